Context: an optimization exercise on an open-source flow, tuned for small area and few clock cycles. The choices shown serve that exercise and are no tape-out recipe.
Where RTL was checked, it was by simulation tests only, not by an equivalence proof against the original.
The runs stand in the order in which they began. Some may have run side by side, so a run need not build on the results above it, and the first need not be the original design.
Not every run is shown, and edits may drop behaviour that the tests do not exercise.
No functional check of the RTL was part of run 1.
Power and IR drop assume default switching activity.

File: flow/run.sh
#!/bin/bash
# synth_recipe.tcl (not shown) runs the flow's synth.tcl, then flattens the netlist and writes it again
# the make line also repeats each setting of config.mk as NAME=value (left out here)
make -C /OpenROAD-flow-scripts/flow DESIGN_CONFIG=/design/flow/config.mk WORK_HOME=/design/flow/orfs CLKGATE_MAP_FILE= SYNTH_SCRIPT=/design/flow/synth_recipe.tcl finish
File: flow/config.mk
export PLATFORM = sky130hd
export DESIGN_NAME = ao68000
export DESIGN_NICKNAME = ao68000
export VERILOG_FILES = /design/flow/design.v
export SDC_FILE = /design/flow/constraint.sdc
export NUM_CORES = 4
export LEC_CHECK = 0
export CAP_MARGIN = 20
export CORE_MARGIN = 2
export CORE_UTILIZATION = 40
export SLEW_MARGIN = 20
export SYNTH_MEMORY_MAX_BITS = 65536
File: flow/constraint.sdc
create_clock -name core_clock -period 12.0 [get_ports {CLK_I}]
set_input_delay 2.4000 -clock core_clock [delete_from_list [all_inputs] [get_ports {CLK_I}]]
set_output_delay 2.4000 -clock core_clock [all_outputs]
set_load 0.01 [all_outputs]
File: flow/design.v
module ao68000 (
    input           CLK_I,               
    input           reset_n,             
    output          CYC_O,               
    output  [31:2]  ADR_O,               
    output  [31:0]  DAT_O,               
    input   [31:0]  DAT_I,               
    output  [3:0]   SEL_O,               
    output          STB_O,               
    output          WE_O,                
    input           ACK_I,               
    input           ERR_I,               
    input           RTY_I,               
    output          SGL_O,               
    output          BLK_O,               
    output          RMW_O,               
    output [2:0]    CTI_O,               
    output [1:0]    BTE_O,               
    output [2:0]    fc_o,                
    input [2:0]     ipl_i,               
    output          reset_o,             
    output          blocked_o            
);
wire [15:0] sr;
wire [2:0]  size;
wire [31:0] address;
wire        address_type;
wire        read_modify_write_flag;
wire [31:0] data_read;
wire [31:0] data_write;
wire [31:0] pc;
wire        prefetch_ir_valid;
wire [79:0] prefetch_ir;
wire        do_reset;
wire        do_read;
wire        do_write;
wire        do_interrupt;
wire        do_blocked;
wire        jmp_address_trap;
wire        jmp_bus_trap;
wire        finished;
wire [7:0]  interrupt_trap;
wire [2:0]  interrupt_mask;
wire        rw_state;
wire [2:0]  fc_state;
wire [7:0]  decoder_trap;
wire [31:0] usp;
wire [31:0] Dn_output;
wire [31:0] An_output;
wire [31:0] result;
wire [3:0]  An_address;
wire [31:0] An_input;
wire [2:0]  Dn_address;
wire [15:0] ir;
wire [8:0]  decoder_micropc;
wire        alu_signal;
wire        alu_mult_div_ready;
wire [8:0]  load_ea;
wire [8:0]  perform_ea_read;
wire [8:0]  perform_ea_write;
wire [8:0]  save_ea;
wire        trace_flag;
wire        group_0_flag;
wire        stop_flag;
wire [8:0]  micro_pc;
wire [31:0] operand1;
wire [31:0] operand2;
wire [4:0]  movem_loop;
wire [15:0] movem_reg;
wire        condition;
wire [87:0] micro_data;
wire [31:0] fault_address_state;
wire [1:0]  pc_change;
wire        prefetch_ir_valid_32;
wire [3:0]  ea_type;
wire [2:0]  ea_mod;
wire [2:0]  ea_reg;
wire [17:0] decoder_alu;
wire [17:0] decoder_alu_reg;
bus_control bus_control_m(
    .CLK_I                  (CLK_I),
    .reset_n                (reset_n),
    .CYC_O                  (CYC_O),
    .ADR_O                  (ADR_O),
    .DAT_O                  (DAT_O),
    .DAT_I                  (DAT_I),
    .SEL_O                  (SEL_O),
    .STB_O                  (STB_O),
    .WE_O                   (WE_O),
    .ACK_I                  (ACK_I),
    .ERR_I                  (ERR_I),
    .RTY_I                  (RTY_I),
    .SGL_O                  (SGL_O),
    .BLK_O                  (BLK_O),
    .RMW_O                  (RMW_O),
    .CTI_O                  (CTI_O),
    .BTE_O                  (BTE_O),
    .fc_o                   (fc_o),
    .ipl_i                  (ipl_i),
    .reset_o                (reset_o),
    .blocked_o              (blocked_o),
    .supervisor_i           (sr[13]),
    .ipm_i                  (sr[10:8]),
    .size_i                 (size),
    .address_i              (address),
    .address_type_i         (address_type),
    .read_modify_write_i    (read_modify_write_flag),
    .data_write_i           (data_write),
    .data_read_o            (data_read),
    .pc_i                   (pc),
    .pc_change_i            (pc_change),
    .prefetch_ir_o          (prefetch_ir),
    .prefetch_ir_valid_32_o (prefetch_ir_valid_32),
    .prefetch_ir_valid_o    (prefetch_ir_valid),
    .prefetch_ir_valid_80_o (),
    .do_reset_i             (do_reset),
    .do_blocked_i           (do_blocked),
    .do_read_i              (do_read),
    .do_write_i             (do_write),
    .do_interrupt_i         (do_interrupt),
    .jmp_address_trap_o     (jmp_address_trap),
    .jmp_bus_trap_o         (jmp_bus_trap),
    .finished_o             (finished),
    .interrupt_trap_o       (interrupt_trap),
    .interrupt_mask_o       (interrupt_mask),
    .rw_state_o             (rw_state),
    .fc_state_o             (fc_state),
    .fault_address_state_o  (fault_address_state)
);
registers registers_m(
    .clock                          (CLK_I),
    .reset_n                        (reset_n),
    .data_read                      (data_read),
    .prefetch_ir                    (prefetch_ir),
    .prefetch_ir_valid              (prefetch_ir_valid),
    .result                         (result),
    .sr                             (sr),
    .rw_state                       (rw_state),
    .fc_state                       (fc_state),
    .fault_address_state            (fault_address_state),
    .interrupt_trap                 (interrupt_trap),
    .interrupt_mask                 (interrupt_mask),
    .decoder_trap                   (decoder_trap),
    .usp                            (usp),
    .Dn_output                      (Dn_output),
    .An_output                      (An_output),
    .pc_change                      (pc_change),
    .ea_reg                         (ea_reg),
    .ea_reg_control                 (micro_data[2:0]),
    .ea_mod                         (ea_mod),
    .ea_mod_control                 (micro_data[6:3]),
    .ea_type                        (ea_type),
    .ea_type_control                (micro_data[10:7]),
    .operand1                       (operand1),
    .operand1_control               (micro_data[14:11]),
    .operand2                       (operand2),
    .operand2_control               (micro_data[17:15]),
    .address                        (address),
    .address_type                   (address_type),
    .address_control                (micro_data[21:18]),
    .size                           (size),
    .size_control                   (micro_data[25:22]),
    .movem_modreg                   (),
    .movem_modreg_control           (micro_data[28:26]),
    .movem_loop                     (movem_loop),
    .movem_loop_control             (micro_data[30:29]),
    .movem_reg                      (movem_reg),
    .movem_reg_control              (micro_data[32:31]),
    .ir                             (ir),
    .ir_control                     (micro_data[34:33]),
    .pc                             (pc),
    .pc_control                     (micro_data[37:35]),
    .trap                           (),
    .trap_control                   (micro_data[41:38]),
    .offset                         (),
    .offset_control                 (micro_data[43:42]),
    .index                          (),
    .index_control                  (micro_data[45:44]),
    .stop_flag                      (stop_flag),
    .stop_flag_control              (micro_data[47:46]),
    .trace_flag                     (trace_flag),
    .trace_flag_control             (micro_data[49:48]),
    .group_0_flag                   (group_0_flag),
    .group_0_flag_control           (micro_data[51:50]),
    .instruction_flag               (),
    .instruction_flag_control       (micro_data[53:52]),
    .read_modify_write_flag         (read_modify_write_flag),
    .read_modify_write_flag_control (micro_data[55:54]),
    .do_reset_flag                  (do_reset),
    .do_reset_flag_control          (micro_data[57:56]),
    .do_interrupt_flag              (do_interrupt),
    .do_interrupt_flag_control      (micro_data[59:58]),
    .do_read_flag                   (do_read),
    .do_read_flag_control           (micro_data[61:60]),
    .do_write_flag                  (do_write),
    .do_write_flag_control          (micro_data[63:62]),
    .do_blocked_flag                (do_blocked),
    .do_blocked_flag_control        (micro_data[65:64]),
    .data_write                     (data_write),
    .data_write_control             (micro_data[67:66]),
    .An_address                     (An_address),
    .An_address_control             (micro_data[69:68]),
    .An_input                       (An_input),
    .An_input_control               (micro_data[72:71]),
    .Dn_address                     (Dn_address),
    .Dn_address_control             (micro_data[73:73]),
    .decoder_alu                    (decoder_alu),
    .decoder_alu_reg                (decoder_alu_reg)
);
memory_registers memory_registers_m(
    .clock              (CLK_I),
    .reset_n            (reset_n),
    .An_address         (An_address),
    .An_input           (An_input),
    .An_write_enable    (micro_data[70:70]),
    .An_output          (An_output),
    .usp                (usp),
    .Dn_address         (Dn_address),
    .Dn_input           (result),
    .Dn_write_enable    (micro_data[74:74]),
    .Dn_size            (size),
    .Dn_output          (Dn_output),
    .micro_pc           (micro_pc),
    .micro_data         (micro_data)
);
decoder decoder_m(
    .clock              (CLK_I),
    .reset_n            (reset_n),
    .supervisor         (sr[13]),
    .ir                 (prefetch_ir[79:64]),
    .decoder_trap       (decoder_trap),
    .decoder_micropc    (decoder_micropc),
    .decoder_alu        (decoder_alu),
    .load_ea            (load_ea),
    .perform_ea_read    (perform_ea_read),
    .perform_ea_write   (perform_ea_write),
    .save_ea            (save_ea),
    .ea_type            (ea_type),
    .ea_mod             (ea_mod),
    .ea_reg             (ea_reg)
);
condition condition_m(
    .cond               (ir[11:8]),
    .ccr                (sr[7:0]),
    .condition          (condition)
);
alu alu_m(
    .clock              (CLK_I),
    .reset_n            (reset_n),
    .address            (address),
    .ir                 (ir),
    .size               (size),
    .operand1           (operand1),
    .operand2           (operand2),
    .interrupt_mask     (interrupt_mask),
    .alu_control        (micro_data[79:75]),
    .sr                 (sr),
    .result             (result),
    .alu_signal         (alu_signal),
    .alu_mult_div_ready (alu_mult_div_ready),
    .decoder_alu_reg    (decoder_alu_reg)
);
microcode_branch microcode_branch_m(
    .clock                  (CLK_I),
    .reset_n                (reset_n),
    .movem_loop             (movem_loop),
    .movem_reg              (movem_reg),
    .operand2               (operand2),
    .alu_signal             (alu_signal),
    .alu_mult_div_ready     (alu_mult_div_ready),
    .condition              (condition),
    .result                 (result),
    .overflow               (sr[1]),
    .stop_flag              (stop_flag),
    .ir                     (ir),
    .decoder_trap           (decoder_trap),
    .trace_flag             (trace_flag),
    .group_0_flag           (group_0_flag),
    .interrupt_mask         (interrupt_mask),
    .load_ea                (load_ea),
    .perform_ea_read        (perform_ea_read),
    .perform_ea_write       (perform_ea_write),
    .save_ea                (save_ea),
    .decoder_micropc        (decoder_micropc),
    .prefetch_ir_valid_32   (prefetch_ir_valid_32),
    .prefetch_ir_valid      (prefetch_ir_valid),
    .jmp_address_trap       (jmp_address_trap),
    .jmp_bus_trap           (jmp_bus_trap),
    .finished               (finished),
    .branch_control         (micro_data[83:80]),
    .branch_offset          (micro_data[87:84]),
    .micro_pc               (micro_pc)
);
endmodule
module bus_control(
    input CLK_I,
    input reset_n,
    output reg CYC_O,
    output reg [31:2] ADR_O,
    output reg [31:0] DAT_O,
    input [31:0] DAT_I,
    output reg [3:0] SEL_O,
    output reg STB_O,
    output reg WE_O,
    input ACK_I,
    input ERR_I,
    input RTY_I,
    output reg SGL_O,
    output reg BLK_O,
    output reg RMW_O,
    output reg [2:0] CTI_O,
    output [1:0] BTE_O,
    output reg [2:0] fc_o,
    input [2:0] ipl_i,
    output reg reset_o,
    output reg blocked_o,
    input supervisor_i,
    input [2:0] ipm_i,
    input [2:0] size_i,
    input [31:0] address_i,
    input address_type_i,
    input read_modify_write_i,
    input [31:0] data_write_i,
    output reg [31:0] data_read_o,
    input [31:0] pc_i,
    input [1:0] pc_change_i,
    output reg [79:0] prefetch_ir_o,
    output reg prefetch_ir_valid_32_o,
    output reg prefetch_ir_valid_o,
    output reg prefetch_ir_valid_80_o,
    input do_reset_i,
    input do_blocked_i,
    input do_read_i,
    input do_write_i,
    input do_interrupt_i,
    output reg jmp_address_trap_o,
    output reg jmp_bus_trap_o,
    output reg finished_o,
    output reg [7:0] interrupt_trap_o,
    output reg [2:0] interrupt_mask_o,
    output reg rw_state_o,
    output reg [2:0] fc_state_o,
    output reg [31:0] fault_address_state_o
);
assign BTE_O = 2'b00;
wire [31:0] pc_i_plus_6;
assign pc_i_plus_6 = pc_i + 32'd6;
wire [31:0] pc_i_plus_4;
assign pc_i_plus_4 = pc_i + 32'd4;
wire [31:0] address_i_plus_4;
assign address_i_plus_4 = address_i + 32'd4;
reg [1:0] saved_pc_change;
parameter [4:0]
    S_INIT      = 5'd0,
    S_RESET     = 5'd1,
    S_BLOCKED   = 5'd2,
    S_INT_1     = 5'd3,
    S_READ_1    = 5'd4,
    S_READ_2    = 5'd5,
    S_READ_3    = 5'd6,
    S_WAIT      = 5'd7,
    S_WRITE_1   = 5'd8,
    S_WRITE_2   = 5'd9,
    S_WRITE_3   = 5'd10,
    S_PC_0      = 5'd11,
    S_PC_1      = 5'd12,
    S_PC_2      = 5'd13,
    S_PC_3      = 5'd14,
    S_PC_4      = 5'd15,
    S_PC_5      = 5'd16,
    S_PC_6      = 5'd17;
parameter [2:0]
    FC_USER_DATA            = 3'd1,
    FC_USER_PROGRAM         = 3'd2,
    FC_SUPERVISOR_DATA      = 3'd5,         
    FC_SUPERVISOR_PROGRAM   = 3'd6,         
    FC_CPU_SPACE            = 3'd7;         
parameter [2:0]
    CTI_CLASSIC_CYCLE       = 3'd0,
    CTI_CONST_CYCLE         = 3'd1,
    CTI_INCR_CYCLE          = 3'd2,
    CTI_END_OF_BURST        = 3'd7;
parameter [7:0]
    VECTOR_BUS_TRAP         = 8'd2,
    VECTOR_ADDRESS_TRAP     = 8'd3;
reg [4:0] current_state;
reg [7:0] reset_counter;
reg [2:0] last_interrupt_mask;
always @(posedge CLK_I or negedge reset_n) begin
    if(reset_n == 1'b0) begin
        interrupt_mask_o <= 3'b000;
        last_interrupt_mask <= 3'b000;
    end
    else if(ipl_i > ipm_i && do_interrupt_i == 1'b0) begin
        interrupt_mask_o <= ipl_i;
        last_interrupt_mask <= interrupt_mask_o;
    end
    else if(do_interrupt_i == 1'b1) begin
        interrupt_mask_o <= last_interrupt_mask;
    end
    else begin
        interrupt_mask_o <= 3'b000;
        last_interrupt_mask <= 3'b000;
    end
end
always @(posedge CLK_I or negedge reset_n) begin
    if(reset_n == 1'b0) begin
        current_state <= S_INIT;
        interrupt_trap_o <= 8'd0;
        prefetch_ir_valid_o <= 1'b0;
        prefetch_ir_valid_32_o <= 1'b0;
        prefetch_ir_valid_80_o <= 1'b0;
        jmp_address_trap_o <= 1'b0;
        jmp_bus_trap_o <= 1'b0;
        CYC_O <= 1'b0;
        ADR_O <= 30'd0;
        DAT_O <= 32'd0;
        SEL_O <= 4'b0;
        STB_O <= 1'b0;
        WE_O <= 1'b0;
        SGL_O <= 1'b0;
        BLK_O <= 1'b0;
        RMW_O <= 1'b0;
        CTI_O <= 3'd0;
        fc_o <= 3'd0;
        reset_o <= 1'b0;
        blocked_o <= 1'b0;
        data_read_o <= 32'd0;
        finished_o <= 1'b0;
        rw_state_o <= 1'b0;
        fc_state_o <= 3'd0;
        fault_address_state_o <= 32'd0;
        saved_pc_change <= 2'b0;
        reset_counter <= 8'd0;
    end
    else begin
        case(current_state)
            S_INIT: begin
                finished_o <= 1'b0;
                jmp_address_trap_o <= 1'b0;
                jmp_bus_trap_o <= 1'b0;
                reset_o <= 1'b0;
                blocked_o <= 1'b0;
                if(do_blocked_i == 1'b1) begin
                    blocked_o <= 1'b1;
                    current_state <= S_BLOCKED;
                end
                else if(do_reset_i == 1'b1) begin
                    reset_o <= 1'b1;
                    reset_counter <= 8'd124;
                    current_state <= S_RESET;
                end
                else if(do_read_i == 1'b1) begin
                    WE_O <= 1'b0;
                    if(supervisor_i == 1'b1)    fc_o <= (address_type_i == 1'b0) ? FC_SUPERVISOR_DATA : FC_SUPERVISOR_PROGRAM;
                    else                        fc_o <= (address_type_i == 1'b0) ? FC_USER_DATA : FC_USER_PROGRAM;
                    if(address_i[0] == 1'b1 && (size_i[0] == 1'b0)) begin  
                        fault_address_state_o <= address_i;
                        rw_state_o <= 1'b1;
                        fc_state_o <= (supervisor_i == 1'b1) ?  ((address_type_i == 1'b0) ? FC_SUPERVISOR_DATA : FC_SUPERVISOR_PROGRAM) :
                                                                ((address_type_i == 1'b0) ? FC_USER_DATA : FC_USER_PROGRAM);
                        interrupt_trap_o <= VECTOR_ADDRESS_TRAP;
                        jmp_address_trap_o <= 1'b1;
                        current_state <= S_WAIT;
                    end
                    else begin
                        CYC_O <= 1'b1;
                        ADR_O <= address_i[31:2];
                        SEL_O <=    (size_i[0] == 1'b1 && address_i[1:0] == 2'b00)? 4'b1000 :
                                    (size_i[0] == 1'b1 && address_i[1:0] == 2'b01)? 4'b0100 :
                                    (size_i[0] == 1'b1 && address_i[1:0] == 2'b10)? 4'b0010 :
                                    (size_i[0] == 1'b1 && address_i[1:0] == 2'b11)? 4'b0001 :
                                    (size_i[1] == 1'b1 && address_i[1] == 2'b0)?    4'b1100 :
                                    (size_i[0] == 1'b0 && address_i[1] == 2'b1)?    4'b0011 :
                                                                                    4'b1111;
                        STB_O <= 1'b1;
                        if(read_modify_write_i == 1'b1) begin
                            SGL_O <= 1'b0;
                            BLK_O <= 1'b0;
                            RMW_O <= 1'b1;
                            CTI_O <= CTI_END_OF_BURST;
                        end
                        else if(address_i[1:0] == 2'b10 && size_i[2] == 1'b1) begin
                            SGL_O <= 1'b0;
                            BLK_O <= 1'b1;
                            RMW_O <= 1'b0;
                            CTI_O <= CTI_INCR_CYCLE;
                        end
                        else begin
                            SGL_O <= 1'b1;
                            BLK_O <= 1'b0;
                            RMW_O <= 1'b0;
                            CTI_O <= CTI_END_OF_BURST;
                        end
                        current_state <= S_READ_1;
                    end
                end
                else if(do_write_i == 1'b1) begin
                    WE_O <= 1'b1;
                    if(supervisor_i == 1'b1)    fc_o <= FC_SUPERVISOR_DATA;
                    else                        fc_o <= FC_USER_DATA;
                    if(address_i[0] == 1'b1 && size_i[0] == 1'b0) begin  
                        fault_address_state_o <= address_i;
                        rw_state_o <= 1'b0;
                        fc_state_o <= (supervisor_i == 1'b1) ? FC_SUPERVISOR_DATA : FC_USER_DATA;
                        interrupt_trap_o <= VECTOR_ADDRESS_TRAP;
                        jmp_address_trap_o <= 1'b1;
                        current_state <= S_WAIT;
                    end
                    else begin
                        CYC_O <= 1'b1;
                        ADR_O <= address_i[31:2];
                        STB_O <= 1'b1;
                        if(address_i[1:0] == 2'b10 && size_i[2] == 1'b1) begin
                            DAT_O <= { 16'b0, data_write_i[31:16] };
                            SEL_O <= 4'b0011;
                        end
                        else if(address_i[1:0] == 2'b00 && size_i[2] == 1'b1) begin
                            DAT_O <= data_write_i[31:0];
                            SEL_O <= 4'b1111;
                        end
                        else if(address_i[1:0] == 2'b10 && size_i[1] == 1'b1) begin
                            DAT_O <= { 16'b0, data_write_i[15:0] };
                            SEL_O <= 4'b0011;
                        end
                        else if(address_i[1:0] == 2'b00 && size_i[1] == 1'b1) begin
                            DAT_O <= { data_write_i[15:0], 16'b0 };
                            SEL_O <= 4'b1100;
                        end
                        else if(address_i[1:0] == 2'b11 && size_i[0] == 1'b1) begin
                            DAT_O <= { 24'b0, data_write_i[7:0] };
                            SEL_O <= 4'b0001;
                        end
                        else if(address_i[1:0] == 2'b10 && size_i[0] == 1'b1) begin
                            DAT_O <= { 16'b0, data_write_i[7:0], 8'b0 };
                            SEL_O <= 4'b0010;
                        end
                        else if(address_i[1:0] == 2'b01 && size_i[0] == 1'b1) begin
                            DAT_O <= { 8'b0, data_write_i[7:0], 16'b0 };
                            SEL_O <= 4'b0100;
                        end
                        else if(address_i[1:0] == 2'b00 && size_i[0] == 1'b1) begin
                            DAT_O <= { data_write_i[7:0], 24'b0 };
                            SEL_O <= 4'b1000;
                        end
                        if(read_modify_write_i == 1'b1) begin
                            SGL_O <= 1'b0;
                            BLK_O <= 1'b0;
                            RMW_O <= 1'b1;
                            CTI_O <= CTI_END_OF_BURST;
                        end
                        else if(address_i[1:0] == 2'b10 && size_i[2] == 1'b1) begin
                            SGL_O <= 1'b0;
                            BLK_O <= 1'b1;
                            RMW_O <= 1'b0;
                            CTI_O <= CTI_INCR_CYCLE;
                        end
                        else begin
                            SGL_O <= 1'b1;
                            BLK_O <= 1'b0;
                            RMW_O <= 1'b0;
                            CTI_O <= CTI_END_OF_BURST;
                        end
                        current_state <= S_WRITE_1;
                    end
                end
                else if(prefetch_ir_valid_o == 1'b0 || pc_change_i != 2'b00) begin
                    if(prefetch_ir_valid_o == 1'b0 || pc_change_i == 2'b10 || pc_change_i == 2'b11) begin
                        prefetch_ir_valid_32_o <= 1'b0;
                        prefetch_ir_valid_o <= 1'b0;
                        prefetch_ir_valid_80_o <= 1'b0;
                        current_state <= S_PC_0;
                    end
                    else if(prefetch_ir_valid_80_o == 1'b0 && pc_change_i == 2'b01) begin
                        prefetch_ir_valid_32_o <= 1'b1;
                        prefetch_ir_valid_o <= 1'b0;
                        prefetch_ir_valid_80_o <= 1'b0;
                        prefetch_ir_o <= { prefetch_ir_o[63:0], 16'b0 };
                        current_state <= S_PC_0;
                    end
                    else begin
                        prefetch_ir_valid_32_o <= 1'b1;
                        prefetch_ir_valid_o <= 1'b1;
                        prefetch_ir_valid_80_o <= 1'b0;
                        prefetch_ir_o <= { prefetch_ir_o[63:0], 16'b0 };
                    end
                end
                else if(do_interrupt_i == 1'b1) begin
                    CYC_O <= 1'b1;
                    ADR_O <= { 27'b111_1111_1111_1111_1111_1111_1111, last_interrupt_mask };
                    SEL_O <= 4'b1111;
                    STB_O <= 1'b1;
                    WE_O <= 1'b0;
                    SGL_O <= 1'b1;
                    BLK_O <= 1'b0;
                    RMW_O <= 1'b0;
                    CTI_O <= CTI_END_OF_BURST;
                    fc_o <= FC_CPU_SPACE;
                    current_state <= S_INT_1;
                end
            end
            S_RESET: begin
                reset_counter <= reset_counter - 8'd1;
                if(reset_counter == 8'd0) begin
                    finished_o <= 1'b1;
                    current_state <= S_WAIT;
                end
            end
            S_BLOCKED: begin
            end
            S_INT_1: begin
                if(ACK_I == 1'b1) begin
                    CYC_O <= 1'b0;
                    STB_O <= 1'b0;
                    interrupt_trap_o <= DAT_I[7:0];
                    finished_o <= 1'b1;
                    current_state <= S_WAIT;
                end
                else if(RTY_I == 1'b1) begin
                    CYC_O <= 1'b0;
                    STB_O <= 1'b0;
                    interrupt_trap_o <= 8'd24 + { 5'b0, interrupt_mask_o };
                    finished_o <= 1'b1;
                    current_state <= S_WAIT;
                end
                else if(ERR_I == 1'b1) begin
                    CYC_O <= 1'b0;
                    STB_O <= 1'b0;
                    interrupt_trap_o <= 8'd24;  
                    finished_o <= 1'b1;
                    current_state <= S_WAIT;
                end
            end
            S_PC_0: begin
                WE_O <= 1'b0;
                if(supervisor_i == 1'b1)    fc_o <= FC_SUPERVISOR_PROGRAM;
                else                        fc_o <= FC_USER_PROGRAM;
                if(pc_i[0] == 1'b1) begin
                    prefetch_ir_valid_32_o <= 1'b1;
                    prefetch_ir_valid_o <= 1'b1;
                    prefetch_ir_valid_80_o <= 1'b1;
                    fault_address_state_o <= pc_i;
                    rw_state_o <= 1'b1;
                    fc_state_o <= (supervisor_i == 1'b1) ? FC_SUPERVISOR_PROGRAM : FC_USER_PROGRAM;
                    interrupt_trap_o <= VECTOR_ADDRESS_TRAP;
                    jmp_address_trap_o <= 1'b1;
                    current_state <= S_WAIT;
                end
                else begin
                    CYC_O <= 1'b1;
                    if(prefetch_ir_valid_32_o == 1'b0)                      ADR_O <= pc_i[31:2];
                    else                                                    ADR_O <= pc_i_plus_6[31:2];
                    SEL_O <= (prefetch_ir_valid_32_o == 1'b0 && pc_i[1:0] == 2'b10)?    4'b0011 :
                                                                                        4'b1111;
                    STB_O <= 1'b1;
                    if(prefetch_ir_valid_32_o == 1'b0) begin
                        SGL_O <= 1'b0;
                        BLK_O <= 1'b1;
                        RMW_O <= 1'b0;
                        CTI_O <= CTI_INCR_CYCLE;
                    end
                    else begin
                        SGL_O <= 1'b1;
                        BLK_O <= 1'b0;
                        RMW_O <= 1'b0;
                        CTI_O <= CTI_END_OF_BURST;
                    end
                    saved_pc_change <= pc_change_i;
                    prefetch_ir_valid_32_o <= 1'b0;
                    current_state <= S_PC_1;
                end
            end
            S_PC_1: begin
                if(pc_change_i != 2'b00) saved_pc_change <= pc_change_i;
                if(ACK_I == 1'b1) begin
                    if(CTI_O == CTI_INCR_CYCLE) begin
                        ADR_O <= pc_i_plus_4[31:2];
                        SEL_O <= 4'b1111;
                        if(pc_i[1:0] == 2'b10) begin
                            SGL_O <= 1'b0;
                            BLK_O <= 1'b1;
                            RMW_O <= 1'b0;
                            CTI_O <= CTI_INCR_CYCLE;
                        end
                        else begin
                            SGL_O <= 1'b0;
                            BLK_O <= 1'b1;
                            RMW_O <= 1'b0;
                            CTI_O <= CTI_END_OF_BURST;
                        end
                        if(pc_i[1:0] == 2'b10)      prefetch_ir_o <= { DAT_I[15:0], 64'b0 };
                        else                        prefetch_ir_o <= { DAT_I[31:0], 48'b0 };
                        current_state <= S_PC_3;
                    end
                    else begin
                        CYC_O <= 1'b0;
                        STB_O <= 1'b0;
                        if(saved_pc_change == 2'b10 || saved_pc_change == 2'b11 || pc_change_i == 2'b10 || pc_change_i == 2'b11) begin
                            prefetch_ir_valid_32_o <= 1'b0;
                            prefetch_ir_valid_o <= 1'b0;
                            prefetch_ir_valid_80_o <= 1'b0;
                            current_state <= S_PC_0;
                        end
                        else if(saved_pc_change == 2'b01 || pc_change_i == 2'b01) begin
                            prefetch_ir_valid_32_o <= 1'b1;
                            prefetch_ir_valid_o <= 1'b1;
                            prefetch_ir_valid_80_o <= 1'b0;
                            prefetch_ir_o <= { prefetch_ir_o[63:32], DAT_I[31:0], 16'b0 };
                            current_state <= S_INIT;
                        end
                        else begin
                            prefetch_ir_valid_32_o <= 1'b1;
                            prefetch_ir_valid_o <= 1'b1;
                            prefetch_ir_valid_80_o <= 1'b1;
                            prefetch_ir_o <= { prefetch_ir_o[79:32], DAT_I[31:0] };
                            current_state <= S_INIT;
                        end
                    end
                end
                else if(RTY_I == 1'b1) begin
                    CYC_O <= 1'b0;
                    STB_O <= 1'b0;
                    current_state <= S_PC_2;
                end
                else if(ERR_I == 1'b1) begin
                    CYC_O <= 1'b0;
                    STB_O <= 1'b0;
                    fault_address_state_o <= { ADR_O, 2'b00 };
                    rw_state_o <= ~WE_O;
                    fc_state_o <= fc_o;
                    interrupt_trap_o <= VECTOR_BUS_TRAP;
                    jmp_bus_trap_o <= 1'b1;
                    current_state <= S_WAIT;
                end
            end
            S_PC_2: begin
                CYC_O <= 1'b1;
                STB_O <= 1'b1;
                current_state <= S_PC_1;
            end
            S_PC_3: begin
                if(ACK_I == 1'b1) begin
                    if(pc_i[1:0] == 2'b10) begin
                        ADR_O <= pc_i_plus_6[31:2];
                        SEL_O <= 4'b1111;
                        SGL_O <= 1'b0;
                        BLK_O <= 1'b1;
                        RMW_O <= 1'b0;
                        CTI_O <= CTI_END_OF_BURST;
                        prefetch_ir_o <= { prefetch_ir_o[79:64], DAT_I[31:0], 32'b0 };
                        current_state <= S_PC_5;
                    end
                    else begin
                        CYC_O <= 1'b0;
                        STB_O <= 1'b0;
                        prefetch_ir_o <= { prefetch_ir_o[79:48], DAT_I[31:0], 16'b0 };
                        prefetch_ir_valid_32_o <= 1'b1;
                        prefetch_ir_valid_o <= 1'b1;
                        prefetch_ir_valid_80_o <= 1'b0;
                        current_state <= S_INIT;
                    end
                end
                else if(RTY_I == 1'b1) begin
                    CYC_O <= 1'b0;
                    STB_O <= 1'b0;
                    current_state <= S_PC_4;
                end
                else if(ERR_I == 1'b1) begin
                    CYC_O <= 1'b0;
                    STB_O <= 1'b0;
                    fault_address_state_o <= { ADR_O, 2'b00 };
                    rw_state_o <= ~WE_O;
                    fc_state_o <= fc_o;
                    interrupt_trap_o <= VECTOR_BUS_TRAP;
                    jmp_bus_trap_o <= 1'b1;
                    current_state <= S_WAIT;
                end
            end
            S_PC_4: begin
                CYC_O <= 1'b1;
                STB_O <= 1'b1;
                current_state <= S_PC_3;
            end
            S_PC_5: begin
                if(ACK_I == 1'b1) begin
                    CYC_O <= 1'b0;
                    STB_O <= 1'b0;
                    prefetch_ir_o <= { prefetch_ir_o[79:32], DAT_I[31:0] };
                    prefetch_ir_valid_32_o <= 1'b1;
                    prefetch_ir_valid_o <= 1'b1;
                    prefetch_ir_valid_80_o <= 1'b1;
                    current_state <= S_INIT;
                end
                else if(RTY_I == 1'b1) begin
                    CYC_O <= 1'b0;
                    STB_O <= 1'b0;
                    current_state <= S_PC_6;
                end
                else if(ERR_I == 1'b1) begin
                    CYC_O <= 1'b0;
                    STB_O <= 1'b0;
                    fault_address_state_o <= { ADR_O, 2'b00 };
                    rw_state_o <= ~WE_O;
                    fc_state_o <= fc_o;
                    interrupt_trap_o <= VECTOR_BUS_TRAP;
                    jmp_bus_trap_o <= 1'b1;
                    current_state <= S_WAIT;
                end
            end
            S_PC_6: begin
                CYC_O <= 1'b1;
                STB_O <= 1'b1;
                current_state <= S_PC_5;
            end
            S_READ_1: begin
                if(ACK_I == 1'b1) begin
                    if(address_i[1:0] == 2'b10 && size_i[2] == 1'b1) begin
                        ADR_O <= address_i_plus_4[31:2];
                        SEL_O <= 4'b1100;
                        CTI_O <= CTI_END_OF_BURST;
                        data_read_o <= { DAT_I[15:0], 16'b0 };
                        current_state <= S_READ_2;
                    end
                    else begin
                        if(read_modify_write_i == 1'b1) begin
                            CYC_O <= 1'b1;
                            STB_O <= 1'b0;
                        end
                        else begin
                            CYC_O <= 1'b0;
                            STB_O <= 1'b0;
                        end
                        if(address_i[1:0] == 2'b00 && size_i[2] == 1'b1)             data_read_o <= DAT_I[31:0];
                        else if(address_i[1:0] == 2'b10 && size_i[1] == 1'b1)        data_read_o <= { {16{DAT_I[15]}}, DAT_I[15:0] };
                        else if(address_i[1:0] == 2'b00 && size_i[1] == 1'b1)        data_read_o <= { {16{DAT_I[31]}}, DAT_I[31:16] };
                        else if(address_i[1:0] == 2'b11 && size_i[0] == 1'b1)        data_read_o <= { {24{DAT_I[7]}}, DAT_I[7:0] };
                        else if(address_i[1:0] == 2'b10 && size_i[0] == 1'b1)        data_read_o <= { {24{DAT_I[15]}}, DAT_I[15:8] };
                        else if(address_i[1:0] == 2'b01 && size_i[0] == 1'b1)        data_read_o <= { {24{DAT_I[23]}}, DAT_I[23:16] };
                        else if(address_i[1:0] == 2'b00 && size_i[0] == 1'b1)        data_read_o <= { {24{DAT_I[31]}}, DAT_I[31:24] };
                        finished_o <= 1'b1;
                        current_state <= S_WAIT;
                    end
                end
                else if(RTY_I == 1'b1) begin
                    CYC_O <= 1'b0;
                    STB_O <= 1'b0;
                    current_state <= S_INIT;
                end
                else if(ERR_I == 1'b1) begin
                    CYC_O <= 1'b0;
                    STB_O <= 1'b0;
                    fault_address_state_o <= { ADR_O, 2'b00 };
                    rw_state_o <= ~WE_O;
                    fc_state_o <= fc_o;
                    interrupt_trap_o <= VECTOR_BUS_TRAP;
                    jmp_bus_trap_o <= 1'b1;
                    current_state <= S_WAIT;
                end
            end
            S_READ_2: begin
                if(ACK_I == 1'b1) begin
                    CYC_O <= 1'b0;
                    STB_O <= 1'b0;
                    data_read_o <= { data_read_o[31:16], DAT_I[31:16] };
                    finished_o <= 1'b1;
                    current_state <= S_WAIT;
                end
                else if(RTY_I == 1'b1) begin
                    CYC_O <= 1'b0;
                    STB_O <= 1'b0;
                    current_state <= S_READ_3;
                end
                else if(ERR_I == 1'b1) begin
                    CYC_O <= 1'b0;
                    STB_O <= 1'b0;
                    fault_address_state_o <= { ADR_O, 2'b00 };
                    rw_state_o <= ~WE_O;
                    fc_state_o <= fc_o;
                    interrupt_trap_o <= VECTOR_BUS_TRAP;
                    jmp_bus_trap_o <= 1'b1;
                    current_state <= S_WAIT;
                end
            end
            S_READ_3: begin
                CYC_O <= 1'b1;
                STB_O <= 1'b1;
                current_state <= S_READ_2;
            end
            S_WAIT: begin
                jmp_address_trap_o <= 1'b0;
                jmp_bus_trap_o <= 1'b0;
                if(do_read_i == 1'b0 && do_write_i == 1'b0 && do_interrupt_i == 1'b0 && do_reset_i == 1'b0) begin
                    finished_o <= 1'b0;
                    current_state <= S_INIT;
                end
            end
            S_WRITE_1: begin
                if(ACK_I == 1'b1) begin
                    if(address_i[1:0] == 2'b10 && size_i[2] == 1'b1) begin
                        ADR_O <= address_i_plus_4[31:2];
                        DAT_O <= { data_write_i[15:0], 16'b0 };
                        SEL_O <= 4'b1100;
                        CTI_O <= CTI_END_OF_BURST;
                        current_state <= S_WRITE_2;
                    end
                    else begin
                        CYC_O <= 1'b0;
                        STB_O <= 1'b0;
                        finished_o <= 1'b1;
                        current_state <= S_WAIT;
                    end
                end
                else if(RTY_I == 1'b1) begin
                    CYC_O <= 1'b0;
                    STB_O <= 1'b0;
                    current_state <= S_INIT;
                end
                else if(ERR_I == 1'b1) begin
                    CYC_O <= 1'b0;
                    STB_O <= 1'b0;
                    fault_address_state_o <= { ADR_O, 2'b00 };
                    rw_state_o <= ~WE_O;
                    fc_state_o <= fc_o;
                    interrupt_trap_o <= VECTOR_BUS_TRAP;
                    jmp_bus_trap_o <= 1'b1;
                    current_state <= S_WAIT;
                end
            end
            S_WRITE_2: begin
                if(ACK_I == 1'b1) begin
                    CYC_O <= 1'b0;
                    STB_O <= 1'b0;
                    finished_o <= 1'b1;
                    current_state <= S_WAIT;
                end
                else if(RTY_I == 1'b1) begin
                    CYC_O <= 1'b0;
                    STB_O <= 1'b0;
                    current_state <= S_WRITE_3;
                end
                else if(ERR_I == 1'b1) begin
                    CYC_O <= 1'b0;
                    STB_O <= 1'b0;
                    fault_address_state_o <= { ADR_O, 2'b00 };
                    rw_state_o <= ~WE_O;
                    fc_state_o <= fc_o;
                    interrupt_trap_o <= VECTOR_BUS_TRAP;
                    jmp_bus_trap_o <= 1'b1;
                    current_state <= S_WAIT;
                end
            end
            S_WRITE_3: begin
                CYC_O <= 1'b1;
                STB_O <= 1'b1;
                current_state <= S_WRITE_2;
            end
        endcase
    end
end
endmodule
module registers(
    input clock,
    input reset_n,
    input [31:0] data_read,
    input [79:0] prefetch_ir,
    input prefetch_ir_valid,
    input [31:0] result,
    input [15:0] sr,
    input rw_state,
    input [2:0] fc_state,
    input [31:0] fault_address_state,
    input [7:0] interrupt_trap,
    input [2:0] interrupt_mask,
    input [7:0] decoder_trap,
    input [31:0] usp,
    input [31:0] Dn_output,
    input [31:0] An_output,
    output [1:0] pc_change,
    output reg [2:0] ea_reg,
    input [2:0] ea_reg_control,
    output reg [2:0] ea_mod,
    input [3:0] ea_mod_control,
    output reg [3:0] ea_type,
    input [3:0] ea_type_control,
    output reg [31:0] operand1,
    input [3:0] operand1_control,
    output reg [31:0] operand2,
    input [2:0] operand2_control,
    output reg [31:0] address,
    output reg address_type,
    input [3:0] address_control,
    output reg [2:0] size,
    input [3:0] size_control,
    output reg [5:0] movem_modreg,
    input [2:0] movem_modreg_control,
    output reg [4:0] movem_loop,
    input [1:0] movem_loop_control,
    output reg [15:0] movem_reg,
    input [1:0] movem_reg_control,
    output reg [15:0] ir,
    input [1:0] ir_control,
    output reg [31:0] pc,
    input [2:0] pc_control,
    output reg [7:0] trap,
    input [3:0] trap_control,
    output reg [31:0] offset,
    input [1:0] offset_control,
    output reg [31:0] index,
    input [1:0] index_control,
    output reg stop_flag,
    input [1:0] stop_flag_control,
    output reg trace_flag,
    input [1:0] trace_flag_control,
    output reg group_0_flag,
    input [1:0] group_0_flag_control,
    output reg instruction_flag,
    input [1:0] instruction_flag_control,
    output reg read_modify_write_flag,
    input [1:0] read_modify_write_flag_control,
    output reg do_reset_flag,
    input [1:0] do_reset_flag_control,
    output reg do_interrupt_flag,
    input [1:0] do_interrupt_flag_control,
    output reg do_read_flag,
    input [1:0] do_read_flag_control,
    output reg do_write_flag,
    input [1:0] do_write_flag_control,
    output reg do_blocked_flag,
    input [1:0] do_blocked_flag_control,
    output reg [31:0] data_write,
    input [1:0] data_write_control,
    output [3:0] An_address,
    input [1:0] An_address_control,
    output [31:0] An_input,
    input [1:0] An_input_control,
    output [2:0] Dn_address,
    input Dn_address_control,
    input [17:0] decoder_alu,
    output reg [17:0] decoder_alu_reg
);
reg [31:0] pc_valid;
always @(posedge clock or negedge reset_n) begin
    if(reset_n == 1'b0) begin
        pc <= 32'd0;
        pc_valid <= 32'd0;
    end
    else begin
        if(pc_control == 3'd1)                       pc = result;
        else if(pc_control == 3'd2)                    pc = pc + 32'd2;
        else if(pc_control == 3'd3)                    pc = pc + 32'd4;
        else if(pc_control == 3'd4)                 pc = (size[2] == 1'b0) ? pc + 32'd2 : pc + 32'd4;
        else if(pc_control == 3'd5)             pc = prefetch_ir[47:16];
        else if(pc_control == 3'd6 && prefetch_ir_valid == 1'b1 && decoder_trap == 8'd0 && stop_flag == 1'b0)
                                                                pc = pc + 32'd2;
        if(pc[0] == 1'b0)  pc_valid <= pc;
    end
end
assign pc_change =
    (    pc_control == 3'd1 || pc_control == 3'd5
    ) ? 2'b11 :
    (    pc_control == 3'd3 || (pc_control == 3'd4 && size[2] == 1'b1)
    ) ? 2'b10 :
    (    pc_control == 3'd2 || (pc_control == 3'd4 && size[2] == 1'b0) ||
        (pc_control == 3'd6 && prefetch_ir_valid == 1'b1 && decoder_trap == 8'd0 && stop_flag == 1'b0)
    ) ? 2'b01 :
    2'b00;
always @(posedge clock or negedge reset_n) begin
    if(reset_n == 1'b0) begin
        size <= 2'b00;
    end
    else if(size_control != 4'd0) begin
        size[0] <= (size_control == 4'd1)
                | ((size_control == 4'd7) && (ir[7:6] == 2'b00))
                | ((size_control == 4'd8) && (ir[13:12] == 2'b01))
                | ((size_control == 4'd10) && (ir[5:3] != 3'b000));
        size[1] <= (size_control == 4'd2)
                | ((size_control == 4'd4) && (ir[7:6] == 2'b00))
                | ((size_control == 4'd5) && (ir[7:6] == 2'b10))
                | ((size_control == 4'd6) && (ir[6] == 1'b0))
                | ((size_control == 4'd7) && (ir[7:6] == 2'b01))
                | ((size_control == 4'd8) && (ir[13:12] == 2'b11))
                | ((size_control == 4'd9) && (ir[8] == 1'b0));
        size[2] <= (size_control == 4'd3)
                | ((size_control == 4'd4) && (ir[7:6] != 2'b00))
                | ((size_control == 4'd5) && (ir[7:6] != 2'b10))
                | ((size_control == 4'd6) && (ir[6] == 1'b1))
                | ((size_control == 4'd7) && (ir[7] == 1'b1))
                | ((size_control == 4'd8) && (ir[12] == 1'b0))
                | ((size_control == 4'd9) && (ir[8] == 1'b1))
                | ((size_control == 4'd10) && (ir[5:3] == 3'b000));
    end
end
always @(posedge clock or negedge reset_n) begin
    if(reset_n == 1'b0)                                         ea_reg <= 3'b000;
    else if(ea_reg_control == 3'd1)                   ea_reg <= ir[2:0];
    else if(ea_reg_control == 3'd2)                  ea_reg <= ir[11:9];
    else if(ea_reg_control == 3'd3)            ea_reg <= movem_modreg[2:0];
    else if(ea_reg_control == 3'd4)                    ea_reg <= 3'b111;
    else if(ea_reg_control == 3'd5)                    ea_reg <= 3'b100;
end
always @(posedge clock or negedge reset_n) begin
    if(reset_n == 1'b0)                                         ea_mod <= 3'b000;
    else if(ea_mod_control == 4'd1)                   ea_mod <= ir[5:3];
    else if(ea_mod_control == 4'd2)            ea_mod <= movem_modreg[5:3];
    else if(ea_mod_control == 4'd3)                   ea_mod <= ir[8:6];
    else if(ea_mod_control == 4'd4)                   ea_mod <= 3'b100;
    else if(ea_mod_control == 4'd5)                    ea_mod <= 3'b111;
    else if(ea_mod_control == 4'd6)                ea_mod <= (ir[3] == 1'b0) ?   3'b000 :   3'b100;
    else if(ea_mod_control == 4'd7)                ea_mod <= (ir[7:3] == 5'b01000 || ir[7:3] == 5'b10001) ?   3'b000 :   3'b001;
    else if(ea_mod_control == 4'd8)                  ea_mod <= 3'b011;
    else if(ea_mod_control == 4'd9)                       ea_mod <= 3'b001;
    else if(ea_mod_control == 4'd10)                       ea_mod <= 3'b000;
    else if(ea_mod_control == 4'd11)           ea_mod <= 3'b101;
end
always @(posedge clock or negedge reset_n) begin
    if(reset_n == 1'b0)                                         ea_type <= 4'd0;
    else if(ea_type_control == 4'd1)                    ea_type <= 4'd1;
    else if(ea_type_control == 4'd2)        ea_type <= 4'd2;
    else if(ea_type_control == 4'd3)    ea_type <= 4'd3;
    else if(ea_type_control == 4'd4)                ea_type <= 4'd4;
    else if(ea_type_control == 4'd5)              ea_type <= 4'd5;
    else if(ea_type_control == 4'd6)                  ea_type <= 4'd6;
    else if(ea_type_control == 4'd7)            ea_type <= 4'd7;
    else if(ea_type_control == 4'd8)                   ea_type <= 4'd8;
end
always @(posedge clock or negedge reset_n) begin
    if(reset_n == 1'b0)                                         operand1 <= 32'hFFFFFFFF;
    else if(operand1_control == 4'd1)                  operand1 <= operand2;
    else if(operand1_control == 4'd2)              operand1 <= address;
    else if(operand1_control == 4'd3)                 operand1 <=
                                                                    (size[0] == 1'b1) ? { {24{data_read[7]}}, data_read[7:0] } :
                                                                    (size[1] == 1'b1) ? { {16{data_read[15]}}, data_read[15:0] } :
                                                                    data_read[31:0];
    else if(operand1_control == 4'd4)            operand1 <=
                                                                    (size[0] == 1'b1) ? { {24{prefetch_ir[71]}}, prefetch_ir[71:64] } :
                                                                    (size[1] == 1'b1) ? { {16{prefetch_ir[79]}}, prefetch_ir[79:64] } :
                                                                    prefetch_ir[79:48];
    else if(operand1_control == 4'd5)               operand1 <= result;
    else if(operand1_control == 4'd6)                     operand1 <= { {24{ir[7]}}, ir[7:0] };
    else if(operand1_control == 4'd7)                   operand1 <= pc_valid;
    else if(operand1_control == 4'd8)                operand1 <= 32'b0;
    else if(operand1_control == 4'd9)                 operand1 <= 32'hFFFFFFFF;
    else if(operand1_control == 4'd10)                   operand1 <= { 16'b0, sr[15], 1'b0, sr[13], 2'b0, sr[10:8], 3'b0, sr[4:0] };
    else if(operand1_control == 4'd11)                  operand1 <= usp;
    else if(operand1_control == 4'd12)                   operand1 <= 
                                                                    (size[1] == 1'b1) ? { {16{An_output[15]}}, An_output[15:0] } :
                                                                    An_output[31:0];
    else if(operand1_control == 4'd13)                   operand1 <=
                                                                    (size[0] == 1'b1) ? { {24{Dn_output[7]}}, Dn_output[7:0] } :
                                                                    (size[1] == 1'b1) ? { {16{Dn_output[15]}}, Dn_output[15:0] } :
                                                                    Dn_output[31:0];
    else if(operand1_control == 4'd14)                   operand1 <= { 16'b0, ir[15:0] };
    else if(operand1_control == 4'd15)        operand1 <= fault_address_state;
end
always @(posedge clock or negedge reset_n) begin
    if(reset_n == 1'b0)                                         operand2 <= 32'hFFFFFFFF;
    else if(operand2_control == 3'd1)                  operand2 <= operand1;
    else if(operand2_control == 3'd2)                    operand2 <= 32'd1;
    else if(operand2_control == 3'd3)                operand2 <=
                                                                    (ir[5] == 1'b0) ? ( (ir[11:9] == 3'b000) ? 32'b1000 : { 29'b0, ir[11:9] } ) :
                                                                    { 26'b0, operand2[5:0] };
    else if(operand2_control == 3'd4)                 operand2 <= (ir[11:9] == 3'b000) ? 32'b1000 : { 29'b0, ir[11:9] };
    else if(operand2_control == 3'd5)               operand2 <= (ir[7:0] == 8'b0) ? operand2[31:0] : { {24{ir[7]}}, ir[7:0] };
    else if(operand2_control == 3'd6)     operand2 <= { 16'b0, 11'b0, rw_state, instruction_flag, fc_state};
    else if(operand2_control == 3'd7)                 operand2 <= operand2 - 32'b1;
end
always @(posedge clock or negedge reset_n) begin
    if(reset_n == 1'b0)                                         address <= 32'b0;
    else if(address_control == 4'd1)           address <= ((size[0]) && ea_reg == 3'b111) ? address + 32'd2 : address + {29'd0,size};
    else if(address_control == 4'd2)           address <= ((size[0]) && ea_reg == 3'b111) ? address - 32'd2 : address - {29'd0,size};
    else if(address_control == 4'd3)              address <= address + 32'd2;
    else if(address_control == 4'd4)         address <= An_output;
    else if(address_control == 4'd5) address <= address + index + offset;
    else if(address_control == 4'd6)            address <= { {16{prefetch_ir[79]}}, prefetch_ir[79:64] };
    else if(address_control == 4'd7)            address <= prefetch_ir[79:48];
    else if(address_control == 4'd8)   address <= pc_valid + index + offset;
    else if(address_control == 4'd9)              address <= {22'b0, trap[7:0], 2'b0};
end
always @(posedge clock or negedge reset_n) begin
    if(reset_n == 1'b0)                                         address_type <= 1'b0;
    else if(address_control == 4'd8)   address_type <= 1'b1;
    else if(address_control != 4'd0)                   address_type <= 1'b0;
end
always @(posedge clock or negedge reset_n) begin
    if(reset_n == 1'b0)                                         movem_modreg <= 6'b0;
    else if(movem_modreg_control == 3'd1)       movem_modreg <= 6'b0;
    else if(movem_modreg_control == 3'd2)movem_modreg <= 6'b001111;
    else if(movem_modreg_control == 3'd3)    movem_modreg <= movem_modreg + 6'd1;
    else if(movem_modreg_control == 3'd4)    movem_modreg <= movem_modreg - 6'd1;
end
always @(posedge clock or negedge reset_n) begin
    if(reset_n == 1'b0)                                         movem_loop <= 5'b0;
    else if(movem_loop_control == 2'd1)           movem_loop <= 5'b0;
    else if(movem_loop_control == 2'd2)        movem_loop <= movem_loop + 5'd1;
end
always @(posedge clock or negedge reset_n) begin
    if(reset_n == 1'b0)                                         movem_reg <= 16'b0;
    else if(movem_reg_control == 2'd1)           movem_reg <= operand1[15:0];
    else if(movem_reg_control == 2'd2)        movem_reg <= { 1'b0, movem_reg[15:1] };
end
always @(posedge clock or negedge reset_n) begin
    if(reset_n == 1'b0)                                         ir <= 16'b0;
    else if(ir_control == 2'd1 && prefetch_ir_valid == 1'b1 && stop_flag == 1'b0)
                                                                ir <= prefetch_ir[79:64];
end
always @(posedge clock or negedge reset_n) begin
    if(reset_n == 1'b0)                                         decoder_alu_reg <= 18'b0;
    else if(ir_control == 2'd1 && prefetch_ir_valid == 1'b1 && stop_flag == 1'b0)
                                                                decoder_alu_reg <= decoder_alu;
end
always @(posedge clock or negedge reset_n) begin
    if(reset_n == 1'b0)                                         trap <= 8'd0;
    else if(trap_control == 4'd1)                trap <= 8'd4;
    else if(trap_control == 4'd2)                  trap <= 8'd5;
    else if(trap_control == 4'd3)                          trap <= 8'd6;
    else if(trap_control == 4'd4)                        trap <= 8'd7;
    else if(trap_control == 4'd5)                trap <= 8'd8;
    else if(trap_control == 4'd6)                        trap <= 8'd9;
    else if(trap_control == 4'd7)                         trap <= { 4'b0010, ir[3:0] };
    else if(trap_control == 4'd8)                 trap <= decoder_trap;
    else if(trap_control == 4'd9)               trap <= interrupt_trap;
end
always @(posedge clock or negedge reset_n) begin
    if(reset_n == 1'b0)                                         offset <= 32'd0;
    else if(offset_control == 2'd1)                    offset <= { {24{prefetch_ir[71]}}, prefetch_ir[71:64] };
    else if(offset_control == 2'd2)                   offset <= { {16{prefetch_ir[79]}}, prefetch_ir[79:64] };
end
always @(posedge clock or negedge reset_n) begin
    if(reset_n == 1'b0)                                         index <= 32'd0;
    else if(index_control == 2'd1)                          index <= 32'd0;
    else if(index_control == 2'd2)              index <=
                                                                    (prefetch_ir[79] == 1'b0) ?
                                                                    (     (prefetch_ir[75] == 1'b0)  ?
                                                                            { {16{Dn_output[15]}}, Dn_output[15:0] } : Dn_output[31:0]
                                                                    ) :
                                                                    (     (prefetch_ir[75] == 1'b0) ?
                                                                            { {16{An_output[15]}}, An_output[15:0] } : An_output[31:0]
                                                                    );
end
always @(posedge clock or negedge reset_n) begin
    if(reset_n == 1'b0)                                         stop_flag <= 1'b0;
    else if(stop_flag_control == 2'd1)                stop_flag <= 1'b1;
    else if(stop_flag_control == 2'd2)              stop_flag <= 1'b0;
end
always @(posedge clock or negedge reset_n) begin
    if(reset_n == 1'b0)                                         trace_flag <= 1'b0;
    else if(trace_flag_control == 2'd1 && prefetch_ir_valid == 1'b1 && decoder_trap == 8'd0 && stop_flag == 1'b0)
                                                                trace_flag <= sr[15];
end
always @(posedge clock or negedge reset_n) begin
    if(reset_n == 1'b0)                                         group_0_flag <= 1'b0;
    else if(group_0_flag_control == 2'd1)          group_0_flag <= 1'b1;
    else if(group_0_flag_control == 2'd2 && prefetch_ir_valid == 1'b1 && stop_flag == 1'b0)
                                                                group_0_flag <= 1'b0;
end
always @(posedge clock or negedge reset_n) begin
    if(reset_n == 1'b0)                                         instruction_flag <= 1'b0;
    else if(instruction_flag_control == 2'd1)  instruction_flag <= 1'b1;
    else if(instruction_flag_control == 2'd2 && prefetch_ir_valid == 1'b1 && decoder_trap == 8'd0 && stop_flag == 1'b0)
                                                                instruction_flag <= 1'b0;
end
always @(posedge clock or negedge reset_n) begin
    if(reset_n == 1'b0)                                                         read_modify_write_flag <= 1'b0;
    else if(read_modify_write_flag_control == 2'd1)      read_modify_write_flag <= 1'b1;
    else if(read_modify_write_flag_control == 2'd2)    read_modify_write_flag <= 1'b0;
end
always @(posedge clock or negedge reset_n) begin
    if(reset_n == 1'b0)                                         do_reset_flag <= 1'b0;
    else if(do_reset_flag_control == 2'd1)        do_reset_flag <= 1'b1;
    else if(do_reset_flag_control == 2'd2)      do_reset_flag <= 1'b0;
end
always @(posedge clock or negedge reset_n) begin
    if(reset_n == 1'b0)                                                         do_interrupt_flag <= 1'b0;
    else if(do_interrupt_flag_control == 2'd1)      do_interrupt_flag <= (interrupt_mask != 3'b000) ? 1'b1 : 1'b0;
    else if(do_interrupt_flag_control == 2'd2)              do_interrupt_flag <= 1'b0;
end
always @(posedge clock or negedge reset_n) begin
    if(reset_n == 1'b0)                                         do_read_flag <= 1'b0;
    else if(do_read_flag_control == 2'd1)          do_read_flag <= 1'b1;
    else if(do_read_flag_control == 2'd2)        do_read_flag <= 1'b0;
end
always @(posedge clock or negedge reset_n) begin
    if(reset_n == 1'b0)                                         do_write_flag <= 1'b0;
    else if(do_write_flag_control == 2'd1)        do_write_flag <= 1'b1;
    else if(do_write_flag_control == 2'd2)      do_write_flag <= 1'b0;
end
always @(posedge clock or negedge reset_n) begin
    if(reset_n == 1'b0)                                         do_blocked_flag <= 1'b0;
    else if(do_blocked_flag_control == 2'd1)    do_blocked_flag <= 1'b1;
end
always @(posedge clock or negedge reset_n) begin
    if(reset_n == 1'b0)                                         data_write <= 32'd0;
    else if(data_write_control == 2'd1)      data_write <= result;
end
assign An_address =
    (An_address_control == 2'd1) ? { sr[13], prefetch_ir[78:76] } :
    (An_address_control == 2'd2) ?           4'b0111 :
    (An_address_control == 2'd3) ?           4'b1111 :
    { sr[13], ea_reg };
assign An_input =
    (An_input_control == 2'd1) ?      address :
    (An_input_control == 2'd2) ?  prefetch_ir[79:48] :
    result;
assign Dn_address = (Dn_address_control == 1'd1) ? prefetch_ir[78:76] : ea_reg;
endmodule
module memory_registers(
    input clock,
    input reset_n,
    input [3:0] An_address,
    input [31:0] An_input,
    input An_write_enable,
    output [31:0] An_output,
    output reg [31:0] usp,
    input [2:0] Dn_address,
    input [31:0] Dn_input,
    input Dn_write_enable,
    input [2:0] Dn_size,
    output [31:0] Dn_output,
    input [8:0] micro_pc,
    output [87:0] micro_data
);
wire An_ram_write_enable    = (An_address == 4'b0111) ? 1'b0 : An_write_enable;
wire [31:0] An_ram_output;
assign An_output            = (An_address == 4'b0111) ? usp : An_ram_output;
wire [3:0] dn_byteena       = (Dn_size[0] == 1'b1) ? 4'b0001 :
                              (Dn_size[1] == 1'b1) ? 4'b0011 :
                              (Dn_size[2] == 1'b1) ? 4'b1111 :
                              4'b0000;
always @(posedge clock or negedge reset_n) begin
    if(reset_n == 1'b0)                                 usp <= 32'd0;
    else if(An_address == 4'b0111 && An_write_enable)   usp <= An_input;
end
reg [31:0] an_mem [0:7];
reg [2:0]  an_addr_q;
always @(posedge clock) begin
    if(An_ram_write_enable) an_mem[An_address[2:0]] <= An_input;
    an_addr_q <= An_address[2:0];
end
assign An_ram_output = an_mem[an_addr_q];
reg [31:0] dn_mem [0:7];
reg [2:0]  dn_addr_q;
always @(posedge clock) begin
    if(Dn_write_enable && dn_byteena[0]) dn_mem[Dn_address][7:0]   <= Dn_input[7:0];
    if(Dn_write_enable && dn_byteena[1]) dn_mem[Dn_address][15:8]  <= Dn_input[15:8];
    if(Dn_write_enable && dn_byteena[2]) dn_mem[Dn_address][23:16] <= Dn_input[23:16];
    if(Dn_write_enable && dn_byteena[3]) dn_mem[Dn_address][31:24] <= Dn_input[31:24];
    dn_addr_q <= Dn_address;
end
assign Dn_output = dn_mem[dn_addr_q];
reg [87:0] micro_rom_q;
always @(posedge clock) begin
    case(micro_pc)
        9'd0: micro_rom_q <= 88'h0000000004000000000000;
        9'd1: micro_rom_q <= 88'h7f00000000000000000000;
        9'd2: micro_rom_q <= 88'h9f01700000002800000000;
        9'd3: micro_rom_q <= 88'h2e0000a890024000030000;
        9'd4: micro_rom_q <= 88'h6f00010000000000000000;
        9'd5: micro_rom_q <= 88'h0000000004000000000000;
        9'd6: micro_rom_q <= 88'h0000000000000000003800;
        9'd7: micro_rom_q <= 88'h00d8000000000000005000;
        9'd8: micro_rom_q <= 88'h0010000000000000000000;
        9'd9: micro_rom_q <= 88'h0000000000000000c000a4;
        9'd10: micro_rom_q <= 88'h1f00000000000000000000;
        9'd11: micro_rom_q <= 88'h3f00000000000000000000;
        9'd12: micro_rom_q <= 88'h4fd8000000000000007000;
        9'd13: micro_rom_q <= 88'h00000000000000008000a4;
        9'd14: micro_rom_q <= 88'h1f00000000000000000000;
        9'd15: micro_rom_q <= 88'h3f00000000000000000000;
        9'd16: micro_rom_q <= 88'h4fd8000000000000007800;
        9'd17: micro_rom_q <= 88'h1f00000000000000000000;
        9'd18: micro_rom_q <= 88'h3f00000000000000000000;
        9'd19: micro_rom_q <= 88'h4fd8000000000000000800;
        9'd20: micro_rom_q <= 88'h0000000000000000c000a4;
        9'd21: micro_rom_q <= 88'h1f00000000000000000000;
        9'd22: micro_rom_q <= 88'h3f00000000000000000000;
        9'd23: micro_rom_q <= 88'h4fd8000000000000000000;
        9'd24: micro_rom_q <= 88'h00000000000000008000a4;
        9'd25: micro_rom_q <= 88'h1f00000000000000000000;
        9'd26: micro_rom_q <= 88'h3f00000000000000000000;
        9'd27: micro_rom_q <= 88'h4f00000000000000000000;
        9'd28: micro_rom_q <= 88'h0000000000000000e400a4;
        9'd29: micro_rom_q <= 88'h2f00000000000000000000;
        9'd30: micro_rom_q <= 88'h00d8000000000000000000;
        9'd31: micro_rom_q <= 88'h7f00000000000000000000;
        9'd32: micro_rom_q <= 88'h0000000000000800000000;
        9'd33: micro_rom_q <= 88'h0000000000000000000800;
        9'd34: micro_rom_q <= 88'h9f00000000000000000000;
        9'd35: micro_rom_q <= 88'h0000000000000000003800;
        9'd36: micro_rom_q <= 88'h00d8000000000000005000;
        9'd37: micro_rom_q <= 88'h0010000000000000000000;
        9'd38: micro_rom_q <= 88'h0000000000000000c000a4;
        9'd39: micro_rom_q <= 88'h1f00000000000000000000;
        9'd40: micro_rom_q <= 88'h3f00000000000000000000;
        9'd41: micro_rom_q <= 88'h4fd8000000000000000000;
        9'd42: micro_rom_q <= 88'h00000000000000008000a4;
        9'd43: micro_rom_q <= 88'h1f00000000000000000000;
        9'd44: micro_rom_q <= 88'h3f00000000000000000000;
        9'd45: micro_rom_q <= 88'h4f00000000000000000000;
        9'd46: micro_rom_q <= 88'h0000000000000000e400a4;
        9'd47: micro_rom_q <= 88'h2f00000000000000000000;
        9'd48: micro_rom_q <= 88'h00d8000000000000000000;
        9'd49: micro_rom_q <= 88'h7f00000000000000000000;
        9'd50: micro_rom_q <= 88'h0000000000000800000000;
        9'd51: micro_rom_q <= 88'h0000000000000000000800;
        9'd52: micro_rom_q <= 88'h5f00000000000000000000;
        9'd53: micro_rom_q <= 88'h3b000000a9003200000000;
        9'd54: micro_rom_q <= 88'hbf00000010020000000000;
        9'd55: micro_rom_q <= 88'h9f00000000000000000000;
        9'd56: micro_rom_q <= 88'h2d00000010000000000000;
        9'd57: micro_rom_q <= 88'hbf00000000818000000000;
        9'd58: micro_rom_q <= 88'hdf00000400000000000000;
        9'd59: micro_rom_q <= 88'h6f08000000000000000000;
        9'd60: micro_rom_q <= 88'hbf00000800824000000000;
        9'd61: micro_rom_q <= 88'h9f00000000000000000000;
        9'd62: micro_rom_q <= 88'h5f00000000000000100000;
        9'd63: micro_rom_q <= 88'h0000000000000000100000;
        9'd64: micro_rom_q <= 88'h5f00000000000000080000;
        9'd65: micro_rom_q <= 88'h7f00000000000000000000;
        9'd66: micro_rom_q <= 88'h0000000000181000100000;
        9'd67: micro_rom_q <= 88'h5f00000000000000140000;
        9'd68: micro_rom_q <= 88'h7f00000000000000100000;
        9'd69: micro_rom_q <= 88'h0002100000040000000000;
        9'd70: micro_rom_q <= 88'h0000100000201000000000;
        9'd71: micro_rom_q <= 88'h5f00000000000000140000;
        9'd72: micro_rom_q <= 88'h7f00000000000000000000;
        9'd73: micro_rom_q <= 88'h5f00000000001000180000;
        9'd74: micro_rom_q <= 88'h7f00000000000000000000;
        9'd75: micro_rom_q <= 88'h5f000000000018001c0000;
        9'd76: micro_rom_q <= 88'h7f00000000000000000000;
        9'd77: micro_rom_q <= 88'h0000000000180000000000;
        9'd78: micro_rom_q <= 88'h5f00000000001000200000;
        9'd79: micro_rom_q <= 88'h7f00000000000000000000;
        9'd80: micro_rom_q <= 88'h0002100000040000000000;
        9'd81: micro_rom_q <= 88'h0000100000200000000000;
        9'd82: micro_rom_q <= 88'h5f00000000001000200000;
        9'd83: micro_rom_q <= 88'hbf00000000004000000000;
        9'd84: micro_rom_q <= 88'h9f00000000000000000000;
        9'd85: micro_rom_q <= 88'h5f00000000000000006800;
        9'd86: micro_rom_q <= 88'h5f00000000000000006000;
        9'd87: micro_rom_q <= 88'h7f00000000000000000000;
        9'd88: micro_rom_q <= 88'h5f00000000002000002000;
        9'd89: micro_rom_q <= 88'h6f00001000000000000000;
        9'd90: micro_rom_q <= 88'h5f00002000000000001800;
        9'd91: micro_rom_q <= 88'h5f04000000000000000000;
        9'd92: micro_rom_q <= 88'h5f00400000000000000000;
        9'd93: micro_rom_q <= 88'h6f00044000000000000000;
        9'd94: micro_rom_q <= 88'h5f00008000000000000000;
        9'd95: micro_rom_q <= 88'h0000000000000000040000;
        9'd96: micro_rom_q <= 88'h5f00c00000000000000000;
        9'd97: micro_rom_q <= 88'h5f00c00000000000000000;
        9'd98: micro_rom_q <= 88'h00000000000000004000d9;
        9'd99: micro_rom_q <= 88'hef00000000000000000000;
        9'd100: micro_rom_q <= 88'h2f180000000000000c0000;
        9'd101: micro_rom_q <= 88'h2f200000000000000c0000;
        9'd102: micro_rom_q <= 88'h2f280000000000000c0000;
        9'd103: micro_rom_q <= 88'h00300000000000010000d2;
        9'd104: micro_rom_q <= 88'h3f00000000000000000000;
        9'd105: micro_rom_q <= 88'h5f00000000000000000000;
        9'd106: micro_rom_q <= 88'h00000000000000014000d2;
        9'd107: micro_rom_q <= 88'h2f00000000000000000000;
        9'd108: micro_rom_q <= 88'h00000000000000004000d9;
        9'd109: micro_rom_q <= 88'h1f00000000000000000000;
        9'd110: micro_rom_q <= 88'h3f38000000000000000000;
        9'd111: micro_rom_q <= 88'h3f400000000000000c0000;
        9'd112: micro_rom_q <= 88'h3a00000000000000000000;
        9'd113: micro_rom_q <= 88'h3f480000000000000c0000;
        9'd114: micro_rom_q <= 88'h3f500000000000000c0000;
        9'd115: micro_rom_q <= 88'h5f00000000000000000000;
        9'd116: micro_rom_q <= 88'h8f000000000000008000ad;
        9'd117: micro_rom_q <= 88'h0000000000002000002000;
        9'd118: micro_rom_q <= 88'h00000000000000a5800109;
        9'd119: micro_rom_q <= 88'h1f00000000000000000000;
        9'd120: micro_rom_q <= 88'haf00000000000000000000;
        9'd121: micro_rom_q <= 88'h7100000000000000000000;
        9'd122: micro_rom_q <= 88'h5200000000000000000000;
        9'd123: micro_rom_q <= 88'h0000000000000001800109;
        9'd124: micro_rom_q <= 88'h2f00000000000000000000;
        9'd125: micro_rom_q <= 88'h0058000000000000c40313;
        9'd126: micro_rom_q <= 88'h3f00000000000000000000;
        9'd127: micro_rom_q <= 88'h5f0000000000014c000000;
        9'd128: micro_rom_q <= 88'hcf00000000000001800109;
        9'd129: micro_rom_q <= 88'h4f00000000000000080000;
        9'd130: micro_rom_q <= 88'h5f00000000000000000000;
        9'd131: micro_rom_q <= 88'h8f000000000000008000ad;
        9'd132: micro_rom_q <= 88'h0000000000002000002000;
        9'd133: micro_rom_q <= 88'h00000000000000a9800189;
        9'd134: micro_rom_q <= 88'h1f00000000000000000000;
        9'd135: micro_rom_q <= 88'haf00000000000000000000;
        9'd136: micro_rom_q <= 88'h8100000000000000000000;
        9'd137: micro_rom_q <= 88'h6200000000000000000000;
        9'd138: micro_rom_q <= 88'h0000000000000001800313;
        9'd139: micro_rom_q <= 88'h2f00000000000000000000;
        9'd140: micro_rom_q <= 88'h0058000000000001800189;
        9'd141: micro_rom_q <= 88'h3f00000000000000000000;
        9'd142: micro_rom_q <= 88'h0000000000000000080000;
        9'd143: micro_rom_q <= 88'h5f00000000000150000000;
        9'd144: micro_rom_q <= 88'hcf00000000000000040000;
        9'd145: micro_rom_q <= 88'h4f00000000000000000000;
        9'd146: micro_rom_q <= 88'h5f00000000000000000000;
        9'd147: micro_rom_q <= 88'h8f000000000000008000ad;
        9'd148: micro_rom_q <= 88'h0000000000002000002000;
        9'd149: micro_rom_q <= 88'h00000000000000a5800189;
        9'd150: micro_rom_q <= 88'h1f00000000000000000000;
        9'd151: micro_rom_q <= 88'haf00000000000000000000;
        9'd152: micro_rom_q <= 88'h8100000000000000000000;
        9'd153: micro_rom_q <= 88'h6200000000000000000000;
        9'd154: micro_rom_q <= 88'h0000000000000001800313;
        9'd155: micro_rom_q <= 88'h2f00000000000000000000;
        9'd156: micro_rom_q <= 88'h0058000000000001800189;
        9'd157: micro_rom_q <= 88'h3f00000000000000000000;
        9'd158: micro_rom_q <= 88'h0000000000000000040000;
        9'd159: micro_rom_q <= 88'h5f0000000000014c000000;
        9'd160: micro_rom_q <= 88'hcf00000000000000000000;
        9'd161: micro_rom_q <= 88'h5f00000000000000000000;
        9'd162: micro_rom_q <= 88'h0000000000000000c00209;
        9'd163: micro_rom_q <= 88'h1f00000000000000000000;
        9'd164: micro_rom_q <= 88'h0000000000000000001000;
        9'd165: micro_rom_q <= 88'h00d8000000000000c000ca;
        9'd166: micro_rom_q <= 88'h3f00000000000000000000;
        9'd167: micro_rom_q <= 88'h5f00000000000000000000;
        9'd168: micro_rom_q <= 88'h0000000000000000c00209;
        9'd169: micro_rom_q <= 88'h1f00000000000000000000;
        9'd170: micro_rom_q <= 88'h0000000000000000001000;
        9'd171: micro_rom_q <= 88'h00d8000000000000c000a4;
        9'd172: micro_rom_q <= 88'h1f00000000000000000000;
        9'd173: micro_rom_q <= 88'hff00000000000000000000;
        9'd174: micro_rom_q <= 88'h8f00000000000001c000ad;
        9'd175: micro_rom_q <= 88'h0000000000002001c02289;
        9'd176: micro_rom_q <= 88'hef00000000000000008000;
        9'd177: micro_rom_q <= 88'hff60000000000000000000;
        9'd178: micro_rom_q <= 88'h8f00000000000001c000ad;
        9'd179: micro_rom_q <= 88'h0000000000002000002000;
        9'd180: micro_rom_q <= 88'h000000000000000000d000;
        9'd181: micro_rom_q <= 88'h0060000000000000000000;
        9'd182: micro_rom_q <= 88'h0000000000000000002800;
        9'd183: micro_rom_q <= 88'h5fd0000000000000000000;
        9'd184: micro_rom_q <= 88'h8f00000000000001c000ad;
        9'd185: micro_rom_q <= 88'h0000000000002001c02289;
        9'd186: micro_rom_q <= 88'hef00000000000000008000;
        9'd187: micro_rom_q <= 88'h4f60000000000000000000;
        9'd188: micro_rom_q <= 88'h5f00000000000000000000;
        9'd189: micro_rom_q <= 88'h0000000000000001c000b1;
        9'd190: micro_rom_q <= 88'h1f00000000000000000000;
        9'd191: micro_rom_q <= 88'h2f00000000000000000000;
        9'd192: micro_rom_q <= 88'h4f00000000000000000000;
        9'd193: micro_rom_q <= 88'h0000000000000001c080b2;
        9'd194: micro_rom_q <= 88'h1f00000000000000000000;
        9'd195: micro_rom_q <= 88'h2f00000000000000000000;
        9'd196: micro_rom_q <= 88'h0068000000000000000000;
        9'd197: micro_rom_q <= 88'hff70000000000000000000;
        9'd198: micro_rom_q <= 88'h0000000000000000c00309;
        9'd199: micro_rom_q <= 88'h2f00000000000000000000;
        9'd200: micro_rom_q <= 88'h00d8000000000000c000ba;
        9'd201: micro_rom_q <= 88'h2f00000000000000000000;
        9'd202: micro_rom_q <= 88'h3f00000000000000000000;
        9'd203: micro_rom_q <= 88'h00d8000000000000c00309;
        9'd204: micro_rom_q <= 88'h3f00000000000000000000;
        9'd205: micro_rom_q <= 88'h5f00000000000000000000;
        9'd206: micro_rom_q <= 88'h0000000000000001c000c1;
        9'd207: micro_rom_q <= 88'hef00000000000000000000;
        9'd208: micro_rom_q <= 88'h4f00000000000000000000;
        9'd209: micro_rom_q <= 88'h0000000000000001c080c2;
        9'd210: micro_rom_q <= 88'hef00000000000000000000;
        9'd211: micro_rom_q <= 88'h4f60000000000000000000;
        9'd212: micro_rom_q <= 88'h5f00000000000000000000;
        9'd213: micro_rom_q <= 88'h0000000000000001c000d2;
        9'd214: micro_rom_q <= 88'h2f00000000000000000000;
        9'd215: micro_rom_q <= 88'h0000000000000001c080d1;
        9'd216: micro_rom_q <= 88'h2f00000000000000000000;
        9'd217: micro_rom_q <= 88'h0000000000000000018000;
        9'd218: micro_rom_q <= 88'h0078000000000000000000;
        9'd219: micro_rom_q <= 88'haf00000000000000000000;
        9'd220: micro_rom_q <= 88'h3300000000000000000000;
        9'd221: micro_rom_q <= 88'h0080000000000000000000;
        9'd222: micro_rom_q <= 88'h5f0000000000000003a800;
        9'd223: micro_rom_q <= 88'hcf00000000000000000000;
        9'd224: micro_rom_q <= 88'h3f00000000000000000000;
        9'd225: micro_rom_q <= 88'h5f00000000000000000000;
        9'd226: micro_rom_q <= 88'h0000000000000000800389;
        9'd227: micro_rom_q <= 88'hef00000000000000000000;
        9'd228: micro_rom_q <= 88'h0000000000000000010000;
        9'd229: micro_rom_q <= 88'h0078000000000000000000;
        9'd230: micro_rom_q <= 88'h0080000000000000000000;
        9'd231: micro_rom_q <= 88'hff00000000000000000000;
        9'd232: micro_rom_q <= 88'h0000000000000002000089;
        9'd233: micro_rom_q <= 88'hef00000000000000000000;
        9'd234: micro_rom_q <= 88'h4f00000000000000000000;
        9'd235: micro_rom_q <= 88'h00d800000000000200029a;
        9'd236: micro_rom_q <= 88'h1f00000000000000000000;
        9'd237: micro_rom_q <= 88'h3f00000000000000000000;
        9'd238: micro_rom_q <= 88'h4f00000000000000000000;
        9'd239: micro_rom_q <= 88'h5f88000000000000000000;
        9'd240: micro_rom_q <= 88'h0000000000000002000089;
        9'd241: micro_rom_q <= 88'hef00000000000000000000;
        9'd242: micro_rom_q <= 88'h4f00000000000000000000;
        9'd243: micro_rom_q <= 88'h00580000000000020000ca;
        9'd244: micro_rom_q <= 88'h3f00000000000000000000;
        9'd245: micro_rom_q <= 88'h5f00000000000000000000;
        9'd246: micro_rom_q <= 88'h0000000000000001c000d2;
        9'd247: micro_rom_q <= 88'h2f00000000000000000000;
        9'd248: micro_rom_q <= 88'h0000000000000001c08289;
        9'd249: micro_rom_q <= 88'hef00000000000000000000;
        9'd250: micro_rom_q <= 88'hff60000000000000000000;
        9'd251: micro_rom_q <= 88'h0000000000000001c000d2;
        9'd252: micro_rom_q <= 88'h2f00000000000000000000;
        9'd253: micro_rom_q <= 88'h0000000000000001c08389;
        9'd254: micro_rom_q <= 88'hef00000000000000000000;
        9'd255: micro_rom_q <= 88'hff60000000000000000000;
        9'd256: micro_rom_q <= 88'h0000000000000001c00089;
        9'd257: micro_rom_q <= 88'hef00000000000000000000;
        9'd258: micro_rom_q <= 88'h4f00000000000000000000;
        9'd259: micro_rom_q <= 88'h0000000000000001c080d2;
        9'd260: micro_rom_q <= 88'h2f00000000000000000000;
        9'd261: micro_rom_q <= 88'h3f60000000000000000000;
        9'd262: micro_rom_q <= 88'h5f00000000000000000000;
        9'd263: micro_rom_q <= 88'h0000000000000001c00089;
        9'd264: micro_rom_q <= 88'hef00000000000000000000;
        9'd265: micro_rom_q <= 88'h4f00000000000000000000;
        9'd266: micro_rom_q <= 88'h0000000000000001c080d2;
        9'd267: micro_rom_q <= 88'h2f00000000000000000000;
        9'd268: micro_rom_q <= 88'h5f60000000000000000000;
        9'd269: micro_rom_q <= 88'h0000000000000002400089;
        9'd270: micro_rom_q <= 88'hef00000000000000000000;
        9'd271: micro_rom_q <= 88'h4f00000000000000000000;
        9'd272: micro_rom_q <= 88'h0000000000000000c080ca;
        9'd273: micro_rom_q <= 88'h2f00000000000000000000;
        9'd274: micro_rom_q <= 88'h3f90000000000000000000;
        9'd275: micro_rom_q <= 88'h5f00000000000000000000;
        9'd276: micro_rom_q <= 88'h0000000000000002400089;
        9'd277: micro_rom_q <= 88'hef00000000000000000000;
        9'd278: micro_rom_q <= 88'h4f00000000000000000000;
        9'd279: micro_rom_q <= 88'h0000000000000000c080ca;
        9'd280: micro_rom_q <= 88'h2f00000000000000000000;
        9'd281: micro_rom_q <= 88'h5f90000000000000000000;
        9'd282: micro_rom_q <= 88'h0000000000000000800409;
        9'd283: micro_rom_q <= 88'hef00000000000000000000;
        9'd284: micro_rom_q <= 88'h4f00000000000000000000;
        9'd285: micro_rom_q <= 88'h00000000000000008080d2;
        9'd286: micro_rom_q <= 88'h2f00000000000000000000;
        9'd287: micro_rom_q <= 88'h0098000000000000000000;
        9'd288: micro_rom_q <= 88'h2400000000000000000000;
        9'd289: micro_rom_q <= 88'hbf0000000000c000000000;
        9'd290: micro_rom_q <= 88'h5f00000000000000000000;
        9'd291: micro_rom_q <= 88'h0000000000000000800409;
        9'd292: micro_rom_q <= 88'hef00000000000000000000;
        9'd293: micro_rom_q <= 88'h4f00000000000000000000;
        9'd294: micro_rom_q <= 88'h0000000000000000c080d2;
        9'd295: micro_rom_q <= 88'h2f00000000000000000000;
        9'd296: micro_rom_q <= 88'h00a0000000000000000000;
        9'd297: micro_rom_q <= 88'h3400000000000000000000;
        9'd298: micro_rom_q <= 88'hbf00000000008000000000;
        9'd299: micro_rom_q <= 88'h5f00000000000000000000;
        9'd300: micro_rom_q <= 88'haf00000000000000000000;
        9'd301: micro_rom_q <= 88'h2500000000000000000000;
        9'd302: micro_rom_q <= 88'h5f00000000000000000000;
        9'd303: micro_rom_q <= 88'hcfa0000000000000000000;
        9'd304: micro_rom_q <= 88'h2400000000000000000000;
        9'd305: micro_rom_q <= 88'h5f00000000000000000000;
        9'd306: micro_rom_q <= 88'h3f00000000000000000000;
        9'd307: micro_rom_q <= 88'h5f00000000000000000000;
        9'd308: micro_rom_q <= 88'h0000000000000000c030d2;
        9'd309: micro_rom_q <= 88'h3f88000000000000000000;
        9'd310: micro_rom_q <= 88'h5f00000000000000000000;
        9'd311: micro_rom_q <= 88'h8f000000000000004000ad;
        9'd312: micro_rom_q <= 88'h0000000000002000002000;
        9'd313: micro_rom_q <= 88'h0000000000000002808289;
        9'd314: micro_rom_q <= 88'hef00000000000000000000;
        9'd315: micro_rom_q <= 88'hffa8000000000000000000;
        9'd316: micro_rom_q <= 88'h8f000000000000004000ad;
        9'd317: micro_rom_q <= 88'h0000000000002000002000;
        9'd318: micro_rom_q <= 88'h0000000000000002808409;
        9'd319: micro_rom_q <= 88'hef00000000000000000000;
        9'd320: micro_rom_q <= 88'h4f00000000000000000000;
        9'd321: micro_rom_q <= 88'h5fa8000000000000000000;
        9'd322: micro_rom_q <= 88'h00000000000000028000d2;
        9'd323: micro_rom_q <= 88'h2f00000000000000000000;
        9'd324: micro_rom_q <= 88'h0000000000000002808289;
        9'd325: micro_rom_q <= 88'hef00000000000000000000;
        9'd326: micro_rom_q <= 88'hffa8000000000000000000;
        9'd327: micro_rom_q <= 88'h00000000000000028000d2;
        9'd328: micro_rom_q <= 88'h2f00000000000000000000;
        9'd329: micro_rom_q <= 88'h0000000000000002808409;
        9'd330: micro_rom_q <= 88'hef00000000000000000000;
        9'd331: micro_rom_q <= 88'h4f00000000000000000000;
        9'd332: micro_rom_q <= 88'h5fa8000000000000000000;
        9'd333: micro_rom_q <= 88'h0000000040000000400289;
        9'd334: micro_rom_q <= 88'hef00000000000000000000;
        9'd335: micro_rom_q <= 88'h3fb0000000000000000000;
        9'd336: micro_rom_q <= 88'h4f00000000000000000000;
        9'd337: micro_rom_q <= 88'h5f00000080000000000000;
        9'd338: micro_rom_q <= 88'h0000000000000001c00289;
        9'd339: micro_rom_q <= 88'hef00000000000000000000;
        9'd340: micro_rom_q <= 88'hffb8000000000000000000;
        9'd341: micro_rom_q <= 88'h00000000000000018000d1;
        9'd342: micro_rom_q <= 88'h2f00000000000000000000;
        9'd343: micro_rom_q <= 88'h3fb8000000000000000000;
        9'd344: micro_rom_q <= 88'h5f00000000000000000000;
        9'd345: micro_rom_q <= 88'h0000000000000001c00289;
        9'd346: micro_rom_q <= 88'hef00000000000000000000;
        9'd347: micro_rom_q <= 88'h4f00000000000000000000;
        9'd348: micro_rom_q <= 88'h5f88000000000000000000;
        9'd349: micro_rom_q <= 88'h0000000000000001c20289;
        9'd350: micro_rom_q <= 88'hef00000000000000000000;
        9'd351: micro_rom_q <= 88'hff60000000000000000000;
        9'd352: micro_rom_q <= 88'h0000000000000000c200c9;
        9'd353: micro_rom_q <= 88'h2f00000000000000000000;
        9'd354: micro_rom_q <= 88'h3f90000000000000000000;
        9'd355: micro_rom_q <= 88'h5f00000000000000000000;
        9'd356: micro_rom_q <= 88'h2600000000000000000000;
        9'd357: micro_rom_q <= 88'h0000000000000000004800;
        9'd358: micro_rom_q <= 88'h2700000000000000000000;
        9'd359: micro_rom_q <= 88'h0000000000000000004000;
        9'd360: micro_rom_q <= 88'h00d8000000000000400289;
        9'd361: micro_rom_q <= 88'h1f00000000000000000000;
        9'd362: micro_rom_q <= 88'hff00000000000000000000;
        9'd363: micro_rom_q <= 88'h0000000000000000003800;
        9'd364: micro_rom_q <= 88'h3cd8000000000000000000;
        9'd365: micro_rom_q <= 88'h8f000000000000008000ad;
        9'd366: micro_rom_q <= 88'h0000000000002000002000;
        9'd367: micro_rom_q <= 88'h7600000000000000000000;
        9'd368: micro_rom_q <= 88'h0000000000000000008000;
        9'd369: micro_rom_q <= 88'h000000000000000002a800;
        9'd370: micro_rom_q <= 88'h00c0000000000000000000;
        9'd371: micro_rom_q <= 88'h7f00000000000000000000;
        9'd372: micro_rom_q <= 88'h0000000000000800000000;
        9'd373: micro_rom_q <= 88'h00d8000000000000000000;
        9'd374: micro_rom_q <= 88'h5f00000000000000000000;
        9'd375: micro_rom_q <= 88'hd700000000000000000000;
        9'd376: micro_rom_q <= 88'h00000000000000008100d1;
        9'd377: micro_rom_q <= 88'h2f00000000000000000000;
        9'd378: micro_rom_q <= 88'h00c8000000000000000000;
        9'd379: micro_rom_q <= 88'h3f00000000000000000000;
        9'd380: micro_rom_q <= 88'h8f000000000000008038ad;
        9'd381: micro_rom_q <= 88'h7800000000000000000000;
        9'd382: micro_rom_q <= 88'h00d8000000000000002000;
        9'd383: micro_rom_q <= 88'h000000000000000000a800;
        9'd384: micro_rom_q <= 88'h7fc0000000000000000000;
        9'd385: micro_rom_q <= 88'h0000000000000800000000;
        9'd386: micro_rom_q <= 88'h00d8000000000000000000;
        9'd387: micro_rom_q <= 88'h5f00000000000000000000;
        9'd388: micro_rom_q <= 88'h5f00000000001000000000;
        9'd389: micro_rom_q <= 88'h0000000000000000805289;
        9'd390: micro_rom_q <= 88'h1fd8000000000000000000;
        9'd391: micro_rom_q <= 88'hff00000000000000000000;
        9'd392: micro_rom_q <= 88'h0000000000000000800409;
        9'd393: micro_rom_q <= 88'hef00000000000000000000;
        9'd394: micro_rom_q <= 88'h4f00000000000000000000;
        9'd395: micro_rom_q <= 88'h5fd0000000000000000000;
        9'd396: micro_rom_q <= 88'h0000000000000000c000c9;
        9'd397: micro_rom_q <= 88'h2f00000000000000000000;
        9'd398: micro_rom_q <= 88'h00d8000000000000000000;
        9'd399: micro_rom_q <= 88'h0000600000000000000000;
        9'd400: micro_rom_q <= 88'h5f00000000000000000000;
        9'd401: micro_rom_q <= 88'h0000000000000000c058c9;
        9'd402: micro_rom_q <= 88'h3fd8000000000000000000;
        9'd403: micro_rom_q <= 88'h5f00000000000000000000;
        9'd404: micro_rom_q <= 88'h0000000000000000c000c9;
        9'd405: micro_rom_q <= 88'h2f00000000000000000000;
        9'd406: micro_rom_q <= 88'h00e0000000000000c000a4;
        9'd407: micro_rom_q <= 88'h1f00000000000000000000;
        9'd408: micro_rom_q <= 88'h3f00000000000000000000;
        9'd409: micro_rom_q <= 88'h4f00000000000000000000;
        9'd410: micro_rom_q <= 88'h0000000000000000c000cc;
        9'd411: micro_rom_q <= 88'h2f00000000000000000000;
        9'd412: micro_rom_q <= 88'h00d8000000000000c000c9;
        9'd413: micro_rom_q <= 88'h3f00000000000000000000;
        9'd414: micro_rom_q <= 88'h8f000000000000008000ad;
        9'd415: micro_rom_q <= 88'h0000000000002000002000;
        9'd416: micro_rom_q <= 88'h0000000000000000c080cc;
        9'd417: micro_rom_q <= 88'h2f00000000000000000000;
        9'd418: micro_rom_q <= 88'h3fc0000000000000000000;
        9'd419: micro_rom_q <= 88'h5f00000000000000000000;
        9'd420: micro_rom_q <= 88'h0000000000000000c000c9;
        9'd421: micro_rom_q <= 88'h2f00000000000000000000;
        9'd422: micro_rom_q <= 88'h00d8000000000000c000cc;
        9'd423: micro_rom_q <= 88'h3f00000000000000000000;
        9'd424: micro_rom_q <= 88'h0000000000000000c000c4;
        9'd425: micro_rom_q <= 88'h1f00000000000000000000;
        9'd426: micro_rom_q <= 88'h2f00000000000000000000;
        9'd427: micro_rom_q <= 88'h4f00000000000000000000;
        9'd428: micro_rom_q <= 88'h00d8000000000000c000c9;
        9'd429: micro_rom_q <= 88'h3f00000000000000000000;
        9'd430: micro_rom_q <= 88'h5f00000000000000000000;
        9'd431: micro_rom_q <= 88'h0000000000000000003800;
        9'd432: micro_rom_q <= 88'h3cd8000000000000000000;
        9'd433: micro_rom_q <= 88'h8f000000000000008000ad;
        9'd434: micro_rom_q <= 88'h0000000000002000002000;
        9'd435: micro_rom_q <= 88'h0000000000000000008000;
        9'd436: micro_rom_q <= 88'h000000000000000002a800;
        9'd437: micro_rom_q <= 88'h00c0000000000000000000;
        9'd438: micro_rom_q <= 88'h7f00000000000000000000;
        9'd439: micro_rom_q <= 88'h0000000000000800003800;
        9'd440: micro_rom_q <= 88'h0000000000000000c000a4;
        9'd441: micro_rom_q <= 88'h1fd8000000000000000000;
        9'd442: micro_rom_q <= 88'hff00000000000000000000;
        9'd443: micro_rom_q <= 88'h0000000000000000c00209;
        9'd444: micro_rom_q <= 88'h1f00000000000000000000;
        9'd445: micro_rom_q <= 88'h0000000000000000001000;
        9'd446: micro_rom_q <= 88'h00d8000000000000000000;
        9'd447: micro_rom_q <= 88'h7f00000000000000000000;
        9'd448: micro_rom_q <= 88'h0000000000000800000000;
        9'd449: micro_rom_q <= 88'h00d8000000000000000000;
        9'd450: micro_rom_q <= 88'h5f00000000000000000000;
        9'd451: micro_rom_q <= 88'h0000000000000000c00209;
        9'd452: micro_rom_q <= 88'h1f00000000000000000000;
        9'd453: micro_rom_q <= 88'h0000000000000000001000;
        9'd454: micro_rom_q <= 88'h00d8000000000000000000;
        9'd455: micro_rom_q <= 88'h7f00000000000000000000;
        9'd456: micro_rom_q <= 88'h0000000000000800003800;
        9'd457: micro_rom_q <= 88'h0000000000000000c000a4;
        9'd458: micro_rom_q <= 88'h1fd8000000000000000000;
        9'd459: micro_rom_q <= 88'hff00000000000000000000;
        9'd460: micro_rom_q <= 88'h00000000000000008000c4;
        9'd461: micro_rom_q <= 88'hef00000000000000000000;
        9'd462: micro_rom_q <= 88'h4f00000000000000000000;
        9'd463: micro_rom_q <= 88'h00d8000000000000c000c4;
        9'd464: micro_rom_q <= 88'hef00000000000000000000;
        9'd465: micro_rom_q <= 88'h4f00000000000000000000;
        9'd466: micro_rom_q <= 88'h00d8000000000000002800;
        9'd467: micro_rom_q <= 88'h00d0000000000000000000;
        9'd468: micro_rom_q <= 88'h7f00000000000000000000;
        9'd469: micro_rom_q <= 88'h0000000000000800000000;
        9'd470: micro_rom_q <= 88'h00d8000000000000000000;
        9'd471: micro_rom_q <= 88'h5f00000000000000000000;
        9'd472: micro_rom_q <= 88'h0000000000000000c000c4;
        9'd473: micro_rom_q <= 88'hef00000000000000000000;
        9'd474: micro_rom_q <= 88'h4f00000000000000000000;
        9'd475: micro_rom_q <= 88'h00d8000000000000000000;
        9'd476: micro_rom_q <= 88'h7f00000000000000000000;
        9'd477: micro_rom_q <= 88'h0000000000000800000000;
        9'd478: micro_rom_q <= 88'h00d8000000000000000000;
        9'd479: micro_rom_q <= 88'h5f00000000000000000000;
        9'd480: micro_rom_q <= 88'h5f00000000000000000000;
        9'd481: micro_rom_q <= 88'hbf0000000001c000000000;
        9'd482: micro_rom_q <= 88'h5f00000000000000000000;
        9'd483: micro_rom_q <= 88'h2900000000000000000000;
        9'd484: micro_rom_q <= 88'hbf00000000010000000000;
        9'd485: micro_rom_q <= 88'h5f00000000000000000000;
        9'd486: micro_rom_q <= 88'h0000000100000000000000;
        9'd487: micro_rom_q <= 88'h6f00000000000000000000;
        9'd488: micro_rom_q <= 88'h5f00000200000000000000;
        9'd489: micro_rom_q <= 88'h8f000000000000008000ad;
        9'd490: micro_rom_q <= 88'h0000000000002000002000;
        9'd491: micro_rom_q <= 88'h5fd0000000400000000000;
        default: micro_rom_q <= 88'h0;
    endcase
end
assign micro_data = micro_rom_q;
endmodule
module decoder(
    input           clock,
    input           reset_n,
    input           supervisor,
    input [15:0]    ir,
    output [7:0]    decoder_trap,
    output [8:0]    decoder_micropc,
    output [17:0]   decoder_alu,
    output [8:0]    save_ea,
    output [8:0]    perform_ea_write,
    output [8:0]    perform_ea_read,
    output [8:0]    load_ea,
    input [3:0]     ea_type,
    input [2:0]     ea_mod,
    input [2:0]     ea_reg
);
parameter [7:0]
    NO_TRAP                             = 8'd0,
    ILLEGAL_INSTRUCTION_TRAP            = 8'd4,
    PRIVILEGE_VIOLATION_TRAP            = 8'd8,
    ILLEGAL_1010_INSTRUCTION_TRAP       = 8'd10,
    ILLEGAL_1111_INSTRUCTION_TRAP       = 8'd11;
parameter [8:0]
    UNUSED_MICROPC                      = 9'd0;
assign { decoder_trap, decoder_micropc } =
    (reset_n == 1'b0) ? { NO_TRAP, UNUSED_MICROPC } :
    ( ( ir[15:0] == 16'b0000_0010_01_111_100 ||
          ir[15:0] == 16'b0000_1010_01_111_100 ||
          ir[15:0] == 16'b0000_0000_01_111_100 ||
          ir[15:0] == 16'b0100_1110_0111_0000 ||
          ir[15:0] == 16'b0100_1110_0111_0010 ||
          ir[15:0] == 16'b0100_1110_0111_0011 ||
         (ir[15:6] == 10'b0100_0110_11 && ir[5:3] != 3'b001 && ir[5:0] != 6'b111_101 && ir[5:0] != 6'b111_110 && ir[5:0] != 6'b111_111) ||
          ir[15:3] == 13'b0100_1110_0110_0 ||
          ir[15:3] == 13'b0100_1110_0110_1 ) && supervisor == 1'b0 ) ? { PRIVILEGE_VIOLATION_TRAP, UNUSED_MICROPC } :
    ( ir[15:0] == 16'b0100_1010_11_111100 ) ? { ILLEGAL_INSTRUCTION_TRAP, UNUSED_MICROPC } :
    ( ir[15:12] == 4'b1010 ) ? { ILLEGAL_1010_INSTRUCTION_TRAP, UNUSED_MICROPC } :
    ( ir[15:12] == 4'b1111 ) ? { ILLEGAL_1111_INSTRUCTION_TRAP, UNUSED_MICROPC } :
    ( ir[15:12] == 4'b0000 && ir[11:9] != 3'b100 && ir[11:9] != 3'b110 && ir[11:9] != 3'b111 && ir[8] == 1'b0 &&
        (ir[7:6] == 2'b00 || ir[7:6] == 2'b01 || ir[7:6] == 2'b10) && ir[5:3] != 3'b001 &&
        (ir[5:3] != 3'b111 || (ir[5:0] == 6'b111_000 || ir[5:0] == 6'b111_001)) &&
        ir[15:0] != 16'b0000_000_0_00_111100 && ir[15:0] != 16'b0000_000_0_01_111100 &&
        ir[15:0] != 16'b0000_001_0_00_111100 && ir[15:0] != 16'b0000_001_0_01_111100 &&
        ir[15:0] != 16'b0000_101_0_00_111100 && ir[15:0] != 16'b0000_101_0_01_111100 ) ? { NO_TRAP, 9'd174 } :
    ( ir[15:0] == 16'b0000_000_0_00_111100 || ir[15:0] == 16'b0000_000_0_01_111100 ||
        ir[15:0] == 16'b0000_001_0_00_111100 || ir[15:0] == 16'b0000_001_0_01_111100 ||
        ir[15:0] == 16'b0000_101_0_00_111100 || ir[15:0] == 16'b0000_101_0_01_111100 ) ?
        { NO_TRAP, 9'd178 } :
    ( ir[15:12] == 4'b0000 && ir[8:6] == 3'b100 && ir[5:3] != 3'b001 &&
        (ir[5:3] != 3'b111 ||
            (ir[5:0] == 6'b111_000 || ir[5:0] == 6'b111_001 || ir[5:0] == 6'b111_010 || ir[5:0] == 6'b111_011 || ir[5:0] == 6'b111_100))
    ) ? { NO_TRAP, 9'd327 } :
    ( ir[15:12] == 4'b0000 && ir[8] == 1'b1 && ir[5:3] == 3'b001 && ( ir[7:6] == 2'b00 || ir[7:6] == 2'b01 ) ) ?
        { NO_TRAP, 9'd98 } :
    ( ir[15:12] == 4'b0000 && ir[8] == 1'b1 && ir[5:3] == 3'b001 && ( ir[7:6] == 2'b10 || ir[7:6] == 2'b11 ) ) ?
        { NO_TRAP, 9'd106 } :
    ( ir[15:12] == 4'b0000 && ir[8] == 1'b1 && ir[5:3] != 3'b001 && ir[8:6] != 3'b100 &&
        (ir[5:3] != 3'b111 || (ir[5:0] == 6'b111_000 || ir[5:0] == 6'b111_001))
    ) ?  { NO_TRAP, 9'd322 } :
    ( ir[15:12] == 4'b0000 && ir[11:8] == 4'b1000 && ir[7:6] == 2'b00 && ir[5:3] != 3'b001 &&
        (ir[5:3] != 3'b111 ||
            (ir[5:0] == 6'b111_000 || ir[5:0] == 6'b111_001 || ir[5:0] == 6'b111_010 || ir[5:0] == 6'b111_011))
    ) ? { NO_TRAP, 9'd316 } :
    ( ir[15:12] == 4'b0000 && ir[11:8] == 4'b1000 && ir[7:6] != 2'b00 && ir[5:3] != 3'b001 &&
        (ir[5:3] != 3'b111 || (ir[5:0] == 6'b111_000 || ir[5:0] == 6'b111_001))
    ) ? { NO_TRAP, 9'd311 } :
    ( ir[15:12] == 4'b0000 && ir[8] == 1'b0 && ir[11:9] == 3'b110 && ir[7:6] != 2'b11 && ir[5:3] != 3'b001 &&
        (ir[5:3] != 3'b111 || (ir[5:0] == 6'b111_000 || ir[5:0] == 6'b111_001))
    ) ? { NO_TRAP, 9'd184 } :
    ( ir[15:14] == 2'b00 && ir[13:12] != 2'b00 && ir[8:6] != 3'b001 &&
        (ir[8:6] != 3'b111 || (ir[11:6] == 6'b000_111 || ir[11:6] == 6'b001_111)) &&
        (ir[13:12] != 2'b01 || ir[5:3] != 3'b001) &&
        (ir[5:3] != 3'b111 ||
            (ir[5:0] == 6'b111_000 || ir[5:0] == 6'b111_001 || ir[5:0] == 6'b111_010 || ir[5:0] == 6'b111_011 || ir[5:0] == 6'b111_100))
    ) ? { NO_TRAP, 9'd232 } :
    ( ir[15:14] == 2'b00 && (ir[13:12] == 2'b11 || ir[13:12] == 2'b10) && ir[8:6] == 3'b001 &&
        (ir[5:3] != 3'b111 ||
            (ir[5:0] == 6'b111_000 || ir[5:0] == 6'b111_001 || ir[5:0] == 6'b111_010 || ir[5:0] == 6'b111_011 || ir[5:0] == 6'b111_100))
    ) ? { NO_TRAP, 9'd240 } :
    (    ir[15:12] == 4'b0100 && ir[5:3] != 3'b001 && (ir[5:3] != 3'b111 || ir[5:0] == 6'b111_000 || ir[5:0] == 6'b111_001) &&
            (    (ir[11:8] == 4'b0000 && ir[7:6] != 2'b11) || (ir[11:8] == 4'b0010 && ir[7:6] != 2'b11) || 
                (ir[11:8] == 4'b0100 && ir[7:6] != 2'b11) || (ir[11:8] == 4'b0110 && ir[7:6] != 2'b11) ||
                (ir[11:6] == 6'b1000_00)
            )
    ) ? { NO_TRAP, 9'd338 } :
    ( ir[15:6] == 10'b0100_0000_11 && ir[5:3] != 3'b001 && (ir[5:3] != 3'b111 || ir[5:0] == 6'b111_000 || ir[5:0] == 6'b111_001)
    ) ? { NO_TRAP, 9'd389 } :
    ( ir[15:12] == 4'b0100 && ir[8:6] == 3'b110 && ir[5:3] != 3'b001 &&
        (ir[5:3] != 3'b111 ||
            (ir[5:0] == 6'b111_000 || ir[5:0] == 6'b111_001 || ir[5:0] == 6'b111_010 || ir[5:0] == 6'b111_011 || ir[5:0] == 6'b111_100))
    ) ? { NO_TRAP, 9'd282 } :
    ( ir[15:12] == 4'b0100 && ir[8:6] == 3'b111  && (ir[5:3] == 3'b010 || ir[5:3] == 3'b101 || ir[5:3] == 3'b110 || ir[5:3] == 3'b111) &&
        (ir[5:3] != 3'b111 ||
            (ir[5:0] == 6'b111_000 || ir[5:0] == 6'b111_001 || ir[5:0] == 6'b111_010 || ir[5:0] == 6'b111_011))
    ) ? { NO_TRAP, 9'd162 } :
    ( (ir[15:6] == 10'b0100_0100_11 || ir[15:6] == 10'b0100_0110_11) && ir[5:3] != 3'b001 &&
        (ir[5:3] != 3'b111 ||
            (ir[5:0] == 6'b111_000 || ir[5:0] == 6'b111_001 || ir[5:0] == 6'b111_010 || ir[5:0] == 6'b111_011 || ir[5:0] == 6'b111_100))
    ) ? { NO_TRAP, 9'd392 } :
    ( ir[15:12] == 4'b0100 && (ir[11:3] == 9'b1000_01_000 || (ir[11:7] == 5'b1000_1 && ir[5:3] == 3'b000) ) ) ? { NO_TRAP, 9'd341 } :
    ( ir[15:6] == 10'b0100_1000_01 && ir[5:3] != 3'b000 && (ir[5:3] == 3'b010 || ir[5:3] == 3'b101 || ir[5:3] == 3'b110 || ir[5:3] == 3'b111) &&
        (ir[5:3] != 3'b111 ||
            (ir[5:0] == 6'b111_000 || ir[5:0] == 6'b111_001 || ir[5:0] == 6'b111_010 || ir[5:0] == 6'b111_011))
    ) ? { NO_TRAP, 9'd168 } :
    ( ir[15:7] == 9'b0100_1000_1 && ir[5:3] == 3'b100 ) ? { NO_TRAP, 9'd131 } :
    ( ir[15:7] == 9'b0100_1000_1 && (ir[5:3] == 3'b010 || ir[5:3] == 3'b101 || ir[5:3] == 3'b110 || ir[5:3] == 3'b111) &&
        (ir[5:3] != 3'b111 || ir[5:0] == 6'b111_000 || ir[5:0] == 6'b111_001)
    ) ? { NO_TRAP, 9'd147 } :
    ( ir[15:8] == 8'b0100_1010 && ir[7:6] != 2'b11 && ir[5:3] != 3'b001 &&
        (ir[5:3] != 3'b111 || (ir[5:0] == 6'b111_000 || ir[5:0] == 6'b111_001))
    ) ? { NO_TRAP, 9'd345 } :
    ( ir[15:6] == 10'b0100_1010_11 && ir[5:3] != 3'b001 &&
        (ir[5:3] != 3'b111 || (ir[5:0] == 6'b111_000 || ir[5:0] == 6'b111_001))
    ) ? { NO_TRAP, 9'd333 } :
    ( ir[15:7] == 9'b0100_1100_1 && (ir[5:3] == 3'b010 || ir[5:3] == 3'b011 || ir[5:3] == 3'b101 || ir[5:3] == 3'b110 || ir[5:3] == 3'b111) &&
        (ir[5:3] != 3'b111 ||
            (ir[5:0] == 6'b111_000 || ir[5:0] == 6'b111_001 || ir[5:0] == 6'b111_010 || ir[5:0] == 6'b111_011))
    ) ? { NO_TRAP, 9'd116 } :
    ( ir[15:4] == 12'b0100_1110_0100 ) ? { NO_TRAP, 9'd481 } :
    ( ir[15:3] == 13'b0100_1110_0101_0 ) ? { NO_TRAP, 9'd404 } :
    ( ir[15:3] == 13'b0100_1110_0101_1 ) ? { NO_TRAP, 9'd420 } :
    ( ir[15:3] == 13'b0100_1110_0110_0 ) ? { NO_TRAP, 9'd396 } :
    ( ir[15:3] == 13'b0100_1110_0110_1 ) ? { NO_TRAP, 9'd401 } :
    ( ir[15:0] == 16'b0100_1110_0111_0000 ) ? { NO_TRAP, 9'd486 } :
    ( ir[15:0] == 16'b0100_1110_0111_0001 ) ? { NO_TRAP, 9'd480 } :
    ( ir[15:0] == 16'b0100_1110_0111_0010 ) ? { NO_TRAP, 9'd489 } :
    ( ir[15:0] == 16'b0100_1110_0111_0011 || ir[15:0] == 16'b0100_1110_0111_0111 ) ? { NO_TRAP, 9'd460 } :
    ( ir[15:0] == 16'b0100_1110_0111_0101 ) ? { NO_TRAP, 9'd472 } :
    ( ir[15:0] == 16'b0100_1110_0111_0110 ) ? { NO_TRAP, 9'd483 } :
    ( ir[15:6] == 10'b0100_1110_10 && (ir[5:3] == 3'b010 || ir[5:3] == 3'b101 || ir[5:3] == 3'b110 || ir[5:3] == 3'b111) &&
        (ir[5:3] != 3'b111 ||
            (ir[5:0] == 6'b111_000 || ir[5:0] == 6'b111_001 || ir[5:0] == 6'b111_010 || ir[5:0] == 6'b111_011))
    ) ? { NO_TRAP, 9'd451 } :
    ( ir[15:6] == 10'b0100_1110_11 && (ir[5:3] == 3'b010 || ir[5:3] == 3'b101 || ir[5:3] == 3'b110 || ir[5:3] == 3'b111) &&
        (ir[5:3] != 3'b111 ||
            (ir[5:0] == 6'b111_000 || ir[5:0] == 6'b111_001 || ir[5:0] == 6'b111_010 || ir[5:0] == 6'b111_011))
    ) ? { NO_TRAP, 9'd443 } :
    ( ir[15:12] == 4'b0101 && ir[7:6] != 2'b11 && ir[5:3] != 3'b001 &&
        (ir[5:3] != 3'b111 || (ir[5:0] == 6'b111_000 || ir[5:0] == 6'b111_001))
    ) ? { NO_TRAP, 9'd349 } :
    ( ir[15:12] == 4'b0101 && ir[7:6] != 2'b11 && ir[7:6] != 2'b00 && ir[5:3] == 3'b001 ) ? { NO_TRAP, 9'd352 } :
    ( ir[15:12] == 4'b0101 && ir[7:6] == 2'b11 && ir[5:3] != 3'b001 &&
        (ir[5:3] != 3'b111 || (ir[5:0] == 6'b111_000 || ir[5:0] == 6'b111_001))
    ) ? { NO_TRAP, 9'd356 } :
    ( ir[15:12] == 4'b0101 && ir[7:6] == 2'b11 && ir[5:3] == 3'b001 ) ? { NO_TRAP, 9'd375 } :
    ( ir[15:12] == 4'b0110 && ir[11:8] == 4'b0001 ) ? { NO_TRAP, 9'd431 } :
    ( ir[15:12] == 4'b0110 && ir[11:8] != 4'b0001 ) ? { NO_TRAP, 9'd363 } :
    ( ir[15:12] == 4'b0111 && ir[8] == 1'b0 ) ? { NO_TRAP, 9'd308 } :
    ( (ir[15:12] == 4'b1011) && (ir[8:6] == 3'b000 || ir[8:6] == 3'b001 || ir[8:6] == 3'b010) &&
        (ir[8:6] != 3'b000 || ir[5:3] != 3'b001) &&
        (ir[5:3] != 3'b111 ||
            (ir[5:0] == 6'b111_000 || ir[5:0] == 6'b111_001 || ir[5:0] == 6'b111_010 || ir[5:0] == 6'b111_011 || ir[5:0] == 6'b111_100))
    ) ? { NO_TRAP, 9'd263 } :
    ( (ir[15:12] == 4'b1011) && (ir[8:6] == 3'b011 || ir[8:6] == 3'b111) &&
        (ir[5:3] != 3'b111 ||
            (ir[5:0] == 6'b111_000 || ir[5:0] == 6'b111_001 || ir[5:0] == 6'b111_010 || ir[5:0] == 6'b111_011 || ir[5:0] == 6'b111_100))
    ) ? { NO_TRAP, 9'd276 } :
    ( ir[15:12] == 4'b1011 && (ir[8:6] == 3'b100 || ir[8:6] == 3'b101 || ir[8:6] == 3'b110) && ir[5:3] == 3'b001) ? { NO_TRAP, 9'd206 } :
    ( ir[15:12] == 4'b1011 && (ir[8:6] == 3'b100 || ir[8:6] == 3'b101 || ir[8:6] == 3'b110) && ir[5:3] != 3'b001 &&
        (ir[5:3] != 3'b111 || (ir[5:0] == 6'b111_000 || ir[5:0] == 6'b111_001))
    ) ? { NO_TRAP, 9'd246 } :
    (     (ir[15:12] == 4'b1101 || ir[15:12] == 4'b1001 || ir[15:12] == 4'b1100 || ir[15:12] == 4'b1000) &&
        (ir[8:4] == 5'b10001 || ir[8:4] == 5'b10010 || ir[8:4] == 5'b10011 ||
         ir[8:4] == 5'b10101 || ir[8:4] == 5'b10110 || ir[8:4] == 5'b10111 ||
         ir[8:4] == 5'b11001 || ir[8:4] == 5'b11010 || ir[8:4] == 5'b11011) &&
        (ir[5:3] != 3'b111 || (ir[5:0] == 6'b111_000 || ir[5:0] == 6'b111_001))
    ) ? { NO_TRAP, 9'd251 } :
    (     (ir[15:12] == 4'b1101 || ir[15:12] == 4'b1001 || ir[15:12] == 4'b1100 || ir[15:12] == 4'b1000) &&
        (ir[8:6] == 3'b000 || ir[8:6] == 3'b001 || ir[8:6] == 3'b010) &&
        (ir[12] != 1'b1 || ir[8:6] != 3'b000 || ir[5:3] != 3'b001) && (ir[12] == 1'b1 || ir[5:3] != 3'b001) &&
        (ir[5:3] != 3'b111 ||
            (ir[5:0] == 6'b111_000 || ir[5:0] == 6'b111_001 || ir[5:0] == 6'b111_010 || ir[5:0] == 6'b111_011 || ir[5:0] == 6'b111_100))
    ) ? { NO_TRAP, 9'd256 } :
    ( (ir[15:12] == 4'b1101 || ir[15:12] == 4'b1001) && (ir[8:6] == 3'b011 || ir[8:6] == 3'b111) &&
        (ir[5:3] != 3'b111 ||
            (ir[5:0] == 6'b111_000 || ir[5:0] == 6'b111_001 || ir[5:0] == 6'b111_010 || ir[5:0] == 6'b111_011 || ir[5:0] == 6'b111_100))
    ) ? { NO_TRAP, 9'd269 } :
    (     ((ir[15:12] == 4'b1100 || ir[15:12] == 4'b1000) && ir[8:4] == 5'b10000) ||
        ((ir[15:12] == 4'b1101 || ir[15:12] == 4'b1001) && (ir[8:4] == 5'b10000 || ir[8:4] == 5'b10100 || ir[8:4] == 5'b11000) ) ) ?
        { NO_TRAP, 9'd189 } :
    ( ir[15:12] == 4'b1100 && (ir[8:3] == 6'b101000 || ir[8:3] == 6'b101001 || ir[8:3] == 6'b110001) ) ? { NO_TRAP, 9'd198 } :
    ( (ir[15:12] == 4'b1100 || ir[15:12] == 4'b1000) && ir[7:6] == 2'b11 && ir[5:3] != 3'b001 &&
        (ir[5:3] != 3'b111 ||
            (ir[5:0] == 6'b111_000 || ir[5:0] == 6'b111_001 || ir[5:0] == 6'b111_010 || ir[5:0] == 6'b111_011 || ir[5:0] == 6'b111_100))
    ) ? { NO_TRAP, 9'd291 } :
    ( ir[15:12] == 4'b1110 && ir[11] == 1'b0 && ir[7:6] == 2'b11 && ir[5:3] != 3'b000 && ir[5:3] != 3'b001 &&
        (ir[5:3] != 3'b111 || (ir[5:0] == 6'b111_000 || ir[5:0] == 6'b111_001))
    ) ?  { NO_TRAP, 9'd226 } :
    ( ir[15:12] == 4'b1110 && (ir[7:6] == 2'b00 || ir[7:6] == 2'b01 || ir[7:6] == 2'b10) ) ?
        { NO_TRAP, 9'd213 } :
    { ILLEGAL_INSTRUCTION_TRAP, UNUSED_MICROPC }
;
assign load_ea =
    (
        (ea_type == 4'd1 && (ea_mod == 3'b000 || ea_mod == 3'b001 || (ea_mod == 3'b111 && ea_reg == 3'b100))) ||
        (ea_type == 4'd5 && ea_mod == 3'b000) ||
        (ea_type == 4'd6 && (ea_mod == 3'b000 || ea_mod == 3'b001)) ||
        (ea_type == 4'd8 && (ea_mod == 3'b000 || (ea_mod == 3'b111 && ea_reg == 3'b100)))
    ) ? 9'd0  
    :
    (ea_mod == 3'b010 && (
        ea_type == 4'd1 || ea_type == 4'd2 || ea_type == 4'd3 ||
        ea_type == 4'd4 || ea_type == 4'd5 || ea_type == 4'd7 ||
        ea_type == 4'd8
    )) ? 9'd62  
    :
    (ea_mod == 3'b011 && (
        ea_type == 4'd1 || ea_type == 4'd2 || ea_type == 4'd7 ||
        ea_type == 4'd5 || ea_type == 4'd8
    )) ? 9'd62  
    :
    (ea_mod == 3'b100 && (
        ea_type == 4'd1 || ea_type == 4'd3 || ea_type == 4'd5 ||
        ea_type == 4'd7 ||    ea_type == 4'd8
    )) ? 9'd63  
    :
    (ea_mod == 3'b101 && (
        ea_type == 4'd1 || ea_type == 4'd2 || ea_type == 4'd3 ||
        ea_type == 4'd4 ||    ea_type == 4'd5 || ea_type == 4'd7 || ea_type == 4'd8
    )) ? 9'd65  
    :
    (ea_mod == 3'b110 && (
        ea_type == 4'd1 || ea_type == 4'd2 || ea_type == 4'd3 ||
        ea_type == 4'd4 || ea_type == 4'd5 || ea_type == 4'd7 || ea_type == 4'd8
    )) ? 9'd68  
    :
    (ea_mod == 3'b111 && ea_reg == 3'b000 && (
        ea_type == 4'd1 || ea_type == 4'd2 || ea_type == 4'd3 ||
        ea_type == 4'd4 ||    ea_type == 4'd5 || ea_type == 4'd7 || ea_type == 4'd8
    )) ? 9'd72  
    :
    (ea_mod == 3'b111 && ea_reg == 3'b001 && (
        ea_type == 4'd1 || ea_type == 4'd2 || ea_type == 4'd3 ||
        ea_type == 4'd4 || ea_type == 4'd5 || ea_type == 4'd7 || ea_type == 4'd8
    )) ? 9'd74  
    :
    (ea_mod == 3'b111 && ea_reg == 3'b010 && (
        ea_type == 4'd1 || ea_type == 4'd2 || ea_type == 4'd4 || ea_type == 4'd8
    )) ? 9'd76  
    :
    (ea_mod == 3'b111 && ea_reg == 3'b011 && (
        ea_type == 4'd1 || ea_type == 4'd2 || ea_type == 4'd4 || ea_type == 4'd8
    )) ? 9'd79  
    :
    9'd83  
;
assign perform_ea_read =
    ( ea_mod == 3'b000 && (ea_type == 4'd1 || ea_type == 4'd5 || ea_type == 4'd6 ||
      ea_type == 4'd8) ) ?
        9'd85 :
    ( ea_mod == 3'b001 && (ea_type == 4'd1 || ea_type == 4'd6) ) ? 9'd86 :
    ( ea_mod == 3'b111 && ea_reg == 3'b100 && (ea_type == 4'd1 || ea_type == 4'd8) ) ?
        9'd87 :
    9'd89
;
assign perform_ea_write =
    ( ea_mod == 3'b000 && (ea_type == 4'd1 || ea_type == 4'd5 || ea_type == 4'd6 ||
      ea_type == 4'd8) ) ?
        9'd91 :
    ( ea_mod == 3'b001 && (ea_type == 4'd1 || ea_type == 4'd6) ) ? 9'd92 :
    9'd93
;
assign save_ea =
    (ea_mod == 3'b011 && (
        ea_type == 4'd1 || ea_type == 4'd2 || ea_type == 4'd7 ||
        ea_type == 4'd5 || ea_type == 4'd8
    )) ? 9'd95  
    :
    (ea_mod == 3'b100 && (
        ea_type == 4'd1 || ea_type == 4'd3 || ea_type == 4'd5 ||
        ea_type == 4'd7 || ea_type == 4'd8
    )) ? 9'd97  
    :
    9'd0  
;
assign decoder_alu[0]  = ((ir[15:12] == 4'b0000 && ir[11:9] == 3'b000)  
                       || (ir[15:12] == 4'b1000));
assign decoder_alu[1]  = ((ir[15:12] == 4'b0000 && ir[11:9] == 3'b001)  
                       || (ir[15:12] == 4'b1100));
assign decoder_alu[2]  = ((ir[15:12] == 4'b0000 && ir[11:9] == 3'b101)  
                       || (ir[15:12] == 4'b1011 && (ir[8:7] == 2'b10 || ir[8:6] == 3'b110) && ir[5:3] != 3'b001));
assign decoder_alu[3]  = ((ir[15:12] == 4'b0000 && ir[11:9] == 3'b011)  
                       || (ir[15:12] == 4'b1101)
                       || (ir[15:12] == 4'b0101 && ir[8] == 1'b0));
assign decoder_alu[4]  = ((ir[15:12] == 4'b0000 && ir[11:9] == 3'b010)  
                       || (ir[15:12] == 4'b1001)
                       || (ir[15:12] == 4'b0101 && ir[8] == 1'b1));
assign decoder_alu[5]  = ((ir[15:12] == 4'b0000 && ir[11:9] == 3'b110)  
                       || (ir[15:12] == 4'b1011 && (ir[8:7] == 2'b10 || ir[8:6] == 3'b110) && ir[5:3] == 3'b001)
                       || (ir[15:12] == 4'b1011 && (ir[8:7] == 2'b00 || ir[8:6] == 3'b010)));
assign decoder_alu[6]  = ((ir[15:12] == 4'b1101)                        
                       || (ir[15:12] == 4'b0101 && ir[8] == 1'b0));
assign decoder_alu[7]  = ((ir[15:12] == 4'b1001)                        
                       || (ir[15:12] == 4'b1011)
                       || (ir[15:12] == 4'b0101 && ir[8] == 1'b1));
assign decoder_alu[8]  = (((ir[7:6] == 2'b11 && ir[10:9] == 2'b00)      
                       ||  (ir[7:6] != 2'b11 && ir[4:3] == 2'b00)) && ir[8] == 1'b1);
assign decoder_alu[9]  = (((ir[7:6] == 2'b11 && ir[10:9] == 2'b01)      
                       ||  (ir[7:6] != 2'b11 && ir[4:3] == 2'b01)) && ir[8] == 1'b1);
assign decoder_alu[10] = (((ir[7:6] == 2'b11 && ir[10:9] == 2'b11)      
                       ||  (ir[7:6] != 2'b11 && ir[4:3] == 2'b11)) && ir[8] == 1'b1);
assign decoder_alu[11] = (((ir[7:6] == 2'b11 && ir[10:9] == 2'b10)      
                       ||  (ir[7:6] != 2'b11 && ir[4:3] == 2'b10)) && ir[8] == 1'b1);
assign decoder_alu[12] = (((ir[7:6] == 2'b11 && ir[10:9] == 2'b00)      
                       ||  (ir[7:6] != 2'b11 && ir[4:3] == 2'b00)) && ir[8] == 1'b0);
assign decoder_alu[13] = (((ir[7:6] == 2'b11 && ir[10:9] == 2'b01)      
                       ||  (ir[7:6] != 2'b11 && ir[4:3] == 2'b01)) && ir[8] == 1'b0);
assign decoder_alu[14] = (((ir[7:6] == 2'b11 && ir[10:9] == 2'b11)      
                       ||  (ir[7:6] != 2'b11 && ir[4:3] == 2'b11)) && ir[8] == 1'b0);
assign decoder_alu[15] = (((ir[7:6] == 2'b11 && ir[10:9] == 2'b10)      
                       ||  (ir[7:6] != 2'b11 && ir[4:3] == 2'b10)) && ir[8] == 1'b0);
assign decoder_alu[16] = ((ir[15:8] == 8'b0100_0110)                    
                       || (ir[15:0] == 16'b0100_1110_0111_0011)
                       || (ir[15:0] == 16'b0100_1110_0111_0010)
                       || (ir[15:0] == 16'b0000_000_0_01_111100)
                       || (ir[15:0] == 16'b0000_001_0_01_111100)
                       || (ir[15:0] == 16'b0000_101_0_01_111100));
assign decoder_alu[17] = ((ir[15:8] == 8'b0100_0100)                    
                       || (ir[15:0] == 16'b0100_1110_0111_0111)
                       || (ir[15:0] == 16'b0000_000_0_00_111100)
                       || (ir[15:0] == 16'b0000_001_0_00_111100)
                       || (ir[15:0] == 16'b0000_101_0_00_111100));
endmodule
module condition(
    input [3:0] cond,
    input [7:0] ccr,
    output condition
);
wire C,V,Z,N;
assign C = ccr[0];
assign V = ccr[1];
assign Z = ccr[2];
assign N = ccr[3];
assign condition =  (cond == 4'b0000) ? 1'b1 :                               
                    (cond == 4'b0001) ? 1'b0 :                               
                    (cond == 4'b0010) ? ~C & ~Z    :                         
                    (cond == 4'b0011) ? C | Z :                              
                    (cond == 4'b0100) ? ~C :                                 
                    (cond == 4'b0101) ? C :                                  
                    (cond == 4'b0110) ? ~Z :                                 
                    (cond == 4'b0111) ? Z :                                  
                    (cond == 4'b1000) ? ~V :                                 
                    (cond == 4'b1001) ? V :                                  
                    (cond == 4'b1010) ? ~N :                                 
                    (cond == 4'b1011) ? N :                                  
                    (cond == 4'b1100) ? (N & V) | (~N & ~V) :                
                    (cond == 4'b1101) ? (N & ~V) | (~N & V)    :             
                    (cond == 4'b1110) ? (N & V & ~Z) | (~N & ~V & ~Z) :      
                    (cond == 4'b1111) ? (Z) | (N & ~V) | (~N & V) :          
                    1'b0;
endmodule
module alu(
    input clock,
    input reset_n,
    input [31:0] address,
    input [15:0] ir,
    input [2:0] size,
    input [31:0] operand1,
    input [31:0] operand2,
    input [2:0] interrupt_mask,
    input [4:0] alu_control,
    output reg [15:0] sr,
    output reg [31:0] result,
    output reg alu_signal,
    output alu_mult_div_ready,
    input [17:0] decoder_alu_reg
);
wire        mult_div_sign = ir[8];
reg  [4:0]  div_count;
reg [16:0]  quotient;
reg [31:0]  dividend, divider;
wire [32:0] div_diff = (dividend - divider);
wire        div_overflow =
    (quotient[16] == 1'b1 ||
        (mult_div_sign == 1'b1 && (
            ((operand1[31] ^ operand2[15]) == 1'b0 && quotient[15] == 1'b1) ||
            ((operand1[31] ^ operand2[15]) == 1'b1 && quotient[15:0] > 16'd32768) )));
wire [15:0] div_quotient = 
    (((operand1[31] ^ operand2[15]) & mult_div_sign) == 1'b0)? quotient[15:0] :
    -quotient[15:0];
wire [15:0] div_remainder =
    ((operand1[31] & mult_div_sign) == 1'b0)? dividend[15:0] :
    -dividend[15:0];
always @(posedge clock or negedge reset_n) begin
    if(reset_n == 1'b0) begin
        div_count <= 5'd0;
    end
    else if(alu_control == 5'd20 && ir[15:12] == 4'b1000 && div_count == 5'd0 && operand2[15:0] != 16'd0) begin
        div_count   <= 5'd18;
        quotient    <= 17'd0;
        if ((!mult_div_sign) || (!operand1[31]))    dividend <= operand1;
        else                                        dividend <= -operand1;
        if ((!mult_div_sign) || (!operand2[15]))    divider <= {operand2[15:0],16'd0};
        else                                        divider <= {-operand2[15:0],16'd0};
    end
    else if(div_count > 5'd1) begin
        if (!div_diff[32]) begin
          dividend <= div_diff[31:0];
          quotient <= {quotient[15:0], 1'b1};
        end
        else begin
          quotient <= {quotient[15:0], 1'b0};
        end
        divider <= {1'b0, divider[31:1]};
        div_count <= div_count - 5'd1;
    end
    else if(alu_control == 5'd20 && ir[15:12] == 4'b1000 && div_count == 5'd1) begin
        div_count <= div_count - 5'd1;
    end
end
wire [33:0] mult_result;
reg signed [33:0] mult_result_q;
always @(posedge clock)
    mult_result_q <= $signed({operand1[15] & mult_div_sign, operand1[15:0]}) * $signed({operand2[15] & mult_div_sign, operand2[15:0]});
assign mult_result = mult_result_q;
assign alu_mult_div_ready = (div_count == 5'd1 || div_count == 5'd0);
reg [2:0] interrupt_mask_copy;
reg was_interrupt;
wire lbit = (((size[0] == 1'b1) ? operand1[7] :           (size[1] == 1'b1) ? operand1[15] :            operand1[31]) & decoder_alu_reg[10]) | (sr[4] & decoder_alu_reg[11]);
wire rbit = (((size[0] == 1'b1) ? operand1[7] :           (size[1] == 1'b1) ? operand1[15] :            operand1[31]) & decoder_alu_reg[12]) | (operand1[0] & decoder_alu_reg[14]) | (sr[4] & decoder_alu_reg[15]);
always @(posedge clock or negedge reset_n) begin
    if(reset_n == 1'b0) begin
        sr                  <= { 1'b0, 1'b0, 1'b1, 2'b0, 3'b111, 8'b0 };
        result              <= 32'd0;
        alu_signal          <= 1'b0;
        interrupt_mask_copy <= 3'b0;
        was_interrupt       <= 1'b0;
    end
    else begin
        case(alu_control)
            5'd1: begin
                interrupt_mask_copy <= interrupt_mask[2:0];
                was_interrupt <= 1'b1;
            end
            5'd2: begin
                if(was_interrupt == 1'b1) begin
                    sr <= { 1'b0, sr[14], 1'b1, sr[12:11], interrupt_mask_copy[2:0], sr[7:0] };
                end
                else begin
                    sr <= { 1'b0, sr[14], 1'b1, sr[12:0] };
                end
                was_interrupt <= 1'b0;
            end
            5'd3: begin
                if(ir[6] == 1'b1)   result[31:24] <= operand1[7:0];
                else                result[15:8] <= operand1[7:0];
            end
            5'd4: begin
                if(ir[6] == 1'b1)   result[23:16] <= operand1[7:0];
                else                result[7:0] <= operand1[7:0];
            end
            5'd5: begin
                if(ir[6] == 1'b1)   result[15:8] <= operand1[7:0];
            end
            5'd6: begin
                if(ir[6] == 1'b1)   result[7:0] <= operand1[7:0];
            end
            5'd7: begin
                if(ir[6] == 1'b1)   result[7:0] <= operand1[31:24];
                else                result[7:0] <= operand1[15:8];
            end
            5'd8: begin
                if(ir[6] == 1'b1)   result[7:0] <= operand1[23:16];
                else                result[7:0] <= operand1[7:0];
            end
            5'd9: begin
                result[7:0] <= operand1[15:8];
            end
            5'd10: begin
                result[7:0] <= operand1[7:0];
            end
            5'd11: begin
                if(size[1] == 1'b1) begin
                    result <= { {16{operand1[15]}}, operand1[15:0] };
                end
                else begin
                    result <= operand1;
                end
            end
            5'd12: begin
                if(decoder_alu_reg[0])                              result[31:0] = operand1[31:0] | operand2[31:0];
                else if(decoder_alu_reg[1])                         result[31:0] = operand1[31:0] & operand2[31:0];
                else if(decoder_alu_reg[2])                         result[31:0] = operand1[31:0] ^ operand2[31:0];
                else if(decoder_alu_reg[3])                         result[31:0] = operand1[31:0] + operand2[31:0];
                else if(decoder_alu_reg[4] | decoder_alu_reg[5])    result[31:0] = operand1[31:0] - operand2[31:0];
                sr[2] <= ((size[0] == 1'b1) ? (result[7:0] == 8'b0) : (size[1] == 1'b1) ? (result[15:0] == 16'b0) : (result[31:0] == 32'b0));
                sr[3] <= ((size[0] == 1'b1) ? result[7] :             (size[1] == 1'b1) ? result[15] :              result[31]);
                if(decoder_alu_reg[5]) begin
                    sr[0] <= (((size[0] == 1'b1) ? operand2[7] :           (size[1] == 1'b1) ? operand2[15] :            operand2[31]) & ~((size[0] == 1'b1) ? operand1[7] :           (size[1] == 1'b1) ? operand1[15] :            operand1[31])) | (((size[0] == 1'b1) ? result[7] :             (size[1] == 1'b1) ? result[15] :              result[31]) & ~((size[0] == 1'b1) ? operand1[7] :           (size[1] == 1'b1) ? operand1[15] :            operand1[31])) | (((size[0] == 1'b1) ? operand2[7] :           (size[1] == 1'b1) ? operand2[15] :            operand2[31]) & ((size[0] == 1'b1) ? result[7] :             (size[1] == 1'b1) ? result[15] :              result[31]));
                    sr[1] <= (~((size[0] == 1'b1) ? operand2[7] :           (size[1] == 1'b1) ? operand2[15] :            operand2[31]) & ((size[0] == 1'b1) ? operand1[7] :           (size[1] == 1'b1) ? operand1[15] :            operand1[31]) & ~((size[0] == 1'b1) ? result[7] :             (size[1] == 1'b1) ? result[15] :              result[31])) | (((size[0] == 1'b1) ? operand2[7] :           (size[1] == 1'b1) ? operand2[15] :            operand2[31]) & ~((size[0] == 1'b1) ? operand1[7] :           (size[1] == 1'b1) ? operand1[15] :            operand1[31]) & ((size[0] == 1'b1) ? result[7] :             (size[1] == 1'b1) ? result[15] :              result[31]));
                end
                else if(decoder_alu_reg[3]) begin
                    sr[0] <= (((size[0] == 1'b1) ? operand2[7] :           (size[1] == 1'b1) ? operand2[15] :            operand2[31]) & ((size[0] == 1'b1) ? operand1[7] :           (size[1] == 1'b1) ? operand1[15] :            operand1[31])) | (~((size[0] == 1'b1) ? result[7] :             (size[1] == 1'b1) ? result[15] :              result[31]) & ((size[0] == 1'b1) ? operand1[7] :           (size[1] == 1'b1) ? operand1[15] :            operand1[31])) | (((size[0] == 1'b1) ? operand2[7] :           (size[1] == 1'b1) ? operand2[15] :            operand2[31]) & ~((size[0] == 1'b1) ? result[7] :             (size[1] == 1'b1) ? result[15] :              result[31]));
                    sr[4] <= (((size[0] == 1'b1) ? operand2[7] :           (size[1] == 1'b1) ? operand2[15] :            operand2[31]) & ((size[0] == 1'b1) ? operand1[7] :           (size[1] == 1'b1) ? operand1[15] :            operand1[31])) | (~((size[0] == 1'b1) ? result[7] :             (size[1] == 1'b1) ? result[15] :              result[31]) & ((size[0] == 1'b1) ? operand1[7] :           (size[1] == 1'b1) ? operand1[15] :            operand1[31])) | (((size[0] == 1'b1) ? operand2[7] :           (size[1] == 1'b1) ? operand2[15] :            operand2[31]) & ~((size[0] == 1'b1) ? result[7] :             (size[1] == 1'b1) ? result[15] :              result[31]));  
                    sr[1] <= (((size[0] == 1'b1) ? operand2[7] :           (size[1] == 1'b1) ? operand2[15] :            operand2[31]) & ((size[0] == 1'b1) ? operand1[7] :           (size[1] == 1'b1) ? operand1[15] :            operand1[31]) & ~((size[0] == 1'b1) ? result[7] :             (size[1] == 1'b1) ? result[15] :              result[31])) | (~((size[0] == 1'b1) ? operand2[7] :           (size[1] == 1'b1) ? operand2[15] :            operand2[31]) & ~((size[0] == 1'b1) ? operand1[7] :           (size[1] == 1'b1) ? operand1[15] :            operand1[31]) & ((size[0] == 1'b1) ? result[7] :             (size[1] == 1'b1) ? result[15] :              result[31]));
                end
                else if(decoder_alu_reg[4]) begin
                    sr[0] <= (((size[0] == 1'b1) ? operand2[7] :           (size[1] == 1'b1) ? operand2[15] :            operand2[31]) & ~((size[0] == 1'b1) ? operand1[7] :           (size[1] == 1'b1) ? operand1[15] :            operand1[31])) | (((size[0] == 1'b1) ? result[7] :             (size[1] == 1'b1) ? result[15] :              result[31]) & ~((size[0] == 1'b1) ? operand1[7] :           (size[1] == 1'b1) ? operand1[15] :            operand1[31])) | (((size[0] == 1'b1) ? operand2[7] :           (size[1] == 1'b1) ? operand2[15] :            operand2[31]) & ((size[0] == 1'b1) ? result[7] :             (size[1] == 1'b1) ? result[15] :              result[31]));
                    sr[4] <= (((size[0] == 1'b1) ? operand2[7] :           (size[1] == 1'b1) ? operand2[15] :            operand2[31]) & ~((size[0] == 1'b1) ? operand1[7] :           (size[1] == 1'b1) ? operand1[15] :            operand1[31])) | (((size[0] == 1'b1) ? result[7] :             (size[1] == 1'b1) ? result[15] :              result[31]) & ~((size[0] == 1'b1) ? operand1[7] :           (size[1] == 1'b1) ? operand1[15] :            operand1[31])) | (((size[0] == 1'b1) ? operand2[7] :           (size[1] == 1'b1) ? operand2[15] :            operand2[31]) & ((size[0] == 1'b1) ? result[7] :             (size[1] == 1'b1) ? result[15] :              result[31]));  
                    sr[1] <= (~((size[0] == 1'b1) ? operand2[7] :           (size[1] == 1'b1) ? operand2[15] :            operand2[31]) & ((size[0] == 1'b1) ? operand1[7] :           (size[1] == 1'b1) ? operand1[15] :            operand1[31]) & ~((size[0] == 1'b1) ? result[7] :             (size[1] == 1'b1) ? result[15] :              result[31])) | (((size[0] == 1'b1) ? operand2[7] :           (size[1] == 1'b1) ? operand2[15] :            operand2[31]) & ~((size[0] == 1'b1) ? operand1[7] :           (size[1] == 1'b1) ? operand1[15] :            operand1[31]) & ((size[0] == 1'b1) ? result[7] :             (size[1] == 1'b1) ? result[15] :              result[31]));
                end
                else begin
                    sr[0] <= 1'b0;
                    sr[1] <= 1'b0;
                end
            end
            5'd13: begin
                if( ir[14:12] == 3'b100) begin
                    result[13:8] = {1'b0, operand1[3:0]} + {1'b0, operand2[3:0]} + {4'b0, sr[4]};
                    result[19:14] = {1'b0, operand1[7:4]} + {1'b0, operand2[7:4]};
                    result[31:23] = operand1[7:0] + operand2[7:0] + {7'b0, sr[4]};
                    result[13:8] = (result[13:8] > 6'd9) ? (result[13:8] + 6'd6) : result[13:8];
                end
                else if( ir[14:12] == 3'b000 ) begin
                    result[13:8] = 6'd32 + {2'b0, operand1[3:0]} - {2'b0, operand2[3:0]} - {5'b0, sr[4]};
                    result[19:14] = 6'd32 + {2'b0, operand1[7:4]} - {2'b0, operand2[7:4]};
                    result[31:23] = operand1[7:0] - operand2[7:0] - {7'b0, sr[4]};
                    result[13:8] = (result[13:8] < 6'd32) ? (result[13:8] - 6'd6) : result[13:8];
                end
            end
            5'd14: begin
                if( ir[14:12] == 3'b100) begin
                    result[19:14] = (result[13:8] > 6'h1F) ? (result[19:14] + 6'd2) :
                                    (result[13:8] > 6'h0F) ? (result[19:14] + 6'd1) :
                                    result[19:14];
                    result[19:14] = (result[19:14] > 6'd9) ? (result[19:14] + 6'd6) : result[19:14];
                    result[7:4] = result[17:14];
                    result[3:0] = result[11:8];
                    sr[0] <= (result[19:14] > 6'd9) ? 1'b1 : 1'b0;
                    sr[4] <= (result[19:14] > 6'd9) ? 1'b1 : 1'b0;
                    sr[1] <= (result[30] == 1'b0 && result[7] == 1'b1) ? 1'b1 : 1'b0;
                end
                else if( ir[14:12] == 3'b000 ) begin
                    result[19:14] = (result[13:8] < 6'd16) ? (result[19:14] - 6'd2) :
                                    (result[13:8] < 6'd32) ? (result[19:14] - 6'd1) :
                                    result[19:14];
                    result[19:14] = (result[19:14] < 6'd32 && result[31] == 1'b1) ? (result[19:14] - 6'd6) : result[19:14];
                    result[7:4] = result[17:14];
                    result[3:0] = result[11:8];
                    sr[0] <= (result[19:14] < 6'd32) ? 1'b1 : 1'b0;
                    sr[4] <= (result[19:14] < 6'd32) ? 1'b1 : 1'b0;
                    sr[1] <= (result[30] == 1'b1 && result[7] == 1'b0) ? 1'b1 : 1'b0;
                end
                else if( ir[14:12] == 3'b101 ) begin
                    result[31:0] = operand1[31:0] + operand2[31:0] + sr[4];
                    sr[0] <= (((size[0] == 1'b1) ? operand2[7] :           (size[1] == 1'b1) ? operand2[15] :            operand2[31]) & ((size[0] == 1'b1) ? operand1[7] :           (size[1] == 1'b1) ? operand1[15] :            operand1[31])) | (~((size[0] == 1'b1) ? result[7] :             (size[1] == 1'b1) ? result[15] :              result[31]) & ((size[0] == 1'b1) ? operand1[7] :           (size[1] == 1'b1) ? operand1[15] :            operand1[31])) | (((size[0] == 1'b1) ? operand2[7] :           (size[1] == 1'b1) ? operand2[15] :            operand2[31]) & ~((size[0] == 1'b1) ? result[7] :             (size[1] == 1'b1) ? result[15] :              result[31]));
                    sr[4] <= (((size[0] == 1'b1) ? operand2[7] :           (size[1] == 1'b1) ? operand2[15] :            operand2[31]) & ((size[0] == 1'b1) ? operand1[7] :           (size[1] == 1'b1) ? operand1[15] :            operand1[31])) | (~((size[0] == 1'b1) ? result[7] :             (size[1] == 1'b1) ? result[15] :              result[31]) & ((size[0] == 1'b1) ? operand1[7] :           (size[1] == 1'b1) ? operand1[15] :            operand1[31])) | (((size[0] == 1'b1) ? operand2[7] :           (size[1] == 1'b1) ? operand2[15] :            operand2[31]) & ~((size[0] == 1'b1) ? result[7] :             (size[1] == 1'b1) ? result[15] :              result[31]));  
                    sr[1] <= (((size[0] == 1'b1) ? operand2[7] :           (size[1] == 1'b1) ? operand2[15] :            operand2[31]) & ((size[0] == 1'b1) ? operand1[7] :           (size[1] == 1'b1) ? operand1[15] :            operand1[31]) & ~((size[0] == 1'b1) ? result[7] :             (size[1] == 1'b1) ? result[15] :              result[31])) | (~((size[0] == 1'b1) ? operand2[7] :           (size[1] == 1'b1) ? operand2[15] :            operand2[31]) & ~((size[0] == 1'b1) ? operand1[7] :           (size[1] == 1'b1) ? operand1[15] :            operand1[31]) & ((size[0] == 1'b1) ? result[7] :             (size[1] == 1'b1) ? result[15] :              result[31]));
                end
                else if( ir[14:12] == 3'b001 ) begin
                    result[31:0] = operand1[31:0] - operand2[31:0] - sr[4];
                    sr[0] <= (((size[0] == 1'b1) ? operand2[7] :           (size[1] == 1'b1) ? operand2[15] :            operand2[31]) & ~((size[0] == 1'b1) ? operand1[7] :           (size[1] == 1'b1) ? operand1[15] :            operand1[31])) | (((size[0] == 1'b1) ? result[7] :             (size[1] == 1'b1) ? result[15] :              result[31]) & ~((size[0] == 1'b1) ? operand1[7] :           (size[1] == 1'b1) ? operand1[15] :            operand1[31])) | (((size[0] == 1'b1) ? operand2[7] :           (size[1] == 1'b1) ? operand2[15] :            operand2[31]) & ((size[0] == 1'b1) ? result[7] :             (size[1] == 1'b1) ? result[15] :              result[31]));
                    sr[4] <= (((size[0] == 1'b1) ? operand2[7] :           (size[1] == 1'b1) ? operand2[15] :            operand2[31]) & ~((size[0] == 1'b1) ? operand1[7] :           (size[1] == 1'b1) ? operand1[15] :            operand1[31])) | (((size[0] == 1'b1) ? result[7] :             (size[1] == 1'b1) ? result[15] :              result[31]) & ~((size[0] == 1'b1) ? operand1[7] :           (size[1] == 1'b1) ? operand1[15] :            operand1[31])) | (((size[0] == 1'b1) ? operand2[7] :           (size[1] == 1'b1) ? operand2[15] :            operand2[31]) & ((size[0] == 1'b1) ? result[7] :             (size[1] == 1'b1) ? result[15] :              result[31]));  
                    sr[1] <= (~((size[0] == 1'b1) ? operand2[7] :           (size[1] == 1'b1) ? operand2[15] :            operand2[31]) & ((size[0] == 1'b1) ? operand1[7] :           (size[1] == 1'b1) ? operand1[15] :            operand1[31]) & ~((size[0] == 1'b1) ? result[7] :             (size[1] == 1'b1) ? result[15] :              result[31])) | (((size[0] == 1'b1) ? operand2[7] :           (size[1] == 1'b1) ? operand2[15] :            operand2[31]) & ~((size[0] == 1'b1) ? operand1[7] :           (size[1] == 1'b1) ? operand1[15] :            operand1[31]) & ((size[0] == 1'b1) ? result[7] :             (size[1] == 1'b1) ? result[15] :              result[31]));
                end
                sr[2] <= sr[2] & ((size[0] == 1'b1) ? (result[7:0] == 8'b0) : (size[1] == 1'b1) ? (result[15:0] == 16'b0) : (result[31:0] == 32'b0));
                sr[3] <= ((size[0] == 1'b1) ? result[7] :             (size[1] == 1'b1) ? result[15] :              result[31]);
            end
            5'd15: begin
                result[31:0] = operand1[31:0];
                sr[1] <= 1'b0;
                if(decoder_alu_reg[11] | decoder_alu_reg[15]) begin
                    sr[0] <= sr[4];
                end
                else begin
                    sr[0] <= 1'b0;
                end
                sr[3] <= ((size[0] == 1'b1) ? result[7] :             (size[1] == 1'b1) ? result[15] :              result[31]);
                sr[2] <= ((size[0] == 1'b1) ? (result[7:0] == 8'b0) : (size[1] == 1'b1) ? (result[15:0] == 16'b0) : (result[31:0] == 32'b0));
            end
            5'd16: begin
                if (decoder_alu_reg[8] | decoder_alu_reg[9] | decoder_alu_reg[10] | decoder_alu_reg[11]) begin
                    result[31:0] = {operand1[30:0], lbit};
                    sr[0] <= ((size[0] == 1'b1) ? operand1[7] :           (size[1] == 1'b1) ? operand1[15] :            operand1[31]);  
                    if (decoder_alu_reg[8])
                        sr[1] <= (sr[1] == 1'b0)? (((size[0] == 1'b1) ? result[7] :             (size[1] == 1'b1) ? result[15] :              result[31]) != ((size[0] == 1'b1) ? operand1[7] :           (size[1] == 1'b1) ? operand1[15] :            operand1[31])) : 1'b1;  
                    else
                        sr[1] <= 1'b0;  
                    if (!decoder_alu_reg[10]) sr[4] <= ((size[0] == 1'b1) ? operand1[7] :           (size[1] == 1'b1) ? operand1[15] :            operand1[31]);  
                end
                else begin
                    result[6:0]   = operand1[7:1];
                    result[7]     = (size[0]) ? rbit : operand1[8];
                    result[14:8]  = operand1[15:9];
                    result[15]    = (size[1]) ? rbit : operand1[16];
                    result[30:16] = operand1[31:17];
                    result[31]    = rbit;
                    sr[0] <= operand1[0];  
                    sr[1] <= 1'b0;         
                    if (!decoder_alu_reg[14]) sr[4] <= operand1[0];  
                end
                sr[3] <= ((size[0] == 1'b1) ? result[7] :             (size[1] == 1'b1) ? result[15] :              result[31]);
                sr[2] <= ((size[0] == 1'b1) ? (result[7:0] == 8'b0) : (size[1] == 1'b1) ? (result[15:0] == 16'b0) : (result[31:0] == 32'b0));
            end
            5'd17: begin
                result = operand1;
                sr[0] <= 1'b0;
                sr[1] <= 1'b0;
                sr[3] <= ((size[0] == 1'b1) ? result[7] :             (size[1] == 1'b1) ? result[15] :              result[31]);
                sr[2] <= ((size[0] == 1'b1) ? (result[7:0] == 8'b0) : (size[1] == 1'b1) ? (result[15:0] == 16'b0) : (result[31:0] == 32'b0));
            end
            5'd18: begin
                if(decoder_alu_reg[6])  result[31:0] = operand1[31:0] + operand2[31:0];
                else                    result[31:0] = operand1[31:0] - operand2[31:0];
                if( ir[15:12] == 4'b1011 ) begin
                    sr[2] <= ((size[0] == 1'b1) ? (result[7:0] == 8'b0) : (size[1] == 1'b1) ? (result[15:0] == 16'b0) : (result[31:0] == 32'b0));
                    sr[3] <= ((size[0] == 1'b1) ? result[7] :             (size[1] == 1'b1) ? result[15] :              result[31]);
                    sr[0] <= (((size[0] == 1'b1) ? operand2[7] :           (size[1] == 1'b1) ? operand2[15] :            operand2[31]) & ~((size[0] == 1'b1) ? operand1[7] :           (size[1] == 1'b1) ? operand1[15] :            operand1[31])) | (((size[0] == 1'b1) ? result[7] :             (size[1] == 1'b1) ? result[15] :              result[31]) & ~((size[0] == 1'b1) ? operand1[7] :           (size[1] == 1'b1) ? operand1[15] :            operand1[31])) | (((size[0] == 1'b1) ? operand2[7] :           (size[1] == 1'b1) ? operand2[15] :            operand2[31]) & ((size[0] == 1'b1) ? result[7] :             (size[1] == 1'b1) ? result[15] :              result[31]));
                    sr[1] <= (~((size[0] == 1'b1) ? operand2[7] :           (size[1] == 1'b1) ? operand2[15] :            operand2[31]) & ((size[0] == 1'b1) ? operand1[7] :           (size[1] == 1'b1) ? operand1[15] :            operand1[31]) & ~((size[0] == 1'b1) ? result[7] :             (size[1] == 1'b1) ? result[15] :              result[31])) | (((size[0] == 1'b1) ? operand2[7] :           (size[1] == 1'b1) ? operand2[15] :            operand2[31]) & ~((size[0] == 1'b1) ? operand1[7] :           (size[1] == 1'b1) ? operand1[15] :            operand1[31]) & ((size[0] == 1'b1) ? result[7] :             (size[1] == 1'b1) ? result[15] :              result[31]));
                end
            end
            5'd19: begin
                result[15:0] = operand1[15:0] - operand2[15:0];
                if( operand1[15:0] != operand2[15:0] && ((~((size[0] == 1'b1) ? operand1[7] :           (size[1] == 1'b1) ? operand1[15] :            operand1[31]) & ((size[0] == 1'b1) ? operand2[7] :           (size[1] == 1'b1) ? operand2[15] :            operand2[31])) | (~((size[0] == 1'b1) ? operand1[7] :           (size[1] == 1'b1) ? operand1[15] :            operand1[31]) & ~((size[0] == 1'b1) ? operand2[7] :           (size[1] == 1'b1) ? operand2[15] :            operand2[31]) & ~((size[0] == 1'b1) ? result[7] :             (size[1] == 1'b1) ? result[15] :              result[31])) | (((size[0] == 1'b1) ? operand1[7] :           (size[1] == 1'b1) ? operand1[15] :            operand1[31]) & ((size[0] == 1'b1) ? operand2[7] :           (size[1] == 1'b1) ? operand2[15] :            operand2[31]) & ~((size[0] == 1'b1) ? result[7] :             (size[1] == 1'b1) ? result[15] :              result[31]))) == 1'b1 ) begin
                    sr[3] <= 1'b0;
                    alu_signal <= 1'b1;
                end
                else if( operand1[15] == 1'b1 ) begin
                    sr[3] <= 1'b1;
                    alu_signal <= 1'b1;
                end
                else begin
                    alu_signal <= 1'b0;
                end
            end
            5'd20: begin
                if(ir[15:12] == 4'b1000 && operand2[15:0] == 16'b0) begin
                    sr[0] <= 1'b0;
                    sr[1] <= 1'b0;
                    sr[2] <= 1'b0;
                    sr[3] <= 1'b0;
                    alu_signal <= 1'b1;
                end
                else if(ir[15:12] == 4'b1000 && div_count == 5'd0) begin
                    alu_signal <= 1'b0;
                end
                else if(ir[15:12] == 4'b1000 && div_overflow == 1'b1) begin
                    sr[0] <= 1'b0;
                    sr[1] <= 1'b1;
                    sr[2] <= 1'b0;
                    sr[3] <= 1'b1;
                    alu_signal <= 1'b1;
                end
                else if( ir[15:12] == 4'b1000 ) begin
                    result[31:0] <= {div_remainder, div_quotient};
                    sr[0] <= 1'b0;
                    sr[1] <= 1'b0;
                    sr[2] <= (div_quotient == 16'b0);
                    sr[3] <= (div_quotient[15] == 1'b1);
                    alu_signal <= 1'b0;
                end
                else if( ir[15:12] == 4'b1100 ) begin
                    result[31:0] <= mult_result[31:0];
                    sr[0] <= 1'b0;
                    sr[1] <= 1'b0;
                    sr[2] <= (mult_result[31:0] == 32'b0);
                    sr[3] <= (mult_result[31] == 1'b1);
                    alu_signal <= 1'b0;
                end
            end
            5'd21: begin  
                if( ir[5:3] != 3'b000 ) begin
                    sr[2] <= ~(operand1[ {2'b0, operand2[2:0]} ]);
                    result = operand1;
                    result[ {2'b0, operand2[2:0]} ] = (ir[7:6] == 2'b01) ? ~(operand1[ {2'b0, operand2[2:0]} ]) : (ir[7:6] == 2'b10) ? 1'b0 : 1'b1;
                end
                else if( ir[5:3] == 3'b000 ) begin
                    sr[2] <= ~(operand1[ operand2[4:0] ]);
                    result = operand1;
                    result[ operand2[4:0] ] = (ir[7:6] == 2'b01) ? ~(operand1[ operand2[4:0] ]) : (ir[7:6] == 2'b10) ? 1'b0 : 1'b1;
                end
            end
            5'd22: begin
                result[7:0] <= { 1'b1, operand1[6:0] };
                sr[0] <= 1'b0;
                sr[1] <= 1'b0;
                sr[3] <= (operand1[7] == 1'b1);
                sr[2] <= (operand1[7:0] == 8'b0);
            end
            5'd23: begin
                if ((ir[11:8] == 4'b0000) || (ir[11:8] == 4'b0010) || (ir[11:8] == 4'b0100) || (ir[11:8] == 4'b0110))
                    result = 32'b0 - (operand1[31:0] & {32{ir[10] | ~ir[9]}}) - ((sr[4] & ~ir[10] & ~ir[9]) | (ir[10] & ir[9]));
                else if( ir[11:6] == 6'b1000_00 ) begin
                    result[3:0] = 5'd25 - operand1[3:0];
                    result[7:4] = (operand1[3:0] > 4'd9) ? (5'd24 - operand1[7:4]) : (5'd25 - operand1[7:4]);
                    if(sr[4] == 1'b0 && result[3:0] == 4'd9 && result[7:4] == 4'd9) begin
                        result[3:0] = 4'd0;
                        result[7:4] = 4'd0;
                    end
                    else if(sr[4] == 1'b0 && (result[3:0] == 4'd9 || result[3:0] == 4'd15)) begin
                        result[3:0] = 4'd0;
                        result[7:4] = result[7:4] + 4'd1;
                    end
                    else if(sr[4] == 1'b0) begin
                        result[3:0] = result[3:0] + 4'd1;
                    end
                    sr[2] <= sr[2] & ((size[0] == 1'b1) ? (result[7:0] == 8'b0) : (size[1] == 1'b1) ? (result[15:0] == 16'b0) : (result[31:0] == 32'b0));
                    sr[0] <= (operand1[7:0] == 8'd0 && sr[4] == 1'b0) ? 1'b0 : 1'b1;
                    sr[4] <= (operand1[7:0] == 8'd0 && sr[4] == 1'b0) ? 1'b0 : 1'b1;  
                end
                else if( ir[11:6] == 6'b1000_01 ) result = { operand1[15:0], operand1[31:16] };
                else if( ir[11:6] == 6'b1000_10 ) result = { result[31:16], {8{operand1[7]}}, operand1[7:0] };
                else if( ir[11:6] == 6'b1000_11 ) result = { {16{operand1[15]}}, operand1[15:0] };
                sr[3] <= ((size[0] == 1'b1) ? result[7] :             (size[1] == 1'b1) ? result[15] :              result[31]);
                if( ir[11:8] == 4'b0010 || ir[11:8] == 4'b0110 || ir[11:6] == 6'b1000_01 || ir[11:7] == 5'b1000_1 ) begin
                    sr[0] <= 1'b0;
                    sr[1] <= 1'b0;
                    sr[2] <= ((size[0] == 1'b1) ? (result[7:0] == 8'b0) : (size[1] == 1'b1) ? (result[15:0] == 16'b0) : (result[31:0] == 32'b0));
                end
                else if( ir[11:8] == 4'b0000 ) begin
                    sr[0] <= ((size[0] == 1'b1) ? operand1[7] :           (size[1] == 1'b1) ? operand1[15] :            operand1[31]) | ((size[0] == 1'b1) ? result[7] :             (size[1] == 1'b1) ? result[15] :              result[31]);
                    sr[4] <= ((size[0] == 1'b1) ? operand1[7] :           (size[1] == 1'b1) ? operand1[15] :            operand1[31]) | ((size[0] == 1'b1) ? result[7] :             (size[1] == 1'b1) ? result[15] :              result[31]);
                    sr[1] <= ((size[0] == 1'b1) ? operand1[7] :           (size[1] == 1'b1) ? operand1[15] :            operand1[31]) & ((size[0] == 1'b1) ? result[7] :             (size[1] == 1'b1) ? result[15] :              result[31]);
                    sr[2] <= sr[2] & ((size[0] == 1'b1) ? (result[7:0] == 8'b0) : (size[1] == 1'b1) ? (result[15:0] == 16'b0) : (result[31:0] == 32'b0));
                end
                else if( ir[11:8] == 4'b0100 ) begin
                    sr[0] <= ((size[0] == 1'b1) ? operand1[7] :           (size[1] == 1'b1) ? operand1[15] :            operand1[31]) | ((size[0] == 1'b1) ? result[7] :             (size[1] == 1'b1) ? result[15] :              result[31]);
                    sr[4] <= ((size[0] == 1'b1) ? operand1[7] :           (size[1] == 1'b1) ? operand1[15] :            operand1[31]) | ((size[0] == 1'b1) ? result[7] :             (size[1] == 1'b1) ? result[15] :              result[31]);
                    sr[1] <= ((size[0] == 1'b1) ? operand1[7] :           (size[1] == 1'b1) ? operand1[15] :            operand1[31]) & ((size[0] == 1'b1) ? result[7] :             (size[1] == 1'b1) ? result[15] :              result[31]);
                    sr[2] <= ((size[0] == 1'b1) ? (result[7:0] == 8'b0) : (size[1] == 1'b1) ? (result[15:0] == 16'b0) : (result[31:0] == 32'b0));
                end
            end
            5'd24: begin
                result <= operand1[31:0] + operand2[31:0];
            end
            5'd25: begin
                result <= operand1[31:0] - operand2[31:0];
            end
            5'd26: begin
                if(decoder_alu_reg[16]) sr <= { operand1[15], 1'b0, operand1[13], 2'b0, operand1[10:8], 3'b0, operand1[4:0] };
                else                    sr <= { sr[15:8], 3'b0, operand1[4:0] };
            end
            5'd27: begin
                result <= operand1;
            end
            5'd28: begin
                if(ir[3:0] == 3'b111) begin
                    result <= operand1 - 32'd4;
                end
                else begin
                    result <= operand1;
                end
            end
        endcase
    end
end
endmodule
module microcode_branch(
    input clock,
    input reset_n,
    input [4:0]     movem_loop,
    input [15:0]    movem_reg,
    input [31:0]    operand2,
    input           alu_signal,
    input           alu_mult_div_ready,
    input           condition,
    input [31:0]    result,
    input           overflow,
    input           stop_flag,
    input [15:0]    ir,
    input [7:0]     decoder_trap,
    input           trace_flag,
    input           group_0_flag,
    input [2:0]     interrupt_mask,
    input [8:0]     load_ea,
    input [8:0]     perform_ea_read,
    input [8:0]     perform_ea_write,
    input [8:0]     save_ea,
    input [8:0]     decoder_micropc,
    input           prefetch_ir_valid_32,
    input           prefetch_ir_valid,
    input           jmp_address_trap,
    input           jmp_bus_trap,
    input           finished,
    input [3:0]     branch_control,
    input [3:0]     branch_offset,
    output [8:0]    micro_pc
);
reg [8:0] micro_pc_0;
reg [8:0] micro_pc_1;
reg [8:0] micro_pc_2;
reg [8:0] micro_pc_3;
assign micro_pc =
    (reset_n == 1'b0) ? 9'd0 :
    (jmp_address_trap == 1'b1 || jmp_bus_trap == 1'b1) ? 9'd3 :
    (   (branch_control == 4'd1               && movem_loop == 5'b10000) ||
        (branch_control == 4'd2                && movem_reg[0] == 0) ||
        (branch_control == 4'd3                 && operand2[5:0] == 6'b0) ||
        (branch_control == 4'd4               && alu_signal == 1'b0) ||
        (branch_control == 4'd5       && alu_mult_div_ready == 1'b1) ||
        (branch_control == 4'd6              && condition == 1'b0) ||
        (branch_control == 4'd7              && condition == 1'b1) ||
        (branch_control == 4'd8                   && result[15:0] == 16'hFFFF) ||
        (branch_control == 4'd9                        && overflow == 1'b0) ||
        (branch_control == 4'd10                 && ir[6] == 1'b0) ||
        (branch_control == 4'd11 && stop_flag == 1'b1) ||
        (branch_control == 4'd12                       && ir[7:0] != 8'b0) ||
        (branch_control == 4'd13 && trace_flag == 1'b0 && interrupt_mask != 3'b000) ||
        (branch_control == 4'd14             && group_0_flag == 1'b0)
    ) ? micro_pc_0 + { 5'd0, branch_offset } :
    (branch_control == 4'd11 && prefetch_ir_valid == 1'b1 && decoder_trap == 8'd0) ?         decoder_micropc :
    (branch_control == 4'd13 && trace_flag == 1'b0 && interrupt_mask == 3'b000) ?            9'd53 :
    (branch_control == 4'd15 && branch_offset == 4'd9) ?                            9'd53 :
    (branch_control == 4'd15 && branch_offset == 4'd1 && load_ea != 9'd0) ?              load_ea :
    (branch_control == 4'd15 && branch_offset == 4'd2) ?                         perform_ea_read :
    (branch_control == 4'd15 && branch_offset == 4'd3) ?                        perform_ea_write :
    (branch_control == 4'd15 && branch_offset == 4'd4 && save_ea != 9'd0) ?              save_ea :
    (branch_control == 4'd15 && branch_offset == 4'd14 && load_ea != 9'd0) ?                 load_ea :
    (branch_control == 4'd15 && branch_offset == 4'd14 && load_ea == 9'd0) ?                 perform_ea_read :
    (branch_control == 4'd15 && branch_offset == 4'd15) ?                                   perform_ea_write :
    (branch_control == 4'd15 && branch_offset == 4'd11) ?                                    9'd35 :
    (branch_control == 4'd15 && branch_offset == 4'd5) ?                                       micro_pc_1 :
    (branch_control == 4'd15 && branch_offset == 4'd13 && interrupt_mask == 3'b000) ?   9'd53 :
    (    (branch_control == 4'd15 && branch_offset == 4'd6 && finished == 1'b0) ||
        (branch_control == 4'd15 && branch_offset == 4'd7 && prefetch_ir_valid == 1'b0) ||
        (branch_control == 4'd15 && branch_offset == 4'd8 && prefetch_ir_valid_32 == 1'b0) ||
        (branch_control == 4'd11 && prefetch_ir_valid == 1'b0)
    ) ? micro_pc_0 :
    micro_pc_0 + 9'd1
;
always @(posedge clock or negedge reset_n) begin
    if(reset_n == 1'b0) micro_pc_0 <= 9'd0;
    else                micro_pc_0 <= micro_pc;
end
always @(posedge clock or negedge reset_n) begin
    if(reset_n == 1'b0) begin
        micro_pc_1 <= 9'd0;
        micro_pc_2 <= 9'd0;
        micro_pc_3 <= 9'd0;
    end
    else if(branch_control == 4'd11 && prefetch_ir_valid == 1'b1 && decoder_trap == 8'd0)
    begin
        micro_pc_1 <= micro_pc_0 + { 5'd0, branch_offset };
        micro_pc_2 <= micro_pc_1;
        micro_pc_3 <= micro_pc_2;
    end
    else if(branch_control == 4'd15) begin
        if(branch_offset == 4'd14 && load_ea != 9'd0) begin
            micro_pc_1 <= perform_ea_read;
            micro_pc_2 <= micro_pc_0 + 9'd1;
            micro_pc_3 <= micro_pc_1;
        end
        else if(branch_offset == 4'd14 && load_ea == 9'd0) begin
            micro_pc_1 <= micro_pc_0 + 9'd1;
            micro_pc_2 <= micro_pc_1;
            micro_pc_3 <= micro_pc_2;
        end
        else if(branch_offset == 4'd15 && save_ea != 9'd0) begin
            micro_pc_1 <= save_ea;
            micro_pc_2 <= micro_pc_1;
            micro_pc_3 <= micro_pc_2;
        end
        else if((branch_offset == 4'd1 && load_ea != 9'd0) ||
                (branch_offset == 4'd2) ||
                (branch_offset == 4'd3) ||
                (branch_offset == 4'd4 && save_ea != 9'd0) ||
                (branch_offset == 4'd11) )
        begin
            micro_pc_1 <= micro_pc_0 + 9'd1;
            micro_pc_2 <= micro_pc_1;
            micro_pc_3 <= micro_pc_2;
        end
        else if(branch_offset == 4'd5) begin
            micro_pc_1 <= micro_pc_2;
            micro_pc_2 <= micro_pc_3;
            micro_pc_3 <= 9'd0;
        end
        else if(branch_offset == 4'd10) begin
            micro_pc_1 <= micro_pc_0;
            micro_pc_2 <= micro_pc_1;
            micro_pc_3 <= micro_pc_2;
        end
        else if(branch_offset == 4'd12) begin
            micro_pc_1 <= micro_pc_2;
            micro_pc_2 <= micro_pc_3;
            micro_pc_3 <= 9'd0;
        end
    end
end
endmodule
==> metrics.csv, run 1 <==
metric,value,unit
synth_area_per_cell,8.36,µm²
synth_edf_count,673,
finalHoldViolations,0,
antenna_left,0,
avgViaCountPerCell,6.99,
synth-main-ff-cell,edfxtp_1,
post-cts-setup-buffers,0,
cts.sinks,1419,
crit_type,reg2reg,
die_h,554,µm
synth_top_area_share,16.7,%
cts_made_buffers,173,
grt_pass1_wl,988000,µm
antenna_found_initial,81,
min_period_over_period,74.7,%
fill_cells,30300,
core,302000,µm²
area_delta_synth_final,10.7,%
layout-drive-gt1-share,10.4,%
gp_congestion,1.10,
cp-end-kind,flop,
route.detailed.drc,0,
crit_fanout,23,
h-tree-depth,4,
rsz0062_at_grt,no,
pin_count,122,
initial_core_util,40.1,%
drv_cap,0,
grt_max_degree,124,
dieWidth,554,µm
drt-initial-drc-count,21500,
finClkSkew,0.0696,ns
async_flop_share,44.5,%
worstSetupStartpointType,flop,
track_usage,45.5,%
synth.area.top_cells,"edfxtp_1, dfrtp_1, fa_1, nand2_1, a21oi_1",
slew_viol_final,0,
synth_cells,14500,
period_needed,8.96,ns
clkLatencyLatePin,0.94,ns
slew_headroom,10.8,%
dp_hpwl,535000,µm
gr-total-overflow,0,
synth_area,121000,µm²
min_path_type,reg2reg,
vias,129000,
drt_pass1_iterations,12,
yosysTopAreaCell,edfxtp_1,
numPortBuffers,119,
synth-seq-area-share,31.7,%
synth_cell_types,124,
setup_viol,0,
wire_per_inst,39.2,µm
grt_pass1_vias,119000,
required,12.82,ns
die-area,307000,µm²
worst_slew_pin_slew,1.32,ns
final.setup.tns,0,ns
clock.fmax,0.112,GHz
wirelength,723000,µm
path_clk_slew,0.07,ns
clockBufferDepth,4,
cts_tree,built,
outcome,finished clean,
ys_ff_latch,1419,
cts-root-buf,clkbuf_16,
hold_buffers,0,
num_rows,202,
arrival,9.78,ns
fin_nets,15100,
post_cts_resized,0,
yosys_warnings,5,
final cells by class:
cell class                      count  area (µm²)  share of cell area, %
Antenna cell                       57         143                  0.106
Timing Repair Buffer              723        5790                   4.32
Clock inverter                     97        1090                  0.815
Multi-Input combinational cell  11300       76400                   57.0
Tap cell                         3978        4980                   3.71
Inverter                          691        2600                   1.94
Sequential cell                  1419       38400                   28.6
Clock buffer                      223        4670                   3.48
worst max-delay path, cell delays in order, from the launching register on:
cell       delay, ns
dfstp_2         0.90
clkinv_1        0.97
ha_1            0.56
nor3b_1         0.19
and4_1          0.28
o22ai_1         0.22
o311ai_0        0.15
a2111o_1        0.49
nor2_1          0.35
o21ai_0         0.15
a31o_2          0.43
inv_1           0.30
ha_1            0.20
buf_4           0.33
clkinv_1        0.15
a2111oi_1       0.94
nand2_1         0.67
nand2_1         0.51
nor2_1          0.07
a311oi_1        0.46
a2111oi_0       0.15
a311o_1         0.36
nand2_1         0.06
per-layer routing:
metal	global-route usage [%]	vias up	part of all wire, %
met2	64.5	10100	41
met1	57.9	63200	37
met4	33.7	54	9.2
met3	14.4	2768	13
met5	0	-	0.057
li1	-	52900	-
final timing paths:
path	slack, ns	depth (start not counted)	to	from
max in group asynchronous	7.57	4	alu_m.result[26]	reset_n
min in group asynchronous	1.40	1	microcode_branch_m.micro_pc_2[6]	reset_n
max	3.04	22	memory_registers_m.micro_rom_q[6]	registers_m.operand2[1]
min	0.42	1	registers_m.do_blocked_flag	memory_registers_m.micro_rom_q[64]
min reg2reg	0.42	1	registers_m.do_blocked_flag	memory_registers_m.micro_rom_q[64]
max reg2reg	3.04	22	memory_registers_m.micro_rom_q[6]	registers_m.operand2[1]
logic make-up after synthesis:
family	Yosys count	share of synthesized area, %
compound gates	4596	24.5
xor+xnor	533	3.87
fa+ha+maj	779	10.3
buf+inv	1814	5.72
flops	1419	31.7
mux	490	5.63
other cells	1	0.00309
simple gates	4870	18.3
synth_stat cells (all sizes together), types with 138 or more instances:
cell,number
o21ai,1168
a31oi,246
nor3,327
a211oi,237
o211ai,193
buf,215
xor2,143
nor2,1506
ha,413
clkbuf,907
a221oi,146
a21oi,1176
fa,359
dfrtp,564
o22ai,153
mux4,138
nand3,392
inv,661
edfxtp,673
mux2,152
xnor2,389
mux2i,200
a22oi,147
nand2,1626
metrics by stage:
step                      hold WS (ns)  instance area (µm²)  std cells  setup WS [ns]  utilization (%)
after floorplan                  0.395               121000      14500           4.34                -
after global placement           0.416               128000      18100           3.18             42.4
after detailed placement         0.411               128000      18100           3.10             42.4
after CTS                        0.425               134000      18400           3.29             44.3
after global routing             0.430               134000      18400           2.70             44.3
final                            0.423               134000      18500           3.04             44.4
placed cells by master, fill, tap and decap left out, types with 133 or more instances in the layout:
| master | count |
|---|---|
| a211oi_1 | 234 |
| a21oi_1 | 1168 |
| a221oi_1 | 146 |
| a22oi_1 | 145 |
| a31oi_1 | 243 |
| buf_4 | 597 |
| clkbuf_16 | 173 |
| dfrtp_1 | 555 |
| edfxtp_1 | 673 |
| fa_1 | 359 |
| ha_1 | 411 |
| inv_1 | 654 |
| mux2_2 | 151 |
| mux2i_1 | 199 |
| mux4_2 | 138 |
| nand2_1 | 1615 |
| nand3_1 | 389 |
| nand4_1 | 133 |
| nor2_1 | 1465 |
| nor3_1 | 307 |
| o211ai_1 | 192 |
| o21ai_0 | 1145 |
| o22ai_1 | 152 |
| xnor2_1 | 388 |
| xor2_1 | 142 |
Power of run 1 is not shown: the default activity estimate is doubtful for this run.
--- run 2: outline of the changes from run 1 ---
flow/design.v: 2729 -> 2890 lines; modules unchanged: 2
  ao68000: edited, 294 -> 318 lines
  bus_control: edited, 666 -> 772 lines, shown in part
  registers: edited, 345 -> 356 lines
  memory_registers: edited, 544 -> 541 lines, not shown
  alu: edited, 396 -> 400 lines
  microcode_branch: edited, 133 -> 152 lines
==> module ao68000, changes in run 2 <==
@@ -70,3 +70,15 @@
 wire        condition;
-wire [87:0] micro_data;
+wire [91:0] micro_data;
+wire        movem_skip_hold = micro_data[90] & movem_reg[0];
+wire        fin_now;
+wire [31:0] data_read_next;
+wire        skip56;
+wire [1:0]  rd_ctl = micro_data[61:60];
+wire [1:0]  wr_ctl = micro_data[63:62];
+wire        bus_done = finished | fin_now;
+wire        fast_rd = micro_data[88] & bus_done & (rd_ctl == 2'd1);
+wire        fast_wr = micro_data[88] & bus_done & (wr_ctl == 2'd1);
+wire        req_read  = ((rd_ctl == 2'd1)  | (do_read  & (rd_ctl != 2'd2)))  & ~fast_rd;
+wire        req_write = ((wr_ctl == 2'd1) | (do_write & (wr_ctl != 2'd2))) & ~fast_wr;
+wire [31:0] data_write_next = (micro_data[67:66] == 2'd1) ? result : data_write;
 wire [31:0] fault_address_state;
@@ -107,3 +119,3 @@
     .read_modify_write_i    (read_modify_write_flag),
-    .data_write_i           (data_write),
+    .data_write_i           (data_write_next),
     .data_read_o            (data_read),
@@ -117,4 +129,4 @@
     .do_blocked_i           (do_blocked),
-    .do_read_i              (do_read),
-    .do_write_i             (do_write),
+    .do_read_i              (req_read),
+    .do_write_i             (req_write),
     .do_interrupt_i         (do_interrupt),
@@ -123,2 +135,4 @@
     .finished_o             (finished),
+    .fin_now_o              (fin_now),
+    .data_read_next_o       (data_read_next),
     .interrupt_trap_o       (interrupt_trap),
@@ -163,7 +177,7 @@
     .movem_modreg                   (),
-    .movem_modreg_control           (micro_data[28:26]),
+    .movem_modreg_control           (movem_skip_hold ? 3'd0 : micro_data[28:26]),
     .movem_loop                     (movem_loop),
-    .movem_loop_control             (micro_data[30:29]),
+    .movem_loop_control             (movem_skip_hold ? 2'd0 : micro_data[30:29]),
     .movem_reg                      (movem_reg),
-    .movem_reg_control              (micro_data[32:31]),
+    .movem_reg_control              (movem_skip_hold ? 2'd0 : micro_data[32:31]),
     .ir                             (ir),
@@ -207,2 +221,6 @@
     .decoder_alu                    (decoder_alu),
+    .fast_rd                        (fast_rd),
+    .fast_wr                        (fast_wr),
+    .data_read_now                  (fin_now ? data_read_next : data_read),
+    .skip56                         (skip56),
     .decoder_alu_reg                (decoder_alu_reg)
@@ -288,3 +306,9 @@
     .jmp_bus_trap           (jmp_bus_trap),
-    .finished               (finished),
+    .finished               (bus_done),
+    .fast_ret               (micro_data[88] & bus_done),
+    .loop_stay              (micro_data[89]),
+    .skip_zero              (micro_data[90]),
+    .loop_back              (micro_data[91]),
+    .skip56                 (skip56),
+    .bus_wait               (finished),
     .branch_control         (micro_data[83:80]),
==> module bus_control, changes in run 2, first 54 of 718 lines <==
@@ -3,9 +3,9 @@
     input reset_n,
-    output reg CYC_O,
-    output reg [31:2] ADR_O,
-    output reg [31:0] DAT_O,
+    output CYC_O,
+    output [31:2] ADR_O,
+    output [31:0] DAT_O,
     input [31:0] DAT_I,
-    output reg [3:0] SEL_O,
-    output reg STB_O,
-    output reg WE_O,
+    output [3:0] SEL_O,
+    output STB_O,
+    output WE_O,
     input ACK_I,
@@ -13,8 +13,8 @@
     input RTY_I,
-    output reg SGL_O,
-    output reg BLK_O,
-    output reg RMW_O,
-    output reg [2:0] CTI_O,
+    output SGL_O,
+    output BLK_O,
+    output RMW_O,
+    output [2:0] CTI_O,
     output [1:0] BTE_O,
-    output reg [2:0] fc_o,
+    output [2:0] fc_o,
     input [2:0] ipl_i,
@@ -44,2 +44,4 @@
     output reg finished_o,
+    output fin_now_o,
+    output [31:0] data_read_next_o,
     output reg [7:0] interrupt_trap_o,
@@ -91,4 +93,112 @@
     VECTOR_ADDRESS_TRAP     = 8'd3;
+reg CYC_q, STB_q, WE_q, SGL_q, BLK_q, RMW_q;
+reg [31:2] ADR_q;
+reg [31:0] DAT_q;
+reg [3:0] SEL_q;
+reg [2:0] CTI_q, fc_q;
 reg [4:0] current_state;
 reg [7:0] reset_counter;
+wire bus_split = (address_i[1:0] == 2'b10 && size_i[2] == 1'b1);
+wire [31:0] rd_extract =
+    (address_i[1:0] == 2'b00 && size_i[2] == 1'b1) ? DAT_I[31:0] :
+    (address_i[1:0] == 2'b10 && size_i[1] == 1'b1) ? { {16{DAT_I[15]}}, DAT_I[15:0] } :
+    (address_i[1:0] == 2'b00 && size_i[1] == 1'b1) ? { {16{DAT_I[31]}}, DAT_I[31:16] } :
+    (address_i[1:0] == 2'b11 && size_i[0] == 1'b1) ? { {24{DAT_I[7]}}, DAT_I[7:0] } :
+    (address_i[1:0] == 2'b10 && size_i[0] == 1'b1) ? { {24{DAT_I[15]}}, DAT_I[15:8] } :
+    (address_i[1:0] == 2'b01 && size_i[0] == 1'b1) ? { {24{DAT_I[23]}}, DAT_I[23:16] } :
+    (address_i[1:0] == 2'b00 && size_i[0] == 1'b1) ? { {24{DAT_I[31]}}, DAT_I[31:24] } :
+    data_read_o;
==> module registers, changes in run 2 <==
@@ -78,3 +78,7 @@
     input [17:0] decoder_alu,
-    output reg [17:0] decoder_alu_reg
+    output reg [17:0] decoder_alu_reg,
+    input fast_rd,
+    input fast_wr,
+    input [31:0] data_read_now,
+    input skip56
 );
@@ -167,2 +171,6 @@
     if(reset_n == 1'b0)                                         operand1 <= 32'hFFFFFFFF;
+    else if(fast_rd)                                            operand1 <=
+                                                                    (size[0] == 1'b1) ? { {24{data_read_now[7]}}, data_read_now[7:0] } :
+                                                                    (size[1] == 1'b1) ? { {16{data_read_now[15]}}, data_read_now[15:0] } :
+                                                                    data_read_now[31:0];
     else if(operand1_control == 4'd1)                  operand1 <= operand2;
@@ -297,2 +305,3 @@
     if(reset_n == 1'b0)                                         instruction_flag <= 1'b0;
+    else if(skip56)                                             instruction_flag <= 1'b1;
     else if(instruction_flag_control == 2'd1)  instruction_flag <= 1'b1;
@@ -318,2 +327,3 @@
     if(reset_n == 1'b0)                                         do_read_flag <= 1'b0;
+    else if(fast_rd)                                            do_read_flag <= 1'b0;
     else if(do_read_flag_control == 2'd1)          do_read_flag <= 1'b1;
@@ -323,2 +333,3 @@
     if(reset_n == 1'b0)                                         do_write_flag <= 1'b0;
+    else if(fast_wr)                                            do_write_flag <= 1'b0;
     else if(do_write_flag_control == 2'd1)        do_write_flag <= 1'b1;
==> module alu, changes in run 2 <==
@@ -67,4 +67,4 @@
 reg was_interrupt;
-wire lbit = (((size[0] == 1'b1) ? operand1[7] :           (size[1] == 1'b1) ? operand1[15] :            operand1[31]) & decoder_alu_reg[10]) | (sr[4] & decoder_alu_reg[11]);
-wire rbit = (((size[0] == 1'b1) ? operand1[7] :           (size[1] == 1'b1) ? operand1[15] :            operand1[31]) & decoder_alu_reg[12]) | (operand1[0] & decoder_alu_reg[14]) | (sr[4] & decoder_alu_reg[15]);
+reg [31:0] result_sh;
+reg Dsh, lbit, rbit;
 always @(posedge clock or negedge reset_n) begin
@@ -220,21 +220,25 @@
             5'd16: begin
+                result_sh = result;
+                Dsh  = (size[0] == 1'b1) ? result_sh[7] : (size[1] == 1'b1) ? result_sh[15] : result_sh[31];
+                lbit = (Dsh & decoder_alu_reg[10]) | (sr[4] & decoder_alu_reg[11]);
+                rbit = (Dsh & decoder_alu_reg[12]) | (result_sh[0] & decoder_alu_reg[14]) | (sr[4] & decoder_alu_reg[15]);
                 if (decoder_alu_reg[8] | decoder_alu_reg[9] | decoder_alu_reg[10] | decoder_alu_reg[11]) begin
-                    result[31:0] = {operand1[30:0], lbit};
-                    sr[0] <= ((size[0] == 1'b1) ? operand1[7] :           (size[1] == 1'b1) ? operand1[15] :            operand1[31]);  
+                    result[31:0] = {result_sh[30:0], lbit};
+                    sr[0] <= Dsh;  
                     if (decoder_alu_reg[8])
-                        sr[1] <= (sr[1] == 1'b0)? (((size[0] == 1'b1) ? result[7] :             (size[1] == 1'b1) ? result[15] :              result[31]) != ((size[0] == 1'b1) ? operand1[7] :           (size[1] == 1'b1) ? operand1[15] :            operand1[31])) : 1'b1;  
+                        sr[1] <= (sr[1] == 1'b0)? (((size[0] == 1'b1) ? result[7] :             (size[1] == 1'b1) ? result[15] :              result[31]) != Dsh) : 1'b1;  
                     else
                         sr[1] <= 1'b0;  
-                    if (!decoder_alu_reg[10]) sr[4] <= ((size[0] == 1'b1) ? operand1[7] :           (size[1] == 1'b1) ? operand1[15] :            operand1[31]);  
+                    if (!decoder_alu_reg[10]) sr[4] <= Dsh;  
                 end
                 else begin
-                    result[6:0]   = operand1[7:1];
-                    result[7]     = (size[0]) ? rbit : operand1[8];
-                    result[14:8]  = operand1[15:9];
-                    result[15]    = (size[1]) ? rbit : operand1[16];
-                    result[30:16] = operand1[31:17];
+                    result[6:0]   = result_sh[7:1];
+                    result[7]     = (size[0]) ? rbit : result_sh[8];
+                    result[14:8]  = result_sh[15:9];
+                    result[15]    = (size[1]) ? rbit : result_sh[16];
+                    result[30:16] = result_sh[31:17];
                     result[31]    = rbit;
-                    sr[0] <= operand1[0];  
+                    sr[0] <= result_sh[0];  
                     sr[1] <= 1'b0;         
-                    if (!decoder_alu_reg[14]) sr[4] <= operand1[0];  
+                    if (!decoder_alu_reg[14]) sr[4] <= result_sh[0];  
                 end
==> module microcode_branch, changes in run 2 <==
@@ -29,3 +29,9 @@
     input [3:0]     branch_offset,
-    output [8:0]    micro_pc
+    output [8:0]    micro_pc,
+    input           fast_ret,
+    input           loop_stay,
+    input           skip_zero,
+    input           loop_back,
+    output          skip56,
+    input           bus_wait
 );
@@ -35,2 +41,6 @@
 reg [8:0] micro_pc_3;
+wire do_return = fast_ret || (branch_control == 4'd15 && branch_offset == 4'd5);
+assign skip56 = do_return && micro_pc_1 == 9'd56 && trace_flag == 1'b0 && interrupt_mask == 3'b000 && !bus_wait &&
+                !(jmp_address_trap == 1'b1 || jmp_bus_trap == 1'b1);
+wire [8:0] return_pc = skip56 ? 9'd53 : micro_pc_1;
 assign micro_pc =
@@ -38,3 +48,7 @@
     (jmp_address_trap == 1'b1 || jmp_bus_trap == 1'b1) ? 9'd3 :
-    (   (branch_control == 4'd1               && movem_loop == 5'b10000) ||
+    (fast_ret) ? return_pc :
+    (loop_stay && operand2[5:0] != 6'd1) ? micro_pc_0 :
+    (skip_zero && movem_reg[0] == 1'b0) ? micro_pc_0 :
+    (loop_back) ? micro_pc_1 + 9'd1 :
+    (   (branch_control == 4'd1               && movem_reg == 16'd0) ||
         (branch_control == 4'd2                && movem_reg[0] == 0) ||
@@ -64,3 +78,3 @@
     (branch_control == 4'd15 && branch_offset == 4'd11) ?                                    9'd35 :
-    (branch_control == 4'd15 && branch_offset == 4'd5) ?                                       micro_pc_1 :
+    (branch_control == 4'd15 && branch_offset == 4'd5) ?                                       return_pc :
     (branch_control == 4'd15 && branch_offset == 4'd13 && interrupt_mask == 3'b000) ?   9'd53 :
@@ -81,2 +95,7 @@
         micro_pc_2 <= 9'd0;
+        micro_pc_3 <= 9'd0;
+    end
+    else if(fast_ret) begin
+        micro_pc_1 <= micro_pc_2;
+        micro_pc_2 <= micro_pc_3;
         micro_pc_3 <= 9'd0;
==> run 2 against run 1 <==
Effect of this change:
- critical endpoint is now SEL_O[2]
- critical path depth down 10
- still clean on timing, DRC and antenna
- design area grew 3.5%
- global-route usage increased by 4.2 points
- highest routed layer unchanged
- cell count up 5.5%
- die area increased by 3.2%
- wire length up 12%
- maximum frequency down 8.2%
- non-clock buffer count up 91
- count of clock-buffer cells in the layout up 3
==> metrics.csv, run 2 <==
metric,value,unit,change
slew_viol_final,0,,unchanged
synth_cell_types,126,,was 124
required,9.60,ns,was 12.82 ns
cts-root-buf,clkbuf_16,,unchanged
synth_area,125000,µm²,was 121000 µm²
grt_pass1_vias,127000,,was 119k
clkLatencyLatePin,0.97,ns,was 0.94 ns
hold_buffers,0,,unchanged
slew_headroom,9.85,%,was 10.8%
grt_max_degree,83,,was 124
grt_pass1_wl,1090000,µm,was 988000 µm
synth_top_area_share,16.2,%,was 16.7%
wirelength,813000,µm,was 723000 µm
arrival,7.36,ns,was 9.78 ns
wl_met3,117000,µm,was 92500 µm
synth_top_family_by_area,compound AO/OA/AOI/OAI gates,,unchanged
synth_adder_area_share,9.96,%,was 10.3%
worstSetupStartpointType,input port,,was flop
dieWidth,563,µm,was 554 µm
outcome,finished clean,,unchanged
drt-initial-drc-count,25500,,was 21.5k
holdPathEnd,registers_m.group_0_flag,,was registers_m.do_blocked_flag
drt_pass1_iterations,15,,was 12
synth.most_common_cell,nand2_1,,unchanged
cp-end-kind,output pin,,was flop
crit_type,in2out,,was reg2reg
dp_hpwl,603000,µm,was 535000 µm
antenna_found_initial,124,,was 81
cpMostUsedCell,buf_4,,was nand2_1
die-area,317000,µm²,was 307000 µm²
synth-seq-area-share,30.7,%,was 31.7%
rsz0062_at_grt,no,,unchanged
numPortBuffers,119,,unchanged
clock.fmax,0.102,GHz,was 0.112 GHz
gp_congestion,1.14,,was 1.10
synth-simple-area-share,18.7,%,was 18.3%
post_cts_resized,0,,unchanged
final.setup.tns,0,ns,unchanged
wire_per_inst,41.8,µm,was 39.2 µm
fin_nets,15900,,was 15.1k
critPathSlowestCell,o21ai_0,,was clkinv_1
setup_viol,0,,unchanged
synth.area.top_cells,"edfxtp_1, dfrtp_1, nand2_1, fa_1, o21ai_0",,"was edfxtp_1, dfrtp_1, fa_1, nand2_1, a21oi_1"
core,311000,µm²,was 302000 µm²
path_clk_slew,0.06,ns,was 0.07 ns
area_delta_synth_final,11.0,%,was 10.7%
vias,139000,,was 129k
yosys_warnings,5,,unchanged
cts_made_buffers,179,,was 173
gr-total-overflow,0,,unchanged
synth-xor-area-share,4.03,%,was 3.87%
cts_tree,built,,unchanged
h-tree-depth,4,,unchanged
num_rows,205,,was 202
min_path_type,reg2reg,,unchanged
yosysTopAreaCell,edfxtp_1,,unchanged
cp_cell_sequence,buf_2 -> nor3b_1 -> and3_1 -> buf_4 -> o21ai_2 -> a22oi_1 -> nand2_1 -> nor2_2 -> buf_4 -> a221oi_1 -> o21ai_0 -> clkdlybuf4s50_1,,was clkinv_1 -> ha_1 -> nor3b_1 -> and4_1 -> o22ai_1 -> o311ai_0 -> a2111o_1 -> nor2_1 -> o21ai_0 -> a31o_2 -> inv_1 -> ha_1 -> buf_4 -> clkinv_1 -> a2111oi_1 -> nand2_1 -> nand2_1 -> nor2_1 -> a311oi_1 -> a2111oi_0 -> a311o_1 -> nand2_1
initial_core_util,40.2,%,was 40.1%
synth.area.mux_share,5.61,%,was 5.63%
worst_slew_pin_slew,1.35,ns,was 1.32 ns
period_needed,9.76,ns,was 8.96 ns
crit_fanout,34,,was 23
final_common_cell,nand2_1,,unchanged
finClkSkew,0.0961,ns,was 0.0696 ns
synth_area_per_cell,8.16,µm²,was 8.36 µm²
async_flop_share,44.2,%,was 44.5%
final_cell_mix,"nand2_1, nor2_1, o21ai_0",,"was nand2_1, nor2_1, a21oi_1"
die_h,563,µm,was 554 µm
wl_met2,318000,µm,was 294000 µm
r2r_start,alu_m.sr[1],,was registers_m.operand2[1]
min_period_over_period,81.4,%,was 74.7%
cpPeakStageDelay,0.97,ns,about the same
ys_ff_latch,1418,,was 1419
finalHoldViolations,0,,unchanged
worstReg2RegEnd,memory_registers_m.micro_rom_q[0],,was memory_registers_m.micro_rom_q[6]
routed.top_layer,met5,,unchanged
pin_count,122,,unchanged
post-cts-setup-buffers,0,,unchanged
met1_length,290000,µm,was 270000 µm
rr_worst_depth,22,,unchanged
route.detailed.drc,0,,unchanged
holdPathStages,2,,was 1
hold_start,memory_registers_m.micro_rom_q[50],,was memory_registers_m.micro_rom_q[64]
layout-drive-gt1-share,10.6,%,was 10.4%
netlist_top_cells_count,"nand2_1, nor2_1, o21ai_0, a21oi_1, clkbuf_1",,"was nand2_1, nor2_1, a21oi_1, o21ai_0, clkbuf_1"
cts.sinks,1418,,was 1419
clockBufferDepth,4,,unchanged
synth_cells,15300,,was 14.5k
synth_edf_count,673,,unchanged
avgViaCountPerCell,7.16,,was 6.99
drv_cap,0,,unchanged
track_usage,49.7,%,was 45.5%
antenna_left,0,,unchanged
regToRegSetupSlack,2.98,ns,was 3.04 ns
synth_compound_area_share,25.0,%,was 24.5%
synth-main-ff-cell,edfxtp_1,,unchanged
[run 2: cell types whose count changed in the layout (fill, tap and decap cells not counted), moves of 37 or more]
cell	delta
o22ai_1	+62
nand2_1	+299
a21oi_1	+77
a22o_1	+46
xor2_1	+49
o21ai_0	+141
buf_4	+94
diode_2	+48
inv_1	+37
[run 2: stage by stage]
stage / setup WS (ns) / util, % / hold WS, ns / instance area [µm²] / instances
floorplan: 3.72 / - / 0.395 / 125000 / 15300
global placement: 2.47 / 42.5 / 0.453 / 132000 / 19000
detailed placement: 2.53 / 42.5 / 0.454 / 132000 / 19000
CTS: 2.49 / 44.5 / 0.463 / 138000 / 19400
global route: 2.30 / 44.5 / 0.511 / 139000 / 19400
finish: 2.24 / 44.6 / 0.459 / 139000 / 19500
[run 2: worst max-delay path by stage]
| stage | startpoint | end | slack [ns] | cells after the start |
|---|---|---|---|---|
| 2_1_floorplan | registers_m.operand2[0] | alu_m.dividend[0] | 3.72 | 14 |
| 3_3_place_gp | ACK_I | SEL_O[3] | 2.47 | 12 |
| 3_5_place_dp | ACK_I | SEL_O[2] | 2.53 | 12 |
| 4_1_cts | ACK_I | SEL_O[2] | 2.49 | 12 |
| 5_1_grt | ACK_I | SEL_O[2] | 2.30 | 12 |
| 6_report | ACK_I | SEL_O[2] | 2.24 | 12 |
[run 2: worst max-delay path: cells and delay by family]
kind | cells | cell delay [ns]
buffers and inverters | 4 | 1.57
AO/OA/AOI/OAI | 4 | 1.97
AND/OR/NAND/NOR | 4 | 1.41
[run 2: cell type report]
| type | count | area (µm²) |
|---|---|---|
| Tap cell | 4140 | 5180 |
| Antenna cell | 105 | 263 |
| Multi-Input combinational cell | 11900 | 79800 |
| Fill cell | 31300 | 173000 |
| Sequential cell | 1418 | 38400 |
| Timing Repair Buffer | 814 | 6450 |
| Inverter | 727 | 2740 |
| Clock inverter | 106 | 1190 |
| Clock buffer | 226 | 4840 |
[run 2: per-layer routing]
metal	track usage (%)	vias up
li1	-	55600
met3	21.1	3813
met4	43.1	68
met5	1.60	-
met1	59.6	67700
met2	67.6	12200
[run 2: logic make-up (layout without fill, tap and decap cells)]
logic type | after synthesis | count (layout)
fa+ha+maj | 781 | 781
flops | 1418 | 1418
buf+inv | 1961 | 1873
mux | 513 | 513
xor+xnor | 575 | 575
simple gates | 5191 | 5191
compound gates | 4882 | 4882
other cells | 1 | 107
Testbench counts for the RTL of run 2, summed over its fixed seeds: cycles 128,247.
Power of run 2 is not shown: the default activity estimate is doubtful for this run.
==> run 3, diff against run 2 <==
--- a/flow/design.v
+++ b/flow/design.v
@@ -70,3 +70,4 @@
 wire        condition;
-wire [91:0] micro_data;
+wire [93:0] micro_data;
+wire        inl_rd_dn, inl_rd_an, inl_ld, inl_wr_dn, inl_wr_an;
 wire        movem_skip_hold = micro_data[90] & movem_reg[0];
@@ -75,2 +76,4 @@
 wire        skip56;
+wire        fuse53;
+wire        bus_idle;
 wire [1:0]  rd_ctl = micro_data[61:60];
@@ -85,2 +88,3 @@
 wire [1:0]  pc_change;
+wire [31:0] pc_next;
 wire        prefetch_ir_valid_32;
@@ -123,2 +127,4 @@
     .pc_change_i            (pc_change),
+    .pc_next_i              (pc_next),
+    .bus_idle_o             (bus_idle),
     .prefetch_ir_o          (prefetch_ir),
@@ -161,2 +167,3 @@
     .pc_change                      (pc_change),
+    .pc_next                        (pc_next),
     .ea_reg                         (ea_reg),
@@ -168,3 +175,3 @@
     .operand1                       (operand1),
-    .operand1_control               (micro_data[14:11]),
+    .operand1_control               (inl_rd_dn ? 4'd13 : inl_rd_an ? 4'd12 : micro_data[14:11]),
     .operand2                       (operand2),
@@ -173,3 +180,3 @@
     .address_type                   (address_type),
-    .address_control                (micro_data[21:18]),
+    .address_control                (inl_ld ? 4'd4 : micro_data[21:18]),
     .size                           (size),
@@ -183,5 +190,5 @@
     .ir                             (ir),
-    .ir_control                     (micro_data[34:33]),
+    .ir_control                     (fuse53 ? 2'd1 : micro_data[34:33]),
     .pc                             (pc),
-    .pc_control                     (micro_data[37:35]),
+    .pc_control                     (fuse53 ? 3'd6 : micro_data[37:35]),
     .trap                           (),
@@ -195,9 +202,9 @@
     .trace_flag                     (trace_flag),
-    .trace_flag_control             (micro_data[49:48]),
+    .trace_flag_control             (fuse53 ? 2'd1 : micro_data[49:48]),
     .group_0_flag                   (group_0_flag),
-    .group_0_flag_control           (micro_data[51:50]),
+    .group_0_flag_control           (fuse53 ? 2'd2 : micro_data[51:50]),
     .instruction_flag               (),
-    .instruction_flag_control       (micro_data[53:52]),
+    .instruction_flag_control       (fuse53 ? 2'd2 : micro_data[53:52]),
     .read_modify_write_flag         (read_modify_write_flag),
-    .read_modify_write_flag_control (micro_data[55:54]),
+    .read_modify_write_flag_control (fuse53 ? 2'd2 : micro_data[55:54]),
     .do_reset_flag                  (do_reset),
@@ -223,4 +230,4 @@
     .fast_wr                        (fast_wr),
-    .data_read_now                  (fin_now ? data_read_next : data_read),
-    .skip56                         (skip56),
+    .data_read_now                  (data_read_next),
+    .skip56                         (skip56 & ~fuse53),
     .decoder_alu_reg                (decoder_alu_reg)
@@ -232,3 +239,3 @@
     .An_input           (An_input),
-    .An_write_enable    (micro_data[70:70]),
+    .An_write_enable    (micro_data[70:70] | inl_wr_an),
     .An_output          (An_output),
@@ -237,3 +244,3 @@
     .Dn_input           (result),
-    .Dn_write_enable    (micro_data[74:74]),
+    .Dn_write_enable    (micro_data[74:74] | inl_wr_dn),
     .Dn_size            (size),
@@ -278,3 +285,4 @@
     .alu_mult_div_ready (alu_mult_div_ready),
-    .decoder_alu_reg    (decoder_alu_reg)
+    .decoder_alu_reg    (decoder_alu_reg),
+    .mult_start         (micro_data[93])
 );
@@ -311,3 +319,21 @@
     .loop_back              (micro_data[91]),
+    .wait_ready             (micro_data[92]),
+    .ea_idle                (micro_data[2:0] == 3'd0 && micro_data[6:3] == 4'd0 && micro_data[10:7] == 4'd0),
+    .plain_word             (micro_data[79:75] == 5'd0 && micro_data[69:68] == 2'd0 && micro_data[72:71] == 2'd0 &&
+                             micro_data[73:73] == 1'd0 && micro_data[21:18] == 4'd0 && micro_data[14:11] == 4'd0),
+    .inl_rd_dn              (inl_rd_dn),
+    .inl_rd_an              (inl_rd_an),
+    .inl_ld                 (inl_ld),
+    .inl_wr_dn              (inl_wr_dn),
+    .inl_wr_an              (inl_wr_an),
     .skip56                 (skip56),
+    .fuse53                 (fuse53),
+    .bus_idle               (bus_idle),
+    .fuse_ok_word           (micro_data[37:35] == 3'd0 && micro_data[34:33] == 2'd0 && micro_data[49:48] == 2'd0 &&
+                             micro_data[51:50] == 2'd0 && micro_data[53:52] == 2'd0 &&
+                             micro_data[55:54] == 2'd0 && micro_data[47:46] == 2'd0 &&
+                             micro_data[61:60] != 2'd1 && micro_data[63:62] != 2'd1 &&
+                             micro_data[59:58] != 2'd1 && micro_data[57:56] != 2'd1 &&
+                             micro_data[79:75] != 5'd1 && micro_data[79:75] != 5'd2 &&
+                             micro_data[79:75] != 5'd26),
     .bus_wait               (finished),
@@ -350,2 +376,4 @@
     input [1:0] pc_change_i,
+    input [31:0] pc_next_i,
+    output bus_idle_o,
     output reg [79:0] prefetch_ir_o,
@@ -371,8 +399,2 @@
 assign BTE_O = 2'b00;
-wire [31:0] pc_i_plus_6;
-assign pc_i_plus_6 = pc_i + 32'd6;
-wire [31:0] pc_i_plus_4;
-assign pc_i_plus_4 = pc_i + 32'd4;
-wire [31:0] address_i_plus_4;
-assign address_i_plus_4 = address_i + 32'd4;
 reg [1:0] saved_pc_change;
@@ -413,3 +435,2 @@
 reg [31:2] ADR_q;
-reg [31:0] DAT_q;
 reg [3:0] SEL_q;
@@ -436,3 +457,27 @@
 wire start_pc = (current_state == S_PC_0) && (pc_i[0] == 1'b0);
-wire start_any = reset_n & (start_rd | start_wr | start_pc);
+wire pf_need  = (prefetch_ir_valid_o == 1'b0 || pc_change_i != 2'b00);
+wire pf_full  = (prefetch_ir_valid_o == 1'b0 || pc_change_i == 2'b10 || pc_change_i == 2'b11);
+wire pf_half  = !pf_full && prefetch_ir_valid_80_o == 1'b0 && pc_change_i == 2'b01;
+wire start_pf = (current_state == S_INIT) && !do_blocked_i && !do_reset_i && !do_read_i && !do_write_i &&
+                pf_need && (pf_full || pf_half) && (pc_next_i[0] == 1'b0);
+wire        inc_use6 = (current_state == S_INIT || current_state == S_PC_0 || current_state == S_PC_3);
+wire [31:0] inc_base = (current_state == S_INIT) ? pc_next_i :
+                       (current_state == S_READ_1 || current_state == S_WRITE_1) ? address_i : pc_i;
+wire [31:2] inc_sum  = inc_base[31:2] + { 28'd0, inc_use6 & inc_base[1], ~(inc_use6 & inc_base[1]) };
+wire [31:0] pc_next_plus_6   = { inc_sum, 2'b00 };
+wire [31:0] pc_i_plus_6      = { inc_sum, 2'b00 };
+wire [31:0] pc_i_plus_4      = { inc_sum, 2'b00 };
+wire [31:0] address_i_plus_4 = { inc_sum, 2'b00 };
+wire start_any = reset_n & (start_rd | start_wr | start_pc | start_pf);
+assign bus_idle_o = (current_state == S_INIT);
+wire [31:0] DAT_w =
+    (current_state == S_WRITE_2 || current_state == S_WRITE_3) ? { data_write_i[15:0], 16'b0 } :
+    (address_i[1:0] == 2'b10 && size_i[2] == 1'b1) ?  { 16'b0, data_write_i[31:16] } :
+    (address_i[1:0] == 2'b00 && size_i[2] == 1'b1) ?  data_write_i[31:0] :
+    (address_i[1:0] == 2'b10 && size_i[1] == 1'b1) ?  { 16'b0, data_write_i[15:0] } :
+    (address_i[1:0] == 2'b00 && size_i[1] == 1'b1) ?  { data_write_i[15:0], 16'b0 } :
+    (address_i[1:0] == 2'b11 && size_i[0] == 1'b1) ?  { 24'b0, data_write_i[7:0] } :
+    (address_i[1:0] == 2'b10 && size_i[0] == 1'b1) ?  { 16'b0, data_write_i[7:0], 8'b0 } :
+    (address_i[1:0] == 2'b01 && size_i[0] == 1'b1) ?  { 8'b0, data_write_i[7:0], 16'b0 } :
+                                                      { data_write_i[7:0], 24'b0 };
 reg [31:2] c_ADR;
@@ -443,3 +488,3 @@
 always @(*) begin
-    c_ADR = ADR_q; c_DAT = DAT_q; c_SEL = SEL_q; c_WE = WE_q;
+    c_ADR = ADR_q; c_DAT = DAT_w; c_SEL = SEL_q; c_WE = WE_q;
     c_SGL = SGL_q; c_BLK = BLK_q; c_RMW = RMW_q; c_CTI = CTI_q; c_fc = fc_q;
@@ -473,24 +518,36 @@
         if(address_i[1:0] == 2'b10 && size_i[2] == 1'b1) begin
-            c_DAT = { 16'b0, data_write_i[31:16] }; c_SEL = 4'b0011;
+            c_SEL = 4'b0011;
         end
         else if(address_i[1:0] == 2'b00 && size_i[2] == 1'b1) begin
-            c_DAT = data_write_i[31:0]; c_SEL = 4'b1111;
+            c_SEL = 4'b1111;
         end
         else if(address_i[1:0] == 2'b10 && size_i[1] == 1'b1) begin
-            c_DAT = { 16'b0, data_write_i[15:0] }; c_SEL = 4'b0011;
+            c_SEL = 4'b0011;
         end
         else if(address_i[1:0] == 2'b00 && size_i[1] == 1'b1) begin
-            c_DAT = { data_write_i[15:0], 16'b0 }; c_SEL = 4'b1100;
+            c_SEL = 4'b1100;
         end
         else if(address_i[1:0] == 2'b11 && size_i[0] == 1'b1) begin
-            c_DAT = { 24'b0, data_write_i[7:0] }; c_SEL = 4'b0001;
+            c_SEL = 4'b0001;
         end
         else if(address_i[1:0] == 2'b10 && size_i[0] == 1'b1) begin
-            c_DAT = { 16'b0, data_write_i[7:0], 8'b0 }; c_SEL = 4'b0010;
+            c_SEL = 4'b0010;
         end
         else if(address_i[1:0] == 2'b01 && size_i[0] == 1'b1) begin
-            c_DAT = { 8'b0, data_write_i[7:0], 16'b0 }; c_SEL = 4'b0100;
+            c_SEL = 4'b0100;
         end
         else if(address_i[1:0] == 2'b00 && size_i[0] == 1'b1) begin
-            c_DAT = { data_write_i[7:0], 24'b0 }; c_SEL = 4'b1000;
+            c_SEL = 4'b1000;
+        end
+    end
+    if(reset_n && start_pf) begin
+        c_WE = 1'b0;
+        c_fc = (supervisor_i == 1'b1) ? FC_SUPERVISOR_PROGRAM : FC_USER_PROGRAM;
+        c_ADR = pf_full ? pc_next_i[31:2] : pc_next_plus_6[31:2];
+        c_SEL = (pf_full && pc_next_i[1:0] == 2'b10) ? 4'b0011 : 4'b1111;
+        if(pf_full) begin
+            c_SGL = 1'b0; c_BLK = 1'b1; c_RMW = 1'b0; c_CTI = CTI_INCR_CYCLE;
+        end
+        else begin
+            c_SGL = 1'b1; c_BLK = 1'b0; c_RMW = 1'b0; c_CTI = CTI_END_OF_BURST;
         end
@@ -550,3 +607,2 @@
         ADR_q <= 30'd0;
-        DAT_q <= 32'd0;
         SEL_q <= 4'b0;
@@ -648,3 +704,2 @@
                         if(address_i[1:0] == 2'b10 && size_i[2] == 1'b1) begin
-                            DAT_q <= { 16'b0, data_write_i[31:16] };
                             SEL_q <= 4'b0011;
@@ -652,3 +707,2 @@
                         else if(address_i[1:0] == 2'b00 && size_i[2] == 1'b1) begin
-                            DAT_q <= data_write_i[31:0];
                             SEL_q <= 4'b1111;
@@ -656,3 +710,2 @@
                         else if(address_i[1:0] == 2'b10 && size_i[1] == 1'b1) begin
-                            DAT_q <= { 16'b0, data_write_i[15:0] };
                             SEL_q <= 4'b0011;
@@ -660,3 +713,2 @@
                         else if(address_i[1:0] == 2'b00 && size_i[1] == 1'b1) begin
-                            DAT_q <= { data_write_i[15:0], 16'b0 };
                             SEL_q <= 4'b1100;
@@ -664,3 +716,2 @@
                         else if(address_i[1:0] == 2'b11 && size_i[0] == 1'b1) begin
-                            DAT_q <= { 24'b0, data_write_i[7:0] };
                             SEL_q <= 4'b0001;
@@ -668,3 +719,2 @@
                         else if(address_i[1:0] == 2'b10 && size_i[0] == 1'b1) begin
-                            DAT_q <= { 16'b0, data_write_i[7:0], 8'b0 };
                             SEL_q <= 4'b0010;
@@ -672,3 +722,2 @@
                         else if(address_i[1:0] == 2'b01 && size_i[0] == 1'b1) begin
-                            DAT_q <= { 8'b0, data_write_i[7:0], 16'b0 };
                             SEL_q <= 4'b0100;
@@ -676,3 +725,2 @@
                         else if(address_i[1:0] == 2'b00 && size_i[0] == 1'b1) begin
-                            DAT_q <= { data_write_i[7:0], 24'b0 };
                             SEL_q <= 4'b1000;
@@ -705,6 +753,19 @@
                         prefetch_ir_valid_80_o <= 1'b0;
-                        current_state <= S_PC_0;
+                        if(pc_next_i[0] == 1'b0) begin
+                            CYC_q <= 1'b1;
+                            STB_q <= 1'b1;
+                            WE_q <= 1'b0;
+                            fc_q <= (supervisor_i == 1'b1) ? FC_SUPERVISOR_PROGRAM : FC_USER_PROGRAM;
+                            ADR_q <= pc_next_i[31:2];
+                            SEL_q <= (pc_next_i[1:0] == 2'b10) ? 4'b0011 : 4'b1111;
+                            SGL_q <= 1'b0;
+                            BLK_q <= 1'b1;
+                            RMW_q <= 1'b0;
+                            CTI_q <= CTI_INCR_CYCLE;
+                            saved_pc_change <= 2'b00;
+                            current_state <= S_PC_1;
+                        end
+                        else current_state <= S_PC_0;
                     end
                     else if(prefetch_ir_valid_80_o == 1'b0 && pc_change_i == 2'b01) begin
-                        prefetch_ir_valid_32_o <= 1'b1;
                         prefetch_ir_valid_o <= 1'b0;
@@ -712,3 +773,21 @@
                         prefetch_ir_o <= { prefetch_ir_o[63:0], 16'b0 };
-                        current_state <= S_PC_0;
+                        if(pc_next_i[0] == 1'b0) begin
+                            prefetch_ir_valid_32_o <= 1'b0;
+                            CYC_q <= 1'b1;
+                            STB_q <= 1'b1;
+                            WE_q <= 1'b0;
+                            fc_q <= (supervisor_i == 1'b1) ? FC_SUPERVISOR_PROGRAM : FC_USER_PROGRAM;
+                            ADR_q <= pc_next_plus_6[31:2];
+                            SEL_q <= 4'b1111;
+                            SGL_q <= 1'b1;
+                            BLK_q <= 1'b0;
+                            RMW_q <= 1'b0;
+                            CTI_q <= CTI_END_OF_BURST;
+                            saved_pc_change <= 2'b00;
+                            current_state <= S_PC_1;
+                        end
+                        else begin
+                            prefetch_ir_valid_32_o <= 1'b1;
+                            current_state <= S_PC_0;
+                        end
                     end
@@ -1032,3 +1111,2 @@
                         ADR_q <= address_i_plus_4[31:2];
-                        DAT_q <= { data_write_i[15:0], 16'b0 };
                         SEL_q <= 4'b1100;
@@ -1108,2 +1186,3 @@
     output [1:0] pc_change,
+    output [31:0] pc_next,
     output reg [2:0] ea_reg,
@@ -1137,3 +1216,3 @@
     input [1:0] offset_control,
-    output reg [31:0] index,
+    output [31:0] index,
     input [1:0] index_control,
@@ -1175,2 +1254,34 @@
 reg [31:0] pc_valid;
+wire pc_inc4 = (pc_control == 3'd3) || (pc_control == 3'd4 && size[2] == 1'b1);
+wire [31:0] pc_plus = pc + (pc_inc4 ? 32'd4 : 32'd2);
+assign pc_next =
+    (pc_control == 3'd1) ?                               result :
+    (pc_control == 3'd2 || pc_control == 3'd3 || pc_control == 3'd4) ? pc_plus :
+    (pc_control == 3'd5) ?                          prefetch_ir[47:16] :
+    (pc_control == 3'd6 && prefetch_ir_valid == 1'b1 && decoder_trap == 8'd0 && stop_flag == 1'b0) ? pc_plus :
+                                                                    pc;
+wire [31:0] index_value =
+    (prefetch_ir[79] == 1'b0) ?
+    (     (prefetch_ir[75] == 1'b0)  ?
+            { {16{Dn_output[15]}}, Dn_output[15:0] } : Dn_output[31:0]
+    ) :
+    (     (prefetch_ir[75] == 1'b0) ?
+            { {16{An_output[15]}}, An_output[15:0] } : An_output[31:0]
+    );
+wire index_load = (index_control == 2'd2);
+wire [31:0] size_step = ((size[0]) && ea_reg == 3'b111) ? 32'd2 : {29'd0,size};
+wire [31:0] imm16 = { {16{prefetch_ir[79]}}, prefetch_ir[79:64] };
+wire [31:0] addr_a =
+    index_load ?                                                offset :
+    (address_control == 4'd8 || address_control == 4'd12) ? pc_valid :
+    (address_control == 4'd10 || address_control == 4'd11) ? An_output :
+                                                                address;
+wire [31:0] addr_b =
+    index_load ?                                                index_value :
+    (address_control == 4'd1) ?                size_step :
+    (address_control == 4'd2 || address_control == 4'd10) ? -size_step :
+    (address_control == 4'd3) ?                   32'd2 :
+    (address_control == 4'd11 || address_control == 4'd12) ? imm16 :
+                                                                offset;
+wire [31:0] addr_sum = addr_a + addr_b;
 always @(posedge clock or negedge reset_n) begin
@@ -1181,10 +1292,4 @@
     else begin
-        if(pc_control == 3'd1)                       pc = result;
-        else if(pc_control == 3'd2)                    pc = pc + 32'd2;
-        else if(pc_control == 3'd3)                    pc = pc + 32'd4;
-        else if(pc_control == 3'd4)                 pc = (size[2] == 1'b0) ? pc + 32'd2 : pc + 32'd4;
-        else if(pc_control == 3'd5)             pc = prefetch_ir[47:16];
-        else if(pc_control == 3'd6 && prefetch_ir_valid == 1'b1 && decoder_trap == 8'd0 && stop_flag == 1'b0)
-                                                                pc = pc + 32'd2;
-        if(pc[0] == 1'b0)  pc_valid <= pc;
+        pc <= pc_next;
+        if(pc_next[0] == 1'b0)  pc_valid <= pc_next;
     end
@@ -1268,5 +1373,5 @@
     else if(operand1_control == 4'd3)                 operand1 <=
-                                                                    (size[0] == 1'b1) ? { {24{data_read[7]}}, data_read[7:0] } :
-                                                                    (size[1] == 1'b1) ? { {16{data_read[15]}}, data_read[15:0] } :
-                                                                    data_read[31:0];
+                                                                    (size[0] == 1'b1) ? { {24{data_read_now[7]}}, data_read_now[7:0] } :
+                                                                    (size[1] == 1'b1) ? { {16{data_read_now[15]}}, data_read_now[15:0] } :
+                                                                    data_read_now[31:0];
     else if(operand1_control == 4'd4)            operand1 <=
@@ -1306,10 +1411,13 @@
     if(reset_n == 1'b0)                                         address <= 32'b0;
-    else if(address_control == 4'd1)           address <= ((size[0]) && ea_reg == 3'b111) ? address + 32'd2 : address + {29'd0,size};
-    else if(address_control == 4'd2)           address <= ((size[0]) && ea_reg == 3'b111) ? address - 32'd2 : address - {29'd0,size};
-    else if(address_control == 4'd3)              address <= address + 32'd2;
+    else if(address_control == 4'd1)           address <= addr_sum;
+    else if(address_control == 4'd2)           address <= addr_sum;
+    else if(address_control == 4'd3)              address <= addr_sum;
     else if(address_control == 4'd4)         address <= An_output;
-    else if(address_control == 4'd5) address <= address + index + offset;
+    else if(address_control == 4'd5) address <= addr_sum;
     else if(address_control == 4'd6)            address <= { {16{prefetch_ir[79]}}, prefetch_ir[79:64] };
     else if(address_control == 4'd7)            address <= prefetch_ir[79:48];
-    else if(address_control == 4'd8)   address <= pc_valid + index + offset;
+    else if(address_control == 4'd8)   address <= addr_sum;
+    else if(address_control == 4'd10)          address <= addr_sum;
+    else if(address_control == 4'd11)          address <= addr_sum;
+    else if(address_control == 4'd12)          address <= addr_sum;
     else if(address_control == 4'd9)              address <= {22'b0, trap[7:0], 2'b0};
@@ -1319,2 +1427,3 @@
     else if(address_control == 4'd8)   address_type <= 1'b1;
+    else if(address_control == 4'd12)          address_type <= 1'b1;
     else if(address_control != 4'd0)                   address_type <= 1'b0;
@@ -1364,15 +1473,5 @@
     else if(offset_control == 2'd2)                   offset <= { {16{prefetch_ir[79]}}, prefetch_ir[79:64] };
+    else if(index_load)                                         offset <= addr_sum;
 end
-always @(posedge clock or negedge reset_n) begin
-    if(reset_n == 1'b0)                                         index <= 32'd0;
-    else if(index_control == 2'd1)                          index <= 32'd0;
-    else if(index_control == 2'd2)              index <=
-                                                                    (prefetch_ir[79] == 1'b0) ?
-                                                                    (     (prefetch_ir[75] == 1'b0)  ?
-                                                                            { {16{Dn_output[15]}}, Dn_output[15:0] } : Dn_output[31:0]
-                                                                    ) :
-                                                                    (     (prefetch_ir[75] == 1'b0) ?
-                                                                            { {16{An_output[15]}}, An_output[15:0] } : An_output[31:0]
-                                                                    );
-end
+assign index = 32'd0;
 always @(posedge clock or negedge reset_n) begin
@@ -1441,2 +1540,3 @@
 assign An_input =
+    (An_input_control == 2'd3) ? addr_sum :
     (An_input_control == 2'd1) ?      address :
@@ -1460,3 +1560,3 @@
     input [8:0] micro_pc,
-    output [91:0] micro_data
+    output [93:0] micro_data
 );
@@ -1474,10 +1574,7 @@
 reg [31:0] an_mem [0:7];
-reg [2:0]  an_addr_q;
 always @(posedge clock) begin
     if(An_ram_write_enable) an_mem[An_address[2:0]] <= An_input;
-    an_addr_q <= An_address[2:0];
 end
-assign An_ram_output = an_mem[an_addr_q];
+assign An_ram_output = an_mem[An_address[2:0]];
 reg [31:0] dn_mem [0:7];
-reg [2:0]  dn_addr_q;
 always @(posedge clock) begin
@@ -1487,497 +1584,481 @@
     if(Dn_write_enable && dn_byteena[3]) dn_mem[Dn_address][31:24] <= Dn_input[31:24];
-    dn_addr_q <= Dn_address;
 end
-assign Dn_output = dn_mem[dn_addr_q];
-reg [91:0] micro_rom_q;
+assign Dn_output = dn_mem[Dn_address];
+reg [93:0] micro_rom_q;
 always @(posedge clock) begin
     case(micro_pc)
-        9'd0: micro_rom_q <= 92'h00000000004000000000000;
-        9'd1: micro_rom_q <= 92'h07f00000000000000000000;
-        9'd2: micro_rom_q <= 92'h09f01700000002800000000;
-        9'd3: micro_rom_q <= 92'h02e0000a890024000030000;
-        9'd4: micro_rom_q <= 92'h06f00010000000000000000;
-        9'd5: micro_rom_q <= 92'h00000000004000000000000;
-        9'd6: micro_rom_q <= 92'h00000000000000000003800;
-        9'd7: micro_rom_q <= 92'h000d8000000000000005000;
-        9'd8: micro_rom_q <= 92'h00010000000000000000000;
-        9'd9: micro_rom_q <= 92'h00000000000000000c000a4;
-        9'd10: micro_rom_q <= 92'h01f00000000000000000000;
-        9'd11: micro_rom_q <= 92'h03f00000000000000000000;
-        9'd12: micro_rom_q <= 92'h04fd8000000000000007000;
-        9'd13: micro_rom_q <= 92'h000000000000000008000a4;
-        9'd14: micro_rom_q <= 92'h01f00000000000000000000;
-        9'd15: micro_rom_q <= 92'h03f00000000000000000000;
-        9'd16: micro_rom_q <= 92'h04fd8000000000000007800;
-        9'd17: micro_rom_q <= 92'h01f00000000000000000000;
-        9'd18: micro_rom_q <= 92'h03f00000000000000000000;
-        9'd19: micro_rom_q <= 92'h04fd8000000000000000800;
-        9'd20: micro_rom_q <= 92'h00000000000000000c000a4;
-        9'd21: micro_rom_q <= 92'h01f00000000000000000000;
-        9'd22: micro_rom_q <= 92'h03f00000000000000000000;
-        9'd23: micro_rom_q <= 92'h04fd8000000000000000000;
-        9'd24: micro_rom_q <= 92'h000000000000000008000a4;
-        9'd25: micro_rom_q <= 92'h01f00000000000000000000;
-        9'd26: micro_rom_q <= 92'h03f00000000000000000000;
-        9'd27: micro_rom_q <= 92'h04f00000000000000000000;
-        9'd28: micro_rom_q <= 92'h00000000000000000e400a4;
-        9'd29: micro_rom_q <= 92'h02f00000000000000000000;
-        9'd30: micro_rom_q <= 92'h000d8000000000000000000;
-        9'd31: micro_rom_q <= 92'h07f00000000000000000000;
-        9'd32: micro_rom_q <= 92'h00000000000000800000000;
-        9'd33: micro_rom_q <= 92'h00000000000000000000800;
-        9'd34: micro_rom_q <= 92'h09f00000000000000000000;
-        9'd35: micro_rom_q <= 92'h00000000000000000003800;
-        9'd36: micro_rom_q <= 92'h000d8000000000000005000;
-        9'd37: micro_rom_q <= 92'h00010000000000000000000;
-        9'd38: micro_rom_q <= 92'h00000000000000000c000a4;
-        9'd39: micro_rom_q <= 92'h01f00000000000000000000;
-        9'd40: micro_rom_q <= 92'h03f00000000000000000000;
-        9'd41: micro_rom_q <= 92'h04fd8000000000000000000;
-        9'd42: micro_rom_q <= 92'h000000000000000008000a4;
-        9'd43: micro_rom_q <= 92'h01f00000000000000000000;
-        9'd44: micro_rom_q <= 92'h03f00000000000000000000;
-        9'd45: micro_rom_q <= 92'h04f00000000000000000000;
-        9'd46: micro_rom_q <= 92'h00000000000000000e400a4;
-        9'd47: micro_rom_q <= 92'h02f00000000000000000000;
-        9'd48: micro_rom_q <= 92'h000d8000000000000000000;
-        9'd49: micro_rom_q <= 92'h07f00000000000000000000;
-        9'd50: micro_rom_q <= 92'h00000000000000800000000;
-        9'd51: micro_rom_q <= 92'h00000000000000000000800;
-        9'd52: micro_rom_q <= 92'h05f00000000000000000000;
-        9'd53: micro_rom_q <= 92'h03b000000a9003200000000;
-        9'd54: micro_rom_q <= 92'h0bf00000010020000000000;
-        9'd55: micro_rom_q <= 92'h09f00000000000000000000;
-        9'd56: micro_rom_q <= 92'h02d00000010000000000000;
-        9'd57: micro_rom_q <= 92'h0bf00000000818000000000;
-        9'd58: micro_rom_q <= 92'h0df00000400000000000000;
-        9'd59: micro_rom_q <= 92'h06f08000000000000000000;
-        9'd60: micro_rom_q <= 92'h0bf00000800824000000000;
-        9'd61: micro_rom_q <= 92'h09f00000000000000000000;
-        9'd62: micro_rom_q <= 92'h05f00000000000000100000;
-        9'd63: micro_rom_q <= 92'h00000000000000000100000;
-        9'd64: micro_rom_q <= 92'h05f00000000000000080000;
-        9'd65: micro_rom_q <= 92'h07f00000000000000000000;
-        9'd66: micro_rom_q <= 92'h00000000000181000100000;
-        9'd67: micro_rom_q <= 92'h05f00000000000000140000;
-        9'd68: micro_rom_q <= 92'h07f00000000000000100000;
-        9'd69: micro_rom_q <= 92'h00002100000040000000000;
-        9'd70: micro_rom_q <= 92'h00000100000201000000000;
-        9'd71: micro_rom_q <= 92'h05f00000000000000140000;
-        9'd72: micro_rom_q <= 92'h07f00000000000000000000;
-        9'd73: micro_rom_q <= 92'h05f00000000001000180000;
-        9'd74: micro_rom_q <= 92'h07f00000000000000000000;
-        9'd75: micro_rom_q <= 92'h05f000000000018001c0000;
-        9'd76: micro_rom_q <= 92'h07f00000000000000000000;
-        9'd77: micro_rom_q <= 92'h00000000000180000000000;
-        9'd78: micro_rom_q <= 92'h05f00000000001000200000;
-        9'd79: micro_rom_q <= 92'h07f00000000000000000000;
-        9'd80: micro_rom_q <= 92'h00002100000040000000000;
-        9'd81: micro_rom_q <= 92'h00000100000200000000000;
-        9'd82: micro_rom_q <= 92'h05f00000000001000200000;
-        9'd83: micro_rom_q <= 92'h0bf00000000004000000000;
-        9'd84: micro_rom_q <= 92'h09f00000000000000000000;
-        9'd85: micro_rom_q <= 92'h05f00000000000000006800;
-        9'd86: micro_rom_q <= 92'h05f00000000000000006000;
-        9'd87: micro_rom_q <= 92'h07f00000000000000000000;
-        9'd88: micro_rom_q <= 92'h05f00000000002000002000;
-        9'd89: micro_rom_q <= 92'h16f00001000000000000000;
-        9'd90: micro_rom_q <= 92'h05f00002000000000001800;
-        9'd91: micro_rom_q <= 92'h05f04000000000000000000;
-        9'd92: micro_rom_q <= 92'h05f00400000000000000000;
-        9'd93: micro_rom_q <= 92'h16f00044000000000000000;
-        9'd94: micro_rom_q <= 92'h05f00008000000000000000;
-        9'd95: micro_rom_q <= 92'h00000000000000000040000;
-        9'd96: micro_rom_q <= 92'h05f00c00000000000000000;
-        9'd97: micro_rom_q <= 92'h05f00c00000000000000000;
-        9'd98: micro_rom_q <= 92'h000000000000000004000d9;
-        9'd99: micro_rom_q <= 92'h0ef00000000000000000000;
-        9'd100: micro_rom_q <= 92'h02f180000000000000c0000;
-        9'd101: micro_rom_q <= 92'h02f200000000000000c0000;
-        9'd102: micro_rom_q <= 92'h02f280000000000000c0000;
-        9'd103: micro_rom_q <= 92'h000300000000000010000d2;
-        9'd104: micro_rom_q <= 92'h03f00000000000000000000;
-        9'd105: micro_rom_q <= 92'h05f00000000000000000000;
-        9'd106: micro_rom_q <= 92'h000000000000000014000d2;
-        9'd107: micro_rom_q <= 92'h02f00000000000000000000;
-        9'd108: micro_rom_q <= 92'h000000000000000004000d9;
-        9'd109: micro_rom_q <= 92'h01f00000000000000000000;
-        9'd110: micro_rom_q <= 92'h03f38000000000000000000;
-        9'd111: micro_rom_q <= 92'h03f400000000000000c0000;
-        9'd112: micro_rom_q <= 92'h03a00000000000000000000;
-        9'd113: micro_rom_q <= 92'h03f480000000000000c0000;
-        9'd114: micro_rom_q <= 92'h03f500000000000000c0000;
-        9'd115: micro_rom_q <= 92'h05f00000000000000000000;
-        9'd116: micro_rom_q <= 92'h08f000000000000008000ad;
-        9'd117: micro_rom_q <= 92'h00000000000002000002000;
-        9'd118: micro_rom_q <= 92'h000000000000000a5800109;
-        9'd119: micro_rom_q <= 92'h01f00000000000000000000;
-        9'd120: micro_rom_q <= 92'h0af00000000000000000000;
-        9'd121: micro_rom_q <= 92'h07100000000000000000000;
-        9'd122: micro_rom_q <= 92'h4520000000000014c000000;
-        9'd123: micro_rom_q <= 92'h00000000000000001800109;
-        9'd124: micro_rom_q <= 92'h02f00000000000000000000;
-        9'd125: micro_rom_q <= 92'h00058000000000000c40313;
-        9'd126: micro_rom_q <= 92'h03f00000000000000000000;
-        9'd127: micro_rom_q <= 92'h8000000000000014c000000;
-        9'd128: micro_rom_q <= 92'h0cf00000000000001800109;
-        9'd129: micro_rom_q <= 92'h04f00000000000000080000;
-        9'd130: micro_rom_q <= 92'h05f00000000000000000000;
-        9'd131: micro_rom_q <= 92'h08f000000000000008000ad;
-        9'd132: micro_rom_q <= 92'h00000000000002000002000;
-        9'd133: micro_rom_q <= 92'h000000000000000a9800189;
-        9'd134: micro_rom_q <= 92'h01f00000000000000000000;
-        9'd135: micro_rom_q <= 92'h0af00000000000000000000;
-        9'd136: micro_rom_q <= 92'h08100000000000000000000;
-        9'd137: micro_rom_q <= 92'h46200000000000150000000;
-        9'd138: micro_rom_q <= 92'h00000000000000001800313;
-        9'd139: micro_rom_q <= 92'h02f00000000000000000000;
-        9'd140: micro_rom_q <= 92'h00058000000000001800189;
-        9'd141: micro_rom_q <= 92'h03f00000000000000000000;
-        9'd142: micro_rom_q <= 92'h00000000000000000080000;
-        9'd143: micro_rom_q <= 92'h80000000000000150000000;
-        9'd144: micro_rom_q <= 92'h0cf00000000000000040000;
-        9'd145: micro_rom_q <= 92'h04f00000000000000000000;
-        9'd146: micro_rom_q <= 92'h05f00000000000000000000;
-        9'd147: micro_rom_q <= 92'h08f000000000000008000ad;
-        9'd148: micro_rom_q <= 92'h00000000000002000002000;
-        9'd149: micro_rom_q <= 92'h000000000000000a5800189;
-        9'd150: micro_rom_q <= 92'h01f00000000000000000000;
-        9'd151: micro_rom_q <= 92'h0af00000000000000000000;
-        9'd152: micro_rom_q <= 92'h08100000000000000000000;
-        9'd153: micro_rom_q <= 92'h4620000000000014c000000;
-        9'd154: micro_rom_q <= 92'h00000000000000001800313;
-        9'd155: micro_rom_q <= 92'h02f00000000000000000000;
-        9'd156: micro_rom_q <= 92'h00058000000000001800189;
-        9'd157: micro_rom_q <= 92'h03f00000000000000000000;
-        9'd158: micro_rom_q <= 92'h00000000000000000040000;
-        9'd159: micro_rom_q <= 92'h8000000000000014c000000;
-        9'd160: micro_rom_q <= 92'h0cf00000000000000000000;
-        9'd161: micro_rom_q <= 92'h05f00000000000000000000;
-        9'd162: micro_rom_q <= 92'h00000000000000000c00209;
-        9'd163: micro_rom_q <= 92'h01f00000000000000000000;
-        9'd164: micro_rom_q <= 92'h00000000000000000001000;
-        9'd165: micro_rom_q <= 92'h000d8000000000000c000ca;
-        9'd166: micro_rom_q <= 92'h03f00000000000000000000;
-        9'd167: micro_rom_q <= 92'h05f00000000000000000000;
-        9'd168: micro_rom_q <= 92'h00000000000000000c00209;
-        9'd169: micro_rom_q <= 92'h01f00000000000000000000;
-        9'd170: micro_rom_q <= 92'h00000000000000000001000;
-        9'd171: micro_rom_q <= 92'h000d8000000000000c000a4;
-        9'd172: micro_rom_q <= 92'h01f00000000000000000000;
-        9'd173: micro_rom_q <= 92'h0ff00000000000000000000;
-        9'd174: micro_rom_q <= 92'h08f00000000000001c000ad;
-        9'd175: micro_rom_q <= 92'h00000000000002001c02289;
-        9'd176: micro_rom_q <= 92'h0ef00000000000000008000;
-        9'd177: micro_rom_q <= 92'h0ff60000000000000000000;
-        9'd178: micro_rom_q <= 92'h08f00000000000001c000ad;
-        9'd179: micro_rom_q <= 92'h00000000000002000002000;
-        9'd180: micro_rom_q <= 92'h0000000000000000000d000;
-        9'd181: micro_rom_q <= 92'h00060000000000000000000;
-        9'd182: micro_rom_q <= 92'h00000000000000000002800;
-        9'd183: micro_rom_q <= 92'h05fd0000000000000000000;
-        9'd184: micro_rom_q <= 92'h08f00000000000001c000ad;
-        9'd185: micro_rom_q <= 92'h00000000000002001c02289;
-        9'd186: micro_rom_q <= 92'h0ef00000000000000008000;
-        9'd187: micro_rom_q <= 92'h04f60000000000000000000;
-        9'd188: micro_rom_q <= 92'h05f00000000000000000000;
-        9'd189: micro_rom_q <= 92'h00000000000000001c000b1;
-        9'd190: micro_rom_q <= 92'h01f00000000000000000000;
-        9'd191: micro_rom_q <= 92'h02f00000000000000000000;
-        9'd192: micro_rom_q <= 92'h04f00000000000000000000;
-        9'd193: micro_rom_q <= 92'h00000000000000001c080b2;
-        9'd194: micro_rom_q <= 92'h01f00000000000000000000;
-        9'd195: micro_rom_q <= 92'h02f00000000000000000000;
-        9'd196: micro_rom_q <= 92'h00068000000000000000000;
-        9'd197: micro_rom_q <= 92'h0ff70000000000000000000;
-        9'd198: micro_rom_q <= 92'h00000000000000000c00309;
-        9'd199: micro_rom_q <= 92'h02f00000000000000000000;
-        9'd200: micro_rom_q <= 92'h000d8000000000000c000ba;
-        9'd201: micro_rom_q <= 92'h02f00000000000000000000;
-        9'd202: micro_rom_q <= 92'h03f00000000000000000000;
-        9'd203: micro_rom_q <= 92'h000d8000000000000c00309;
-        9'd204: micro_rom_q <= 92'h03f00000000000000000000;
-        9'd205: micro_rom_q <= 92'h05f00000000000000000000;
-        9'd206: micro_rom_q <= 92'h00000000000000001c000c1;
-        9'd207: micro_rom_q <= 92'h0ef00000000000000000000;
-        9'd208: micro_rom_q <= 92'h04f00000000000000000000;
-        9'd209: micro_rom_q <= 92'h00000000000000001c080c2;
-        9'd210: micro_rom_q <= 92'h0ef00000000000000000000;
-        9'd211: micro_rom_q <= 92'h04f60000000000000000000;
-        9'd212: micro_rom_q <= 92'h05f00000000000000000000;
-        9'd213: micro_rom_q <= 92'h00000000000000001c000d2;
-        9'd214: micro_rom_q <= 92'h02f00000000000000000000;
-        9'd215: micro_rom_q <= 92'h00000000000000001c080d1;
-        9'd216: micro_rom_q <= 92'h02f00000000000000000000;
-        9'd217: micro_rom_q <= 92'h00000000000000000018000;
-        9'd218: micro_rom_q <= 92'h00078000000000000000000;
-        9'd219: micro_rom_q <= 92'h02300000000000000000000;
-        9'd220: micro_rom_q <= 92'h20080000000000000038000;
-        9'd221: micro_rom_q <= 92'h03f00000000000000002800;
-        9'd222: micro_rom_q <= 92'h05f00000000000000000000;
-        9'd226: micro_rom_q <= 92'h00000000000000000800389;
-        9'd227: micro_rom_q <= 92'h0ef00000000000000000000;
-        9'd228: micro_rom_q <= 92'h00000000000000000010000;
-        9'd229: micro_rom_q <= 92'h00078000000000000000000;
-        9'd230: micro_rom_q <= 92'h00080000000000000000000;
-        9'd231: micro_rom_q <= 92'h0ff00000000000000000000;
-        9'd232: micro_rom_q <= 92'h00000000000000002000089;
-        9'd233: micro_rom_q <= 92'h0ef00000000000000000000;
-        9'd234: micro_rom_q <= 92'h04f00000000000000000000;
-        9'd235: micro_rom_q <= 92'h000d800000000000200029a;
-        9'd236: micro_rom_q <= 92'h01f00000000000000000000;
-        9'd237: micro_rom_q <= 92'h03f00000000000000000000;
-        9'd238: micro_rom_q <= 92'h04f00000000000000000000;
-        9'd239: micro_rom_q <= 92'h05f88000000000000000000;
-        9'd240: micro_rom_q <= 92'h00000000000000002000089;
-        9'd241: micro_rom_q <= 92'h0ef00000000000000000000;
-        9'd242: micro_rom_q <= 92'h04f00000000000000000000;
-        9'd243: micro_rom_q <= 92'h000580000000000020000ca;
-        9'd244: micro_rom_q <= 92'h03f00000000000000000000;
-        9'd245: micro_rom_q <= 92'h05f00000000000000000000;
-        9'd246: micro_rom_q <= 92'h00000000000000001c000d2;
-        9'd247: micro_rom_q <= 92'h02f00000000000000000000;
-        9'd248: micro_rom_q <= 92'h00000000000000001c08289;
-        9'd249: micro_rom_q <= 92'h0ef00000000000000000000;
-        9'd250: micro_rom_q <= 92'h0ff60000000000000000000;
-        9'd251: micro_rom_q <= 92'h00000000000000001c000d2;
-        9'd252: micro_rom_q <= 92'h02f00000000000000000000;
-        9'd253: micro_rom_q <= 92'h00000000000000001c08389;
-        9'd254: micro_rom_q <= 92'h0ef00000000000000000000;
-        9'd255: micro_rom_q <= 92'h0ff60000000000000000000;
-        9'd256: micro_rom_q <= 92'h00000000000000001c00089;
-        9'd257: micro_rom_q <= 92'h0ef00000000000000000000;
-        9'd258: micro_rom_q <= 92'h04f00000000000000000000;
-        9'd259: micro_rom_q <= 92'h00000000000000001c080d2;
-        9'd260: micro_rom_q <= 92'h02f00000000000000000000;
-        9'd261: micro_rom_q <= 92'h03f60000000000000000000;
-        9'd262: micro_rom_q <= 92'h05f00000000000000000000;
-        9'd263: micro_rom_q <= 92'h00000000000000001c00089;
-        9'd264: micro_rom_q <= 92'h0ef00000000000000000000;
-        9'd265: micro_rom_q <= 92'h04f00000000000000000000;
-        9'd266: micro_rom_q <= 92'h00000000000000001c080d2;
-        9'd267: micro_rom_q <= 92'h02f00000000000000000000;
-        9'd268: micro_rom_q <= 92'h05f60000000000000000000;
-        9'd269: micro_rom_q <= 92'h00000000000000002400089;
-        9'd270: micro_rom_q <= 92'h0ef00000000000000000000;
-        9'd271: micro_rom_q <= 92'h04f00000000000000000000;
-        9'd272: micro_rom_q <= 92'h00000000000000000c080ca;
-        9'd273: micro_rom_q <= 92'h02f00000000000000000000;
-        9'd274: micro_rom_q <= 92'h03f90000000000000000000;
-        9'd275: micro_rom_q <= 92'h05f00000000000000000000;
-        9'd276: micro_rom_q <= 92'h00000000000000002400089;
-        9'd277: micro_rom_q <= 92'h0ef00000000000000000000;
-        9'd278: micro_rom_q <= 92'h04f00000000000000000000;
-        9'd279: micro_rom_q <= 92'h00000000000000000c080ca;
-        9'd280: micro_rom_q <= 92'h02f00000000000000000000;
-        9'd281: micro_rom_q <= 92'h05f90000000000000000000;
-        9'd282: micro_rom_q <= 92'h00000000000000000800409;
-        9'd283: micro_rom_q <= 92'h0ef00000000000000000000;
-        9'd284: micro_rom_q <= 92'h04f00000000000000000000;
-        9'd285: micro_rom_q <= 92'h000000000000000008080d2;
-        9'd286: micro_rom_q <= 92'h02f00000000000000000000;
-        9'd287: micro_rom_q <= 92'h00098000000000000000000;
-        9'd288: micro_rom_q <= 92'h02400000000000000000000;
-        9'd289: micro_rom_q <= 92'h0bf0000000000c000000000;
-        9'd290: micro_rom_q <= 92'h05f00000000000000000000;
-        9'd291: micro_rom_q <= 92'h00000000000000000800409;
-        9'd292: micro_rom_q <= 92'h0ef00000000000000000000;
-        9'd293: micro_rom_q <= 92'h04f00000000000000000000;
-        9'd294: micro_rom_q <= 92'h00000000000000000c080d2;
-        9'd295: micro_rom_q <= 92'h02f00000000000000000000;
-        9'd296: micro_rom_q <= 92'h000a0000000000000000000;
-        9'd297: micro_rom_q <= 92'h03400000000000000000000;
-        9'd298: micro_rom_q <= 92'h0bf00000000008000000000;
-        9'd299: micro_rom_q <= 92'h05f00000000000000000000;
-        9'd300: micro_rom_q <= 92'h0af00000000000000000000;
-        9'd301: micro_rom_q <= 92'h02500000000000000000000;
-        9'd302: micro_rom_q <= 92'h05f00000000000000000000;
-        9'd303: micro_rom_q <= 92'h0cfa0000000000000000000;
-        9'd304: micro_rom_q <= 92'h02400000000000000000000;
-        9'd305: micro_rom_q <= 92'h05f00000000000000000000;
-        9'd306: micro_rom_q <= 92'h03f00000000000000000000;
-        9'd307: micro_rom_q <= 92'h05f00000000000000000000;
-        9'd308: micro_rom_q <= 92'h00000000000000000c030d2;
-        9'd309: micro_rom_q <= 92'h03f88000000000000000000;
-        9'd310: micro_rom_q <= 92'h05f00000000000000000000;
-        9'd311: micro_rom_q <= 92'h08f000000000000004000ad;
-        9'd312: micro_rom_q <= 92'h00000000000002000002000;
-        9'd313: micro_rom_q <= 92'h00000000000000002808289;
-        9'd314: micro_rom_q <= 92'h0ef00000000000000000000;
-        9'd315: micro_rom_q <= 92'h0ffa8000000000000000000;
-        9'd316: micro_rom_q <= 92'h08f000000000000004000ad;
-        9'd317: micro_rom_q <= 92'h00000000000002000002000;
-        9'd318: micro_rom_q <= 92'h00000000000000002808409;
-        9'd319: micro_rom_q <= 92'h0ef00000000000000000000;
-        9'd320: micro_rom_q <= 92'h04f00000000000000000000;
-        9'd321: micro_rom_q <= 92'h05fa8000000000000000000;
-        9'd322: micro_rom_q <= 92'h000000000000000028000d2;
-        9'd323: micro_rom_q <= 92'h02f00000000000000000000;
-        9'd324: micro_rom_q <= 92'h00000000000000002808289;
-        9'd325: micro_rom_q <= 92'h0ef00000000000000000000;
-        9'd326: micro_rom_q <= 92'h0ffa8000000000000000000;
-        9'd327: micro_rom_q <= 92'h000000000000000028000d2;
-        9'd328: micro_rom_q <= 92'h02f00000000000000000000;
-        9'd329: micro_rom_q <= 92'h00000000000000002808409;
-        9'd330: micro_rom_q <= 92'h0ef00000000000000000000;
-        9'd331: micro_rom_q <= 92'h04f00000000000000000000;
-        9'd332: micro_rom_q <= 92'h05fa8000000000000000000;
-        9'd333: micro_rom_q <= 92'h00000000040000000400289;
-        9'd334: micro_rom_q <= 92'h0ef00000000000000000000;
-        9'd335: micro_rom_q <= 92'h03fb0000000000000000000;
-        9'd336: micro_rom_q <= 92'h04f00000000000000000000;
-        9'd337: micro_rom_q <= 92'h05f00000080000000000000;
-        9'd338: micro_rom_q <= 92'h00000000000000001c00289;
-        9'd339: micro_rom_q <= 92'h0ef00000000000000000000;
-        9'd340: micro_rom_q <= 92'h0ffb8000000000000000000;
-        9'd341: micro_rom_q <= 92'h000000000000000018000d1;
-        9'd342: micro_rom_q <= 92'h02f00000000000000000000;
-        9'd343: micro_rom_q <= 92'h03fb8000000000000000000;
-        9'd344: micro_rom_q <= 92'h05f00000000000000000000;
-        9'd345: micro_rom_q <= 92'h00000000000000001c00289;
-        9'd346: micro_rom_q <= 92'h0ef00000000000000000000;
-        9'd347: micro_rom_q <= 92'h04f00000000000000000000;
-        9'd348: micro_rom_q <= 92'h05f88000000000000000000;
-        9'd349: micro_rom_q <= 92'h00000000000000001c20289;
-        9'd350: micro_rom_q <= 92'h0ef00000000000000000000;
-        9'd351: micro_rom_q <= 92'h0ff60000000000000000000;
-        9'd352: micro_rom_q <= 92'h00000000000000000c200c9;
-        9'd353: micro_rom_q <= 92'h02f00000000000000000000;
-        9'd354: micro_rom_q <= 92'h03f90000000000000000000;
-        9'd355: micro_rom_q <= 92'h05f00000000000000000000;
-        9'd356: micro_rom_q <= 92'h02600000000000000000000;
-        9'd357: micro_rom_q <= 92'h00000000000000000004800;
-        9'd358: micro_rom_q <= 92'h02700000000000000000000;
-        9'd359: micro_rom_q <= 92'h00000000000000000004000;
-        9'd360: micro_rom_q <= 92'h000d8000000000000400289;
-        9'd361: micro_rom_q <= 92'h01f00000000000000000000;
-        9'd362: micro_rom_q <= 92'h0ff00000000000000000000;
-        9'd363: micro_rom_q <= 92'h00000000000000000003800;
-        9'd364: micro_rom_q <= 92'h03cd8000000000000000000;
-        9'd365: micro_rom_q <= 92'h08f000000000000008000ad;
-        9'd366: micro_rom_q <= 92'h00000000000002000002000;
-        9'd367: micro_rom_q <= 92'h07600000000000000000000;
-        9'd368: micro_rom_q <= 92'h00000000000000000008000;
-        9'd369: micro_rom_q <= 92'h0000000000000000002a800;
-        9'd370: micro_rom_q <= 92'h000c0000000000000000000;
-        9'd371: micro_rom_q <= 92'h07f00000000000000000000;
-        9'd372: micro_rom_q <= 92'h00000000000000800000000;
-        9'd373: micro_rom_q <= 92'h000d8000000000000000000;
-        9'd374: micro_rom_q <= 92'h05f00000000000000000000;
-        9'd375: micro_rom_q <= 92'h0d700000000000000000000;
-        9'd376: micro_rom_q <= 92'h000000000000000008100d1;
-        9'd377: micro_rom_q <= 92'h02f00000000000000000000;
-        9'd378: micro_rom_q <= 92'h000c8000000000000000000;
-        9'd379: micro_rom_q <= 92'h03f00000000000000000000;
-        9'd380: micro_rom_q <= 92'h08f000000000000008038ad;
-        9'd381: micro_rom_q <= 92'h07800000000000000000000;
-        9'd382: micro_rom_q <= 92'h000d8000000000000002000;
-        9'd383: micro_rom_q <= 92'h0000000000000000000a800;
-        9'd384: micro_rom_q <= 92'h07fc0000000000000000000;
-        9'd385: micro_rom_q <= 92'h00000000000000800000000;
-        9'd386: micro_rom_q <= 92'h000d8000000000000000000;
-        9'd387: micro_rom_q <= 92'h05f00000000000000000000;
-        9'd388: micro_rom_q <= 92'h05f00000000001000000000;
-        9'd389: micro_rom_q <= 92'h00000000000000000805289;
-        9'd390: micro_rom_q <= 92'h01fd8000000000000000000;
-        9'd391: micro_rom_q <= 92'h0ff00000000000000000000;
-        9'd392: micro_rom_q <= 92'h00000000000000000800409;
-        9'd393: micro_rom_q <= 92'h0ef00000000000000000000;
-        9'd394: micro_rom_q <= 92'h04f00000000000000000000;
-        9'd395: micro_rom_q <= 92'h05fd0000000000000000000;
-        9'd396: micro_rom_q <= 92'h00000000000000000c000c9;
-        9'd397: micro_rom_q <= 92'h02f00000000000000000000;
-        9'd398: micro_rom_q <= 92'h000d8000000000000000000;
-        9'd399: micro_rom_q <= 92'h00000600000000000000000;
-        9'd400: micro_rom_q <= 92'h05f00000000000000000000;
-        9'd401: micro_rom_q <= 92'h00000000000000000c058c9;
-        9'd402: micro_rom_q <= 92'h03fd8000000000000000000;
-        9'd403: micro_rom_q <= 92'h05f00000000000000000000;
-        9'd404: micro_rom_q <= 92'h00000000000000000c000c9;
-        9'd405: micro_rom_q <= 92'h02f00000000000000000000;
-        9'd406: micro_rom_q <= 92'h000e0000000000000c000a4;
-        9'd407: micro_rom_q <= 92'h01f00000000000000000000;
-        9'd408: micro_rom_q <= 92'h03f00000000000000000000;
-        9'd409: micro_rom_q <= 92'h04f00000000000000000000;
-        9'd410: micro_rom_q <= 92'h00000000000000000c000cc;
-        9'd411: micro_rom_q <= 92'h02f00000000000000000000;
-        9'd412: micro_rom_q <= 92'h000d8000000000000c000c9;
-        9'd413: micro_rom_q <= 92'h03f00000000000000000000;
-        9'd414: micro_rom_q <= 92'h08f000000000000008000ad;
-        9'd415: micro_rom_q <= 92'h00000000000002000002000;
-        9'd416: micro_rom_q <= 92'h00000000000000000c080cc;
-        9'd417: micro_rom_q <= 92'h02f00000000000000000000;
-        9'd418: micro_rom_q <= 92'h03fc0000000000000000000;
-        9'd419: micro_rom_q <= 92'h05f00000000000000000000;
-        9'd420: micro_rom_q <= 92'h00000000000000000c000c9;
-        9'd421: micro_rom_q <= 92'h02f00000000000000000000;
-        9'd422: micro_rom_q <= 92'h000d8000000000000c000cc;
-        9'd423: micro_rom_q <= 92'h03f00000000000000000000;
-        9'd424: micro_rom_q <= 92'h00000000000000000c000c4;
-        9'd425: micro_rom_q <= 92'h01f00000000000000000000;
-        9'd426: micro_rom_q <= 92'h02f00000000000000000000;
-        9'd427: micro_rom_q <= 92'h04f00000000000000000000;
-        9'd428: micro_rom_q <= 92'h000d8000000000000c000c9;
-        9'd429: micro_rom_q <= 92'h03f00000000000000000000;
-        9'd430: micro_rom_q <= 92'h05f00000000000000000000;
-        9'd431: micro_rom_q <= 92'h00000000000000000003800;
-        9'd432: micro_rom_q <= 92'h03cd8000000000000000000;
-        9'd433: micro_rom_q <= 92'h08f000000000000008000ad;
-        9'd434: micro_rom_q <= 92'h00000000000002000002000;
-        9'd435: micro_rom_q <= 92'h00000000000000000008000;
-        9'd436: micro_rom_q <= 92'h0000000000000000002a800;
-        9'd437: micro_rom_q <= 92'h000c0000000000000000000;
-        9'd438: micro_rom_q <= 92'h07f00000000000000000000;
-        9'd439: micro_rom_q <= 92'h00000000000000800003800;
-        9'd440: micro_rom_q <= 92'h00000000000000000c000a4;
-        9'd441: micro_rom_q <= 92'h01fd8000000000000000000;
-        9'd442: micro_rom_q <= 92'h0ff00000000000000000000;
-        9'd443: micro_rom_q <= 92'h00000000000000000c00209;
-        9'd444: micro_rom_q <= 92'h01f00000000000000000000;
-        9'd445: micro_rom_q <= 92'h00000000000000000001000;
-        9'd446: micro_rom_q <= 92'h000d8000000000000000000;
-        9'd447: micro_rom_q <= 92'h07f00000000000000000000;
-        9'd448: micro_rom_q <= 92'h00000000000000800000000;
-        9'd449: micro_rom_q <= 92'h000d8000000000000000000;
-        9'd450: micro_rom_q <= 92'h05f00000000000000000000;
-        9'd451: micro_rom_q <= 92'h00000000000000000c00209;
-        9'd452: micro_rom_q <= 92'h01f00000000000000000000;
-        9'd453: micro_rom_q <= 92'h00000000000000000001000;
-        9'd454: micro_rom_q <= 92'h000d8000000000000000000;
-        9'd455: micro_rom_q <= 92'h07f00000000000000000000;
-        9'd456: micro_rom_q <= 92'h00000000000000800003800;
-        9'd457: micro_rom_q <= 92'h00000000000000000c000a4;
-        9'd458: micro_rom_q <= 92'h01fd8000000000000000000;
-        9'd459: micro_rom_q <= 92'h0ff00000000000000000000;
-        9'd460: micro_rom_q <= 92'h000000000000000008000c4;
-        9'd461: micro_rom_q <= 92'h0ef00000000000000000000;
-        9'd462: micro_rom_q <= 92'h04f00000000000000000000;
-        9'd463: micro_rom_q <= 92'h000d8000000000000c000c4;
-        9'd464: micro_rom_q <= 92'h0ef00000000000000000000;
-        9'd465: micro_rom_q <= 92'h04f00000000000000000000;
-        9'd466: micro_rom_q <= 92'h000d8000000000000002800;
-        9'd467: micro_rom_q <= 92'h000d0000000000000000000;
-        9'd468: micro_rom_q <= 92'h07f00000000000000000000;
-        9'd469: micro_rom_q <= 92'h00000000000000800000000;
-        9'd470: micro_rom_q <= 92'h000d8000000000000000000;
-        9'd471: micro_rom_q <= 92'h05f00000000000000000000;
-        9'd472: micro_rom_q <= 92'h00000000000000000c000c4;
-        9'd473: micro_rom_q <= 92'h0ef00000000000000000000;
-        9'd474: micro_rom_q <= 92'h04f00000000000000000000;
-        9'd475: micro_rom_q <= 92'h000d8000000000000000000;
-        9'd476: micro_rom_q <= 92'h07f00000000000000000000;
-        9'd477: micro_rom_q <= 92'h00000000000000800000000;
-        9'd478: micro_rom_q <= 92'h000d8000000000000000000;
-        9'd479: micro_rom_q <= 92'h05f00000000000000000000;
-        9'd480: micro_rom_q <= 92'h05f00000000000000000000;
-        9'd481: micro_rom_q <= 92'h0bf0000000001c000000000;
-        9'd482: micro_rom_q <= 92'h05f00000000000000000000;
-        9'd483: micro_rom_q <= 92'h02900000000000000000000;
-        9'd484: micro_rom_q <= 92'h0bf00000000010000000000;
-        9'd485: micro_rom_q <= 92'h05f00000000000000000000;
-        9'd486: micro_rom_q <= 92'h00000000100000000000000;
-        9'd487: micro_rom_q <= 92'h06f00000000000000000000;
-        9'd488: micro_rom_q <= 92'h05f00000200000000000000;
-        9'd489: micro_rom_q <= 92'h08f000000000000008000ad;
-        9'd490: micro_rom_q <= 92'h00000000000002000002000;
-        9'd491: micro_rom_q <= 92'h05fd0000000400000000000;
+        9'd0: micro_rom_q <= 94'h000000000004000000000000;
+        9'd1: micro_rom_q <= 94'h007f00000000000000000000;
+        9'd2: micro_rom_q <= 94'h009f01700000002800000000;
+        9'd3: micro_rom_q <= 94'h002e0000a890024000030000;
+        9'd4: micro_rom_q <= 94'h006f00010000000000000000;
+        9'd5: micro_rom_q <= 94'h000000000004000000000000;
+        9'd6: micro_rom_q <= 94'h000000000000000000003800;
+        9'd7: micro_rom_q <= 94'h0000d8000000000000005000;
+        9'd8: micro_rom_q <= 94'h000010000000000000000000;
+        9'd9: micro_rom_q <= 94'h000000000000000000c000a4;
+        9'd10: micro_rom_q <= 94'h001f00000000000000000000;
+        9'd11: micro_rom_q <= 94'h003f00000000000000000000;
+        9'd12: micro_rom_q <= 94'h004fd8000000000000007000;
+        9'd13: micro_rom_q <= 94'h0000000000000000008000a4;
+        9'd14: micro_rom_q <= 94'h001f00000000000000000000;
+        9'd15: micro_rom_q <= 94'h003f00000000000000000000;
+        9'd16: micro_rom_q <= 94'h004fd8000000000000007800;
+        9'd17: micro_rom_q <= 94'h001f00000000000000000000;
+        9'd18: micro_rom_q <= 94'h003f00000000000000000000;
+        9'd19: micro_rom_q <= 94'h004fd8000000000000000800;
+        9'd20: micro_rom_q <= 94'h000000000000000000c000a4;
+        9'd21: micro_rom_q <= 94'h001f00000000000000000000;
+        9'd22: micro_rom_q <= 94'h003f00000000000000000000;
+        9'd23: micro_rom_q <= 94'h004fd8000000000000000000;
+        9'd24: micro_rom_q <= 94'h0000000000000000008000a4;
+        9'd25: micro_rom_q <= 94'h001f00000000000000000000;
+        9'd26: micro_rom_q <= 94'h003f00000000000000000000;
+        9'd27: micro_rom_q <= 94'h004f00000000000000000000;
+        9'd28: micro_rom_q <= 94'h000000000000000000e400a4;
+        9'd29: micro_rom_q <= 94'h002f00000000000000000000;
+        9'd30: micro_rom_q <= 94'h0000d8000000000000000000;
+        9'd31: micro_rom_q <= 94'h007f00000000000000000000;
+        9'd32: micro_rom_q <= 94'h000000000000000800000000;
+        9'd33: micro_rom_q <= 94'h000000000000000000000800;
+        9'd34: micro_rom_q <= 94'h009f00000000000000000000;
+        9'd35: micro_rom_q <= 94'h000000000000000000003800;
+        9'd36: micro_rom_q <= 94'h0000d8000000000000005000;
+        9'd37: micro_rom_q <= 94'h000010000000000000000000;
+        9'd38: micro_rom_q <= 94'h000000000000000000c000a4;
+        9'd39: micro_rom_q <= 94'h001f00000000000000000000;
+        9'd40: micro_rom_q <= 94'h003f00000000000000000000;
+        9'd41: micro_rom_q <= 94'h004fd8000000000000000000;
+        9'd42: micro_rom_q <= 94'h0000000000000000008000a4;
+        9'd43: micro_rom_q <= 94'h001f00000000000000000000;
+        9'd44: micro_rom_q <= 94'h003f00000000000000000000;
+        9'd45: micro_rom_q <= 94'h004f00000000000000000000;
+        9'd46: micro_rom_q <= 94'h000000000000000000e400a4;
+        9'd47: micro_rom_q <= 94'h002f00000000000000000000;
+        9'd48: micro_rom_q <= 94'h0000d8000000000000000000;
+        9'd49: micro_rom_q <= 94'h007f00000000000000000000;
+        9'd50: micro_rom_q <= 94'h000000000000000800000000;
+        9'd51: micro_rom_q <= 94'h000000000000000000000800;
+        9'd52: micro_rom_q <= 94'h005f00000000000000000000;
+        9'd53: micro_rom_q <= 94'h003b000000a9003200000000;
+        9'd54: micro_rom_q <= 94'h00bf00000010020000000000;
+        9'd55: micro_rom_q <= 94'h009f00000000000000000000;
+        9'd56: micro_rom_q <= 94'h002d00000010000000000000;
+        9'd57: micro_rom_q <= 94'h00bf00000000818000000000;
+        9'd58: micro_rom_q <= 94'h00df00000400000000000000;
+        9'd59: micro_rom_q <= 94'h006f08000000000000000000;
+        9'd60: micro_rom_q <= 94'h00bf00000800824000000000;
+        9'd61: micro_rom_q <= 94'h009f00000000000000000000;
+        9'd62: micro_rom_q <= 94'h005f00000000000000100000;
+        9'd63: micro_rom_q <= 94'h005f00000000000000280000;
+        9'd65: micro_rom_q <= 94'h007f00000000000000000000;
+        9'd66: micro_rom_q <= 94'h005f000000000010002c0000;
+        9'd68: micro_rom_q <= 94'h007f00000000000000100000;
+        9'd69: micro_rom_q <= 94'h000002100000040000000000;
+        9'd70: micro_rom_q <= 94'h000002100000201000000000;
+        9'd71: micro_rom_q <= 94'h005f00000000000000140000;
+        9'd72: micro_rom_q <= 94'h007f00000000000000000000;
+        9'd73: micro_rom_q <= 94'h005f00000000001000180000;
+        9'd74: micro_rom_q <= 94'h007f00000000000000000000;
+        9'd75: micro_rom_q <= 94'h005f000000000018001c0000;
+        9'd76: micro_rom_q <= 94'h007f00000000000000000000;
+        9'd77: micro_rom_q <= 94'h005f00000000001000300000;
+        9'd79: micro_rom_q <= 94'h007f00000000000000000000;
+        9'd80: micro_rom_q <= 94'h000002100000040000000000;
+        9'd81: micro_rom_q <= 94'h000002100000200000000000;
+        9'd82: micro_rom_q <= 94'h005f00000000001000200000;
+        9'd83: micro_rom_q <= 94'h00bf00000000004000000000;
+        9'd84: micro_rom_q <= 94'h009f00000000000000000000;
+        9'd85: micro_rom_q <= 94'h005f00000000000000006800;
+        9'd86: micro_rom_q <= 94'h005f00000000000000006000;
+        9'd87: micro_rom_q <= 94'h007f00000000000000000000;
+        9'd88: micro_rom_q <= 94'h005f00000000002000002000;
+        9'd89: micro_rom_q <= 94'h016f00001000000000000000;
+        9'd90: micro_rom_q <= 94'h005f00002000000000001800;
+        9'd91: micro_rom_q <= 94'h005f04000000000000000000;
+        9'd92: micro_rom_q <= 94'h005f00400000000000000000;
+        9'd93: micro_rom_q <= 94'h016f00044000000000000000;
+        9'd94: micro_rom_q <= 94'h005f00008000000000000000;
+        9'd95: micro_rom_q <= 94'h005f01c00000000000040000;
+        9'd97: micro_rom_q <= 94'h005f00c00000000000000000;
+        9'd98: micro_rom_q <= 94'h0000000000000000004000d9;
+        9'd99: micro_rom_q <= 94'h00ef00000000000000000000;
+        9'd100: micro_rom_q <= 94'h002f180000000000000c0000;
+        9'd101: micro_rom_q <= 94'h002f200000000000000c0000;
+        9'd102: micro_rom_q <= 94'h002f280000000000000c0000;
+        9'd103: micro_rom_q <= 94'h0000300000000000010000d2;
+        9'd104: micro_rom_q <= 94'h003f00000000000000000000;
+        9'd105: micro_rom_q <= 94'h005f00000000000000000000;
+        9'd106: micro_rom_q <= 94'h0000000000000000014000d2;
+        9'd107: micro_rom_q <= 94'h002f00000000000000000000;
+        9'd108: micro_rom_q <= 94'h0000000000000000004000d9;
+        9'd109: micro_rom_q <= 94'h001f00000000000000000000;
+        9'd110: micro_rom_q <= 94'h003f38000000000000000000;
+        9'd111: micro_rom_q <= 94'h003f400000000000000c0000;
+        9'd112: micro_rom_q <= 94'h003a00000000000000000000;
+        9'd113: micro_rom_q <= 94'h003f480000000000000c0000;
+        9'd114: micro_rom_q <= 94'h003f500000000000000c0000;
+        9'd115: micro_rom_q <= 94'h005f00000000000000000000;
+        9'd116: micro_rom_q <= 94'h008f000000000000008000ad;
+        9'd117: micro_rom_q <= 94'h000000000000002000002000;
+        9'd118: micro_rom_q <= 94'h0000000000000000a5800109;
+        9'd119: micro_rom_q <= 94'h001f00000000000000000000;
+        9'd120: micro_rom_q <= 94'h00af00000000000000000000;
+        9'd121: micro_rom_q <= 94'h04410000000000014d800109;
+        9'd122: micro_rom_q <= 94'h002f00000000000000000000;
+        9'd123: micro_rom_q <= 94'h000058000000000000c40313;
+        9'd124: micro_rom_q <= 94'h083f0000000000014c000000;
+        9'd125: micro_rom_q <= 94'h00cf00000000000001800109;
+        9'd126: micro_rom_q <= 94'h004f00000000000000080000;
+        9'd127: micro_rom_q <= 94'h005f00000000000000000000;
+        9'd131: micro_rom_q <= 94'h008f000000000000008000ad;
+        9'd132: micro_rom_q <= 94'h000000000000002000002000;
+        9'd133: micro_rom_q <= 94'h0000000000000000a9800189;
+        9'd134: micro_rom_q <= 94'h001f00000000000000000000;
+        9'd135: micro_rom_q <= 94'h00af00000000000000000000;
+        9'd136: micro_rom_q <= 94'h044100000000000151800313;
+        9'd137: micro_rom_q <= 94'h002f00000000000001800189;
+        9'd138: micro_rom_q <= 94'h003f58000000000000000000;
+        9'd139: micro_rom_q <= 94'h080000000000000150080000;
+        9'd140: micro_rom_q <= 94'h00cf00000000000000040189;
+        9'd141: micro_rom_q <= 94'h004f00000000000000000000;
+        9'd142: micro_rom_q <= 94'h005f00000000000000000000;
+        9'd147: micro_rom_q <= 94'h008f000000000000008000ad;
+        9'd148: micro_rom_q <= 94'h000000000000002000002000;
+        9'd149: micro_rom_q <= 94'h0000000000000000a5800189;
+        9'd150: micro_rom_q <= 94'h001f00000000000000000000;
+        9'd151: micro_rom_q <= 94'h00af00000000000000000000;
+        9'd152: micro_rom_q <= 94'h04410000000000014d800313;
+        9'd153: micro_rom_q <= 94'h002f00000000000001800189;
+        9'd154: micro_rom_q <= 94'h003f58000000000000000000;
+        9'd155: micro_rom_q <= 94'h08000000000000014c040000;
+        9'd156: micro_rom_q <= 94'h00cf00000000000000000000;
+        9'd157: micro_rom_q <= 94'h005f00000000000000000000;
+        9'd162: micro_rom_q <= 94'h000000000000000000c00209;
+        9'd163: micro_rom_q <= 94'h001f00000000000000000000;
+        9'd164: micro_rom_q <= 94'h000000000000000000001000;
+        9'd165: micro_rom_q <= 94'h0000d8000000000000c000ca;
+        9'd166: micro_rom_q <= 94'h003f00000000000000000000;
+        9'd167: micro_rom_q <= 94'h005f00000000000000000000;
+        9'd168: micro_rom_q <= 94'h000000000000000000c00209;
+        9'd169: micro_rom_q <= 94'h001f00000000000000000000;
+        9'd170: micro_rom_q <= 94'h000000000000000000001000;
+        9'd171: micro_rom_q <= 94'h0000d8000000000000c000a4;
+        9'd172: micro_rom_q <= 94'h001f00000000000000000000;
+        9'd173: micro_rom_q <= 94'h00ff00000000000000000000;
+        9'd174: micro_rom_q <= 94'h008f00000000000001c000ad;
+        9'd175: micro_rom_q <= 94'h000000000000002001c02289;
+        9'd176: micro_rom_q <= 94'h00ef00000000000000008000;
+        9'd177: micro_rom_q <= 94'h00ff60000000000000000000;
+        9'd178: micro_rom_q <= 94'h008f00000000000001c000ad;
+        9'd179: micro_rom_q <= 94'h000000000000002000002000;
+        9'd180: micro_rom_q <= 94'h00000000000000000000d000;
+        9'd181: micro_rom_q <= 94'h000060000000000000000000;
+        9'd182: micro_rom_q <= 94'h000000000000000000002800;
+        9'd183: micro_rom_q <= 94'h005fd0000000000000000000;
+        9'd184: micro_rom_q <= 94'h008f00000000000001c000ad;
+        9'd185: micro_rom_q <= 94'h000000000000002001c02289;
+        9'd186: micro_rom_q <= 94'h00ef00000000000000008000;
+        9'd187: micro_rom_q <= 94'h004f60000000000000000000;
+        9'd188: micro_rom_q <= 94'h005f00000000000000000000;
+        9'd189: micro_rom_q <= 94'h000000000000000001c000b1;
+        9'd190: micro_rom_q <= 94'h001f00000000000000000000;
+        9'd191: micro_rom_q <= 94'h002f00000000000000000000;
+        9'd192: micro_rom_q <= 94'h004f00000000000000000000;
+        9'd193: micro_rom_q <= 94'h000000000000000001c080b2;
+        9'd194: micro_rom_q <= 94'h001f00000000000000000000;
+        9'd195: micro_rom_q <= 94'h002f00000000000000000000;
+        9'd196: micro_rom_q <= 94'h000068000000000000000000;
+        9'd197: micro_rom_q <= 94'h00ff70000000000000000000;
+        9'd198: micro_rom_q <= 94'h000000000000000000c00309;
+        9'd199: micro_rom_q <= 94'h002f00000000000000000000;
+        9'd200: micro_rom_q <= 94'h0000d8000000000000c000ba;
+        9'd201: micro_rom_q <= 94'h002f00000000000000000000;
+        9'd202: micro_rom_q <= 94'h003f00000000000000000000;
+        9'd203: micro_rom_q <= 94'h0000d8000000000000c00309;
+        9'd204: micro_rom_q <= 94'h003f00000000000000000000;
+        9'd205: micro_rom_q <= 94'h005f00000000000000000000;
+        9'd206: micro_rom_q <= 94'h000000000000000001c000c1;
+        9'd207: micro_rom_q <= 94'h00ef00000000000000000000;
+        9'd208: micro_rom_q <= 94'h004f00000000000000000000;
+        9'd209: micro_rom_q <= 94'h000000000000000001c080c2;
+        9'd210: micro_rom_q <= 94'h00ef00000000000000000000;
+        9'd211: micro_rom_q <= 94'h004f60000000000000000000;
+        9'd212: micro_rom_q <= 94'h005f00000000000000000000;
+        9'd213: micro_rom_q <= 94'h000000000000000001c000d2;
+        9'd214: micro_rom_q <= 94'h002f00000000000000000000;
+        9'd215: micro_rom_q <= 94'h000000000000000001c080d1;
+        9'd216: micro_rom_q <= 94'h002f00000000000000000000;
+        9'd217: micro_rom_q <= 94'h000000000000000000018000;
+        9'd218: micro_rom_q <= 94'h000078000000000000000000;
+        9'd219: micro_rom_q <= 94'h002300000000000000000000;
+        9'd220: micro_rom_q <= 94'h020080000000000000038000;
+        9'd221: micro_rom_q <= 94'h003f00000000000000002800;
+        9'd222: micro_rom_q <= 94'h005f00000000000000000000;
+        9'd226: micro_rom_q <= 94'h000000000000000000800389;
+        9'd227: micro_rom_q <= 94'h00ef00000000000000000000;
+        9'd228: micro_rom_q <= 94'h000000000000000000010000;
+        9'd229: micro_rom_q <= 94'h000078000000000000000000;
+        9'd230: micro_rom_q <= 94'h000080000000000000000000;
+        9'd231: micro_rom_q <= 94'h00ff00000000000000000000;
+        9'd232: micro_rom_q <= 94'h000000000000000002000089;
+        9'd233: micro_rom_q <= 94'h00ef00000000000000000000;
+        9'd234: micro_rom_q <= 94'h004f00000000000000000000;
+        9'd235: micro_rom_q <= 94'h0000d800000000000200029a;
+        9'd236: micro_rom_q <= 94'h001f00000000000000000000;
+        9'd237: micro_rom_q <= 94'h003f00000000000000000000;
+        9'd238: micro_rom_q <= 94'h004f00000000000000000000;
+        9'd239: micro_rom_q <= 94'h005f88000000000000000000;
+        9'd240: micro_rom_q <= 94'h000000000000000002000089;
+        9'd241: micro_rom_q <= 94'h00ef00000000000000000000;
+        9'd242: micro_rom_q <= 94'h004f00000000000000000000;
+        9'd243: micro_rom_q <= 94'h0000580000000000020000ca;
+        9'd244: micro_rom_q <= 94'h003f00000000000000000000;
+        9'd245: micro_rom_q <= 94'h005f00000000000000000000;
+        9'd246: micro_rom_q <= 94'h000000000000000001c000d2;
+        9'd247: micro_rom_q <= 94'h002f00000000000000000000;
+        9'd248: micro_rom_q <= 94'h000000000000000001c08289;
+        9'd249: micro_rom_q <= 94'h00ef00000000000000000000;
+        9'd250: micro_rom_q <= 94'h00ff60000000000000000000;
+        9'd251: micro_rom_q <= 94'h000000000000000001c000d2;
+        9'd252: micro_rom_q <= 94'h002f00000000000000000000;
+        9'd253: micro_rom_q <= 94'h000000000000000001c08389;
+        9'd254: micro_rom_q <= 94'h00ef00000000000000000000;
+        9'd255: micro_rom_q <= 94'h00ff60000000000000000000;
+        9'd256: micro_rom_q <= 94'h000000000000000001c00089;
+        9'd257: micro_rom_q <= 94'h00ef00000000000000000000;
+        9'd258: micro_rom_q <= 94'h004f00000000000000000000;
+        9'd259: micro_rom_q <= 94'h000000000000000001c080d2;
+        9'd260: micro_rom_q <= 94'h002f00000000000000000000;
+        9'd261: micro_rom_q <= 94'h003f60000000000000000000;
+        9'd262: micro_rom_q <= 94'h005f00000000000000000000;
+        9'd263: micro_rom_q <= 94'h000000000000000001c00089;
+        9'd264: micro_rom_q <= 94'h00ef00000000000000000000;
+        9'd265: micro_rom_q <= 94'h004f00000000000000000000;
+        9'd266: micro_rom_q <= 94'h000000000000000001c080d2;
+        9'd267: micro_rom_q <= 94'h002f00000000000000000000;
+        9'd268: micro_rom_q <= 94'h005f60000000000000000000;
+        9'd269: micro_rom_q <= 94'h000000000000000002400089;
+        9'd270: micro_rom_q <= 94'h00ef00000000000000000000;
+        9'd271: micro_rom_q <= 94'h004f00000000000000000000;
+        9'd272: micro_rom_q <= 94'h000000000000000000c080ca;
+        9'd273: micro_rom_q <= 94'h002f00000000000000000000;
+        9'd274: micro_rom_q <= 94'h003f90000000000000000000;
+        9'd275: micro_rom_q <= 94'h005f00000000000000000000;
+        9'd276: micro_rom_q <= 94'h000000000000000002400089;
+        9'd277: micro_rom_q <= 94'h00ef00000000000000000000;
+        9'd278: micro_rom_q <= 94'h004f00000000000000000000;
+        9'd279: micro_rom_q <= 94'h000000000000000000c080ca;
+        9'd280: micro_rom_q <= 94'h002f00000000000000000000;
+        9'd281: micro_rom_q <= 94'h005f90000000000000000000;
+        9'd282: micro_rom_q <= 94'h000000000000000000800409;
+        9'd283: micro_rom_q <= 94'h00ef00000000000000000000;
+        9'd284: micro_rom_q <= 94'h004f00000000000000000000;
+        9'd285: micro_rom_q <= 94'h0000000000000000008080d2;
+        9'd286: micro_rom_q <= 94'h002f00000000000000000000;
+        9'd287: micro_rom_q <= 94'h000098000000000000000000;
+        9'd288: micro_rom_q <= 94'h002400000000000000000000;
+        9'd289: micro_rom_q <= 94'h00bf0000000000c000000000;
+        9'd290: micro_rom_q <= 94'h005f00000000000000000000;
+        9'd291: micro_rom_q <= 94'h000000000000000000800409;
+        9'd292: micro_rom_q <= 94'h00ef00000000000000000000;
+        9'd293: micro_rom_q <= 94'h004f00000000000000000000;
+        9'd294: micro_rom_q <= 94'h000000000000000000c080d2;
+        9'd295: micro_rom_q <= 94'h002f00000000000000000000;
+        9'd296: micro_rom_q <= 94'h2000a0000000000000000000;
+        9'd297: micro_rom_q <= 94'h003400000000000000000000;
+        9'd298: micro_rom_q <= 94'h00bf00000000008000000000;
+        9'd299: micro_rom_q <= 94'h005f00000000000000000000;
+        9'd300: micro_rom_q <= 94'h00af00000000000000000000;
+        9'd301: micro_rom_q <= 94'h102500000000000000000000;
+        9'd302: micro_rom_q <= 94'h005f00000000000000000000;
+        9'd303: micro_rom_q <= 94'h00cfa0000000000000000000;
+        9'd304: micro_rom_q <= 94'h002400000000000000000000;
+        9'd305: micro_rom_q <= 94'h005f00000000000000000000;
+        9'd306: micro_rom_q <= 94'h003f00000000000000000000;
+        9'd307: micro_rom_q <= 94'h005f00000000000000000000;
+        9'd308: micro_rom_q <= 94'h000000000000000000c030d2;
+        9'd309: micro_rom_q <= 94'h003f88000000000000000000;
+        9'd310: micro_rom_q <= 94'h005f00000000000000000000;
+        9'd311: micro_rom_q <= 94'h008f000000000000004000ad;
+        9'd312: micro_rom_q <= 94'h000000000000002000002000;
+        9'd313: micro_rom_q <= 94'h000000000000000002808289;
+        9'd314: micro_rom_q <= 94'h00ef00000000000000000000;
+        9'd315: micro_rom_q <= 94'h00ffa8000000000000000000;
+        9'd316: micro_rom_q <= 94'h008f000000000000004000ad;
+        9'd317: micro_rom_q <= 94'h000000000000002000002000;
+        9'd318: micro_rom_q <= 94'h000000000000000002808409;
+        9'd319: micro_rom_q <= 94'h00ef00000000000000000000;
+        9'd320: micro_rom_q <= 94'h004f00000000000000000000;
+        9'd321: micro_rom_q <= 94'h005fa8000000000000000000;
+        9'd322: micro_rom_q <= 94'h0000000000000000028000d2;
+        9'd323: micro_rom_q <= 94'h002f00000000000000000000;
+        9'd324: micro_rom_q <= 94'h000000000000000002808289;
+        9'd325: micro_rom_q <= 94'h00ef00000000000000000000;
+        9'd326: micro_rom_q <= 94'h00ffa8000000000000000000;
+        9'd327: micro_rom_q <= 94'h0000000000000000028000d2;
+        9'd328: micro_rom_q <= 94'h002f00000000000000000000;
+        9'd329: micro_rom_q <= 94'h000000000000000002808409;
+        9'd330: micro_rom_q <= 94'h00ef00000000000000000000;
+        9'd331: micro_rom_q <= 94'h004f00000000000000000000;
+        9'd332: micro_rom_q <= 94'h005fa8000000000000000000;
+        9'd333: micro_rom_q <= 94'h000000000040000000400289;
+        9'd334: micro_rom_q <= 94'h00ef00000000000000000000;
+        9'd335: micro_rom_q <= 94'h003fb0000000000000000000;
+        9'd336: micro_rom_q <= 94'h004f00000000000000000000;
+        9'd337: micro_rom_q <= 94'h005f00000080000000000000;
+        9'd338: micro_rom_q <= 94'h000000000000000001c00289;
+        9'd339: micro_rom_q <= 94'h00ef00000000000000000000;
+        9'd340: micro_rom_q <= 94'h00ffb8000000000000000000;
+        9'd341: micro_rom_q <= 94'h0000000000000000018000d1;
+        9'd342: micro_rom_q <= 94'h002f00000000000000000000;
+        9'd343: micro_rom_q <= 94'h003fb8000000000000000000;
+        9'd344: micro_rom_q <= 94'h005f00000000000000000000;
+        9'd345: micro_rom_q <= 94'h000000000000000001c00289;
+        9'd346: micro_rom_q <= 94'h00ef00000000000000000000;
+        9'd347: micro_rom_q <= 94'h004f00000000000000000000;
+        9'd348: micro_rom_q <= 94'h005f88000000000000000000;
+        9'd349: micro_rom_q <= 94'h000000000000000001c20289;
+        9'd350: micro_rom_q <= 94'h00ef00000000000000000000;
+        9'd351: micro_rom_q <= 94'h00ff60000000000000000000;
+        9'd352: micro_rom_q <= 94'h000000000000000000c200c9;
+        9'd353: micro_rom_q <= 94'h002f00000000000000000000;
+        9'd354: micro_rom_q <= 94'h003f90000000000000000000;
+        9'd355: micro_rom_q <= 94'h005f00000000000000000000;
+        9'd356: micro_rom_q <= 94'h002600000000000000000000;
+        9'd357: micro_rom_q <= 94'h000000000000000000004800;
+        9'd358: micro_rom_q <= 94'h002700000000000000000000;
+        9'd359: micro_rom_q <= 94'h000000000000000000004000;
+        9'd360: micro_rom_q <= 94'h0000d8000000000000400289;
+        9'd361: micro_rom_q <= 94'h001f00000000000000000000;
+        9'd362: micro_rom_q <= 94'h00ff00000000000000000000;
+        9'd363: micro_rom_q <= 94'h000000000000000000003800;
+        9'd364: micro_rom_q <= 94'h003cd8000000000000000000;
+        9'd365: micro_rom_q <= 94'h008f000000000000008000ad;
+        9'd366: micro_rom_q <= 94'h000000000000002000002000;
+        9'd367: micro_rom_q <= 94'h007600000000000000000000;
+        9'd368: micro_rom_q <= 94'h000000000000000000008000;
+        9'd369: micro_rom_q <= 94'h00000000000000000002a800;
+        9'd370: micro_rom_q <= 94'h0000c0000000000000000000;
+        9'd371: micro_rom_q <= 94'h007f00000000000000000000;
+        9'd372: micro_rom_q <= 94'h000000000000000800000000;
+        9'd373: micro_rom_q <= 94'h0000d8000000000000000000;
+        9'd374: micro_rom_q <= 94'h005f00000000000000000000;
+        9'd375: micro_rom_q <= 94'h00d700000000000000000000;
+        9'd376: micro_rom_q <= 94'h0000000000000000008100d1;
+        9'd377: micro_rom_q <= 94'h002f00000000000000000000;
+        9'd378: micro_rom_q <= 94'h0000c8000000000000000000;
+        9'd379: micro_rom_q <= 94'h003f00000000000000000000;
+        9'd380: micro_rom_q <= 94'h008f000000000000008038ad;
+        9'd381: micro_rom_q <= 94'h007800000000000000000000;
+        9'd382: micro_rom_q <= 94'h0000d8000000000000002000;
+        9'd383: micro_rom_q <= 94'h00000000000000000000a800;
+        9'd384: micro_rom_q <= 94'h007fc0000000000000000000;
+        9'd385: micro_rom_q <= 94'h000000000000000800000000;
+        9'd386: micro_rom_q <= 94'h0000d8000000000000000000;
+        9'd387: micro_rom_q <= 94'h005f00000000000000000000;
+        9'd388: micro_rom_q <= 94'h005f00000000001000000000;
+        9'd389: micro_rom_q <= 94'h000000000000000000805289;
+        9'd390: micro_rom_q <= 94'h001fd8000000000000000000;
+        9'd391: micro_rom_q <= 94'h00ff00000000000000000000;
+        9'd392: micro_rom_q <= 94'h000000000000000000800409;
+        9'd393: micro_rom_q <= 94'h00ef00000000000000000000;
+        9'd394: micro_rom_q <= 94'h004f00000000000000000000;
+        9'd395: micro_rom_q <= 94'h005fd0000000000000000000;
+        9'd396: micro_rom_q <= 94'h000000000000000000c000c9;
+        9'd397: micro_rom_q <= 94'h002f00000000000000000000;
+        9'd398: micro_rom_q <= 94'h0000d8000000000000000000;
+        9'd399: micro_rom_q <= 94'h000000600000000000000000;
+        9'd400: micro_rom_q <= 94'h005f00000000000000000000;
+        9'd401: micro_rom_q <= 94'h000000000000000000c058c9;
+        9'd402: micro_rom_q <= 94'h003fd8000000000000000000;
+        9'd403: micro_rom_q <= 94'h005f00000000000000000000;
+        9'd404: micro_rom_q <= 94'h000000000000000000c000c9;
+        9'd405: micro_rom_q <= 94'h002f00000000000000000000;
+        9'd406: micro_rom_q <= 94'h0000e0000000000000c000a4;
+        9'd407: micro_rom_q <= 94'h001f00000000000000000000;
+        9'd408: micro_rom_q <= 94'h003f00000000000000000000;
+        9'd409: micro_rom_q <= 94'h004f00000000000000000000;
+        9'd410: micro_rom_q <= 94'h000000000000000000c000cc;
+        9'd411: micro_rom_q <= 94'h002f00000000000000000000;
+        9'd412: micro_rom_q <= 94'h0000d8000000000000c000c9;
+        9'd413: micro_rom_q <= 94'h003f00000000000000000000;
+        9'd414: micro_rom_q <= 94'h008f000000000000008000ad;
+        9'd415: micro_rom_q <= 94'h000000000000002000002000;
+        9'd416: micro_rom_q <= 94'h000000000000000000c080cc;
+        9'd417: micro_rom_q <= 94'h002f00000000000000000000;
+        9'd418: micro_rom_q <= 94'h003fc0000000000000000000;
+        9'd419: micro_rom_q <= 94'h005f00000000000000000000;
+        9'd420: micro_rom_q <= 94'h000000000000000000c000c9;
+        9'd421: micro_rom_q <= 94'h002f00000000000000000000;
+        9'd422: micro_rom_q <= 94'h0000d8000000000000c000cc;
+        9'd423: micro_rom_q <= 94'h003f00000000000000000000;
+        9'd424: micro_rom_q <= 94'h000000000000000000c000c4;
+        9'd425: micro_rom_q <= 94'h001f00000000000000000000;
+        9'd426: micro_rom_q <= 94'h002f00000000000000000000;
+        9'd427: micro_rom_q <= 94'h004f00000000000000000000;
+        9'd428: micro_rom_q <= 94'h0000d8000000000000c000c9;
+        9'd429: micro_rom_q <= 94'h003f00000000000000000000;
+        9'd430: micro_rom_q <= 94'h005f00000000000000000000;
+        9'd431: micro_rom_q <= 94'h000000000000000000003800;
+        9'd432: micro_rom_q <= 94'h003cd8000000000000000000;
+        9'd433: micro_rom_q <= 94'h008f000000000000008000ad;
+        9'd434: micro_rom_q <= 94'h000000000000002000002000;
+        9'd435: micro_rom_q <= 94'h000000000000000000008000;
+        9'd436: micro_rom_q <= 94'h00000000000000000002a800;
+        9'd437: micro_rom_q <= 94'h0000c0000000000000000000;
+        9'd438: micro_rom_q <= 94'h007f00000000000000000000;
+        9'd439: micro_rom_q <= 94'h000000000000000800003800;
+        9'd440: micro_rom_q <= 94'h000000000000000000c000a4;
+        9'd441: micro_rom_q <= 94'h001fd8000000000000000000;
+        9'd442: micro_rom_q <= 94'h00ff00000000000000000000;
+        9'd443: micro_rom_q <= 94'h000000000000000000c00209;
+        9'd444: micro_rom_q <= 94'h001f00000000000000000000;
+        9'd445: micro_rom_q <= 94'h000000000000000000001000;
+        9'd446: micro_rom_q <= 94'h0000d8000000000000000000;
+        9'd447: micro_rom_q <= 94'h007f00000000000000000000;
+        9'd448: micro_rom_q <= 94'h000000000000000800000000;
+        9'd449: micro_rom_q <= 94'h0000d8000000000000000000;
+        9'd450: micro_rom_q <= 94'h005f00000000000000000000;
+        9'd451: micro_rom_q <= 94'h000000000000000000c00209;
+        9'd452: micro_rom_q <= 94'h001f00000000000000000000;
+        9'd453: micro_rom_q <= 94'h000000000000000000001000;
+        9'd454: micro_rom_q <= 94'h0000d8000000000000000000;
+        9'd455: micro_rom_q <= 94'h007f00000000000000000000;
+        9'd456: micro_rom_q <= 94'h000000000000000800003800;
+        9'd457: micro_rom_q <= 94'h000000000000000000c000a4;
+        9'd458: micro_rom_q <= 94'h001fd8000000000000000000;
+        9'd459: micro_rom_q <= 94'h00ff00000000000000000000;
+        9'd460: micro_rom_q <= 94'h0000000000000000008000c4;
+        9'd461: micro_rom_q <= 94'h00ef00000000000000000000;
+        9'd462: micro_rom_q <= 94'h004f00000000000000000000;
+        9'd463: micro_rom_q <= 94'h0000d8000000000000c000c4;
+        9'd464: micro_rom_q <= 94'h00ef00000000000000000000;
+        9'd465: micro_rom_q <= 94'h004f00000000000000000000;
+        9'd466: micro_rom_q <= 94'h0000d8000000000000002800;
+        9'd467: micro_rom_q <= 94'h0000d0000000000000000000;
+        9'd468: micro_rom_q <= 94'h007f00000000000000000000;
+        9'd469: micro_rom_q <= 94'h000000000000000800000000;
+        9'd470: micro_rom_q <= 94'h0000d8000000000000000000;
+        9'd471: micro_rom_q <= 94'h005f00000000000000000000;
+        9'd472: micro_rom_q <= 94'h000000000000000000c000c4;
+        9'd473: micro_rom_q <= 94'h00ef00000000000000000000;
+        9'd474: micro_rom_q <= 94'h004f00000000000000000000;
+        9'd475: micro_rom_q <= 94'h0000d8000000000000000000;
+        9'd476: micro_rom_q <= 94'h007f00000000000000000000;
+        9'd477: micro_rom_q <= 94'h000000000000000800000000;
+        9'd478: micro_rom_q <= 94'h0000d8000000000000000000;
+        9'd479: micro_rom_q <= 94'h005f00000000000000000000;
+        9'd480: micro_rom_q <= 94'h005f00000000000000000000;
+        9'd481: micro_rom_q <= 94'h00bf0000000001c000000000;
+        9'd482: micro_rom_q <= 94'h005f00000000000000000000;
+        9'd483: micro_rom_q <= 94'h002900000000000000000000;
+        9'd484: micro_rom_q <= 94'h00bf00000000010000000000;
+        9'd485: micro_rom_q <= 94'h005f00000000000000000000;
+        9'd486: micro_rom_q <= 94'h000000000100000000000000;
+        9'd487: micro_rom_q <= 94'h006f00000000000000000000;
+        9'd488: micro_rom_q <= 94'h005f00000200000000000000;
+        9'd489: micro_rom_q <= 94'h008f000000000000008000ad;
+        9'd490: micro_rom_q <= 94'h000000000000002000002000;
+        9'd491: micro_rom_q <= 94'h005fd0000000400000000000;
         default: micro_rom_q <= 88'h0;
@@ -2352,3 +2433,4 @@
     output alu_mult_div_ready,
-    input [17:0] decoder_alu_reg
+    input [17:0] decoder_alu_reg,
+    input mult_start
 );
@@ -2398,9 +2480,60 @@
 wire [33:0] mult_result;
-reg signed [33:0] mult_result_q;
-always @(posedge clock)
-    mult_result_q <= $signed({operand1[15] & mult_div_sign, operand1[15:0]}) * $signed({operand2[15] & mult_div_sign, operand2[15:0]});
+reg [33:0] mult_result_q;
+reg [4:0]  mul_count;    
+wire [17:0] mul_a    = { {2{operand1[15] & mult_div_sign}}, operand1[15:0] };
+wire        mul_neg  = (mul_count == 5'd2);
+wire        mul_use  = mul_neg ? (operand2[15] & mult_div_sign) : mult_result_q[0];
+wire [17:0] mul_sum  = mult_result_q[33:16] + ((mul_neg ? ~mul_a : mul_a) & {18{mul_use}}) + { 17'b0, mul_neg & mul_use };
+always @(posedge clock or negedge reset_n) begin
+    if(reset_n == 1'b0)                 mul_count <= 5'd0;
+    else if(mult_start && ir[15:12] == 4'b1100) mul_count <= 5'd18;
+    else if(mul_count > 5'd1)           mul_count <= mul_count - 5'd1;
+end
+always @(posedge clock) begin
+    if(mult_start && ir[15:12] == 4'b1100) mult_result_q <= { 18'b0, operand2[15:0] };
+    else if(mul_count > 5'd2)           mult_result_q <= { mul_sum[17], mul_sum, mult_result_q[15:1] };
+    else if(mul_count == 5'd2)          mult_result_q <= { mul_sum, mult_result_q[15:0] };
+end
 assign mult_result = mult_result_q;
-assign alu_mult_div_ready = (div_count == 5'd1 || div_count == 5'd0);
+assign alu_mult_div_ready = (div_count == 5'd1 || div_count == 5'd0) && (mul_count == 5'd1 || mul_count == 5'd0);
 reg [2:0] interrupt_mask_copy;
 reg was_interrupt;
+reg [31:0] add_a, add_b;
+reg        add_cin;
+always @(*) begin
+    add_a = operand1; add_b = operand2; add_cin = 1'b0;
+    case(alu_control)
+        5'd12: begin
+            if(!decoder_alu_reg[3]) begin add_b = ~operand2; add_cin = 1'b1; end
+        end
+        5'd13: begin
+            add_a = { 24'b0, operand1[7:0] };
+            if(ir[14:12] == 3'b100) begin add_b = { 24'b0, operand2[7:0] };  add_cin = sr[4];  end
+            else                    begin add_b = ~{ 24'b0, operand2[7:0] }; add_cin = ~sr[4]; end
+        end
+        5'd14: begin
+            if(ir[14:12] == 3'b001) begin add_b = ~operand2; add_cin = ~sr[4]; end
+            else                    begin                    add_cin = sr[4];  end
+        end
+        5'd18: begin
+            if(!decoder_alu_reg[6]) begin add_b = ~operand2; add_cin = 1'b1; end
+        end
+        5'd19: begin
+            add_b = ~operand2; add_cin = 1'b1;
+        end
+        5'd23: begin
+            add_a = 32'b0;
+            add_b = ~(operand1[31:0] & {32{ir[10] | ~ir[9]}});
+            add_cin = ~((sr[4] & ~ir[10] & ~ir[9]) | (ir[10] & ir[9]));
+        end
+        5'd25: begin
+            add_b = ~operand2; add_cin = 1'b1;
+        end
+        5'd28: begin
+            add_b = ~32'd4; add_cin = 1'b1;
+        end
+        default: ;
+    endcase
+end
+wire [31:0] add_sum = add_a + add_b + { 31'b0, add_cin };
 reg [31:0] result_sh;
@@ -2470,4 +2603,4 @@
                 else if(decoder_alu_reg[2])                         result[31:0] = operand1[31:0] ^ operand2[31:0];
-                else if(decoder_alu_reg[3])                         result[31:0] = operand1[31:0] + operand2[31:0];
-                else if(decoder_alu_reg[4] | decoder_alu_reg[5])    result[31:0] = operand1[31:0] - operand2[31:0];
+                else if(decoder_alu_reg[3])                         result[31:0] = add_sum;
+                else if(decoder_alu_reg[4] | decoder_alu_reg[5])    result[31:0] = add_sum;
                 sr[2] <= ((size[0] == 1'b1) ? (result[7:0] == 8'b0) : (size[1] == 1'b1) ? (result[15:0] == 16'b0) : (result[31:0] == 32'b0));
@@ -2497,3 +2630,3 @@
                     result[19:14] = {1'b0, operand1[7:4]} + {1'b0, operand2[7:4]};
-                    result[31:23] = operand1[7:0] + operand2[7:0] + {7'b0, sr[4]};
+                    result[31:23] = add_sum[8:0];
                     result[13:8] = (result[13:8] > 6'd9) ? (result[13:8] + 6'd6) : result[13:8];
@@ -2503,3 +2636,3 @@
                     result[19:14] = 6'd32 + {2'b0, operand1[7:4]} - {2'b0, operand2[7:4]};
-                    result[31:23] = operand1[7:0] - operand2[7:0] - {7'b0, sr[4]};
+                    result[31:23] = add_sum[8:0];
                     result[13:8] = (result[13:8] < 6'd32) ? (result[13:8] - 6'd6) : result[13:8];
@@ -2531,3 +2664,3 @@
                 else if( ir[14:12] == 3'b101 ) begin
-                    result[31:0] = operand1[31:0] + operand2[31:0] + sr[4];
+                    result[31:0] = add_sum;
                     sr[0] <= (((size[0] == 1'b1) ? operand2[7] :           (size[1] == 1'b1) ? operand2[15] :            operand2[31]) & ((size[0] == 1'b1) ? operand1[7] :           (size[1] == 1'b1) ? operand1[15] :            operand1[31])) | (~((size[0] == 1'b1) ? result[7] :             (size[1] == 1'b1) ? result[15] :              result[31]) & ((size[0] == 1'b1) ? operand1[7] :           (size[1] == 1'b1) ? operand1[15] :            operand1[31])) | (((size[0] == 1'b1) ? operand2[7] :           (size[1] == 1'b1) ? operand2[15] :            operand2[31]) & ~((size[0] == 1'b1) ? result[7] :             (size[1] == 1'b1) ? result[15] :              result[31]));
@@ -2537,3 +2670,3 @@
                 else if( ir[14:12] == 3'b001 ) begin
-                    result[31:0] = operand1[31:0] - operand2[31:0] - sr[4];
+                    result[31:0] = add_sum;
                     sr[0] <= (((size[0] == 1'b1) ? operand2[7] :           (size[1] == 1'b1) ? operand2[15] :            operand2[31]) & ~((size[0] == 1'b1) ? operand1[7] :           (size[1] == 1'b1) ? operand1[15] :            operand1[31])) | (((size[0] == 1'b1) ? result[7] :             (size[1] == 1'b1) ? result[15] :              result[31]) & ~((size[0] == 1'b1) ? operand1[7] :           (size[1] == 1'b1) ? operand1[15] :            operand1[31])) | (((size[0] == 1'b1) ? operand2[7] :           (size[1] == 1'b1) ? operand2[15] :            operand2[31]) & ((size[0] == 1'b1) ? result[7] :             (size[1] == 1'b1) ? result[15] :              result[31]));
@@ -2593,4 +2726,4 @@
             5'd18: begin
-                if(decoder_alu_reg[6])  result[31:0] = operand1[31:0] + operand2[31:0];
-                else                    result[31:0] = operand1[31:0] - operand2[31:0];
+                if(decoder_alu_reg[6])  result[31:0] = add_sum;
+                else                    result[31:0] = add_sum;
                 if( ir[15:12] == 4'b1011 ) begin
@@ -2603,3 +2736,3 @@
             5'd19: begin
-                result[15:0] = operand1[15:0] - operand2[15:0];
+                result[15:0] = add_sum[15:0];
                 if( operand1[15:0] != operand2[15:0] && ((~((size[0] == 1'b1) ? operand1[7] :           (size[1] == 1'b1) ? operand1[15] :            operand1[31]) & ((size[0] == 1'b1) ? operand2[7] :           (size[1] == 1'b1) ? operand2[15] :            operand2[31])) | (~((size[0] == 1'b1) ? operand1[7] :           (size[1] == 1'b1) ? operand1[15] :            operand1[31]) & ~((size[0] == 1'b1) ? operand2[7] :           (size[1] == 1'b1) ? operand2[15] :            operand2[31]) & ~((size[0] == 1'b1) ? result[7] :             (size[1] == 1'b1) ? result[15] :              result[31])) | (((size[0] == 1'b1) ? operand1[7] :           (size[1] == 1'b1) ? operand1[15] :            operand1[31]) & ((size[0] == 1'b1) ? operand2[7] :           (size[1] == 1'b1) ? operand2[15] :            operand2[31]) & ~((size[0] == 1'b1) ? result[7] :             (size[1] == 1'b1) ? result[15] :              result[31]))) == 1'b1 ) begin
@@ -2672,3 +2805,3 @@
                 if ((ir[11:8] == 4'b0000) || (ir[11:8] == 4'b0010) || (ir[11:8] == 4'b0100) || (ir[11:8] == 4'b0110))
-                    result = 32'b0 - (operand1[31:0] & {32{ir[10] | ~ir[9]}}) - ((sr[4] & ~ir[10] & ~ir[9]) | (ir[10] & ir[9]));
+                    result = add_sum;
                 else if( ir[11:6] == 6'b1000_00 ) begin
@@ -2714,6 +2847,6 @@
             5'd24: begin
-                result <= operand1[31:0] + operand2[31:0];
+                result <= add_sum;
             end
             5'd25: begin
-                result <= operand1[31:0] - operand2[31:0];
+                result <= add_sum;
             end
@@ -2728,3 +2861,3 @@
                 if(ir[3:0] == 3'b111) begin
-                    result <= operand1 - 32'd4;
+                    result <= add_sum;
                 end
@@ -2772,3 +2905,14 @@
     input           loop_back,
+    input           wait_ready,
+    input           plain_word,
+    input           ea_idle,
+    output          inl_rd_dn,
+    output          inl_rd_an,
+    output          inl_ld,
+    output          inl_wr_dn,
+    output          inl_wr_an,
     output          skip56,
+    output          fuse53,
+    input           bus_idle,
+    input           fuse_ok_word,
     input           bus_wait
@@ -2779,13 +2923,46 @@
 reg [8:0] micro_pc_3;
-wire do_return = fast_ret || (branch_control == 4'd15 && branch_offset == 4'd5);
+wire is_proc    = (branch_control == 4'd15) && !(jmp_address_trap == 1'b1 || jmp_bus_trap == 1'b1);
+wire call_rd    = is_proc && (branch_offset == 4'd2 || (branch_offset == 4'd14 && load_ea == 9'd0));
+assign inl_rd_dn = call_rd && perform_ea_read == 9'd85;
+assign inl_rd_an = call_rd && perform_ea_read == 9'd86;
+assign inl_ld    = is_proc && (branch_offset == 4'd1 || branch_offset == 4'd14) &&
+                   load_ea == 9'd62 && plain_word;
+wire call_wr    = is_proc && plain_word &&
+                  (branch_offset == 4'd3 || (branch_offset == 4'd15 && save_ea == 9'd0));
+assign inl_wr_dn = call_wr && perform_ea_write == 9'd91;
+assign inl_wr_an = call_wr && perform_ea_write == 9'd92;
+wire inl_wr_ret = (inl_wr_dn || inl_wr_an) && branch_offset == 4'd15;
+wire inl_next   = inl_rd_dn || inl_rd_an || (inl_ld && branch_offset == 4'd1) ||
+                  ((inl_wr_dn || inl_wr_an) && branch_offset == 4'd3);
+wire inl_ld_rd  = inl_ld && branch_offset == 4'd14;
+wire do_return = fast_ret || inl_wr_ret || (branch_control == 4'd15 && branch_offset == 4'd5);
 assign skip56 = do_return && micro_pc_1 == 9'd56 && trace_flag == 1'b0 && interrupt_mask == 3'b000 && !bus_wait &&
                 !(jmp_address_trap == 1'b1 || jmp_bus_trap == 1'b1);
-wire [8:0] return_pc = skip56 ? 9'd53 : micro_pc_1;
-assign micro_pc =
+assign fuse53 = skip56 && fuse_ok_word && bus_idle && !fast_ret && prefetch_ir_valid == 1'b1 && decoder_trap == 8'd0 && stop_flag == 1'b0;
+wire [8:0] return_pc = fuse53 ? decoder_micropc : skip56 ? 9'd53 : micro_pc_1;
+wire [8:0] micro_pc_raw;
+reg pure_save, pure_load;
+always @(*) begin
+    case(micro_pc_raw)
+        9'd27, 9'd45, 9'd141, 9'd192, 9'd208, 9'd234, 9'd238, 9'd242, 9'd258, 9'd265, 9'd271, 9'd278, 9'd284, 9'd293, 9'd320, 9'd331, 9'd336, 9'd347, 9'd394, 9'd409, 9'd427, 9'd462, 9'd465, 9'd474: pure_save = 1'b1;
+        default: pure_save = 1'b0;
+    endcase
+    case(micro_pc_raw)
+        9'd10, 9'd14, 9'd17, 9'd21, 9'd25, 9'd39, 9'd43, 9'd109, 9'd119, 9'd134, 9'd150, 9'd163, 9'd169, 9'd172, 9'd190, 9'd194, 9'd236, 9'd361, 9'd407, 9'd425, 9'd444, 9'd452: pure_load = 1'b1;
+        default: pure_load = 1'b0;
+    endcase
+end
+wire skip_nop = ea_idle && reset_n && !fuse53 && !(jmp_address_trap == 1'b1 || jmp_bus_trap == 1'b1) &&
+                ((pure_save && save_ea == 9'd0) || (pure_load && load_ea == 9'd0));
+assign micro_pc = skip_nop ? micro_pc_raw + 9'd1 : micro_pc_raw;
+assign micro_pc_raw =
     (reset_n == 1'b0) ? 9'd0 :
     (jmp_address_trap == 1'b1 || jmp_bus_trap == 1'b1) ? 9'd3 :
-    (fast_ret) ? return_pc :
-    (loop_stay && operand2[5:0] != 6'd1) ? micro_pc_0 :
-    (skip_zero && movem_reg[0] == 1'b0) ? micro_pc_0 :
+    (fast_ret || inl_wr_ret) ? return_pc :
     (loop_back) ? micro_pc_1 + 9'd1 :
+    (inl_next) ? micro_pc_0 + 9'd1 :
+    (inl_ld_rd) ? perform_ea_read :
+    (loop_stay && operand2[5:0] != 6'd1) ? micro_pc_0 :
+    (skip_zero && movem_reg[0] == 1'b0 && movem_reg != 16'd0) ? micro_pc_0 :
+    (wait_ready && alu_mult_div_ready == 1'b0) ? micro_pc_0 :
     (   (branch_control == 4'd1               && movem_reg == 16'd0) ||
@@ -2835,3 +3012,5 @@
     end
-    else if(fast_ret) begin
+    else if(fuse53) begin
+    end
+    else if(fast_ret || inl_wr_ret) begin
         micro_pc_1 <= micro_pc_2;
@@ -2840,2 +3019,9 @@
     end
+    else if(inl_next) begin
+    end
+    else if(inl_ld_rd) begin
+        micro_pc_1 <= micro_pc_0 + 9'd1;
+        micro_pc_2 <= micro_pc_1;
+        micro_pc_3 <= micro_pc_2;
+    end
     else if(branch_control == 4'd11 && prefetch_ir_valid == 1'b1 && decoder_trap == 8'd0)
==> run 3 against run 2 <==
Effect of this change:
- still clean on timing, DRC and antenna
- first-iteration DRC count down 12%
- non-clock buffer count grew 366
- sequential cell count fell by 45
- hold slack lost 0.028 ns
- clock skew down 0.015 ns
- cell count fell by 11%
- synthesized cell count shrank 12%
- critical endpoint is now ADR_O[26]
- largest cell class unchanged
==> metrics.csv, run 3 <==
metric,value,unit,change
outcome,finished clean,,unchanged
synth-seq-area-share,35.2,%,was 30.7%
synth_top_area_share,19.5,%,was 16.2%
wirelength,687000,µm,was 813000 µm
die_h,519,µm,was 563 µm
pin_count,122,,unchanged
whs,0.431,ns,was 0.459 ns
antenna_left,0,,unchanged
finalHoldViolations,0,,unchanged
final_common_cell,nand2_1,,unchanged
synth_top_family_by_area,compound AO/OA/AOI/OAI gates,,unchanged
required,9.60,ns,about the same
num_rows,189,,was 205
synth-main-ff-cell,edfxtp_1,,unchanged
finClkSkew,0.0806,ns,was 0.0961 ns
crit_type,reg2out,,was in2out
gp_congestion,1.14,,about the same
wire_per_inst,39.4,µm,was 41.8 µm
critPathSlowestCell,edfxtp_1,,was o21ai_0
area_delta_synth_final,15.1,%,was 11.0%
synth_compound_area_share,29.2,%,was 25.0%
async_flop_share,42.5,%,was 44.2%
synth-simple-area-share,20.0,%,was 18.7%
route.detailed.drc,0,,unchanged
cts.sinks,1373,,was 1418
synth.area.mux_share,4.04,%,was 5.61%
track_usage,48.7,%,was 49.7%
drt_pass1_iterations,12,,was 15
yosys_warnings,5,,unchanged
antenna_found_initial,117,,was 124
final_cell_area,122000,µm²,was 139000 µm²
cpMostUsedCell,and3_1,,was buf_4
synth_adder_area_share,3.49,%,was 9.96%
layout-drive-gt1-share,13.5,%,was 10.6%
final_cell_mix,"nand2_1, o21ai_0, nor2_1",,"was nand2_1, nor2_1, o21ai_0"
period_needed,11.76,ns,was 9.76 ns
min_period_over_period,98.0,%,was 81.4%
initial_core_util,40.2,%,about the same
slew_headroom,8.61,%,was 9.85%
core,265000,µm²,was 311000 µm²
synth_area_per_cell,7.90,µm²,was 8.16 µm²
gr-total-overflow,0,,unchanged
crit_fanout,18,,was 34
fin_nets,14000,,was 15.9k
synth-xor-area-share,2.46,%,was 4.03%
drv_cap,0,,unchanged
grt_max_degree,102,,was 83
fill_cells,26600,,was 31.3k
synth_area,106000,µm²,was 125000 µm²
cpPeakStageDelay,0.58,ns,was 0.97 ns
clockBufferDepth,4,,unchanged
synth_cells,13500,,was 15.3k
numPortBuffers,119,,unchanged
cts_tree,built,,unchanged
netlist_top_cells_count,"nand2_1, o21ai_0, nor2_1, a21oi_1, clkbuf_1",,"was nand2_1, nor2_1, o21ai_0, a21oi_1, clkbuf_1"
rr_worst_depth,36,,was 22
grt_pass1_wl,930000,µm,was 1090000 µm
dieWidth,519,µm,was 563 µm
ys_ff_latch,1373,,was 1418
cp-end-kind,output pin,,unchanged
synth_edf_count,689,,was 673
slew_viol_final,0,,unchanged
clkLatencyLatePin,0.91,ns,was 0.97 ns
vias,124000,,was 139k
holdPathStages,1,,was 2
cts_made_buffers,164,,was 179
dp_hpwl,506000,µm,was 603000 µm
synth.most_common_cell,nand2_1,,unchanged
path_clk_slew,0.06,ns,about the same
clock.fmax,0.0850,GHz,was 0.102 GHz
min_path_type,reg2reg,,unchanged
die-area,270000,µm²,was 317000 µm²
drt-initial-drc-count,22400,,was 25.5k
worst_slew_pin_slew,1.36,ns,was 1.35 ns
grt_pass1_vias,112000,,was 127k
yosysTopAreaCell,edfxtp_1,,unchanged
arrival,9.36,ns,was 7.36 ns
synth.area.top_cells,"edfxtp_1, dfrtp_1, o21ai_0, nand2_1, a21oi_1",,"was edfxtp_1, dfrtp_1, nand2_1, fa_1, o21ai_0"
h-tree-depth,4,,unchanged
setup_viol,0,,unchanged
place_area,116000,µm²,was 132000 µm²
cts-root-buf,clkbuf_16,,unchanged
avgViaCountPerCell,7.13,,was 7.16
worstSetupStartpointType,flop,,was input port
synth_cell_types,133,,was 126
run 3: cell count changes after synthesis, sizes merged, moves of 108 or more:
cell	delta
o21ai	+211
xnor2	-165
ha	-148
nand2	-108
xor2	-111
nor2	-272
inv	-308
fa	-344
run 3: cell type report:
type,instances,area [µm²],area share [%]
Clock inverter,95,1220,0.996
Antenna cell,86,215,0.176
Multi-Input combinational cell,10500,63600,52.0
Inverter,411,1540,1.26
Clock buffer,208,4480,3.67
Tap cell,3533,4420,3.62
Timing Repair Buffer,1180,9350,7.65
Sequential cell,1373,37400,30.6
run 3: worst paths after layout:
path,to,start,slack [ns]
max in group asynchronous,registers_m.offset[30],reset_n,6.44
max,ADR_O[26],bus_control_m.prefetch_ir_o[71],0.24
min in group asynchronous,bus_control_m.interrupt_trap_o[2],reset_n,1.77
max reg2reg,memory_registers_m.usp[30],memory_registers_m.micro_rom_q[69],0.78
min,registers_m.do_blocked_flag,memory_registers_m.micro_rom_q[64],0.43
min reg2reg,registers_m.do_blocked_flag,memory_registers_m.micro_rom_q[64],0.43
run 3: critical path, delay by kind of cell (launching register included):
family | cells | cell delay (ns)
and+or+nand+nor | 17 | 2.94
buffers and inverters | 9 | 1.75
DFF | 1 | 0.58
adders and majority gates | 2 | 0.45
xor gates and xnor gates | 1 | 0.12
AOI/OAI and AO/OA | 12 | 2.58
run 3: cells by family (layout without fill, tap and decap cells):
kind of cell	Yosys count	after routing
AND/OR/NAND/NOR	4685	4685
flip-flops	1373	1373
AO/OA/AOI/OAI	4898	4898
adder cells (fa/ha/maj)	288	288
XOR/XNOR	299	299
buffers and inverters	1545	1894
other	1	88
multiplexers	366	366
run 3: layer usage:
metal,up-vias,wire length [µm],global-route usage (%)
li1,50500,-,-
met1,59400,245000,59.0
met2,11000,267000,66.2
met3,3263,102000,20.8
met4,80,71400,40.4
met5,-,818,1.09
run 3: timing repair:
item / CTS / global route
hold buffers: 0 / 0
pin swaps: 2 / 15
setup buffers: 0 / 8
gates resized for setup: 14 / 45
setup endpoints to repair: 9 / 10
run 3: stage by stage:
step	setup slack, ns	utilization (%)	instances	setup TNS [ns]
floorplan	1.11	-	13500	0
global placement	-0.785	43.8	17000	-4.09
detailed placement	-0.676	43.8	17000	-3.61
CTS	0.0208	46.0	17300	0
global route	-0.0000107	46.1	17400	-0.0000107
finish	0.236	46.2	17400	0
Testbench counts for the RTL of run 3, summed over its fixed seeds: cycles 101,947.
Power of run 3 is not shown: the default activity estimate is doubtful for this run.
==> run 4, diff against run 3 <==
--- a/flow/design.v
+++ b/flow/design.v
@@ -50,2 +50,3 @@
 wire [31:0] result;
+wire [31:0] result_next;
 wire [3:0]  An_address;
@@ -71,3 +72,15 @@
 wire [93:0] micro_data;
-wire        inl_rd_dn, inl_rd_an, inl_ld, inl_wr_dn, inl_wr_an;
+wire        inl_rd_dn, inl_rd_an, inl_ld, inl_wr_dn, inl_wr_an, inl_sv_post, inl_sv_pre;
+wire        mstep_inc, mstep_dec;
+reg         mstep_inc_q, mstep_dec_q;
+always @(posedge CLK_I or negedge reset_n) begin
+    if(reset_n == 1'b0) begin
+        mstep_inc_q <= 1'b0;
+        mstep_dec_q <= 1'b0;
+    end
+    else begin
+        mstep_inc_q <= mstep_inc;
+        mstep_dec_q <= mstep_dec;
+    end
+end
 wire        movem_skip_hold = micro_data[90] & movem_reg[0];
@@ -85,3 +98,3 @@
 wire        req_write = ((wr_ctl == 2'd1) | (do_write & (wr_ctl != 2'd2))) & ~fast_wr;
-wire [31:0] data_write_next = (micro_data[67:66] == 2'd1) ? result : data_write;
+wire [31:0] data_write_next = result;
 wire [31:0] fault_address_state;
@@ -95,2 +108,7 @@
 wire [17:0] decoder_alu_reg;
+wire [17:0] decoder_alu_ir;
+alu_decode alu_decode_m(
+    .ir                 (ir),
+    .decoder_alu        (decoder_alu_ir)
+);
 bus_control bus_control_m(
@@ -156,2 +174,3 @@
     .result                         (result),
+    .result_next                    (result_next),
     .sr                             (sr),
@@ -180,3 +199,4 @@
     .address_type                   (address_type),
-    .address_control                (inl_ld ? 4'd4 : micro_data[21:18]),
+    .address_control                (inl_ld ? 4'd4 : (inl_sv_post | mstep_inc_q) ? 4'd1 :
+                                     mstep_dec_q ? 4'd2 : micro_data[21:18]),
     .size                           (size),
@@ -184,7 +204,8 @@
     .movem_modreg                   (),
-    .movem_modreg_control           (movem_skip_hold ? 3'd0 : micro_data[28:26]),
+    .movem_modreg_control           (mstep_inc ? 3'd3 : mstep_dec ? 3'd4 :
+                                     movem_skip_hold ? 3'd0 : micro_data[28:26]),
     .movem_loop                     (movem_loop),
-    .movem_loop_control             (movem_skip_hold ? 2'd0 : micro_data[30:29]),
+    .movem_loop_control             ((mstep_inc | mstep_dec) ? 2'd2 : movem_skip_hold ? 2'd0 : micro_data[30:29]),
     .movem_reg                      (movem_reg),
-    .movem_reg_control              (movem_skip_hold ? 2'd0 : micro_data[32:31]),
+    .movem_reg_control              ((mstep_inc | mstep_dec) ? 2'd2 : movem_skip_hold ? 2'd0 : micro_data[32:31]),
     .ir                             (ir),
@@ -224,3 +245,3 @@
     .An_input                       (An_input),
-    .An_input_control               (micro_data[72:71]),
+    .An_input_control               (inl_sv_post ? 2'd3 : inl_sv_pre ? 2'd1 : micro_data[72:71]),
     .Dn_address                     (Dn_address),
@@ -239,3 +260,3 @@
     .An_input           (An_input),
-    .An_write_enable    (micro_data[70:70] | inl_wr_an),
+    .An_write_enable    (micro_data[70:70] | inl_wr_an | inl_sv_post | inl_sv_pre),
     .An_output          (An_output),
@@ -243,3 +264,3 @@
     .Dn_address         (Dn_address),
-    .Dn_input           (result),
+    .Dn_input           (result_next),
     .Dn_write_enable    (micro_data[74:74] | inl_wr_dn),
@@ -285,3 +306,4 @@
     .alu_mult_div_ready (alu_mult_div_ready),
-    .decoder_alu_reg    (decoder_alu_reg),
+    .result_next        (result_next),
+    .decoder_alu_reg    (decoder_alu_ir),
     .mult_start         (micro_data[93])
@@ -321,2 +343,4 @@
     .ea_idle                (micro_data[2:0] == 3'd0 && micro_data[6:3] == 4'd0 && micro_data[10:7] == 4'd0),
+    .wr_ok_word             (micro_data[69:68] == 2'd0 && micro_data[72:71] == 2'd0 && micro_data[73:73] == 1'd0 &&
+                             micro_data[25:22] == 4'd0 && micro_data[2:0] == 3'd0 && micro_data[6:3] == 4'd0 && micro_data[10:7] == 4'd0),
     .plain_word             (micro_data[79:75] == 5'd0 && micro_data[69:68] == 2'd0 && micro_data[72:71] == 2'd0 &&
@@ -328,2 +352,9 @@
     .inl_wr_an              (inl_wr_an),
+    .inl_sv_post            (inl_sv_post),
+    .inl_sv_pre             (inl_sv_pre),
+    .mstep_inc              (mstep_inc),
+    .mstep_dec              (mstep_dec),
+    .sv_ok_word             (micro_data[21:18] == 4'd0 && micro_data[69:68] == 2'd0 && micro_data[72:71] == 2'd0 &&
+                             micro_data[70:70] == 1'd0 && micro_data[25:22] == 4'd0 &&
+                             micro_data[2:0] == 3'd0 && micro_data[6:3] == 4'd0 && micro_data[10:7] == 4'd0),
     .skip56                 (skip56),
@@ -470,3 +501,8 @@
 wire [31:0] address_i_plus_4 = { inc_sum, 2'b00 };
-wire start_any = reset_n & (start_rd | start_wr | start_pc | start_pf);
+reg running;
+always @(posedge CLK_I or negedge reset_n) begin
+    if(reset_n == 1'b0) running <= 1'b0;
+    else                running <= 1'b1;
+end
+wire start_any = running & (start_rd | start_wr | start_pc | start_pf);
 assign bus_idle_o = (current_state == S_INIT);
@@ -490,3 +526,3 @@
     c_SGL = SGL_q; c_BLK = BLK_q; c_RMW = RMW_q; c_CTI = CTI_q; c_fc = fc_q;
-    if(reset_n && (start_rd || start_wr)) begin
+    if(running && (start_rd || start_wr)) begin
         c_ADR = address_i[31:2];
@@ -502,3 +538,3 @@
     end
-    if(reset_n && start_rd) begin
+    if(running && start_rd) begin
         c_WE = 1'b0;
@@ -514,3 +550,3 @@
     end
-    if(reset_n && start_wr) begin
+    if(running && start_wr) begin
         c_WE = 1'b1;
@@ -542,3 +578,3 @@
     end
-    if(reset_n && start_pf) begin
+    if(running && start_pf) begin
         c_WE = 1'b0;
@@ -554,3 +590,3 @@
     end
-    if(reset_n && start_pc) begin
+    if(running && start_pc) begin
         c_WE = 1'b0;
@@ -1175,2 +1211,3 @@
     input [31:0] result,
+    input [31:0] result_next,
     input [15:0] sr,
@@ -1289,3 +1326,2 @@
         pc <= 32'd0;
-        pc_valid <= 32'd0;
     end
@@ -1293,5 +1329,7 @@
         pc <= pc_next;
-        if(pc_next[0] == 1'b0)  pc_valid <= pc_next;
     end
 end
+always @(posedge clock) begin
+    if(pc_next[0] == 1'b0)  pc_valid <= pc_next;
+end
 assign pc_change =
@@ -1364,5 +1402,4 @@
 end
-always @(posedge clock or negedge reset_n) begin
-    if(reset_n == 1'b0)                                         operand1 <= 32'hFFFFFFFF;
-    else if(fast_rd)                                            operand1 <=
+always @(posedge clock) begin
+    if(fast_rd)                                            operand1 <=
                                                                     (size[0] == 1'b1) ? { {24{data_read_now[7]}}, data_read_now[7:0] } :
@@ -1397,5 +1434,4 @@
 end
-always @(posedge clock or negedge reset_n) begin
-    if(reset_n == 1'b0)                                         operand2 <= 32'hFFFFFFFF;
-    else if(operand2_control == 3'd1)                  operand2 <= operand1;
+always @(posedge clock) begin
+    if(operand2_control == 3'd1)                  operand2 <= operand1;
     else if(operand2_control == 3'd2)                    operand2 <= 32'd1;
@@ -1409,5 +1445,4 @@
 end
-always @(posedge clock or negedge reset_n) begin
-    if(reset_n == 1'b0)                                         address <= 32'b0;
-    else if(address_control == 4'd1)           address <= addr_sum;
+always @(posedge clock) begin
+    if(address_control == 4'd1)           address <= addr_sum;
     else if(address_control == 4'd2)           address <= addr_sum;
@@ -1469,5 +1504,4 @@
 end
-always @(posedge clock or negedge reset_n) begin
-    if(reset_n == 1'b0)                                         offset <= 32'd0;
-    else if(offset_control == 2'd1)                    offset <= { {24{prefetch_ir[71]}}, prefetch_ir[71:64] };
+always @(posedge clock) begin
+    if(offset_control == 2'd1)                    offset <= { {24{prefetch_ir[71]}}, prefetch_ir[71:64] };
     else if(offset_control == 2'd2)                   offset <= { {16{prefetch_ir[79]}}, prefetch_ir[79:64] };
@@ -1543,3 +1577,3 @@
     (An_input_control == 2'd2) ?  prefetch_ir[79:48] :
-    result;
+    result_next;
 assign Dn_address = (Dn_address_control == 1'd1) ? prefetch_ir[78:76] : ea_reg;
@@ -1791,8 +1825,6 @@
         9'd216: micro_rom_q <= 94'h002f00000000000000000000;
-        9'd217: micro_rom_q <= 94'h000000000000000000018000;
-        9'd218: micro_rom_q <= 94'h000078000000000000000000;
-        9'd219: micro_rom_q <= 94'h002300000000000000000000;
-        9'd220: micro_rom_q <= 94'h020080000000000000038000;
-        9'd221: micro_rom_q <= 94'h003f00000000000000002800;
-        9'd222: micro_rom_q <= 94'h005f00000000000000000000;
+        9'd217: micro_rom_q <= 94'h000078000000000000018000;
+        9'd218: micro_rom_q <= 94'h002300000000000000000000;
+        9'd219: micro_rom_q <= 94'h020080000000000000038000;
+        9'd220: micro_rom_q <= 94'h00ff00000000000000002800;
         9'd226: micro_rom_q <= 94'h000000000000000000800389;
@@ -1946,16 +1978,15 @@
         9'd374: micro_rom_q <= 94'h005f00000000000000000000;
-        9'd375: micro_rom_q <= 94'h00d700000000000000000000;
+        9'd375: micro_rom_q <= 94'h00c700000000000000000000;
         9'd376: micro_rom_q <= 94'h0000000000000000008100d1;
         9'd377: micro_rom_q <= 94'h002f00000000000000000000;
-        9'd378: micro_rom_q <= 94'h0000c8000000000000000000;
-        9'd379: micro_rom_q <= 94'h003f00000000000000000000;
-        9'd380: micro_rom_q <= 94'h008f000000000000008038ad;
-        9'd381: micro_rom_q <= 94'h007800000000000000000000;
-        9'd382: micro_rom_q <= 94'h0000d8000000000000002000;
-        9'd383: micro_rom_q <= 94'h00000000000000000000a800;
-        9'd384: micro_rom_q <= 94'h007fc0000000000000000000;
-        9'd385: micro_rom_q <= 94'h000000000000000800000000;
-        9'd386: micro_rom_q <= 94'h0000d8000000000000000000;
-        9'd387: micro_rom_q <= 94'h005f00000000000000000000;
-        9'd388: micro_rom_q <= 94'h005f00000000001000000000;
+        9'd378: micro_rom_q <= 94'h003fc8000000000000000000;
+        9'd379: micro_rom_q <= 94'h008f000000000000008038ad;
+        9'd380: micro_rom_q <= 94'h007800000000000000000000;
+        9'd381: micro_rom_q <= 94'h0000d8000000000000002000;
+        9'd382: micro_rom_q <= 94'h00000000000000000000a800;
+        9'd383: micro_rom_q <= 94'h007fc0000000000000000000;
+        9'd384: micro_rom_q <= 94'h000000000000000800000000;
+        9'd385: micro_rom_q <= 94'h0000d8000000000000000000;
+        9'd386: micro_rom_q <= 94'h005f00000000000000000000;
+        9'd387: micro_rom_q <= 94'h005f00000000001000000000;
         9'd389: micro_rom_q <= 94'h000000000000000000805289;
@@ -2093,3 +2124,2 @@
 assign { decoder_trap, decoder_micropc } =
-    (reset_n == 1'b0) ? { NO_TRAP, UNUSED_MICROPC } :
     ( ( ir[15:0] == 16'b0000_0010_01_111_100 ||
@@ -2391,2 +2421,54 @@
 endmodule
+module alu_decode(
+    input  [15:0] ir,
+    output [17:0] decoder_alu
+);
+assign decoder_alu[0]  = ((ir[15:12] == 4'b0000 && ir[11:9] == 3'b000)  
+                       || (ir[15:12] == 4'b1000));
+assign decoder_alu[1]  = ((ir[15:12] == 4'b0000 && ir[11:9] == 3'b001)  
+                       || (ir[15:12] == 4'b1100));
+assign decoder_alu[2]  = ((ir[15:12] == 4'b0000 && ir[11:9] == 3'b101)  
+                       || (ir[15:12] == 4'b1011 && (ir[8:7] == 2'b10 || ir[8:6] == 3'b110) && ir[5:3] != 3'b001));
+assign decoder_alu[3]  = ((ir[15:12] == 4'b0000 && ir[11:9] == 3'b011)  
+                       || (ir[15:12] == 4'b1101)
+                       || (ir[15:12] == 4'b0101 && ir[8] == 1'b0));
+assign decoder_alu[4]  = ((ir[15:12] == 4'b0000 && ir[11:9] == 3'b010)  
+                       || (ir[15:12] == 4'b1001)
+                       || (ir[15:12] == 4'b0101 && ir[8] == 1'b1));
+assign decoder_alu[5]  = ((ir[15:12] == 4'b0000 && ir[11:9] == 3'b110)  
+                       || (ir[15:12] == 4'b1011 && (ir[8:7] == 2'b10 || ir[8:6] == 3'b110) && ir[5:3] == 3'b001)
+                       || (ir[15:12] == 4'b1011 && (ir[8:7] == 2'b00 || ir[8:6] == 3'b010)));
+assign decoder_alu[6]  = ((ir[15:12] == 4'b1101)                        
+                       || (ir[15:12] == 4'b0101 && ir[8] == 1'b0));
+assign decoder_alu[7]  = ((ir[15:12] == 4'b1001)                        
+                       || (ir[15:12] == 4'b1011)
+                       || (ir[15:12] == 4'b0101 && ir[8] == 1'b1));
+assign decoder_alu[8]  = (((ir[7:6] == 2'b11 && ir[10:9] == 2'b00)      
+                       ||  (ir[7:6] != 2'b11 && ir[4:3] == 2'b00)) && ir[8] == 1'b1);
+assign decoder_alu[9]  = (((ir[7:6] == 2'b11 && ir[10:9] == 2'b01)      
+                       ||  (ir[7:6] != 2'b11 && ir[4:3] == 2'b01)) && ir[8] == 1'b1);
+assign decoder_alu[10] = (((ir[7:6] == 2'b11 && ir[10:9] == 2'b11)      
+                       ||  (ir[7:6] != 2'b11 && ir[4:3] == 2'b11)) && ir[8] == 1'b1);
+assign decoder_alu[11] = (((ir[7:6] == 2'b11 && ir[10:9] == 2'b10)      
+                       ||  (ir[7:6] != 2'b11 && ir[4:3] == 2'b10)) && ir[8] == 1'b1);
+assign decoder_alu[12] = (((ir[7:6] == 2'b11 && ir[10:9] == 2'b00)      
+                       ||  (ir[7:6] != 2'b11 && ir[4:3] == 2'b00)) && ir[8] == 1'b0);
+assign decoder_alu[13] = (((ir[7:6] == 2'b11 && ir[10:9] == 2'b01)      
+                       ||  (ir[7:6] != 2'b11 && ir[4:3] == 2'b01)) && ir[8] == 1'b0);
+assign decoder_alu[14] = (((ir[7:6] == 2'b11 && ir[10:9] == 2'b11)      
+                       ||  (ir[7:6] != 2'b11 && ir[4:3] == 2'b11)) && ir[8] == 1'b0);
+assign decoder_alu[15] = (((ir[7:6] == 2'b11 && ir[10:9] == 2'b10)      
+                       ||  (ir[7:6] != 2'b11 && ir[4:3] == 2'b10)) && ir[8] == 1'b0);
+assign decoder_alu[16] = ((ir[15:8] == 8'b0100_0110)                    
+                       || (ir[15:0] == 16'b0100_1110_0111_0011)
+                       || (ir[15:0] == 16'b0100_1110_0111_0010)
+                       || (ir[15:0] == 16'b0000_000_0_01_111100)
+                       || (ir[15:0] == 16'b0000_001_0_01_111100)
+                       || (ir[15:0] == 16'b0000_101_0_01_111100));
+assign decoder_alu[17] = ((ir[15:8] == 8'b0100_0100)                    
+                       || (ir[15:0] == 16'b0100_1110_0111_0111)
+                       || (ir[15:0] == 16'b0000_000_0_00_111100)
+                       || (ir[15:0] == 16'b0000_001_0_00_111100)
+                       || (ir[15:0] == 16'b0000_101_0_00_111100));
+endmodule
 module condition(
@@ -2433,2 +2515,3 @@
     output alu_mult_div_ready,
+    output [31:0] result_next,
     input [17:0] decoder_alu_reg,
@@ -2480,11 +2563,17 @@
 wire [33:0] mult_result;
-reg [33:0] mult_result_q;
+reg [19:0] mul_h;
+reg [17:0] mul_l;
+reg        mul_q;
 reg [4:0]  mul_count;    
-wire [17:0] mul_a    = { {2{operand1[15] & mult_div_sign}}, operand1[15:0] };
-wire        mul_neg  = (mul_count == 5'd2);
-wire        mul_use  = mul_neg ? (operand2[15] & mult_div_sign) : mult_result_q[0];
-wire [17:0] mul_sum  = mult_result_q[33:16] + ((mul_neg ? ~mul_a : mul_a) & {18{mul_use}}) + { 17'b0, mul_neg & mul_use };
+wire [2:0]  mul_bt   = { mul_l[1], mul_l[0], mul_q };
+wire        mul_zero = (mul_bt == 3'b000) || (mul_bt == 3'b111);
+wire        mul_neg  = mul_bt[2] && !(mul_bt[1] && mul_bt[0]);
+wire        mul_two  = (mul_bt == 3'b011) || (mul_bt == 3'b100);
+wire [19:0] mul_a    = { {4{operand1[15] & mult_div_sign}}, operand1[15:0] };
+wire [19:0] mul_sel  = mul_two ? { mul_a[18:0], 1'b0 } : mul_a;
+wire [19:0] mul_add  = mul_zero ? 20'd0 : (mul_neg ? ~mul_sel : mul_sel);
+wire [19:0] mul_sum  = mul_h + mul_add + { 19'd0, mul_neg & ~mul_zero };
 always @(posedge clock or negedge reset_n) begin
     if(reset_n == 1'b0)                 mul_count <= 5'd0;
-    else if(mult_start && ir[15:12] == 4'b1100) mul_count <= 5'd18;
+    else if(mult_start && ir[15:12] == 4'b1100) mul_count <= 5'd10;
     else if(mul_count > 5'd1)           mul_count <= mul_count - 5'd1;
@@ -2492,7 +2581,14 @@
 always @(posedge clock) begin
-    if(mult_start && ir[15:12] == 4'b1100) mult_result_q <= { 18'b0, operand2[15:0] };
-    else if(mul_count > 5'd2)           mult_result_q <= { mul_sum[17], mul_sum, mult_result_q[15:1] };
-    else if(mul_count == 5'd2)          mult_result_q <= { mul_sum, mult_result_q[15:0] };
+    if(mult_start && ir[15:12] == 4'b1100) begin
+        mul_h <= 20'd0;
+        mul_l <= { {2{operand2[15] & mult_div_sign}}, operand2[15:0] };
+        mul_q <= 1'b0;
+    end
+    else if(mul_count > 5'd1) begin
+        mul_h <= { {2{mul_sum[19]}}, mul_sum[19:2] };
+        mul_l <= { mul_sum[1:0], mul_l[17:2] };
+        mul_q <= mul_l[1];
+    end
 end
-assign mult_result = mult_result_q;
+assign mult_result = { mul_h[15:0], mul_l };
 assign alu_mult_div_ready = (div_count == 5'd1 || div_count == 5'd0) && (mul_count == 5'd1 || mul_count == 5'd0);
@@ -2540,15 +2636,18 @@
 reg Dsh, lbit, rbit;
-always @(posedge clock or negedge reset_n) begin
-    if(reset_n == 1'b0) begin
-        sr                  <= { 1'b0, 1'b0, 1'b1, 2'b0, 3'b111, 8'b0 };
-        result              <= 32'd0;
-        alu_signal          <= 1'b0;
-        interrupt_mask_copy <= 3'b0;
-        was_interrupt       <= 1'b0;
-    end
-    else begin
+reg [15:0] sr_n;
+reg [31:0] result_n;
+reg        alu_signal_n;
+reg [2:0]  imc_n;
+reg        was_int_n;
+always @(*) begin
+    sr_n = sr;
+    result_n = result;
+    alu_signal_n = alu_signal;
+    imc_n = interrupt_mask_copy;
+    was_int_n = was_interrupt;
+    result_sh = result; Dsh = 1'b0; lbit = 1'b0; rbit = 1'b0;
         case(alu_control)
             5'd1: begin
-                interrupt_mask_copy <= interrupt_mask[2:0];
-                was_interrupt <= 1'b1;
+                imc_n = interrupt_mask[2:0];
+                was_int_n = 1'b1;
             end
@@ -2556,36 +2655,36 @@
                 if(was_interrupt == 1'b1) begin
-                    sr <= { 1'b0, sr[14], 1'b1, sr[12:11], interrupt_mask_copy[2:0], sr[7:0] };
+                    sr_n = { 1'b0, sr[14], 1'b1, sr[12:11], interrupt_mask_copy[2:0], sr[7:0] };
                 end
                 else begin
-                    sr <= { 1'b0, sr[14], 1'b1, sr[12:0] };
+                    sr_n = { 1'b0, sr[14], 1'b1, sr[12:0] };
                 end
-                was_interrupt <= 1'b0;
+                was_int_n = 1'b0;
             end
             5'd3: begin
-                if(ir[6] == 1'b1)   result[31:24] <= operand1[7:0];
-                else                result[15:8] <= operand1[7:0];
+                if(ir[6] == 1'b1)   result_n[31:24] = operand1[7:0];
+                else                result_n[15:8] = operand1[7:0];
             end
             5'd4: begin
-                if(ir[6] == 1'b1)   result[23:16] <= operand1[7:0];
-                else                result[7:0] <= operand1[7:0];
+                if(ir[6] == 1'b1)   result_n[23:16] = operand1[7:0];
+                else                result_n[7:0] = operand1[7:0];
             end
             5'd5: begin
-                if(ir[6] == 1'b1)   result[15:8] <= operand1[7:0];
+                if(ir[6] == 1'b1)   result_n[15:8] = operand1[7:0];
             end
             5'd6: begin
-                if(ir[6] == 1'b1)   result[7:0] <= operand1[7:0];
+                if(ir[6] == 1'b1)   result_n[7:0] = operand1[7:0];
             end
             5'd7: begin
-                if(ir[6] == 1'b1)   result[7:0] <= operand1[31:24];
-                else                result[7:0] <= operand1[15:8];
+                if(ir[6] == 1'b1)   result_n[7:0] = operand1[31:24];
+                else                result_n[7:0] = operand1[15:8];
             end
             5'd8: begin
-                if(ir[6] == 1'b1)   result[7:0] <= operand1[23:16];
-                else                result[7:0] <= operand1[7:0];
+                if(ir[6] == 1'b1)   result_n[7:0] = operand1[23:16];
+                else                result_n[7:0] = operand1[7:0];
             end
             5'd9: begin
-                result[7:0] <= operand1[15:8];
+                result_n[7:0] = operand1[15:8];
             end
             5'd10: begin
-                result[7:0] <= operand1[7:0];
+                result_n[7:0] = operand1[7:0];
             end
@@ -2593,6 +2692,6 @@
                 if(size[1] == 1'b1) begin
-                    result <= { {16{operand1[15]}}, operand1[15:0] };
+                    result_n = { {16{operand1[15]}}, operand1[15:0] };
                 end
                 else begin
-                    result <= operand1;
+                    result_n = operand1;
                 end
@@ -2600,26 +2699,26 @@
             5'd12: begin
-                if(decoder_alu_reg[0])                              result[31:0] = operand1[31:0] | operand2[31:0];
-                else if(decoder_alu_reg[1])                         result[31:0] = operand1[31:0] & operand2[31:0];
-                else if(decoder_alu_reg[2])                         result[31:0] = operand1[31:0] ^ operand2[31:0];
-                else if(decoder_alu_reg[3])                         result[31:0] = add_sum;
-                else if(decoder_alu_reg[4] | decoder_alu_reg[5])    result[31:0] = add_sum;
-                sr[2] <= ((size[0] == 1'b1) ? (result[7:0] == 8'b0) : (size[1] == 1'b1) ? (result[15:0] == 16'b0) : (result[31:0] == 32'b0));
-                sr[3] <= ((size[0] == 1'b1) ? result[7] :             (size[1] == 1'b1) ? result[15] :              result[31]);
+                if(decoder_alu_reg[0])                              result_n[31:0] = operand1[31:0] | operand2[31:0];
+                else if(decoder_alu_reg[1])                         result_n[31:0] = operand1[31:0] & operand2[31:0];
+                else if(decoder_alu_reg[2])                         result_n[31:0] = operand1[31:0] ^ operand2[31:0];
+                else if(decoder_alu_reg[3])                         result_n[31:0] = add_sum;
+                else if(decoder_alu_reg[4] | decoder_alu_reg[5])    result_n[31:0] = add_sum;
+                sr_n[2] = ((size[0] == 1'b1) ? (result_n[7:0] == 8'b0) : (size[1] == 1'b1) ? (result_n[15:0] == 16'b0) : (result_n[31:0] == 32'b0));
+                sr_n[3] = ((size[0] == 1'b1) ? result_n[7] :             (size[1] == 1'b1) ? result_n[15] :              result_n[31]);
                 if(decoder_alu_reg[5]) begin
-                    sr[0] <= (((size[0] == 1'b1) ? operand2[7] :           (size[1] == 1'b1) ? operand2[15] :            operand2[31]) & ~((size[0] == 1'b1) ? operand1[7] :           (size[1] == 1'b1) ? operand1[15] :            operand1[31])) | (((size[0] == 1'b1) ? result[7] :             (size[1] == 1'b1) ? result[15] :              result[31]) & ~((size[0] == 1'b1) ? operand1[7] :           (size[1] == 1'b1) ? operand1[15] :            operand1[31])) | (((size[0] == 1'b1) ? operand2[7] :           (size[1] == 1'b1) ? operand2[15] :            operand2[31]) & ((size[0] == 1'b1) ? result[7] :             (size[1] == 1'b1) ? result[15] :              result[31]));
-                    sr[1] <= (~((size[0] == 1'b1) ? operand2[7] :           (size[1] == 1'b1) ? operand2[15] :            operand2[31]) & ((size[0] == 1'b1) ? operand1[7] :           (size[1] == 1'b1) ? operand1[15] :            operand1[31]) & ~((size[0] == 1'b1) ? result[7] :             (size[1] == 1'b1) ? result[15] :              result[31])) | (((size[0] == 1'b1) ? operand2[7] :           (size[1] == 1'b1) ? operand2[15] :            operand2[31]) & ~((size[0] == 1'b1) ? operand1[7] :           (size[1] == 1'b1) ? operand1[15] :            operand1[31]) & ((size[0] == 1'b1) ? result[7] :             (size[1] == 1'b1) ? result[15] :              result[31]));
+                    sr_n[0] = (((size[0] == 1'b1) ? operand2[7] :           (size[1] == 1'b1) ? operand2[15] :            operand2[31]) & ~((size[0] == 1'b1) ? operand1[7] :           (size[1] == 1'b1) ? operand1[15] :            operand1[31])) | (((size[0] == 1'b1) ? result_n[7] :             (size[1] == 1'b1) ? result_n[15] :              result_n[31]) & ~((size[0] == 1'b1) ? operand1[7] :           (size[1] == 1'b1) ? operand1[15] :            operand1[31])) | (((size[0] == 1'b1) ? operand2[7] :           (size[1] == 1'b1) ? operand2[15] :            operand2[31]) & ((size[0] == 1'b1) ? result_n[7] :             (size[1] == 1'b1) ? result_n[15] :              result_n[31]));
+                    sr_n[1] = (~((size[0] == 1'b1) ? operand2[7] :           (size[1] == 1'b1) ? operand2[15] :            operand2[31]) & ((size[0] == 1'b1) ? operand1[7] :           (size[1] == 1'b1) ? operand1[15] :            operand1[31]) & ~((size[0] == 1'b1) ? result_n[7] :             (size[1] == 1'b1) ? result_n[15] :              result_n[31])) | (((size[0] == 1'b1) ? operand2[7] :           (size[1] == 1'b1) ? operand2[15] :            operand2[31]) & ~((size[0] == 1'b1) ? operand1[7] :           (size[1] == 1'b1) ? operand1[15] :            operand1[31]) & ((size[0] == 1'b1) ? result_n[7] :             (size[1] == 1'b1) ? result_n[15] :              result_n[31]));
                 end
                 else if(decoder_alu_reg[3]) begin
-                    sr[0] <= (((size[0] == 1'b1) ? operand2[7] :           (size[1] == 1'b1) ? operand2[15] :            operand2[31]) & ((size[0] == 1'b1) ? operand1[7] :           (size[1] == 1'b1) ? operand1[15] :            operand1[31])) | (~((size[0] == 1'b1) ? result[7] :             (size[1] == 1'b1) ? result[15] :              result[31]) & ((size[0] == 1'b1) ? operand1[7] :           (size[1] == 1'b1) ? operand1[15] :            operand1[31])) | (((size[0] == 1'b1) ? operand2[7] :           (size[1] == 1'b1) ? operand2[15] :            operand2[31]) & ~((size[0] == 1'b1) ? result[7] :             (size[1] == 1'b1) ? result[15] :              result[31]));
-                    sr[4] <= (((size[0] == 1'b1) ? operand2[7] :           (size[1] == 1'b1) ? operand2[15] :            operand2[31]) & ((size[0] == 1'b1) ? operand1[7] :           (size[1] == 1'b1) ? operand1[15] :            operand1[31])) | (~((size[0] == 1'b1) ? result[7] :             (size[1] == 1'b1) ? result[15] :              result[31]) & ((size[0] == 1'b1) ? operand1[7] :           (size[1] == 1'b1) ? operand1[15] :            operand1[31])) | (((size[0] == 1'b1) ? operand2[7] :           (size[1] == 1'b1) ? operand2[15] :            operand2[31]) & ~((size[0] == 1'b1) ? result[7] :             (size[1] == 1'b1) ? result[15] :              result[31]));  
-                    sr[1] <= (((size[0] == 1'b1) ? operand2[7] :           (size[1] == 1'b1) ? operand2[15] :            operand2[31]) & ((size[0] == 1'b1) ? operand1[7] :           (size[1] == 1'b1) ? operand1[15] :            operand1[31]) & ~((size[0] == 1'b1) ? result[7] :             (size[1] == 1'b1) ? result[15] :              result[31])) | (~((size[0] == 1'b1) ? operand2[7] :           (size[1] == 1'b1) ? operand2[15] :            operand2[31]) & ~((size[0] == 1'b1) ? operand1[7] :           (size[1] == 1'b1) ? operand1[15] :            operand1[31]) & ((size[0] == 1'b1) ? result[7] :             (size[1] == 1'b1) ? result[15] :              result[31]));
+                    sr_n[0] = (((size[0] == 1'b1) ? operand2[7] :           (size[1] == 1'b1) ? operand2[15] :            operand2[31]) & ((size[0] == 1'b1) ? operand1[7] :           (size[1] == 1'b1) ? operand1[15] :            operand1[31])) | (~((size[0] == 1'b1) ? result_n[7] :             (size[1] == 1'b1) ? result_n[15] :              result_n[31]) & ((size[0] == 1'b1) ? operand1[7] :           (size[1] == 1'b1) ? operand1[15] :            operand1[31])) | (((size[0] == 1'b1) ? operand2[7] :           (size[1] == 1'b1) ? operand2[15] :            operand2[31]) & ~((size[0] == 1'b1) ? result_n[7] :             (size[1] == 1'b1) ? result_n[15] :              result_n[31]));
+                    sr_n[4] = (((size[0] == 1'b1) ? operand2[7] :           (size[1] == 1'b1) ? operand2[15] :            operand2[31]) & ((size[0] == 1'b1) ? operand1[7] :           (size[1] == 1'b1) ? operand1[15] :            operand1[31])) | (~((size[0] == 1'b1) ? result_n[7] :             (size[1] == 1'b1) ? result_n[15] :              result_n[31]) & ((size[0] == 1'b1) ? operand1[7] :           (size[1] == 1'b1) ? operand1[15] :            operand1[31])) | (((size[0] == 1'b1) ? operand2[7] :           (size[1] == 1'b1) ? operand2[15] :            operand2[31]) & ~((size[0] == 1'b1) ? result_n[7] :             (size[1] == 1'b1) ? result_n[15] :              result_n[31]));  
+                    sr_n[1] = (((size[0] == 1'b1) ? operand2[7] :           (size[1] == 1'b1) ? operand2[15] :            operand2[31]) & ((size[0] == 1'b1) ? operand1[7] :           (size[1] == 1'b1) ? operand1[15] :            operand1[31]) & ~((size[0] == 1'b1) ? result_n[7] :             (size[1] == 1'b1) ? result_n[15] :              result_n[31])) | (~((size[0] == 1'b1) ? operand2[7] :           (size[1] == 1'b1) ? operand2[15] :            operand2[31]) & ~((size[0] == 1'b1) ? operand1[7] :           (size[1] == 1'b1) ? operand1[15] :            operand1[31]) & ((size[0] == 1'b1) ? result_n[7] :             (size[1] == 1'b1) ? result_n[15] :              result_n[31]));
                 end
                 else if(decoder_alu_reg[4]) begin
-                    sr[0] <= (((size[0] == 1'b1) ? operand2[7] :           (size[1] == 1'b1) ? operand2[15] :            operand2[31]) & ~((size[0] == 1'b1) ? operand1[7] :           (size[1] == 1'b1) ? operand1[15] :            operand1[31])) | (((size[0] == 1'b1) ? result[7] :             (size[1] == 1'b1) ? result[15] :              result[31]) & ~((size[0] == 1'b1) ? operand1[7] :           (size[1] == 1'b1) ? operand1[15] :            operand1[31])) | (((size[0] == 1'b1) ? operand2[7] :           (size[1] == 1'b1) ? operand2[15] :            operand2[31]) & ((size[0] == 1'b1) ? result[7] :             (size[1] == 1'b1) ? result[15] :              result[31]));
-                    sr[4] <= (((size[0] == 1'b1) ? operand2[7] :           (size[1] == 1'b1) ? operand2[15] :            operand2[31]) & ~((size[0] == 1'b1) ? operand1[7] :           (size[1] == 1'b1) ? operand1[15] :            operand1[31])) | (((size[0] == 1'b1) ? result[7] :             (size[1] == 1'b1) ? result[15] :              result[31]) & ~((size[0] == 1'b1) ? operand1[7] :           (size[1] == 1'b1) ? operand1[15] :            operand1[31])) | (((size[0] == 1'b1) ? operand2[7] :           (size[1] == 1'b1) ? operand2[15] :            operand2[31]) & ((size[0] == 1'b1) ? result[7] :             (size[1] == 1'b1) ? result[15] :              result[31]));  
-                    sr[1] <= (~((size[0] == 1'b1) ? operand2[7] :           (size[1] == 1'b1) ? operand2[15] :            operand2[31]) & ((size[0] == 1'b1) ? operand1[7] :           (size[1] == 1'b1) ? operand1[15] :            operand1[31]) & ~((size[0] == 1'b1) ? result[7] :             (size[1] == 1'b1) ? result[15] :              result[31])) | (((size[0] == 1'b1) ? operand2[7] :           (size[1] == 1'b1) ? operand2[15] :            operand2[31]) & ~((size[0] == 1'b1) ? operand1[7] :           (size[1] == 1'b1) ? operand1[15] :            operand1[31]) & ((size[0] == 1'b1) ? result[7] :             (size[1] == 1'b1) ? result[15] :              result[31]));
+                    sr_n[0] = (((size[0] == 1'b1) ? operand2[7] :           (size[1] == 1'b1) ? operand2[15] :            operand2[31]) & ~((size[0] == 1'b1) ? operand1[7] :           (size[1] == 1'b1) ? operand1[15] :            operand1[31])) | (((size[0] == 1'b1) ? result_n[7] :             (size[1] == 1'b1) ? result_n[15] :              result_n[31]) & ~((size[0] == 1'b1) ? operand1[7] :           (size[1] == 1'b1) ? operand1[15] :            operand1[31])) | (((size[0] == 1'b1) ? operand2[7] :           (size[1] == 1'b1) ? operand2[15] :            operand2[31]) & ((size[0] == 1'b1) ? result_n[7] :             (size[1] == 1'b1) ? result_n[15] :              result_n[31]));
+                    sr_n[4] = (((size[0] == 1'b1) ? operand2[7] :           (size[1] == 1'b1) ? operand2[15] :            operand2[31]) & ~((size[0] == 1'b1) ? operand1[7] :           (size[1] == 1'b1) ? operand1[15] :            operand1[31])) | (((size[0] == 1'b1) ? result_n[7] :             (size[1] == 1'b1) ? result_n[15] :              result_n[31]) & ~((size[0] == 1'b1) ? operand1[7] :           (size[1] == 1'b1) ? operand1[15] :            operand1[31])) | (((size[0] == 1'b1) ? operand2[7] :           (size[1] == 1'b1) ? operand2[15] :            operand2[31]) & ((size[0] == 1'b1) ? result_n[7] :             (size[1] == 1'b1) ? result_n[15] :              result_n[31]));  
+                    sr_n[1] = (~((size[0] == 1'b1) ? operand2[7] :           (size[1] == 1'b1) ? operand2[15] :            operand2[31]) & ((size[0] == 1'b1) ? operand1[7] :           (size[1] == 1'b1) ? operand1[15] :            operand1[31]) & ~((size[0] == 1'b1) ? result_n[7] :             (size[1] == 1'b1) ? result_n[15] :              result_n[31])) | (((size[0] == 1'b1) ? operand2[7] :           (size[1] == 1'b1) ? operand2[15] :            operand2[31]) & ~((size[0] == 1'b1) ? operand1[7] :           (size[1] == 1'b1) ? operand1[15] :            operand1[31]) & ((size[0] == 1'b1) ? result_n[7] :             (size[1] == 1'b1) ? result_n[15] :              result_n[31]));
                 end
                 else begin
-                    sr[0] <= 1'b0;
-                    sr[1] <= 1'b0;
+                    sr_n[0] = 1'b0;
+                    sr_n[1] = 1'b0;
                 end
@@ -2628,12 +2727,12 @@
                 if( ir[14:12] == 3'b100) begin
-                    result[13:8] = {1'b0, operand1[3:0]} + {1'b0, operand2[3:0]} + {4'b0, sr[4]};
-                    result[19:14] = {1'b0, operand1[7:4]} + {1'b0, operand2[7:4]};
-                    result[31:23] = add_sum[8:0];
-                    result[13:8] = (result[13:8] > 6'd9) ? (result[13:8] + 6'd6) : result[13:8];
+                    result_n[13:8] = {1'b0, operand1[3:0]} + {1'b0, operand2[3:0]} + {4'b0, sr[4]};
+                    result_n[19:14] = {1'b0, operand1[7:4]} + {1'b0, operand2[7:4]};
+                    result_n[31:23] = add_sum[8:0];
+                    result_n[13:8] = (result_n[13:8] > 6'd9) ? (result_n[13:8] + 6'd6) : result_n[13:8];
                 end
                 else if( ir[14:12] == 3'b000 ) begin
-                    result[13:8] = 6'd32 + {2'b0, operand1[3:0]} - {2'b0, operand2[3:0]} - {5'b0, sr[4]};
-                    result[19:14] = 6'd32 + {2'b0, operand1[7:4]} - {2'b0, operand2[7:4]};
-                    result[31:23] = add_sum[8:0];
-                    result[13:8] = (result[13:8] < 6'd32) ? (result[13:8] - 6'd6) : result[13:8];
+                    result_n[13:8] = 6'd32 + {2'b0, operand1[3:0]} - {2'b0, operand2[3:0]} - {5'b0, sr[4]};
+                    result_n[19:14] = 6'd32 + {2'b0, operand1[7:4]} - {2'b0, operand2[7:4]};
+                    result_n[31:23] = add_sum[8:0];
+                    result_n[13:8] = (result_n[13:8] < 6'd32) ? (result_n[13:8] - 6'd6) : result_n[13:8];
                 end
@@ -2642,52 +2741,52 @@
                 if( ir[14:12] == 3'b100) begin
-                    result[19:14] = (result[13:8] > 6'h1F) ? (result[19:14] + 6'd2) :
-                                    (result[13:8] > 6'h0F) ? (result[19:14] + 6'd1) :
-                                    result[19:14];
-                    result[19:14] = (result[19:14] > 6'd9) ? (result[19:14] + 6'd6) : result[19:14];
-                    result[7:4] = result[17:14];
-                    result[3:0] = result[11:8];
-                    sr[0] <= (result[19:14] > 6'd9) ? 1'b1 : 1'b0;
-                    sr[4] <= (result[19:14] > 6'd9) ? 1'b1 : 1'b0;
-                    sr[1] <= (result[30] == 1'b0 && result[7] == 1'b1) ? 1'b1 : 1'b0;
+                    result_n[19:14] = (result_n[13:8] > 6'h1F) ? (result_n[19:14] + 6'd2) :
+                                    (result_n[13:8] > 6'h0F) ? (result_n[19:14] + 6'd1) :
+                                    result_n[19:14];
+                    result_n[19:14] = (result_n[19:14] > 6'd9) ? (result_n[19:14] + 6'd6) : result_n[19:14];
+                    result_n[7:4] = result_n[17:14];
+                    result_n[3:0] = result_n[11:8];
+                    sr_n[0] = (result_n[19:14] > 6'd9) ? 1'b1 : 1'b0;
+                    sr_n[4] = (result_n[19:14] > 6'd9) ? 1'b1 : 1'b0;
+                    sr_n[1] = (result_n[30] == 1'b0 && result_n[7] == 1'b1) ? 1'b1 : 1'b0;
                 end
                 else if( ir[14:12] == 3'b000 ) begin
-                    result[19:14] = (result[13:8] < 6'd16) ? (result[19:14] - 6'd2) :
-                                    (result[13:8] < 6'd32) ? (result[19:14] - 6'd1) :
-                                    result[19:14];
-                    result[19:14] = (result[19:14] < 6'd32 && result[31] == 1'b1) ? (result[19:14] - 6'd6) : result[19:14];
-                    result[7:4] = result[17:14];
-                    result[3:0] = result[11:8];
-                    sr[0] <= (result[19:14] < 6'd32) ? 1'b1 : 1'b0;
-                    sr[4] <= (result[19:14] < 6'd32) ? 1'b1 : 1'b0;
-                    sr[1] <= (result[30] == 1'b1 && result[7] == 1'b0) ? 1'b1 : 1'b0;
+                    result_n[19:14] = (result_n[13:8] < 6'd16) ? (result_n[19:14] - 6'd2) :
+                                    (result_n[13:8] < 6'd32) ? (result_n[19:14] - 6'd1) :
+                                    result_n[19:14];
+                    result_n[19:14] = (result_n[19:14] < 6'd32 && result_n[31] == 1'b1) ? (result_n[19:14] - 6'd6) : result_n[19:14];
+                    result_n[7:4] = result_n[17:14];
+                    result_n[3:0] = result_n[11:8];
+                    sr_n[0] = (result_n[19:14] < 6'd32) ? 1'b1 : 1'b0;
+                    sr_n[4] = (result_n[19:14] < 6'd32) ? 1'b1 : 1'b0;
+                    sr_n[1] = (result_n[30] == 1'b1 && result_n[7] == 1'b0) ? 1'b1 : 1'b0;
                 end
                 else if( ir[14:12] == 3'b101 ) begin
-                    result[31:0] = add_sum;
-                    sr[0] <= (((size[0] == 1'b1) ? operand2[7] :           (size[1] == 1'b1) ? operand2[15] :            operand2[31]) & ((size[0] == 1'b1) ? operand1[7] :           (size[1] == 1'b1) ? operand1[15] :            operand1[31])) | (~((size[0] == 1'b1) ? result[7] :             (size[1] == 1'b1) ? result[15] :              result[31]) & ((size[0] == 1'b1) ? operand1[7] :           (size[1] == 1'b1) ? operand1[15] :            operand1[31])) | (((size[0] == 1'b1) ? operand2[7] :           (size[1] == 1'b1) ? operand2[15] :            operand2[31]) & ~((size[0] == 1'b1) ? result[7] :             (size[1] == 1'b1) ? result[15] :              result[31]));
-                    sr[4] <= (((size[0] == 1'b1) ? operand2[7] :           (size[1] == 1'b1) ? operand2[15] :            operand2[31]) & ((size[0] == 1'b1) ? operand1[7] :           (size[1] == 1'b1) ? operand1[15] :            operand1[31])) | (~((size[0] == 1'b1) ? result[7] :             (size[1] == 1'b1) ? result[15] :              result[31]) & ((size[0] == 1'b1) ? operand1[7] :           (size[1] == 1'b1) ? operand1[15] :            operand1[31])) | (((size[0] == 1'b1) ? operand2[7] :           (size[1] == 1'b1) ? operand2[15] :            operand2[31]) & ~((size[0] == 1'b1) ? result[7] :             (size[1] == 1'b1) ? result[15] :              result[31]));  
-                    sr[1] <= (((size[0] == 1'b1) ? operand2[7] :           (size[1] == 1'b1) ? operand2[15] :            operand2[31]) & ((size[0] == 1'b1) ? operand1[7] :           (size[1] == 1'b1) ? operand1[15] :            operand1[31]) & ~((size[0] == 1'b1) ? result[7] :             (size[1] == 1'b1) ? result[15] :              result[31])) | (~((size[0] == 1'b1) ? operand2[7] :           (size[1] == 1'b1) ? operand2[15] :            operand2[31]) & ~((size[0] == 1'b1) ? operand1[7] :           (size[1] == 1'b1) ? operand1[15] :            operand1[31]) & ((size[0] == 1'b1) ? result[7] :             (size[1] == 1'b1) ? result[15] :              result[31]));
+                    result_n[31:0] = add_sum;
+                    sr_n[0] = (((size[0] == 1'b1) ? operand2[7] :           (size[1] == 1'b1) ? operand2[15] :            operand2[31]) & ((size[0] == 1'b1) ? operand1[7] :           (size[1] == 1'b1) ? operand1[15] :            operand1[31])) | (~((size[0] == 1'b1) ? result_n[7] :             (size[1] == 1'b1) ? result_n[15] :              result_n[31]) & ((size[0] == 1'b1) ? operand1[7] :           (size[1] == 1'b1) ? operand1[15] :            operand1[31])) | (((size[0] == 1'b1) ? operand2[7] :           (size[1] == 1'b1) ? operand2[15] :            operand2[31]) & ~((size[0] == 1'b1) ? result_n[7] :             (size[1] == 1'b1) ? result_n[15] :              result_n[31]));
+                    sr_n[4] = (((size[0] == 1'b1) ? operand2[7] :           (size[1] == 1'b1) ? operand2[15] :            operand2[31]) & ((size[0] == 1'b1) ? operand1[7] :           (size[1] == 1'b1) ? operand1[15] :            operand1[31])) | (~((size[0] == 1'b1) ? result_n[7] :             (size[1] == 1'b1) ? result_n[15] :              result_n[31]) & ((size[0] == 1'b1) ? operand1[7] :           (size[1] == 1'b1) ? operand1[15] :            operand1[31])) | (((size[0] == 1'b1) ? operand2[7] :           (size[1] == 1'b1) ? operand2[15] :            operand2[31]) & ~((size[0] == 1'b1) ? result_n[7] :             (size[1] == 1'b1) ? result_n[15] :              result_n[31]));  
+                    sr_n[1] = (((size[0] == 1'b1) ? operand2[7] :           (size[1] == 1'b1) ? operand2[15] :            operand2[31]) & ((size[0] == 1'b1) ? operand1[7] :           (size[1] == 1'b1) ? operand1[15] :            operand1[31]) & ~((size[0] == 1'b1) ? result_n[7] :             (size[1] == 1'b1) ? result_n[15] :              result_n[31])) | (~((size[0] == 1'b1) ? operand2[7] :           (size[1] == 1'b1) ? operand2[15] :            operand2[31]) & ~((size[0] == 1'b1) ? operand1[7] :           (size[1] == 1'b1) ? operand1[15] :            operand1[31]) & ((size[0] == 1'b1) ? result_n[7] :             (size[1] == 1'b1) ? result_n[15] :              result_n[31]));
                 end
                 else if( ir[14:12] == 3'b001 ) begin
-                    result[31:0] = add_sum;
-                    sr[0] <= (((size[0] == 1'b1) ? operand2[7] :           (size[1] == 1'b1) ? operand2[15] :            operand2[31]) & ~((size[0] == 1'b1) ? operand1[7] :           (size[1] == 1'b1) ? operand1[15] :            operand1[31])) | (((size[0] == 1'b1) ? result[7] :             (size[1] == 1'b1) ? result[15] :              result[31]) & ~((size[0] == 1'b1) ? operand1[7] :           (size[1] == 1'b1) ? operand1[15] :            operand1[31])) | (((size[0] == 1'b1) ? operand2[7] :           (size[1] == 1'b1) ? operand2[15] :            operand2[31]) & ((size[0] == 1'b1) ? result[7] :             (size[1] == 1'b1) ? result[15] :              result[31]));
-                    sr[4] <= (((size[0] == 1'b1) ? operand2[7] :           (size[1] == 1'b1) ? operand2[15] :            operand2[31]) & ~((size[0] == 1'b1) ? operand1[7] :           (size[1] == 1'b1) ? operand1[15] :            operand1[31])) | (((size[0] == 1'b1) ? result[7] :             (size[1] == 1'b1) ? result[15] :              result[31]) & ~((size[0] == 1'b1) ? operand1[7] :           (size[1] == 1'b1) ? operand1[15] :            operand1[31])) | (((size[0] == 1'b1) ? operand2[7] :           (size[1] == 1'b1) ? operand2[15] :            operand2[31]) & ((size[0] == 1'b1) ? result[7] :             (size[1] == 1'b1) ? result[15] :              result[31]));  
-                    sr[1] <= (~((size[0] == 1'b1) ? operand2[7] :           (size[1] == 1'b1) ? operand2[15] :            operand2[31]) & ((size[0] == 1'b1) ? operand1[7] :           (size[1] == 1'b1) ? operand1[15] :            operand1[31]) & ~((size[0] == 1'b1) ? result[7] :             (size[1] == 1'b1) ? result[15] :              result[31])) | (((size[0] == 1'b1) ? operand2[7] :           (size[1] == 1'b1) ? operand2[15] :            operand2[31]) & ~((size[0] == 1'b1) ? operand1[7] :           (size[1] == 1'b1) ? operand1[15] :            operand1[31]) & ((size[0] == 1'b1) ? result[7] :             (size[1] == 1'b1) ? result[15] :              result[31]));
+                    result_n[31:0] = add_sum;
+                    sr_n[0] = (((size[0] == 1'b1) ? operand2[7] :           (size[1] == 1'b1) ? operand2[15] :            operand2[31]) & ~((size[0] == 1'b1) ? operand1[7] :           (size[1] == 1'b1) ? operand1[15] :            operand1[31])) | (((size[0] == 1'b1) ? result_n[7] :             (size[1] == 1'b1) ? result_n[15] :              result_n[31]) & ~((size[0] == 1'b1) ? operand1[7] :           (size[1] == 1'b1) ? operand1[15] :            operand1[31])) | (((size[0] == 1'b1) ? operand2[7] :           (size[1] == 1'b1) ? operand2[15] :            operand2[31]) & ((size[0] == 1'b1) ? result_n[7] :             (size[1] == 1'b1) ? result_n[15] :              result_n[31]));
+                    sr_n[4] = (((size[0] == 1'b1) ? operand2[7] :           (size[1] == 1'b1) ? operand2[15] :            operand2[31]) & ~((size[0] == 1'b1) ? operand1[7] :           (size[1] == 1'b1) ? operand1[15] :            operand1[31])) | (((size[0] == 1'b1) ? result_n[7] :             (size[1] == 1'b1) ? result_n[15] :              result_n[31]) & ~((size[0] == 1'b1) ? operand1[7] :           (size[1] == 1'b1) ? operand1[15] :            operand1[31])) | (((size[0] == 1'b1) ? operand2[7] :           (size[1] == 1'b1) ? operand2[15] :            operand2[31]) & ((size[0] == 1'b1) ? result_n[7] :             (size[1] == 1'b1) ? result_n[15] :              result_n[31]));  
+                    sr_n[1] = (~((size[0] == 1'b1) ? operand2[7] :           (size[1] == 1'b1) ? operand2[15] :            operand2[31]) & ((size[0] == 1'b1) ? operand1[7] :           (size[1] == 1'b1) ? operand1[15] :            operand1[31]) & ~((size[0] == 1'b1) ? result_n[7] :             (size[1] == 1'b1) ? result_n[15] :              result_n[31])) | (((size[0] == 1'b1) ? operand2[7] :           (size[1] == 1'b1) ? operand2[15] :            operand2[31]) & ~((size[0] == 1'b1) ? operand1[7] :           (size[1] == 1'b1) ? operand1[15] :            operand1[31]) & ((size[0] == 1'b1) ? result_n[7] :             (size[1] == 1'b1) ? result_n[15] :              result_n[31]));
                 end
-                sr[2] <= sr[2] & ((size[0] == 1'b1) ? (result[7:0] == 8'b0) : (size[1] == 1'b1) ? (result[15:0] == 16'b0) : (result[31:0] == 32'b0));
-                sr[3] <= ((size[0] == 1'b1) ? result[7] :             (size[1] == 1'b1) ? result[15] :              result[31]);
+                sr_n[2] = sr[2] & ((size[0] == 1'b1) ? (result_n[7:0] == 8'b0) : (size[1] == 1'b1) ? (result_n[15:0] == 16'b0) : (result_n[31:0] == 32'b0));
+                sr_n[3] = ((size[0] == 1'b1) ? result_n[7] :             (size[1] == 1'b1) ? result_n[15] :              result_n[31]);
             end
             5'd15: begin
-                result[31:0] = operand1[31:0];
-                sr[1] <= 1'b0;
+                result_n[31:0] = operand1[31:0];
+                sr_n[1] = 1'b0;
                 if(decoder_alu_reg[11] | decoder_alu_reg[15]) begin
-                    sr[0] <= sr[4];
+                    sr_n[0] = sr[4];
                 end
                 else begin
-                    sr[0] <= 1'b0;
+                    sr_n[0] = 1'b0;
                 end
-                sr[3] <= ((size[0] == 1'b1) ? result[7] :             (size[1] == 1'b1) ? result[15] :              result[31]);
-                sr[2] <= ((size[0] == 1'b1) ? (result[7:0] == 8'b0) : (size[1] == 1'b1) ? (result[15:0] == 16'b0) : (result[31:0] == 32'b0));
+                sr_n[3] = ((size[0] == 1'b1) ? result_n[7] :             (size[1] == 1'b1) ? result_n[15] :              result_n[31]);
+                sr_n[2] = ((size[0] == 1'b1) ? (result_n[7:0] == 8'b0) : (size[1] == 1'b1) ? (result_n[15:0] == 16'b0) : (result_n[31:0] == 32'b0));
             end
             5'd16: begin
-                result_sh = result;
+                result_sh = result_n;
                 Dsh  = (size[0] == 1'b1) ? result_sh[7] : (size[1] == 1'b1) ? result_sh[15] : result_sh[31];
@@ -2696,39 +2795,39 @@
                 if (decoder_alu_reg[8] | decoder_alu_reg[9] | decoder_alu_reg[10] | decoder_alu_reg[11]) begin
-                    result[31:0] = {result_sh[30:0], lbit};
-                    sr[0] <= Dsh;  
+                    result_n[31:0] = {result_sh[30:0], lbit};
+                    sr_n[0] = Dsh;  
                     if (decoder_alu_reg[8])
-                        sr[1] <= (sr[1] == 1'b0)? (((size[0] == 1'b1) ? result[7] :             (size[1] == 1'b1) ? result[15] :              result[31]) != Dsh) : 1'b1;  
+                        sr_n[1] = (sr[1] == 1'b0)? (((size[0] == 1'b1) ? result_n[7] :             (size[1] == 1'b1) ? result_n[15] :              result_n[31]) != Dsh) : 1'b1;  
                     else
-                        sr[1] <= 1'b0;  
-                    if (!decoder_alu_reg[10]) sr[4] <= Dsh;  
+                        sr_n[1] = 1'b0;  
+                    if (!decoder_alu_reg[10]) sr_n[4] = Dsh;  
                 end
                 else begin
-                    result[6:0]   = result_sh[7:1];
-                    result[7]     = (size[0]) ? rbit : result_sh[8];
-                    result[14:8]  = result_sh[15:9];
-                    result[15]    = (size[1]) ? rbit : result_sh[16];
-                    result[30:16] = result_sh[31:17];
-                    result[31]    = rbit;
-                    sr[0] <= result_sh[0];  
-                    sr[1] <= 1'b0;         
-                    if (!decoder_alu_reg[14]) sr[4] <= result_sh[0];  
+                    result_n[6:0]   = result_sh[7:1];
+                    result_n[7]     = (size[0]) ? rbit : result_sh[8];
+                    result_n[14:8]  = result_sh[15:9];
+                    result_n[15]    = (size[1]) ? rbit : result_sh[16];
+                    result_n[30:16] = result_sh[31:17];
+                    result_n[31]    = rbit;
+                    sr_n[0] = result_sh[0];  
+                    sr_n[1] = 1'b0;         
+                    if (!decoder_alu_reg[14]) sr_n[4] = result_sh[0];  
                 end
-                sr[3] <= ((size[0] == 1'b1) ? result[7] :             (size[1] == 1'b1) ? result[15] :              result[31]);
-                sr[2] <= ((size[0] == 1'b1) ? (result[7:0] == 8'b0) : (size[1] == 1'b1) ? (result[15:0] == 16'b0) : (result[31:0] == 32'b0));
+                sr_n[3] = ((size[0] == 1'b1) ? result_n[7] :             (size[1] == 1'b1) ? result_n[15] :              result_n[31]);
+                sr_n[2] = ((size[0] == 1'b1) ? (result_n[7:0] == 8'b0) : (size[1] == 1'b1) ? (result_n[15:0] == 16'b0) : (result_n[31:0] == 32'b0));
             end
             5'd17: begin
-                result = operand1;
-                sr[0] <= 1'b0;
-                sr[1] <= 1'b0;
-                sr[3] <= ((size[0] == 1'b1) ? result[7] :             (size[1] == 1'b1) ? result[15] :              result[31]);
-                sr[2] <= ((size[0] == 1'b1) ? (result[7:0] == 8'b0) : (size[1] == 1'b1) ? (result[15:0] == 16'b0) : (result[31:0] == 32'b0));
+                result_n = operand1;
+                sr_n[0] = 1'b0;
+                sr_n[1] = 1'b0;
+                sr_n[3] = ((size[0] == 1'b1) ? result_n[7] :             (size[1] == 1'b1) ? result_n[15] :              result_n[31]);
+                sr_n[2] = ((size[0] == 1'b1) ? (result_n[7:0] == 8'b0) : (size[1] == 1'b1) ? (result_n[15:0] == 16'b0) : (result_n[31:0] == 32'b0));
             end
             5'd18: begin
-                if(decoder_alu_reg[6])  result[31:0] = add_sum;
-                else                    result[31:0] = add_sum;
+                if(decoder_alu_reg[6])  result_n[31:0] = add_sum;
+                else                    result_n[31:0] = add_sum;
                 if( ir[15:12] == 4'b1011 ) begin
-                    sr[2] <= ((size[0] == 1'b1) ? (result[7:0] == 8'b0) : (size[1] == 1'b1) ? (result[15:0] == 16'b0) : (result[31:0] == 32'b0));
-                    sr[3] <= ((size[0] == 1'b1) ? result[7] :             (size[1] == 1'b1) ? result[15] :              result[31]);
-                    sr[0] <= (((size[0] == 1'b1) ? operand2[7] :           (size[1] == 1'b1) ? operand2[15] :            operand2[31]) & ~((size[0] == 1'b1) ? operand1[7] :           (size[1] == 1'b1) ? operand1[15] :            operand1[31])) | (((size[0] == 1'b1) ? result[7] :             (size[1] == 1'b1) ? result[15] :              result[31]) & ~((size[0] == 1'b1) ? operand1[7] :           (size[1] == 1'b1) ? operand1[15] :            operand1[31])) | (((size[0] == 1'b1) ? operand2[7] :           (size[1] == 1'b1) ? operand2[15] :            operand2[31]) & ((size[0] == 1'b1) ? result[7] :             (size[1] == 1'b1) ? result[15] :              result[31]));
-                    sr[1] <= (~((size[0] == 1'b1) ? operand2[7] :           (size[1] == 1'b1) ? operand2[15] :            operand2[31]) & ((size[0] == 1'b1) ? operand1[7] :           (size[1] == 1'b1) ? operand1[15] :            operand1[31]) & ~((size[0] == 1'b1) ? result[7] :             (size[1] == 1'b1) ? result[15] :              result[31])) | (((size[0] == 1'b1) ? operand2[7] :           (size[1] == 1'b1) ? operand2[15] :            operand2[31]) & ~((size[0] == 1'b1) ? operand1[7] :           (size[1] == 1'b1) ? operand1[15] :            operand1[31]) & ((size[0] == 1'b1) ? result[7] :             (size[1] == 1'b1) ? result[15] :              result[31]));
+                    sr_n[2] = ((size[0] == 1'b1) ? (result_n[7:0] == 8'b0) : (size[1] == 1'b1) ? (result_n[15:0] == 16'b0) : (result_n[31:0] == 32'b0));
+                    sr_n[3] = ((size[0] == 1'b1) ? result_n[7] :             (size[1] == 1'b1) ? result_n[15] :              result_n[31]);
+                    sr_n[0] = (((size[0] == 1'b1) ? operand2[7] :           (size[1] == 1'b1) ? operand2[15] :            operand2[31]) & ~((size[0] == 1'b1) ? operand1[7] :           (size[1] == 1'b1) ? operand1[15] :            operand1[31])) | (((size[0] == 1'b1) ? result_n[7] :             (size[1] == 1'b1) ? result_n[15] :              result_n[31]) & ~((size[0] == 1'b1) ? operand1[7] :           (size[1] == 1'b1) ? operand1[15] :            operand1[31])) | (((size[0] == 1'b1) ? operand2[7] :           (size[1] == 1'b1) ? operand2[15] :            operand2[31]) & ((size[0] == 1'b1) ? result_n[7] :             (size[1] == 1'b1) ? result_n[15] :              result_n[31]));
+                    sr_n[1] = (~((size[0] == 1'b1) ? operand2[7] :           (size[1] == 1'b1) ? operand2[15] :            operand2[31]) & ((size[0] == 1'b1) ? operand1[7] :           (size[1] == 1'b1) ? operand1[15] :            operand1[31]) & ~((size[0] == 1'b1) ? result_n[7] :             (size[1] == 1'b1) ? result_n[15] :              result_n[31])) | (((size[0] == 1'b1) ? operand2[7] :           (size[1] == 1'b1) ? operand2[15] :            operand2[31]) & ~((size[0] == 1'b1) ? operand1[7] :           (size[1] == 1'b1) ? operand1[15] :            operand1[31]) & ((size[0] == 1'b1) ? result_n[7] :             (size[1] == 1'b1) ? result_n[15] :              result_n[31]));
                 end
@@ -2736,13 +2835,13 @@
             5'd19: begin
-                result[15:0] = add_sum[15:0];
-                if( operand1[15:0] != operand2[15:0] && ((~((size[0] == 1'b1) ? operand1[7] :           (size[1] == 1'b1) ? operand1[15] :            operand1[31]) & ((size[0] == 1'b1) ? operand2[7] :           (size[1] == 1'b1) ? operand2[15] :            operand2[31])) | (~((size[0] == 1'b1) ? operand1[7] :           (size[1] == 1'b1) ? operand1[15] :            operand1[31]) & ~((size[0] == 1'b1) ? operand2[7] :           (size[1] == 1'b1) ? operand2[15] :            operand2[31]) & ~((size[0] == 1'b1) ? result[7] :             (size[1] == 1'b1) ? result[15] :              result[31])) | (((size[0] == 1'b1) ? operand1[7] :           (size[1] == 1'b1) ? operand1[15] :            operand1[31]) & ((size[0] == 1'b1) ? operand2[7] :           (size[1] == 1'b1) ? operand2[15] :            operand2[31]) & ~((size[0] == 1'b1) ? result[7] :             (size[1] == 1'b1) ? result[15] :              result[31]))) == 1'b1 ) begin
-                    sr[3] <= 1'b0;
-                    alu_signal <= 1'b1;
+                result_n[15:0] = add_sum[15:0];
+                if( operand1[15:0] != operand2[15:0] && ((~((size[0] == 1'b1) ? operand1[7] :           (size[1] == 1'b1) ? operand1[15] :            operand1[31]) & ((size[0] == 1'b1) ? operand2[7] :           (size[1] == 1'b1) ? operand2[15] :            operand2[31])) | (~((size[0] == 1'b1) ? operand1[7] :           (size[1] == 1'b1) ? operand1[15] :            operand1[31]) & ~((size[0] == 1'b1) ? operand2[7] :           (size[1] == 1'b1) ? operand2[15] :            operand2[31]) & ~((size[0] == 1'b1) ? result_n[7] :             (size[1] == 1'b1) ? result_n[15] :              result_n[31])) | (((size[0] == 1'b1) ? operand1[7] :           (size[1] == 1'b1) ? operand1[15] :            operand1[31]) & ((size[0] == 1'b1) ? operand2[7] :           (size[1] == 1'b1) ? operand2[15] :            operand2[31]) & ~((size[0] == 1'b1) ? result_n[7] :             (size[1] == 1'b1) ? result_n[15] :              result_n[31]))) == 1'b1 ) begin
+                    sr_n[3] = 1'b0;
+                    alu_signal_n = 1'b1;
                 end
                 else if( operand1[15] == 1'b1 ) begin
-                    sr[3] <= 1'b1;
-                    alu_signal <= 1'b1;
+                    sr_n[3] = 1'b1;
+                    alu_signal_n = 1'b1;
                 end
                 else begin
-                    alu_signal <= 1'b0;
+                    alu_signal_n = 1'b0;
                 end
@@ -2751,33 +2850,33 @@
                 if(ir[15:12] == 4'b1000 && operand2[15:0] == 16'b0) begin
-                    sr[0] <= 1'b0;
-                    sr[1] <= 1'b0;
-                    sr[2] <= 1'b0;
-                    sr[3] <= 1'b0;
-                    alu_signal <= 1'b1;
+                    sr_n[0] = 1'b0;
+                    sr_n[1] = 1'b0;
+                    sr_n[2] = 1'b0;
+                    sr_n[3] = 1'b0;
+                    alu_signal_n = 1'b1;
                 end
                 else if(ir[15:12] == 4'b1000 && div_count == 5'd0) begin
-                    alu_signal <= 1'b0;
+                    alu_signal_n = 1'b0;
                 end
                 else if(ir[15:12] == 4'b1000 && div_overflow == 1'b1) begin
-                    sr[0] <= 1'b0;
-                    sr[1] <= 1'b1;
-                    sr[2] <= 1'b0;
-                    sr[3] <= 1'b1;
-                    alu_signal <= 1'b1;
+                    sr_n[0] = 1'b0;
+                    sr_n[1] = 1'b1;
+                    sr_n[2] = 1'b0;
+                    sr_n[3] = 1'b1;
+                    alu_signal_n = 1'b1;
                 end
                 else if( ir[15:12] == 4'b1000 ) begin
-                    result[31:0] <= {div_remainder, div_quotient};
-                    sr[0] <= 1'b0;
-                    sr[1] <= 1'b0;
-                    sr[2] <= (div_quotient == 16'b0);
-                    sr[3] <= (div_quotient[15] == 1'b1);
-                    alu_signal <= 1'b0;
+                    result_n[31:0] = {div_remainder, div_quotient};
+                    sr_n[0] = 1'b0;
+                    sr_n[1] = 1'b0;
+                    sr_n[2] = (div_quotient == 16'b0);
+                    sr_n[3] = (div_quotient[15] == 1'b1);
+                    alu_signal_n = 1'b0;
                 end
                 else if( ir[15:12] == 4'b1100 ) begin
-                    result[31:0] <= mult_result[31:0];
-                    sr[0] <= 1'b0;
-                    sr[1] <= 1'b0;
-                    sr[2] <= (mult_result[31:0] == 32'b0);
-                    sr[3] <= (mult_result[31] == 1'b1);
-                    alu_signal <= 1'b0;
+                    result_n[31:0] = mult_result[31:0];
+                    sr_n[0] = 1'b0;
+                    sr_n[1] = 1'b0;
+                    sr_n[2] = (mult_result[31:0] == 32'b0);
+                    sr_n[3] = (mult_result[31] == 1'b1);
+                    alu_signal_n = 1'b0;
                 end
@@ -2786,10 +2885,10 @@
                 if( ir[5:3] != 3'b000 ) begin
-                    sr[2] <= ~(operand1[ {2'b0, operand2[2:0]} ]);
-                    result = operand1;
-                    result[ {2'b0, operand2[2:0]} ] = (ir[7:6] == 2'b01) ? ~(operand1[ {2'b0, operand2[2:0]} ]) : (ir[7:6] == 2'b10) ? 1'b0 : 1'b1;
+                    sr_n[2] = ~(operand1[ {2'b0, operand2[2:0]} ]);
+                    result_n = operand1;
+                    result_n[ {2'b0, operand2[2:0]} ] = (ir[7:6] == 2'b01) ? ~(operand1[ {2'b0, operand2[2:0]} ]) : (ir[7:6] == 2'b10) ? 1'b0 : 1'b1;
                 end
                 else if( ir[5:3] == 3'b000 ) begin
-                    sr[2] <= ~(operand1[ operand2[4:0] ]);
-                    result = operand1;
-                    result[ operand2[4:0] ] = (ir[7:6] == 2'b01) ? ~(operand1[ operand2[4:0] ]) : (ir[7:6] == 2'b10) ? 1'b0 : 1'b1;
+                    sr_n[2] = ~(operand1[ operand2[4:0] ]);
+                    result_n = operand1;
+                    result_n[ operand2[4:0] ] = (ir[7:6] == 2'b01) ? ~(operand1[ operand2[4:0] ]) : (ir[7:6] == 2'b10) ? 1'b0 : 1'b1;
                 end
@@ -2797,7 +2896,7 @@
             5'd22: begin
-                result[7:0] <= { 1'b1, operand1[6:0] };
-                sr[0] <= 1'b0;
-                sr[1] <= 1'b0;
-                sr[3] <= (operand1[7] == 1'b1);
-                sr[2] <= (operand1[7:0] == 8'b0);
+                result_n[7:0] = { 1'b1, operand1[6:0] };
+                sr_n[0] = 1'b0;
+                sr_n[1] = 1'b0;
+                sr_n[3] = (operand1[7] == 1'b1);
+                sr_n[2] = (operand1[7:0] == 8'b0);
             end
@@ -2805,41 +2904,41 @@
                 if ((ir[11:8] == 4'b0000) || (ir[11:8] == 4'b0010) || (ir[11:8] == 4'b0100) || (ir[11:8] == 4'b0110))
-                    result = add_sum;
+                    result_n = add_sum;
                 else if( ir[11:6] == 6'b1000_00 ) begin
-                    result[3:0] = 5'd25 - operand1[3:0];
-                    result[7:4] = (operand1[3:0] > 4'd9) ? (5'd24 - operand1[7:4]) : (5'd25 - operand1[7:4]);
-                    if(sr[4] == 1'b0 && result[3:0] == 4'd9 && result[7:4] == 4'd9) begin
-                        result[3:0] = 4'd0;
-                        result[7:4] = 4'd0;
+                    result_n[3:0] = 5'd25 - operand1[3:0];
+                    result_n[7:4] = (operand1[3:0] > 4'd9) ? (5'd24 - operand1[7:4]) : (5'd25 - operand1[7:4]);
+                    if(sr[4] == 1'b0 && result_n[3:0] == 4'd9 && result_n[7:4] == 4'd9) begin
+                        result_n[3:0] = 4'd0;
+                        result_n[7:4] = 4'd0;
                     end
-                    else if(sr[4] == 1'b0 && (result[3:0] == 4'd9 || result[3:0] == 4'd15)) begin
-                        result[3:0] = 4'd0;
-                        result[7:4] = result[7:4] + 4'd1;
+                    else if(sr[4] == 1'b0 && (result_n[3:0] == 4'd9 || result_n[3:0] == 4'd15)) begin
+                        result_n[3:0] = 4'd0;
+                        result_n[7:4] = result_n[7:4] + 4'd1;
                     end
                     else if(sr[4] == 1'b0) begin
-                        result[3:0] = result[3:0] + 4'd1;
+                        result_n[3:0] = result_n[3:0] + 4'd1;
                     end
-                    sr[2] <= sr[2] & ((size[0] == 1'b1) ? (result[7:0] == 8'b0) : (size[1] == 1'b1) ? (result[15:0] == 16'b0) : (result[31:0] == 32'b0));
-                    sr[0] <= (operand1[7:0] == 8'd0 && sr[4] == 1'b0) ? 1'b0 : 1'b1;
-                    sr[4] <= (operand1[7:0] == 8'd0 && sr[4] == 1'b0) ? 1'b0 : 1'b1;  
-                end
-                else if( ir[11:6] == 6'b1000_01 ) result = { operand1[15:0], operand1[31:16] };
-                else if( ir[11:6] == 6'b1000_10 ) result = { result[31:16], {8{operand1[7]}}, operand1[7:0] };
-                else if( ir[11:6] == 6'b1000_11 ) result = { {16{operand1[15]}}, operand1[15:0] };
-                sr[3] <= ((size[0] == 1'b1) ? result[7] :             (size[1] == 1'b1) ? result[15] :              result[31]);
+                    sr_n[2] = sr[2] & ((size[0] == 1'b1) ? (result_n[7:0] == 8'b0) : (size[1] == 1'b1) ? (result_n[15:0] == 16'b0) : (result_n[31:0] == 32'b0));
+                    sr_n[0] = (operand1[7:0] == 8'd0 && sr[4] == 1'b0) ? 1'b0 : 1'b1;
+                    sr_n[4] = (operand1[7:0] == 8'd0 && sr[4] == 1'b0) ? 1'b0 : 1'b1;  
+                end
+                else if( ir[11:6] == 6'b1000_01 ) result_n = { operand1[15:0], operand1[31:16] };
+                else if( ir[11:6] == 6'b1000_10 ) result_n = { result_n[31:16], {8{operand1[7]}}, operand1[7:0] };
+                else if( ir[11:6] == 6'b1000_11 ) result_n = { {16{operand1[15]}}, operand1[15:0] };
+                sr_n[3] = ((size[0] == 1'b1) ? result_n[7] :             (size[1] == 1'b1) ? result_n[15] :              result_n[31]);
                 if( ir[11:8] == 4'b0010 || ir[11:8] == 4'b0110 || ir[11:6] == 6'b1000_01 || ir[11:7] == 5'b1000_1 ) begin
-                    sr[0] <= 1'b0;
-                    sr[1] <= 1'b0;
-                    sr[2] <= ((size[0] == 1'b1) ? (result[7:0] == 8'b0) : (size[1] == 1'b1) ? (result[15:0] == 16'b0) : (result[31:0] == 32'b0));
+                    sr_n[0] = 1'b0;
+                    sr_n[1] = 1'b0;
+                    sr_n[2] = ((size[0] == 1'b1) ? (result_n[7:0] == 8'b0) : (size[1] == 1'b1) ? (result_n[15:0] == 16'b0) : (result_n[31:0] == 32'b0));
                 end
                 else if( ir[11:8] == 4'b0000 ) begin
-                    sr[0] <= ((size[0] == 1'b1) ? operand1[7] :           (size[1] == 1'b1) ? operand1[15] :            operand1[31]) | ((size[0] == 1'b1) ? result[7] :             (size[1] == 1'b1) ? result[15] :              result[31]);
-                    sr[4] <= ((size[0] == 1'b1) ? operand1[7] :           (size[1] == 1'b1) ? operand1[15] :            operand1[31]) | ((size[0] == 1'b1) ? result[7] :             (size[1] == 1'b1) ? result[15] :              result[31]);
-                    sr[1] <= ((size[0] == 1'b1) ? operand1[7] :           (size[1] == 1'b1) ? operand1[15] :            operand1[31]) & ((size[0] == 1'b1) ? result[7] :             (size[1] == 1'b1) ? result[15] :              result[31]);
-                    sr[2] <= sr[2] & ((size[0] == 1'b1) ? (result[7:0] == 8'b0) : (size[1] == 1'b1) ? (result[15:0] == 16'b0) : (result[31:0] == 32'b0));
+                    sr_n[0] = ((size[0] == 1'b1) ? operand1[7] :           (size[1] == 1'b1) ? operand1[15] :            operand1[31]) | ((size[0] == 1'b1) ? result_n[7] :             (size[1] == 1'b1) ? result_n[15] :              result_n[31]);
+                    sr_n[4] = ((size[0] == 1'b1) ? operand1[7] :           (size[1] == 1'b1) ? operand1[15] :            operand1[31]) | ((size[0] == 1'b1) ? result_n[7] :             (size[1] == 1'b1) ? result_n[15] :              result_n[31]);
+                    sr_n[1] = ((size[0] == 1'b1) ? operand1[7] :           (size[1] == 1'b1) ? operand1[15] :            operand1[31]) & ((size[0] == 1'b1) ? result_n[7] :             (size[1] == 1'b1) ? result_n[15] :              result_n[31]);
+                    sr_n[2] = sr[2] & ((size[0] == 1'b1) ? (result_n[7:0] == 8'b0) : (size[1] == 1'b1) ? (result_n[15:0] == 16'b0) : (result_n[31:0] == 32'b0));
                 end
                 else if( ir[11:8] == 4'b0100 ) begin
-                    sr[0] <= ((size[0] == 1'b1) ? operand1[7] :           (size[1] == 1'b1) ? operand1[15] :            operand1[31]) | ((size[0] == 1'b1) ? result[7] :             (size[1] == 1'b1) ? result[15] :              result[31]);
-                    sr[4] <= ((size[0] == 1'b1) ? operand1[7] :           (size[1] == 1'b1) ? operand1[15] :            operand1[31]) | ((size[0] == 1'b1) ? result[7] :             (size[1] == 1'b1) ? result[15] :              result[31]);
-                    sr[1] <= ((size[0] == 1'b1) ? operand1[7] :           (size[1] == 1'b1) ? operand1[15] :            operand1[31]) & ((size[0] == 1'b1) ? result[7] :             (size[1] == 1'b1) ? result[15] :              result[31]);
-                    sr[2] <= ((size[0] == 1'b1) ? (result[7:0] == 8'b0) : (size[1] == 1'b1) ? (result[15:0] == 16'b0) : (result[31:0] == 32'b0));
+                    sr_n[0] = ((size[0] == 1'b1) ? operand1[7] :           (size[1] == 1'b1) ? operand1[15] :            operand1[31]) | ((size[0] == 1'b1) ? result_n[7] :             (size[1] == 1'b1) ? result_n[15] :              result_n[31]);
+                    sr_n[4] = ((size[0] == 1'b1) ? operand1[7] :           (size[1] == 1'b1) ? operand1[15] :            operand1[31]) | ((size[0] == 1'b1) ? result_n[7] :             (size[1] == 1'b1) ? result_n[15] :              result_n[31]);
+                    sr_n[1] = ((size[0] == 1'b1) ? operand1[7] :           (size[1] == 1'b1) ? operand1[15] :            operand1[31]) & ((size[0] == 1'b1) ? result_n[7] :             (size[1] == 1'b1) ? result_n[15] :              result_n[31]);
+                    sr_n[2] = ((size[0] == 1'b1) ? (result_n[7:0] == 8'b0) : (size[1] == 1'b1) ? (result_n[15:0] == 16'b0) : (result_n[31:0] == 32'b0));
                 end
@@ -2847,13 +2946,13 @@
             5'd24: begin
-                result <= add_sum;
+                result_n = add_sum;
             end
             5'd25: begin
-                result <= add_sum;
+                result_n = add_sum;
             end
             5'd26: begin
-                if(decoder_alu_reg[16]) sr <= { operand1[15], 1'b0, operand1[13], 2'b0, operand1[10:8], 3'b0, operand1[4:0] };
-                else                    sr <= { sr[15:8], 3'b0, operand1[4:0] };
+                if(decoder_alu_reg[16]) sr_n = { operand1[15], 1'b0, operand1[13], 2'b0, operand1[10:8], 3'b0, operand1[4:0] };
+                else                    sr_n = { sr[15:8], 3'b0, operand1[4:0] };
             end
             5'd27: begin
-                result <= operand1;
+                result_n = operand1;
             end
@@ -2861,6 +2960,6 @@
                 if(ir[3:0] == 3'b111) begin
-                    result <= add_sum;
+                    result_n = add_sum;
                 end
                 else begin
-                    result <= operand1;
+                    result_n = operand1;
                 end
@@ -2868,2 +2967,17 @@
         endcase
+end
+assign result_next = result_n;
+always @(posedge clock) result <= result_n;
+always @(posedge clock or negedge reset_n) begin
+    if(reset_n == 1'b0) begin
+        sr                  <= { 1'b0, 1'b0, 1'b1, 2'b0, 3'b111, 8'b0 };
+        alu_signal          <= 1'b0;
+        interrupt_mask_copy <= 3'b0;
+        was_interrupt       <= 1'b0;
+    end
+    else begin
+        sr                  <= sr_n;
+        alu_signal          <= alu_signal_n;
+        interrupt_mask_copy <= imc_n;
+        was_interrupt       <= was_int_n;
     end
@@ -2907,2 +3021,3 @@
     input           plain_word,
+    input           wr_ok_word,
     input           ea_idle,
@@ -2913,2 +3028,7 @@
     output          inl_wr_an,
+    output          inl_sv_post,
+    output          inl_sv_pre,
+    output          mstep_inc,
+    output          mstep_dec,
+    input           sv_ok_word,
     output          skip56,
@@ -2929,3 +3049,3 @@
                    load_ea == 9'd62 && plain_word;
-wire call_wr    = is_proc && plain_word &&
+wire call_wr    = is_proc && wr_ok_word &&
                   (branch_offset == 4'd3 || (branch_offset == 4'd15 && save_ea == 9'd0));
@@ -2934,5 +3054,10 @@
 wire inl_wr_ret = (inl_wr_dn || inl_wr_an) && branch_offset == 4'd15;
-wire inl_next   = inl_rd_dn || inl_rd_an || (inl_ld && branch_offset == 4'd1) ||
+wire call_sv    = is_proc && sv_ok_word && branch_offset == 4'd4;
+assign inl_sv_post = call_sv && save_ea == 9'd95;
+assign inl_sv_pre  = call_sv && save_ea == 9'd97;
+wire inl_next   = inl_rd_dn || inl_rd_an || (inl_ld && branch_offset == 4'd1) || inl_sv_post || inl_sv_pre ||
                   ((inl_wr_dn || inl_wr_an) && branch_offset == 4'd3);
 wire inl_ld_rd  = inl_ld && branch_offset == 4'd14;
+assign mstep_inc = fast_ret && !(jmp_address_trap == 1'b1 || jmp_bus_trap == 1'b1) && micro_pc_1 == 9'd155;
+assign mstep_dec = fast_ret && !(jmp_address_trap == 1'b1 || jmp_bus_trap == 1'b1) && micro_pc_1 == 9'd139;
 wire do_return = fast_ret || inl_wr_ret || (branch_control == 4'd15 && branch_offset == 4'd5);
@@ -2960,2 +3085,3 @@
     (jmp_address_trap == 1'b1 || jmp_bus_trap == 1'b1) ? 9'd3 :
+    (mstep_inc || mstep_dec) ? micro_pc_2 + 9'd1 :
     (fast_ret || inl_wr_ret) ? return_pc :
==> run 4 against run 3 <==
Effect of this change:
- die area shrank 1.5%
- core utilization is essentially flat
- critical path type unchanged
- largest cell class unchanged
- critical path depth shrank 7
- register-to-register slack lost 0.19 ns
==> metrics.csv, run 4 <==
metric,value,unit,change
outcome,finished clean,,unchanged
yosys_warnings,6,,was 5
route.detailed.drc,0,,unchanged
initial_core_util,40.3,%,was 40.2%
pin_count,122,,unchanged
dieWidth,516,µm,was 519 µm
slew_headroom,12.2,%,was 8.61%
layout-drive-gt1-share,11.9,%,was 13.5%
die-area,266000,µm²,was 270000 µm²
rsz0062_at_grt,no,,
finalHoldViolations,0,,unchanged
critPathSlowestCell,clkdlybuf4s50_1,,was edfxtp_1
synth_area,105000,µm²,was 106000 µm²
clock.fmax,0.0850,GHz,about the same
powerDensity,327,nW/µm²,
power_frac_clock,13.8,%,
die_h,516,µm,was 519 µm
gp_congestion,1.14,,about the same
synth_top_area_share,24.4,%,was 19.5%
numPortBuffers,119,,unchanged
dp_hpwl,527000,µm,was 506000 µm
cp-end-kind,output pin,,unchanged
synth-main-ff-cell,edfxtp_1,,unchanged
worstSetupStartpointType,flop,,unchanged
finClkSkew,0.105,ns,was 0.0806 ns
async_flop_share,26.2,%,was 42.5%
core,260000,µm²,was 265000 µm²
drv_cap,0,,unchanged
final_common_cell,nand2_1,,unchanged
sw_frac_of_total,57.4,%,
synth_edf_count,850,,was 689
final.setup.tns,0,ns,unchanged
avgViaCountPerCell,7.42,,was 7.13
cts_tree,built,,unchanged
fin_nets,13700,,was 14.0k
synth_cells,13200,,was 13.5k
synth-seq-area-share,35.3,%,was 35.2%
min_path_type,reg2reg,,unchanged
synth.area.top_cells,"edfxtp_1, dfrtp_1, o21ai_0, nand2_1, a21oi_1",,unchanged
comb_power_share,65.4,%,
total_power,39.3,mW,
path_clk_slew,0.05,ns,was 0.06 ns
cts-root-buf,clkbuf_16,,unchanged
intPower,16.7,mW,
hold_buffers,0,,unchanged
antenna_found_initial,111,,was 117
cts_made_buffers,165,,was 164
place_ws,0.662,ns,was -0.676 ns
yosysTopAreaCell,edfxtp_1,,unchanged
period_needed,11.76,ns,about the same
track_usage,51.8,%,was 48.7%
wire_per_inst,42.0,µm,was 39.4 µm
cpPeakStageDelay,0.64,ns,was 0.58 ns
required,9.60,ns,about the same
arrival,9.36,ns,about the same
slew_viol_final,0,,unchanged
ys_ff_latch,1332,,was 1373
p_sw,22.5,mW,
regToRegSetupSlack,0.59,ns,was 0.78 ns
drt_pass1_iterations,22,,was 12
num_rows,187,,was 189
drt-initial-drc-count,25400,,was 22.4k
layout_setup_ws,0.241,ns,was 0.236 ns
irDropWorstVdd,0.231,mV,
crit_fanout,6,,was 18
area_delta_synth_final,14.7,%,was 15.1%
worst_slew_pin_slew,1.31,ns,was 1.36 ns
pwr-share-seq,20.8,%,
min_period_over_period,98.0,%,about the same
power.leakage,45.0,nW,
setup_viol,0,,unchanged
grt_max_degree,132,,was 102
final_cell_area,120000,µm²,was 122000 µm²
h-tree-depth,4,,unchanged
fill_cells,25400,,was 26.6k
synth_area_per_cell,7.93,µm²,was 7.90 µm²
clkLatencyLatePin,0.92,ns,was 0.91 ns
place_area,114000,µm²,was 116000 µm²
synth.most_common_cell,nand2_1,,unchanged
crit_type,reg2out,,unchanged
clockBufferDepth,4,,unchanged
grt_pass1_wl,963000,µm,was 930000 µm
vias,127000,,was 124k
netlist_top_cells_count,"nand2_1, o21ai_0, nor2_1, a21oi_1, clkbuf_1",,unchanged
cts.sinks,1332,,was 1373
synth_cell_types,124,,was 133
antenna_left,0,,unchanged
post-route-util,46.2,%,about the same
gr-total-overflow,0,,unchanged
grt_pass1_vias,114000,,was 112k
final_cell_mix,"nand2_1, o21ai_0, nor2_1",,unchanged
wirelength,716000,µm,was 687000 µm
## run 4: changes by cell type after synthesis, sizes merged, moves of 44 or more
cell    change
a21oi      +44
nor3       -74
nand2     -129
a22o       +53
dfstp      -64
o21ai     -183
mux2i      +52
dfrtp     -171
edfxtp    +161
## run 4: area by class of cell
type / instances / area, µm² / share of cell area [%]
clock inverter: 76 / 1020 / 0.847
clock buffer: 218 / 4660 / 3.88
sequential: 1332 / 36900 / 30.8
timing repair buffer: 1094 / 8750 / 7.29
inverter: 409 / 1540 / 1.28
multi-input combinational: 10300 / 62600 / 52.1
antenna: 103 / 258 / 0.215
tap: 3496 / 4370 / 3.64
## run 4: what timing repair did
item,4_1_cts,5_1_grt
gates resized for setup,1,16
pin swaps,1,0
setup endpoints to repair,1,8
hold endpoints to repair,0,0
setup buffers,8,14
## run 4: stage by stage
stage	hold WS (ns)	instances
5_1_grt	0.464	17000
6_report	0.450	17100
4_1_cts	0.442	16900
3_5_place_dp	0.411	16600
2_1_floorplan	0.395	13200
3_3_place_gp	0.437	16600
## run 4: logic make-up after synthesis
group | count (synthesis) | synth area share [%]
AOI/OAI and AO/OA | 4820 | 29.4
xor gates and xnor gates | 327 | 2.77
adders and majority gates | 290 | 3.56
buffers and inverters | 1545 | 5.67
DFF | 1332 | 35.3
muxes | 353 | 3.59
other | 2 | 0.00717
and+or+nand+nor | 4536 | 19.7
## run 4: power groups by stage
stage | clock network, mW | registers (mW) | logic [mW]
3_3_place_gp | 0 | 8.03 | 23.2
4_1_cts | 5.41 | 7.97 | 23.5
3_5_place_dp | 0 | 8.06 | 23.3
6_report | 5.44 | 8.17 | 25.7
2_1_floorplan | 0 | 7.08 | 12.0
5_1_grt | 5.58 | 8.11 | 25.6
## run 4: worst paths after layout
kind,endpoint,from,cells past startpoint
max,ADR_O[29],bus_control_m.prefetch_ir_o[76],34
min,registers_m.do_blocked_flag,memory_registers_m.micro_rom_q[64],1
max reg2reg,memory_registers_m.usp[30],memory_registers_m.micro_rom_q[5],35
min reg2reg,registers_m.do_blocked_flag,memory_registers_m.micro_rom_q[64],1
max in group asynchronous,registers_m.ir[7],reset_n,4
min in group asynchronous,bus_control_m.reset_counter[5],reset_n,1
## run 4: worst max-delay path, delay by kind of cell, from the launching register on
family	cells	cell delay, ns
and+or+nand+nor	19	4.07
AOI/OAI and AO/OA	7	1.78
buffers and inverters	5	1.24
adders and majority gates	2	0.66
DFF	1	0.53
xor gates and xnor gates	1	0.18
## run 4: metal layers
layer  up-vias  GRT usage (%)  wire length, µm
li1      49600              -                -
met1     61100           64.6           262000
met2     12400           67.6           269000
met3      3277           27.6           122000
met4        77           35.2            61900
met5         -           1.57             1060
Testbench counts for the RTL of run 4, summed over its fixed seeds: cycles 94,879.
==> run 5, diff against run 4 <==
--- a/flow/config.mk
+++ b/flow/config.mk
@@ -10,2 +10,4 @@
 export CORE_UTILIZATION = 40
+export CTS_BUF_LIST = sky130_fd_sc_hd__clkbuf_8
+export GPL_TIMING_DRIVEN = 0
 export SLEW_MARGIN = 20
==> run 5 against run 4 <==
Effect of this change:
- now fails the layout checks on negative setup slack
- count of clock-buffer cells in the layout grew 45
- design area shrank 0.73%
- clock skew grew 0.029 ns
- wire length grew 9.2%
- non-clock buffer count grew 296
- combinational power grew 5%
- core utilization shrank 0.34 points
- synthesized cell count is the same
- clock power shrank 15%
- maximum frequency shrank 6.0%
- register-to-register slack lost 1.1 ns
- sequential share of layout area grew 0.21 points
- critical endpoint is now memory_registers_m.micro_rom_q[78]
- largest cell class unchanged
==> metrics.csv, run 5 <==
metric,value,unit,change
cp-end-kind,flop,,was output pin
drt-initial-drc-count,27400,,was 25.4k
total_power,39.9,mW,was 39.3 mW
crit_type,reg2reg,,was reg2out
clkLatencyLatePin,1.16,ns,was 0.92 ns
synth-seq-area-share,35.3,%,unchanged
hold_start,memory_registers_m.micro_rom_q[64],,unchanged
synth.area.top_cells,"edfxtp_1, dfrtp_1, o21ai_0, nand2_1, a21oi_1",,unchanged
gr-total-overflow,0,,unchanged
holdPathStages,1,,unchanged
setup_viol,52,,was 0
required,12.83,ns,was 9.60 ns
drt_pass1_iterations,14,,was 22
vias,131000,,was 127k
ys_ff_latch,1332,,unchanged
initial_core_util,40.3,%,unchanged
yosys_warnings,6,,unchanged
r2r_start,alu_m.result[14],,was memory_registers_m.micro_rom_q[5]
cpPeakStageDelay,1.26,ns,was 0.64 ns
fin_nets,14000,,was 13.7k
num_rows,187,,unchanged
regToRegSetupSlack,-0.51,ns,was 0.59 ns
cts-root-buf,clkbuf_8,,was clkbuf_16
slew_viol_final,0,,unchanged
core,260000,µm²,unchanged
dieWidth,516,µm,unchanged
cts_tree,built,,unchanged
drv_cap,0,,unchanged
antenna_found_initial,138,,was 111
place_area,113000,µm²,was 114000 µm²
critPathSlowestCell,dfxtp_1,,was clkdlybuf4s50_1
netlist_top_cells_count,"nand2_1, o21ai_0, nor2_1, a21oi_1, clkbuf_1",,unchanged
grt_pass1_wl,1030000,µm,was 963000 µm
cts.sinks,1332,,unchanged
layout-drive-gt1-share,8.95,%,was 11.9%
wirelength,782000,µm,was 716000 µm
gr-usage-met3,34.5,%,was 27.6%
dp_hpwl,594000,µm,was 527000 µm
critical-path-top-delay-family,compound AO/OA/AOI/OAI gates,,was simple AND/OR/NAND/NOR gates
final_cell_area,119000,µm²,was 120000 µm²
cp.buffers_inverters,7,,was 5
synth_top_area_share,24.4,%,unchanged
synth_area,105000,µm²,unchanged
synth_edf_count,850,,unchanged
rr_worst_depth,29,,was 35
antenna_left,0,,unchanged
h-tree-depth,4,,unchanged
cts_made_buffers,238,,was 165
finalHoldViolations,0,,unchanged
area_delta_synth_final,13.9,%,was 14.7%
gp_congestion,1.21,,was 1.14
track_usage,56.6,%,was 51.8%
power.leakage,43.6,nW,was 45.0 nW
worstReg2RegEnd,memory_registers_m.micro_rom_q[78],,was memory_registers_m.usp[30]
synth_cell_types,124,,unchanged
min_path_type,reg2reg,,unchanged
grtUsageMet2,70.7,%,was 67.6%
avgViaCountPerCell,7.50,,was 7.42
synth-main-ff-cell,edfxtp_1,,unchanged
slew_headroom,2.03,%,was 12.2%
min_period_over_period,104,%,was 98.0%
clockBufferDepth,4,,unchanged
grt_max_degree,83,,was 132
finClkSkew,0.134,ns,was 0.105 ns
synth.most_common_cell,nand2_1,,unchanged
grt_util_met1,67.9,%,was 64.6%
worst_slew_pin_slew,1.47,ns,was 1.31 ns
irDropWorstVdd,0.301,mV,was 0.231 mV
grt_pass1_vias,116000,,was 114k
cpMostUsedCell,clkbuf_1,,
path_clk_slew,0.06,ns,was 0.05 ns
yosysTopAreaCell,edfxtp_1,,unchanged
worstSetupStartpointType,flop,,unchanged
holdPathEnd,registers_m.do_blocked_flag,,unchanged
powerDensity,335,nW/µm²,was 327 nW/µm²
wire_per_inst,44.6,µm,was 42.0 µm
route.detailed.drc,0,,unchanged
layout_setup_ws,-0.511,ns,was 0.241 ns
synth_cells,13200,,unchanged
period_needed,12.51,ns,was 11.76 ns
outcome,finished with violations,,was finished clean
crit_fanout,12,,was 6
die-area,266000,µm²,unchanged
pin_count,122,,unchanged
arrival,13.34,ns,was 9.36 ns
die_h,516,µm,unchanged
grt-busiest-layer,met2,,unchanged
final_common_cell,nand2_1,,unchanged
synth_area_per_cell,7.93,µm²,unchanged
final_cell_mix,"nand2_1, o21ai_0, nor2_1",,unchanged
async_flop_share,26.2,%,unchanged
hold_buffers,0,,unchanged
clock.fmax,0.0799,GHz,was 0.0850 GHz
numPortBuffers,95,,was 119
violations,negative setup slack,,
-- run 5: cell counts after synthesis --
No cell type changed its count.
-- run 5: routing by layer --
layer / up-vias / share of wire [%]
met2: 13900 / 36
met3: 4100 / 18
met5: - / 0.32
met4: 81 / 10
li1: 50500 / -
met1: 62900 / 36
-- run 5: how the worst max path moves through the flow --
| stage | startpoint | end | slack (ns) | cells after the start |
|---|---|---|---|---|
| after CTS | bus_control_m.prefetch_ir_o[78] | ADR_O[31] | 0.0006 | 36 |
| final | alu_m.result[14] | memory_registers_m.micro_rom_q[78] | -0.51 | 29 |
| after global placement | reset_n | memory_registers_m.micro_rom_q[85] | -17.44 | 23 |
| after detailed placement | ACK_I | memory_registers_m.micro_rom_q[85] | -1.54 | 29 |
| after floorplan | bus_control_m.prefetch_ir_o[69] | ADR_O[30] | 2.59 | 30 |
| after global routing | memory_registers_m.micro_rom_q[75] | alu_m.sr[4] | -0.16 | 32 |
-- run 5: worst register-to-register path: cells and delay by family, from the launching register on --
family,cells,cell delay [ns]
adder cells (fa/ha/maj),2,0.67
XOR/XNOR,1,0.27
buffers and inverters,7,2.94
AO/OA/AOI/OAI,12,3.62
flip-flops,1,1.26
AND/OR/NAND/NOR,7,3.54
-- run 5: layout make-up --
class	count	area [µm²]
timing repair buffer	263	3240
sequential	1332	36900
clock buffer	263	3620
multi-input combinational	10300	63200
tap	3496	4370
buffer	1127	4670
inverter	409	1550
clock inverter	170	1270
fill	26400	141000
antenna	147	368
-- run 5: cells by family after synthesis --
kind of cell / count (synthesis) / synth area share, %
flops: 1332 / 35.3
mux: 353 / 3.59
xor+xnor: 327 / 2.77
buf+inv: 1545 / 5.67
compound gates: 4820 / 29.4
simple gates: 4536 / 19.7
other cells: 2 / 0.00717
fa+ha+maj: 290 / 3.56
-- run 5: through the flow --
stage	instances	hold slack [ns]	util, %	setup slack [ns]	TNS [ns]
after floorplan	13200	0.395	-	2.59	0
after global placement	16800	0.403	42.3	-17.44	-6215.08
after detailed placement	16900	0.404	43.4	-1.54	-52.17
after CTS	17400	0.414	45.4	0.000600	0
after global routing	17400	0.428	45.7	-0.163	-0.207
final	17500	0.411	45.9	-0.511	-7.80
-- run 5: where the power goes --
part | internal, mW | switching (mW) | total, mW
registers | 6.58 | 1.74 | 8.32
clock network | 2.39 | 2.23 | 4.62
logic | 6.52 | 20.4 | 27.0
total | 15.5 | 24.4 | 39.9
-- run 5: repair_timing --
item	4_1_cts	5_1_grt
resized for setup	111	124
buffers inserted	20	20
pin swaps	9	16
setup endpoints to repair	93	147
==> run 6, diff against run 5 <==
--- a/flow/design.v
+++ b/flow/design.v
@@ -71,3 +71,4 @@
 wire        condition;
-wire [93:0] micro_data;
+wire [94:0] micro_data;
+wire        pf_wait = micro_data[94] & ~prefetch_ir_valid;
 wire        inl_rd_dn, inl_rd_an, inl_ld, inl_wr_dn, inl_wr_an, inl_sv_post, inl_sv_pre;
@@ -96,4 +97,4 @@
 wire        fast_wr = micro_data[88] & bus_done & (wr_ctl == 2'd1);
-wire        req_read  = ((rd_ctl == 2'd1)  | (do_read  & (rd_ctl != 2'd2)))  & ~fast_rd;
-wire        req_write = ((wr_ctl == 2'd1) | (do_write & (wr_ctl != 2'd2))) & ~fast_wr;
+wire        req_read  = (rd_ctl == 2'd1)  | (do_read  & (rd_ctl != 2'd2));
+wire        req_write = (wr_ctl == 2'd1) | (do_write & (wr_ctl != 2'd2));
 wire [31:0] data_write_next = result;
@@ -186,2 +187,3 @@
     .pc_change                      (pc_change),
+    .address_sel                    (mstep_dec_q ? 4'd2 : micro_data[21:18]),
     .pc_next                        (pc_next),
@@ -194,3 +196,3 @@
     .operand1                       (operand1),
-    .operand1_control               (inl_rd_dn ? 4'd13 : inl_rd_an ? 4'd12 : micro_data[14:11]),
+    .operand1_control               (inl_rd_dn ? 4'd13 : inl_rd_an ? 4'd12 : pf_wait ? 4'd0 : micro_data[14:11]),
     .operand2                       (operand2),
@@ -200,3 +202,3 @@
     .address_control                (inl_ld ? 4'd4 : (inl_sv_post | mstep_inc_q) ? 4'd1 :
-                                     mstep_dec_q ? 4'd2 : micro_data[21:18]),
+                                     mstep_dec_q ? 4'd2 : pf_wait ? 4'd0 : micro_data[21:18]),
     .size                           (size),
@@ -213,3 +215,3 @@
     .pc                             (pc),
-    .pc_control                     (fuse53 ? 3'd6 : micro_data[37:35]),
+    .pc_control                     (fuse53 ? 3'd6 : pf_wait ? 3'd0 : micro_data[37:35]),
     .trap                           (),
@@ -342,2 +344,3 @@
     .wait_ready             (micro_data[92]),
+    .pf_wait                (pf_wait),
     .ea_idle                (micro_data[2:0] == 3'd0 && micro_data[6:3] == 4'd0 && micro_data[10:7] == 4'd0),
@@ -1223,2 +1226,3 @@
     output [1:0] pc_change,
+    input [3:0] address_sel,
     output [31:0] pc_next,
@@ -1312,4 +1316,4 @@
     index_load ?                                                offset :
-    (address_control == 4'd8 || address_control == 4'd12) ? pc_valid :
-    (address_control == 4'd10 || address_control == 4'd11) ? An_output :
+    (address_sel == 4'd8 || address_sel == 4'd12) ? pc_valid :
+    (address_sel == 4'd10 || address_sel == 4'd11) ? An_output :
                                                                 address;
@@ -1317,7 +1321,7 @@
     index_load ?                                                index_value :
-    (address_control == 4'd1) ?                size_step :
-    (address_control == 4'd2 || address_control == 4'd10) ? -size_step :
-    (address_control == 4'd3) ?                   32'd2 :
-    (address_control == 4'd11 || address_control == 4'd12) ? imm16 :
-                                                                offset;
+    (address_sel == 4'd2 || address_sel == 4'd10) ? -size_step :
+    (address_sel == 4'd3) ?                       32'd2 :
+    (address_sel == 4'd11 || address_sel == 4'd12) ? imm16 :
+    (address_sel == 4'd5 || address_sel == 4'd8) ? offset :
+                                                                size_step;
 wire [31:0] addr_sum = addr_a + addr_b;
@@ -1594,3 +1598,3 @@
     input [8:0] micro_pc,
-    output [93:0] micro_data
+    output [94:0] micro_data
 );
@@ -1620,476 +1624,471 @@
 assign Dn_output = dn_mem[Dn_address];
-reg [93:0] micro_rom_q;
+reg [94:0] micro_rom_q;
 always @(posedge clock) begin
     case(micro_pc)
-        9'd0: micro_rom_q <= 94'h000000000004000000000000;
-        9'd1: micro_rom_q <= 94'h007f00000000000000000000;
-        9'd2: micro_rom_q <= 94'h009f01700000002800000000;
-        9'd3: micro_rom_q <= 94'h002e0000a890024000030000;
-        9'd4: micro_rom_q <= 94'h006f00010000000000000000;
-        9'd5: micro_rom_q <= 94'h000000000004000000000000;
-        9'd6: micro_rom_q <= 94'h000000000000000000003800;
-        9'd7: micro_rom_q <= 94'h0000d8000000000000005000;
-        9'd8: micro_rom_q <= 94'h000010000000000000000000;
-        9'd9: micro_rom_q <= 94'h000000000000000000c000a4;
-        9'd10: micro_rom_q <= 94'h001f00000000000000000000;
-        9'd11: micro_rom_q <= 94'h003f00000000000000000000;
-        9'd12: micro_rom_q <= 94'h004fd8000000000000007000;
-        9'd13: micro_rom_q <= 94'h0000000000000000008000a4;
-        9'd14: micro_rom_q <= 94'h001f00000000000000000000;
-        9'd15: micro_rom_q <= 94'h003f00000000000000000000;
-        9'd16: micro_rom_q <= 94'h004fd8000000000000007800;
-        9'd17: micro_rom_q <= 94'h001f00000000000000000000;
-        9'd18: micro_rom_q <= 94'h003f00000000000000000000;
-        9'd19: micro_rom_q <= 94'h004fd8000000000000000800;
-        9'd20: micro_rom_q <= 94'h000000000000000000c000a4;
-        9'd21: micro_rom_q <= 94'h001f00000000000000000000;
-        9'd22: micro_rom_q <= 94'h003f00000000000000000000;
-        9'd23: micro_rom_q <= 94'h004fd8000000000000000000;
-        9'd24: micro_rom_q <= 94'h0000000000000000008000a4;
-        9'd25: micro_rom_q <= 94'h001f00000000000000000000;
-        9'd26: micro_rom_q <= 94'h003f00000000000000000000;
-        9'd27: micro_rom_q <= 94'h004f00000000000000000000;
-        9'd28: micro_rom_q <= 94'h000000000000000000e400a4;
-        9'd29: micro_rom_q <= 94'h002f00000000000000000000;
-        9'd30: micro_rom_q <= 94'h0000d8000000000000000000;
-        9'd31: micro_rom_q <= 94'h007f00000000000000000000;
-        9'd32: micro_rom_q <= 94'h000000000000000800000000;
-        9'd33: micro_rom_q <= 94'h000000000000000000000800;
-        9'd34: micro_rom_q <= 94'h009f00000000000000000000;
-        9'd35: micro_rom_q <= 94'h000000000000000000003800;
-        9'd36: micro_rom_q <= 94'h0000d8000000000000005000;
-        9'd37: micro_rom_q <= 94'h000010000000000000000000;
-        9'd38: micro_rom_q <= 94'h000000000000000000c000a4;
-        9'd39: micro_rom_q <= 94'h001f00000000000000000000;
-        9'd40: micro_rom_q <= 94'h003f00000000000000000000;
-        9'd41: micro_rom_q <= 94'h004fd8000000000000000000;
-        9'd42: micro_rom_q <= 94'h0000000000000000008000a4;
-        9'd43: micro_rom_q <= 94'h001f00000000000000000000;
-        9'd44: micro_rom_q <= 94'h003f00000000000000000000;
-        9'd45: micro_rom_q <= 94'h004f00000000000000000000;
-        9'd46: micro_rom_q <= 94'h000000000000000000e400a4;
-        9'd47: micro_rom_q <= 94'h002f00000000000000000000;
-        9'd48: micro_rom_q <= 94'h0000d8000000000000000000;
-        9'd49: micro_rom_q <= 94'h007f00000000000000000000;
-        9'd50: micro_rom_q <= 94'h000000000000000800000000;
-        9'd51: micro_rom_q <= 94'h000000000000000000000800;
-        9'd52: micro_rom_q <= 94'h005f00000000000000000000;
-        9'd53: micro_rom_q <= 94'h003b000000a9003200000000;
-        9'd54: micro_rom_q <= 94'h00bf00000010020000000000;
-        9'd55: micro_rom_q <= 94'h009f00000000000000000000;
-        9'd56: micro_rom_q <= 94'h002d00000010000000000000;
-        9'd57: micro_rom_q <= 94'h00bf00000000818000000000;
-        9'd58: micro_rom_q <= 94'h00df00000400000000000000;
-        9'd59: micro_rom_q <= 94'h006f08000000000000000000;
-        9'd60: micro_rom_q <= 94'h00bf00000800824000000000;
-        9'd61: micro_rom_q <= 94'h009f00000000000000000000;
-        9'd62: micro_rom_q <= 94'h005f00000000000000100000;
-        9'd63: micro_rom_q <= 94'h005f00000000000000280000;
-        9'd65: micro_rom_q <= 94'h007f00000000000000000000;
-        9'd66: micro_rom_q <= 94'h005f000000000010002c0000;
-        9'd68: micro_rom_q <= 94'h007f00000000000000100000;
-        9'd69: micro_rom_q <= 94'h000002100000040000000000;
-        9'd70: micro_rom_q <= 94'h000002100000201000000000;
-        9'd71: micro_rom_q <= 94'h005f00000000000000140000;
-        9'd72: micro_rom_q <= 94'h007f00000000000000000000;
-        9'd73: micro_rom_q <= 94'h005f00000000001000180000;
-        9'd74: micro_rom_q <= 94'h007f00000000000000000000;
-        9'd75: micro_rom_q <= 94'h005f000000000018001c0000;
-        9'd76: micro_rom_q <= 94'h007f00000000000000000000;
-        9'd77: micro_rom_q <= 94'h005f00000000001000300000;
-        9'd79: micro_rom_q <= 94'h007f00000000000000000000;
-        9'd80: micro_rom_q <= 94'h000002100000040000000000;
-        9'd81: micro_rom_q <= 94'h000002100000200000000000;
-        9'd82: micro_rom_q <= 94'h005f00000000001000200000;
-        9'd83: micro_rom_q <= 94'h00bf00000000004000000000;
-        9'd84: micro_rom_q <= 94'h009f00000000000000000000;
-        9'd85: micro_rom_q <= 94'h005f00000000000000006800;
-        9'd86: micro_rom_q <= 94'h005f00000000000000006000;
-        9'd87: micro_rom_q <= 94'h007f00000000000000000000;
-        9'd88: micro_rom_q <= 94'h005f00000000002000002000;
-        9'd89: micro_rom_q <= 94'h016f00001000000000000000;
-        9'd90: micro_rom_q <= 94'h005f00002000000000001800;
-        9'd91: micro_rom_q <= 94'h005f04000000000000000000;
-        9'd92: micro_rom_q <= 94'h005f00400000000000000000;
-        9'd93: micro_rom_q <= 94'h016f00044000000000000000;
-        9'd94: micro_rom_q <= 94'h005f00008000000000000000;
-        9'd95: micro_rom_q <= 94'h005f01c00000000000040000;
-        9'd97: micro_rom_q <= 94'h005f00c00000000000000000;
-        9'd98: micro_rom_q <= 94'h0000000000000000004000d9;
-        9'd99: micro_rom_q <= 94'h00ef00000000000000000000;
-        9'd100: micro_rom_q <= 94'h002f180000000000000c0000;
-        9'd101: micro_rom_q <= 94'h002f200000000000000c0000;
-        9'd102: micro_rom_q <= 94'h002f280000000000000c0000;
-        9'd103: micro_rom_q <= 94'h0000300000000000010000d2;
-        9'd104: micro_rom_q <= 94'h003f00000000000000000000;
-        9'd105: micro_rom_q <= 94'h005f00000000000000000000;
-        9'd106: micro_rom_q <= 94'h0000000000000000014000d2;
-        9'd107: micro_rom_q <= 94'h002f00000000000000000000;
-        9'd108: micro_rom_q <= 94'h0000000000000000004000d9;
-        9'd109: micro_rom_q <= 94'h001f00000000000000000000;
-        9'd110: micro_rom_q <= 94'h003f38000000000000000000;
-        9'd111: micro_rom_q <= 94'h003f400000000000000c0000;
-        9'd112: micro_rom_q <= 94'h003a00000000000000000000;
-        9'd113: micro_rom_q <= 94'h003f480000000000000c0000;
-        9'd114: micro_rom_q <= 94'h003f500000000000000c0000;
-        9'd115: micro_rom_q <= 94'h005f00000000000000000000;
-        9'd116: micro_rom_q <= 94'h008f000000000000008000ad;
-        9'd117: micro_rom_q <= 94'h000000000000002000002000;
-        9'd118: micro_rom_q <= 94'h0000000000000000a5800109;
-        9'd119: micro_rom_q <= 94'h001f00000000000000000000;
-        9'd120: micro_rom_q <= 94'h00af00000000000000000000;
-        9'd121: micro_rom_q <= 94'h04410000000000014d800109;
-        9'd122: micro_rom_q <= 94'h002f00000000000000000000;
-        9'd123: micro_rom_q <= 94'h000058000000000000c40313;
-        9'd124: micro_rom_q <= 94'h083f0000000000014c000000;
-        9'd125: micro_rom_q <= 94'h00cf00000000000001800109;
-        9'd126: micro_rom_q <= 94'h004f00000000000000080000;
-        9'd127: micro_rom_q <= 94'h005f00000000000000000000;
-        9'd131: micro_rom_q <= 94'h008f000000000000008000ad;
-        9'd132: micro_rom_q <= 94'h000000000000002000002000;
-        9'd133: micro_rom_q <= 94'h0000000000000000a9800189;
-        9'd134: micro_rom_q <= 94'h001f00000000000000000000;
-        9'd135: micro_rom_q <= 94'h00af00000000000000000000;
-        9'd136: micro_rom_q <= 94'h044100000000000151800313;
-        9'd137: micro_rom_q <= 94'h002f00000000000001800189;
-        9'd138: micro_rom_q <= 94'h003f58000000000000000000;
-        9'd139: micro_rom_q <= 94'h080000000000000150080000;
-        9'd140: micro_rom_q <= 94'h00cf00000000000000040189;
-        9'd141: micro_rom_q <= 94'h004f00000000000000000000;
-        9'd142: micro_rom_q <= 94'h005f00000000000000000000;
-        9'd147: micro_rom_q <= 94'h008f000000000000008000ad;
-        9'd148: micro_rom_q <= 94'h000000000000002000002000;
-        9'd149: micro_rom_q <= 94'h0000000000000000a5800189;
-        9'd150: micro_rom_q <= 94'h001f00000000000000000000;
-        9'd151: micro_rom_q <= 94'h00af00000000000000000000;
-        9'd152: micro_rom_q <= 94'h04410000000000014d800313;
-        9'd153: micro_rom_q <= 94'h002f00000000000001800189;
-        9'd154: micro_rom_q <= 94'h003f58000000000000000000;
-        9'd155: micro_rom_q <= 94'h08000000000000014c040000;
-        9'd156: micro_rom_q <= 94'h00cf00000000000000000000;
-        9'd157: micro_rom_q <= 94'h005f00000000000000000000;
-        9'd162: micro_rom_q <= 94'h000000000000000000c00209;
-        9'd163: micro_rom_q <= 94'h001f00000000000000000000;
-        9'd164: micro_rom_q <= 94'h000000000000000000001000;
-        9'd165: micro_rom_q <= 94'h0000d8000000000000c000ca;
-        9'd166: micro_rom_q <= 94'h003f00000000000000000000;
-        9'd167: micro_rom_q <= 94'h005f00000000000000000000;
-        9'd168: micro_rom_q <= 94'h000000000000000000c00209;
-        9'd169: micro_rom_q <= 94'h001f00000000000000000000;
-        9'd170: micro_rom_q <= 94'h000000000000000000001000;
-        9'd171: micro_rom_q <= 94'h0000d8000000000000c000a4;
-        9'd172: micro_rom_q <= 94'h001f00000000000000000000;
-        9'd173: micro_rom_q <= 94'h00ff00000000000000000000;
-        9'd174: micro_rom_q <= 94'h008f00000000000001c000ad;
-        9'd175: micro_rom_q <= 94'h000000000000002001c02289;
-        9'd176: micro_rom_q <= 94'h00ef00000000000000008000;
-        9'd177: micro_rom_q <= 94'h00ff60000000000000000000;
-        9'd178: micro_rom_q <= 94'h008f00000000000001c000ad;
-        9'd179: micro_rom_q <= 94'h000000000000002000002000;
-        9'd180: micro_rom_q <= 94'h00000000000000000000d000;
-        9'd181: micro_rom_q <= 94'h000060000000000000000000;
-        9'd182: micro_rom_q <= 94'h000000000000000000002800;
-        9'd183: micro_rom_q <= 94'h005fd0000000000000000000;
-        9'd184: micro_rom_q <= 94'h008f00000000000001c000ad;
-        9'd185: micro_rom_q <= 94'h000000000000002001c02289;
-        9'd186: micro_rom_q <= 94'h00ef00000000000000008000;
-        9'd187: micro_rom_q <= 94'h004f60000000000000000000;
-        9'd188: micro_rom_q <= 94'h005f00000000000000000000;
-        9'd189: micro_rom_q <= 94'h000000000000000001c000b1;
-        9'd190: micro_rom_q <= 94'h001f00000000000000000000;
-        9'd191: micro_rom_q <= 94'h002f00000000000000000000;
-        9'd192: micro_rom_q <= 94'h004f00000000000000000000;
-        9'd193: micro_rom_q <= 94'h000000000000000001c080b2;
-        9'd194: micro_rom_q <= 94'h001f00000000000000000000;
-        9'd195: micro_rom_q <= 94'h002f00000000000000000000;
-        9'd196: micro_rom_q <= 94'h000068000000000000000000;
-        9'd197: micro_rom_q <= 94'h00ff70000000000000000000;
-        9'd198: micro_rom_q <= 94'h000000000000000000c00309;
-        9'd199: micro_rom_q <= 94'h002f00000000000000000000;
-        9'd200: micro_rom_q <= 94'h0000d8000000000000c000ba;
-        9'd201: micro_rom_q <= 94'h002f00000000000000000000;
-        9'd202: micro_rom_q <= 94'h003f00000000000000000000;
-        9'd203: micro_rom_q <= 94'h0000d8000000000000c00309;
-        9'd204: micro_rom_q <= 94'h003f00000000000000000000;
-        9'd205: micro_rom_q <= 94'h005f00000000000000000000;
-        9'd206: micro_rom_q <= 94'h000000000000000001c000c1;
-        9'd207: micro_rom_q <= 94'h00ef00000000000000000000;
-        9'd208: micro_rom_q <= 94'h004f00000000000000000000;
-        9'd209: micro_rom_q <= 94'h000000000000000001c080c2;
-        9'd210: micro_rom_q <= 94'h00ef00000000000000000000;
-        9'd211: micro_rom_q <= 94'h004f60000000000000000000;
-        9'd212: micro_rom_q <= 94'h005f00000000000000000000;
-        9'd213: micro_rom_q <= 94'h000000000000000001c000d2;
-        9'd214: micro_rom_q <= 94'h002f00000000000000000000;
-        9'd215: micro_rom_q <= 94'h000000000000000001c080d1;
-        9'd216: micro_rom_q <= 94'h002f00000000000000000000;
-        9'd217: micro_rom_q <= 94'h000078000000000000018000;
-        9'd218: micro_rom_q <= 94'h002300000000000000000000;
-        9'd219: micro_rom_q <= 94'h020080000000000000038000;
-        9'd220: micro_rom_q <= 94'h00ff00000000000000002800;
-        9'd226: micro_rom_q <= 94'h000000000000000000800389;
-        9'd227: micro_rom_q <= 94'h00ef00000000000000000000;
-        9'd228: micro_rom_q <= 94'h000000000000000000010000;
-        9'd229: micro_rom_q <= 94'h000078000000000000000000;
-        9'd230: micro_rom_q <= 94'h000080000000000000000000;
-        9'd231: micro_rom_q <= 94'h00ff00000000000000000000;
-        9'd232: micro_rom_q <= 94'h000000000000000002000089;
-        9'd233: micro_rom_q <= 94'h00ef00000000000000000000;
-        9'd234: micro_rom_q <= 94'h004f00000000000000000000;
-        9'd235: micro_rom_q <= 94'h0000d800000000000200029a;
-        9'd236: micro_rom_q <= 94'h001f00000000000000000000;
-        9'd237: micro_rom_q <= 94'h003f00000000000000000000;
-        9'd238: micro_rom_q <= 94'h004f00000000000000000000;
-        9'd239: micro_rom_q <= 94'h005f88000000000000000000;
-        9'd240: micro_rom_q <= 94'h000000000000000002000089;
-        9'd241: micro_rom_q <= 94'h00ef00000000000000000000;
-        9'd242: micro_rom_q <= 94'h004f00000000000000000000;
-        9'd243: micro_rom_q <= 94'h0000580000000000020000ca;
-        9'd244: micro_rom_q <= 94'h003f00000000000000000000;
-        9'd245: micro_rom_q <= 94'h005f00000000000000000000;
-        9'd246: micro_rom_q <= 94'h000000000000000001c000d2;
-        9'd247: micro_rom_q <= 94'h002f00000000000000000000;
-        9'd248: micro_rom_q <= 94'h000000000000000001c08289;
-        9'd249: micro_rom_q <= 94'h00ef00000000000000000000;
-        9'd250: micro_rom_q <= 94'h00ff60000000000000000000;
-        9'd251: micro_rom_q <= 94'h000000000000000001c000d2;
-        9'd252: micro_rom_q <= 94'h002f00000000000000000000;
-        9'd253: micro_rom_q <= 94'h000000000000000001c08389;
-        9'd254: micro_rom_q <= 94'h00ef00000000000000000000;
-        9'd255: micro_rom_q <= 94'h00ff60000000000000000000;
-        9'd256: micro_rom_q <= 94'h000000000000000001c00089;
-        9'd257: micro_rom_q <= 94'h00ef00000000000000000000;
-        9'd258: micro_rom_q <= 94'h004f00000000000000000000;
-        9'd259: micro_rom_q <= 94'h000000000000000001c080d2;
-        9'd260: micro_rom_q <= 94'h002f00000000000000000000;
-        9'd261: micro_rom_q <= 94'h003f60000000000000000000;
-        9'd262: micro_rom_q <= 94'h005f00000000000000000000;
-        9'd263: micro_rom_q <= 94'h000000000000000001c00089;
-        9'd264: micro_rom_q <= 94'h00ef00000000000000000000;
-        9'd265: micro_rom_q <= 94'h004f00000000000000000000;
-        9'd266: micro_rom_q <= 94'h000000000000000001c080d2;
-        9'd267: micro_rom_q <= 94'h002f00000000000000000000;
-        9'd268: micro_rom_q <= 94'h005f60000000000000000000;
-        9'd269: micro_rom_q <= 94'h000000000000000002400089;
-        9'd270: micro_rom_q <= 94'h00ef00000000000000000000;
-        9'd271: micro_rom_q <= 94'h004f00000000000000000000;
-        9'd272: micro_rom_q <= 94'h000000000000000000c080ca;
-        9'd273: micro_rom_q <= 94'h002f00000000000000000000;
-        9'd274: micro_rom_q <= 94'h003f90000000000000000000;
-        9'd275: micro_rom_q <= 94'h005f00000000000000000000;
-        9'd276: micro_rom_q <= 94'h000000000000000002400089;
-        9'd277: micro_rom_q <= 94'h00ef00000000000000000000;
-        9'd278: micro_rom_q <= 94'h004f00000000000000000000;
-        9'd279: micro_rom_q <= 94'h000000000000000000c080ca;
-        9'd280: micro_rom_q <= 94'h002f00000000000000000000;
-        9'd281: micro_rom_q <= 94'h005f90000000000000000000;
-        9'd282: micro_rom_q <= 94'h000000000000000000800409;
-        9'd283: micro_rom_q <= 94'h00ef00000000000000000000;
-        9'd284: micro_rom_q <= 94'h004f00000000000000000000;
-        9'd285: micro_rom_q <= 94'h0000000000000000008080d2;
-        9'd286: micro_rom_q <= 94'h002f00000000000000000000;
-        9'd287: micro_rom_q <= 94'h000098000000000000000000;
-        9'd288: micro_rom_q <= 94'h002400000000000000000000;
-        9'd289: micro_rom_q <= 94'h00bf0000000000c000000000;
-        9'd290: micro_rom_q <= 94'h005f00000000000000000000;
-        9'd291: micro_rom_q <= 94'h000000000000000000800409;
-        9'd292: micro_rom_q <= 94'h00ef00000000000000000000;
-        9'd293: micro_rom_q <= 94'h004f00000000000000000000;
-        9'd294: micro_rom_q <= 94'h000000000000000000c080d2;
-        9'd295: micro_rom_q <= 94'h002f00000000000000000000;
-        9'd296: micro_rom_q <= 94'h2000a0000000000000000000;
-        9'd297: micro_rom_q <= 94'h003400000000000000000000;
-        9'd298: micro_rom_q <= 94'h00bf00000000008000000000;
-        9'd299: micro_rom_q <= 94'h005f00000000000000000000;
-        9'd300: micro_rom_q <= 94'h00af00000000000000000000;
-        9'd301: micro_rom_q <= 94'h102500000000000000000000;
-        9'd302: micro_rom_q <= 94'h005f00000000000000000000;
-        9'd303: micro_rom_q <= 94'h00cfa0000000000000000000;
-        9'd304: micro_rom_q <= 94'h002400000000000000000000;
-        9'd305: micro_rom_q <= 94'h005f00000000000000000000;
-        9'd306: micro_rom_q <= 94'h003f00000000000000000000;
-        9'd307: micro_rom_q <= 94'h005f00000000000000000000;
-        9'd308: micro_rom_q <= 94'h000000000000000000c030d2;
-        9'd309: micro_rom_q <= 94'h003f88000000000000000000;
-        9'd310: micro_rom_q <= 94'h005f00000000000000000000;
-        9'd311: micro_rom_q <= 94'h008f000000000000004000ad;
-        9'd312: micro_rom_q <= 94'h000000000000002000002000;
-        9'd313: micro_rom_q <= 94'h000000000000000002808289;
-        9'd314: micro_rom_q <= 94'h00ef00000000000000000000;
-        9'd315: micro_rom_q <= 94'h00ffa8000000000000000000;
-        9'd316: micro_rom_q <= 94'h008f000000000000004000ad;
-        9'd317: micro_rom_q <= 94'h000000000000002000002000;
-        9'd318: micro_rom_q <= 94'h000000000000000002808409;
-        9'd319: micro_rom_q <= 94'h00ef00000000000000000000;
-        9'd320: micro_rom_q <= 94'h004f00000000000000000000;
-        9'd321: micro_rom_q <= 94'h005fa8000000000000000000;
-        9'd322: micro_rom_q <= 94'h0000000000000000028000d2;
-        9'd323: micro_rom_q <= 94'h002f00000000000000000000;
-        9'd324: micro_rom_q <= 94'h000000000000000002808289;
-        9'd325: micro_rom_q <= 94'h00ef00000000000000000000;
-        9'd326: micro_rom_q <= 94'h00ffa8000000000000000000;
-        9'd327: micro_rom_q <= 94'h0000000000000000028000d2;
-        9'd328: micro_rom_q <= 94'h002f00000000000000000000;
-        9'd329: micro_rom_q <= 94'h000000000000000002808409;
-        9'd330: micro_rom_q <= 94'h00ef00000000000000000000;
-        9'd331: micro_rom_q <= 94'h004f00000000000000000000;
-        9'd332: micro_rom_q <= 94'h005fa8000000000000000000;
-        9'd333: micro_rom_q <= 94'h000000000040000000400289;
-        9'd334: micro_rom_q <= 94'h00ef00000000000000000000;
-        9'd335: micro_rom_q <= 94'h003fb0000000000000000000;
-        9'd336: micro_rom_q <= 94'h004f00000000000000000000;
-        9'd337: micro_rom_q <= 94'h005f00000080000000000000;
-        9'd338: micro_rom_q <= 94'h000000000000000001c00289;
-        9'd339: micro_rom_q <= 94'h00ef00000000000000000000;
-        9'd340: micro_rom_q <= 94'h00ffb8000000000000000000;
-        9'd341: micro_rom_q <= 94'h0000000000000000018000d1;
-        9'd342: micro_rom_q <= 94'h002f00000000000000000000;
-        9'd343: micro_rom_q <= 94'h003fb8000000000000000000;
-        9'd344: micro_rom_q <= 94'h005f00000000000000000000;
-        9'd345: micro_rom_q <= 94'h000000000000000001c00289;
-        9'd346: micro_rom_q <= 94'h00ef00000000000000000000;
-        9'd347: micro_rom_q <= 94'h004f00000000000000000000;
-        9'd348: micro_rom_q <= 94'h005f88000000000000000000;
-        9'd349: micro_rom_q <= 94'h000000000000000001c20289;
-        9'd350: micro_rom_q <= 94'h00ef00000000000000000000;
-        9'd351: micro_rom_q <= 94'h00ff60000000000000000000;
-        9'd352: micro_rom_q <= 94'h000000000000000000c200c9;
-        9'd353: micro_rom_q <= 94'h002f00000000000000000000;
-        9'd354: micro_rom_q <= 94'h003f90000000000000000000;
-        9'd355: micro_rom_q <= 94'h005f00000000000000000000;
-        9'd356: micro_rom_q <= 94'h002600000000000000000000;
-        9'd357: micro_rom_q <= 94'h000000000000000000004800;
-        9'd358: micro_rom_q <= 94'h002700000000000000000000;
-        9'd359: micro_rom_q <= 94'h000000000000000000004000;
-        9'd360: micro_rom_q <= 94'h0000d8000000000000400289;
-        9'd361: micro_rom_q <= 94'h001f00000000000000000000;
-        9'd362: micro_rom_q <= 94'h00ff00000000000000000000;
-        9'd363: micro_rom_q <= 94'h000000000000000000003800;
-        9'd364: micro_rom_q <= 94'h003cd8000000000000000000;
-        9'd365: micro_rom_q <= 94'h008f000000000000008000ad;
-        9'd366: micro_rom_q <= 94'h000000000000002000002000;
-        9'd367: micro_rom_q <= 94'h007600000000000000000000;
-        9'd368: micro_rom_q <= 94'h000000000000000000008000;
-        9'd369: micro_rom_q <= 94'h00000000000000000002a800;
-        9'd370: micro_rom_q <= 94'h0000c0000000000000000000;
-        9'd371: micro_rom_q <= 94'h007f00000000000000000000;
-        9'd372: micro_rom_q <= 94'h000000000000000800000000;
-        9'd373: micro_rom_q <= 94'h0000d8000000000000000000;
-        9'd374: micro_rom_q <= 94'h005f00000000000000000000;
-        9'd375: micro_rom_q <= 94'h00c700000000000000000000;
-        9'd376: micro_rom_q <= 94'h0000000000000000008100d1;
-        9'd377: micro_rom_q <= 94'h002f00000000000000000000;
-        9'd378: micro_rom_q <= 94'h003fc8000000000000000000;
-        9'd379: micro_rom_q <= 94'h008f000000000000008038ad;
-        9'd380: micro_rom_q <= 94'h007800000000000000000000;
-        9'd381: micro_rom_q <= 94'h0000d8000000000000002000;
-        9'd382: micro_rom_q <= 94'h00000000000000000000a800;
-        9'd383: micro_rom_q <= 94'h007fc0000000000000000000;
-        9'd384: micro_rom_q <= 94'h000000000000000800000000;
-        9'd385: micro_rom_q <= 94'h0000d8000000000000000000;
-        9'd386: micro_rom_q <= 94'h005f00000000000000000000;
-        9'd387: micro_rom_q <= 94'h005f00000000001000000000;
-        9'd389: micro_rom_q <= 94'h000000000000000000805289;
-        9'd390: micro_rom_q <= 94'h001fd8000000000000000000;
-        9'd391: micro_rom_q <= 94'h00ff00000000000000000000;
-        9'd392: micro_rom_q <= 94'h000000000000000000800409;
-        9'd393: micro_rom_q <= 94'h00ef00000000000000000000;
-        9'd394: micro_rom_q <= 94'h004f00000000000000000000;
-        9'd395: micro_rom_q <= 94'h005fd0000000000000000000;
-        9'd396: micro_rom_q <= 94'h000000000000000000c000c9;
-        9'd397: micro_rom_q <= 94'h002f00000000000000000000;
-        9'd398: micro_rom_q <= 94'h0000d8000000000000000000;
-        9'd399: micro_rom_q <= 94'h000000600000000000000000;
-        9'd400: micro_rom_q <= 94'h005f00000000000000000000;
-        9'd401: micro_rom_q <= 94'h000000000000000000c058c9;
-        9'd402: micro_rom_q <= 94'h003fd8000000000000000000;
-        9'd403: micro_rom_q <= 94'h005f00000000000000000000;
-        9'd404: micro_rom_q <= 94'h000000000000000000c000c9;
-        9'd405: micro_rom_q <= 94'h002f00000000000000000000;
-        9'd406: micro_rom_q <= 94'h0000e0000000000000c000a4;
-        9'd407: micro_rom_q <= 94'h001f00000000000000000000;
-        9'd408: micro_rom_q <= 94'h003f00000000000000000000;
-        9'd409: micro_rom_q <= 94'h004f00000000000000000000;
-        9'd410: micro_rom_q <= 94'h000000000000000000c000cc;
-        9'd411: micro_rom_q <= 94'h002f00000000000000000000;
-        9'd412: micro_rom_q <= 94'h0000d8000000000000c000c9;
-        9'd413: micro_rom_q <= 94'h003f00000000000000000000;
-        9'd414: micro_rom_q <= 94'h008f000000000000008000ad;
-        9'd415: micro_rom_q <= 94'h000000000000002000002000;
-        9'd416: micro_rom_q <= 94'h000000000000000000c080cc;
-        9'd417: micro_rom_q <= 94'h002f00000000000000000000;
-        9'd418: micro_rom_q <= 94'h003fc0000000000000000000;
-        9'd419: micro_rom_q <= 94'h005f00000000000000000000;
-        9'd420: micro_rom_q <= 94'h000000000000000000c000c9;
-        9'd421: micro_rom_q <= 94'h002f00000000000000000000;
-        9'd422: micro_rom_q <= 94'h0000d8000000000000c000cc;
-        9'd423: micro_rom_q <= 94'h003f00000000000000000000;
-        9'd424: micro_rom_q <= 94'h000000000000000000c000c4;
-        9'd425: micro_rom_q <= 94'h001f00000000000000000000;
-        9'd426: micro_rom_q <= 94'h002f00000000000000000000;
-        9'd427: micro_rom_q <= 94'h004f00000000000000000000;
-        9'd428: micro_rom_q <= 94'h0000d8000000000000c000c9;
-        9'd429: micro_rom_q <= 94'h003f00000000000000000000;
-        9'd430: micro_rom_q <= 94'h005f00000000000000000000;
-        9'd431: micro_rom_q <= 94'h000000000000000000003800;
-        9'd432: micro_rom_q <= 94'h003cd8000000000000000000;
-        9'd433: micro_rom_q <= 94'h008f000000000000008000ad;
-        9'd434: micro_rom_q <= 94'h000000000000002000002000;
-        9'd435: micro_rom_q <= 94'h000000000000000000008000;
-        9'd436: micro_rom_q <= 94'h00000000000000000002a800;
-        9'd437: micro_rom_q <= 94'h0000c0000000000000000000;
-        9'd438: micro_rom_q <= 94'h007f00000000000000000000;
-        9'd439: micro_rom_q <= 94'h000000000000000800003800;
-        9'd440: micro_rom_q <= 94'h000000000000000000c000a4;
-        9'd441: micro_rom_q <= 94'h001fd8000000000000000000;
-        9'd442: micro_rom_q <= 94'h00ff00000000000000000000;
-        9'd443: micro_rom_q <= 94'h000000000000000000c00209;
-        9'd444: micro_rom_q <= 94'h001f00000000000000000000;
-        9'd445: micro_rom_q <= 94'h000000000000000000001000;
-        9'd446: micro_rom_q <= 94'h0000d8000000000000000000;
-        9'd447: micro_rom_q <= 94'h007f00000000000000000000;
-        9'd448: micro_rom_q <= 94'h000000000000000800000000;
-        9'd449: micro_rom_q <= 94'h0000d8000000000000000000;
-        9'd450: micro_rom_q <= 94'h005f00000000000000000000;
-        9'd451: micro_rom_q <= 94'h000000000000000000c00209;
-        9'd452: micro_rom_q <= 94'h001f00000000000000000000;
-        9'd453: micro_rom_q <= 94'h000000000000000000001000;
-        9'd454: micro_rom_q <= 94'h0000d8000000000000000000;
-        9'd455: micro_rom_q <= 94'h007f00000000000000000000;
-        9'd456: micro_rom_q <= 94'h000000000000000800003800;
-        9'd457: micro_rom_q <= 94'h000000000000000000c000a4;
-        9'd458: micro_rom_q <= 94'h001fd8000000000000000000;
-        9'd459: micro_rom_q <= 94'h00ff00000000000000000000;
-        9'd460: micro_rom_q <= 94'h0000000000000000008000c4;
-        9'd461: micro_rom_q <= 94'h00ef00000000000000000000;
-        9'd462: micro_rom_q <= 94'h004f00000000000000000000;
-        9'd463: micro_rom_q <= 94'h0000d8000000000000c000c4;
-        9'd464: micro_rom_q <= 94'h00ef00000000000000000000;
-        9'd465: micro_rom_q <= 94'h004f00000000000000000000;
-        9'd466: micro_rom_q <= 94'h0000d8000000000000002800;
-        9'd467: micro_rom_q <= 94'h0000d0000000000000000000;
-        9'd468: micro_rom_q <= 94'h007f00000000000000000000;
-        9'd469: micro_rom_q <= 94'h000000000000000800000000;
-        9'd470: micro_rom_q <= 94'h0000d8000000000000000000;
-        9'd471: micro_rom_q <= 94'h005f00000000000000000000;
-        9'd472: micro_rom_q <= 94'h000000000000000000c000c4;
-        9'd473: micro_rom_q <= 94'h00ef00000000000000000000;
-        9'd474: micro_rom_q <= 94'h004f00000000000000000000;
-        9'd475: micro_rom_q <= 94'h0000d8000000000000000000;
-        9'd476: micro_rom_q <= 94'h007f00000000000000000000;
-        9'd477: micro_rom_q <= 94'h000000000000000800000000;
-        9'd478: micro_rom_q <= 94'h0000d8000000000000000000;
-        9'd479: micro_rom_q <= 94'h005f00000000000000000000;
-        9'd480: micro_rom_q <= 94'h005f00000000000000000000;
-        9'd481: micro_rom_q <= 94'h00bf0000000001c000000000;
-        9'd482: micro_rom_q <= 94'h005f00000000000000000000;
-        9'd483: micro_rom_q <= 94'h002900000000000000000000;
-        9'd484: micro_rom_q <= 94'h00bf00000000010000000000;
-        9'd485: micro_rom_q <= 94'h005f00000000000000000000;
-        9'd486: micro_rom_q <= 94'h000000000100000000000000;
-        9'd487: micro_rom_q <= 94'h006f00000000000000000000;
-        9'd488: micro_rom_q <= 94'h005f00000200000000000000;
-        9'd489: micro_rom_q <= 94'h008f000000000000008000ad;
-        9'd490: micro_rom_q <= 94'h000000000000002000002000;
-        9'd491: micro_rom_q <= 94'h005fd0000000400000000000;
+        9'd0: micro_rom_q <= 95'h000000000004000000000000;
+        9'd1: micro_rom_q <= 95'h007f00000000000000000000;
+        9'd2: micro_rom_q <= 95'h009f01700000002800000000;
+        9'd3: micro_rom_q <= 95'h002e0000a890024000030000;
+        9'd4: micro_rom_q <= 95'h006f00010000000000000000;
+        9'd5: micro_rom_q <= 95'h000000000004000000000000;
+        9'd6: micro_rom_q <= 95'h000000000000000000003800;
+        9'd7: micro_rom_q <= 95'h0000d8000000000000005000;
+        9'd8: micro_rom_q <= 95'h000010000000000000000000;
+        9'd9: micro_rom_q <= 95'h000000000000000000c000a4;
+        9'd10: micro_rom_q <= 95'h001f00000000000000000000;
+        9'd11: micro_rom_q <= 95'h003f00000000000000000000;
+        9'd12: micro_rom_q <= 95'h004fd8000000000000007000;
+        9'd13: micro_rom_q <= 95'h0000000000000000008000a4;
+        9'd14: micro_rom_q <= 95'h001f00000000000000000000;
+        9'd15: micro_rom_q <= 95'h003f00000000000000000000;
+        9'd16: micro_rom_q <= 95'h004fd8000000000000007800;
+        9'd17: micro_rom_q <= 95'h001f00000000000000000000;
+        9'd18: micro_rom_q <= 95'h003f00000000000000000000;
+        9'd19: micro_rom_q <= 95'h004fd8000000000000000800;
+        9'd20: micro_rom_q <= 95'h000000000000000000c000a4;
+        9'd21: micro_rom_q <= 95'h001f00000000000000000000;
+        9'd22: micro_rom_q <= 95'h003f00000000000000000000;
+        9'd23: micro_rom_q <= 95'h004fd8000000000000000000;
+        9'd24: micro_rom_q <= 95'h0000000000000000008000a4;
+        9'd25: micro_rom_q <= 95'h001f00000000000000000000;
+        9'd26: micro_rom_q <= 95'h003f00000000000000000000;
+        9'd27: micro_rom_q <= 95'h004f00000000000000000000;
+        9'd28: micro_rom_q <= 95'h000000000000000000e400a4;
+        9'd29: micro_rom_q <= 95'h002f00000000000000000000;
+        9'd30: micro_rom_q <= 95'h0000d8000000000000000000;
+        9'd31: micro_rom_q <= 95'h007f00000000000000000000;
+        9'd32: micro_rom_q <= 95'h000000000000000800000000;
+        9'd33: micro_rom_q <= 95'h000000000000000000000800;
+        9'd34: micro_rom_q <= 95'h009f00000000000000000000;
+        9'd35: micro_rom_q <= 95'h000000000000000000003800;
+        9'd36: micro_rom_q <= 95'h0000d8000000000000005000;
+        9'd37: micro_rom_q <= 95'h000010000000000000000000;
+        9'd38: micro_rom_q <= 95'h000000000000000000c000a4;
+        9'd39: micro_rom_q <= 95'h001f00000000000000000000;
+        9'd40: micro_rom_q <= 95'h003f00000000000000000000;
+        9'd41: micro_rom_q <= 95'h004fd8000000000000000000;
+        9'd42: micro_rom_q <= 95'h0000000000000000008000a4;
+        9'd43: micro_rom_q <= 95'h001f00000000000000000000;
+        9'd44: micro_rom_q <= 95'h003f00000000000000000000;
+        9'd45: micro_rom_q <= 95'h004f00000000000000000000;
+        9'd46: micro_rom_q <= 95'h000000000000000000e400a4;
+        9'd47: micro_rom_q <= 95'h002f00000000000000000000;
+        9'd48: micro_rom_q <= 95'h0000d8000000000000000000;
+        9'd49: micro_rom_q <= 95'h007f00000000000000000000;
+        9'd50: micro_rom_q <= 95'h000000000000000800000000;
+        9'd51: micro_rom_q <= 95'h000000000000000000000800;
+        9'd52: micro_rom_q <= 95'h005f00000000000000000000;
+        9'd53: micro_rom_q <= 95'h003b000000a9003200000000;
+        9'd54: micro_rom_q <= 95'h00bf00000010020000000000;
+        9'd55: micro_rom_q <= 95'h009f00000000000000000000;
+        9'd56: micro_rom_q <= 95'h002d00000010000000000000;
+        9'd57: micro_rom_q <= 95'h00bf00000000818000000000;
+        9'd58: micro_rom_q <= 95'h00df00000400000000000000;
+        9'd59: micro_rom_q <= 95'h006f08000000000000000000;
+        9'd60: micro_rom_q <= 95'h00bf00000800824000000000;
+        9'd61: micro_rom_q <= 95'h009f00000000000000000000;
+        9'd62: micro_rom_q <= 95'h005f00000000000000100000;
+        9'd63: micro_rom_q <= 95'h005f00000000000000280000;
+        9'd65: micro_rom_q <= 95'h405f000000000010002c0000;
+        9'd68: micro_rom_q <= 95'h007f00000000000000100000;
+        9'd69: micro_rom_q <= 95'h000002100000040000000000;
+        9'd70: micro_rom_q <= 95'h000002100000201000000000;
+        9'd71: micro_rom_q <= 95'h005f00000000000000140000;
+        9'd72: micro_rom_q <= 95'h405f00000000001000180000;
+        9'd74: micro_rom_q <= 95'h405f000000000018001c0000;
+        9'd76: micro_rom_q <= 95'h405f00000000001000300000;
+        9'd79: micro_rom_q <= 95'h007f00000000000000000000;
+        9'd80: micro_rom_q <= 95'h000002100000040000000000;
+        9'd81: micro_rom_q <= 95'h000002100000200000000000;
+        9'd82: micro_rom_q <= 95'h005f00000000001000200000;
+        9'd83: micro_rom_q <= 95'h00bf00000000004000000000;
+        9'd84: micro_rom_q <= 95'h009f00000000000000000000;
+        9'd85: micro_rom_q <= 95'h005f00000000000000006800;
+        9'd86: micro_rom_q <= 95'h005f00000000000000006000;
+        9'd87: micro_rom_q <= 95'h405f00000000002000002000;
+        9'd89: micro_rom_q <= 95'h016f00001000000000000000;
+        9'd90: micro_rom_q <= 95'h005f00002000000000001800;
+        9'd91: micro_rom_q <= 95'h005f04000000000000000000;
+        9'd92: micro_rom_q <= 95'h005f00400000000000000000;
+        9'd93: micro_rom_q <= 95'h016f00044000000000000000;
+        9'd94: micro_rom_q <= 95'h005f00008000000000000000;
+        9'd95: micro_rom_q <= 95'h005f01c00000000000040000;
+        9'd97: micro_rom_q <= 95'h005f00c00000000000000000;
+        9'd98: micro_rom_q <= 95'h0000000000000000004000d9;
+        9'd99: micro_rom_q <= 95'h00ef00000000000000000000;
+        9'd100: micro_rom_q <= 95'h002f180000000000000c0000;
+        9'd101: micro_rom_q <= 95'h002f200000000000000c0000;
+        9'd102: micro_rom_q <= 95'h002f280000000000000c0000;
+        9'd103: micro_rom_q <= 95'h0000300000000000010000d2;
+        9'd104: micro_rom_q <= 95'h00ff00000000000000000000;
+        9'd105: micro_rom_q <= 95'h005f00000000000000000000;
+        9'd106: micro_rom_q <= 95'h0000000000000000014000d2;
+        9'd107: micro_rom_q <= 95'h002f00000000000000000000;
+        9'd108: micro_rom_q <= 95'h0000000000000000004000d9;
+        9'd109: micro_rom_q <= 95'h001f00000000000000000000;
+        9'd110: micro_rom_q <= 95'h003f38000000000000000000;
+        9'd111: micro_rom_q <= 95'h003f400000000000000c0000;
+        9'd112: micro_rom_q <= 95'h003a00000000000000000000;
+        9'd113: micro_rom_q <= 95'h003f480000000000000c0000;
+        9'd114: micro_rom_q <= 95'h00ff500000000000000c0000;
+        9'd115: micro_rom_q <= 95'h005f00000000000000000000;
+        9'd116: micro_rom_q <= 95'h008f000000000000008000ad;
+        9'd117: micro_rom_q <= 95'h000000000000002000002000;
+        9'd118: micro_rom_q <= 95'h0000000000000000a5800109;
+        9'd119: micro_rom_q <= 95'h001f00000000000000000000;
+        9'd120: micro_rom_q <= 95'h00af00000000000000000000;
+        9'd121: micro_rom_q <= 95'h04410000000000014d800109;
+        9'd122: micro_rom_q <= 95'h002f00000000000000000000;
+        9'd123: micro_rom_q <= 95'h000058000000000000c40313;
+        9'd124: micro_rom_q <= 95'h083f0000000000014c000000;
+        9'd125: micro_rom_q <= 95'h00cf00000000000001800109;
+        9'd126: micro_rom_q <= 95'h004f00000000000000080000;
+        9'd127: micro_rom_q <= 95'h005f00000000000000000000;
+        9'd131: micro_rom_q <= 95'h008f000000000000008000ad;
+        9'd132: micro_rom_q <= 95'h000000000000002000002000;
+        9'd133: micro_rom_q <= 95'h0000000000000000a9800189;
+        9'd134: micro_rom_q <= 95'h001f00000000000000000000;
+        9'd135: micro_rom_q <= 95'h00af00000000000000000000;
+        9'd136: micro_rom_q <= 95'h044100000000000151800313;
+        9'd137: micro_rom_q <= 95'h002f00000000000001800189;
+        9'd138: micro_rom_q <= 95'h003f58000000000000000000;
+        9'd139: micro_rom_q <= 95'h080000000000000150080000;
+        9'd140: micro_rom_q <= 95'h00cf00000000000000040189;
+        9'd141: micro_rom_q <= 95'h004f00000000000000000000;
+        9'd142: micro_rom_q <= 95'h005f00000000000000000000;
+        9'd147: micro_rom_q <= 95'h008f000000000000008000ad;
+        9'd148: micro_rom_q <= 95'h000000000000002000002000;
+        9'd149: micro_rom_q <= 95'h0000000000000000a5800189;
+        9'd150: micro_rom_q <= 95'h001f00000000000000000000;
+        9'd151: micro_rom_q <= 95'h00af00000000000000000000;
+        9'd152: micro_rom_q <= 95'h04410000000000014d800313;
+        9'd153: micro_rom_q <= 95'h002f00000000000001800189;
+        9'd154: micro_rom_q <= 95'h003f58000000000000000000;
+        9'd155: micro_rom_q <= 95'h08000000000000014c040000;
+        9'd156: micro_rom_q <= 95'h00cf00000000000000000000;
+        9'd157: micro_rom_q <= 95'h005f00000000000000000000;
+        9'd162: micro_rom_q <= 95'h000000000000000000c00209;
+        9'd163: micro_rom_q <= 95'h001f00000000000000000000;
+        9'd164: micro_rom_q <= 95'h000000000000000000001000;
+        9'd165: micro_rom_q <= 95'h0000d8000000000000c000ca;
+        9'd166: micro_rom_q <= 95'h00ff00000000000000000000;
+        9'd167: micro_rom_q <= 95'h005f00000000000000000000;
+        9'd168: micro_rom_q <= 95'h000000000000000000c00209;
+        9'd169: micro_rom_q <= 95'h001f00000000000000000000;
+        9'd170: micro_rom_q <= 95'h000000000000000000001000;
+        9'd171: micro_rom_q <= 95'h0000d8000000000000c000a4;
+        9'd172: micro_rom_q <= 95'h001f00000000000000000000;
+        9'd173: micro_rom_q <= 95'h00ff00000000000000000000;
+        9'd174: micro_rom_q <= 95'h008f00000000000001c000ad;
+        9'd175: micro_rom_q <= 95'h000000000000002001c02289;
+        9'd176: micro_rom_q <= 95'h00ef00000000000000008000;
+        9'd177: micro_rom_q <= 95'h00ff60000000000000000000;
+        9'd178: micro_rom_q <= 95'h008f00000000000001c000ad;
+        9'd179: micro_rom_q <= 95'h000000000000002000002000;
+        9'd180: micro_rom_q <= 95'h00000000000000000000d000;
+        9'd181: micro_rom_q <= 95'h000060000000000000000000;
+        9'd182: micro_rom_q <= 95'h000000000000000000002800;
+        9'd183: micro_rom_q <= 95'h005fd0000000000000000000;
+        9'd184: micro_rom_q <= 95'h008f00000000000001c000ad;
+        9'd185: micro_rom_q <= 95'h000000000000002001c02289;
+        9'd186: micro_rom_q <= 95'h00ef00000000000000008000;
+        9'd187: micro_rom_q <= 95'h004f60000000000000000000;
+        9'd188: micro_rom_q <= 95'h005f00000000000000000000;
+        9'd189: micro_rom_q <= 95'h000000000000000001c000b1;
+        9'd190: micro_rom_q <= 95'h001f00000000000000000000;
+        9'd191: micro_rom_q <= 95'h002f00000000000000000000;
+        9'd192: micro_rom_q <= 95'h004f00000000000000000000;
+        9'd193: micro_rom_q <= 95'h000000000000000001c080b2;
+        9'd194: micro_rom_q <= 95'h001f00000000000000000000;
+        9'd195: micro_rom_q <= 95'h002f00000000000000000000;
+        9'd196: micro_rom_q <= 95'h000068000000000000000000;
+        9'd197: micro_rom_q <= 95'h00ff70000000000000000000;
+        9'd198: micro_rom_q <= 95'h000000000000000000c00309;
+        9'd199: micro_rom_q <= 95'h002f00000000000000000000;
+        9'd200: micro_rom_q <= 95'h0000d8000000000000c000ba;
+        9'd201: micro_rom_q <= 95'h002f00000000000000000000;
+        9'd202: micro_rom_q <= 95'h003f00000000000000000000;
+        9'd203: micro_rom_q <= 95'h0000d8000000000000c00309;
+        9'd204: micro_rom_q <= 95'h00ff00000000000000000000;
+        9'd205: micro_rom_q <= 95'h005f00000000000000000000;
+        9'd206: micro_rom_q <= 95'h000000000000000001c000c1;
+        9'd207: micro_rom_q <= 95'h00ef00000000000000000000;
+        9'd208: micro_rom_q <= 95'h004f00000000000000000000;
+        9'd209: micro_rom_q <= 95'h000000000000000001c080c2;
+        9'd210: micro_rom_q <= 95'h00ef00000000000000000000;
+        9'd211: micro_rom_q <= 95'h004f60000000000000000000;
+        9'd212: micro_rom_q <= 95'h005f00000000000000000000;
+        9'd213: micro_rom_q <= 95'h000000000000000001c000d2;
+        9'd214: micro_rom_q <= 95'h002f00000000000000000000;
+        9'd215: micro_rom_q <= 95'h000000000000000001c080d1;
+        9'd216: micro_rom_q <= 95'h002f00000000000000000000;
+        9'd217: micro_rom_q <= 95'h000078000000000000018000;
+        9'd218: micro_rom_q <= 95'h002300000000000000000000;
+        9'd219: micro_rom_q <= 95'h020080000000000000038000;
+        9'd220: micro_rom_q <= 95'h00ff00000000000000002800;
+        9'd226: micro_rom_q <= 95'h000000000000000000800389;
+        9'd227: micro_rom_q <= 95'h00ef00000000000000000000;
+        9'd228: micro_rom_q <= 95'h000000000000000000010000;
+        9'd229: micro_rom_q <= 95'h000078000000000000000000;
+        9'd230: micro_rom_q <= 95'h000080000000000000000000;
+        9'd231: micro_rom_q <= 95'h00ff00000000000000000000;
+        9'd232: micro_rom_q <= 95'h000000000000000002000089;
+        9'd233: micro_rom_q <= 95'h00ef00000000000000000000;
+        9'd234: micro_rom_q <= 95'h004f00000000000000000000;
+        9'd235: micro_rom_q <= 95'h0000d800000000000200029a;
+        9'd236: micro_rom_q <= 95'h001f00000000000000000000;
+        9'd237: micro_rom_q <= 95'h003f00000000000000000000;
+        9'd238: micro_rom_q <= 95'h004f00000000000000000000;
+        9'd239: micro_rom_q <= 95'h005f88000000000000000000;
+        9'd240: micro_rom_q <= 95'h000000000000000002000089;
+        9'd241: micro_rom_q <= 95'h00ef00000000000000000000;
+        9'd242: micro_rom_q <= 95'h004f00000000000000000000;
+        9'd243: micro_rom_q <= 95'h0000580000000000020000ca;
+        9'd244: micro_rom_q <= 95'h00ff00000000000000000000;
+        9'd245: micro_rom_q <= 95'h005f00000000000000000000;
+        9'd246: micro_rom_q <= 95'h000000000000000001c000d2;
+        9'd247: micro_rom_q <= 95'h002f00000000000000000000;
+        9'd248: micro_rom_q <= 95'h000000000000000001c08289;
+        9'd249: micro_rom_q <= 95'h00ef00000000000000000000;
+        9'd250: micro_rom_q <= 95'h00ff60000000000000000000;
+        9'd251: micro_rom_q <= 95'h000000000000000001c000d2;
+        9'd252: micro_rom_q <= 95'h002f00000000000000000000;
+        9'd253: micro_rom_q <= 95'h000000000000000001c08389;
+        9'd254: micro_rom_q <= 95'h00ef00000000000000000000;
+        9'd255: micro_rom_q <= 95'h00ff60000000000000000000;
+        9'd256: micro_rom_q <= 95'h000000000000000001c00089;
+        9'd257: micro_rom_q <= 95'h00ef00000000000000000000;
+        9'd258: micro_rom_q <= 95'h004f00000000000000000000;
+        9'd259: micro_rom_q <= 95'h000000000000000001c080d2;
+        9'd260: micro_rom_q <= 95'h002f00000000000000000000;
+        9'd261: micro_rom_q <= 95'h00ff60000000000000000000;
+        9'd262: micro_rom_q <= 95'h005f00000000000000000000;
+        9'd263: micro_rom_q <= 95'h000000000000000001c00089;
+        9'd264: micro_rom_q <= 95'h00ef00000000000000000000;
+        9'd265: micro_rom_q <= 95'h004f00000000000000000000;
+        9'd266: micro_rom_q <= 95'h000000000000000001c080d2;
+        9'd267: micro_rom_q <= 95'h002f00000000000000000000;
+        9'd268: micro_rom_q <= 95'h005f60000000000000000000;
+        9'd269: micro_rom_q <= 95'h000000000000000002400089;
+        9'd270: micro_rom_q <= 95'h00ef00000000000000000000;
+        9'd271: micro_rom_q <= 95'h004f00000000000000000000;
+        9'd272: micro_rom_q <= 95'h000000000000000000c080ca;
+        9'd273: micro_rom_q <= 95'h002f00000000000000000000;
+        9'd274: micro_rom_q <= 95'h00ff90000000000000000000;
+        9'd275: micro_rom_q <= 95'h005f00000000000000000000;
+        9'd276: micro_rom_q <= 95'h000000000000000002400089;
+        9'd277: micro_rom_q <= 95'h00ef00000000000000000000;
+        9'd278: micro_rom_q <= 95'h004f00000000000000000000;
+        9'd279: micro_rom_q <= 95'h000000000000000000c080ca;
+        9'd280: micro_rom_q <= 95'h002f00000000000000000000;
+        9'd281: micro_rom_q <= 95'h005f90000000000000000000;
+        9'd282: micro_rom_q <= 95'h000000000000000000800409;
+        9'd283: micro_rom_q <= 95'h00ef00000000000000000000;
+        9'd284: micro_rom_q <= 95'h004f00000000000000000000;
+        9'd285: micro_rom_q <= 95'h0000000000000000008080d2;
+        9'd286: micro_rom_q <= 95'h002f00000000000000000000;
+        9'd287: micro_rom_q <= 95'h000098000000000000000000;
+        9'd288: micro_rom_q <= 95'h002400000000000000000000;
+        9'd289: micro_rom_q <= 95'h00bf0000000000c000000000;
+        9'd290: micro_rom_q <= 95'h005f00000000000000000000;
+        9'd291: micro_rom_q <= 95'h000000000000000000800409;
+        9'd292: micro_rom_q <= 95'h00ef00000000000000000000;
+        9'd293: micro_rom_q <= 95'h004f00000000000000000000;
+        9'd294: micro_rom_q <= 95'h000000000000000000c080d2;
+        9'd295: micro_rom_q <= 95'h002f00000000000000000000;
+        9'd296: micro_rom_q <= 95'h2000a0000000000000000000;
+        9'd297: micro_rom_q <= 95'h003400000000000000000000;
+        9'd298: micro_rom_q <= 95'h00bf00000000008000000000;
+        9'd299: micro_rom_q <= 95'h005f00000000000000000000;
+        9'd300: micro_rom_q <= 95'h00af00000000000000000000;
+        9'd301: micro_rom_q <= 95'h102500000000000000000000;
+        9'd302: micro_rom_q <= 95'h005f00000000000000000000;
+        9'd303: micro_rom_q <= 95'h00cfa0000000000000000000;
+        9'd304: micro_rom_q <= 95'h002400000000000000000000;
+        9'd305: micro_rom_q <= 95'h005f00000000000000000000;
+        9'd306: micro_rom_q <= 95'h00ff00000000000000000000;
+        9'd307: micro_rom_q <= 95'h005f00000000000000000000;
+        9'd308: micro_rom_q <= 95'h000000000000000000c030d2;
+        9'd309: micro_rom_q <= 95'h00ff88000000000000000000;
+        9'd310: micro_rom_q <= 95'h005f00000000000000000000;
+        9'd311: micro_rom_q <= 95'h008f000000000000004000ad;
+        9'd312: micro_rom_q <= 95'h000000000000002000002000;
+        9'd313: micro_rom_q <= 95'h000000000000000002808289;
+        9'd314: micro_rom_q <= 95'h00ef00000000000000000000;
+        9'd315: micro_rom_q <= 95'h00ffa8000000000000000000;
+        9'd316: micro_rom_q <= 95'h008f000000000000004000ad;
+        9'd317: micro_rom_q <= 95'h000000000000002000002000;
+        9'd318: micro_rom_q <= 95'h000000000000000002808409;
+        9'd319: micro_rom_q <= 95'h00ef00000000000000000000;
+        9'd320: micro_rom_q <= 95'h004f00000000000000000000;
+        9'd321: micro_rom_q <= 95'h005fa8000000000000000000;
+        9'd322: micro_rom_q <= 95'h0000000000000000028000d2;
+        9'd323: micro_rom_q <= 95'h002f00000000000000000000;
+        9'd324: micro_rom_q <= 95'h000000000000000002808289;
+        9'd325: micro_rom_q <= 95'h00ef00000000000000000000;
+        9'd326: micro_rom_q <= 95'h00ffa8000000000000000000;
+        9'd327: micro_rom_q <= 95'h0000000000000000028000d2;
+        9'd328: micro_rom_q <= 95'h002f00000000000000000000;
+        9'd329: micro_rom_q <= 95'h000000000000000002808409;
+        9'd330: micro_rom_q <= 95'h00ef00000000000000000000;
+        9'd331: micro_rom_q <= 95'h004f00000000000000000000;
+        9'd332: micro_rom_q <= 95'h005fa8000000000000000000;
+        9'd333: micro_rom_q <= 95'h000000000040000000400289;
+        9'd334: micro_rom_q <= 95'h00ef00000000000000000000;
+        9'd335: micro_rom_q <= 95'h003fb0000000000000000000;
+        9'd336: micro_rom_q <= 95'h004f00000000000000000000;
+        9'd337: micro_rom_q <= 95'h005f00000080000000000000;
+        9'd338: micro_rom_q <= 95'h000000000000000001c00289;
+        9'd339: micro_rom_q <= 95'h00ef00000000000000000000;
+        9'd340: micro_rom_q <= 95'h00ffb8000000000000000000;
+        9'd341: micro_rom_q <= 95'h0000000000000000018000d1;
+        9'd342: micro_rom_q <= 95'h002f00000000000000000000;
+        9'd343: micro_rom_q <= 95'h00ffb8000000000000000000;
+        9'd344: micro_rom_q <= 95'h005f00000000000000000000;
+        9'd345: micro_rom_q <= 95'h000000000000000001c00289;
+        9'd346: micro_rom_q <= 95'h00ef00000000000000000000;
+        9'd347: micro_rom_q <= 95'h004f00000000000000000000;
+        9'd348: micro_rom_q <= 95'h005f88000000000000000000;
+        9'd349: micro_rom_q <= 95'h000000000000000001c20289;
+        9'd350: micro_rom_q <= 95'h00ef00000000000000000000;
+        9'd351: micro_rom_q <= 95'h00ff60000000000000000000;
+        9'd352: micro_rom_q <= 95'h000000000000000000c200c9;
+        9'd353: micro_rom_q <= 95'h002f00000000000000000000;
+        9'd354: micro_rom_q <= 95'h00ff90000000000000000000;
+        9'd355: micro_rom_q <= 95'h005f00000000000000000000;
+        9'd356: micro_rom_q <= 95'h002600000000000000000000;
+        9'd357: micro_rom_q <= 95'h000000000000000000004800;
+        9'd358: micro_rom_q <= 95'h002700000000000000000000;
+        9'd359: micro_rom_q <= 95'h000000000000000000004000;
+        9'd360: micro_rom_q <= 95'h0000d8000000000000400289;
+        9'd361: micro_rom_q <= 95'h001f00000000000000000000;
+        9'd362: micro_rom_q <= 95'h00ff00000000000000000000;
+        9'd363: micro_rom_q <= 95'h000000000000000000003800;
+        9'd364: micro_rom_q <= 95'h003cd8000000000000000000;
+        9'd365: micro_rom_q <= 95'h008f000000000000008000ad;
+        9'd366: micro_rom_q <= 95'h000000000000002000002000;
+        9'd367: micro_rom_q <= 95'h007600000000000000000000;
+        9'd368: micro_rom_q <= 95'h000000000000000000008000;
+        9'd369: micro_rom_q <= 95'h00000000000000000002a800;
+        9'd370: micro_rom_q <= 95'h0000c0000000000000000000;
+        9'd371: micro_rom_q <= 95'h007f00000000000000000000;
+        9'd372: micro_rom_q <= 95'h000000000000000800000000;
+        9'd373: micro_rom_q <= 95'h0000d8000000000000000000;
+        9'd374: micro_rom_q <= 95'h005f00000000000000000000;
+        9'd375: micro_rom_q <= 95'h00c700000000000000000000;
+        9'd376: micro_rom_q <= 95'h0000000000000000008100d1;
+        9'd377: micro_rom_q <= 95'h002f00000000000000000000;
+        9'd378: micro_rom_q <= 95'h003fc8000000000000000000;
+        9'd379: micro_rom_q <= 95'h008f000000000000008038ad;
+        9'd380: micro_rom_q <= 95'h007800000000000000000000;
+        9'd381: micro_rom_q <= 95'h0000d8000000000000002000;
+        9'd382: micro_rom_q <= 95'h00000000000000000000a800;
+        9'd383: micro_rom_q <= 95'h007fc0000000000000000000;
+        9'd384: micro_rom_q <= 95'h000000000000000800000000;
+        9'd385: micro_rom_q <= 95'h0000d8000000000000000000;
+        9'd386: micro_rom_q <= 95'h005f00000000000000000000;
+        9'd387: micro_rom_q <= 95'h005f00000000001000000000;
+        9'd389: micro_rom_q <= 95'h000000000000000000805289;
+        9'd390: micro_rom_q <= 95'h001fd8000000000000000000;
+        9'd391: micro_rom_q <= 95'h00ff00000000000000000000;
+        9'd392: micro_rom_q <= 95'h000000000000000000800409;
+        9'd393: micro_rom_q <= 95'h00ef00000000000000000000;
+        9'd394: micro_rom_q <= 95'h004f00000000000000000000;
+        9'd395: micro_rom_q <= 95'h005fd0000000000000000000;
+        9'd396: micro_rom_q <= 95'h000000000000000000c000c9;
+        9'd397: micro_rom_q <= 95'h002f00000000000000000000;
+        9'd398: micro_rom_q <= 95'h0000d8000000000000000000;
+        9'd399: micro_rom_q <= 95'h000000600000000000000000;
+        9'd400: micro_rom_q <= 95'h005f00000000000000000000;
+        9'd401: micro_rom_q <= 95'h000000000000000000c058c9;
+        9'd402: micro_rom_q <= 95'h00ffd8000000000000000000;
+        9'd403: micro_rom_q <= 95'h005f00000000000000000000;
+        9'd404: micro_rom_q <= 95'h000000000000000000c000c9;
+        9'd405: micro_rom_q <= 95'h002f00000000000000000000;
+        9'd406: micro_rom_q <= 95'h0000e0000000000000c000a4;
+        9'd407: micro_rom_q <= 95'h001f00000000000000000000;
+        9'd408: micro_rom_q <= 95'h003f00000000000000000000;
+        9'd409: micro_rom_q <= 95'h004f00000000000000000000;
+        9'd410: micro_rom_q <= 95'h000000000000000000c000cc;
+        9'd411: micro_rom_q <= 95'h002f00000000000000000000;
+        9'd412: micro_rom_q <= 95'h0000d8000000000000c000c9;
+        9'd413: micro_rom_q <= 95'h003f00000000000000000000;
+        9'd414: micro_rom_q <= 95'h008f000000000000008000ad;
+        9'd415: micro_rom_q <= 95'h000000000000002000002000;
+        9'd416: micro_rom_q <= 95'h000000000000000000c080cc;
+        9'd417: micro_rom_q <= 95'h002f00000000000000000000;
+        9'd418: micro_rom_q <= 95'h00ffc0000000000000000000;
+        9'd419: micro_rom_q <= 95'h005f00000000000000000000;
+        9'd420: micro_rom_q <= 95'h000000000000000000c000c9;
+        9'd421: micro_rom_q <= 95'h002f00000000000000000000;
+        9'd422: micro_rom_q <= 95'h0000d8000000000000c000cc;
+        9'd423: micro_rom_q <= 95'h003f00000000000000000000;
+        9'd424: micro_rom_q <= 95'h000000000000000000c000c4;
+        9'd425: micro_rom_q <= 95'h001f00000000000000000000;
+        9'd426: micro_rom_q <= 95'h002f00000000000000000000;
+        9'd427: micro_rom_q <= 95'h004f00000000000000000000;
+        9'd428: micro_rom_q <= 95'h0000d8000000000000c000c9;
+        9'd429: micro_rom_q <= 95'h00ff00000000000000000000;
+        9'd430: micro_rom_q <= 95'h005f00000000000000000000;
+        9'd431: micro_rom_q <= 95'h000000000000000000003800;
+        9'd432: micro_rom_q <= 95'h003cd8000000000000000000;
+        9'd433: micro_rom_q <= 95'h008f000000000000008000ad;
+        9'd434: micro_rom_q <= 95'h000000000000002000002000;
+        9'd435: micro_rom_q <= 95'h000000000000000000008000;
+        9'd436: micro_rom_q <= 95'h00000000000000000002a800;
+        9'd437: micro_rom_q <= 95'h0000c0000000000000000000;
+        9'd438: micro_rom_q <= 95'h007f00000000000000000000;
+        9'd439: micro_rom_q <= 95'h000000000000000800003800;
+        9'd440: micro_rom_q <= 95'h000000000000000000c000a4;
+        9'd441: micro_rom_q <= 95'h001fd8000000000000000000;
+        9'd442: micro_rom_q <= 95'h00ff00000000000000000000;
+        9'd443: micro_rom_q <= 95'h000000000000000000c00209;
+        9'd444: micro_rom_q <= 95'h001f00000000000000000000;
+        9'd445: micro_rom_q <= 95'h000000000000000000001000;
+        9'd446: micro_rom_q <= 95'h0000d8000000000000000000;
+        9'd447: micro_rom_q <= 95'h007f00000000000000000000;
+        9'd448: micro_rom_q <= 95'h000000000000000800000000;
+        9'd449: micro_rom_q <= 95'h0000d8000000000000000000;
+        9'd450: micro_rom_q <= 95'h005f00000000000000000000;
+        9'd451: micro_rom_q <= 95'h000000000000000000c00209;
+        9'd452: micro_rom_q <= 95'h001f00000000000000000000;
+        9'd453: micro_rom_q <= 95'h000000000000000000001000;
+        9'd454: micro_rom_q <= 95'h0000d8000000000000000000;
+        9'd455: micro_rom_q <= 95'h007f00000000000000000000;
+        9'd456: micro_rom_q <= 95'h000000000000000800003800;
+        9'd457: micro_rom_q <= 95'h000000000000000000c000a4;
+        9'd458: micro_rom_q <= 95'h001fd8000000000000000000;
+        9'd459: micro_rom_q <= 95'h00ff00000000000000000000;
+        9'd460: micro_rom_q <= 95'h0000000000000000008000c4;
+        9'd461: micro_rom_q <= 95'h00ef00000000000000000000;
+        9'd462: micro_rom_q <= 95'h004f00000000000000000000;
+        9'd463: micro_rom_q <= 95'h0000d8000000000000c000c4;
+        9'd464: micro_rom_q <= 95'h00ef00000000000000000000;
+        9'd465: micro_rom_q <= 95'h004f00000000000000000000;
+        9'd466: micro_rom_q <= 95'h0000d8000000000000002800;
+        9'd467: micro_rom_q <= 95'h0000d0000000000000000000;
+        9'd468: micro_rom_q <= 95'h007f00000000000000000000;
+        9'd469: micro_rom_q <= 95'h000000000000000800000000;
+        9'd470: micro_rom_q <= 95'h0000d8000000000000000000;
+        9'd471: micro_rom_q <= 95'h005f00000000000000000000;
+        9'd472: micro_rom_q <= 95'h000000000000000000c000c4;
+        9'd473: micro_rom_q <= 95'h00ef00000000000000000000;
+        9'd474: micro_rom_q <= 95'h004f00000000000000000000;
+        9'd475: micro_rom_q <= 95'h0000d8000000000000000000;
+        9'd476: micro_rom_q <= 95'h007f00000000000000000000;
+        9'd477: micro_rom_q <= 95'h000000000000000800000000;
+        9'd478: micro_rom_q <= 95'h0000d8000000000000000000;
+        9'd479: micro_rom_q <= 95'h005f00000000000000000000;
+        9'd480: micro_rom_q <= 95'h005f00000000000000000000;
+        9'd481: micro_rom_q <= 95'h00bf0000000001c000000000;
+        9'd482: micro_rom_q <= 95'h005f00000000000000000000;
+        9'd483: micro_rom_q <= 95'h002900000000000000000000;
+        9'd484: micro_rom_q <= 95'h00bf00000000010000000000;
+        9'd485: micro_rom_q <= 95'h005f00000000000000000000;
+        9'd486: micro_rom_q <= 95'h000000000100000000000000;
+        9'd487: micro_rom_q <= 95'h006f00000000000000000000;
+        9'd488: micro_rom_q <= 95'h005f00000200000000000000;
+        9'd489: micro_rom_q <= 95'h008f000000000000008000ad;
+        9'd490: micro_rom_q <= 95'h000000000000002000002000;
+        9'd491: micro_rom_q <= 95'h005fd0000000400000000000;
         default: micro_rom_q <= 88'h0;
@@ -3020,2 +3019,3 @@
     input           wait_ready,
+    input           pf_wait,
     input           plain_word,
@@ -3062,6 +3062,8 @@
 assign mstep_dec = fast_ret && !(jmp_address_trap == 1'b1 || jmp_bus_trap == 1'b1) && micro_pc_1 == 9'd139;
-wire do_return = fast_ret || inl_wr_ret || (branch_control == 4'd15 && branch_offset == 4'd5);
+wire do_return = fast_ret || inl_wr_ret || (branch_control == 4'd15 && branch_offset == 4'd5 && !pf_wait);
 assign skip56 = do_return && micro_pc_1 == 9'd56 && trace_flag == 1'b0 && interrupt_mask == 3'b000 && !bus_wait &&
                 !(jmp_address_trap == 1'b1 || jmp_bus_trap == 1'b1);
-assign fuse53 = skip56 && fuse_ok_word && bus_idle && !fast_ret && prefetch_ir_valid == 1'b1 && decoder_trap == 8'd0 && stop_flag == 1'b0;
+wire do_return_nf = inl_wr_ret || (branch_control == 4'd15 && branch_offset == 4'd5 && !pf_wait);
+assign fuse53 = do_return_nf && micro_pc_1 == 9'd56 && trace_flag == 1'b0 && interrupt_mask == 3'b000 && !bus_wait &&
+                !(jmp_address_trap == 1'b1 || jmp_bus_trap == 1'b1) && fuse_ok_word && bus_idle && prefetch_ir_valid == 1'b1 && decoder_trap == 8'd0 && stop_flag == 1'b0;
 wire [8:0] return_pc = fuse53 ? decoder_micropc : skip56 ? 9'd53 : micro_pc_1;
@@ -3085,2 +3087,3 @@
     (jmp_address_trap == 1'b1 || jmp_bus_trap == 1'b1) ? 9'd3 :
+    (pf_wait) ? micro_pc_0 :
     (mstep_inc || mstep_dec) ? micro_pc_2 + 9'd1 :
@@ -3138,2 +3141,4 @@
     end
+    else if(pf_wait) begin
+    end
     else if(fuse53) begin
--- a/flow/config.mk
+++ b/flow/config.mk
@@ -10,4 +10,3 @@
 export CORE_UTILIZATION = 40
-export CTS_BUF_LIST = sky130_fd_sc_hd__clkbuf_8
-export GPL_TIMING_DRIVEN = 0
+export SETUP_SLACK_MARGIN = 0.3
 export SLEW_MARGIN = 20
==> run 6 against run 5 <==
Effect of this change:
- the run now finishes clean
- global-route usage down 3.8 points
- sequential cell count up 1
- synthesized cell count down 0.73%
- wire length fell by 6.8%
- clock skew shrank 0.0039 ns
- core utilization increased by 0.21 points
- via count is 3.6% lower
- largest cell class unchanged
==> metrics.csv, run 6 <==
metric,value,unit,change
outcome,finished clean,,was finished with violations
min_path_type,reg2reg,,unchanged
arrival,9.11,ns,was 13.34 ns
wire_per_inst,43.2,µm,was 44.6 µm
grt_pass1_wl,975000,µm,was 1030000 µm
cpPeakStageDelay,0.67,ns,was 1.26 ns
synth_cells,13100,,was 13.2k
final_cell_mix,"nand2_1, a21oi_1, nor2_1",,"was nand2_1, o21ai_0, nor2_1"
cts_tree,built,,unchanged
antenna_left,0,,unchanged
finClkSkew,0.130,ns,was 0.134 ns
yosys_warnings,6,,unchanged
holdPathStages,1,,unchanged
gp_congestion,1.17,,was 1.21
initial_core_util,40.2,%,was 40.3%
async_flop_share,26.2,%,about the same
synth_area,104000,µm²,was 105000 µm²
drv_cap,0,,unchanged
setup_viol,0,,was 52
route.detailed.drc,0,,unchanged
synth_area_per_cell,7.95,µm²,was 7.93 µm²
ys_ff_latch,1333,,was 1332
min_period_over_period,95.9,%,was 104%
whs,0.413,ns,was 0.411 ns
crit_type,reg2out,,was reg2reg
rsz0062_at_grt,no,,
clockBufferDepth,4,,unchanged
gr-total-overflow,0,,unchanged
numPortBuffers,119,,was 95
required,9.60,ns,was 12.83 ns
dp.cells,16500,,was 16.9k
worstSetupStartpointType,flop,,unchanged
synth_top_area_share,24.5,%,was 24.4%
die-area,265000,µm²,was 266000 µm²
final_common_cell,nand2_1,,unchanged
dp_hpwl,537000,µm,was 594000 µm
clock.fmax,0.0869,GHz,was 0.0799 GHz
synth-main-ff-cell,edfxtp_1,,unchanged
grt_pass1_vias,115000,,was 116k
worst_slew_pin_slew,1.35,ns,was 1.47 ns
drt-initial-drc-count,25500,,was 27.4k
wirelength,729000,µm,was 782000 µm
slew_headroom,8.95,%,was 2.03%
synth_cell_types,125,,was 124
die_h,515,µm,was 516 µm
path_clk_slew,0.06,ns,about the same
fin_nets,13600,,was 14.0k
cts_made_buffers,166,,was 238
netlist_top_cells_count,"nand2_1, a21oi_1, nor2_1, o21ai_0, clkbuf_1",,"was nand2_1, o21ai_0, nor2_1, a21oi_1, clkbuf_1"
track_usage,52.7,%,was 56.6%
synth.area.top_cells,"edfxtp_1, dfrtp_1, a21oi_1, o21ai_0, nand2_1",,"was edfxtp_1, dfrtp_1, o21ai_0, nand2_1, a21oi_1"
pin_count,122,,unchanged
h-tree-depth,4,,unchanged
core,259000,µm²,was 260000 µm²
synth.most_common_cell,nand2_1,,unchanged
cp-end-kind,output pin,,was flop
drt_pass1_iterations,14,,unchanged
period_needed,11.51,ns,was 12.51 ns
fill_cells,25500,,was 26.4k
crit_fanout,15,,was 12
area_delta_synth_final,14.7,%,was 13.9%
vias,127000,,was 131k
synth-seq-area-share,35.4,%,was 35.3%
critPathSlowestCell,edfxtp_1,,was dfxtp_1
slew_viol_final,0,,unchanged
avgViaCountPerCell,7.51,,was 7.50
grt_max_degree,146,,was 83
final.setup.tns,0,ns,was -7.80 ns
cts.sinks,1333,,was 1332
finalHoldViolations,0,,unchanged
antenna_found_initial,98,,was 138
clkLatencyLatePin,0.93,ns,was 1.16 ns
yosysTopAreaCell,edfxtp_1,,unchanged
cpMostUsedCell,buf_4,,was clkbuf_1
cts-root-buf,clkbuf_16,,was clkbuf_8
synth_edf_count,850,,unchanged
num_rows,187,,unchanged
dieWidth,515,µm,was 516 µm
rr_worst_depth,32,,was 29
layout-drive-gt1-share,12.0,%,was 8.95%
finalNonFillerCells,16900,,was 17.5k
==> run 6: logic make-up (layout without fill, tap and decap cells) <==
kind of cell	count (synthesis)	after routing	share of synthesized area, %
compound gates	4853	4853	29.6
fa+ha+maj	290	290	3.58
buf+inv	1485	1772	5.46
simple gates	4485	4485	19.8
flops	1333	1333	35.4
xor+xnor	364	364	3.07
other cells	2	86	0.00720
mux	297	297	3.06
==> run 6: path summary, 6_finish.rpt <==
check	start	endpoint	slack (ns)
hold reg to reg	memory_registers_m.micro_rom_q[64]	registers_m.do_blocked_flag	0.41
hold / removal	memory_registers_m.micro_rom_q[64]	registers_m.do_blocked_flag	0.41
setup / recovery	bus_control_m.prefetch_ir_o[74]	ADR_O[20]	0.49
max in group asynchronous	reset_n	registers_m.pc[20]	7.80
setup reg to reg	registers_m.ir[12]	memory_registers_m.an_mem[3][31]	0.58
min in group asynchronous	reset_n	microcode_branch_m.micro_pc_2[7]	1.37
==> run 6: what timing repair did <==
action	in CTS	in global routing
endpoints found under the setup margin	15	16
gates resized for setup	7	31
hold buffers	0	0
pin swaps	0	3
buffers inserted	11	20
==> run 6: worst max-delay path: cells and delay by family, from the launching register on <==
kind            cells  cell delay, ns
simple gates       12            3.04
buf+inv             9            1.67
fa+ha+maj           4            1.28
compound gates      6            1.22
flops               1            0.67
xor+xnor            1            0.25
mux                 1            0.16
==> run 6: final cells by class <==
cell class	instances	area (µm²)	area share (%)
clock buffers	227	4700	3.93
multi-input cells	10300	62500	52.2
repair buffers	1088	8670	7.25
diodes	83	208	0.174
inverters	385	1450	1.21
well taps	3402	4260	3.56
clock inverters	72	831	0.695
flip-flops and latches	1333	37000	30.9
==> run 6: metal layers <==
metal | global-route usage [%] | up-vias | routed length [µm]
li1 | - | 49500 | -
met1 | 64.5 | 61200 | 262000
met2 | 69.4 | 12500 | 273000
met3 | 27.8 | 3512 | 125000
met4 | 37.7 | 66 | 67800
met5 | 2.87 | - | 1440
==> run 6: stage by stage <==
stage          worst slack (ns)  area (µm²)  utilization [%]
3_3_place_gp              0.204      113000             43.7
2_1_floorplan              2.23      104000                -
6_report                  0.486      120000             46.1
5_1_grt                   0.263      119000             46.0
3_5_place_dp              0.555      113000             43.7
4_1_cts                   0.346      119000             45.9
Testbench counts for the RTL of run 6, summed over its fixed seeds: cycles 91,137.
Power of run 6 is not shown: the default activity estimate is doubtful for this run.
==> run 7, diff against run 6 <==
--- a/flow/config.mk
+++ b/flow/config.mk
@@ -10,3 +10,3 @@
 export CORE_UTILIZATION = 40
-export SETUP_SLACK_MARGIN = 0.3
+export SETUP_SLACK_MARGIN = 0.6
 export SLEW_MARGIN = 20
==> run 7 against run 6 <==
Effect of this change:
- setup slack better by 0.24 ns
- hold slack better by 0.00065 ns
- critical path depth is 7 lower
- first-iteration DRC count is 1.8% lower
- largest cell class unchanged
- critical endpoint is now ADR_O[31]
- still clean on timing, DRC and antenna
- global-route usage hardly changed
==> metrics.csv, run 7 <==
metric,value,unit,change
outcome,finished clean,,unchanged
h-tree-depth,4,,unchanged
fill_cells,25500,,about the same
die_h,515,µm,unchanged
grt_pass1_vias,115000,,about the same
hold_start,memory_registers_m.micro_rom_q[64],,unchanged
final_cell_mix,"nand2_1, a21oi_1, nor2_1",,unchanged
finalHoldViolations,0,,unchanged
seqCellArea,37000,µm²,unchanged
track_usage,52.8,%,was 52.7%
synth-simple-area-share,19.8,%,unchanged
min_path_type,reg2reg,,unchanged
arrival,8.87,ns,was 9.11 ns
synth_compound_area_share,29.6,%,unchanged
finClkSkew,0.130,ns,about the same
cts-root-buf,clkbuf_16,,unchanged
dieWidth,515,µm,unchanged
synth-xor-area-share,3.07,%,unchanged
clkLatencyLatePin,0.94,ns,was 0.93 ns
netlist_top_cells_count,"nand2_1, a21oi_1, nor2_1, o21ai_0, clkbuf_1",,unchanged
avgViaCountPerCell,7.52,,was 7.51
synth_area_per_cell,7.95,µm²,unchanged
core,259000,µm²,unchanged
critPathSlowestCell,or4_1,,was edfxtp_1
crit_type,reg2out,,unchanged
period_needed,11.27,ns,was 11.51 ns
hold_buffers,0,,unchanged
route.detailed.drc,0,,unchanged
synth_adder_area_share,3.58,%,unchanged
cp-end-kind,output pin,,unchanged
gp_congestion,1.17,,unchanged
synth.most_common_cell,nand2_1,,unchanged
fin_nets,13600,,about the same
wirelength,729000,µm,about the same
r2r_start,registers_m.ir[12],,unchanged
final.setup.tns,0,ns,unchanged
synth-seq-area-share,35.4,%,unchanged
initial_core_util,40.2,%,unchanged
required,9.60,ns,about the same
synth_top_family_by_area,compound AO/OA/AOI/OAI gates,,unchanged
grt_pass1_wl,975000,µm,about the same
drt_pass1_iterations,15,,was 14
worstSetupStartpointType,flop,,unchanged
clockBufferDepth,4,,unchanged
drt-initial-drc-count,25000,,was 25.5k
multi_input_area,62600,µm²,was 62500 µm²
grt_max_degree,146,,unchanged
final_common_cell,nand2_1,,unchanged
num_rows,187,,unchanged
yosysTopAreaCell,edfxtp_1,,unchanged
synth-main-ff-cell,edfxtp_1,,unchanged
drv_cap,0,,unchanged
synth.area.top_cells,"edfxtp_1, dfrtp_1, a21oi_1, o21ai_0, nand2_1",,unchanged
pin_count,122,,unchanged
setup_viol,0,,unchanged
vias,127000,,about the same
synth_top_area_share,24.5,%,unchanged
synth_cell_types,125,,unchanged
async_flop_share,26.2,%,unchanged
path_clk_slew,0.07,ns,was 0.06 ns
cpPeakStageDelay,0.68,ns,was 0.67 ns
cts_tree,built,,unchanged
die-area,265000,µm²,unchanged
synth_cells,13100,,unchanged
cts_made_buffers,166,,unchanged
cpMostUsedCell,buf_4,,unchanged
dp_hpwl,537000,µm,unchanged
min_period_over_period,93.9,%,was 95.9%
antenna_found_initial,93,,was 98
synth_area,104000,µm²,unchanged
wire_per_inst,43.2,µm,about the same
worst_slew_pin_slew,1.32,ns,was 1.35 ns
clock.fmax,0.0887,GHz,was 0.0869 GHz
rsz0062_at_grt,no,,unchanged
cts.sinks,1333,,unchanged
synth_edf_count,850,,unchanged
gr-total-overflow,0,,unchanged
critical_path.startpoint,bus_control_m.prefetch_ir_o[65],,was bus_control_m.prefetch_ir_o[74]
ys_ff_latch,1333,,unchanged
area_delta_synth_final,14.9,%,was 14.7%
yosys_warnings,6,,unchanged
antenna_left,0,,unchanged
layout-drive-gt1-share,12.3,%,was 12.0%
slew_viol_final,0,,unchanged
numPortBuffers,119,,unchanged
synth.area.mux_share,3.06,%,unchanged
crit_fanout,10,,was 15
slew_headroom,11.1,%,was 8.95%
[run 7: final timing paths]
| kind | end | slack, ns | depth (start not counted) |
|---|---|---|---|
| setup / recovery | ADR_O[31] | 0.73 | 26 |
| hold / removal | registers_m.do_blocked_flag | 0.41 | 1 |
| max in group asynchronous | registers_m.pc[27] | 7.78 | 4 |
| hold reg to reg | registers_m.do_blocked_flag | 0.41 | 1 |
| min in group asynchronous | microcode_branch_m.micro_pc_2[7] | 1.38 | 1 |
| setup reg to reg | memory_registers_m.an_mem[3][31] | 0.77 | 32 |
[run 7: cell families (layout without fill, tap and decap cells)]
group / Yosys count / in the layout
AOI/OAI and AO/OA: 4853 / 4853
xor gates and xnor gates: 364 / 364
adders and majority gates: 290 / 290
buffers and inverters: 1485 / 1784
DFF: 1333 / 1333
muxes: 297 / 297
other: 2 / 71
and+or+nand+nor: 4485 / 4485
[run 7: critical path: cells and delay by family, from the launching register on]
kind                      cells  cell delay (ns)
and+or+nand+nor              11             3.76
AOI/OAI and AO/OA             7             1.74
buffers and inverters         5             1.39
DFF                           1             0.53
xor gates and xnor gates      2             0.33
muxes                         1             0.29
[run 7: through the flow]
step | utilization (%) | area, µm² | cells | hold WS (ns) | worst slack (ns)
2_1_floorplan | - | 104000 | 13100 | 0.395 | 2.23
3_3_place_gp | 43.7 | 113000 | 16500 | 0.403 | 0.204
3_5_place_dp | 43.7 | 113000 | 16500 | 0.400 | 0.555
4_1_cts | 45.9 | 119000 | 16800 | 0.412 | 0.620
5_1_grt | 46.1 | 120000 | 16800 | 0.426 | 0.590
6_report | 46.2 | 120000 | 16900 | 0.414 | 0.726
[run 7: repair_timing]
| item | CTS | global route |
|---|---|---|
| pin swaps | 4 | 14 |
| cloned | 0 | 0 |
| setup buffers | 25 | 16 |
| gates resized for setup | 31 | 45 |
| setup endpoints to repair | 17 | 26 |
[run 7: layout make-up]
class	instances	share of cell area [%]
multi-input cells	10300	52.3
clock inverters	72	0.694
well taps	3402	3.55
diodes	68	0.142
clock buffers	227	3.93
flip-flops and latches	1333	30.9
repair buffers	1100	7.34
inverters	385	1.21
[run 7: per-layer routing]
metal | up-vias | global-route usage [%] | routed length [µm]
met5 | - | 1.44 | 956
met4 | 68 | 37.5 | 69200
met3 | 3552 | 28.4 | 127000
met2 | 12700 | 69.4 | 272000
met1 | 61100 | 64.4 | 260000
li1 | 49500 | - | -
Power of run 7 is not shown: the default activity estimate is doubtful for this run.

==> port drivers added, routing unchanged <==
The results above use ideal ports. As a check the final layouts listed here were re-extracted and re-timed, cells and wires unchanged. Step 1 sets driving cells, clkbuf_16 on the clock port and buf_2 on the other inputs (assumed; they add their load-dependent delay and slew). Step 2 moves the port delays by t, midway between the first and last clock arrival at a register: inputs arrive t later, outputs are due t later. That takes back most of the time a late clock gives input paths. Three values: ideal, step 1, step 2; two values: the first two.
| run | shift t [ns] | setup WS [ns] | worst setup path at the end | clock arrival spread, ns | slew at the worst register clock pin (ns) |
|---|---|---|---|---|---|
| run 1 | 0.998 | 3.039 / 3.039 / 2.787 | input to register | 0.071 / 0.071 | 0.10 / 0.10 |
| run 2 | 1.030 | 2.235 / 2.212 / 2.078 | input to register | 0.096 / 0.097 | 0.07 / 0.07 |
| run 3 | 0.980 | 0.236 / 0.132 / 0.294 | input to output | 0.081 / 0.081 | 0.07 / 0.07 |
| run 4 | 0.980 | 0.241 / 0.129 / 0.587 | register to register | 0.106 / 0.105 | 0.09 / 0.09 |
| run 5 | 1.211 | -0.511 / -0.511 / -1.502 | input to register | 0.134 / 0.134 | 0.09 / 0.09 |
| run 6 | 0.964 | 0.486 / 0.385 / -0.071 | input to register | 0.130 / 0.131 | 0.08 / 0.08 |
| run 7 | 0.977 | 0.726 / 0.622 / -0.066 | input to register | 0.131 / 0.130 | 0.09 / 0.09 |
Met with ideal ports but missed after step 2: setup timing in run 6 and run 7. For run 5, which loses most, drivers alone change the setup slack by 0.000 ns; drivers and shift together by -0.991 ns.
